What follows belongs to an exercise in optimizing a design on an open flow for small area; a production flow would make more cautious choices. Where RTL was checked, it was by simulation tests only, not by an equivalence proof against the original. The runs stand in the order in which they began. Some may have run side by side, so a run need not build on the results above it, and the first need not be the original design. Not every run is shown, and edits may drop behaviour that the tests do not exercise. No functional check of the RTL was part of runs 15 and 19. In runs 12 to 33 the design's own scripts or RTL, not TritonCTS, make the clock network. The clock port is modelled as an ideal driver, which makes a skipped or thinned clock tree look cheaper than it is; a real chip needs a root buffer or a tree. Power and IR drop assume default switching activity.

===== flow/run.sh =====
#!/bin/bash
# synth_recipe.tcl (not shown) runs the flow's synth.tcl, then flattens the netlist and writes it again
# the make line also repeats each setting of config.mk as NAME=value (left out here)
make -C /OpenROAD-flow-scripts/flow DESIGN_CONFIG=/design/flow/config.mk WORK_HOME=/design/flow/orfs CLKGATE_MAP_FILE= SYNTH_SCRIPT=/design/flow/synth_recipe.tcl finish

===== flow/config.mk =====
export PLATFORM = sky130hd
export DESIGN_NAME = top_wrapper
export DESIGN_NICKNAME = top_wrapper
export VERILOG_FILES = /design/flow/design.v
export SDC_FILE = /design/flow/constraint.sdc
export NUM_CORES = 4
export LEC_CHECK = 0
export CAP_MARGIN = 20
export CORE_MARGIN = 2
export CORE_UTILIZATION = 40
export SLEW_MARGIN = 20

===== flow/constraint.sdc =====
create_clock -name core_clock -period 10.0 [get_ports {clk}]
set_input_delay 2.0000 -clock core_clock [delete_from_list [all_inputs] [get_ports {clk}]]
set_output_delay 2.0000 -clock core_clock [all_outputs]
set_load 0.01 [all_outputs]

===== flow/design.v =====
`timescale 1ns / 1ps
module spi_dac(
    input  wire        sys_clk,        
    input  wire        rst_n,
    output wire        mosi1,
    output reg         sclk,
    output reg         cs_n,
    input  wire        start,
    output reg         done
    );
parameter clk_freq = 100000000;
parameter baud_rate = 115200;   
localparam clkcount = (clk_freq/baud_rate);  
integer count;
wire sclk_rise = !(count < clkcount/2) && !sclk;
always@(posedge sys_clk)
    begin
     if (!rst_n) begin
        count <= 0;
        sclk <= 0;
        end else if(count < clkcount/2)
        count <= count + 1;
        else begin
        count <= 0;
        sclk <= ~sclk;
      end 
end
reg  [3:0]  shiftCounter;
reg  [15:0] temp1, temp2;
reg enShiftCounter;
always @(posedge sys_clk) begin
    if (!rst_n) begin                
        temp1        <= 16'h0;          
        end
    else if (sclk_rise && start) begin
        temp1        <= {4'b0000, 12'hfff};  
  end
end
parameter IDLE       = 2'd0,
          SAMPLE     = 2'd1,
          SHIFT_DATA = 2'd2,
          DONE       = 2'd3;
reg [1:0] state, nstate;
assign mosi1 = (state == SHIFT_DATA) ? temp1[15-shiftCounter] : 1'b0;
always @(posedge sys_clk) begin
    if (!rst_n)
        state <= IDLE;
    else if (sclk_rise)
        state <= nstate;
end   
always @(*) begin
    case (state)
        IDLE: begin
            if (start)
                nstate = SAMPLE;
            else
                nstate = IDLE;
        end
        SAMPLE: begin
            nstate = SHIFT_DATA;
        end
        SHIFT_DATA: begin
            if (shiftCounter == 4'b1111)
                nstate = DONE;
            else
                nstate = SHIFT_DATA;
        end
        DONE: begin
            nstate = IDLE;
        end
        default: nstate = IDLE;
    endcase
end
always @(*) begin
    case (state)
        IDLE: begin
            done           = 0;
            cs_n           = 1;
            enShiftCounter = 0;
        end
        SAMPLE: begin
            done           = 0;
            cs_n           = 1;
            enShiftCounter = 0;
        end
        SHIFT_DATA: begin
            done           = 0;
            cs_n           = 0;
            enShiftCounter = 1;
        end
        DONE: begin
            done           = 1;
            cs_n           = 1;
            enShiftCounter = 0;
        end
        default: begin
            done           = 0;
            cs_n           = 1;
            enShiftCounter = 0;
        end
    endcase
end
always@(posedge sys_clk)
begin
if (sclk_rise)
case(state)
IDLE, SAMPLE, DONE : shiftCounter <= 0;
SHIFT_DATA : shiftCounter <= shiftCounter + 1;
default : shiftCounter <= 0;
endcase
end
endmodule
`timescale 1ns / 1ps
module spi_adc_with_fifo_wr(
    input  wire        clk,         
    input  wire        reset_n,     
    input  wire        sample,      
    input  wire        din1,        
    output reg         cs_n,        
    output reg         sclk,
    output reg         write_to_fifo,       
    output reg         ready,
    output reg         done,
    output wire [7:0] adc1_dout   
);
reg  [3:0]  bit_count;               
reg  [15:0] adc1_data, adc2_data;    
parameter IDLE             = 3'd0,
          SAMPLE           = 3'd1,
          READ_DONE        = 3'd3,
          SEND_FIRST_BYTE  = 3'd4,
          SEND_SECOND_BYTE = 3'd5,
          DONE             = 3'd6;
reg [2:0] state, nstate;            
assign adc1_dout = (state == SEND_FIRST_BYTE ) ? adc1_data[7:0] : (state == SEND_SECOND_BYTE)? {4'h0,adc1_data[11:8]} : 12'h0;
parameter clk_freq = 100000000;
parameter baud_rate = 115200;   
localparam clkcount = (clk_freq/baud_rate);  
integer count;
wire sclk_rise = !(count < clkcount/2) && !sclk;
always@(posedge clk)
    begin
     if (!reset_n) begin
        count <= 0;
        sclk <= 0;
        end else if(count < clkcount/2)
        count <= count + 1;
        else begin
        count <= 0;
        sclk <= ~sclk;
      end 
end
always @(posedge clk) begin
    if (!reset_n) begin
        bit_count  <= 0;
        adc1_data  <= 16'h0000;
        adc2_data  <= 16'h0000;
    end else if (!sclk_rise) begin
    end else if (state == SAMPLE && bit_count != 4'd15) begin
        bit_count  <= bit_count + 1;
        adc1_data  <= {adc1_data[14:0], din1};   
    end else begin
        bit_count <= 0;
    end
end
always @(posedge clk) begin
    if (!reset_n)
        state <= IDLE;
    else if (sclk_rise)
        state <= nstate;
end
always @(*) begin
    case (state)
        IDLE: begin
            if (sample)
                nstate = SAMPLE;
            else
                nstate = IDLE;
        end
        SAMPLE: begin
            if (bit_count == 4'd15)
                nstate = READ_DONE;
            else
                nstate = SAMPLE;
        end
        READ_DONE: begin
            nstate = SEND_FIRST_BYTE;
        end
        SEND_FIRST_BYTE:begin
            nstate = SEND_SECOND_BYTE;
        end
        SEND_SECOND_BYTE:begin
            nstate = DONE;
        end
        DONE:begin
            nstate = IDLE;
        end
        default: begin
            nstate = IDLE;
        end
    endcase
end
always @(*) begin
    case (state)
        IDLE: begin
            write_to_fifo = 0;
            cs_n  = 1;    
            ready = 1;    
            done  = 0;
        end
        SAMPLE: begin
            write_to_fifo = 0;
            cs_n  = 0;    
            ready = 0;    
            done  = 0;
        end
        READ_DONE: begin
            write_to_fifo = 0;
            cs_n  = 1;    
            ready = 0;    
            done  = 0;
        end
       SEND_FIRST_BYTE:begin
            write_to_fifo = 1;
            cs_n  = 1;    
            ready = 0;    
            done  = 0; 
       end
      SEND_SECOND_BYTE:begin
            write_to_fifo = 1;
            cs_n  = 1;    
            ready = 0;    
            done  = 0; 
       end
       DONE: begin
            write_to_fifo = 0;
            cs_n  = 1;    
            ready = 1;    
            done  = 1; 
       end
        default: begin
            write_to_fifo = 0;
            cs_n  = 1;
            ready = 1;
            done  = 0;
        end
    endcase
end
endmodule
`timescale 1ns / 1ps
module fifo_top(
    input  wire        rst_n,
    input  wire        clk,
    input  wire        en,
    input  wire        push_in,
    input  wire        pop_in,
    input  wire [7:0]  din,
    output wire [7:0]  dout,
    output wire        empty,
    output wire        full
);
parameter clk_freq = 100000000;
parameter baud_rate = 115200;   
localparam clkcount = (clk_freq/baud_rate);  
integer count;
reg sclk;
wire sclk_rise = !(count < clkcount/2) && !sclk;
always@(posedge clk)
    begin
     if (!rst_n) begin
        count <= 0;
        sclk <= 0;
        end else if(count < clkcount/2)
        count <= count + 1;
        else begin
        count <= 0;
        sclk <= ~sclk;
      end 
end
reg  [7:0] mem [15:0];
reg  [3:0] waddr;
wire       push, pop;
reg empty_t;
always @(posedge clk) begin
    if (rst_n == 1'b0)
        empty_t <= 1'b0;
    else if (sclk_rise) begin
        case ({push, pop})
            2'b01:   empty_t <= (~|(waddr) | ~en);
            2'b10:   empty_t <= 1'b0;
            default: empty_t <= (~|(waddr) | ~en);
        endcase
    end
end
reg full_t;
always @(posedge clk) begin
    if (rst_n == 1'b0)
        full_t <= 1'b0;
    else if (sclk_rise) begin
        case ({push, pop})
            2'b10: full_t <= (&(waddr) | ~en);
            2'b01: full_t <= 1'b0;
            default: full_t <= (&(waddr) | ~en)  ;
        endcase
    end
end
assign push = push_in & ~full_t;
assign pop  = pop_in  & ~empty_t;
assign dout = mem[0];
always @(posedge clk) begin
    if (rst_n == 1'b0)
        waddr <= 4'h0;
    else if (sclk_rise) begin
        case ({push, pop})
            2'b10: if (waddr != 4'hf && !full_t) waddr <= waddr + 1;
            2'b01: if (waddr != 0 && !empty_t)   waddr <= waddr - 1;
            default: ;
        endcase
    end
end
integer i;
always @(posedge clk) begin
    if (rst_n == 1'b0) begin
        for (i = 0; i < 16; i = i + 1)
            mem[i] <= 8'h00;
    end
    else if (sclk_rise) begin
        case ({push, pop})
            2'b00: ;  
            2'b01: begin  
                for (i = 0; i < 15; i = i + 1)
                    mem[i] <= mem[i+1];
                mem[15] <= 8'h00;
            end
            2'b10: begin  
                mem[waddr] <= din;
            end
            2'b11: begin  
                for (i = 0; i < 15; i = i + 1)
                    mem[i] <= mem[i+1];
                mem[15] <= 8'h00;
                mem[waddr - 1] <= din;
            end
        endcase
    end
end
assign empty = empty_t;
assign full  = full_t;
endmodule
module uarttx
(
input clk,rst_n,
input newd,
input fifo_empty,
input [7:0] fifo_in,
output reg pop_data,
output reg tx,
output reg donetx
);
parameter clk_freq = 100000000;
parameter baud_rate = 115200;   
localparam clkcount = (clk_freq/baud_rate);  
integer count;
reg uclk;
  always@(posedge clk)
    begin
      if(rst_n == 1'b0) begin
        count <= 0;
        uclk <= 0;
      end
      else if(count < clkcount/2)
        count <= count + 1;
      else begin
        count <= 0;
        uclk <= ~uclk;
      end 
end
wire uclk_rise = !(count < clkcount/2) && !uclk;
integer counts;
parameter idle = 0,
          start = 1,
          transfer = 2,
          get_data_from_fifo = 3,
          done     = 4;
reg [2:0] state;
  reg [7:0] din;
  always@(posedge clk)
    begin
      if(rst_n == 1'b0) 
      begin
        state <= idle;
        counts <= 0;
        tx     <= 1'b1;
        donetx <= 1'b0;
        pop_data <= 0;
      end
     else if (uclk_rise)
     begin
     case(state)
       idle:
         begin
           counts <= 0;
           tx     <= 1'b1;
           donetx <= 1'b0;
           pop_data <= 0; 
           if(start== 1'b1 & fifo_empty == 1'b0)
             state <= get_data_from_fifo;
           else
             state <= idle;
         end
         get_data_from_fifo: begin
             din       <= fifo_in;
             pop_data <= 1;  
             state     <= transfer; 
         end
      transfer: begin
         pop_data <= 0; 
        if(counts <= 7) begin
           counts <= counts + 1;
           tx <= din[counts];
           state <= transfer;
        end
        else 
        begin
           counts <= 0;
           tx <= 1'b1;
           state <= idle;
          donetx <= 1'b1;
        end
      end
      default : state <= idle;
    endcase
  end
end
endmodule
module top_wrapper (
    input  wire       clk,
    input  wire       rst_n,
    input  wire       start_sample,    
    input  wire       din1,            
    output wire       cs_n,
    output wire       sclk,
    output wire       dac_sclk,
    output wire       dac_cs,
    output wire       dac_mosi,
    output wire       tx             
);
  wire        write_to_fifo;
  wire [7:0]  adc_data;
  wire        pop_data;       
  wire [7:0]  fifo_in;        
  wire        new_data;       
  wire fifo_empty;
  wire dac_done;
  wire ready;
  wire adc_done;
  wire fifo_full;
  wire donetx;
spi_dac u_spi_dac (
    .sys_clk   (clk),
    .rst_n     (rst_n),
    .mosi1     (dac_mosi),
    .sclk      (dac_sclk),
    .cs_n      (dac_cs),
    .start     (start_sample),
    .done      (dac_done)
);
  spi_adc_with_fifo_wr u_spi_adc (
    .clk(clk),
    .reset_n(rst_n),
    .sample(start_sample),
    .din1(din1),
    .cs_n(cs_n),
    .sclk(sclk),
    .write_to_fifo(write_to_fifo),
    .ready(ready),
    .done(adc_done),
    .adc1_dout(adc_data)
  );
  fifo_top u_fifo (
    .rst_n(rst_n),
    .clk(clk),
    .en(start_sample),                   
    .push_in(write_to_fifo),     
    .pop_in(pop_data),           
    .din(adc_data),              
    .dout(fifo_in),              
    .empty(fifo_empty),
    .full(fifo_full)
  );
  uarttx u_uarttx_inst (
    .clk       (clk),
    .rst_n     (rst_n),
    .fifo_empty(fifo_empty),
    .newd      (start_sample),     
    .fifo_in   (fifo_in),      
    .pop_data  (pop_data),     
    .tx        (tx),           
    .donetx    (donetx)        
  );
endmodule

==> results of run 1 <==
per-layer routing:
layer / GRT usage (%) / routed length [um] / share of wire, %
met1: 21.4 / 15600 / 48
met2: 25.7 / 15000 / 46
met3: 3.23 / 1490 / 4.6
met4: 4.83 / 680 / 2.1
met5: 0 / 0 / 0
layout make-up:
cell class	count	area share, %
clock buffers	55	6.41
clock inverters	14	0.691
inverters	40	0.846
multi-input cells	1183	41.6
flip-flops and latches	336	45.8
well taps	525	3.70
repair buffers	21	0.987
worst paths after layout:
kind	end	from	depth (start not counted)
worst max register to register	u_fifo.mem[9][2]$_DFFE_PP_	u_spi_adc.state[2]$_SDFFE_PN0P_	9
worst max-delay path	cs_n	u_spi_adc.state[0]$_SDFFE_PN0P_	3
worst min-delay path	u_uarttx_inst.din[6]$_DFFE_PP_	u_fifo.mem[0][6]$_DFFE_PP_	0
worst min register to register	u_uarttx_inst.din[6]$_DFFE_PP_	u_fifo.mem[0][6]$_DFFE_PP_	0
registers in the layout (all words and copies together) (netlist names), 8 cells and up:
| name | flops |
|---|---|
| u_fifo.mem | 128 |
| u_spi_adc.adc1_data | 12 |
| u_spi_adc.count | 32 |
| u_fifo.count | 32 |
| u_uarttx_inst.counts | 32 |
| u_spi_dac.count | 32 |
| u_uarttx_inst.din | 8 |
| u_uarttx_inst.count | 32 |
worst reg2reg max path, cell delays in order, from the launching register on:
cell and delay (ns):
dfxtp_1 0.46, nor2b_1 0.47, nand2b_1 0.18, inv_1 0.11
ha_1 0.34, nand2b_1 0.18, o21ai_0 0.11, a221oi_1 0.85
or3_1 0.53, nand2_1 0.35
power breakdown:
part           switching [mW]  total, mW  internal, mW
registers              0.0127       1.47          1.46
clock network           0.546       1.39         0.843
logic                  0.0363     0.0482        0.0119
per-stage QoR:
stage | std cells | instance area [um^2] | worst slack, ns | util [%] | total power, mW
3_3_place_gp | 2105 | 16500 | 5.78 | 41.4 | 1.55
4_1_cts | 2174 | 17700 | 5.97 | 44.6 | 2.96
6_report | 2174 | 17700 | 6.01 | 44.6 | 2.91
2_1_floorplan | 1663 | 16100 | 6.46 | - | 1.53
5_1_grt | 2174 | 17700 | 5.76 | 44.6 | 3.01
3_5_place_dp | 2105 | 16500 | 5.72 | 41.4 | 1.55
cell usage after synthesis, types with 3 or more instances:
| cell type | instances | share of area (%) |
|---|---|---|
| o32ai_1 | 3 | 0.16 |
| a311oi_1 | 3 | 0.16 |
| clkbuf_1 | 57 | 1.3 |
| edfxtp_1 | 140 | 26 |
| buf_1 | 4 | 0.093 |
| nand3_1 | 69 | 2.1 |
| a21oi_1 | 55 | 1.7 |
| o21a_1 | 3 | 0.14 |
| nor2b_1 | 5 | 0.19 |
| mux2_2 | 4 | 0.28 |
| and3_1 | 22 | 0.85 |
| nand4_1 | 35 | 1.4 |
| nand2_1 | 233 | 5.4 |
| o31ai_1 | 6 | 0.28 |
| o22ai_1 | 10 | 0.39 |
| and2_1 | 12 | 0.46 |
| dfxtp_1 | 196 | 24 |
| buf_2 | 26 | 0.81 |
| nand2b_1 | 16 | 0.62 |
| nor3_1 | 49 | 1.5 |
| o21ai_0 | 41 | 1.3 |
| xor2_1 | 43 | 2.3 |
| or4_1 | 8 | 0.37 |
| buf_6 | 6 | 0.42 |
| o311a_1 | 6 | 0.37 |
| nor2_1 | 170 | 4.0 |
| nor4_1 | 51 | 2.0 |
| mux2i_1 | 127 | 7.9 |
| a211oi_1 | 3 | 0.14 |
| and4_1 | 30 | 1.6 |
| a221oi_1 | 3 | 0.16 |
| or3_1 | 28 | 1.1 |
| a31oi_1 | 8 | 0.31 |
| inv_1 | 40 | 0.93 |
| xnor2_1 | 77 | 4.2 |
| ha_1 | 16 | 1.2 |
| buf_4 | 10 | 0.46 |
| nand4b_1 | 6 | 0.33 |
cells by family (layout without fill, tap and decap cells):
group / after synthesis / in the layout / synth area share, %
AOI/OAI and AO/OA: 170 / 170 / 6.92
xor gates and xnor gates: 120 / 120 / 6.51
adders and majority gates: 16 / 16 / 1.24
buffers and inverters: 144 / 130 / 4.07
DFF: 336 / 336 / 50.3
muxes: 133 / 133 / 8.43
and+or+nand+nor: 744 / 744 / 22.5
==> reports/metrics.cfg, run 1 <==
[status]
outcome=finished clean

[route]
first_pass_iters=5
drt-initial-drc-count=790
drcViolationCount=0
routed_wl_um=32700
detailroute.via_count=11600
wire_per_inst_um=15.0
detail-route-antenna-nets=0
via_per_inst=5.34

[clock_network]
insertion_delay_ns=0.53
clk_pin_slew_worst_paths_ns=0.06
cts_made_buffers=39
cts_tree=built
postCtsSetupBuffers=0
ctsRootBufferMaster=clkbuf_16
h-tree-depth=2
cts_hold_buffers=0
post_cts_resized=0
cts_buffer_depth=3
cts_sinks=336

[floorplanning]
die_h_um=205
die-area_um2=42000
core_area_um2=39800
ioPinCount=10
floorplan.initialDensity_pct=40.5
placement_rows=73
die_w_um=205

[final_layout]
filler_cell_count=3741
seqCellArea_um2=8130
multi_input_area_um2=7380
area.growth.synth_to_final_pct=9.91
most-common-layout-cells=nand2_1, dfxtp_1, nor2_1, edfxtp_1, mux2i_1
design.final.nets=1641
layout_commonest_cell=nand2_1
drive_gt1_share_pct=5.82
antennaDiodeCount=0

[timing]
fin_worst_hold_slack_ns=0.417
period_minus_slack_ns=3.99
clock.fmax_mhz=251
max_slew.worst_pin.slew_ns=1.03
setup_viol_count_final=0
period_share_pct=39.9
report.final.hold_viol_count=0
rsz0062_at_grt=false
finClkSkew_ns=0.0214
slew_violations=0
slew_headroom_pct=31.4
timing.setup.tns_ns=0

[synthesis]
synth_enable_flop_cells=140
syn_avg_cell_area_um2=9.71
synth_async_sr_flop_share_pct=0
ys_types=72
ys.warnings.count=4
yosysSeqAreaShare_pct=50.3
syn-num-nets=1683
synthesis.instances=1663
ys_seq_elements=336
netlist_area_um2=16100
ys_dominant_reg_cell=dfxtp_1

[run]
max_capacitance_violation_count=0

[grt]
antenna_violations_before_repair=0
grt_util_all_layers_pct=15.9
via_count_of_the_first_global_routing_pass=11000
grt_pass1_wl_um=55400
grt_max_degree=81
global_route.overflow_total=0

[worst_setup_path]
timing.critical_path.to_type=output pin
setup.worst_path.start_class=flop
worst-path-buf-inv=1
worstPathCellList=nor2b_1 -> nand2b_1 -> clkdlybuf4s50_1
required_time_at_the_worst_slack_endpoint_ns=8.00
crit_path_max_fanout=9
critPathKind=reg -> out
timing.critical_path.max_delay_family=flip-flops
timing.reg2reg.setup_slack_ns=6.07
critical-path-max-stage-delay_ns=0.51
arrival_ns=1.99
cell_with_the_largest_stage_delay_on_the_worst_path=dfxtp_1

[placed_design]
port_buffers=9
gp_routability_congestion=0.810
post-dp-hpwl_um=20600

[power_and_ir_drop]
power_leakage_nw=6.23
worst_ir_drop_vdd_mv=0.109
power-per-cell-area_nw_per_um2=164

[min_path]
min-delay-path-class=reg -> reg

==> inputs of run 2 (changes only) <==
==> flow/design.v (replaced) <==
module top_wrapper (
    input  wire       clk,
    input  wire       rst_n,
    input  wire       start_sample,
    input  wire       din1,
    output wire       cs_n,
    output wire       sclk,
    output wire       dac_sclk,
    output wire       dac_cs,
    output wire       dac_mosi,
    output wire       tx
);
  wire rst = !rst_n;
  reg  [8:0] lf;
  reg        sc;
  wire       term = (lf == 9'd364);
  wire       E    = term & !sc;
  always @(posedge clk) begin
    if (rst | term) lf <= 9'd0;
    else            lf <= {lf[7:0], ~(lf[8] ^ lf[4])};
    if (rst)        sc <= 1'b0;
    else if (term)  sc <= ~sc;
  end
  assign sclk     = sc;
  assign dac_sclk = sc;
  reg  [4:0]  as;
  reg  [11:0] adc;
  wire adc_w1 = (as == 5'd17);
  wire adc_w2 = (as == 5'd18);
  always @(posedge clk) begin
    if (rst) as <= 5'd31;
    else if (E) begin
      if (as == 5'd19 || (as == 5'd31 && !start_sample)) as <= 5'd31;
      else as <= as + 5'd1;
    end
    if (E && !as[4] && as[3:0] != 4'd15) adc <= {adc[10:0], din1};
  end
  assign cs_n = as[4];
  reg [4:0] ds;
  always @(posedge clk) begin
    if (rst) ds <= 5'd17;
    else if (E) begin
      if (ds == 5'd17) ds <= start_sample ? 5'd31 : 5'd17;
      else ds <= ds + 5'd1;
    end
  end
  assign dac_cs   = ds[4];
  assign dac_mosi = !ds[4] & (ds[3] | ds[2]);
  reg       ug, ux;       
  reg [8:0] sr;           
  reg       txr;
  reg  [3:0] w;
  reg        e, f;
  wire push = (adc_w1 | adc_w2) & !f;
  wire pop  = ux & sr[8] & !e;
  wire w0   = (w == 4'd0);
  wire w15  = (w == 4'd15);
  always @(posedge clk) begin
    if (rst) begin
      w <= 4'd0; e <= 1'b0; f <= 1'b0;
    end else if (E) begin
      case ({push, pop})
        2'b10: begin
          if (!w15) w <= w + 4'd1;
          e <= 1'b0;
          f <= w15 | !start_sample;
        end
        2'b01: begin
          if (!w0) w <= w - 4'd1;
          e <= w0 | !start_sample;
          f <= 1'b0;
        end
        default: begin
          e <= w0 | !start_sample;
          f <= w15 | !start_sample;
        end
      endcase
    end
  end
  reg [6:0] ph;
  reg       pend, act;
  wire      ph_last = &ph;
  always @(posedge clk) begin
    if (rst) begin
      ph <= 7'd0; pend <= 1'b1; act <= 1'b0;
    end else begin
      ph <= ph + 7'd1;
      if (ph_last) act <= pend;
      if (E) pend <= 1'b1;
      else if (ph_last) pend <= 1'b0;
    end
  end
  reg  [127:0] R;
  wire [3:0]   j    = ph[6:3];
  wire [2:0]   bi   = ph[2:0];
  wire [3:0]   tgt  = pop ? w - 4'd1 : w;
  wire         clr  = !ug & !ux & w0 & !e;    
  wire         dbit = adc_w1 ? adc[bi] : (!bi[2] & adc[{2'b10, bi[1:0]}]);
  wire         rin  = !act                ? R[127] :
                      clr                 ? 1'b0 :
                      (push && j == tgt)  ? dbit :
                      pop                 ? ((j == 4'd15) ? 1'b0 : R[119]) :
                                            R[127];
  always @(posedge clk) R <= {R[126:0], rin};
  wire cap   = act & ug & (ph[6:4] == 3'd0) & (!ph[3] | ph[2:0] == 3'd0);
  wire sr_in = cap & (ph[3] | R[127]);
  always @(posedge clk) begin
    if (cap | (E & ux)) sr <= {sr_in, sr[8:1]};
    if (rst) begin
      ug <= 1'b0; ux <= 1'b0; txr <= 1'b1;
    end else if (E) begin
      if (ug) begin
        ug <= 1'b0; ux <= 1'b1;
      end else if (ux) begin
        if (sr[8:1] == 8'd0) begin ux <= 1'b0; txr <= 1'b1; end
        else txr <= sr[0];
      end else if (!e) begin
        ug <= 1'b1;
      end
    end
  end
  assign tx = txr;
endmodule
==> run 2 against run 1 <==
Die area down 66%. Register-to-register slack better by 1.6 ns. Global-route usage down 4.7 points. Flip-flop and latch count down 149. Clock skew down 0.016 ns. Non-clock buffer count down 11. Design area down 65%. Count of clock-buffer cells in the layout down 37. Wire length down 78%.
==> reports/metrics.cfg, run 2 <==
[status]
outcome=finished clean

[worst_setup_path]
setup.worst_path.start=ds[2]$_SDFFE_PN0P_
arrival_ns=1.50  ; -0.49 ns
critical-path-max-stage-delay_ns=0.53  ; +0.02 ns
timing.reg2reg.setup_slack_ns=7.70  ; +1.63 ns
endpoint=dac_mosi
r2r.worst_path.cells=4  ; -5
crit-reg2reg-capture=sr[4]$_DFFE_PP_
required_time_at_the_worst_slack_endpoint_ns=8.00  ; about the same
worstPathCellList=nor2_1 -> nor2_1 -> clkdlybuf4s50_1
critPathKind=reg -> out
setup.worst_path.start_class=flop
regToRegStartpoint=lf[2]$_SDFF_PP0_
crit_path_max_fanout=5  ; -4
worst-path-buf-inv=1  ; unchanged
critical-path-top-cell-by-count=nor2_1
cell_with_the_largest_stage_delay_on_the_worst_path=clkdlybuf4s50_1
timing.critical_path.max_delay_family=buffers and inverters
timing.critical_path.to_type=output pin
cp.depth=3  ; unchanged

[synthesis]
syn-num-nets=406  ; -76%
synth_top_cell_area_share_pct=62.5  ; +36 points
post_synth_most_frequent_cells=dfxtp_1, nand2_1, edfxtp_1
ys_types=55  ; -24%
synthMostInstantiatedCell=dfxtp_1
ys.warnings.count=1  ; -3
synth_async_sr_flop_share_pct=0  ; unchanged
yosysSeqAreaShare_pct=74.3  ; +24 points
netlist_area_um2=5320  ; -67%
netlist.top_cell.by_area=dfxtp_1
synthesis.instances=392  ; -76%
synth_enable_flop_cells=21  ; -85%
ys_seq_elements=187  ; -44%
synth.area.top_cells=dfxtp_1, edfxtp_1, ha_1
ys_dominant_reg_cell=dfxtp_1
syn_avg_cell_area_um2=13.6  ; +40%

[clock_network]
h-tree-depth=4  ; +2
post_cts_resized=0  ; unchanged
clk_pin_slew_worst_paths_ns=0.07  ; about the same
postCtsSetupBuffers=0  ; unchanged
cts_made_buffers=17  ; -56%
ctsRootBufferMaster=clkbuf_16
cts_sinks=187  ; -44%
cts_hold_buffers=0  ; unchanged
cts_buffer_depth=2  ; -1
insertion_delay_ns=0.41  ; -0.12 ns
cts_tree=built

[placed_design]
worst_setup_slack_post_dpl_ns=6.23  ; +0.514 ns
post-dp-hpwl_um=4400  ; -79%
port_buffers=9  ; unchanged
gp_routability_congestion=0.713  ; -12%
placed_cell_area_um2=5570  ; -66%

[final_layout]
top_register=R
multi_input_area_um2=1270  ; -83%
area.growth.synth_to_final_pct=16.0
most-common-layout-cells=dfxtp_1, nand2_1, edfxtp_1, clkbuf_16
layout_commonest_cell=dfxtp_1
filler_cell_count=1198  ; -68%
final_core_area_utilization_pct=47.0  ; +2.4 points
largest_register_ff_count=128  ; unchanged
antennaDiodeCount=0  ; unchanged
stdcell_area_um2=6170  ; -65%
largest_registers=R: 128 flops, adc: 12 flops
seqCellArea_um2=3950  ; -51%
drive_gt1_share_pct=10.7  ; +4.9 points
design.final.nets=422  ; -74%

[power_and_ir_drop]
seq_power_share_pct=53.5  ; +2.9 points
power_leakage_nw=2.40  ; -61%
power.share.clock_pct=45.7  ; -2.0 points
worst_ir_drop_vdd_mv=0.137  ; +26%
finalPower_mw=1.42  ; -51%
power-per-cell-area_nw_per_um2=231  ; +41%
netSwitchingFraction_pct=20.5  ; +0.051 points
pwr-share-comb_pct=0.8  ; -0.9 points
internal_power_mw=1.13  ; -51%
switching_power_uw=292  ; -51%

[floorplanning]
ioPinCount=10  ; unchanged
core_area_um2=13100  ; -67%
die-area_um2=14200  ; -66%
placement_rows=42  ; -42%
die_w_um=119  ; -42%
floorplan.initialDensity_pct=40.5  ; -0.044 points
die_h_um=119  ; -42%

[grt]
global_route.overflow_total=0  ; unchanged
grt_pass1_wl_um=12300  ; -78%
via_count_of_the_first_global_routing_pass=2696  ; -76%
grt_util_all_layers_pct=11.2  ; -4.7 points
grt_max_degree=36  ; -56%
antenna_violations_before_repair=0  ; unchanged

[timing]
slew_violations=0  ; unchanged
finClkSkew_ns=0.00582  ; -0.0155 ns
setup_viol_count_final=0  ; unchanged
slew_headroom_pct=32.7  ; +1.3 points
max_slew.worst_pin.slew_ns=1.01  ; -0.0195 ns
report.final.hold_viol_count=0  ; unchanged
finalWorstSetupSlack_ns=6.50  ; +0.488 ns
rsz0062_at_grt=false
period_minus_slack_ns=3.50  ; -0.488 ns
period_share_pct=35.0  ; -4.9 points
clock.fmax_mhz=285  ; +14%
timing.setup.tns_ns=0  ; unchanged

[min_path]
worst_hold_startpoint=R[111]$_DFF_P_
min-delay-path-class=reg -> reg

[route]
drt-initial-drc-count=107  ; -86%
wire_per_inst_um=12.1  ; -20%
via_per_inst=4.52  ; -15%
drcViolationCount=0  ; unchanged
detail-route-antenna-nets=0  ; unchanged
first_pass_iters=4  ; -1
routed_wl_um=7220  ; -78%
detailroute.via_count=2701  ; -77%

[run]
max_capacitance_violation_count=0  ; unchanged

[run 2: metal layers]
layer	track usage (%)	routed length (um)	part of all wire [%]	vias to the layer above
met5	0	0	0	-
met4	4.93	97	1.3	0
met3	4.79	226	3.1	10
met2	16.2	3190	44	27
met1	14.6	3700	51	1296
li1	-	-	-	1368
[run 2: worst min-delay path by stage]
stage | slack [ns] | endpoint | depth (start not counted)
global route | 0.33 | R[92]$_DFF_P_ | 0
detailed placement | 0.31 | R[28]$_DFF_P_ | 0
global placement | 0.31 | R[83]$_DFF_P_ | 0
floorplan | 0.31 | R[100]$_DFF_P_ | 0
CTS | 0.33 | R[127]$_DFF_P_ | 0
finish | 0.33 | R[112]$_DFF_P_ | 0
[run 2: area by class of cell]
class | count | share of cell area [%]
clock buffer | 18 | 7.30
clock inverter | 14 | 2.41
inverter | 9 | 0.547
multi-input combinational | 183 | 20.6
sequential | 187 | 64.0
tap | 176 | 3.57
timing repair buffer | 10 | 1.58
[run 2: through the flow]
step,hold slack (ns),cells
final,0.326,597
after global routing,0.331,597
after CTS,0.329,597
after detailed placement,0.312,565
after global placement,0.312,565
after floorplan,0.310,392
[run 2: kinds of logic after synthesis]
family,Yosys count,synth area share [%]
compound gates,42,5.31
mux,10,2.59
fa+ha+maj,10,2.35
buf+inv,22,1.86
simple gates,106,11.1
flops,187,74.3
xor+xnor,15,2.47
[run 2: power by group through the flow]
| stage | registers (mW) | clock network (mW) | logic, mW |
|---|---|---|---|
| floorplan | 0.777 | 0 | 0.00894 |
| global placement | 0.779 | 0 | 0.0109 |
| detailed placement | 0.779 | 0 | 0.0114 |
| CTS | 0.762 | 0.671 | 0.0115 |
| global route | 0.762 | 0.702 | 0.0123 |
| finish | 0.762 | 0.651 | 0.0111 |
==> inputs of run 3 (changes only) <==
--- a/flow/design.v
+++ b/flow/design.v
@@ -23,17 +23,19 @@
   end
   assign sclk     = sc;
   assign dac_sclk = sc;
-  reg  [4:0]  as;
-  reg  [11:0] adc;
+  reg  [4:0] as;
+  reg        db;                  
+  reg  [3:0] hn;                  
   wire adc_w1 = (as == 5'd17);
   wire adc_w2 = (as == 5'd18);
+  wire adc_sh = (as[4:3] == 2'b00 && as[3:0] != 4'd0) || as[4:3] == 2'b01;  
   always @(posedge clk) begin
     if (rst) as <= 5'd31;
     else if (E) begin
       if (as == 5'd19 || (as == 5'd31 && !start_sample)) as <= 5'd31;
       else as <= as + 5'd1;
     end
-    if (E && !as[4] && as[3:0] != 4'd15) adc <= {adc[10:0], din1};
+    if (E) db <= din1;
   end
   assign cs_n = as[4];
   reg [4:0] ds;
@@ -84,28 +86,29 @@
     if (rst) begin
       ph <= 7'd0; pend <= 1'b1; act <= 1'b0;
     end else begin
-      ph <= ph + 7'd1;
+      ph <= ph + ((E & pop) ? 7'h79 : 7'h01);
       if (ph_last) act <= pend;
       if (E) pend <= 1'b1;
       else if (ph_last) pend <= 1'b0;
     end
   end
   reg  [127:0] R;
-  wire [3:0]   j    = ph[6:3];
+  reg          dly;
   wire [2:0]   bi   = ph[2:0];
-  wire [3:0]   tgt  = pop ? w - 4'd1 : w;
-  wire         clr  = !ug & !ux & w0 & !e;    
-  wire         dbit = adc_w1 ? adc[bi] : (!bi[2] & adc[{2'b10, bi[1:0]}]);
-  wire         rin  = !act                ? R[127] :
-                      clr                 ? 1'b0 :
-                      (push && j == tgt)  ? dbit :
-                      pop                 ? ((j == 4'd15) ? 1'b0 : R[119]) :
-                                            R[127];
-  always @(posedge clk) R <= {R[126:0], rin};
-  wire cap   = act & ug & (ph[6:4] == 3'd0) & (!ph[3] | ph[2:0] == 3'd0);
-  wire sr_in = cap & (ph[3] | R[127]);
+  wire         atw  = act & (ph[6:3] == w);
+  wire         rin  = (atw & adc_sh) ? ((bi == 3'd0) ? db : dly) :
+                      (atw & adc_w2) ? (!bi[2] & hn[bi[1:0]]) :
+                                       R[127];
   always @(posedge clk) begin
-    if (cap | (E & ux)) sr <= {sr_in, sr[8:1]};
+    R   <= {R[126:0], rin};
+    dly <= R[127];
+    if (atw & adc_sh & (bi == 3'd7)) hn <= {hn[2:0], R[127]};
+  end
+  wire cap  = act & ug & (ph[6:3] == 4'd0);
+  always @(posedge clk) begin
+    if (cap | (E & ux)) sr[7:0] <= {cap ? (!w0 & R[127]) : sr[8], sr[7:1]};
+    if (cap) sr[8] <= 1'b1;
+    else if (E & ux) sr[8] <= 1'b0;
     if (rst) begin
       ug <= 1'b0; ux <= 1'b0; txr <= 1'b1;
     end else if (E) begin
==> run 3 against run 2 <==
Total power is 1.4% lower. Design area is 4.2% lower. Wire length is 5.3% lower. Sequential share of layout area is 0.58 points lower. Global-route usage is 0.46 points higher. Core utilization is 1.6 points higher. Via count is 6.0% lower. Area after synthesis is 5.4% lower. Hold slack worse by 0.0014 ns. Sequential power is 3.9% lower. Worst setup slack worse by 0.043 ns.
==> reports/metrics.cfg, run 3 <==
[route]
drt-initial-drc-count=85  ; -21%
wire_per_inst_um=12.0  ; -1.1%
via_per_inst=4.44  ; -1.9%
drcViolationCount=0  ; unchanged
routed_wl_um=6840  ; -5.3%
detail-route-antenna-nets=0  ; unchanged
first_pass_iters=4  ; unchanged
detailroute.via_count=2538  ; -6.0%

[worst_setup_path]
critPathKind=in -> reg
timing.critical_path.max_delay_family=buffers and inverters
setup.worst_path.start_class=input port
worst-path-buf-inv=2  ; +1
arrival_ns=3.86  ; +2.36 ns
critical-path-max-stage-delay_ns=0.87  ; +0.34 ns
required_time_at_the_worst_slack_endpoint_ns=10.31  ; +2.31 ns
r2r.worst_path.cells=8  ; +4
crit_path_max_fanout=19  ; +14
timing.critical_path.to_type=flop
regToRegStartpoint=lf[2]$_SDFF_PP0_
worstPathCellList=clkdlybuf4s50_1 -> clkinv_1 -> a211oi_2
crit-reg2reg-capture=ph[5]$_SDFF_PN0_
cell_with_the_largest_stage_delay_on_the_worst_path=clkdlybuf4s50_1
timing.reg2reg.setup_slack_ns=7.19  ; -0.51 ns

[min_path]
min_delay_worst_endpoint=R[92]$_DFF_P_
worst_hold_startpoint=R[91]$_DFF_P_
whs_path_depth=0  ; unchanged
min-delay-path-class=reg -> reg

[clock_network]
cts_buffer_depth=2  ; unchanged
cts_tree=built
h-tree-depth=4  ; unchanged
cts_hold_buffers=0  ; unchanged
post_cts_resized=0  ; unchanged
insertion_delay_ns=0.42  ; about the same
ctsRootBufferMaster=clkbuf_16
postCtsSetupBuffers=0  ; unchanged
cts_sinks=181  ; -3.2%
clk_pin_slew_worst_paths_ns=0.06  ; about the same
cts_made_buffers=17  ; unchanged

[grt]
grt_max_degree=20  ; -44%
grt_pass1_wl_um=11600  ; -5.6%
grt_util_all_layers_pct=11.7  ; +0.46 points
antenna_violations_before_repair=0  ; unchanged
global_route.overflow_total=0  ; unchanged
via_count_of_the_first_global_routing_pass=2433  ; -9.8%

[final_layout]
filler_cell_count=1069  ; -11%
design.final.nets=411  ; -2.6%
area.growth.synth_to_final_pct=17.5
antennaDiodeCount=0  ; unchanged
stdcell_area_um2=5910  ; -4.2%
largest_registers=R: 128 flops, lf: 9 flops, sr: 9 flops
layout_commonest_cell=dfxtp_1
most-common-layout-cells=dfxtp_1, nand2_1, clkbuf_16, nor2_1, a21oi_1
top_register=R
drive_gt1_share_pct=9.65  ; -1.0 points
fin_cells=572  ; -4.2%
largest_register_ff_count=128  ; unchanged
multi_input_area_um2=1210  ; -4.9%
seqCellArea_um2=3750  ; -5.1%

[floorplanning]
die-area_um2=13500  ; -5.2%
die_h_um=116  ; -2.7%
placement_rows=40  ; -4.8%
core_area_um2=12200  ; -7.4%
die_w_um=116  ; -2.7%
ioPinCount=10  ; unchanged
floorplan.initialDensity_pct=41.4  ; +0.87 points

[timing]
finClkSkew_ns=0.0145  ; +0.00868 ns
period_share_pct=35.5  ; +0.43 points
report.final.hold_viol_count=0  ; unchanged
period_minus_slack_ns=3.55  ; +0.0431 ns
slew_violations=0  ; unchanged
max_slew.worst_pin.slew_ns=0.630  ; -0.377 ns
fin_worst_hold_slack_ns=0.324  ; -0.00137 ns
timing.setup.tns_ns=0  ; unchanged
rsz0062_at_grt=false
clock.fmax_mhz=282  ; -1.2%
setup_viol_count_final=0  ; unchanged
slew_headroom_pct=57.9  ; +25 points

[synthesis]
netlist.top_cell.by_area=dfxtp_1
ys_types=52  ; -5.5%
ys_seq_elements=181  ; -3.2%
synth_async_sr_flop_share_pct=0  ; unchanged
syn_avg_cell_area_um2=13.6  ; +0.46%
syn-num-nets=389  ; -4.2%
netlist_area_um2=5030  ; -5.4%
synth_enable_flop_cells=13  ; -38%
post_synth_most_frequent_cells=dfxtp_1, nand2_1, a21oi_1, nor2_1, ha_1
ys.warnings.count=1  ; unchanged
synthMostInstantiatedCell=dfxtp_1
synthesis.instances=369  ; -5.9%
synth_top_cell_area_share_pct=66.8  ; +4.4 points
ys_dominant_reg_cell=dfxtp_1
synth.area.top_cells=dfxtp_1, edfxtp_1, ha_1
yosysSeqAreaShare_pct=74.6  ; +0.29 points

[placed_design]
numPlacedInstances=540  ; -4.4%
placed_cell_area_um2=5310  ; -4.8%
post-dp-hpwl_um=4160  ; -5.4%
gp_routability_congestion=0.678  ; -4.8%
port_buffers=9  ; unchanged

[power_and_ir_drop]
finalPower_mw=1.40  ; -1.4%
power_leakage_nw=2.41  ; +0.23%
internal_power_mw=1.14  ; +0.55%
netSwitchingFraction_pct=18.9  ; -1.6 points
power.share.clock_pct=47.1  ; +1.4 points
pwr-share-comb_pct=0.7  ; about the same
seq_power_share_pct=52.2  ; -1.3 points
switching_power_uw=266  ; -9.1%
power-per-cell-area_nw_per_um2=237  ; +2.9%
worst_ir_drop_vdd_mv=0.145  ; +6.1%

[run]
max_capacitance_violation_count=0  ; unchanged

[status]
outcome=finished clean

[run 3: cell count changes after synthesis, sizes merged, moves of 4 or more]
cell,previous run,this run
a21oi,8,18
and2,13,6
nor2,11,17
ha,10,15
a21boi,5,0
nor2b,10,3
nand2,25,21
nand3,13,7
clkbuf,8,4
edfxtp,21,13
[run 3: worst max-delay path by stage]
| stage | from | endpoint | depth (start not counted) |
|---|---|---|---|
| 4_1_cts | ds[2]$_SDFFE_PN0N_ | dac_mosi | 3 |
| 6_report | rst_n | w[1]$_SDFFE_PN0P_ | 3 |
| 2_1_floorplan | rst_n | act$_SDFFE_PN0P_ | 4 |
| 3_3_place_gp | rst_n | w[1]$_SDFFE_PN0P_ | 3 |
| 5_1_grt | rst_n | w[1]$_SDFFE_PN0P_ | 3 |
| 3_5_place_dp | rst_n | w[1]$_SDFFE_PN0P_ | 3 |
[run 3: cells by family (layout without fill, tap and decap cells)]
| family | Yosys count | in the layout | share of synthesized area, % |
|---|---|---|---|
| buffers and inverters | 18 | 53 | 1.44 |
| adders and majority gates | 16 | 16 | 4.13 |
| xor gates and xnor gates | 17 | 17 | 2.96 |
| DFF | 181 | 181 | 74.6 |
| AOI/OAI and AO/OA | 41 | 41 | 5.27 |
| muxes | 6 | 6 | 1.44 |
| and+or+nand+nor | 90 | 90 | 10.2 |
[run 3: per-stage QoR]
stage                     worst slack [ns]  util (%)
final                                 6.45      48.6
after floorplan                       7.17         -
after detailed placement              6.05      43.6
after CTS                             6.46      48.6
after global placement                6.20      43.6
after global routing                  6.30      48.6
[run 3: final cells by class]
class | count | share of cell area, %
Sequential cell | 181 | 63.5
Multi-Input combinational cell | 170 | 20.4
Inverter | 12 | 0.762
Clock inverter | 10 | 1.93
Timing Repair Buffer | 9 | 1.52
Clock buffer | 22 | 8.38
Tap cell | 168 | 3.55
[run 3: per-layer routing]
layer  share of wire (%)  track usage, %  up-vias
met3                 3.4            4.46        8
met2                  43            15.9       29
li1                    -               -     1301
met1                  52            15.5     1200
met4                 1.8            7.46        0
met5                   0               0        -
[run 3: power by group through the flow]
stage | logic, mW | registers, mW | clock network (mW)
floorplan | 0.00747 | 0.748 | 0
global placement | 0.0104 | 0.749 | 0
detailed placement | 0.0104 | 0.749 | 0
CTS | 0.0105 | 0.732 | 0.678
global route | 0.0116 | 0.732 | 0.709
finish | 0.0103 | 0.732 | 0.662
==> inputs of run 4 (changes only) <==
--- a/flow/config.mk
+++ b/flow/config.mk
@@ -8,4 +8,7 @@
 export CAP_MARGIN = 20
 export CORE_MARGIN = 2
 export CORE_UTILIZATION = 40
+export CTS_BUF_LIST = sky130_fd_sc_hd__clkbuf_8
+export CTS_CLUSTER_DIAMETER = 150
+export CTS_CLUSTER_SIZE = 50
 export SLEW_MARGIN = 20
==> run 4 against run 3 <==
Still clean on timing, DRC and antenna. Critical endpoint is now dac_mosi. Core utilization shrank 1.5 points. Area after synthesis is the same. Synthesized cell count is the same. Wire length shrank 1.7%. Sequential share of layout area grew 2.1 points. Maximum frequency grew 0.14%. Clock power shrank 24%. Largest power group unchanged. Register-to-register slack is essentially flat. Sequential power is essentially flat.
==> reports/metrics.cfg, run 4 <==
[route]
detailroute.via_count=2542  ; +0.16%
detail-route-antenna-nets=0  ; unchanged
drt-initial-drc-count=104  ; +22%
drcViolationCount=0  ; unchanged
via_per_inst=4.44  ; +0.16%
routed_wl_um=6730  ; -1.7%
first_pass_iters=4  ; unchanged
wire_per_inst_um=11.8  ; -1.7%

[worst_setup_path]
crit_path_max_fanout=7  ; -12
worstPathCellList=nor2_1 -> nor2_1 -> clkdlybuf4s50_1
required_time_at_the_worst_slack_endpoint_ns=8.00  ; -2.31 ns
arrival_ns=1.54  ; -2.32 ns
critPathKind=reg -> out
timing.critical_path.max_delay_family=buffers and inverters
critical-path-top-cell-by-count=nor2_1
setup.worst_path.start_class=flop
worst-path-buf-inv=1  ; -1
timing.critical_path.to_type=output pin
cell_with_the_largest_stage_delay_on_the_worst_path=clkdlybuf4s50_1
critical-path-max-stage-delay_ns=0.53  ; -0.34 ns

[synthesis]
synth_enable_flop_cells=13  ; unchanged
yosysSeqAreaShare_pct=74.6  ; unchanged
ys_dominant_reg_cell=dfxtp_1
synthMostInstantiatedCell=dfxtp_1
syn_avg_cell_area_um2=13.6  ; unchanged
netlist_area_um2=5030  ; unchanged
synth_top_cell_area_share_pct=66.8  ; unchanged
synth_xor_area_share_pct=2.96  ; unchanged
synthesis.instances=369  ; unchanged
synth.area.mux_share_pct=1.44  ; unchanged
ys_seq_elements=181  ; unchanged
ys_types=52  ; unchanged
synth_async_sr_flop_share_pct=0  ; unchanged
main_combinational_cell_family_by_area_after_synthesis=simple AND/OR/NAND/NOR gates
ys.warnings.count=1  ; unchanged
synth.area.top_cells=dfxtp_1, edfxtp_1, ha_1
post_synth_most_frequent_cells=dfxtp_1, nand2_1, a21oi_1, nor2_1, ha_1
syn-num-nets=389  ; unchanged
netlist.top_cell.by_area=dfxtp_1
synth_simple_gate_area_share_pct=10.2  ; unchanged
compound_gate_fraction_of_synth_area_pct=5.27  ; unchanged
synth_fa_ha_area_share_pct=4.13  ; unchanged

[power_and_ir_drop]
finalPower_mw=1.24  ; -11%
power_leakage_nw=2.33  ; -3.4%
worst_ir_drop_vdd_mv=0.131  ; -9.8%
power-per-cell-area_nw_per_um2=217  ; -8.5%

[grt]
global_route.overflow_total=0  ; unchanged
grt_util_all_layers_pct=11.4  ; -0.25 points
grt_max_degree=20  ; unchanged
antenna_violations_before_repair=0  ; unchanged
via_count_of_the_first_global_routing_pass=2410  ; -0.95%
grt_pass1_wl_um=11500  ; -1.4%

[clock_network]
cts_buffer_depth=2  ; unchanged
ctsRootBufferMaster=clkbuf_8
postCtsSetupBuffers=0  ; unchanged
cts_tree=built
h-tree-depth=4  ; unchanged
clk_pin_slew_worst_paths_ns=0.09  ; +0.03 ns
cts_hold_buffers=0  ; unchanged
post_cts_resized=0  ; unchanged
insertion_delay_ns=0.43  ; about the same
cts_sinks=181  ; unchanged
cts_made_buffers=17  ; unchanged

[final_layout]
drive_gt1_share_pct=9.65  ; unchanged
filler_cell_count=1082  ; +1.2%
top_register=R
largest_registers=R: 128 flops, lf: 9 flops, sr: 9 flops
layout_commonest_cell=dfxtp_1
most-common-layout-cells=dfxtp_1, nand2_1, clkbuf_8, nor2_1, a21oi_1
final_core_area_utilization_pct=47.1  ; -1.5 points
fin_cells=572  ; unchanged
antennaDiodeCount=0  ; unchanged
design.final.nets=411  ; unchanged
largest_register_ff_count=128  ; unchanged
area.growth.synth_to_final_pct=13.8

[run]
max_capacitance_violation_count=0  ; unchanged

[timing]
period_minus_slack_ns=3.54  ; -0.00510 ns
period_share_pct=35.4  ; -0.051 points
setup_viol_count_final=0  ; unchanged
fin_worst_hold_slack_ns=0.325  ; +0.000613 ns
finClkSkew_ns=0.00669  ; -0.00782 ns
rsz0062_at_grt=false
clock.fmax_mhz=282  ; +0.14%
slew_violations=0  ; unchanged
report.final.hold_viol_count=0  ; unchanged
max_slew.worst_pin.slew_ns=0.631  ; +0.00103 ns
slew_headroom_pct=57.8  ; -0.069 points
timing.setup.tns_ns=0  ; unchanged

[min_path]
min-delay-path-class=reg -> reg

[status]
outcome=finished clean

[placed_design]
post-dp-hpwl_um=4160  ; unchanged
port_buffers=9  ; unchanged
numPlacedInstances=540  ; unchanged
gp_routability_congestion=0.678  ; unchanged

[floorplanning]
ioPinCount=10  ; unchanged
die_w_um=116  ; unchanged
die-area_um2=13500  ; unchanged
core_area_um2=12200  ; unchanged
placement_rows=40  ; unchanged
floorplan.initialDensity_pct=41.4  ; unchanged
die_h_um=116  ; unchanged

-- run 4: path summary, 6_finish.rpt --
path / startpoint / to / slack [ns] / cells after the start
worst min register to register: R[76]$_DFF_P_ / R[77]$_DFF_P_ / 0.32 / 0
worst max register to register: lf[2]$_SDFF_PP0_ / ph[5]$_SDFF_PN0_ / 7.18 / 8
worst max-delay path: ds[2]$_SDFFE_PN0N_ / dac_mosi / 6.46 / 3
worst min-delay path: R[76]$_DFF_P_ / R[77]$_DFF_P_ / 0.32 / 0
-- run 4: area by class of cell --
type / count / area, um^2 / share of cell area, %
sequential: 181 / 3750 / 65.5
multi-input combinational: 170 / 1210 / 21.1
clock buffer: 20 / 275 / 4.81
tap: 168 / 210 / 3.67
clock inverter: 12 / 148 / 2.58
timing repair buffer: 9 / 90.1 / 1.57
inverter: 12 / 45.0 / 0.786
-- run 4: stage by stage --
stage	area, um^2	setup WS (ns)
finish	5730	6.46
global route	5730	6.33
CTS	5730	6.42
detailed placement	5310	6.05
global placement	5310	6.20
floorplan	5030	7.17
-- run 4: cells by family (layout without fill, tap and decap cells) --
| group | Yosys count | count (layout) |
|---|---|---|
| xor+xnor | 17 | 17 |
| simple gates | 90 | 90 |
| compound gates | 41 | 41 |
| buf+inv | 18 | 53 |
| flops | 181 | 181 |
| fa+ha+maj | 16 | 16 |
| mux | 6 | 6 |
-- run 4: metal layers --
metal | up-vias | share of wire [%] | global-route usage, % | routed length, um
met5 | - | 0 | 0 | 0
met4 | 0 | 1.1 | 5.00 | 76
met3 | 7 | 4.1 | 5.29 | 273
met2 | 40 | 42 | 15.6 | 2850
met1 | 1199 | 52 | 15.5 | 3520
li1 | 1296 | - | - | -
-- run 4: power by group --
group	internal, mW	leakage, nW	switching, mW
registers	0.729	1.48	0.00227
logic	0.00489	0.630	0.00546
clock network	0.267	0.221	0.235
==> inputs of run 5 (changes only) <==
--- a/flow/config.mk
+++ b/flow/config.mk
@@ -9,6 +9,6 @@
 export CORE_MARGIN = 2
 export CORE_UTILIZATION = 40
 export CTS_BUF_LIST = sky130_fd_sc_hd__clkbuf_8
-export CTS_CLUSTER_DIAMETER = 150
-export CTS_CLUSTER_SIZE = 50
+export CTS_CLUSTER_DIAMETER = 100
+export CTS_CLUSTER_SIZE = 30
 export SLEW_MARGIN = 20
==> run 5 against run 4 <==
Still clean. Maximum frequency stayed put. Total power stayed put. Flip-flop and latch count did not move. Design area unchanged. Via count unchanged. Non-clock buffer count unchanged. Clock skew is the same. Worst setup slack did not move. Count of clock-buffer cells in the layout did not move. Critical path type unchanged. Critical endpoint unchanged.
==> reports/metrics.cfg, run 5 <==
[status]
outcome=finished clean

[route]
drt-initial-drc-count=104  ; unchanged
wire_per_inst_um=11.8  ; unchanged
first_pass_iters=4  ; unchanged
via_per_inst=4.44  ; unchanged
drcViolationCount=0  ; unchanged
routed_wl_um=6730  ; unchanged
detailroute.via_count=2542  ; unchanged
detail-route-antenna-nets=0  ; unchanged

[timing]
rsz0062_at_grt=false
period_share_pct=35.4  ; unchanged
setup_viol_count_final=0  ; unchanged
slew_violations=0  ; unchanged
finalWorstSetupSlack_ns=6.46  ; unchanged
max_slew.worst_pin.slew_ns=0.631  ; unchanged
slew_headroom_pct=57.8  ; unchanged
finClkSkew_ns=0.00669  ; unchanged
timing.setup.tns_ns=0  ; unchanged
report.final.hold_viol_count=0  ; unchanged
clock.fmax_mhz=282  ; unchanged
period_minus_slack_ns=3.54  ; unchanged

[synthesis]
yosysSeqAreaShare_pct=74.6  ; unchanged
netlist_area_um2=5030  ; unchanged
post_synth_most_frequent_cells=dfxtp_1, nand2_1, a21oi_1, nor2_1, ha_1
syn-num-nets=389  ; unchanged
syn_avg_cell_area_um2=13.6  ; unchanged
ys_seq_elements=181  ; unchanged
ys_types=52  ; unchanged
synth_top_cell_area_share_pct=66.8  ; unchanged
synth.area.top_cells=dfxtp_1, edfxtp_1, ha_1
synth_async_sr_flop_share_pct=0  ; unchanged
netlist.top_cell.by_area=dfxtp_1
ys.warnings.count=1  ; unchanged
synthMostInstantiatedCell=dfxtp_1
ys_dominant_reg_cell=dfxtp_1
synth_enable_flop_cells=13  ; unchanged
synthesis.instances=369  ; unchanged

[worst_setup_path]
required_time_at_the_worst_slack_endpoint_ns=8.00  ; about the same
setup.worst_path.start_class=flop
crit_path_max_fanout=7  ; unchanged
arrival_ns=1.54  ; about the same
timing.critical_path.to_type=output pin
critPathKind=reg -> out
timing.critical_path.max_delay_family=buffers and inverters
cell_with_the_largest_stage_delay_on_the_worst_path=clkdlybuf4s50_1
critical-path-top-cell-by-count=nor2_1
critical-path-max-stage-delay_ns=0.53  ; about the same
worst-path-buf-inv=1  ; unchanged
worstPathCellList=nor2_1 -> nor2_1 -> clkdlybuf4s50_1

[floorplanning]
die-area_um2=13500  ; unchanged
core_area_um2=12200  ; unchanged
die_w_um=116  ; unchanged
ioPinCount=10  ; unchanged
floorplan.initialDensity_pct=41.4  ; unchanged
die_h_um=116  ; unchanged
placement_rows=40  ; unchanged

[min_path]
min-delay-path-class=reg -> reg

[clock_network]
cts_tree=built
cts_hold_buffers=0  ; unchanged
cts_made_buffers=17  ; unchanged
clk_pin_slew_worst_paths_ns=0.09  ; about the same
insertion_delay_ns=0.43  ; about the same
postCtsSetupBuffers=0  ; unchanged
cts_sinks=181  ; unchanged
h-tree-depth=4  ; unchanged
cts_buffer_depth=2  ; unchanged
post_cts_resized=0  ; unchanged
ctsRootBufferMaster=clkbuf_8

[placed_design]
port_buffers=9  ; unchanged
gp_routability_congestion=0.678  ; unchanged
worst_setup_slack_post_dpl_ns=6.05  ; unchanged
post-dp-hpwl_um=4160  ; unchanged

[power_and_ir_drop]
power-per-cell-area_nw_per_um2=217  ; unchanged
power_leakage_nw=2.33  ; unchanged
worst_ir_drop_vdd_mv=0.131  ; unchanged

[final_layout]
design.final.nets=411  ; unchanged
filler_cell_count=1082  ; unchanged
largest_registers=R: 128 flops, lf: 9 flops, sr: 9 flops
antennaDiodeCount=0  ; unchanged
largest_register_ff_count=128  ; unchanged
layout_commonest_cell=dfxtp_1
drive_gt1_share_pct=9.65  ; unchanged
area.growth.synth_to_final_pct=13.8  ; unchanged
most-common-layout-cells=dfxtp_1, nand2_1, clkbuf_8, nor2_1, a21oi_1
top_register=R

[grt]
grt_max_degree=20  ; unchanged
grt_util_all_layers_pct=11.4  ; unchanged
grt_pass1_wl_um=11500  ; unchanged
global_route.overflow_total=0  ; unchanged
antenna_violations_before_repair=0  ; unchanged
via_count_of_the_first_global_routing_pass=2410  ; unchanged

[run]
max_capacitance_violation_count=0  ; unchanged

run 5: worst register-to-register path, delay by kind of cell, from the launching register on:
| family | cells | cell delay, ns |
|---|---|---|
| flip-flops | 1 | 0.35 |
| XOR/XNOR | 1 | 0.17 |
| AND/OR/NAND/NOR | 4 | 1.37 |
| adder cells (fa/ha/maj) | 1 | 0.38 |
| AO/OA/AOI/OAI | 2 | 0.42 |
run 5: area by class of cell:
type,count,area (um^2),area share (%)
clock buffers,20,275,4.81
repair buffers,9,90.1,1.57
flip-flops and latches,181,3750,65.5
clock inverters,12,148,2.58
well taps,168,210,3.67
multi-input cells,170,1210,21.1
inverters,12,45.0,0.786
run 5: logic make-up (layout without fill, tap and decap cells):
kind of cell / after synthesis / count (layout) / share of synthesized area (%)
AND/OR/NAND/NOR: 90 / 90 / 10.2
adder cells (fa/ha/maj): 16 / 16 / 4.13
AO/OA/AOI/OAI: 41 / 41 / 5.27
multiplexers: 6 / 6 / 1.44
flip-flops: 181 / 181 / 74.6
buffers and inverters: 18 / 53 / 1.44
XOR/XNOR: 17 / 17 / 2.96
run 5: power breakdown:
part	switching, mW	internal [mW]
registers	0.00227	0.729
logic	0.00546	0.00489
clock network	0.235	0.267
total	0.243	1.00
run 5: layer usage:
layer	track usage [%]	share of wire [%]	vias to the layer above
met2	15.6	42	40
met4	5.00	1.1	0
met5	0	0	-
li1	-	-	1296
met3	5.29	4.1	7
met1	15.5	52	1199
run 5: path summary, 6_finish.rpt:
path | startpoint | end | slack [ns] | depth (start not counted)
max | ds[2]$_SDFFE_PN0N_ | dac_mosi | 6.46 | 3
min | R[76]$_DFF_P_ | R[77]$_DFF_P_ | 0.32 | 0
max reg2reg | lf[2]$_SDFF_PP0_ | ph[5]$_SDFF_PN0_ | 7.18 | 8
min reg2reg | R[76]$_DFF_P_ | R[77]$_DFF_P_ | 0.32 | 0
run 5: metrics by stage:
stage          cell area, um^2  utilization, %  hold slack, ns  cells  power, mW
6_report                  5730            47.1           0.325    572       1.24
5_1_grt                   5730            47.1           0.330    572       1.29
4_1_cts                   5730            47.1           0.324    572       1.26
3_5_place_dp              5310            43.6           0.312    540      0.759
3_3_place_gp              5310            43.6           0.313    540      0.759
2_1_floorplan             5030               -           0.310    369      0.755
==> inputs of run 6 (changes only) <==
--- a/flow/config.mk
+++ b/flow/config.mk
@@ -8,7 +8,7 @@
 export CAP_MARGIN = 20
 export CORE_MARGIN = 2
 export CORE_UTILIZATION = 40
-export CTS_BUF_LIST = sky130_fd_sc_hd__clkbuf_8
-export CTS_CLUSTER_DIAMETER = 100
-export CTS_CLUSTER_SIZE = 30
+export CTS_BUF_LIST = sky130_fd_sc_hd__clkbuf_16
+export CTS_CLUSTER_DIAMETER = 200
+export CTS_CLUSTER_SIZE = 60
 export SLEW_MARGIN = 20
==> run 6 against run 5 <==
Synthesized cell count unchanged. Critical path type is now in -> reg. Largest power group unchanged. Highest routed layer unchanged. Clock skew increased by 0.0021 ns. Global-route usage increased by 0.13 points. Clock power increased by 26%. Count of clock-buffer cells in the layout decreased by 2. Hold slack got worse by 0.0025 ns. Non-clock buffer count unchanged. Via count decreased by 0.16%. Critical endpoint is now w[1]$_SDFFE_PN0P_. Area after synthesis unchanged.
==> reports/metrics.cfg, run 6 <==
[route]
dr_wl_met3_um=263  ; -3.7%
route.met2.wl_um=2890  ; +1.4%
drt-initial-drc-count=87  ; -16%
wire_per_inst_um=11.9  ; +1.6%
top_signal_layer_used=met4
detail-route-antenna-nets=0  ; unchanged
via_per_inst=4.44  ; -0.16%
first_pass_iters=4  ; unchanged
wl_met1_um=3550  ; +0.94%
drcViolationCount=0  ; unchanged
detailroute.via_count=2538  ; -0.16%
routed_wl_um=6830  ; +1.6%

[clock_network]
clk_pin_slew_worst_paths_ns=0.06  ; -0.03 ns
insertion_delay_ns=0.41  ; -0.02 ns
cts_made_buffers=17  ; unchanged
h-tree-depth=4  ; unchanged
cts_hold_buffers=0  ; unchanged
cts_sinks=181  ; unchanged
postCtsSetupBuffers=0  ; unchanged
ctsRootBufferMaster=clkbuf_16
post_cts_resized=0  ; unchanged
cts_tree=built
cts_buffer_depth=2  ; unchanged

[timing]
period_share_pct=35.4  ; about the same
clock.fmax_mhz=282  ; about the same
setup_viol_count_final=0  ; unchanged
rsz0062_at_grt=false
slew_headroom_pct=57.7  ; -0.13 points
max_slew.worst_pin.slew_ns=0.633  ; +0.00198 ns
slew_violations=0  ; unchanged
period_minus_slack_ns=3.54  ; -0.000640 ns
timing.setup.tns_ns=0  ; unchanged
report.final.hold_viol_count=0  ; unchanged
finClkSkew_ns=0.00878  ; +0.00209 ns

[final_layout]
largest_register_ff_count=128  ; unchanged
top_register=R
final_core_area_utilization_pct=48.4  ; +1.3 points
design.final.nets=411  ; unchanged
antennaDiodeCount=0  ; unchanged
layout_commonest_cell=dfxtp_1
largest_registers=R: 128 flops, lf: 9 flops, sr: 9 flops
drive_gt1_share_pct=8.91  ; -0.74 points
area.growth.synth_to_final_pct=16.9
most-common-layout-cells=dfxtp_1, nand2_1, clkbuf_16, nor2_1, a21oi_1

[synthesis]
ys_dominant_reg_cell=dfxtp_1
ys_seq_elements=181  ; unchanged
synth_async_sr_flop_share_pct=0  ; unchanged
post_synth_most_frequent_cells=dfxtp_1, nand2_1, a21oi_1, nor2_1, ha_1
syn_avg_cell_area_um2=13.6  ; unchanged
ys_types=52  ; unchanged
synth_top_cell_area_share_pct=66.8  ; unchanged
synthMostInstantiatedCell=dfxtp_1
yosysSeqAreaShare_pct=74.6  ; unchanged
syn-num-nets=389  ; unchanged
synth.area.top_cells=dfxtp_1, edfxtp_1, ha_1
ys.warnings.count=1  ; unchanged
netlist_area_um2=5030  ; unchanged
synth_enable_flop_cells=13  ; unchanged
synthesis.instances=369  ; unchanged
netlist.top_cell.by_area=dfxtp_1

[floorplanning]
die_w_um=116  ; unchanged
floorplan.initialDensity_pct=41.4  ; unchanged
die-area_um2=13500  ; unchanged
placement_rows=40  ; unchanged
ioPinCount=10  ; unchanged
core_area_um2=12200  ; unchanged
die_h_um=116  ; unchanged

[grt]
via_count_of_the_first_global_routing_pass=2451  ; +1.7%
grt_pass1_wl_um=11600  ; +1.3%
global_route.overflow_total=0  ; unchanged
grt_util_all_layers_pct=11.5  ; +0.13 points
grt_max_degree=20  ; unchanged
antenna_violations_before_repair=0  ; unchanged

[worst_setup_path]
timing.critical_path.max_delay_family=buffers and inverters
cell_with_the_largest_stage_delay_on_the_worst_path=clkdlybuf4s50_1
required_time_at_the_worst_slack_endpoint_ns=10.31  ; +2.31 ns
setup.worst_path.start_class=input port
regToRegStartpoint=lf[2]$_SDFF_PP0_
crit_path_max_fanout=19  ; +12
arrival_ns=3.85  ; +2.31 ns
timing.critical_path.to_type=flop
crit-reg2reg-capture=ph[5]$_SDFF_PN0_
r2r.worst_path.cells=8  ; unchanged
worstPathCellList=clkdlybuf4s50_1 -> clkinv_1 -> a211oi_2
cp.depth=3  ; unchanged
worst-path-buf-inv=2  ; +1
critical-path-max-stage-delay_ns=0.87  ; +0.34 ns
setup.worst_path.start=rst_n
timing.reg2reg.setup_slack_ns=7.20  ; +0.02 ns
critPathKind=in -> reg
endpoint=w[1]$_SDFFE_PN0P_

[power_and_ir_drop]
power-per-cell-area_nw_per_um2=234  ; +7.8%
power_leakage_nw=2.39  ; +2.9%
worst_ir_drop_vdd_mv=0.148  ; +13%

[placed_design]
post-dp-hpwl_um=4160  ; unchanged
gp_routability_congestion=0.678  ; unchanged
port_buffers=9  ; unchanged

[run]
max_capacitance_violation_count=0  ; unchanged

[min_path]
min-delay-path-class=reg -> reg

[status]
outcome=finished clean

run 6: cell counts after synthesis:
Identical to the previous run, type by type.
run 6: metrics by stage:
stage	setup slack [ns]	power, mW	std cells	cell area (um^2)	hold WS (ns)
after floorplan	7.17	0.755	369	5030	0.310
after global placement	6.20	0.759	540	5310	0.313
after detailed placement	6.05	0.759	540	5310	0.312
after CTS	6.46	1.40	572	5880	0.323
after global routing	6.30	1.43	572	5880	0.329
final	6.46	1.38	572	5880	0.322
run 6: power by group:
group / switching [mW] / internal [mW] / total (mW)
combinational: 0.00544 / 0.00488 / 0.0103
sequential: 0.00224 / 0.730 / 0.732
clock: 0.255 / 0.380 / 0.635
total: 0.263 / 1.11 / 1.38
run 6: per-layer routing:
layer / GRT usage, % / vias to the layer above
met2: 15.9 / 28
met5: 0 / -
met1: 15.5 / 1199
li1: - / 1302
met3: 5.09 / 9
met4: 5.56 / 0
run 6: logic make-up after synthesis:
| group | after synthesis | synth area share [%] |
|---|---|---|
| DFF | 181 | 74.6 |
| and+or+nand+nor | 90 | 10.2 |
| AOI/OAI and AO/OA | 41 | 5.27 |
| buffers and inverters | 18 | 1.44 |
| xor gates and xnor gates | 17 | 2.96 |
| adders and majority gates | 16 | 4.13 |
| muxes | 6 | 1.44 |
run 6: worst min path at each step:
stage,slack (ns),startpoint,cells past startpoint,endpoint
3_3_place_gp,0.31,R[45]$_DFF_P_,0,R[46]$_DFF_P_
2_1_floorplan,0.31,R[99]$_DFF_P_,0,R[100]$_DFF_P_
5_1_grt,0.33,R[76]$_DFF_P_,0,R[77]$_DFF_P_
6_report,0.32,R[107]$_DFF_P_,0,R[108]$_DFF_P_
4_1_cts,0.32,R[73]$_DFF_P_,0,R[74]$_DFF_P_
3_5_place_dp,0.31,R[28]$_DFF_P_,0,R[29]$_DFF_P_
run 6: area by class of cell:
type	instances	area (um^2)
clock inverters	14	129
inverters	12	45.0
repair buffers	9	90.1
clock buffers	18	450
fillers	1080	6280
multi-input cells	170	1210
flip-flops and latches	181	3750
well taps	168	210
==> inputs of run 7 (changes only) <==
==> flow/flow/run.sh (new file) <==
#!/bin/bash
# Standard layout, with clock tree synthesis options of our own.
set -euo pipefail
export CTS_ARGS="-sink_clustering_enable -repair_clock_nets -dont_use_dummy_load -buf_list sky130_fd_sc_hd__clkbuf_8 -sink_clustering_size 60 -sink_clustering_max_diameter 200 -sink_buffer_max_cap_derate 0.1"
bash standard.sh > standard.log 2>&1
==> flow/standard.sh (new file) <==
#!/bin/bash
# synth_recipe.tcl (not shown) runs the flow's synth.tcl, then flattens the netlist and writes it again
# the make line also repeats each setting of config.mk as NAME=value (left out here)
make -C /OpenROAD-flow-scripts/flow DESIGN_CONFIG=/design/flow/config.mk WORK_HOME=/design/flow/orfs CLKGATE_MAP_FILE= SYNTH_SCRIPT=/design/flow/synth_recipe.tcl "${@:-finish}"
--- a/flow/config.mk
+++ b/flow/config.mk
@@ -8,7 +8,4 @@
 export CAP_MARGIN = 20
 export CORE_MARGIN = 2
 export CORE_UTILIZATION = 40
-export CTS_BUF_LIST = sky130_fd_sc_hd__clkbuf_16
-export CTS_CLUSTER_DIAMETER = 200
-export CTS_CLUSTER_SIZE = 60
 export SLEW_MARGIN = 20
removed: flow/run.sh
==> run 7 against run 6 <==
Still clean on timing, DRC and antenna. Sequential power barely moved. Total power fell by 21%. Clock skew rose by 0.0092 ns. First-iteration DRC count rose by 9.2%. Area after synthesis did not move. Critical path depth did not move. Hold slack got worse by 0.0095 ns. Worst setup slack got worse by 0.0090 ns. Register-to-register slack barely moved. Clock power fell by 45%. Cell count fell by 2.6%. Non-clock buffer count did not move. Critical path type unchanged. Critical endpoint unchanged. Highest routed layer unchanged.
==> reports/metrics.cfg, run 7 <==
[floorplanning]
die_h_um=116  ; unchanged
die_w_um=116  ; unchanged
placement_rows=40  ; unchanged
ioPinCount=10  ; unchanged
floorplan.initialDensity_pct=41.4  ; unchanged
core_area_um2=12200  ; unchanged
die-area_um2=13500  ; unchanged

[synthesis]
synthMostInstantiatedCell=dfxtp_1
yosysSeqAreaShare_pct=74.6  ; unchanged
ys_seq_elements=181  ; unchanged
syn_avg_cell_area_um2=13.6  ; unchanged
synth_top_cell_area_share_pct=66.8  ; unchanged
netlist_area_um2=5030  ; unchanged
synth_async_sr_flop_share_pct=0  ; unchanged
post_synth_most_frequent_cells=dfxtp_1, nand2_1, a21oi_1, nor2_1, ha_1
ys_dominant_reg_cell=dfxtp_1
syn-num-nets=389  ; unchanged
synth_enable_flop_cells=13  ; unchanged
ys_types=52  ; unchanged
netlist.top_cell.by_area=dfxtp_1
synth.area.top_cells=dfxtp_1, edfxtp_1, ha_1
ys.warnings.count=1  ; unchanged
synthesis.instances=369  ; unchanged

[placed_design]
worst_setup_slack_post_dpl_ns=6.05  ; unchanged
port_buffers=9  ; unchanged
post-dp-hpwl_um=4160  ; unchanged
gp_routability_congestion=0.678  ; unchanged
numPlacedInstances=540  ; unchanged

[grt]
global_route.overflow_total=0  ; unchanged
via_count_of_the_first_global_routing_pass=2389  ; -2.5%
grt_util_all_layers_pct=11.4  ; -0.19 points
grt_max_degree=20  ; unchanged
antenna_violations_before_repair=0  ; unchanged
grt_pass1_wl_um=11400  ; -2.3%

[final_layout]
drive_gt1_share_pct=6.43  ; -2.5 points
antennaDiodeCount=0  ; unchanged
largest_registers=R: 128 flops, lf: 9 flops, sr: 9 flops
final_core_area_utilization_pct=45.5  ; -2.8 points
most-common-layout-cells=dfxtp_1, nand2_1, nor2_1, a21oi_1, clkbuf_8
top_register=R
largest_register_ff_count=128  ; unchanged
layout_commonest_cell=dfxtp_1
filler_cell_count=1102  ; +2.0%
fin_cells=557  ; -2.6%
area.growth.synth_to_final_pct=10.1
design.final.nets=411  ; unchanged

[clock_network]
cts_sinks=181  ; unchanged
clk_pin_slew_worst_paths_ns=0.08  ; +0.02 ns
insertion_delay_ns=0.42  ; about the same
cts_tree=built
postCtsSetupBuffers=0  ; unchanged
ctsRootBufferMaster=clkbuf_8
cts_made_buffers=17  ; unchanged
post_cts_resized=0  ; unchanged
cts_buffer_depth=2  ; unchanged
h-tree-depth=4  ; unchanged
cts_hold_buffers=0  ; unchanged

[worst_setup_path]
timing.critical_path.to_type=flop
crit_path_max_fanout=19  ; unchanged
timing.critical_path.max_delay_family=buffers and inverters
setup.worst_path.start_class=input port
worstPathCellList=clkdlybuf4s50_1 -> clkinv_1 -> a211oi_2
timing.reg2reg.setup_slack_ns=7.19  ; about the same
required_time_at_the_worst_slack_endpoint_ns=10.31  ; about the same
cell_with_the_largest_stage_delay_on_the_worst_path=clkdlybuf4s50_1
regToRegStartpoint=lf[2]$_SDFF_PP0_
worst-path-buf-inv=2  ; unchanged
arrival_ns=3.86  ; about the same
r2r.worst_path.cells=8  ; unchanged
critical-path-max-stage-delay_ns=0.88  ; about the same
critPathKind=in -> reg
crit-reg2reg-capture=ph[5]$_SDFF_PN0_

[route]
first_pass_iters=4  ; unchanged
detail-route-antenna-nets=0  ; unchanged
wire_per_inst_um=12.0  ; +0.50%
routed_wl_um=6680  ; -2.1%
via_per_inst=4.50  ; +1.4%
drcViolationCount=0  ; unchanged
detailroute.via_count=2507  ; -1.2%
drt-initial-drc-count=95  ; +9.2%

[min_path]
worst_hold_startpoint=R[65]$_DFF_P_
min_delay_worst_endpoint=R[66]$_DFF_P_
min-delay-path-class=reg -> reg
whs_path_depth=0  ; unchanged

[power_and_ir_drop]
worst_ir_drop_vdd_mv=0.113  ; -24%
finalPower_mw=1.09  ; -21%
power_leakage_nw=2.23  ; -7.0%
power-per-cell-area_nw_per_um2=197  ; -16%

[timing]
finalWorstSetupSlack_ns=6.45  ; -0.00903 ns
finClkSkew_ns=0.0180  ; +0.00923 ns
slew_violations=0  ; unchanged
timing.setup.tns_ns=0  ; unchanged
rsz0062_at_grt=false
setup_viol_count_final=0  ; unchanged
clock.fmax_mhz=282  ; -0.25%
max_slew.worst_pin.slew_ns=0.637  ; +0.00341 ns
period_minus_slack_ns=3.55  ; +0.00903 ns
period_share_pct=35.5  ; +0.090 points
slew_headroom_pct=57.4  ; -0.23 points
report.final.hold_viol_count=0  ; unchanged

[status]
outcome=finished clean

[run]
max_capacitance_violation_count=0  ; unchanged

run 7: cell counts after synthesis:
No cell type changed its count.
run 7: how the worst max path moves through the flow:
stage                             from                end  slack, ns  cells after the start
floorplan                        rst_n   act$_SDFFE_PN0P_       7.17                      4
global placement                 rst_n  w[1]$_SDFFE_PN0P_       6.20                      3
detailed placement               rst_n  w[1]$_SDFFE_PN0P_       6.05                      3
CTS                 ds[2]$_SDFFE_PN0N_           dac_mosi       6.43                      3
global route                     rst_n  w[1]$_SDFFE_PN0P_       6.33                      3
finish                           rst_n  w[1]$_SDFFE_PN0P_       6.45                      3
run 7: final cells by class:
cell class              instances  area [um^2]  share of cell area (%)
flip-flops and latches        181         3750                    67.8
multi-input cells             170         1210                    21.8
clock buffers                  17          234                    4.22
well taps                     168          210                    3.79
repair buffers                  9         90.1                    1.63
inverters                      12         45.0                   0.813
run 7: power breakdown:
part | switching (mW) | internal [mW]
Clock | 0.200 | 0.150
Sequential | 0.00226 | 0.730
Combinational | 0.00547 | 0.00488
run 7: through the flow:
step	cell area [um^2]	hold WS, ns
finish	5540	0.313
global route	5540	0.319
CTS	5540	0.313
detailed placement	5310	0.312
global placement	5310	0.313
floorplan	5030	0.310
run 7: logic make-up (layout without fill, tap and decap cells):
group	count (synthesis)	in the layout	synth area share, %
flip-flops	181	181	74.6
AND/OR/NAND/NOR	90	90	10.2
AO/OA/AOI/OAI	41	41	5.27
buffers and inverters	18	38	1.44
XOR/XNOR	17	17	2.96
adder cells (fa/ha/maj)	16	16	4.13
multiplexers	6	6	1.44
run 7: routing by layer:
| metal | vias up | wire, um | GRT usage (%) |
|---|---|---|---|
| li1 | 1279 | - | - |
| met1 | 1183 | 3560 | 15.4 |
| met3 | 9 | 274 | 6.02 |
| met2 | 36 | 2760 | 15.2 |
| met4 | 0 | 86 | 4.60 |
| met5 | - | 0 | 0 |
==> inputs of run 8 (changes only) <==
==> flow/flow/run.sh (replaced) <==
#!/bin/bash
# Standard layout, with clock tree synthesis options of our own.
set -euo pipefail
export CTS_ARGS="-sink_clustering_enable -repair_clock_nets -dont_use_dummy_load -buf_list sky130_fd_sc_hd__clkbuf_16 -sink_clustering_size 100 -sink_clustering_max_diameter 500 -sink_buffer_max_cap_derate 0.5"
bash standard.sh > standard.log 2>&1
==> run 8 against run 7 <==
Maximum frequency hardly changed. Sequential share of layout area is 2.3 points lower. Worst setup slack worse by 0.0023 ns. Count of clock-buffer cells in the layout stayed put. Area after synthesis stayed put. Largest cell class unchanged.
==> reports/metrics.cfg, run 8 <==
[synthesis]
synthesis.instances=369  ; unchanged
synth_async_sr_flop_share_pct=0  ; unchanged
ys_dominant_reg_cell=dfxtp_1
yosysSeqAreaShare_pct=74.6  ; unchanged
synth_enable_flop_cells=13  ; unchanged
ys_types=52  ; unchanged
ys_seq_elements=181  ; unchanged
ys.warnings.count=1  ; unchanged
netlist.top_cell.by_area=dfxtp_1
netlist_area_um2=5030  ; unchanged
synth.area.top_cells=dfxtp_1, edfxtp_1, ha_1
synthMostInstantiatedCell=dfxtp_1
post_synth_most_frequent_cells=dfxtp_1, nand2_1, a21oi_1, nor2_1, ha_1
synth_top_cell_area_share_pct=66.8  ; unchanged
syn-num-nets=389  ; unchanged
syn_avg_cell_area_um2=13.6  ; unchanged

[worst_setup_path]
regToRegStartpoint=lf[2]$_SDFF_PP0_
cell_with_the_largest_stage_delay_on_the_worst_path=clkdlybuf4s50_1
required_time_at_the_worst_slack_endpoint_ns=10.30  ; about the same
r2r.worst_path.cells=8  ; unchanged
critPathKind=in -> reg
worstPathCellList=clkdlybuf4s50_1 -> clkinv_1 -> a211oi_2
crit_path_max_fanout=19  ; unchanged
timing.reg2reg.setup_slack_ns=7.20  ; about the same
timing.critical_path.max_delay_family=buffers and inverters
worst-path-buf-inv=2  ; unchanged
critical-path-max-stage-delay_ns=0.88  ; about the same
cp.depth=3  ; unchanged
arrival_ns=3.85  ; about the same
setup.worst_path.start_class=input port
timing.critical_path.to_type=flop
crit-reg2reg-capture=ph[5]$_SDFF_PN0_

[final_layout]
stdcell_area_um2=5730  ; +3.5%
largest_register_ff_count=128  ; unchanged
largest_registers=R: 128 flops, lf: 9 flops, sr: 9 flops
most-common-layout-cells=dfxtp_1, nand2_1, nor2_1, a21oi_1, clkbuf_16
design.final.nets=411  ; unchanged
drive_gt1_share_pct=6.43  ; unchanged
top_register=R
antennaDiodeCount=0  ; unchanged
layout_commonest_cell=dfxtp_1
area.growth.synth_to_final_pct=13.9

[placed_design]
post-dp-hpwl_um=4160  ; unchanged
placed_cell_area_um2=5310  ; unchanged
gp_routability_congestion=0.678  ; unchanged
port_buffers=9  ; unchanged

[floorplanning]
die-area_um2=13500  ; unchanged
core_area_um2=12200  ; unchanged
die_w_um=116  ; unchanged
placement_rows=40  ; unchanged
floorplan.initialDensity_pct=41.4  ; unchanged
die_h_um=116  ; unchanged
ioPinCount=10  ; unchanged

[status]
outcome=finished clean

[route]
drcViolationCount=0  ; unchanged
first_pass_iters=4  ; unchanged
routed_wl_um=6650  ; -0.55%
detailroute.via_count=2507  ; unchanged
drt-initial-drc-count=98  ; +3.2%
detail-route-antenna-nets=0  ; unchanged
via_per_inst=4.50  ; unchanged
wire_per_inst_um=11.9  ; -0.55%

[clock_network]
cts_sinks=181  ; unchanged
cts_tree=built
cts_buffer_depth=2  ; unchanged
insertion_delay_ns=0.41  ; about the same
post_cts_resized=0  ; unchanged
cts_made_buffers=17  ; unchanged
ctsRootBufferMaster=clkbuf_16
h-tree-depth=4  ; unchanged
cts_hold_buffers=0  ; unchanged
clk_pin_slew_worst_paths_ns=0.06  ; -0.02 ns
postCtsSetupBuffers=0  ; unchanged

[grt]
grt_max_degree=20  ; unchanged
via_count_of_the_first_global_routing_pass=2413  ; +1.0%
grt_pass1_wl_um=11400  ; unchanged
grt_util_all_layers_pct=11.3  ; -0.026 points
antenna_violations_before_repair=0  ; unchanged
global_route.overflow_total=0  ; unchanged

[timing]
timing.setup.tns_ns=0  ; unchanged
slew_violations=0  ; unchanged
slew_headroom_pct=57.4  ; -0.060 points
period_share_pct=35.5  ; about the same
fin_worst_hold_slack_ns=0.318  ; +0.00528 ns
clock.fmax_mhz=282  ; about the same
rsz0062_at_grt=false
period_minus_slack_ns=3.55  ; +0.00230 ns
report.final.hold_viol_count=0  ; unchanged
max_slew.worst_pin.slew_ns=0.638  ; +0.000888 ns
setup_viol_count_final=0  ; unchanged
finClkSkew_ns=0.0142  ; -0.00378 ns

[power_and_ir_drop]
netSwitchingFraction_pct=18.0  ; -1.0 points
pwr-share-comb_pct=0.8  ; about the same
seq_power_share_pct=58.4  ; -8.6 points
finalPower_mw=1.26  ; +15%
switching_power_uw=226  ; +8.8%
internal_power_mw=1.03  ; +16%
worst_ir_drop_vdd_mv=0.112  ; -0.87%
power.share.clock_pct=40.8  ; +8.7 points
power-per-cell-area_nw_per_um2=219  ; +11%
power_leakage_nw=2.31  ; +3.9%

[min_path]
min-delay-path-class=reg -> reg
min_delay_worst_endpoint=R[74]$_DFF_P_
worst_hold_startpoint=R[73]$_DFF_P_
whs_path_depth=0  ; unchanged

[run]
max_capacitance_violation_count=0  ; unchanged

run 8: how the worst max path moves through the flow:
stage / end / startpoint / slack (ns)
after CTS: dac_mosi / ds[2]$_SDFFE_PN0N_ / 6.47
after floorplan: act$_SDFFE_PN0P_ / rst_n / 7.17
after global placement: w[1]$_SDFFE_PN0P_ / rst_n / 6.20
after global routing: w[1]$_SDFFE_PN0P_ / rst_n / 6.29
final: w[1]$_SDFFE_PN0P_ / rst_n / 6.45
after detailed placement: w[1]$_SDFFE_PN0P_ / rst_n / 6.05
run 8: worst register-to-register path: cells and delay by family, from the launching register on:
family	cells	cell delay, ns
AND/OR/NAND/NOR	4	1.37
flip-flops	1	0.34
AO/OA/AOI/OAI	2	0.42
XOR/XNOR	1	0.17
adder cells (fa/ha/maj)	1	0.38
run 8: logic make-up after synthesis:
| kind of cell | Yosys count | synth area share (%) |
|---|---|---|
| AOI/OAI and AO/OA | 41 | 5.27 |
| xor gates and xnor gates | 17 | 2.96 |
| adders and majority gates | 16 | 4.13 |
| buffers and inverters | 18 | 1.44 |
| DFF | 181 | 74.6 |
| muxes | 6 | 1.44 |
| and+or+nand+nor | 90 | 10.2 |
run 8: final cells by class:
class                   count  area [um^2]
flip-flops and latches    181         3750
inverters                  12         45.0
clock buffers              17          425
fillers                  1081         6430
multi-input cells         170         1210
well taps                 168          210
repair buffers              9         90.1
run 8: stage by stage:
stage                     util, %  instances  setup WS, ns
after floorplan                 -        369          7.17
after global placement       43.6        540          6.20
final                        47.1        557          6.45
after CTS                    47.1        557          6.47
after detailed placement     43.6        540          6.05
after global routing         47.1        557          6.29
run 8: metal layers:
| layer | share of wire, % | global-route usage (%) |
|---|---|---|
| met2 | 42 | 15.3 |
| met1 | 53 | 15.3 |
| met4 | 1.5 | 6.75 |
| met5 | 0 | 0 |
| met3 | 3.8 | 4.46 |
run 8: power by group through the flow:
stage / combinational (mW) / sequential, mW / clock [mW]
after floorplan: 0.00747 / 0.748 / 0
after global placement: 0.0104 / 0.749 / 0
after detailed placement: 0.0104 / 0.749 / 0
after CTS: 0.0105 / 0.733 / 0.530
after global routing: 0.0116 / 0.733 / 0.557
final: 0.0103 / 0.733 / 0.513
==> inputs of run 9 (changes only) <==
==> flow/flow/run.sh (replaced) <==
#!/bin/bash
# Standard layout, with clock tree synthesis told not to add dummy loads.
set -euo pipefail
export CTS_ARGS="-sink_clustering_enable -repair_clock_nets -dont_use_dummy_load -buf_list sky130_fd_sc_hd__clkbuf_8 -sink_clustering_size 30 -sink_clustering_max_diameter 100"
bash standard.sh > standard.log 2>&1
==> run 9 against run 8 <==
Hold slack worse by 0.0053 ns. Maximum frequency about the same. Critical path depth unchanged. Core utilization down 1.6 points. First-iteration DRC count down 3.1%. Clock power down 32%. Worst setup slack better by 0.0023 ns. Global-route usage about the same. Largest power group unchanged.
==> reports/metrics.cfg, run 9 <==
[status]
outcome=finished clean

[final_layout]
seqCellArea_um2=3750  ; unchanged
largest_registers=R: 128 flops, lf: 9 flops, sr: 9 flops
most-common-layout-cells=dfxtp_1, nand2_1, nor2_1, a21oi_1, clkbuf_8
area.growth.synth_to_final_pct=10.1
design.final.nets=411  ; unchanged
multi_input_area_um2=1210  ; unchanged
fin_cells=557  ; unchanged
drive_gt1_share_pct=6.43  ; unchanged
antennaDiodeCount=0  ; unchanged
layout_commonest_cell=dfxtp_1
final_core_area_utilization_pct=45.5  ; -1.6 points
filler_cell_count=1102  ; +1.9%
largest_register_ff_count=128  ; unchanged
top_register=R

[floorplanning]
die_h_um=116  ; unchanged
core_area_um2=12200  ; unchanged
die_w_um=116  ; unchanged
ioPinCount=10  ; unchanged
placement_rows=40  ; unchanged
floorplan.initialDensity_pct=41.4  ; unchanged
die-area_um2=13500  ; unchanged

[timing]
setup_viol_count_final=0  ; unchanged
fin_worst_hold_slack_ns=0.313  ; -0.00528 ns
slew_violations=0  ; unchanged
period_share_pct=35.5  ; about the same
slew_headroom_pct=57.4  ; +0.060 points
timing.setup.tns_ns=0  ; unchanged
max_slew.worst_pin.slew_ns=0.637  ; -0.000888 ns
period_minus_slack_ns=3.55  ; -0.00230 ns
rsz0062_at_grt=false
report.final.hold_viol_count=0  ; unchanged
finClkSkew_ns=0.0180  ; +0.00378 ns
clock.fmax_mhz=282  ; about the same

[power_and_ir_drop]
power.share.clock_pct=32.1  ; -8.7 points
internal_power_uw=885  ; -14%
power-per-cell-area_nw_per_um2=197  ; -10%
netSwitchingFraction_pct=19.0  ; +1.0 points
finalPower_mw=1.09  ; -13%
switching_power_uw=207  ; -8.0%
pwr-share-comb_pct=0.9  ; about the same
seq_power_share_pct=67.0  ; +8.6 points
power_leakage_nw=2.23  ; -3.8%
worst_ir_drop_vdd_mv=0.113  ; +0.87%

[clock_network]
cts_tree=built
cts_made_buffers=17  ; unchanged
cts_hold_buffers=0  ; unchanged
ctsRootBufferMaster=clkbuf_8
insertion_delay_ns=0.42  ; about the same
postCtsSetupBuffers=0  ; unchanged
h-tree-depth=4  ; unchanged
clk_pin_slew_worst_paths_ns=0.08  ; +0.02 ns
cts_sinks=181  ; unchanged
post_cts_resized=0  ; unchanged
cts_buffer_depth=2  ; unchanged

[grt]
antenna_violations_before_repair=0  ; unchanged
grt_util_all_layers_pct=11.4  ; +0.026 points
grt_pass1_wl_um=11400  ; unchanged
grt_max_degree=20  ; unchanged
via_count_of_the_first_global_routing_pass=2389  ; -0.99%
global_route.overflow_total=0  ; unchanged

[synthesis]
synth.area.mux_share_pct=1.44  ; unchanged
synth.area.top_cells=dfxtp_1, edfxtp_1, ha_1
post_synth_most_frequent_cells=dfxtp_1, nand2_1, a21oi_1, nor2_1, ha_1
synth_enable_flop_cells=13  ; unchanged
synth_fa_ha_area_share_pct=4.13  ; unchanged
synthMostInstantiatedCell=dfxtp_1
main_combinational_cell_family_by_area_after_synthesis=simple AND/OR/NAND/NOR gates
synth_simple_gate_area_share_pct=10.2  ; unchanged
netlist_area_um2=5030  ; unchanged
ys_types=52  ; unchanged
synthesis.instances=369  ; unchanged
ys_dominant_reg_cell=dfxtp_1
synth_top_cell_area_share_pct=66.8  ; unchanged
netlist.top_cell.by_area=dfxtp_1
syn-num-nets=389  ; unchanged
yosysSeqAreaShare_pct=74.6  ; unchanged
synth_async_sr_flop_share_pct=0  ; unchanged
compound_gate_fraction_of_synth_area_pct=5.27  ; unchanged
syn_avg_cell_area_um2=13.6  ; unchanged
synth_xor_area_share_pct=2.96  ; unchanged
ys.warnings.count=1  ; unchanged
ys_seq_elements=181  ; unchanged

[min_path]
whs_path_depth=0  ; unchanged
min_delay_worst_endpoint=R[66]$_DFF_P_
min-delay-path-class=reg -> reg
worst_hold_startpoint=R[65]$_DFF_P_

[route]
first_pass_iters=4  ; unchanged
drt-initial-drc-count=95  ; -3.1%
wire_per_inst_um=12.0  ; +0.56%
detailroute.via_count=2507  ; unchanged
drcViolationCount=0  ; unchanged
detail-route-antenna-nets=0  ; unchanged
routed_wl_um=6680  ; +0.56%
via_per_inst=4.50  ; unchanged

[placed_design]
gp_routability_congestion=0.678  ; unchanged
port_buffers=9  ; unchanged
numPlacedInstances=540  ; unchanged
post-dp-hpwl_um=4160  ; unchanged

[worst_setup_path]
arrival_ns=3.86  ; about the same
crit-reg2reg-capture=ph[5]$_SDFF_PN0_
timing.reg2reg.setup_slack_ns=7.19  ; about the same
regToRegStartpoint=lf[2]$_SDFF_PP0_
r2r.worst_path.cells=8  ; unchanged
critPathKind=in -> reg
crit_path_max_fanout=19  ; unchanged
timing.critical_path.to_type=flop
setup.worst_path.start_class=input port
required_time_at_the_worst_slack_endpoint_ns=10.31  ; about the same

[run]
max_capacitance_violation_count=0  ; unchanged

## run 9: cell counts after synthesis
Identical to the previous run, type by type.
## run 9: power by group through the flow
stage / Sequential, mW / Combinational (mW) / Clock (mW)
final: 0.732 / 0.0104 / 0.350
after global routing: 0.732 / 0.0117 / 0.393
after CTS: 0.732 / 0.0105 / 0.364
after detailed placement: 0.749 / 0.0104 / 0
after global placement: 0.749 / 0.0104 / 0
after floorplan: 0.748 / 0.00747 / 0
## run 9: critical path, stage by stage
cell             delay [ns]
clkdlybuf4s50_1        0.88
clkinv_1               0.65
a211oi_2               0.33
## run 9: final cells by class
cell class	count	share of cell area, %
clock buffer	17	4.22
inverter	12	0.813
multi-input combinational	170	21.8
sequential	181	67.8
tap	168	3.79
timing repair buffer	9	1.63
## run 9: worst max-delay path by stage
stage,start,end
floorplan,rst_n,act$_SDFFE_PN0P_
global placement,rst_n,w[1]$_SDFFE_PN0P_
detailed placement,rst_n,w[1]$_SDFFE_PN0P_
CTS,ds[2]$_SDFFE_PN0N_,dac_mosi
global route,rst_n,w[1]$_SDFFE_PN0P_
finish,rst_n,w[1]$_SDFFE_PN0P_
## run 9: per-stage QoR
stage	cell area, um^2	setup WS, ns
floorplan	5030	7.17
global placement	5310	6.20
detailed placement	5310	6.05
CTS	5540	6.43
global route	5540	6.33
finish	5540	6.45
## run 9: cell families (layout without fill, tap and decap cells)
| logic type | after synthesis | in the layout |
|---|---|---|
| DFF | 181 | 181 |
| and+or+nand+nor | 90 | 90 |
| AOI/OAI and AO/OA | 41 | 41 |
| buffers and inverters | 18 | 38 |
| xor gates and xnor gates | 17 | 17 |
| adders and majority gates | 16 | 16 |
| muxes | 6 | 6 |
## run 9: routing by layer
metal	GRT usage, %	part of all wire [%]	wire length [um]
met2	15.2	41	2760
met1	15.4	53	3560
met4	4.60	1.3	86
met3	6.02	4.1	274
met5	0	0	0
==> inputs of run 10 (changes only) <==
==> flow/flow/run.sh (replaced) <==
#!/bin/bash
# Standard layout, with clock tree synthesis options of our own.
set -euo pipefail
export CTS_ARGS="-sink_clustering_enable -repair_clock_nets -dont_use_dummy_load -buf_list sky130_fd_sc_hd__clkbuf_8 -sink_buffer_max_cap_derate 0.3"
bash standard.sh > standard.log 2>&1
==> run 10 against run 9 <==
Register-to-register slack barely moved. Still clean. Clock power barely moved. Via count did not move. Hold slack did not move. Count of clock-buffer cells in the layout did not move. Core utilization did not move. Synthesized cell count did not move. Non-clock buffer count did not move. Die area did not move. Critical path depth did not move. Wire length did not move. Maximum frequency did not move.
==> reports/metrics.cfg, run 10 <==
[status]
outcome=finished clean

[worst_setup_path]
timing.critical_path.to_type=flop
arrival_ns=3.86  ; about the same
setup.worst_path.start_class=input port
required_time_at_the_worst_slack_endpoint_ns=10.31  ; about the same
critPathKind=in -> reg
crit_path_max_fanout=19  ; unchanged

[route]
first_pass_iters=4  ; unchanged
detailroute.via_count=2507  ; unchanged
detail-route-antenna-nets=0  ; unchanged
drcViolationCount=0  ; unchanged
routed_wl_um=6680  ; unchanged
drt-initial-drc-count=95  ; unchanged
wire_per_inst_um=12.0  ; unchanged
via_per_inst=4.50  ; unchanged

[synthesis]
synth_xor_area_share_pct=2.96  ; unchanged
synth.area.top_cells=dfxtp_1, edfxtp_1, ha_1
syn_avg_cell_area_um2=13.6  ; unchanged
compound_gate_fraction_of_synth_area_pct=5.27  ; unchanged
netlist_area_um2=5030  ; unchanged
synth_async_sr_flop_share_pct=0  ; unchanged
ys_dominant_reg_cell=dfxtp_1
yosysSeqAreaShare_pct=74.6  ; unchanged
netlist.top_cell.by_area=dfxtp_1
synth_enable_flop_cells=13  ; unchanged
synth_fa_ha_area_share_pct=4.13  ; unchanged
post_synth_most_frequent_cells=dfxtp_1, nand2_1, a21oi_1, nor2_1, ha_1
main_combinational_cell_family_by_area_after_synthesis=simple AND/OR/NAND/NOR gates
synthesis.instances=369  ; unchanged
syn-num-nets=389  ; unchanged
ys.warnings.count=1  ; unchanged
synth.area.mux_share_pct=1.44  ; unchanged
ys_seq_elements=181  ; unchanged
synthMostInstantiatedCell=dfxtp_1
ys_types=52  ; unchanged
synth_top_cell_area_share_pct=66.8  ; unchanged
synth_simple_gate_area_share_pct=10.2  ; unchanged

[timing]
period_minus_slack_ns=3.55  ; unchanged
report.final.hold_viol_count=0  ; unchanged
setup_viol_count_final=0  ; unchanged
rsz0062_at_grt=false
period_share_pct=35.5  ; unchanged
finClkSkew_ns=0.0180  ; unchanged
slew_violations=0  ; unchanged
fin_worst_hold_slack_ns=0.313  ; unchanged
clock.fmax_mhz=282  ; unchanged
timing.setup.tns_ns=0  ; unchanged
max_slew.worst_pin.slew_ns=0.637  ; unchanged
slew_headroom_pct=57.4  ; unchanged

[clock_network]
insertion_delay_ns=0.42  ; about the same
cts_sinks=181  ; unchanged
post_cts_resized=0  ; unchanged
cts_made_buffers=17  ; unchanged
postCtsSetupBuffers=0  ; unchanged
cts_hold_buffers=0  ; unchanged
ctsRootBufferMaster=clkbuf_8
cts_tree=built
clk_pin_slew_worst_paths_ns=0.08  ; about the same
cts_buffer_depth=2  ; unchanged
h-tree-depth=4  ; unchanged

[power_and_ir_drop]
internal_power_uw=885  ; unchanged
seq_power_share_pct=67.0  ; about the same
power-per-cell-area_nw_per_um2=197  ; unchanged
power.share.clock_pct=32.1  ; about the same
netSwitchingFraction_pct=19.0  ; unchanged
pwr-share-comb_pct=0.9  ; about the same
power_leakage_nw=2.23  ; unchanged
worst_ir_drop_vdd_mv=0.113  ; unchanged
switching_power_uw=207  ; unchanged

[final_layout]
top_register=R
largest_register_ff_count=128  ; unchanged
area.growth.synth_to_final_pct=10.1  ; unchanged
most-common-layout-cells=dfxtp_1, nand2_1, nor2_1, a21oi_1, clkbuf_8
fin_cells=557  ; unchanged
filler_cell_count=1102  ; unchanged
layout_commonest_cell=dfxtp_1
largest_registers=R: 128 flops, lf: 9 flops, sr: 9 flops
design.final.nets=411  ; unchanged
antennaDiodeCount=0  ; unchanged
drive_gt1_share_pct=6.43  ; unchanged

[grt]
grt_max_degree=20  ; unchanged
grt_pass1_wl_um=11400  ; unchanged
grt_util_all_layers_pct=11.4  ; unchanged
global_route.overflow_total=0  ; unchanged
antenna_violations_before_repair=0  ; unchanged
via_count_of_the_first_global_routing_pass=2389  ; unchanged

[floorplanning]
ioPinCount=10  ; unchanged
floorplan.initialDensity_pct=41.4  ; unchanged
die_w_um=116  ; unchanged
die_h_um=116  ; unchanged
core_area_um2=12200  ; unchanged
die-area_um2=13500  ; unchanged
placement_rows=40  ; unchanged

[placed_design]
port_buffers=9  ; unchanged
numPlacedInstances=540  ; unchanged
gp_routability_congestion=0.678  ; unchanged
post-dp-hpwl_um=4160  ; unchanged

[min_path]
min-delay-path-class=reg -> reg

[run]
max_capacitance_violation_count=0  ; unchanged

## run 10: layer usage
layer / part of all wire, % / GRT usage (%) / vias up
li1: - / - / 1279
met1: 53 / 15.4 / 1183
met2: 41 / 15.2 / 36
met3: 4.1 / 6.02 / 9
met4: 1.3 / 4.60 / 0
met5: 0 / 0 / -
## run 10: path summary, 6_finish.rpt
check                   startpoint                 to  slack [ns]  cells past startpoint
hold reg to reg      R[65]$_DFF_P_      R[66]$_DFF_P_        0.31                      0
hold / removal       R[65]$_DFF_P_      R[66]$_DFF_P_        0.31                      0
setup reg to reg  lf[2]$_SDFF_PP0_   ph[5]$_SDFF_PN0_        7.19                      8
setup / recovery             rst_n  w[1]$_SDFFE_PN0P_        6.45                      3
## run 10: through the flow
step / instance area (um^2) / util [%] / setup slack (ns) / power, mW
5_1_grt: 5540 / 45.5 / 6.33 / 1.14
3_5_place_dp: 5310 / 43.6 / 6.05 / 0.759
4_1_cts: 5540 / 45.5 / 6.43 / 1.11
6_report: 5540 / 45.5 / 6.45 / 1.09
3_3_place_gp: 5310 / 43.6 / 6.20 / 0.759
2_1_floorplan: 5030 / - / 7.17 / 0.755
## run 10: cell families (layout without fill, tap and decap cells)
kind of cell    count (synthesis)  after routing
compound gates                 41             41
xor+xnor                       17             17
fa+ha+maj                      16             16
buf+inv                        18             38
flops                         181            181
mux                             6              6
simple gates                   90             90
## run 10: critical path, cell delays in order
cell and delay (ns):
clkdlybuf4s50_1 0.88, clkinv_1 0.65, a211oi_2 0.33
## run 10: power groups by stage
stage	Combinational (mW)	Clock (mW)	Sequential, mW
final	0.0104	0.350	0.732
after global routing	0.0117	0.393	0.732
after floorplan	0.00747	0	0.748
after global placement	0.0104	0	0.749
after CTS	0.0105	0.364	0.732
after detailed placement	0.0104	0	0.749
## run 10: cell type report
cell class | count | area, um^2 | area share (%)
timing repair buffer | 9 | 90.1 | 1.63
tap | 168 | 210 | 3.79
multi-input combinational | 170 | 1210 | 21.8
inverter | 12 | 45.0 | 0.813
clock buffer | 17 | 234 | 4.22
sequential | 181 | 3750 | 67.8
==> inputs of run 11 (changes only) <==
==> flow/flow/run.sh (replaced) <==
#!/bin/bash
# Standard layout, with clock tree synthesis options of our own.
set -euo pipefail
export CTS_ARGS="-sink_clustering_enable -repair_clock_nets -dont_use_dummy_load -buf_list sky130_fd_sc_hd__clkbuf_8 -sink_buffer_max_cap_derate 1.0"
bash standard.sh > standard.log 2>&1
==> run 11 against run 10 <==
Still clean. Wire length unchanged. Area after synthesis unchanged. Critical path depth unchanged. Clock skew unchanged. Largest power group unchanged.
==> reports/metrics.cfg, run 11 <==
[status]
outcome=finished clean

[run]
max_capacitance_violation_count=0  ; unchanged

[synthesis]
post_synth_most_frequent_cells=dfxtp_1, nand2_1, a21oi_1, nor2_1, ha_1
ys.warnings.count=1  ; unchanged
synth_top_cell_area_share_pct=66.8  ; unchanged
ys_seq_elements=181  ; unchanged
syn-num-nets=389  ; unchanged
netlist.top_cell.by_area=dfxtp_1
ys_types=52  ; unchanged
synthMostInstantiatedCell=dfxtp_1
synth.area.top_cells=dfxtp_1, edfxtp_1, ha_1
ys_dominant_reg_cell=dfxtp_1
synth_enable_flop_cells=13  ; unchanged
synthesis.instances=369  ; unchanged
synth_async_sr_flop_share_pct=0  ; unchanged
yosysSeqAreaShare_pct=74.6  ; unchanged
netlist_area_um2=5030  ; unchanged
syn_avg_cell_area_um2=13.6  ; unchanged

[final_layout]
seqCellArea_um2=3750  ; unchanged
area.growth.synth_to_final_pct=10.1  ; unchanged
largest_registers=R: 128 flops, lf: 9 flops, sr: 9 flops
antennaDiodeCount=0  ; unchanged
design.final.nets=411  ; unchanged
layout_commonest_cell=dfxtp_1
drive_gt1_share_pct=6.43  ; unchanged
top_register=R
filler_cell_count=1102  ; unchanged
fin_cells=557  ; unchanged
stdcell_area_um2=5540  ; unchanged
most-common-layout-cells=dfxtp_1, nand2_1, nor2_1, a21oi_1, clkbuf_8
multi_input_area_um2=1210  ; unchanged
largest_register_ff_count=128  ; unchanged
final_core_area_utilization_pct=45.5  ; unchanged

[worst_setup_path]
cell_with_the_largest_stage_delay_on_the_worst_path=clkdlybuf4s50_1
critPathKind=in -> reg
timing.critical_path.to_type=flop
arrival_ns=3.86  ; about the same
timing.reg2reg.setup_slack_ns=7.19  ; about the same
crit-reg2reg-capture=ph[5]$_SDFF_PN0_
worstPathCellList=clkdlybuf4s50_1 -> clkinv_1 -> a211oi_2
regToRegStartpoint=lf[2]$_SDFF_PP0_
r2r.worst_path.cells=8  ; unchanged
critical-path-max-stage-delay_ns=0.88  ; about the same
crit_path_max_fanout=19  ; unchanged
setup.worst_path.start_class=input port
required_time_at_the_worst_slack_endpoint_ns=10.31  ; about the same

[clock_network]
cts_tree=built
cts_made_buffers=17  ; unchanged
postCtsSetupBuffers=0  ; unchanged
clk_pin_slew_worst_paths_ns=0.08  ; about the same
ctsRootBufferMaster=clkbuf_8
cts_hold_buffers=0  ; unchanged
cts_sinks=181  ; unchanged
h-tree-depth=4  ; unchanged
insertion_delay_ns=0.42  ; about the same
post_cts_resized=0  ; unchanged
cts_buffer_depth=2  ; unchanged

[power_and_ir_drop]
worst_ir_drop_vdd_mv=0.113  ; unchanged
finalPower_mw=1.09  ; unchanged
power_leakage_nw=2.23  ; unchanged
power-per-cell-area_nw_per_um2=197  ; unchanged

[floorplanning]
floorplan.initialDensity_pct=41.4  ; unchanged
die_h_um=116  ; unchanged
die-area_um2=13500  ; unchanged
core_area_um2=12200  ; unchanged
die_w_um=116  ; unchanged
placement_rows=40  ; unchanged
ioPinCount=10  ; unchanged

[timing]
finalWorstSetupSlack_ns=6.45  ; unchanged
slew_headroom_pct=57.4  ; unchanged
setup_viol_count_final=0  ; unchanged
report.final.hold_viol_count=0  ; unchanged
rsz0062_at_grt=false
max_slew.worst_pin.slew_ns=0.637  ; unchanged
timing.setup.tns_ns=0  ; unchanged
slew_violations=0  ; unchanged
period_minus_slack_ns=3.55  ; unchanged
fin_worst_hold_slack_ns=0.313  ; unchanged
period_share_pct=35.5  ; unchanged
finClkSkew_ns=0.0180  ; unchanged
clock.fmax_mhz=282  ; unchanged

[grt]
global_route.peak_usage_layer=met1
grt_max_degree=20  ; unchanged
antenna_violations_before_repair=0  ; unchanged
grt_pass1_wl_um=11400  ; unchanged
global_route.usage.met2_pct=15.2  ; unchanged
global_route.overflow_total=0  ; unchanged
met3_usage_pct=6.02  ; unchanged
grt_util_all_layers_pct=11.4  ; unchanged
grt_util_met1_pct=15.4  ; unchanged
via_count_of_the_first_global_routing_pass=2389  ; unchanged

[placed_design]
post-dp-hpwl_um=4160  ; unchanged
port_buffers=9  ; unchanged
numPlacedInstances=540  ; unchanged
worst_setup_slack_post_dpl_ns=6.05  ; unchanged
gp_routability_congestion=0.678  ; unchanged
placed_cell_area_um2=5310  ; unchanged

[route]
detailroute.via_count=2507  ; unchanged
detail-route-antenna-nets=0  ; unchanged
first_pass_iters=4  ; unchanged
wire_per_inst_um=12.0  ; unchanged
drcViolationCount=0  ; unchanged
drt-initial-drc-count=95  ; unchanged
routed_wl_um=6680  ; unchanged
via_per_inst=4.50  ; unchanged

[min_path]
worst_hold_startpoint=R[65]$_DFF_P_
whs_path_depth=0  ; unchanged
min-delay-path-class=reg -> reg
min_delay_worst_endpoint=R[66]$_DFF_P_

-- run 11: cell counts after synthesis --
Identical to the previous run, type by type.
-- run 11: cell type report --
class / instances / share of cell area, %
Sequential cell: 181 / 67.8
Multi-Input combinational cell: 170 / 21.8
Clock buffer: 17 / 4.22
Tap cell: 168 / 3.79
Timing Repair Buffer: 9 / 1.63
Inverter: 12 / 0.813
-- run 11: worst max-delay path, delay by kind of cell --
| kind | cells | cell delay, ns |
|---|---|---|
| buffers and inverters | 2 | 1.53 |
| AOI/OAI and AO/OA | 1 | 0.33 |
-- run 11: how the worst max path moves through the flow --
stage / start / slack [ns] / endpoint
3_5_place_dp: rst_n / 6.05 / w[1]$_SDFFE_PN0P_
5_1_grt: rst_n / 6.33 / w[1]$_SDFFE_PN0P_
3_3_place_gp: rst_n / 6.20 / w[1]$_SDFFE_PN0P_
6_report: rst_n / 6.45 / w[1]$_SDFFE_PN0P_
2_1_floorplan: rst_n / 7.17 / act$_SDFFE_PN0P_
4_1_cts: ds[2]$_SDFFE_PN0N_ / 6.43 / dac_mosi
-- run 11: power by group --
group,internal [mW],switching (mW)
clock network,0.150,0.200
registers,0.730,0.00226
logic,0.00488,0.00547
total,0.885,0.207
-- run 11: kinds of logic (layout without fill, tap and decap cells) --
kind of cell | after synthesis | in the layout | synth area share [%]
DFF | 181 | 181 | 74.6
and+or+nand+nor | 90 | 90 | 10.2
AOI/OAI and AO/OA | 41 | 41 | 5.27
buffers and inverters | 18 | 38 | 1.44
xor gates and xnor gates | 17 | 17 | 2.96
adders and majority gates | 16 | 16 | 4.13
muxes | 6 | 6 | 1.44
-- run 11: layer usage --
layer | share of wire, % | routed length (um)
met5 | 0 | 0
met2 | 41 | 2760
met3 | 4.1 | 274
met1 | 53 | 3560
met4 | 1.3 | 86
==> inputs of run 12 (changes only) <==
==> flow/flow/run.sh (replaced) <==
#!/bin/bash
# Standard layout, except that the clock tree is built by flow/cts_tree.tcl:
# the clock port drives CTS_NLEAF buffers (through a root buffer if
# CTS_ROOT_CELL is set), each driving one group of flip-flops chosen by
# position; and the ports are buffered with the smallest buffer.
set -euo pipefail
export PRE_CTS_TCL="$PWD/flow/cts_tree.tcl"
export CTS_NLEAF=10
export CTS_LEAF_CELL=sky130_fd_sc_hd__clkbuf_8
export CTS_ROOT_CELL=sky130_fd_sc_hd__clkbuf_16
export BUFFER_PORTS_ARGS="-inputs -outputs -buffer_cell sky130_fd_sc_hd__buf_1"
bash standard.sh > standard.log 2>&1
==> flow/flow/cts_tree.tcl (new file) <==
# A small clock tree in place of TritonCTS: the clock flip-flops are split
# into NLEAF groups by position (k-means), each group is driven by one clock
# buffer placed at its centre, and the clock port drives the group buffers,
# directly or through one root buffer (CTS_ROOT_CELL).
proc clock_tree_synthesis {args} {
  set nleaf  $::env(CTS_NLEAF)
  set bufcell $::env(CTS_LEAF_CELL)
  set block [ord::get_db_block]
  set db [ord::get_db]
  set clknet [$block findNet clk]
  set master [$db findMaster $bufcell]
  # sinks and their positions
  set sinks {}
  foreach it [$clknet getITerms] {
    set inst [$it getInst]
    set bb [$inst getBBox]
    set x [expr {([$bb xMin] + [$bb xMax]) / 2.0}]
    set y [expr {([$bb yMin] + [$bb yMax]) / 2.0}]
    lappend sinks [list $it $x $y]
  }
  set n [llength $sinks]
  puts "custom cts: $n sinks, $nleaf groups of $bufcell"
  # k-means, seeded along the sorted x+y diagonal
  set sorted [lsort -real -index 1 [lmap s $sinks {list $s [expr {[lindex $s 1] + [lindex $s 2]}]}]]
  set cx {}; set cy {}
  for {set k 0} {$k < $nleaf} {incr k} {
    set s [lindex [lindex $sorted [expr {int(($k + 0.5) * $n / $nleaf)}]] 0]
    lappend cx [lindex $s 1]; lappend cy [lindex $s 2]
  }
  set cap [expr {int(ceil(1.0 * $n / $nleaf)) + 2}]
  for {set iter 0} {$iter < 30} {incr iter} {
    # balanced assignment: greedy by distance with a size cap
    set pairs {}
    set i 0
    foreach s $sinks {
      for {set k 0} {$k < $nleaf} {incr k} {
        set d [expr {abs([lindex $s 1] - [lindex $cx $k]) + abs([lindex $s 2] - [lindex $cy $k])}]
        lappend pairs [list $d $i $k]
      }
      incr i
    }
    set pairs [lsort -real -index 0 $pairs]
    set asg [lrepeat $n -1]
    set cnt [lrepeat $nleaf 0]
    foreach p $pairs {
      lassign $p d i k
      if {[lindex $asg $i] >= 0} continue
      if {[lindex $cnt $k] >= $cap} continue
      lset asg $i $k
      lset cnt $k [expr {[lindex $cnt $k] + 1}]
    }
    set sx [lrepeat $nleaf 0.0]; set sy [lrepeat $nleaf 0.0]
    for {set i 0} {$i < $n} {incr i} {
      set k [lindex $asg $i]
      lset sx $k [expr {[lindex $sx $k] + [lindex [lindex $sinks $i] 1]}]
      lset sy $k [expr {[lindex $sy $k] + [lindex [lindex $sinks $i] 2]}]
    }
    for {set k 0} {$k < $nleaf} {incr k} {
      if {[lindex $cnt $k] > 0} {
        lset cx $k [expr {[lindex $sx $k] / [lindex $cnt $k]}]
        lset cy $k [expr {[lindex $sy $k] / [lindex $cnt $k]}]
      }
    }
  }
  puts "custom cts: group sizes $cnt"
  # optional root buffer between the clock port and the group buffers
  set drvnet $clknet
  if {[info exists ::env(CTS_ROOT_CELL)] && $::env(CTS_ROOT_CELL) ne ""} {
    set rmaster [$db findMaster $::env(CTS_ROOT_CELL)]
    set root [odb::dbInst_create $block $rmaster "clkbuf_root"]
    set drvnet [odb::dbNet_create $block "clknet_root"]
    $drvnet setSigType CLOCK
    [$root findITerm A] connect $clknet
    [$root findITerm X] connect $drvnet
    set mx 0.0; set my 0.0
    for {set k 0} {$k < $nleaf} {incr k} {
      set mx [expr {$mx + [lindex $cx $k] / $nleaf}]
      set my [expr {$my + [lindex $cy $k] / $nleaf}]
    }
    $root setLocation [expr {int($mx)}] [expr {int($my)}]
    $root setPlacementStatus PLACED
  }
  # make the group buffers and nets
  for {set k 0} {$k < $nleaf} {incr k} {
    set buf [odb::dbInst_create $block $master "clkbuf_leaf_$k"]
    set net [odb::dbNet_create $block "clknet_leaf_$k"]
    $net setSigType CLOCK
    [$buf findITerm A] connect $drvnet
    [$buf findITerm X] connect $net
    set w [[$buf getMaster] getWidth]
    set h [[$buf getMaster] getHeight]
    $buf setLocation [expr {int([lindex $cx $k] - $w / 2)}] [expr {int([lindex $cy $k] - $h / 2)}]
    $buf setPlacementStatus PLACED
    for {set i 0} {$i < $n} {incr i} {
      if {[lindex $asg $i] == $k} {
        set it [lindex [lindex $sinks $i] 0]
        $it disconnect
        $it connect $net
      }
    }
  }
  $clknet setSigType CLOCK
  set_propagated_clock [all_clocks]
}
==> run 12 against run 11 <==
Still clean. Wire length is 1.7% lower. Core utilization down 1.0 points. Die area unchanged. Sequential power barely moved. Maximum frequency increased by 9.6%. Flip-flop and latch count unchanged. Design area is 2.3% lower. Critical path depth is the same. Total power shrank 4.9%. Register-to-register slack hardly changed. Area after synthesis did not move. Worst setup slack better by 0.31 ns. Largest cell class unchanged.
==> reports/metrics.cfg, run 12 <==
[worst_setup_path]
worst-path-buf-inv=2  ; unchanged
timing.reg2reg.setup_slack_ns=7.19  ; about the same
arrival_ns=3.53  ; -0.33 ns
setup.worst_path.start_class=input port
critPathKind=in -> reg
crit-reg2reg-capture=ph[5]$_SDFF_PN0_
regToRegStartpoint=lf[2]$_SDFF_PP0_
setup.worst_path.start=rst_n
endpoint=w[1]$_SDFFE_PN0P_
r2r.worst_path.cells=8  ; unchanged
required_time_at_the_worst_slack_endpoint_ns=10.29  ; -0.02 ns
crit_path_max_fanout=19  ; unchanged
cp.depth=3  ; unchanged
worstPathCellList=buf_1 -> clkinv_1 -> a211oi_2
critical-path-max-stage-delay_ns=0.67  ; -0.21 ns
timing.critical_path.max_delay_family=buffers and inverters
cell_with_the_largest_stage_delay_on_the_worst_path=clkinv_1
timing.critical_path.to_type=flop

[synthesis]
netlist.top_cell.by_area=dfxtp_1
synth_top_cell_area_share_pct=66.8  ; unchanged
ys_seq_elements=181  ; unchanged
synth_simple_gate_area_share_pct=10.2  ; unchanged
netlist_area_um2=5030  ; unchanged
synth_fa_ha_area_share_pct=4.13  ; unchanged
syn-num-nets=389  ; unchanged
compound_gate_fraction_of_synth_area_pct=5.27  ; unchanged
ys_dominant_reg_cell=dfxtp_1
synth_async_sr_flop_share_pct=0  ; unchanged
post_synth_most_frequent_cells=dfxtp_1, nand2_1, a21oi_1, nor2_1, ha_1
synthMostInstantiatedCell=dfxtp_1
syn_avg_cell_area_um2=13.6  ; unchanged
ys.warnings.count=1  ; unchanged
synth_xor_area_share_pct=2.96  ; unchanged
synthesis.instances=369  ; unchanged
synth.area.top_cells=dfxtp_1, edfxtp_1, ha_1
synth_enable_flop_cells=13  ; unchanged
synth.area.mux_share_pct=1.44  ; unchanged
yosysSeqAreaShare_pct=74.6  ; unchanged
main_combinational_cell_family_by_area_after_synthesis=simple AND/OR/NAND/NOR gates
ys_types=52  ; unchanged

[status]
outcome=finished clean

[final_layout]
antennaDiodeCount=0  ; unchanged
final_core_area_utilization_pct=44.5  ; -1.0 points
largest_registers=R: 128 flops, lf: 9 flops, sr: 9 flops
drive_gt1_share_pct=4.96  ; -1.5 points
top_register=R
filler_cell_count=1142  ; +3.6%
largest_register_ff_count=128  ; unchanged
design.final.nets=405  ; -1.5%
area.growth.synth_to_final_pct=7.53
stdcell_area_um2=5410  ; -2.3%
layout_commonest_cell=dfxtp_1
most-common-layout-cells=dfxtp_1, nand2_1, nor2_1, a21oi_1, ha_1

[power_and_ir_drop]
power-per-cell-area_nw_per_um2=192  ; -2.6%
power_leakage_nw=2.16  ; -2.8%
worst_ir_drop_vdd_mv=0.140  ; +24%

[min_path]
min-delay-path-class=reg -> reg

[grt]
global_route.usage.met2_pct=14.7  ; -0.51 points
grt_max_degree=22  ; +10%
via_count_of_the_first_global_routing_pass=2298  ; -3.8%
grt_util_all_layers_pct=9.96  ; -1.4 points
global_route.peak_usage_layer=met1
grt_util_met1_pct=15.8  ; +0.48 points
global_route.overflow_total=0  ; unchanged
grt_pass1_wl_um=11200  ; -1.6%
antenna_violations_before_repair=0  ; unchanged
met3_usage_pct=1.61  ; -4.4 points

[floorplanning]
core_area_um2=12200  ; unchanged
die_h_um=116  ; unchanged
placement_rows=40  ; unchanged
die_w_um=116  ; unchanged
die-area_um2=13500  ; unchanged
ioPinCount=10  ; unchanged
floorplan.initialDensity_pct=41.4  ; unchanged

[timing]
period_share_pct=32.4  ; -3.1 points
period_minus_slack_ns=3.24  ; -0.311 ns
clock.fmax_mhz=309  ; +9.6%
finalWorstSetupSlack_ns=6.76  ; +0.311 ns
rsz0062_at_grt=false
timing.setup.tns_ns=0  ; unchanged
max_slew.worst_pin.slew_ns=0.760  ; +0.123 ns
setup_viol_count_final=0  ; unchanged
slew_headroom_pct=49.4  ; -8.1 points
report.final.hold_viol_count=0  ; unchanged
slew_violations=0  ; unchanged
finClkSkew_ns=0.0471  ; +0.0291 ns

[clock_network]
postCtsSetupBuffers=0  ; unchanged
cts_hold_buffers=0  ; unchanged
clk_pin_slew_worst_paths_ns=0.12  ; +0.04 ns
insertion_delay_ns=0.37  ; -0.05 ns
post_cts_resized=0  ; unchanged

[route]
first_pass_iters=4  ; unchanged
drcViolationCount=0  ; unchanged
detailroute.via_count=2443  ; -2.6%
drt-initial-drc-count=124  ; +31%
wire_per_inst_um=11.9  ; -0.60%
via_per_inst=4.43  ; -1.5%
routed_wl_um=6570  ; -1.7%
detail-route-antenna-nets=0  ; unchanged

[run]
max_capacitance_violation_count=0  ; unchanged

[placed_design]
worst_setup_slack_post_dpl_ns=6.39  ; +0.340 ns
post-dp-hpwl_um=4220  ; +1.4%
placed_cell_area_um2=5250  ; -1.1%
gp_routability_congestion=0.721  ; +6.3%
port_buffers=9  ; unchanged

## run 12: worst min path at each step
stage	start	end	slack, ns	cells past startpoint
floorplan	R[99]$_DFF_P_	R[100]$_DFF_P_	0.31	0
global placement	R[105]$_DFF_P_	R[106]$_DFF_P_	0.31	0
detailed placement	R[3]$_DFF_P_	R[4]$_DFF_P_	0.31	0
CTS	R[124]$_DFF_P_	R[125]$_DFF_P_	0.29	0
global route	R[124]$_DFF_P_	R[125]$_DFF_P_	0.29	0
finish	R[124]$_DFF_P_	R[125]$_DFF_P_	0.29	0
## run 12: kinds of logic (layout without fill, tap and decap cells)
kind of cell             count (synthesis)  count (layout)
AO/OA/AOI/OAI                           41              41
XOR/XNOR                                17              17
adder cells (fa/ha/maj)                 16              16
buffers and inverters                   18              32
flip-flops                             181             181
multiplexers                             6               6
AND/OR/NAND/NOR                         90              90
## run 12: metrics by stage
step                      total power [mW]  hold WS [ns]  instances
after global placement               0.758         0.312        540
after global routing                  1.08         0.294        551
after floorplan                      0.755         0.310        369
final                                 1.04         0.288        551
after detailed placement             0.758         0.312        540
after CTS                             1.06         0.289        551
## run 12: area by class of cell
class	count	area (um^2)	area share (%)
Tap cell	168	210	3.88
Inverter	12	45.0	0.832
Buffer	11	163	3.01
Multi-Input combinational cell	170	1210	22.3
Timing Repair Buffer	9	33.8	0.624
Sequential cell	181	3750	69.4
## run 12: where the power goes
part           internal [mW]  leakage (nW)  switching, mW
Combinational        0.00413         0.605        0.00551
Clock                  0.109        0.0842          0.188
Sequential             0.730          1.48        0.00222
## run 12: worst reg2reg max path: stages (launching register included)
cell and delay [ns]:
dfxtp_1 0.36, nor3b_1 0.40, nand3_1 0.29, nor3b_1 0.60, ha_1 0.39, a41o_1 0.23
a21oi_1 0.18, xor2_1 0.16, nor2_1 0.05
## run 12: routing by layer
metal	routed length [um]	vias to the layer above
met2	2620	20
met1	3600	1144
met5	0	-
li1	-	1268
met4	104	0
met3	245	11
==> inputs of run 13 (changes only) <==
--- a/flow/flow/run.sh
+++ b/flow/flow/run.sh
@@ -5,7 +5,7 @@
 # position; and the ports are buffered with the smallest buffer.
 set -euo pipefail
 export PRE_CTS_TCL="$PWD/flow/cts_tree.tcl"
-export CTS_NLEAF=10
+export CTS_NLEAF=12
 export CTS_LEAF_CELL=sky130_fd_sc_hd__clkbuf_8
 export CTS_ROOT_CELL=sky130_fd_sc_hd__clkbuf_16
 export BUFFER_PORTS_ARGS="-inputs -outputs -buffer_cell sky130_fd_sc_hd__buf_1"
==> run 13 against run 12 <==
First-iteration DRC count fell by 16%. Critical path type unchanged. Global-route usage up 0.079 points. Wire length grew 0.56%. Via count is 1.0% higher. Core utilization is 0.23 points higher. Register-to-register slack about the same. Die area unchanged. Maximum frequency grew 0.36%.
==> reports/metrics.cfg, run 13 <==
[status]
outcome=finished clean

[grt]
global_route.overflow_total=0  ; unchanged
via_count_of_the_first_global_routing_pass=2328  ; +1.3%
antenna_violations_before_repair=0  ; unchanged
grt_util_all_layers_pct=10.0  ; +0.079 points
grt_pass1_wl_um=11300  ; +0.68%
grt_max_degree=20  ; -9.1%

[worst_setup_path]
critPathKind=in -> reg
crit-reg2reg-capture=ph[6]$_SDFF_PN0_
setup.worst_path.start_class=input port
crit_path_max_fanout=19  ; unchanged
timing.critical_path.to_type=flop
critical-path-max-stage-delay_ns=0.66  ; about the same
timing.reg2reg.setup_slack_ns=7.20  ; about the same
r2r.worst_path.cells=8  ; unchanged
cell_with_the_largest_stage_delay_on_the_worst_path=clkinv_1
regToRegStartpoint=lf[2]$_SDFF_PP0_
required_time_at_the_worst_slack_endpoint_ns=10.28  ; about the same
worstPathCellList=buf_1 -> clkinv_1 -> a211oi_2
arrival_ns=3.51  ; -0.02 ns

[final_layout]
most-common-layout-cells=dfxtp_1, nand2_1, nor2_1, a21oi_1, ha_1
largest_register_ff_count=128  ; unchanged
area.growth.synth_to_final_pct=8.08
filler_cell_count=1136  ; -0.53%
antennaDiodeCount=0  ; unchanged
final_core_area_utilization_pct=44.7  ; +0.23 points
top_register=R
design.final.nets=407  ; +0.49%
drive_gt1_share_pct=5.45  ; +0.49 points
largest_registers=R: 128 flops, lf: 9 flops, sr: 9 flops
layout_commonest_cell=dfxtp_1

[synthesis]
syn_avg_cell_area_um2=13.6  ; unchanged
ys_types=52  ; unchanged
netlist.top_cell.by_area=dfxtp_1
synthesis.instances=369  ; unchanged
ys_dominant_reg_cell=dfxtp_1
ys_seq_elements=181  ; unchanged
ys.warnings.count=1  ; unchanged
yosysSeqAreaShare_pct=74.6  ; unchanged
netlist_area_um2=5030  ; unchanged
synth_async_sr_flop_share_pct=0  ; unchanged
post_synth_most_frequent_cells=dfxtp_1, nand2_1, a21oi_1, nor2_1, ha_1
synth.area.top_cells=dfxtp_1, edfxtp_1, ha_1
syn-num-nets=389  ; unchanged
synthMostInstantiatedCell=dfxtp_1
synth_enable_flop_cells=13  ; unchanged
synth_top_cell_area_share_pct=66.8  ; unchanged

[timing]
timing.setup.tns_ns=0  ; unchanged
period_share_pct=32.3  ; -0.12 points
finalWorstSetupSlack_ns=6.77  ; +0.0116 ns
slew_headroom_pct=50.1  ; +0.75 points
clock.fmax_mhz=310  ; +0.36%
finClkSkew_ns=0.0139  ; -0.0331 ns
rsz0062_at_grt=false
report.final.hold_viol_count=0  ; unchanged
period_minus_slack_ns=3.23  ; -0.0116 ns
setup_viol_count_final=0  ; unchanged
max_slew.worst_pin.slew_ns=0.748  ; -0.0112 ns
slew_violations=0  ; unchanged

[power_and_ir_drop]
finalPower_mw=1.06  ; +2.1%
switching_power_uw=201  ; +2.5%
pwr-share-comb_pct=0.9  ; about the same
internal_power_uw=860  ; +2.0%
power_leakage_nw=2.18  ; +0.66%
power-per-cell-area_nw_per_um2=195  ; +1.6%
netSwitchingFraction_pct=18.9  ; +0.074 points
worst_ir_drop_vdd_mv=0.119  ; -15%
power.share.clock_pct=30.1  ; +1.5 points
seq_power_share_pct=69.0  ; -1.4 points

[clock_network]
clk_pin_slew_worst_paths_ns=0.09  ; -0.03 ns
postCtsSetupBuffers=0  ; unchanged
post_cts_resized=0  ; unchanged
cts_hold_buffers=0  ; unchanged
insertion_delay_ns=0.36  ; about the same

[floorplanning]
placement_rows=40  ; unchanged
floorplan.initialDensity_pct=41.4  ; unchanged
ioPinCount=10  ; unchanged
die-area_um2=13500  ; unchanged
die_h_um=116  ; unchanged
core_area_um2=12200  ; unchanged
die_w_um=116  ; unchanged

[route]
first_pass_iters=4  ; unchanged
via_per_inst=4.46  ; +0.66%
detailroute.via_count=2468  ; +1.0%
drt-initial-drc-count=104  ; -16%
drcViolationCount=0  ; unchanged
detail-route-antenna-nets=0  ; unchanged
wire_per_inst_um=12.0  ; +0.20%
routed_wl_um=6610  ; +0.56%

[placed_design]
gp_routability_congestion=0.721  ; unchanged
port_buffers=9  ; unchanged
worst_setup_slack_post_dpl_ns=6.39  ; unchanged
post-dp-hpwl_um=4220  ; unchanged

[min_path]
whs_path_depth=0  ; unchanged
worst_hold_startpoint=R[58]$_DFF_P_
min_delay_worst_endpoint=R[59]$_DFF_P_
min-delay-path-class=reg -> reg

[run]
max_capacitance_violation_count=0  ; unchanged

## run 13: cell counts after synthesis
No cell type changed its count.
## run 13: kinds of logic after synthesis
| kind of cell | count (synthesis) | share of synthesized area [%] |
|---|---|---|
| DFF | 181 | 74.6 |
| and+or+nand+nor | 90 | 10.2 |
| AOI/OAI and AO/OA | 41 | 5.27 |
| buffers and inverters | 18 | 1.44 |
| xor gates and xnor gates | 17 | 2.96 |
| adders and majority gates | 16 | 4.13 |
| muxes | 6 | 1.44 |
## run 13: area by class of cell
| cell class | instances | area, um^2 | share of cell area, % |
|---|---|---|---|
| multi-input combinational | 170 | 1210 | 22.2 |
| buffer | 13 | 190 | 3.50 |
| timing repair buffer | 9 | 33.8 | 0.621 |
| inverter | 12 | 45.0 | 0.828 |
| tap | 168 | 210 | 3.86 |
| sequential | 181 | 3750 | 69.0 |
## run 13: layer usage
layer | global-route usage (%) | wire (um) | up-vias
li1 | - | - | 1274
met1 | 15.6 | 3510 | 1159
met2 | 14.9 | 2730 | 22
met3 | 1.19 | 164 | 13
met4 | 2.62 | 204 | 0
met5 | 0 | 0 | -
## run 13: critical path, delay by kind of cell
kind	cells	cell delay, ns
AO/OA/AOI/OAI	1	0.29
buffers and inverters	2	1.21
## run 13: how the worst max path moves through the flow
stage | slack, ns | cells past startpoint | end | start
2_1_floorplan | 7.17 | 4 | act$_SDFFE_PN0P_ | rst_n
3_3_place_gp | 6.45 | 3 | w[1]$_SDFFE_PN0P_ | rst_n
3_5_place_dp | 6.39 | 3 | w[1]$_SDFFE_PN0P_ | rst_n
4_1_cts | 6.76 | 3 | w[1]$_SDFFE_PN0P_ | rst_n
5_1_grt | 6.60 | 3 | f$_SDFFE_PN0N_ | rst_n
6_report | 6.77 | 3 | w[1]$_SDFFE_PN0P_ | rst_n
## run 13: per-stage QoR
stage          instances  instance area, um^2  hold WS, ns
5_1_grt              553                 5440        0.321
3_3_place_gp         540                 5250        0.312
3_5_place_dp         540                 5250        0.312
4_1_cts              553                 5440        0.317
2_1_floorplan        369                 5030        0.310
6_report             553                 5440        0.312
## run 13: power groups by stage
stage | Clock [mW] | Sequential, mW | Combinational (mW)
2_1_floorplan | 0 | 0.748 | 0.00747
3_3_place_gp | 0 | 0.749 | 0.00961
3_5_place_dp | 0 | 0.748 | 0.00976
4_1_cts | 0.333 | 0.731 | 0.00981
5_1_grt | 0.359 | 0.732 | 0.0110
6_report | 0.320 | 0.731 | 0.00964
==> inputs of run 14 (changes only) <==
--- a/flow/flow/run.sh
+++ b/flow/flow/run.sh
@@ -5,7 +5,7 @@
 # position; and the ports are buffered with the smallest buffer.
 set -euo pipefail
 export PRE_CTS_TCL="$PWD/flow/cts_tree.tcl"
-export CTS_NLEAF=12
+export CTS_NLEAF=11
 export CTS_LEAF_CELL=sky130_fd_sc_hd__clkbuf_8
 export CTS_ROOT_CELL=sky130_fd_sc_hd__clkbuf_16
 export BUFFER_PORTS_ARGS="-inputs -outputs -buffer_cell sky130_fd_sc_hd__buf_1"
==> run 14 against run 13 <==
Hold slack better by 0.0016 ns. Clock skew up 0.0029 ns. Design area down 0.25%. Sequential power about the same.
==> reports/metrics.cfg, run 14 <==
[floorplanning]
die-area_um2=13500  ; unchanged
die_h_um=116  ; unchanged
floorplan.initialDensity_pct=41.4  ; unchanged
core_area_um2=12200  ; unchanged
die_w_um=116  ; unchanged
ioPinCount=10  ; unchanged
placement_rows=40  ; unchanged

[grt]
grt_util_met1_pct=15.5  ; -0.14 points
met3_usage_pct=1.87  ; +0.67 points
global_route.overflow_total=0  ; unchanged
grt_pass1_wl_um=11200  ; -0.43%
antenna_violations_before_repair=0  ; unchanged
grt_max_degree=20  ; unchanged
global_route.peak_usage_layer=met1
global_route.usage.met2_pct=15.0  ; +0.039 points
via_count_of_the_first_global_routing_pass=2314  ; -0.60%
grt_util_all_layers_pct=9.95  ; -0.090 points

[final_layout]
most-common-layout-cells=dfxtp_1, nand2_1, nor2_1, a21oi_1, ha_1
layout_commonest_cell=dfxtp_1
stdcell_area_um2=5430  ; -0.25%
largest_registers=R: 128 flops, lf: 9 flops, sr: 9 flops
top_register=R
design.final.nets=406  ; -0.25%
largest_register_ff_count=128  ; unchanged
antennaDiodeCount=0  ; unchanged
drive_gt1_share_pct=5.21  ; -0.25 points
fin_cells=552  ; -0.18%
area.growth.synth_to_final_pct=7.81

[synthesis]
synthesis.instances=369  ; unchanged
syn_avg_cell_area_um2=13.6  ; unchanged
main_combinational_cell_family_by_area_after_synthesis=simple AND/OR/NAND/NOR gates
ys_types=52  ; unchanged
ys_seq_elements=181  ; unchanged
post_synth_most_frequent_cells=dfxtp_1, nand2_1, a21oi_1, nor2_1, ha_1
ys.warnings.count=1  ; unchanged
netlist.top_cell.by_area=dfxtp_1
synth_top_cell_area_share_pct=66.8  ; unchanged
synth_async_sr_flop_share_pct=0  ; unchanged
netlist_area_um2=5030  ; unchanged
synth.area.mux_share_pct=1.44  ; unchanged
syn-num-nets=389  ; unchanged
synth_enable_flop_cells=13  ; unchanged
synth.area.top_cells=dfxtp_1, edfxtp_1, ha_1
synth_simple_gate_area_share_pct=10.2  ; unchanged
synth_fa_ha_area_share_pct=4.13  ; unchanged
ys_dominant_reg_cell=dfxtp_1
synthMostInstantiatedCell=dfxtp_1
yosysSeqAreaShare_pct=74.6  ; unchanged
compound_gate_fraction_of_synth_area_pct=5.27  ; unchanged
synth_xor_area_share_pct=2.96  ; unchanged

[worst_setup_path]
critical-path-max-stage-delay_ns=0.65  ; about the same
crit-reg2reg-capture=ph[6]$_SDFF_PN0_
timing.reg2reg.setup_slack_ns=7.23  ; +0.03 ns
cell_with_the_largest_stage_delay_on_the_worst_path=clkinv_1
arrival_ns=3.51  ; about the same
worstPathCellList=buf_1 -> clkinv_1 -> a211oi_2
timing.critical_path.max_delay_family=buffers and inverters
critPathKind=in -> reg
worst-path-buf-inv=2  ; unchanged
cp.depth=3  ; unchanged
timing.critical_path.to_type=flop
crit_path_max_fanout=19  ; unchanged
required_time_at_the_worst_slack_endpoint_ns=10.28  ; about the same
regToRegStartpoint=lf[2]$_SDFF_PP0_
r2r.worst_path.cells=8  ; unchanged
setup.worst_path.start_class=input port

[route]
wire_per_inst_um=11.9  ; -0.50%
via_per_inst=4.44  ; -0.51%
detailroute.via_count=2451  ; -0.69%
first_pass_iters=3  ; -1
drt-initial-drc-count=117  ; +13%
detail-route-antenna-nets=0  ; unchanged
routed_wl_um=6560  ; -0.68%
drcViolationCount=0  ; unchanged

[placed_design]
placed_cell_area_um2=5250  ; unchanged
worst_setup_slack_post_dpl_ns=6.39  ; unchanged
numPlacedInstances=540  ; unchanged
post-dp-hpwl_um=4220  ; unchanged
port_buffers=9  ; unchanged
gp_routability_congestion=0.721  ; unchanged

[clock_network]
clk_pin_slew_worst_paths_ns=0.09  ; about the same
insertion_delay_ns=0.36  ; about the same
post_cts_resized=0  ; unchanged
postCtsSetupBuffers=0  ; unchanged
cts_hold_buffers=0  ; unchanged

[min_path]
whs_path_depth=0  ; unchanged
min-delay-path-class=reg -> reg
min_delay_worst_endpoint=R[59]$_DFF_P_
worst_hold_startpoint=R[58]$_DFF_P_

[timing]
max_slew.worst_pin.slew_ns=0.755  ; +0.00643 ns
finClkSkew_ns=0.0169  ; +0.00293 ns
slew_violations=0  ; unchanged
timing.setup.tns_ns=0  ; unchanged
slew_headroom_pct=49.7  ; -0.43 points
rsz0062_at_grt=false
finalWorstSetupSlack_ns=6.76  ; -0.00787 ns
report.final.hold_viol_count=0  ; unchanged
setup_viol_count_final=0  ; unchanged
period_minus_slack_ns=3.24  ; +0.00787 ns
clock.fmax_mhz=309  ; -0.24%
period_share_pct=32.4  ; +0.079 points

[power_and_ir_drop]
power-per-cell-area_nw_per_um2=193  ; -0.97%
worst_ir_drop_vdd_mv=0.138  ; +15%
power_leakage_nw=2.17  ; -0.33%

[run]
max_capacitance_violation_count=0  ; unchanged

[status]
outcome=finished clean

[run 14: cell counts after synthesis]
No cell type changed its count.
[run 14: layout make-up]
cell class	instances	area, um^2
well taps	168	210
flip-flops and latches	181	3750
fillers	1137	6740
plain buffers	12	176
repair buffers	9	33.8
inverters	12	45.0
multi-input cells	170	1210
[run 14: metrics by stage]
| stage | hold slack (ns) | util [%] | power [mW] |
|---|---|---|---|
| 3_5_place_dp | 0.312 | 43.2 | 0.758 |
| 6_report | 0.314 | 44.6 | 1.05 |
| 2_1_floorplan | 0.310 | - | 0.755 |
| 5_1_grt | 0.320 | 44.6 | 1.09 |
| 4_1_cts | 0.316 | 44.6 | 1.06 |
| 3_3_place_gp | 0.312 | 43.2 | 0.758 |
[run 14: routing by layer]
metal | wire length [um] | share of wire, % | vias to the layer above
met5 | 0 | 0 | -
met4 | 67 | 1.0 | 0
met3 | 278 | 4.2 | 8
met2 | 2740 | 42 | 22
met1 | 3480 | 53 | 1151
li1 | - | - | 1270
[run 14: cells by family (layout without fill, tap and decap cells)]
logic type	Yosys count	count (layout)
XOR/XNOR	17	17
multiplexers	6	6
flip-flops	181	181
adder cells (fa/ha/maj)	16	16
buffers and inverters	18	33
AND/OR/NAND/NOR	90	90
AO/OA/AOI/OAI	41	41
[run 14: how the worst max path moves through the flow]
| stage | start | endpoint | slack (ns) |
|---|---|---|---|
| after floorplan | rst_n | act$_SDFFE_PN0P_ | 7.17 |
| final | rst_n | w[1]$_SDFFE_PN0P_ | 6.76 |
| after detailed placement | rst_n | w[1]$_SDFFE_PN0P_ | 6.39 |
| after global routing | rst_n | f$_SDFFE_PN0N_ | 6.60 |
| after CTS | rst_n | w[1]$_SDFFE_PN0P_ | 6.76 |
| after global placement | rst_n | w[1]$_SDFFE_PN0P_ | 6.45 |
[run 14: report_power, final]
part	leakage [nW]	internal, mW	switching, mW
clock network	0.0914	0.118	0.189
logic	0.605	0.00413	0.00547
registers	1.48	0.729	0.00226
==> inputs of run 15 (changes only) <==
==> flow/design.v (replaced) <==
module top_wrapper (
    input  wire       clk,
    input  wire       rst_n,
    input  wire       start_sample,
    input  wire       din1,
    output wire       cs_n,
    output wire       sclk,
    output wire       dac_sclk,
    output wire       dac_cs,
    output wire       dac_mosi,
    output wire       tx
);
  wire rst = !rst_n;
  reg  [8:0] lf;
  reg        sc;
  wire       term = (lf == 9'd364);
  wire       E    = term & !sc;
  always @(posedge clk) begin
    if (rst | term) lf <= 9'd0;
    else            lf <= {lf[7:0], ~(lf[8] ^ lf[4])};
    if (rst)        sc <= 1'b0;
    else if (term)  sc <= ~sc;
  end
  assign sclk     = sc;
  assign dac_sclk = sc;
  reg  [4:0] as;
  reg        db;                  
  wire adc_w1 = (as == 5'd17);
  wire adc_w2 = (as == 5'd18);
  wire       aset = (as == 5'd19) | (&as & !start_sample);
  wire [4:0] at   = {&as[3:0], &as[2:0], &as[1:0], as[0], 1'b1};
  always @(posedge clk) begin
    if (rst) as <= 5'd31;
    else if (E) as <= (as ^ at) | {5{aset}};
    if (E) db <= din1;
  end
  assign cs_n = as[4];
  reg [4:0] ds;
  wire       dset = (ds == 5'd16) | (ds == 5'd30 & !start_sample);
  wire [4:0] dt   = {&ds[3:0], &ds[2:0], &ds[1:0], ds[0], 1'b1};
  always @(posedge clk) begin
    if (rst) ds <= 5'd30;
    else if (E) ds <= dset ? 5'd30 : (ds ^ dt);
  end
  assign dac_cs   = ds[4];
  assign dac_mosi = !ds[4] & (ds[3] | ds[2]);
  reg       ug, ux;       
  reg [8:0] sr;           
  reg       txr;
  reg  [3:0] w;
  reg        e, f;
  wire push = (adc_w1 | adc_w2) & !f;
  wire pop  = ux & sr[8] & !e;
  wire w0   = (w == 4'd0);
  wire w15  = (w == 4'd15);
  wire push_only = push & !pop;
  wire pop_only  = pop & !push;
  wire wu = E & push_only & !w15;
  wire wd = E & pop_only;
  wire [3:0] wt = {(wu & w[0] & w[1] & w[2]) | (wd & !w[0] & !w[1] & !w[2]),
                   (wu & w[0] & w[1])        | (wd & !w[0] & !w[1]),
                   (wu & w[0])               | (wd & !w[0]),
                   wu | wd};
  always @(posedge clk) begin
    if (rst) begin
      w <= 4'd0; e <= 1'b0; f <= 1'b0;
    end else begin
      w <= w ^ wt;
      if (E) begin
        e <= !push_only & (w0 | !start_sample);
        f <= !pop_only & (w15 | !start_sample);
      end
    end
  end
  reg [6:0] ph;
  reg       pend, act;
  wire      ph_last = &ph;
  wire       cy  = &ph[2:0];
  wire       pp  = E & pop;
  wire       pu  = cy & !pp;
  wire       pdn = pp & !cy;
  wire [6:0] pt  = {(pu & ph[3] & ph[4] & ph[5]) | (pdn & !ph[3] & !ph[4] & !ph[5]),
                    (pu & ph[3] & ph[4])         | (pdn & !ph[3] & !ph[4]),
                    (pu & ph[3])                 | (pdn & !ph[3]),
                    pu | pdn,
                    ph[1] & ph[0], ph[0], 1'b1};
  always @(posedge clk) begin
    if (rst) begin
      ph <= 7'd0; pend <= 1'b1; act <= 1'b0;
    end else begin
      ph <= ph ^ pt;
      if (ph_last) act <= pend;
      if (E) pend <= 1'b1;
      else if (ph_last) pend <= 1'b0;
    end
  end
  reg  [127:0] R;
  reg  [3:0]   hr;                            
  wire [2:0]   bi   = ph[2:0];
  wire         atw  = (ph[6:3] == w);
  wire         wlo  = atw & (as[4:3] == 2'b01) & (bi == ~as[2:0]);
  wire         whi  = atw & adc_w2;
  wire         rin  = wlo ? db : whi ? (!bi[2] & hr[3]) : R[127];
  wire         hin  = (as[4:2] == 3'b001 && ph[1:0] == ~as[1:0]) ? db : hr[3];
  always @(posedge clk) begin
    R  <= {R[126:0], rin};
    hr <= {hr[2:0], hin};
  end
  wire cap  = act & ug & (ph[6:3] == 4'd0);
  wire xe   = E & ux;
  wire done = (sr[8:1] == 8'd0);
  always @(posedge clk) begin
    if (cap | xe) sr[7:0] <= {cap ? (!w0 & R[127]) : sr[8], sr[7:1]};
    sr[8] <= cap | (sr[8] & !xe);
    if (rst) begin
      ug <= 1'b0; ux <= 1'b0; txr <= 1'b1;
    end else if (E) begin
      ug  <= !ug & !ux & !e;
      ux  <= ug | (ux & !done);
      if (ux) txr <= sr[0];
    end
  end
  assign tx = txr;
endmodule
==> run 15 against run 14 <==
Cell count is 4.5% lower. Flip-flop and latch count shrank 1. Design area decreased by 2.7%. Clock power about the same. Wire length shrank 4.2%. Worst setup slack gained 0.16 ns. First-iteration DRC count down 17%. Critical path type is now reg -> out. Largest cell class unchanged. Largest power group unchanged.
==> reports/metrics.cfg, run 15 <==
[route]
wire_per_inst_um=11.9  ; +0.39%
via_per_inst=4.58  ; +3.1%
routed_wl_um=6290  ; -4.2%
detail-route-antenna-nets=0  ; unchanged
detailroute.via_count=2412  ; -1.6%
drt-initial-drc-count=97  ; -17%
first_pass_iters=5  ; +2
drcViolationCount=0  ; unchanged

[final_layout]
drive_gt1_share_pct=5.00  ; -0.21 points
area.growth.synth_to_final_pct=7.30
multi_input_area_um2=1150  ; -4.9%
filler_cell_count=1093  ; -3.9%
layout_commonest_cell=dfxtp_1
largest_registers=R: 128 flops, lf: 9 flops, sr: 9 flops
design.final.nets=399  ; -1.7%
most-common-layout-cells=dfxtp_1, nand2_1, and2_1, ha_1
largest_register_ff_count=128  ; unchanged
seqCellArea_um2=3690  ; -1.6%
antennaDiodeCount=0  ; unchanged
top_register=R
stdcell_area_um2=5280  ; -2.7%

[timing]
slew_headroom_pct=62.3  ; +13 points
report.final.hold_viol_count=0  ; unchanged
timing.setup.tns_ns=0  ; unchanged
period_minus_slack_ns=3.07  ; -0.162 ns
slew_violations=0  ; unchanged
max_slew.worst_pin.slew_ns=0.564  ; -0.191 ns
period_share_pct=30.7  ; -1.6 points
setup_viol_count_final=0  ; unchanged
finClkSkew_ns=0.0291  ; +0.0123 ns
rsz0062_at_grt=false
clock.fmax_mhz=325  ; +5.3%

[floorplanning]
core_area_um2=12000  ; -1.2%
die_h_um=115  ; -1.1%
die_w_um=115  ; -1.1%
placement_rows=40  ; unchanged
die-area_um2=13200  ; -2.2%
ioPinCount=10  ; unchanged
floorplan.initialDensity_pct=40.9  ; -0.44 points

[clock_network]
insertion_delay_ns=0.36  ; about the same
postCtsSetupBuffers=0  ; unchanged
clk_pin_slew_worst_paths_ns=0.10  ; about the same
cts_hold_buffers=0  ; unchanged
post_cts_resized=0  ; unchanged

[worst_setup_path]
regToRegStartpoint=lf[1]$_SDFF_PP0_
timing.reg2reg.setup_slack_ns=7.49  ; +0.26 ns
crit-reg2reg-capture=ph[5]$_SDFF_PN0_
r2r.worst_path.cells=10  ; +2
setup.worst_path.start=ds[2]$_SDFFE_PN1P_
critPathKind=reg -> out
crit_path_max_fanout=6  ; -13
arrival_ns=1.07  ; -2.44 ns
setup.worst_path.start_class=flop
timing.critical_path.to_type=output pin
required_time_at_the_worst_slack_endpoint_ns=8.00  ; -2.28 ns
endpoint=dac_mosi

[power_and_ir_drop]
power_leakage_nw=2.07  ; -4.7%
switching_power_uw=197  ; +0.25%
worst_ir_drop_vdd_mv=0.123  ; -11%
internal_power_uw=846  ; -0.66%
power-per-cell-area_nw_per_um2=198  ; +2.3%
netSwitchingFraction_pct=18.9  ; +0.14 points
power.share.clock_pct=29.6  ; +0.3 points
pwr-share-comb_pct=0.8  ; about the same
seq_power_share_pct=69.6  ; -0.2 points

[grt]
global_route.overflow_total=0  ; unchanged
antenna_violations_before_repair=0  ; unchanged
grt_max_degree=34  ; +70%
grt_util_all_layers_pct=9.42  ; -0.54 points
via_count_of_the_first_global_routing_pass=2205  ; -4.7%
grt_pass1_wl_um=10500  ; -6.7%

[synthesis]
synth.area.top_cells=dfxtp_1, edfxtp_1, ha_1
ys_dominant_reg_cell=dfxtp_1
synthesis.instances=367  ; -0.54%
synth_async_sr_flop_share_pct=0  ; unchanged
ys_seq_elements=180  ; -0.55%
yosysSeqAreaShare_pct=75.1  ; +0.52 points
synth_enable_flop_cells=9  ; -4
ys_types=46  ; -12%
synthMostInstantiatedCell=dfxtp_1
synth_top_cell_area_share_pct=69.6  ; +2.8 points
netlist.top_cell.by_area=dfxtp_1
netlist_area_um2=4920  ; -2.3%
post_synth_most_frequent_cells=dfxtp_1, nand2_1, and2_1
ys.warnings.count=1  ; unchanged
syn-num-nets=384  ; -1.3%
syn_avg_cell_area_um2=13.4  ; -1.8%

[placed_design]
placed_cell_area_um2=5100  ; -2.8%
port_buffers=9  ; unchanged
post-dp-hpwl_um=3850  ; -8.8%
gp_routability_congestion=0.758  ; +5.1%

[min_path]
min-delay-path-class=reg -> reg

[run]
max_capacitance_violation_count=0  ; unchanged

[status]
outcome=finished clean

[run 15: cell types whose count changed in the layout (fill, tap and decap cells not counted), sizes merged, moves of 4 or more]
cell | before | now
and3 | 9 | 4
edfxtp | 13 | 9
inv | 11 | 6
and2 | 6 | 17
a21oi | 18 | 11
nor3 | 1 | 5
nor2b | 3 | 10
xor2 | 10 | 5
nor2 | 17 | 8
[run 15: worst min path at each step]
| stage | startpoint | end | slack (ns) | cells past startpoint |
|---|---|---|---|---|
| floorplan | R[99]$_DFF_P_ | R[100]$_DFF_P_ | 0.31 | 0 |
| global placement | R[117]$_DFF_P_ | R[118]$_DFF_P_ | 0.31 | 0 |
| global route | R[52]$_DFF_P_ | R[53]$_DFF_P_ | 0.30 | 0 |
| finish | R[52]$_DFF_P_ | R[53]$_DFF_P_ | 0.29 | 0 |
| CTS | R[52]$_DFF_P_ | R[53]$_DFF_P_ | 0.30 | 0 |
| detailed placement | R[32]$_DFF_P_ | R[33]$_DFF_P_ | 0.31 | 0 |
[run 15: cells by family (layout without fill, tap and decap cells)]
| logic type | count (synthesis) | after routing | synth area share, % |
|---|---|---|---|
| buffers and inverters | 17 | 30 | 1.55 |
| AOI/OAI and AO/OA | 34 | 34 | 4.15 |
| and+or+nand+nor | 104 | 104 | 12.3 |
| xor gates and xnor gates | 13 | 13 | 2.32 |
| DFF | 180 | 180 | 75.1 |
| adders and majority gates | 13 | 13 | 3.31 |
| muxes | 6 | 6 | 1.25 |
[run 15: through the flow]
stage / hold WS [ns] / setup WS (ns) / std cells / total power, mW / utilization [%]
CTS: 0.298 / 6.91 / 527 / 1.06 / 43.9
global route: 0.298 / 6.86 / 527 / 1.08 / 43.9
finish: 0.294 / 6.93 / 527 / 1.04 / 43.9
detailed placement: 0.312 / 6.82 / 515 / 0.751 / 42.5
floorplan: 0.310 / 7.17 / 367 / 0.748 / -
global placement: 0.311 / 6.90 / 515 / 0.751 / 42.5
[run 15: final cells by class]
cell class	count	area share [%]
Timing Repair Buffer	11	0.925
Sequential cell	180	70.0
Buffer	12	3.34
Multi-Input combinational cell	170	21.7
Tap cell	147	3.49
Inverter	7	0.498
[run 15: layer usage]
layer	vias up	GRT usage, %	wire length (um)
li1	1251	-	-
met3	11	1.63	270
met2	31	14.1	2520
met5	-	0	0
met1	1119	14.4	3380
met4	0	1.93	120
[run 15: power groups by stage]
stage | Clock, mW | Sequential (mW) | Combinational (mW)
after floorplan | 0 | 0.742 | 0.00646
after global placement | 0 | 0.742 | 0.00844
after detailed placement | 0 | 0.742 | 0.00867
after CTS | 0.323 | 0.726 | 0.00874
after global routing | 0.347 | 0.726 | 0.0100
final | 0.309 | 0.725 | 0.00859
[run 15: critical path, stage by stage, from the launching register on]
cell and delay (ns):
dfxtp_1 0.42, nor2_1 0.07, nor2_1 0.08, buf_1 0.15
==> inputs of run 16 (changes only) <==
--- a/flow/design.v
+++ b/flow/design.v
@@ -107,17 +107,21 @@
     hr <= {hr[2:0], hin};
   end
   wire cap  = act & ug & (ph[6:3] == 4'd0);
-  wire xe   = E & ux;
-  wire done = (sr[8:1] == 8'd0);
   always @(posedge clk) begin
-    if (cap | xe) sr[7:0] <= {cap ? (!w0 & R[127]) : sr[8], sr[7:1]};
-    sr[8] <= cap | (sr[8] & !xe);
+    if (cap | (E & ux)) sr[7:0] <= {cap ? (!w0 & R[127]) : sr[8], sr[7:1]};
+    if (cap) sr[8] <= 1'b1;
+    else if (E & ux) sr[8] <= 1'b0;
     if (rst) begin
       ug <= 1'b0; ux <= 1'b0; txr <= 1'b1;
     end else if (E) begin
-      ug  <= !ug & !ux & !e;
-      ux  <= ug | (ux & !done);
-      if (ux) txr <= sr[0];
+      if (ug) begin
+        ug <= 1'b0; ux <= 1'b1;
+      end else if (ux) begin
+        if (sr[8:1] == 8'd0) begin ux <= 1'b0; txr <= 1'b1; end
+        else txr <= sr[0];
+      end else if (!e) begin
+        ug <= 1'b1;
+      end
     end
   end
   assign tx = txr;
==> run 16 against run 15 <==
Still clean. Maximum frequency is 10% lower. Total power shrank 0.51%. Via count down 1.8%. Sequential share of layout area increased by 0.94 points. Register-to-register slack lost 0.05 ns. Clock power shrank 2%. Cell count is 1.1% lower. Synthesized cell count shrank 1.4%. First-iteration DRC count up 3.1%. Hold slack better by 0.023 ns.
==> reports/metrics.cfg, run 16 <==
[timing]
finClkSkew_ns=0.0215  ; -0.00759 ns
rsz0062_at_grt=false
timing.setup.tns_ns=0  ; unchanged
slew_violations=0  ; unchanged
setup_viol_count_final=0  ; unchanged
clock.fmax_mhz=292  ; -10%
max_slew.worst_pin.slew_ns=0.591  ; +0.0278 ns
report.final.hold_viol_count=0  ; unchanged
period_minus_slack_ns=3.43  ; +0.356 ns
slew_headroom_pct=60.3  ; -2.0 points
finalWorstSetupSlack_ns=6.57  ; -0.356 ns
period_share_pct=34.3  ; +3.6 points

[synthesis]
ys.warnings.count=1  ; unchanged
ys_types=45  ; -2.2%
ys_seq_elements=180  ; unchanged
post_synth_most_frequent_cells=dfxtp_1, nand2_1, a21oi_1, nor2_1, ha_1
ys_dominant_reg_cell=dfxtp_1
syn_avg_cell_area_um2=13.4  ; +0.38%
synth_enable_flop_cells=9  ; unchanged
syn-num-nets=379  ; -1.3%
netlist_area_um2=4870  ; -0.99%
synthesis.instances=362  ; -1.4%
yosysSeqAreaShare_pct=75.9  ; +0.75 points
synth_top_cell_area_share_pct=70.3  ; +0.70 points
synthMostInstantiatedCell=dfxtp_1
synth_async_sr_flop_share_pct=0  ; unchanged
netlist.top_cell.by_area=dfxtp_1
synth.area.top_cells=dfxtp_1, edfxtp_1, ha_1

[final_layout]
design.final.nets=393  ; -1.5%
layout_commonest_cell=dfxtp_1
antennaDiodeCount=0  ; unchanged
area.growth.synth_to_final_pct=6.94
most-common-layout-cells=dfxtp_1, nand2_1, nor2_1, a21oi_1, ha_1
drive_gt1_share_pct=5.08  ; +0.080 points
final_core_area_utilization_pct=43.5  ; -0.40 points
stdcell_area_um2=5210  ; -1.3%
largest_registers=R: 128 flops, lf: 9 flops, sr: 9 flops
top_register=R
filler_cell_count=1101  ; +0.73%
largest_register_ff_count=128  ; unchanged

[floorplanning]
core_area_um2=12000  ; -0.42%
placement_rows=40  ; unchanged
die_h_um=114  ; -0.48%
ioPinCount=10  ; unchanged
floorplan.initialDensity_pct=40.7  ; -0.24 points
die_w_um=114  ; -0.48%
die-area_um2=13100  ; -0.96%

[worst_setup_path]
setup.worst_path.start=rst_n
required_time_at_the_worst_slack_endpoint_ns=10.23  ; +2.23 ns
critPathKind=in -> reg
setup.worst_path.start_class=input port
timing.critical_path.to_type=flop
regToRegStartpoint=lf[1]$_SDFF_PP0_
crit_path_max_fanout=19  ; +13
arrival_ns=3.65  ; +2.58 ns

[route]
detailroute.via_count=2368  ; -1.8%
first_pass_iters=4  ; -1
via_per_inst=4.55  ; -0.69%
wire_per_inst_um=12.2  ; +2.6%
drcViolationCount=0  ; unchanged
routed_wl_um=6380  ; +1.4%
drt-initial-drc-count=100  ; +3.1%
detail-route-antenna-nets=0  ; unchanged

[grt]
via_count_of_the_first_global_routing_pass=2254  ; +2.2%
antenna_violations_before_repair=0  ; unchanged
grt_max_degree=20  ; -41%
grt_util_all_layers_pct=9.87  ; +0.46 points
grt_pass1_wl_um=10800  ; +3.2%
global_route.overflow_total=0  ; unchanged

[power_and_ir_drop]
power_leakage_nw=2.05  ; -1.1%
finalPower_mw=1.04  ; -0.51%
worst_ir_drop_vdd_mv=0.151  ; +22%
power-per-cell-area_nw_per_um2=199  ; +0.83%

[clock_network]
clk_pin_slew_worst_paths_ns=0.09  ; about the same
post_cts_resized=0  ; unchanged
insertion_delay_ns=0.35  ; about the same
cts_hold_buffers=0  ; unchanged
postCtsSetupBuffers=0  ; unchanged

[placed_design]
port_buffers=9  ; unchanged
placed_cell_area_um2=5030  ; -1.4%
post-dp-hpwl_um=4030  ; +4.8%
worst_setup_slack_post_dpl_ns=6.17  ; -0.650 ns
gp_routability_congestion=0.754  ; -0.51%

[run]
max_capacitance_violation_count=0  ; unchanged

[status]
outcome=finished clean

[min_path]
worst_hold_startpoint=R[75]$_DFF_P_
min-delay-path-class=reg -> reg

## run 16: worst paths after layout
path	endpoint	slack, ns	cells past startpoint
max	ds[1]$_SDFFE_PN1N_	6.57	4
min reg2reg	R[76]$_DFF_P_	0.32	0
min	R[76]$_DFF_P_	0.32	0
max reg2reg	ph[5]$_SDFF_PN0_	7.44	10
## run 16: kinds of logic after synthesis
| family | after synthesis | synth area share, % |
|---|---|---|
| muxes | 4 | 0.848 |
| DFF | 180 | 75.9 |
| buffers and inverters | 18 | 1.95 |
| and+or+nand+nor | 94 | 10.4 |
| xor gates and xnor gates | 17 | 3.06 |
| AOI/OAI and AO/OA | 36 | 4.50 |
| adders and majority gates | 13 | 3.34 |
## run 16: power breakdown
part | internal, mW | switching, mW | total, mW
logic | 0.00319 | 0.00475 | 0.00794
registers | 0.723 | 0.00175 | 0.725
clock network | 0.118 | 0.187 | 0.304
## run 16: critical path, stage by stage
cell,delay (ns)
buf_1,0.35
clkinv_1,0.62
a31oi_1,0.54
o211ai_1,0.14
## run 16: layout make-up
type	instances	area, um^2	area share, %
repair buffers	9	33.8	0.649
plain buffers	12	176	3.39
flip-flops and latches	180	3690	70.9
well taps	147	184	3.53
inverters	9	38.8	0.745
multi-input cells	164	1080	20.7
## run 16: through the flow
stage | cells | hold slack, ns
2_1_floorplan | 362 | 0.310
3_3_place_gp | 509 | 0.313
3_5_place_dp | 509 | 0.312
4_1_cts | 521 | 0.320
5_1_grt | 521 | 0.321
6_report | 521 | 0.317
## run 16: layer usage
layer	part of all wire (%)	wire length (um)	up-vias	track usage, %
met5	0	0	-	0
met4	1.7	111	0	2.11
met3	3.3	210	8	1.38
met2	43	2770	24	15.2
met1	52	3290	1114	14.9
li1	-	-	1222	-
==> inputs of run 17 (changes only) <==
--- a/flow/flow/run.sh
+++ b/flow/flow/run.sh
@@ -5,7 +5,7 @@
 # position; and the ports are buffered with the smallest buffer.
 set -euo pipefail
 export PRE_CTS_TCL="$PWD/flow/cts_tree.tcl"
-export CTS_NLEAF=11
+export CTS_NLEAF=10
 export CTS_LEAF_CELL=sky130_fd_sc_hd__clkbuf_8
 export CTS_ROOT_CELL=sky130_fd_sc_hd__clkbuf_16
 export BUFFER_PORTS_ARGS="-inputs -outputs -buffer_cell sky130_fd_sc_hd__buf_1"
--- a/flow/config.mk
+++ b/flow/config.mk
@@ -7,5 +7,5 @@
 export LEC_CHECK = 0
 export CAP_MARGIN = 20
 export CORE_MARGIN = 2
-export CORE_UTILIZATION = 40
+export CORE_UTILIZATION = 70
 export SLEW_MARGIN = 20
==> run 17 against run 16 <==
Design area is 1.9% lower. Sequential share of layout area increased by 1.4 points. Clock power decreased by 4%. Die area down 42%. Synthesized cell count is the same. Register-to-register slack got worse by 0.02 ns. Core utilization rose by 32 points. Wire length grew 6.8%. Critical endpoint unchanged. Largest cell class unchanged.
==> reports/metrics.cfg, run 17 <==
[worst_setup_path]
worst-path-buf-inv=2  ; unchanged
worstPathCellList=buf_1 -> clkinv_1 -> a31oi_1 -> o211ai_1
required_time_at_the_worst_slack_endpoint_ns=10.19  ; -0.04 ns
arrival_ns=3.61  ; -0.04 ns
setup.worst_path.start_class=input port
critical-path-max-stage-delay_ns=0.59  ; -0.03 ns
critPathKind=in -> reg
timing.critical_path.max_delay_family=buffers and inverters
timing.critical_path.to_type=flop
crit_path_max_fanout=19  ; unchanged
cell_with_the_largest_stage_delay_on_the_worst_path=clkinv_1

[synthesis]
synth.area.top_cells=dfxtp_1, edfxtp_1, ha_1
synth_top_cell_area_share_pct=70.3  ; unchanged
netlist.top_cell.by_area=dfxtp_1
ys_seq_elements=180  ; unchanged
synthMostInstantiatedCell=dfxtp_1
ys_types=45  ; unchanged
ys_dominant_reg_cell=dfxtp_1
post_synth_most_frequent_cells=dfxtp_1, nand2_1, a21oi_1, nor2_1, ha_1
syn_avg_cell_area_um2=13.4  ; unchanged
yosysSeqAreaShare_pct=75.9  ; unchanged
synth_async_sr_flop_share_pct=0  ; unchanged
netlist_area_um2=4870  ; unchanged
synthesis.instances=362  ; unchanged
ys.warnings.count=1  ; unchanged
syn-num-nets=379  ; unchanged
synth_enable_flop_cells=9  ; unchanged

[run]
max_capacitance_violation_count=0  ; unchanged

[power_and_ir_drop]
power.share.clock_pct=28.6  ; -0.7 points
power-per-cell-area_nw_per_um2=201  ; +0.84%
seq_power_share_pct=70.7  ; +0.8 points
worst_ir_drop_vdd_mv=0.162  ; +7.3%
internal_power_uw=836  ; -0.99%
netSwitchingFraction_pct=18.6  ; -0.048 points
pwr-share-comb_pct=0.8  ; about the same
switching_power_uw=191  ; -1.3%
power_leakage_nw=2.04  ; -0.35%

[timing]
slew_headroom_pct=62.3  ; +2.0 points
max_slew.worst_pin.slew_ns=0.561  ; -0.0300 ns
timing.setup.tns_ns=0  ; unchanged
finClkSkew_ns=0.0290  ; +0.00744 ns
period_minus_slack_ns=3.42  ; -0.00896 ns
setup_viol_count_final=0  ; unchanged
period_share_pct=34.2  ; -0.090 points
clock.fmax_mhz=292  ; +0.26%
rsz0062_at_grt=false
report.final.hold_viol_count=0  ; unchanged
slew_violations=0  ; unchanged

[placed_design]
port_buffers=9  ; unchanged
numPlacedInstances=442  ; -13%
post-dp-hpwl_um=4280  ; +6.2%
gp_routability_congestion=0.787  ; +4.4%

[route]
wire_per_inst_um=15.0  ; +23%
routed_wl_um=6810  ; +6.8%
drcViolationCount=0  ; unchanged
detail-route-antenna-nets=0  ; unchanged
detailroute.via_count=2394  ; +1.1%
drt-initial-drc-count=90  ; -10%
first_pass_iters=4  ; unchanged
via_per_inst=5.28  ; +16%

[floorplanning]
die_h_um=87.4  ; -24%
die-area_um2=7640  ; -42%
ioPinCount=10  ; unchanged
placement_rows=30  ; -25%
die_w_um=87.4  ; -24%
floorplan.initialDensity_pct=72.1  ; +31 points
core_area_um2=6760  ; -44%

[grt]
antenna_violations_before_repair=0  ; unchanged
global_route.usage.met2_pct=28.7  ; +14 points
grt_util_met1_pct=27.4  ; +12 points
global_route.peak_usage_layer=met2
grt_max_degree=21  ; +5.0%
grt_pass1_wl_um=11100  ; +2.6%
global_route.overflow_total=0  ; unchanged
grt_util_all_layers_pct=18.1  ; +8.2 points
via_count_of_the_first_global_routing_pass=2304  ; +2.2%
met3_usage_pct=1.80  ; +0.42 points

[clock_network]
insertion_delay_ns=0.35  ; about the same
postCtsSetupBuffers=0  ; unchanged
cts_hold_buffers=0  ; unchanged
clk_pin_slew_worst_paths_ns=0.11  ; +0.02 ns
post_cts_resized=0  ; unchanged

[final_layout]
most-common-layout-cells=dfxtp_1, nand2_1, nor2_1, a21oi_1, ha_1
layout_commonest_cell=dfxtp_1
filler_cell_count=423  ; -62%
seqCellArea_um2=3690  ; unchanged
antennaDiodeCount=0  ; unchanged
top_register=R
area.growth.synth_to_final_pct=4.93
largest_registers=R: 128 flops, lf: 9 flops, sr: 9 flops
design.final.nets=392  ; -0.25%
drive_gt1_share_pct=4.83  ; -0.25 points
multi_input_area_um2=1080  ; unchanged
largest_register_ff_count=128  ; unchanged
fin_cells=453  ; -13%

[status]
outcome=finished clean

[min_path]
min-delay-path-class=reg -> reg

## run 17: layout make-up
type | count | area share [%]
Buffer | 11 | 3.18
Inverter | 9 | 0.759
Sequential cell | 180 | 72.3
Timing Repair Buffer | 9 | 0.661
Tap cell | 80 | 1.96
Multi-Input combinational cell | 164 | 21.1
## run 17: path summary, 6_finish.rpt
check	start	endpoint	slack, ns	cells past startpoint
worst min register to register	R[58]$_DFF_P_	R[59]$_DFF_P_	0.32	0
worst max register to register	lf[1]$_SDFF_PP0_	ph[5]$_SDFF_PN0_	7.42	10
worst max-delay path	rst_n	ds[1]$_SDFFE_PN1N_	6.58	4
worst min-delay path	R[58]$_DFF_P_	R[59]$_DFF_P_	0.32	0
## run 17: power by group through the flow
stage | sequential, mW | combinational, mW | clock, mW
floorplan | 0.741 | 0.00585 | 0
global placement | 0.742 | 0.00762 | 0
detailed placement | 0.742 | 0.00792 | 0
CTS | 0.725 | 0.00798 | 0.302
global route | 0.726 | 0.00904 | 0.324
finish | 0.725 | 0.00798 | 0.293
## run 17: worst reg2reg max path: stages, from the launching register on
cell      delay, ns
dfxtp_1        0.33
or3_4          0.39
or4_1          0.65
clkinv_4       0.25
nand2b_1       0.11
inv_1          0.07
ha_1           0.19
nor3b_1        0.20
a31oi_1        0.08
xor2_1         0.16
nor2_1         0.09
## run 17: routing by layer
layer | vias up | routed length, um
li1 | 1230 | -
met1 | 1122 | 3440
met2 | 32 | 3080
met3 | 10 | 184
met4 | 0 | 103
met5 | - | 0
## run 17: per-stage QoR
step / cell area (um^2) / power (mW) / hold WS, ns / worst slack, ns / util, %
floorplan: 4870 / 0.747 / 0.310 / 7.29 / -
global placement: 4950 / 0.749 / 0.312 / 6.32 / 73.2
detailed placement: 4950 / 0.750 / 0.312 / 6.24 / 73.2
CTS: 5110 / 1.04 / 0.313 / 6.58 / 75.6
global route: 5110 / 1.06 / 0.322 / 6.36 / 75.6
finish: 5110 / 1.03 / 0.317 / 6.58 / 75.6
## run 17: cells by family (layout without fill, tap and decap cells)
| group | count (synthesis) | after routing | share of synthesized area, % |
|---|---|---|---|
| XOR/XNOR | 17 | 17 | 3.06 |
| AND/OR/NAND/NOR | 94 | 94 | 10.4 |
| flip-flops | 180 | 180 | 75.9 |
| multiplexers | 4 | 4 | 0.848 |
| adder cells (fa/ha/maj) | 13 | 13 | 3.34 |
| buffers and inverters | 18 | 29 | 1.95 |
| AO/OA/AOI/OAI | 36 | 36 | 4.50 |
==> inputs of run 18 (changes only) <==
--- a/flow/flow/run.sh
+++ b/flow/flow/run.sh
@@ -5,7 +5,7 @@
 # position; and the ports are buffered with the smallest buffer.
 set -euo pipefail
 export PRE_CTS_TCL="$PWD/flow/cts_tree.tcl"
-export CTS_NLEAF=10
+export CTS_NLEAF=9
 export CTS_LEAF_CELL=sky130_fd_sc_hd__clkbuf_8
 export CTS_ROOT_CELL=sky130_fd_sc_hd__clkbuf_16
 export BUFFER_PORTS_ARGS="-inputs -outputs -buffer_cell sky130_fd_sc_hd__buf_1"
==> run 18 against run 17 <==
Cell count down 0.22%. Die area unchanged. Sequential power about the same. Wire length down 1.6%. Highest routed layer unchanged. Via count down 1.4%. Clock power down 3%. Largest power group unchanged. First-iteration DRC count down 23%. Global-route usage down 0.32 points. Area after synthesis unchanged. Hold slack better by 0.0060 ns. Worst setup slack better by 0.023 ns.
==> reports/metrics.cfg, run 18 <==
[synthesis]
ys.warnings.count=1  ; unchanged
yosysSeqAreaShare_pct=75.9  ; unchanged
syn_avg_cell_area_um2=13.4  ; unchanged
synth_async_sr_flop_share_pct=0  ; unchanged
ys_dominant_reg_cell=dfxtp_1
synth_top_cell_area_share_pct=70.3  ; unchanged
synth.area.top_cells=dfxtp_1, edfxtp_1, ha_1
synthesis.instances=362  ; unchanged
ys_seq_elements=180  ; unchanged
ys_types=45  ; unchanged
netlist.top_cell.by_area=dfxtp_1
syn-num-nets=379  ; unchanged
synth_enable_flop_cells=9  ; unchanged
post_synth_most_frequent_cells=dfxtp_1, nand2_1, a21oi_1, nor2_1, ha_1
synthMostInstantiatedCell=dfxtp_1
netlist_area_um2=4870  ; unchanged

[power_and_ir_drop]
switching_power_uw=190  ; about the same
worst_ir_drop_vdd_mv=0.169  ; +4.2%
power-per-cell-area_nw_per_um2=200  ; -0.57%
seq_power_share_pct=71.3  ; +0.6 points
finalPower_mw=1.02  ; -0.84%
netSwitchingFraction_pct=18.7  ; +0.14 points
power.share.clock_pct=27.9  ; -0.7 points
pwr-share-comb_pct=0.8  ; about the same
internal_power_uw=827  ; -1.0%
power_leakage_nw=2.03  ; -0.35%

[timing]
max_slew.worst_pin.slew_ns=0.564  ; +0.00228 ns
finClkSkew_ns=0.0203  ; -0.00870 ns
period_minus_slack_ns=3.40  ; -0.0227 ns
clock.fmax_mhz=294  ; +0.67%
rsz0062_at_grt=false
timing.setup.tns_ns=0  ; unchanged
report.final.hold_viol_count=0  ; unchanged
period_share_pct=34.0  ; -0.23 points
slew_violations=0  ; unchanged
setup_viol_count_final=0  ; unchanged
slew_headroom_pct=62.2  ; -0.15 points

[final_layout]
top_register=R
most-common-layout-cells=dfxtp_1, nand2_1, nor2_1, a21oi_1, ha_1
final_core_area_utilization_pct=75.4  ; -0.20 points
area.growth.synth_to_final_pct=4.65
design.final.nets=391  ; -0.26%
drive_gt1_share_pct=4.57  ; -0.26 points
layout_commonest_cell=dfxtp_1
largest_registers=R: 128 flops, lf: 9 flops, sr: 9 flops
antennaDiodeCount=0  ; unchanged
largest_register_ff_count=128  ; unchanged

[worst_setup_path]
crit_path_max_fanout=19  ; unchanged
critPathKind=in -> reg
required_time_at_the_worst_slack_endpoint_ns=10.21  ; +0.02 ns
critical-path-max-stage-delay_ns=0.59  ; about the same
timing.critical_path.max_delay_family=buffers and inverters
cell_with_the_largest_stage_delay_on_the_worst_path=clkinv_1
setup.worst_path.start_class=input port
arrival_ns=3.61  ; about the same
worstPathCellList=buf_1 -> clkinv_1 -> a31oi_1 -> o211ai_1
timing.critical_path.to_type=flop
worst-path-buf-inv=2  ; unchanged

[grt]
grt_pass1_wl_um=11000  ; -0.99%
global_route.overflow_total=0  ; unchanged
antenna_violations_before_repair=0  ; unchanged
grt_max_degree=23  ; +9.5%
via_count_of_the_first_global_routing_pass=2282  ; -0.95%
grt_util_all_layers_pct=17.8  ; -0.32 points

[clock_network]
insertion_delay_ns=0.35  ; about the same
clk_pin_slew_worst_paths_ns=0.11  ; about the same
postCtsSetupBuffers=0  ; unchanged
cts_hold_buffers=0  ; unchanged
post_cts_resized=0  ; unchanged

[route]
drcViolationCount=0  ; unchanged
routed_wl_um=6700  ; -1.6%
detail-route-antenna-nets=0  ; unchanged
detailroute.via_count=2360  ; -1.4%
first_pass_iters=4  ; unchanged
drt-initial-drc-count=69  ; -23%
via_per_inst=5.22  ; -1.2%
wire_per_inst_um=14.8  ; -1.4%

[run]
max_capacitance_violation_count=0  ; unchanged

[floorplanning]
floorplan.initialDensity_pct=72.1  ; unchanged
placement_rows=30  ; unchanged
die_w_um=87.4  ; unchanged
core_area_um2=6760  ; unchanged
ioPinCount=10  ; unchanged
die_h_um=87.4  ; unchanged
die-area_um2=7640  ; unchanged

[status]
outcome=finished clean

[min_path]
min-delay-path-class=reg -> reg

[placed_design]
post-dp-hpwl_um=4280  ; unchanged
port_buffers=9  ; unchanged
gp_routability_congestion=0.787  ; unchanged

[run 18: cell counts after synthesis]
No cell type changed its count.
[run 18: final timing paths]
path	from	end	slack, ns	cells after the start
setup / recovery	rst_n	ds[1]$_SDFFE_PN1N_	6.60	4
hold / removal	R[0]$_DFF_P_	R[1]$_DFF_P_	0.32	0
setup reg to reg	lf[1]$_SDFF_PP0_	ph[5]$_SDFF_PN0_	7.34	10
hold reg to reg	R[0]$_DFF_P_	R[1]$_DFF_P_	0.32	0
[run 18: worst reg2reg max path: stages (launching register included)]
cell	delay [ns]
dfxtp_1	0.33
or3_4	0.39
or4_1	0.65
clkinv_4	0.25
nand2b_1	0.12
inv_1	0.08
ha_1	0.19
nor3b_1	0.23
a31oi_1	0.08
xor2_1	0.16
nor2_1	0.09
[run 18: kinds of logic after synthesis]
kind of cell | Yosys count | synth area share (%)
simple gates | 94 | 10.4
flops | 180 | 75.9
buf+inv | 18 | 1.95
xor+xnor | 17 | 3.06
mux | 4 | 0.848
compound gates | 36 | 4.50
fa+ha+maj | 13 | 3.34
[run 18: cell type report]
| class | count | area [um^2] |
|---|---|---|
| sequential | 180 | 3690 |
| fill | 429 | 1660 |
| multi-input combinational | 164 | 1080 |
| buffer | 10 | 149 |
| tap | 80 | 100 |
| inverter | 9 | 38.8 |
| timing repair buffer | 9 | 33.8 |
[run 18: power groups by stage]
| stage | clock network [mW] | registers [mW] | logic [mW] |
|---|---|---|---|
| after CTS | 0.288 | 0.725 | 0.00797 |
| after global placement | 0 | 0.742 | 0.00762 |
| after floorplan | 0 | 0.741 | 0.00585 |
| after detailed placement | 0 | 0.742 | 0.00792 |
| after global routing | 0.312 | 0.726 | 0.00905 |
| final | 0.284 | 0.726 | 0.00797 |
[run 18: layer usage]
layer	vias up	share of wire (%)	track usage [%]
li1	1224	-	-
met1	1085	51	27.3
met2	40	44	27.9
met3	11	4.0	1.61
met4	0	1.5	3.36
met5	-	0	0
[run 18: stage by stage]
step / hold WS (ns) / area [um^2] / cells / setup WS, ns
final: 0.323 / 5090 / 452 / 6.60
after global routing: 0.326 / 5090 / 452 / 6.37
after CTS: 0.324 / 5090 / 452 / 6.60
after global placement: 0.312 / 4950 / 442 / 6.32
after detailed placement: 0.312 / 4950 / 442 / 6.24
after floorplan: 0.310 / 4870 / 362 / 7.29
==> inputs of run 19 (changes only) <==
--- a/flow/design.v
+++ b/flow/design.v
@@ -44,13 +44,14 @@
   end
   assign dac_cs   = ds[4];
   assign dac_mosi = !ds[4] & (ds[3] | ds[2]);
-  reg       ug, ux;       
-  reg [8:0] sr;           
+  reg [3:0] u;
+  reg       pb;           
+  reg       nb;           
   reg       txr;
   reg  [3:0] w;
   reg        e, f;
   wire push = (adc_w1 | adc_w2) & !f;
-  wire pop  = ux & sr[8] & !e;
+  wire pop  = (u == 4'd0) & !e;
   wire w0   = (w == 4'd0);
   wire w15  = (w == 4'd15);
   wire push_only = push & !pop;
@@ -72,9 +73,7 @@
       end
     end
   end
-  reg [6:0] ph;
-  reg       pend, act;
-  wire      ph_last = &ph;
+  reg  [6:0] ph;
   wire       cy  = &ph[2:0];
   wire       pp  = E & pop;
   wire       pu  = cy & !pp;
@@ -85,43 +84,34 @@
                     pu | pdn,
                     ph[1] & ph[0], ph[0], 1'b1};
   always @(posedge clk) begin
-    if (rst) begin
-      ph <= 7'd0; pend <= 1'b1; act <= 1'b0;
-    end else begin
-      ph <= ph ^ pt;
-      if (ph_last) act <= pend;
-      if (E) pend <= 1'b1;
-      else if (ph_last) pend <= 1'b0;
-    end
+    if (rst) ph <= 7'd0;
+    else     ph <= ph ^ pt;
   end
   reg  [127:0] R;
   reg  [3:0]   hr;                            
   wire [2:0]   bi   = ph[2:0];
   wire         atw  = (ph[6:3] == w);
   wire         wlo  = atw & (as[4:3] == 2'b01) & (bi == ~as[2:0]);
-  wire         whi  = atw & adc_w2;
+  wire         whi  = atw & adc_w2 & !(w15 & pb);
   wire         rin  = wlo ? db : whi ? (!bi[2] & hr[3]) : R[127];
   wire         hin  = (as[4:2] == 3'b001 && ph[1:0] == ~as[1:0]) ? db : hr[3];
   always @(posedge clk) begin
     R  <= {R[126:0], rin};
     hr <= {hr[2:0], hin};
   end
-  wire cap  = act & ug & (ph[6:3] == 4'd0);
+  wire rd = !u[3] & (ph[6:3] == {4{pb}}) & (ph[2:0] == u[2:0]);
   always @(posedge clk) begin
-    if (cap | (E & ux)) sr[7:0] <= {cap ? (!w0 & R[127]) : sr[8], sr[7:1]};
-    if (cap) sr[8] <= 1'b1;
-    else if (E & ux) sr[8] <= 1'b0;
+    if (rd) nb <= R[127] & (pb | !w0);
     if (rst) begin
-      ug <= 1'b0; ux <= 1'b0; txr <= 1'b1;
+      u <= 4'd9; txr <= 1'b1;
     end else if (E) begin
-      if (ug) begin
-        ug <= 1'b0; ux <= 1'b1;
-      end else if (ux) begin
-        if (sr[8:1] == 8'd0) begin ux <= 1'b0; txr <= 1'b1; end
-        else txr <= sr[0];
-      end else if (!e) begin
-        ug <= 1'b1;
-      end
+      if (u == 4'd9) begin
+        if (!e) u <= 4'd15;
+      end else u <= u + 4'd1;
+      if (!u[3]) txr <= nb;
+      else if (u == 4'd8) txr <= 1'b1;
+      if (u == 4'd15) pb <= 1'b0;
+      else if (u == 4'd0) pb <= !e;
     end
   end
   assign tx = txr;
==> run 19 against run 18 <==
First-iteration DRC count up 36%. Critical path type unchanged. Core utilization increased by 0.32 points. Sequential share of layout area shrank 4.6 points. Still clean. Area after synthesis increased by 0.85%. Clock skew increased by 0.00063 ns.
==> reports/metrics.cfg, run 19 <==
[grt]
global_route.overflow_total=0  ; unchanged
antenna_violations_before_repair=0  ; unchanged
grt_max_degree=25  ; +8.7%
grt_util_all_layers_pct=18.7  ; +0.93 points
grt_pass1_wl_um=11500  ; +5.1%
via_count_of_the_first_global_routing_pass=2438  ; +6.8%

[synthesis]
synth_async_sr_flop_share_pct=0  ; unchanged
post_synth_most_frequent_cells=dfxtp_1, nand2_1, ha_1
ys_dominant_reg_cell=dfxtp_1
ys_seq_elements=173  ; -3.9%
netlist.top_cell.by_area=dfxtp_1
synth.area.top_cells=dfxtp_1, ha_1, nand2_1
ys_types=58  ; +29%
synthesis.instances=381  ; +5.2%
synth_enable_flop_cells=3  ; -6
synth_top_cell_area_share_pct=69.3  ; -1.0 points
ys.warnings.count=1  ; unchanged
syn-num-nets=401  ; +5.8%
synthMostInstantiatedCell=dfxtp_1
netlist_area_um2=4910  ; +0.85%
syn_avg_cell_area_um2=12.9  ; -4.2%
yosysSeqAreaShare_pct=71.2  ; -4.7 points

[route]
via_per_inst=5.16  ; -1.2%
first_pass_iters=4  ; unchanged
detail-route-antenna-nets=0  ; unchanged
wire_per_inst_um=14.0  ; -5.3%
detailroute.via_count=2508  ; +6.3%
drcViolationCount=0  ; unchanged
routed_wl_um=6830  ; +1.8%
drt-initial-drc-count=94  ; +36%

[worst_setup_path]
critical-path-max-stage-delay_ns=0.65  ; +0.06 ns
setup.worst_path.start_class=input port
timing.critical_path.to_type=flop
critPathKind=in -> reg
required_time_at_the_worst_slack_endpoint_ns=10.21  ; about the same
worstPathCellList=buf_1 -> inv_1 -> a21oi_1 -> o211ai_1
arrival_ns=3.75  ; +0.14 ns
cell_with_the_largest_stage_delay_on_the_worst_path=buf_1
crit_path_max_fanout=24  ; +5
timing.critical_path.max_delay_family=buffers and inverters
worst-path-buf-inv=2  ; unchanged

[timing]
timing.setup.tns_ns=0  ; unchanged
max_slew.worst_pin.slew_ns=0.888  ; +0.324 ns
slew_headroom_pct=40.8  ; -21 points
fin_worst_hold_slack_ns=0.310  ; -0.0130 ns
report.final.hold_viol_count=0  ; unchanged
finClkSkew_ns=0.0209  ; +0.000630 ns
rsz0062_at_grt=false
clock.fmax_mhz=282  ; -4.1%
setup_viol_count_final=0  ; unchanged
slew_violations=0  ; unchanged
period_share_pct=35.4  ; +1.4 points
period_minus_slack_ns=3.54  ; +0.145 ns

[min_path]
min-delay-path-class=reg -> reg

[clock_network]
cts_hold_buffers=0  ; unchanged
clk_pin_slew_worst_paths_ns=0.11  ; about the same
post_cts_resized=0  ; unchanged
insertion_delay_ns=0.35  ; about the same
postCtsSetupBuffers=0  ; unchanged

[floorplanning]
placement_rows=30  ; unchanged
floorplan.initialDensity_pct=72.3  ; +0.21 points
core_area_um2=6790  ; +0.56%
ioPinCount=10  ; unchanged
die_h_um=87.8  ; +0.41%
die-area_um2=7700  ; +0.81%
die_w_um=87.8  ; +0.41%

[placed_design]
gp_routability_congestion=0.825  ; +4.9%
numPlacedInstances=476  ; +7.7%
port_buffers=9  ; unchanged
placed_cell_area_um2=5000  ; +1.0%
post-dp-hpwl_um=4440  ; +3.7%

[power_and_ir_drop]
power-per-cell-area_nw_per_um2=191  ; -4.6%
worst_ir_drop_vdd_mv=0.170  ; +0.63%
power_leakage_nw=2.04  ; +0.17%
finalPower_uw=981  ; -3.6%

[final_layout]
antennaDiodeCount=0  ; unchanged
area.growth.synth_to_final_pct=4.79
largest_register_ff_count=128  ; unchanged
largest_registers=R: 128 flops, lf: 9 flops, ph: 7 flops
stdcell_area_um2=5140  ; +0.98%
fin_cells=486  ; +7.5%
design.final.nets=412  ; +5.4%
drive_gt1_share_pct=6.67  ; +2.1 points
most-common-layout-cells=dfxtp_1, nand2_1, ha_1, nor2_1, inv_1
top_register=R
layout_commonest_cell=dfxtp_1

[run]
max_capacitance_violation_count=0  ; unchanged

[status]
outcome=finished clean

==> run 19: cell count changes in the layout (fill, tap and decap cells not counted), moves of 4 or more <==
cell / delta
edfxtp_1: -6
inv_1: +6
xor2_1: -4
and2_1: -6
and3_1: +7
nand3_1: +5
==> run 19: where the power goes <==
part	switching (mW)	internal, mW	leakage, nW
clock network	0.178	0.100	0.0770
logic	0.00511	0.00339	0.564
registers	0.00224	0.692	1.40
total	0.185	0.796	2.04
==> run 19: path summary, 6_finish.rpt <==
path                         from            endpoint  slack, ns  depth (start not counted)
hold / removal      R[62]$_DFF_P_       R[63]$_DFF_P_       0.31                          0
setup reg to reg  sc$_SDFFE_PN0N_    ph[6]$_SDFF_PN0_       7.82                         10
hold reg to reg     R[62]$_DFF_P_       R[63]$_DFF_P_       0.31                          0
setup / recovery            rst_n  as[1]$_SDFFE_PN1P_       6.46                          4
==> run 19: worst reg2reg max path: cells and delay by family (launching register included) <==
family | cells | cell delay [ns]
buffers and inverters | 2 | 0.32
AO/OA/AOI/OAI | 1 | 0.20
adder cells (fa/ha/maj) | 1 | 0.15
XOR/XNOR | 1 | 0.15
AND/OR/NAND/NOR | 5 | 0.90
flip-flops | 1 | 0.38
==> run 19: cells by family after synthesis <==
kind of cell               count (synthesis)  synth area share, %
buffers and inverters                     25                 2.60
and+or+nand+nor                          104                 12.8
DFF                                      173                 71.2
muxes                                      6                 1.27
adders and majority gates                 16                 4.08
AOI/OAI and AO/OA                         42                 5.38
xor gates and xnor gates                  15                 2.68
==> run 19: routing by layer <==
metal  share of wire [%]  vias to the layer above  track usage [%]
li1                    -                     1290                -
met5                   0                        -                0
met3                 3.4                       14             2.17
met1                  50                     1172             26.7
met2                  44                       32             30.9
met4                 2.4                        0             4.62
==> run 19: layout make-up <==
cell class                      count  area [um^2]
Sequential cell                   173         3490
Fill cell                         421         1650
Multi-Input combinational cell    183         1290
Buffer                             10          149
Tap cell                           96          120
Inverter                           14         52.6
Timing Repair Buffer               10         41.3
==> run 19: stage by stage <==
| stage | setup slack, ns | util [%] |
|---|---|---|
| 6_report | 6.46 | 75.7 |
| 5_1_grt | 6.19 | 75.7 |
| 4_1_cts | 6.51 | 75.7 |
| 3_5_place_dp | 6.14 | 73.5 |
| 3_3_place_gp | 6.20 | 73.5 |
| 2_1_floorplan | 7.10 | - |
==> inputs of run 20 (changes only) <==
--- a/flow/design.v
+++ b/flow/design.v
@@ -103,15 +103,12 @@
   always @(posedge clk) begin
     if (rd) nb <= R[127] & (pb | !w0);
     if (rst) begin
-      u <= 4'd9; txr <= 1'b1;
+      u <= 4'd14; txr <= 1'b1;
     end else if (E) begin
-      if (u == 4'd9) begin
-        if (!e) u <= 4'd15;
-      end else u <= u + 4'd1;
-      if (!u[3]) txr <= nb;
-      else if (u == 4'd8) txr <= 1'b1;
-      if (u == 4'd15) pb <= 1'b0;
-      else if (u == 4'd0) pb <= !e;
+      if (u == 4'd8) u <= 4'd14;
+      else if (u != 4'd14 || !e) u <= u + 4'd1;
+      txr <= u[3] | nb;
+      pb  <= (u == 4'd0) ? !e : (pb & !u[3]);
     end
   end
   assign tx = txr;
==> run 20 against run 19 <==
Wire length decreased by 0.35%. Via count decreased by 2.2%. Critical path type unchanged. First-iteration DRC count grew 3.2%. Largest power group unchanged. Synthesized cell count decreased by 1.3%. Still clean on timing, DRC and antenna. Core utilization decreased by 0.81 points.
==> reports/metrics.cfg, run 20 <==
[status]
outcome=finished clean

[worst_setup_path]
timing.critical_path.max_delay_family=buffers and inverters
worst-path-buf-inv=2  ; unchanged
crit_path_max_fanout=23  ; -4.2%
required_time_at_the_worst_slack_endpoint_ns=10.23  ; +0.02 ns
regToRegStartpoint=lf[2]$_SDFF_PP0_
cell_with_the_largest_stage_delay_on_the_worst_path=buf_1
arrival_ns=3.71  ; -0.04 ns
setup.worst_path.start_class=input port
critPathKind=in -> reg
r2r.worst_path.cells=8  ; -2
worstPathCellList=buf_1 -> inv_1 -> a21oi_1 -> o211ai_1
critical-path-max-stage-delay_ns=0.61  ; -0.04 ns
cp.depth=4  ; unchanged
crit-reg2reg-capture=ph[5]$_SDFF_PN0_
timing.reg2reg.setup_slack_ns=7.34  ; -0.48 ns
timing.critical_path.to_type=flop

[timing]
rsz0062_at_grt=false
slew_headroom_pct=44.7  ; +3.9 points
finClkSkew_ns=0.0271  ; +0.00622 ns
period_minus_slack_ns=3.48  ; -0.0596 ns
report.final.hold_viol_count=0  ; unchanged
clock.fmax_mhz=287  ; +1.7%
timing.setup.tns_ns=0  ; unchanged
setup_viol_count_final=0  ; unchanged
max_slew.worst_pin.slew_ns=0.829  ; -0.0587 ns
slew_violations=0  ; unchanged
period_share_pct=34.8  ; -0.60 points

[final_layout]
antennaDiodeCount=0  ; unchanged
stdcell_area_um2=5030  ; -2.2%
fin_cells=463  ; -4.7%
top_register=R
design.final.nets=405  ; -1.7%
layout_commonest_cell=dfxtp_1
largest_register_ff_count=128  ; unchanged
area.growth.synth_to_final_pct=4.68
largest_registers=R: 128 flops, lf: 9 flops, ph: 7 flops
drive_gt1_share_pct=5.22  ; -1.4 points
most-common-layout-cells=dfxtp_1, nand2_1, nor2_1, ha_1, inv_1

[synthesis]
ys_dominant_reg_cell=dfxtp_1
synth.area.top_cells=dfxtp_1, ha_1, xor2_1
main_combinational_cell_family_by_area_after_synthesis=simple AND/OR/NAND/NOR gates
netlist.top_cell.by_area=dfxtp_1
synthMostInstantiatedCell=dfxtp_1
ys_types=48  ; -17%
synth_enable_flop_cells=3  ; unchanged
synth_async_sr_flop_share_pct=0  ; unchanged
synthesis.instances=376  ; -1.3%
synth_simple_gate_area_share_pct=11.1  ; -1.7 points
netlist_area_um2=4810  ; -2.1%
ys_seq_elements=173  ; unchanged
ys.warnings.count=1  ; unchanged
synth_xor_area_share_pct=3.46  ; +0.78 points
syn-num-nets=396  ; -1.2%
compound_gate_fraction_of_synth_area_pct=4.61  ; -0.77 points
syn_avg_cell_area_um2=12.8  ; -0.76%
synth.area.mux_share_pct=1.54  ; +0.26 points
yosysSeqAreaShare_pct=72.7  ; +1.5 points
synth_top_cell_area_share_pct=70.8  ; +1.5 points
post_synth_most_frequent_cells=dfxtp_1, nand2_1, nor2_1
synth_fa_ha_area_share_pct=4.16  ; +0.086 points

[clock_network]
post_cts_resized=0  ; unchanged
clk_pin_slew_worst_paths_ns=0.11  ; about the same
insertion_delay_ns=0.36  ; about the same
postCtsSetupBuffers=0  ; unchanged
cts_hold_buffers=0  ; unchanged

[floorplanning]
ioPinCount=10  ; unchanged
die-area_um2=7550  ; -2.0%
die_h_um=86.9  ; -0.99%
core_area_um2=6720  ; -1.1%
placement_rows=30  ; unchanged
die_w_um=86.9  ; -0.99%
floorplan.initialDensity_pct=71.6  ; -0.70 points

[min_path]
min-delay-path-class=reg -> reg
worst_hold_startpoint=R[124]$_DFF_P_
whs_path_depth=0  ; unchanged
min_delay_worst_endpoint=R[125]$_DFF_P_

[placed_design]
post-dp-hpwl_um=4330  ; -2.5%
placed_cell_area_um2=4880  ; -2.2%
port_buffers=9  ; unchanged
numPlacedInstances=453  ; -4.8%
gp_routability_congestion=0.788  ; -4.6%

[grt]
global_route.overflow_total=0  ; unchanged
antenna_violations_before_repair=0  ; unchanged
grt_util_all_layers_pct=18.5  ; -0.17 points
via_count_of_the_first_global_routing_pass=2280  ; -6.5%
grt_max_degree=24  ; -4.0%
grt_pass1_wl_um=11300  ; -2.3%

[power_and_ir_drop]
worst_ir_drop_vdd_mv=0.219  ; +29%
power-per-cell-area_nw_per_um2=194  ; +1.9%
power_leakage_nw=2.05  ; +0.64%

[route]
detailroute.via_count=2452  ; -2.2%
routed_wl_um=6800  ; -0.35%
drcViolationCount=0  ; unchanged
detail-route-antenna-nets=0  ; unchanged
first_pass_iters=4  ; unchanged
drt-initial-drc-count=97  ; +3.2%
via_per_inst=5.30  ; +2.6%
wire_per_inst_um=14.7  ; +4.6%

[run]
max_capacitance_violation_count=0  ; unchanged

==> run 20: power breakdown <==
group | switching (mW) | internal (mW)
combinational | 0.00483 | 0.00355
sequential | 0.00218 | 0.692
clock | 0.175 | 0.100
total | 0.182 | 0.796
==> run 20: worst max-delay path by stage <==
stage                     slack [ns]    startpoint            endpoint
after floorplan                 7.10  start_sample  ds[3]$_SDFFE_PN1P_
after global placement          6.26         rst_n  as[1]$_SDFFE_PN1P_
after detailed placement        6.19         rst_n  as[1]$_SDFFE_PN1P_
after CTS                       6.54         rst_n  as[1]$_SDFFE_PN1P_
after global routing            6.37         rst_n  as[1]$_SDFFE_PN1P_
final                           6.52         rst_n  as[1]$_SDFFE_PN1P_
==> run 20: through the flow <==
stage | utilization, % | hold slack, ns | setup slack [ns] | power (mW)
global placement | 72.7 | 0.311 | 6.26 | 0.718
finish | 74.9 | 0.324 | 6.52 | 0.978
floorplan | - | 0.310 | 7.10 | 0.716
CTS | 74.9 | 0.326 | 6.54 | 0.986
detailed placement | 72.7 | 0.312 | 6.19 | 0.719
global route | 74.9 | 0.328 | 6.37 | 1.01
==> run 20: logic make-up after synthesis <==
group	count (synthesis)
simple gates	99
fa+ha+maj	16
flops	173
compound gates	35
xor+xnor	19
mux	7
buf+inv	27
==> run 20: layout make-up <==
type / instances / area (um^2)
Inverter: 15 / 61.3
Buffer: 10 / 149
Fill cell: 417 / 1690
Timing Repair Buffer: 9 / 33.8
Sequential cell: 173 / 3490
Tap cell: 80 / 100
Multi-Input combinational cell: 176 / 1200
==> run 20: worst reg2reg max path: cells and delay by family (launching register included) <==
family                   cells  cell delay, ns
adder cells (fa/ha/maj)      1            0.22
XOR/XNOR                     1            0.15
flip-flops                   1            0.35
AND/OR/NAND/NOR              5            1.66
AO/OA/AOI/OAI                1            0.14
==> run 20: routing by layer <==
metal	part of all wire, %	track usage, %	wire length (um)
met4	2.2	4.40	152
met2	45	29.4	3060
met3	2.9	2.18	195
met5	0	0	0
met1	50	27.5	3390
==> inputs of run 21 (changes only) <==
--- a/flow/config.mk
+++ b/flow/config.mk
@@ -7,5 +7,5 @@
 export LEC_CHECK = 0
 export CAP_MARGIN = 20
 export CORE_MARGIN = 2
-export CORE_UTILIZATION = 70
+export CORE_UTILIZATION = 60
 export SLEW_MARGIN = 20
==> run 21 against run 20 <==
Design area increased by 0.55%. Sequential power is essentially flat. Largest power group unchanged. Still clean on timing, DRC and antenna. Via count shrank 2.5%.
==> reports/metrics.cfg, run 21 <==
[status]
outcome=finished clean

[worst_setup_path]
cp.depth=4  ; unchanged
arrival_ns=3.65  ; -0.06 ns
setup.worst_path.start_class=input port
cell_with_the_largest_stage_delay_on_the_worst_path=buf_1
timing.reg2reg.setup_slack_ns=7.38  ; +0.04 ns
crit_path_max_fanout=23  ; unchanged
worstPathCellList=buf_1 -> inv_1 -> a21oi_1 -> o211ai_1
worst-path-buf-inv=2  ; unchanged
crit-reg2reg-capture=ph[5]$_SDFF_PN0_
endpoint=as[1]$_SDFFE_PN1P_
required_time_at_the_worst_slack_endpoint_ns=10.23  ; about the same
timing.critical_path.max_delay_family=buffers and inverters
regToRegStartpoint=lf[2]$_SDFF_PP0_
critPathKind=in -> reg
setup.worst_path.start=rst_n
timing.critical_path.to_type=flop
critical-path-max-stage-delay_ns=0.58  ; -0.03 ns
r2r.worst_path.cells=8  ; unchanged

[grt]
grt_util_all_layers_pct=15.1  ; -3.4 points
global_route.overflow_total=0  ; unchanged
grt_pass1_wl_um=10800  ; -4.5%
via_count_of_the_first_global_routing_pass=2120  ; -7.0%
grt_max_degree=24  ; unchanged
antenna_violations_before_repair=0  ; unchanged

[placed_design]
port_buffers=9  ; unchanged
post-dp-hpwl_um=3990  ; -7.9%
gp_routability_congestion=0.775  ; -1.7%

[timing]
period_share_pct=34.2  ; -0.67 points
clock.fmax_mhz=293  ; +2.0%
fin_worst_hold_slack_ns=0.316  ; -0.00789 ns
timing.setup.tns_ns=0  ; unchanged
max_slew.worst_pin.slew_ns=0.794  ; -0.0348 ns
setup_viol_count_final=0  ; unchanged
report.final.hold_viol_count=0  ; unchanged
slew_headroom_pct=47.0  ; +2.3 points
rsz0062_at_grt=false
finClkSkew_ns=0.0367  ; +0.00956 ns
period_minus_slack_ns=3.42  ; -0.0667 ns
slew_violations=0  ; unchanged

[final_layout]
most-common-layout-cells=dfxtp_1, nand2_1, nor2_1, ha_1, inv_1
area.growth.synth_to_final_pct=5.26
filler_cell_count=596  ; +43%
largest_register_ff_count=128  ; unchanged
design.final.nets=405  ; unchanged
top_register=R
drive_gt1_share_pct=5.22  ; unchanged
layout_commonest_cell=dfxtp_1
antennaDiodeCount=0  ; unchanged
largest_registers=R: 128 flops, lf: 9 flops, ph: 7 flops

[synthesis]
syn-num-nets=396  ; unchanged
synth_async_sr_flop_share_pct=0  ; unchanged
syn_avg_cell_area_um2=12.8  ; unchanged
netlist_area_um2=4810  ; unchanged
yosysSeqAreaShare_pct=72.7  ; unchanged
post_synth_most_frequent_cells=dfxtp_1, nand2_1, nor2_1
ys_dominant_reg_cell=dfxtp_1
synth_top_cell_area_share_pct=70.8  ; unchanged
ys_seq_elements=173  ; unchanged
synthMostInstantiatedCell=dfxtp_1
netlist.top_cell.by_area=dfxtp_1
synth_enable_flop_cells=3  ; unchanged
ys.warnings.count=1  ; unchanged
ys_types=48  ; unchanged
synthesis.instances=376  ; unchanged
synth.area.top_cells=dfxtp_1, ha_1, xor2_1

[route]
drcViolationCount=0  ; unchanged
detail-route-antenna-nets=0  ; unchanged
routed_wl_um=6270  ; -7.8%
first_pass_iters=4  ; unchanged
detailroute.via_count=2391  ; -2.5%
via_per_inst=4.93  ; -6.9%
drt-initial-drc-count=67  ; -31%
wire_per_inst_um=12.9  ; -12%

[floorplanning]
die_w_um=93.5  ; +7.6%
die-area_um2=8750  ; +16%
die_h_um=93.5  ; +7.6%
core_area_um2=7730  ; +15%
floorplan.initialDensity_pct=62.2  ; -9.3 points
ioPinCount=10  ; unchanged
placement_rows=32  ; +6.7%

[min_path]
min-delay-path-class=reg -> reg

[power_and_ir_drop]
power-per-cell-area_nw_per_um2=194  ; -0.24%
worst_ir_drop_vdd_mv=0.163  ; -25%
power_leakage_nw=2.05  ; unchanged

[clock_network]
cts_hold_buffers=0  ; unchanged
clk_pin_slew_worst_paths_ns=0.12  ; about the same
postCtsSetupBuffers=0  ; unchanged
insertion_delay_ns=0.36  ; about the same
post_cts_resized=0  ; unchanged

[run]
max_capacitance_violation_count=0  ; unchanged

==> run 21: logic make-up (layout without fill, tap and decap cells) <==
family	count (synthesis)	in the layout	share of synthesized area, %
DFF	173	173	72.7
and+or+nand+nor	99	99	11.1
AOI/OAI and AO/OA	35	35	4.61
buffers and inverters	27	34	2.47
xor gates and xnor gates	19	19	3.46
adders and majority gates	16	16	4.16
muxes	7	7	1.54
==> run 21: stage by stage <==
step                      setup slack [ns]  cell area [um^2]  cells  power (mW)  util [%]
after floorplan                       7.10              4810    376       0.716         -
after global placement                6.24              4910    475       0.718      63.6
after detailed placement              6.13              4910    475       0.718      63.6
after CTS                             6.51              5060    485       0.993      65.5
after global routing                  6.24              5060    485        1.02      65.5
final                                 6.58              5060    485       0.981      65.5
==> run 21: cell type report <==
class	count	area (um^2)	area share, %
Sequential cell	173	3490	69.0
Multi-Input combinational cell	176	1200	23.6
Buffer	10	149	2.94
Tap cell	102	128	2.52
Inverter	15	61.3	1.21
Timing Repair Buffer	9	33.8	0.667
==> run 21: report_power, final <==
group	internal, mW	switching [mW]
Clock	0.100	0.179
Sequential	0.692	0.00205
Combinational	0.00346	0.00441
Total	0.796	0.185
==> run 21: how the worst min path moves through the flow <==
stage | depth (start not counted) | from | endpoint
floorplan | 0 | R[99]$_DFF_P_ | R[100]$_DFF_P_
global placement | 0 | R[121]$_DFF_P_ | R[122]$_DFF_P_
CTS | 0 | R[84]$_DFF_P_ | R[85]$_DFF_P_
global route | 0 | R[84]$_DFF_P_ | R[85]$_DFF_P_
finish | 0 | R[84]$_DFF_P_ | R[85]$_DFF_P_
detailed placement | 0 | R[124]$_DFF_P_ | R[125]$_DFF_P_
==> run 21: routing by layer <==
layer	vias up	GRT usage, %	share of wire, %
met4	0	3.31	2.0
met5	-	0	0
met1	1109	25.4	55
met2	18	20.8	39
met3	9	1.69	3.0
li1	1255	-	-
==> inputs of run 22 (changes only) <==
--- a/flow/flow/run.sh
+++ b/flow/flow/run.sh
@@ -5,7 +5,7 @@
 # position; and the ports are buffered with the smallest buffer.
 set -euo pipefail
 export PRE_CTS_TCL="$PWD/flow/cts_tree.tcl"
-export CTS_NLEAF=9
+export CTS_NLEAF=10
 export CTS_LEAF_CELL=sky130_fd_sc_hd__clkbuf_8
 export CTS_ROOT_CELL=sky130_fd_sc_hd__clkbuf_16
 export BUFFER_PORTS_ARGS="-inputs -outputs -buffer_cell sky130_fd_sc_hd__buf_1"
--- a/flow/config.mk
+++ b/flow/config.mk
@@ -7,5 +7,5 @@
 export LEC_CHECK = 0
 export CAP_MARGIN = 20
 export CORE_MARGIN = 2
-export CORE_UTILIZATION = 60
+export CORE_UTILIZATION = 70
 export SLEW_MARGIN = 20
==> run 22 against run 21 <==
Area after synthesis unchanged. Cell count shrank 4.3%. Synthesized cell count stayed put. Critical endpoint unchanged.
==> reports/metrics.cfg, run 22 <==
[status]
outcome=finished clean

[timing]
period_minus_slack_ns=3.53  ; +0.113 ns
timing.setup.tns_ns=0  ; unchanged
finalWorstSetupSlack_ns=6.47  ; -0.113 ns
period_share_pct=35.3  ; +1.1 points
rsz0062_at_grt=false
max_slew.worst_pin.slew_ns=0.838  ; +0.0437 ns
finClkSkew_ns=0.0407  ; +0.00399 ns
slew_headroom_pct=44.1  ; -2.9 points
slew_violations=0  ; unchanged
report.final.hold_viol_count=0  ; unchanged
setup_viol_count_final=0  ; unchanged
clock.fmax_mhz=283  ; -3.2%

[worst_setup_path]
required_time_at_the_worst_slack_endpoint_ns=10.18  ; -0.05 ns
arrival_ns=3.71  ; +0.06 ns
critPathKind=in -> reg
timing.reg2reg.setup_slack_ns=7.38  ; about the same
timing.critical_path.to_type=flop
crit_path_max_fanout=23  ; unchanged
setup.worst_path.start_class=input port

[grt]
global_route.overflow_total=0  ; unchanged
via_count_of_the_first_global_routing_pass=2301  ; +8.5%
grt_pass1_wl_um=11200  ; +4.5%
antenna_violations_before_repair=0  ; unchanged
grt_max_degree=24  ; unchanged
grt_util_all_layers_pct=18.6  ; +3.4 points

[clock_network]
cts_hold_buffers=0  ; unchanged
post_cts_resized=0  ; unchanged
postCtsSetupBuffers=0  ; unchanged
insertion_delay_ns=0.35  ; about the same
clk_pin_slew_worst_paths_ns=0.10  ; -0.02 ns

[synthesis]
netlist.top_cell.by_area=dfxtp_1
syn_avg_cell_area_um2=12.8  ; unchanged
ys_types=48  ; unchanged
netlist_area_um2=4810  ; unchanged
synth_fa_ha_area_share_pct=4.16  ; unchanged
post_synth_most_frequent_cells=dfxtp_1, nand2_1, nor2_1
synth_enable_flop_cells=3  ; unchanged
ys_dominant_reg_cell=dfxtp_1
synth.area.top_cells=dfxtp_1, ha_1, xor2_1
synth_async_sr_flop_share_pct=0  ; unchanged
syn-num-nets=396  ; unchanged
synth_xor_area_share_pct=3.46  ; unchanged
synthesis.instances=376  ; unchanged
main_combinational_cell_family_by_area_after_synthesis=simple AND/OR/NAND/NOR gates
ys_seq_elements=173  ; unchanged
compound_gate_fraction_of_synth_area_pct=4.61  ; unchanged
synth_top_cell_area_share_pct=70.8  ; unchanged
yosysSeqAreaShare_pct=72.7  ; unchanged
synthMostInstantiatedCell=dfxtp_1
synth.area.mux_share_pct=1.54  ; unchanged
synth_simple_gate_area_share_pct=11.1  ; unchanged
ys.warnings.count=1  ; unchanged

[route]
detail-route-antenna-nets=0  ; unchanged
via_per_inst=5.31  ; +7.7%
wire_per_inst_um=14.8  ; +14%
drt-initial-drc-count=111  ; +66%
detailroute.via_count=2464  ; +3.1%
routed_wl_um=6860  ; +9.4%
drcViolationCount=0  ; unchanged
first_pass_iters=5  ; +1

[placed_design]
post-dp-hpwl_um=4330  ; +8.6%
numPlacedInstances=453  ; -4.6%
placed_cell_area_um2=4880  ; -0.56%
port_buffers=9  ; unchanged
worst_setup_slack_post_dpl_ns=6.19  ; +0.0615 ns
gp_routability_congestion=0.788  ; +1.7%

[floorplanning]
die_w_um=86.9  ; -7.1%
core_area_um2=6720  ; -13%
floorplan.initialDensity_pct=71.6  ; +9.3 points
die_h_um=86.9  ; -7.1%
ioPinCount=10  ; unchanged
placement_rows=30  ; -6.3%
die-area_um2=7550  ; -14%

[power_and_ir_drop]
power-per-cell-area_nw_per_um2=197  ; +1.6%
worst_ir_drop_vdd_mv=0.181  ; +11%
finalPower_uw=994  ; +1.3%
power_leakage_nw=2.06  ; +0.35%

[final_layout]
stdcell_area_um2=5050  ; -0.27%
layout_commonest_cell=dfxtp_1
area.growth.synth_to_final_pct=4.97
most-common-layout-cells=dfxtp_1, nand2_1, nor2_1, ha_1, inv_1
largest_registers=R: 128 flops, lf: 9 flops, ph: 7 flops
drive_gt1_share_pct=5.47  ; +0.25 points
fin_cells=464  ; -4.3%
design.final.nets=406  ; +0.25%
largest_register_ff_count=128  ; unchanged
top_register=R
antennaDiodeCount=0  ; unchanged

[run]
max_capacitance_violation_count=0  ; unchanged

[min_path]
min-delay-path-class=reg -> reg

run 22: changes by cell type in the layout (fill, tap and decap cells not counted):
cell	change
clkbuf_8	+1
run 22: metrics by stage:
stage	util, %	hold WS [ns]
CTS	75.1	0.332
floorplan	-	0.310
global route	75.1	0.332
finish	75.1	0.324
global placement	72.7	0.311
detailed placement	72.7	0.312
run 22: path summary, 6_finish.rpt:
path	start	end	cells after the start
max reg2reg	lf[2]$_SDFF_PP0_	ph[5]$_SDFF_PN0_	8
max	rst_n	as[1]$_SDFFE_PN1P_	4
min reg2reg	R[28]$_DFF_P_	R[29]$_DFF_P_	0
min	R[28]$_DFF_P_	R[29]$_DFF_P_	0
run 22: critical path, stage by stage:
cell and delay, ns:
buf_1 0.61, inv_1 0.51, a21oi_1 0.44, o211ai_1 0.14
run 22: area by class of cell:
| cell class | instances | area (um^2) |
|---|---|---|
| buffer | 11 | 163 |
| fill | 420 | 1670 |
| inverter | 15 | 61.3 |
| multi-input combinational | 176 | 1200 |
| sequential | 173 | 3490 |
| tap | 80 | 100 |
| timing repair buffer | 9 | 33.8 |
run 22: logic make-up (layout without fill, tap and decap cells):
group	count (synthesis)	count (layout)
buffers and inverters	27	35
XOR/XNOR	19	19
adder cells (fa/ha/maj)	16	16
AND/OR/NAND/NOR	99	99
AO/OA/AOI/OAI	35	35
flip-flops	173	173
multiplexers	7	7
run 22: per-layer routing:
metal	up-vias	global-route usage [%]	routed length, um
met3	20	2.94	306
met2	56	28.5	2980
li1	1260	-	-
met4	0	4.83	180
met1	1128	27.7	3390
met5	-	0	0
run 22: power breakdown:
| part | total (mW) | internal [mW] | switching [mW] |
|---|---|---|---|
| sequential | 0.694 | 0.692 | 0.00225 |
| clock | 0.291 | 0.109 | 0.182 |
| combinational | 0.00833 | 0.00355 | 0.00477 |
==> inputs of run 23 (changes only) <==
==> flow/flow/run.sh (replaced) <==
#!/bin/bash
# Standard layout, except that the clock tree is built by flow/cts_tree.tcl
# (a root buffer and CTS_NLEAF or more group buffers, each driving the
# flip-flops of one area), and the ports are buffered with the smallest
# buffer. Each tool's output goes to standard.log and the ORFS logs.
set -euo pipefail
export PRE_CTS_TCL="$PWD/flow/cts_tree.tcl"
export CTS_NLEAF=8
export CTS_SLEW_TARGET_PS=115
export CTS_LEAF_CELL=sky130_fd_sc_hd__clkbuf_8
export CTS_ROOT_CELL=sky130_fd_sc_hd__clkbuf_16
export BUFFER_PORTS_ARGS="-inputs -outputs -buffer_cell sky130_fd_sc_hd__buf_1"
bash standard.sh > standard.log 2>&1
==> flow/flow/cts_tree.tcl (replaced) <==
# A small clock tree in place of TritonCTS. The clock flip-flops are split
# into groups by position (balanced k-means), each group is driven by one
# clock buffer at its centre, and one root buffer between the clock port and
# the group buffers. The number of groups starts at CTS_NLEAF and grows until
# the largest slew at a flip-flop clock pin, estimated from the placement,
# is at most CTS_SLEW_TARGET_PS.

proc cts_groups {sinks nleaf} {
  set n [llength $sinks]
  set sorted [lsort -real -index 1 [lmap s $sinks {list $s [expr {[lindex $s 1] + [lindex $s 2]}]}]]
  set cx {}; set cy {}
  for {set k 0} {$k < $nleaf} {incr k} {
    set s [lindex [lindex $sorted [expr {int(($k + 0.5) * $n / $nleaf)}]] 0]
    lappend cx [lindex $s 1]; lappend cy [lindex $s 2]
  }
  set cap [expr {int(ceil(1.0 * $n / $nleaf)) + 2}]
  for {set iter 0} {$iter < 30} {incr iter} {
    set pairs {}
    set i 0
    foreach s $sinks {
      for {set k 0} {$k < $nleaf} {incr k} {
        set d [expr {abs([lindex $s 1] - [lindex $cx $k]) + abs([lindex $s 2] - [lindex $cy $k])}]
        lappend pairs [list $d $i $k]
      }
      incr i
    }
    set pairs [lsort -real -index 0 $pairs]
    set asg [lrepeat $n -1]
    set cnt [lrepeat $nleaf 0]
    foreach p $pairs {
      lassign $p d i k
      if {[lindex $asg $i] >= 0} continue
      if {[lindex $cnt $k] >= $cap} continue
      lset asg $i $k
      lset cnt $k [expr {[lindex $cnt $k] + 1}]
    }
    set sx [lrepeat $nleaf 0.0]; set sy [lrepeat $nleaf 0.0]
    for {set i 0} {$i < $n} {incr i} {
      set k [lindex $asg $i]
      lset sx $k [expr {[lindex $sx $k] + [lindex [lindex $sinks $i] 1]}]
      lset sy $k [expr {[lindex $sy $k] + [lindex [lindex $sinks $i] 2]}]
    }
    for {set k 0} {$k < $nleaf} {incr k} {
      if {[lindex $cnt $k] > 0} {
        lset cx $k [expr {[lindex $sx $k] / [lindex $cnt $k]}]
        lset cy $k [expr {[lindex $sy $k] / [lindex $cnt $k]}]
      }
    }
  }
  return [list $asg $cx $cy $cnt]
}

proc cts_place {inst x y} {
  set m [$inst getMaster]
  $inst setLocation [expr {int($x - [$m getWidth] / 2)}] [expr {int($y - [$m getHeight] / 2)}]
  $inst setPlacementStatus PLACED
}

proc cts_build {sinks nleaf} {
  set block [ord::get_db_block]
  set db [ord::get_db]
  set clknet [$block findNet clk]
  lassign [cts_groups $sinks $nleaf] asg cx cy cnt
  puts "custom cts: $nleaf groups, sizes $cnt"
  set root [odb::dbInst_create $block [$db findMaster $::env(CTS_ROOT_CELL)] "clkbuf_root"]
  set rnet [odb::dbNet_create $block "clknet_root"]
  $rnet setSigType CLOCK
  [$root findITerm A] connect $clknet
  [$root findITerm X] connect $rnet
  set mx 0.0; set my 0.0
  for {set k 0} {$k < $nleaf} {incr k} {
    set mx [expr {$mx + [lindex $cx $k] / $nleaf}]
    set my [expr {$my + [lindex $cy $k] / $nleaf}]
  }
  cts_place $root $mx $my
  set lmaster [$db findMaster $::env(CTS_LEAF_CELL)]
  set n [llength $sinks]
  for {set k 0} {$k < $nleaf} {incr k} {
    set buf [odb::dbInst_create $block $lmaster "clkbuf_leaf_$k"]
    set net [odb::dbNet_create $block "clknet_leaf_$k"]
    $net setSigType CLOCK
    [$buf findITerm A] connect $rnet
    [$buf findITerm X] connect $net
    cts_place $buf [lindex $cx $k] [lindex $cy $k]
    for {set i 0} {$i < $n} {incr i} {
      if {[lindex $asg $i] == $k} {
        set it [lindex [lindex $sinks $i] 0]
        $it disconnect
        $it connect $net
      }
    }
  }
}

proc cts_teardown {sinks nleaf} {
  set block [ord::get_db_block]
  set clknet [$block findNet clk]
  foreach s $sinks {
    set it [lindex $s 0]
    $it disconnect
    $it connect $clknet
  }
  for {set k 0} {$k < $nleaf} {incr k} {
    odb::dbInst_destroy [$block findInst "clkbuf_leaf_$k"]
    odb::dbNet_destroy [$block findNet "clknet_leaf_$k"]
  }
  odb::dbInst_destroy [$block findInst "clkbuf_root"]
  odb::dbNet_destroy [$block findNet "clknet_root"]
}

proc cts_max_slew_ps {} {
  estimate_parasitics -placement
  set worst 0.0
  foreach pin [all_registers -clock_pins -edge_triggered] {
    foreach edge {rise fall} {
      set s [get_property $pin slew_max_$edge]
      set ps [expr {[sta::time_ui_sta $s] * 1e12}]
      if {$ps > $worst} { set worst $ps }
    }
  }
  return $worst
}

proc clock_tree_synthesis {args} {
  set block [ord::get_db_block]
  set clknet [$block findNet clk]
  set sinks {}
  foreach it [$clknet getITerms] {
    set bb [[$it getInst] getBBox]
    lappend sinks [list $it [expr {([$bb xMin] + [$bb xMax]) / 2.0}] [expr {([$bb yMin] + [$bb yMax]) / 2.0}]]
  }
  puts "custom cts: [llength $sinks] sinks"
  set_propagated_clock [all_clocks]
  set nleaf $::env(CTS_NLEAF)
  while {1} {
    cts_build $sinks $nleaf
    set slew [cts_max_slew_ps]
    puts "custom cts: $nleaf groups, estimated worst clock pin slew $slew ps"
    if {$slew <= $::env(CTS_SLEW_TARGET_PS) || $nleaf >= 40} break
    cts_teardown $sinks $nleaf
    incr nleaf
  }
  $clknet setSigType CLOCK
}
--- a/flow/config.mk
+++ b/flow/config.mk
@@ -7,5 +7,5 @@
 export LEC_CHECK = 0
 export CAP_MARGIN = 20
 export CORE_MARGIN = 2
-export CORE_UTILIZATION = 70
+export CORE_UTILIZATION = 60
 export SLEW_MARGIN = 20
==> run 23 against run 22 <==
Core utilization shrank 9.4 points. Design area up 0.55%. Clock power about the same. Die area rose by 16%.
==> reports/metrics.cfg, run 23 <==
[status]
outcome=finished clean

[route]
first_pass_iters=4  ; -1
via_per_inst=4.93  ; -7.2%
drcViolationCount=0  ; unchanged
detailroute.via_count=2394  ; -2.8%
routed_wl_um=6260  ; -8.8%
wire_per_inst_um=12.9  ; -13%
detail-route-antenna-nets=0  ; unchanged
drt-initial-drc-count=60  ; -46%

[worst_setup_path]
timing.reg2reg.setup_slack_ns=7.37  ; about the same
setup.worst_path.start_class=input port
cell_with_the_largest_stage_delay_on_the_worst_path=buf_1
regToRegStartpoint=lf[2]$_SDFF_PP0_
timing.critical_path.to_type=flop
critPathKind=in -> reg
worstPathCellList=buf_1 -> inv_1 -> a21oi_1 -> o211ai_1
arrival_ns=3.65  ; -0.06 ns
r2r.worst_path.cells=8  ; unchanged
crit_path_max_fanout=23  ; unchanged
setup.worst_path.start=rst_n
critical-path-max-stage-delay_ns=0.58  ; -0.03 ns
crit-reg2reg-capture=ph[5]$_SDFF_PN0_
required_time_at_the_worst_slack_endpoint_ns=10.22  ; +0.04 ns

[final_layout]
largest_registers=R: 128 flops, lf: 9 flops, ph: 7 flops
stdcell_area_um2=5070  ; +0.55%
filler_cell_count=601  ; +43%
most-common-layout-cells=dfxtp_1, nand2_1, nor2_1, ha_1, inv_1
final_core_area_utilization_pct=65.7  ; -9.4 points
largest_register_ff_count=128  ; unchanged
design.final.nets=406  ; unchanged
area.growth.synth_to_final_pct=5.54
layout_commonest_cell=dfxtp_1
drive_gt1_share_pct=5.47  ; unchanged
top_register=R
antennaDiodeCount=0  ; unchanged

[timing]
rsz0062_at_grt=false
fin_worst_hold_slack_ns=0.324  ; +0.0000180 ns
finClkSkew_ns=0.0208  ; -0.0199 ns
clock.fmax_mhz=292  ; +3.0%
period_minus_slack_ns=3.43  ; -0.102 ns
setup_viol_count_final=0  ; unchanged
max_slew.worst_pin.slew_ns=0.797  ; -0.0417 ns
report.final.hold_viol_count=0  ; unchanged
slew_headroom_pct=46.9  ; +2.8 points
timing.setup.tns_ns=0  ; unchanged
period_share_pct=34.3  ; -1.0 points
slew_violations=0  ; unchanged

[floorplanning]
core_area_um2=7730  ; +15%
die_w_um=93.5  ; +7.6%
die-area_um2=8750  ; +16%
ioPinCount=10  ; unchanged
die_h_um=93.5  ; +7.6%
floorplan.initialDensity_pct=62.2  ; -9.3 points
placement_rows=32  ; +6.7%

[clock_network]
insertion_delay_ns=0.35  ; about the same
clk_pin_slew_worst_paths_ns=0.10  ; about the same
cts_hold_buffers=0  ; unchanged
post_cts_resized=0  ; unchanged
postCtsSetupBuffers=0  ; unchanged

[grt]
grt_pass1_wl_um=10700  ; -5.1%
global_route.overflow_total=0  ; unchanged
antenna_violations_before_repair=0  ; unchanged
via_count_of_the_first_global_routing_pass=2121  ; -7.8%
grt_util_all_layers_pct=15.0  ; -3.6 points
grt_max_degree=24  ; unchanged

[power_and_ir_drop]
finalPower_uw=991  ; -0.28%
worst_ir_drop_vdd_mv=0.175  ; -3.1%
power-per-cell-area_nw_per_um2=195  ; -0.82%
power_leakage_nw=2.06  ; unchanged

[synthesis]
synthesis.instances=376  ; unchanged
ys_types=48  ; unchanged
synth_enable_flop_cells=3  ; unchanged
synth_top_cell_area_share_pct=70.8  ; unchanged
yosysSeqAreaShare_pct=72.7  ; unchanged
netlist.top_cell.by_area=dfxtp_1
synth_async_sr_flop_share_pct=0  ; unchanged
post_synth_most_frequent_cells=dfxtp_1, nand2_1, nor2_1
ys_seq_elements=173  ; unchanged
synthMostInstantiatedCell=dfxtp_1
netlist_area_um2=4810  ; unchanged
synth.area.top_cells=dfxtp_1, ha_1, xor2_1
ys_dominant_reg_cell=dfxtp_1
syn_avg_cell_area_um2=12.8  ; unchanged
syn-num-nets=396  ; unchanged
ys.warnings.count=1  ; unchanged

[placed_design]
gp_routability_congestion=0.775  ; -1.7%
post-dp-hpwl_um=3990  ; -7.9%
port_buffers=9  ; unchanged
placed_cell_area_um2=4910  ; +0.56%

[min_path]
whs_path_depth=0  ; unchanged
min_delay_worst_endpoint=R[112]$_DFF_P_
worst_hold_startpoint=R[111]$_DFF_P_
min-delay-path-class=reg -> reg

[run]
max_capacitance_violation_count=0  ; unchanged

-- run 23: cell counts after synthesis --
Identical to the previous run, type by type.
-- run 23: final cells by class --
class                      count  area (um^2)  share of cell area (%)
buffer                        11          163                    3.21
timing repair buffer           9         33.8                   0.666
tap                          102          128                    2.51
inverter                      15         61.3                    1.21
multi-input combinational    176         1200                    23.6
sequential                   173         3490                    68.8
-- run 23: worst max path at each step --
stage                                    end  slack, ns
after global placement    as[1]$_SDFFE_PN1P_       6.24
after global routing      as[1]$_SDFFE_PN1P_       6.24
after floorplan           ds[3]$_SDFFE_PN1P_       7.10
after CTS                 as[1]$_SDFFE_PN1P_       6.50
after detailed placement  as[1]$_SDFFE_PN1P_       6.13
final                     as[1]$_SDFFE_PN1P_       6.57
-- run 23: cells by family (layout without fill, tap and decap cells) --
group / after synthesis / after routing / synth area share (%)
buffers and inverters: 27 / 35 / 2.47
adders and majority gates: 16 / 16 / 4.16
AOI/OAI and AO/OA: 35 / 35 / 4.61
and+or+nand+nor: 99 / 99 / 11.1
xor gates and xnor gates: 19 / 19 / 3.46
DFF: 173 / 173 / 72.7
muxes: 7 / 7 / 1.54
-- run 23: critical path, delay by kind of cell --
family | cells | cell delay [ns]
AOI/OAI and AO/OA | 2 | 0.58
buffers and inverters | 2 | 1.06
-- run 23: power breakdown --
group          internal, mW  total, mW  switching, mW
registers             0.692      0.694        0.00205
logic               0.00346    0.00787        0.00441
clock network         0.109      0.289          0.180
-- run 23: per-stage QoR --
| stage | std cells | worst slack, ns |
|---|---|---|
| after floorplan | 376 | 7.10 |
| after global placement | 475 | 6.24 |
| after detailed placement | 475 | 6.13 |
| after CTS | 486 | 6.50 |
| after global routing | 486 | 6.24 |
| final | 486 | 6.57 |
-- run 23: routing by layer --
metal | routed length [um] | up-vias | part of all wire (%) | track usage [%]
met2 | 2500 | 22 | 40 | 20.9
met3 | 227 | 14 | 3.6 | 1.93
met5 | 0 | - | 0 | 0
li1 | - | 1256 | - | -
met1 | 3400 | 1102 | 54 | 24.9
met4 | 132 | 0 | 2.1 | 2.57
==> inputs of run 24 (changes only) <==
--- a/flow/config.mk
+++ b/flow/config.mk
@@ -7,5 +7,5 @@
 export LEC_CHECK = 0
 export CAP_MARGIN = 20
 export CORE_MARGIN = 2
-export CORE_UTILIZATION = 60
+export CORE_UTILIZATION = 70
 export SLEW_MARGIN = 20
==> run 24 against run 23 <==
Global-route usage is 4.1 points higher. First-iteration DRC count grew 95%. Core utilization increased by 9.4 points. Maximum frequency decreased by 3.8%. Design area shrank 0.54%. Cell count down 4.5%. Wire length up 12%. Area after synthesis unchanged. Synthesized cell count stayed put. Via count rose by 3.4%. Flip-flop and latch count unchanged. Largest cell class unchanged.
==> reports/metrics.cfg, run 24 <==
[status]
outcome=finished clean

[grt]
grt_util_all_layers_pct=19.1  ; +4.1 points
global_route.overflow_total=0  ; unchanged
grt_util_met1_pct=28.5  ; +3.6 points
global_route.usage.met2_pct=28.7  ; +7.9 points
via_count_of_the_first_global_routing_pass=2328  ; +9.8%
met3_usage_pct=3.32  ; +1.4 points
global_route.peak_usage_layer=met2
grt_pass1_wl_um=11500  ; +7.9%
antenna_violations_before_repair=0  ; unchanged
grt_max_degree=24  ; unchanged

[clock_network]
postCtsSetupBuffers=0  ; unchanged
clk_pin_slew_worst_paths_ns=0.11  ; about the same
cts_hold_buffers=0  ; unchanged
insertion_delay_ns=0.35  ; about the same
post_cts_resized=0  ; unchanged

[synthesis]
synth_top_cell_area_share_pct=70.8  ; unchanged
netlist.top_cell.by_area=dfxtp_1
synth_async_sr_flop_share_pct=0  ; unchanged
syn-num-nets=396  ; unchanged
synth_enable_flop_cells=3  ; unchanged
ys_seq_elements=173  ; unchanged
netlist_area_um2=4810  ; unchanged
ys_types=48  ; unchanged
synth.area.top_cells=dfxtp_1, ha_1, xor2_1
post_synth_most_frequent_cells=dfxtp_1, nand2_1, nor2_1
synthMostInstantiatedCell=dfxtp_1
ys_dominant_reg_cell=dfxtp_1
yosysSeqAreaShare_pct=72.7  ; unchanged
syn_avg_cell_area_um2=12.8  ; unchanged
synthesis.instances=376  ; unchanged
ys.warnings.count=1  ; unchanged

[final_layout]
largest_register_ff_count=128  ; unchanged
top_register=R
largest_registers=R: 128 flops, lf: 9 flops, ph: 7 flops
antennaDiodeCount=0  ; unchanged
design.final.nets=406  ; unchanged
area.growth.synth_to_final_pct=4.97
drive_gt1_share_pct=5.47  ; unchanged
fin_cells=464  ; -4.5%
most-common-layout-cells=dfxtp_1, nand2_1, nor2_1, ha_1, inv_1
layout_commonest_cell=dfxtp_1

[route]
drt-initial-drc-count=117  ; +95%
via_per_inst=5.34  ; +8.3%
routed_wl_um=7020  ; +12%
detailroute.via_count=2476  ; +3.4%
detail-route-antenna-nets=0  ; unchanged
drcViolationCount=0  ; unchanged
wire_per_inst_um=15.1  ; +18%
first_pass_iters=5  ; +1

[power_and_ir_drop]
power-per-cell-area_nw_per_um2=197  ; +0.81%
internal_power_uw=805  ; about the same
power.share.clock_pct=29.3  ; about the same
netSwitchingFraction_pct=19.0  ; +0.19 points
pwr-share-comb_pct=0.9  ; about the same
worst_ir_drop_vdd_mv=0.182  ; +3.8%
power_leakage_nw=2.06  ; unchanged
seq_power_share_pct=69.9  ; about the same
switching_power_uw=189  ; +1.3%

[floorplanning]
die-area_um2=7550  ; -14%
die_h_um=86.9  ; -7.1%
ioPinCount=10  ; unchanged
core_area_um2=6720  ; -13%
placement_rows=30  ; -6.3%
floorplan.initialDensity_pct=71.6  ; +9.3 points
die_w_um=86.9  ; -7.1%

[worst_setup_path]
critPathKind=in -> reg
arrival_ns=3.74  ; +0.09 ns
r2r.worst_path.cells=8  ; unchanged
setup.worst_path.start_class=input port
regToRegStartpoint=lf[2]$_SDFF_PP0_
required_time_at_the_worst_slack_endpoint_ns=10.18  ; -0.04 ns
timing.reg2reg.setup_slack_ns=7.37  ; about the same
timing.critical_path.to_type=flop
crit-reg2reg-capture=ph[5]$_SDFF_PN0_
worstPathCellList=buf_1 -> inv_1 -> a21oi_1 -> o211ai_1
crit_path_max_fanout=23  ; unchanged
critical-path-max-stage-delay_ns=0.64  ; +0.06 ns
cell_with_the_largest_stage_delay_on_the_worst_path=buf_1

[placed_design]
post-dp-hpwl_um=4330  ; +8.6%
numPlacedInstances=453  ; -4.6%
port_buffers=9  ; unchanged
gp_routability_congestion=0.788  ; +1.7%

[timing]
finClkSkew_ns=0.0402  ; +0.0194 ns
period_share_pct=35.6  ; +1.3 points
clock.fmax_mhz=281  ; -3.8%
timing.setup.tns_ns=0  ; unchanged
rsz0062_at_grt=false
period_minus_slack_ns=3.56  ; +0.134 ns
report.final.hold_viol_count=0  ; unchanged
slew_violations=0  ; unchanged
max_slew.worst_pin.slew_ns=0.872  ; +0.0751 ns
fin_worst_hold_slack_ns=0.328  ; +0.00358 ns
slew_headroom_pct=41.9  ; -5.0 points
setup_viol_count_final=0  ; unchanged

[min_path]
whs_path_depth=0  ; unchanged
min-delay-path-class=reg -> reg
min_delay_worst_endpoint=R[29]$_DFF_P_
worst_hold_startpoint=R[28]$_DFF_P_

[run]
max_capacitance_violation_count=0  ; unchanged

## run 24: final cells by class
cell class,instances,area (um^2)
multi-input cells,176,1200
fillers,397,1670
flip-flops and latches,173,3490
repair buffers,9,33.8
well taps,80,100
plain buffers,11,163
inverters,15,61.3
## run 24: kinds of logic after synthesis
family                     Yosys count  share of synthesized area, %
DFF                                173                          72.7
and+or+nand+nor                     99                          11.1
AOI/OAI and AO/OA                   35                          4.61
buffers and inverters               27                          2.47
xor gates and xnor gates            19                          3.46
adders and majority gates           16                          4.16
muxes                                7                          1.54
## run 24: routing by layer
layer,vias up,part of all wire (%)
met4,0,2.6
met2,46,44
li1,1254,-
met1,1159,50
met3,17,4.0
met5,-,0
## run 24: worst max path at each step
stage	endpoint	cells past startpoint	start	slack [ns]
finish	as[1]$_SDFFE_PN1P_	4	rst_n	6.44
global route	as[1]$_SDFFE_PN1P_	4	rst_n	6.29
CTS	as[1]$_SDFFE_PN1P_	4	rst_n	6.51
detailed placement	as[1]$_SDFFE_PN1P_	4	rst_n	6.19
global placement	as[1]$_SDFFE_PN1P_	4	rst_n	6.26
floorplan	ds[3]$_SDFFE_PN1P_	4	start_sample	7.10
## run 24: through the flow
step	setup slack (ns)	utilization, %	power (mW)	area (um^2)
final	6.44	75.1	0.994	5050
after CTS	6.51	75.1	1.00	5050
after global routing	6.29	75.1	1.03	5050
after detailed placement	6.19	72.7	0.719	4880
after global placement	6.26	72.7	0.718	4880
after floorplan	7.10	-	0.716	4810
## run 24: power groups by stage
stage	Combinational [mW]	Clock, mW	Sequential (mW)
after global routing	0.00948	0.322	0.695
after detailed placement	0.00830	0	0.710
final	0.00850	0.291	0.694
after floorplan	0.00625	0	0.709
after global placement	0.00789	0	0.710
after CTS	0.00853	0.298	0.694
## run 24: worst max-delay path, delay by kind of cell
kind / cells / cell delay (ns)
buffers and inverters: 2 / 1.16
AO/OA/AOI/OAI: 2 / 0.58
==> inputs of run 25 (changes only) <==
--- a/flow/flow/cts_tree.tcl
+++ b/flow/flow/cts_tree.tcl
@@ -13,13 +13,13 @@
     set s [lindex [lindex $sorted [expr {int(($k + 0.5) * $n / $nleaf)}]] 0]
     lappend cx [lindex $s 1]; lappend cy [lindex $s 2]
   }
-  set cap [expr {int(ceil(1.0 * $n / $nleaf)) + 2}]
+  set cap [expr {int(ceil(1.0 * $n / $nleaf))}]
   for {set iter 0} {$iter < 30} {incr iter} {
     set pairs {}
     set i 0
     foreach s $sinks {
       for {set k 0} {$k < $nleaf} {incr k} {
-        set d [expr {abs([lindex $s 1] - [lindex $cx $k]) + abs([lindex $s 2] - [lindex $cy $k])}]
+        set d [expr {pow([lindex $s 1] - [lindex $cx $k], 2) + pow([lindex $s 2] - [lindex $cy $k], 2)}]
         lappend pairs [list $d $i $k]
       }
       incr i
==> run 25 against run 24 <==
Cell count grew 0.22%. Synthesized cell count is the same. Critical path depth unchanged. Flip-flop and latch count stayed put. Core utilization up 0.20 points. Maximum frequency increased by 2.2%. Clock skew is 0.027 ns lower. Design area increased by 0.27%. Total power rose by 1.1%. Via count is essentially flat. Die area stayed put. Area after synthesis unchanged. Largest power group unchanged.
==> reports/metrics.cfg, run 25 <==
[synthesis]
syn-num-nets=396  ; unchanged
synth.area.top_cells=dfxtp_1, ha_1, xor2_1
synth_top_cell_area_share_pct=70.8  ; unchanged
ys_types=48  ; unchanged
post_synth_most_frequent_cells=dfxtp_1, nand2_1, nor2_1
synthesis.instances=376  ; unchanged
netlist_area_um2=4810  ; unchanged
netlist.top_cell.by_area=dfxtp_1
synth_enable_flop_cells=3  ; unchanged
ys.warnings.count=1  ; unchanged
ys_seq_elements=173  ; unchanged
synthMostInstantiatedCell=dfxtp_1
synth_async_sr_flop_share_pct=0  ; unchanged
syn_avg_cell_area_um2=12.8  ; unchanged
ys_dominant_reg_cell=dfxtp_1
yosysSeqAreaShare_pct=72.7  ; unchanged

[worst_setup_path]
critical-path-max-stage-delay_ns=0.62  ; -0.02 ns
critPathKind=in -> reg
cell_with_the_largest_stage_delay_on_the_worst_path=buf_1
crit-reg2reg-capture=ph[5]$_SDFF_PN0_
setup.worst_path.start_class=input port
crit_path_max_fanout=23  ; unchanged
regToRegStartpoint=lf[2]$_SDFF_PP0_
timing.critical_path.to_type=flop
required_time_at_the_worst_slack_endpoint_ns=10.23  ; +0.05 ns
worstPathCellList=buf_1 -> inv_1 -> a21oi_1 -> o211ai_1
timing.reg2reg.setup_slack_ns=7.37  ; about the same
endpoint=as[1]$_SDFFE_PN1P_
setup.worst_path.start=rst_n
r2r.worst_path.cells=8  ; unchanged
arrival_ns=3.71  ; -0.03 ns

[grt]
grt_pass1_wl_um=11500  ; -0.24%
grt_max_degree=24  ; unchanged
antenna_violations_before_repair=0  ; unchanged
global_route.overflow_total=0  ; unchanged
grt_util_all_layers_pct=18.9  ; -0.13 points
via_count_of_the_first_global_routing_pass=2321  ; -0.30%

[final_layout]
layout_commonest_cell=dfxtp_1
antennaDiodeCount=0  ; unchanged
multi_input_area_um2=1200  ; unchanged
drive_gt1_share_pct=5.71  ; +0.25 points
filler_cell_count=418  ; +5.3%
area.growth.synth_to_final_pct=5.26
largest_registers=R: 128 flops, lf: 9 flops, ph: 7 flops
seqCellArea_um2=3490  ; unchanged
largest_register_ff_count=128  ; unchanged
fin_cells=465  ; +0.22%
design.final.nets=407  ; +0.25%
top_register=R
final_core_area_utilization_pct=75.3  ; +0.20 points
most-common-layout-cells=dfxtp_1, nand2_1, nor2_1, ha_1, inv_1

[clock_network]
postCtsSetupBuffers=0  ; unchanged
clk_pin_slew_worst_paths_ns=0.10  ; about the same
insertion_delay_ns=0.35  ; about the same
post_cts_resized=0  ; unchanged
cts_hold_buffers=0  ; unchanged

[floorplanning]
die-area_um2=7550  ; unchanged
placement_rows=30  ; unchanged
floorplan.initialDensity_pct=71.6  ; unchanged
die_w_um=86.9  ; unchanged
ioPinCount=10  ; unchanged
core_area_um2=6720  ; unchanged
die_h_um=86.9  ; unchanged

[status]
outcome=finished clean

[route]
drt-initial-drc-count=105  ; -10%
detailroute.via_count=2478  ; +0.081%
via_per_inst=5.33  ; -0.13%
first_pass_iters=4  ; -1
routed_wl_um=6950  ; -1.0%
drcViolationCount=0  ; unchanged
wire_per_inst_um=14.9  ; -1.3%
detail-route-antenna-nets=0  ; unchanged

[min_path]
whs_path_depth=0  ; unchanged
min-delay-path-class=reg -> reg

[power_and_ir_drop]
worst_ir_drop_vdd_mv=0.212  ; +17%
finalPower_mw=1.00  ; +1.1%
power_leakage_nw=2.06  ; +0.35%
switching_power_uw=191  ; +1.3%
seq_power_share_pct=69.1  ; -0.8 points
netSwitchingFraction_pct=19.0  ; +0.033 points
power-per-cell-area_nw_per_um2=198  ; +0.80%
power.share.clock_pct=30.1  ; +0.8 points
pwr-share-comb_pct=0.8  ; about the same
internal_power_uw=813  ; +1.0%

[run]
max_capacitance_violation_count=0  ; unchanged

[placed_design]
port_buffers=9  ; unchanged
numPlacedInstances=453  ; unchanged
post-dp-hpwl_um=4330  ; unchanged
gp_routability_congestion=0.788  ; unchanged

[timing]
setup_viol_count_final=0  ; unchanged
period_share_pct=34.8  ; -0.76 points
timing.setup.tns_ns=0  ; unchanged
period_minus_slack_ns=3.48  ; -0.0755 ns
finClkSkew_ns=0.0137  ; -0.0265 ns
clock.fmax_mhz=287  ; +2.2%
report.final.hold_viol_count=0  ; unchanged
rsz0062_at_grt=false
slew_headroom_pct=43.5  ; +1.6 points
slew_violations=0  ; unchanged
max_slew.worst_pin.slew_ns=0.847  ; -0.0242 ns

-- run 25: area by class of cell --
class | count | share of cell area [%]
buffer | 12 | 3.49
sequential | 173 | 69.0
inverter | 15 | 1.21
tap | 80 | 1.98
timing repair buffer | 9 | 0.667
multi-input combinational | 176 | 23.6
-- run 25: critical path, delay by kind of cell --
| kind | cells | cell delay (ns) |
|---|---|---|
| AO/OA/AOI/OAI | 2 | 0.58 |
| buffers and inverters | 2 | 1.13 |
-- run 25: through the flow --
step / cell area (um^2) / hold slack [ns] / worst slack, ns
global route: 5060 / 0.333 / 6.38
floorplan: 4810 / 0.310 / 7.10
global placement: 4880 / 0.311 / 6.26
detailed placement: 4880 / 0.312 / 6.19
finish: 5060 / 0.322 / 6.52
CTS: 5060 / 0.322 / 6.55
-- run 25: layer usage --
layer  part of all wire, %  track usage, %  routed length [um]
met1                    49            27.9                3410
met2                    45            30.2                3110
met3                   3.6            2.09                 249
met4                   2.7            4.83                 189
met5                     0               0                   0
-- run 25: cells by family (layout without fill, tap and decap cells) --
| group | after synthesis | after routing | synth area share (%) |
|---|---|---|---|
| fa+ha+maj | 16 | 16 | 4.16 |
| compound gates | 35 | 35 | 4.61 |
| simple gates | 99 | 99 | 11.1 |
| xor+xnor | 19 | 19 | 3.46 |
| buf+inv | 27 | 36 | 2.47 |
| mux | 7 | 7 | 1.54 |
| flops | 173 | 173 | 72.7 |
-- run 25: how the worst min path moves through the flow --
stage | startpoint | to | slack [ns]
5_1_grt | R[124]$_DFF_P_ | R[125]$_DFF_P_ | 0.33
3_5_place_dp | R[49]$_DFF_P_ | R[50]$_DFF_P_ | 0.31
2_1_floorplan | R[99]$_DFF_P_ | R[100]$_DFF_P_ | 0.31
4_1_cts | R[6]$_DFF_P_ | R[7]$_DFF_P_ | 0.32
6_report | R[6]$_DFF_P_ | R[7]$_DFF_P_ | 0.32
3_3_place_gp | R[92]$_DFF_P_ | R[93]$_DFF_P_ | 0.31
-- run 25: power by group through the flow --
| stage | logic, mW | registers [mW] | clock network [mW] |
|---|---|---|---|
| after global routing | 0.00940 | 0.695 | 0.332 |
| after detailed placement | 0.00830 | 0.710 | 0 |
| after global placement | 0.00789 | 0.710 | 0 |
| after floorplan | 0.00625 | 0.709 | 0 |
| after CTS | 0.00840 | 0.694 | 0.307 |
| final | 0.00835 | 0.694 | 0.302 |
==> inputs of run 26 (changes only) <==
--- a/flow/config.mk
+++ b/flow/config.mk
@@ -7,5 +7,5 @@
 export LEC_CHECK = 0
 export CAP_MARGIN = 20
 export CORE_MARGIN = 2
-export CORE_UTILIZATION = 70
+export CORE_UTILIZATION = 60
 export SLEW_MARGIN = 20
==> run 26 against run 25 <==
Sequential share of layout area down 0.19 points. Via count decreased by 2.5%. Clock skew rose by 0.0023 ns. Clock power shrank 3%. Synthesized cell count unchanged. Area after synthesis unchanged. Largest cell class unchanged. Highest routed layer unchanged.
==> reports/metrics.cfg, run 26 <==
[power_and_ir_drop]
power_leakage_nw=2.06  ; -0.35%
switching_power_uw=190  ; -0.83%
seq_power_share_pct=69.8  ; +0.7 points
power.share.clock_pct=29.4  ; -0.7 points
worst_ir_drop_vdd_mv=0.163  ; -23%
power-per-cell-area_nw_per_um2=196  ; -1.3%
pwr-share-comb_pct=0.8  ; about the same
internal_power_uw=805  ; -1.1%
finalPower_uw=994  ; -1.0%
netSwitchingFraction_pct=19.1  ; +0.035 points

[synthesis]
synth_top_cell_area_share_pct=70.8  ; unchanged
ys.warnings.count=1  ; unchanged
ys_dominant_reg_cell=dfxtp_1
syn-num-nets=396  ; unchanged
synthMostInstantiatedCell=dfxtp_1
synth_async_sr_flop_share_pct=0  ; unchanged
synthesis.instances=376  ; unchanged
netlist_area_um2=4810  ; unchanged
ys_seq_elements=173  ; unchanged
netlist.top_cell.by_area=dfxtp_1
post_synth_most_frequent_cells=dfxtp_1, nand2_1, nor2_1
synth_enable_flop_cells=3  ; unchanged
syn_avg_cell_area_um2=12.8  ; unchanged
ys_types=48  ; unchanged
yosysSeqAreaShare_pct=72.7  ; unchanged
synth.area.top_cells=dfxtp_1, ha_1, xor2_1

[timing]
max_slew.worst_pin.slew_ns=0.799  ; -0.0486 ns
slew_violations=0  ; unchanged
period_minus_slack_ns=3.44  ; -0.0473 ns
finClkSkew_ns=0.0159  ; +0.00225 ns
clock.fmax_mhz=291  ; +1.4%
slew_headroom_pct=46.7  ; +3.2 points
timing.setup.tns_ns=0  ; unchanged
fin_worst_hold_slack_ns=0.328  ; +0.00571 ns
report.final.hold_viol_count=0  ; unchanged
setup_viol_count_final=0  ; unchanged
period_share_pct=34.4  ; -0.47 points
rsz0062_at_grt=false

[grt]
grt_pass1_wl_um=10800  ; -5.6%
grt_max_degree=24  ; unchanged
via_count_of_the_first_global_routing_pass=2137  ; -7.9%
antenna_violations_before_repair=0  ; unchanged
grt_util_all_layers_pct=15.3  ; -3.7 points
global_route.overflow_total=0  ; unchanged

[worst_setup_path]
required_time_at_the_worst_slack_endpoint_ns=10.22  ; about the same
r2r.worst_path.cells=8  ; unchanged
crit_path_max_fanout=23  ; unchanged
critPathKind=in -> reg
arrival_ns=3.65  ; -0.06 ns
setup.worst_path.start_class=input port
timing.critical_path.to_type=flop

[placed_design]
gp_routability_congestion=0.775  ; -1.7%
numPlacedInstances=475  ; +4.9%
port_buffers=9  ; unchanged
post-dp-hpwl_um=3990  ; -7.9%

[route]
first_pass_iters=5  ; +1
via_per_inst=4.97  ; -6.7%
drt-initial-drc-count=73  ; -30%
wire_per_inst_um=13.1  ; -12%
drcViolationCount=0  ; unchanged
detail-route-antenna-nets=0  ; unchanged
routed_wl_um=6360  ; -8.5%
detailroute.via_count=2416  ; -2.5%

[floorplanning]
core_area_um2=7730  ; +15%
die_w_um=93.5  ; +7.6%
placement_rows=32  ; +6.7%
ioPinCount=10  ; unchanged
floorplan.initialDensity_pct=62.2  ; -9.3 points
die-area_um2=8750  ; +16%
die_h_um=93.5  ; +7.6%

[final_layout]
area.growth.synth_to_final_pct=5.54
fin_cells=486  ; +4.5%
layout_commonest_cell=dfxtp_1
top_register=R
most-common-layout-cells=dfxtp_1, nand2_1, nor2_1, ha_1, inv_1
design.final.nets=406  ; -0.25%
drive_gt1_share_pct=5.47  ; -0.25 points
final_core_area_utilization_pct=65.7  ; -9.7 points
largest_registers=R: 128 flops, lf: 9 flops, ph: 7 flops
largest_register_ff_count=128  ; unchanged
antennaDiodeCount=0  ; unchanged

[clock_network]
postCtsSetupBuffers=0  ; unchanged
clk_pin_slew_worst_paths_ns=0.09  ; about the same
post_cts_resized=0  ; unchanged
cts_hold_buffers=0  ; unchanged
insertion_delay_ns=0.36  ; about the same

[min_path]
min-delay-path-class=reg -> reg
whs_path_depth=0  ; unchanged

[run]
max_capacitance_violation_count=0  ; unchanged

[status]
outcome=finished clean

[run 26: cell counts after synthesis]
No cell type changed its count.
[run 26: metal layers]
| layer | share of wire, % | global-route usage [%] |
|---|---|---|
| met5 | 0 | 0 |
| met4 | 2.1 | 2.94 |
| met3 | 3.0 | 2.10 |
| met2 | 41 | 21.5 |
| met1 | 53 | 25.1 |
[run 26: final cells by class]
cell class | count | area [um^2]
Buffer | 11 | 163
Fill cell | 592 | 2650
Inverter | 15 | 61.3
Multi-Input combinational cell | 176 | 1200
Sequential cell | 173 | 3490
Tap cell | 102 | 128
Timing Repair Buffer | 9 | 33.8
[run 26: power by group through the flow]
stage          clock (mW)  sequential (mW)  combinational [mW]
2_1_floorplan           0            0.709             0.00625
3_3_place_gp            0            0.710             0.00790
3_5_place_dp            0            0.710             0.00808
4_1_cts             0.304            0.694             0.00814
5_1_grt             0.326            0.695             0.00952
6_report            0.292            0.694             0.00788
[run 26: worst paths after layout]
path | from | end | slack [ns]
worst max-delay path | rst_n | as[1]$_SDFFE_PN1P_ | 6.56
worst min-delay path | R[92]$_DFF_P_ | R[93]$_DFF_P_ | 0.33
worst max register to register | lf[2]$_SDFF_PP0_ | ph[5]$_SDFF_PN0_ | 7.34
worst min register to register | R[92]$_DFF_P_ | R[93]$_DFF_P_ | 0.33
[run 26: cell families (layout without fill, tap and decap cells)]
family          after synthesis  after routing  share of synthesized area (%)
flops                       173            173                           72.7
simple gates                 99             99                           11.1
compound gates               35             35                           4.61
buf+inv                      27             35                           2.47
xor+xnor                     19             19                           3.46
fa+ha+maj                    16             16                           4.16
mux                           7              7                           1.54
[run 26: stage by stage]
step                instance area (um^2)  setup WS, ns
floorplan                           4810          7.10
global placement                    4910          6.24
detailed placement                  4910          6.13
CTS                                 5070          6.50
global route                        5070          6.23
finish                              5070          6.56
[run 26: critical path, cell delays in order]
cell and delay (ns):
buf_1 0.59, inv_1 0.47, a21oi_1 0.43, o211ai_1 0.16
==> inputs of run 27 (changes only) <==
--- a/flow/flow/run.sh
+++ b/flow/flow/run.sh
@@ -8,6 +8,6 @@
 export CTS_NLEAF=8
 export CTS_SLEW_TARGET_PS=115
 export CTS_LEAF_CELL=sky130_fd_sc_hd__clkbuf_8
-export CTS_ROOT_CELL=sky130_fd_sc_hd__clkbuf_16
+export CTS_ROOT_CELL=sky130_fd_sc_hd__clkbuf_4
 export BUFFER_PORTS_ARGS="-inputs -outputs -buffer_cell sky130_fd_sc_hd__buf_1"
 bash standard.sh > standard.log 2>&1
--- a/flow/flow/cts_tree.tcl
+++ b/flow/flow/cts_tree.tcl
@@ -13,13 +13,13 @@
     set s [lindex [lindex $sorted [expr {int(($k + 0.5) * $n / $nleaf)}]] 0]
     lappend cx [lindex $s 1]; lappend cy [lindex $s 2]
   }
-  set cap [expr {int(ceil(1.0 * $n / $nleaf))}]
+  set cap [expr {int(ceil(1.0 * $n / $nleaf)) + 2}]
   for {set iter 0} {$iter < 30} {incr iter} {
     set pairs {}
     set i 0
     foreach s $sinks {
       for {set k 0} {$k < $nleaf} {incr k} {
-        set d [expr {pow([lindex $s 1] - [lindex $cx $k], 2) + pow([lindex $s 2] - [lindex $cy $k], 2)}]
+        set d [expr {abs([lindex $s 1] - [lindex $cx $k]) + abs([lindex $s 2] - [lindex $cy $k])}]
         lappend pairs [list $d $i $k]
       }
       incr i
--- a/flow/config.mk
+++ b/flow/config.mk
@@ -7,5 +7,5 @@
 export LEC_CHECK = 0
 export CAP_MARGIN = 20
 export CORE_MARGIN = 2
-export CORE_UTILIZATION = 60
+export CORE_UTILIZATION = 70
 export SLEW_MARGIN = 20
==> run 27 against run 26 <==
Cell count down 4.5%. Hold slack got worse by 0.0036 ns. Design area is 0.89% lower. Critical endpoint unchanged. Via count rose by 1.8%. Synthesized cell count did not move. Die area down 14%. Register-to-register slack improved by 0.04 ns. Area after synthesis stayed put. Flip-flop and latch count unchanged. Sequential share of layout area rose by 0.62 points. Clock skew rose by 0.024 ns.
==> reports/metrics.cfg, run 27 <==
[final_layout]
design.final.nets=406  ; unchanged
drive_gt1_share_pct=5.47  ; unchanged
area.growth.synth_to_final_pct=4.61
most-common-layout-cells=dfxtp_1, nand2_1, nor2_1, ha_1, inv_1
largest_register_ff_count=128  ; unchanged
antennaDiodeCount=0  ; unchanged
layout_commonest_cell=dfxtp_1
largest_registers=R: 128 flops, lf: 9 flops, ph: 7 flops
fin_cells=464  ; -4.5%
top_register=R
filler_cell_count=418  ; -29%
final_core_area_utilization_pct=74.9  ; +9.2 points

[route]
via_per_inst=5.30  ; +6.6%
drt-initial-drc-count=90  ; +23%
wire_per_inst_um=14.6  ; +12%
detail-route-antenna-nets=0  ; unchanged
drcViolationCount=0  ; unchanged
first_pass_iters=4  ; -1
routed_wl_um=6800  ; +6.9%
detailroute.via_count=2459  ; +1.8%

[floorplanning]
die_w_um=86.9  ; -7.1%
die-area_um2=7550  ; -14%
placement_rows=30  ; -6.3%
ioPinCount=10  ; unchanged
core_area_um2=6720  ; -13%
die_h_um=86.9  ; -7.1%
floorplan.initialDensity_pct=71.6  ; +9.3 points

[placed_design]
gp_routability_congestion=0.788  ; +1.7%
numPlacedInstances=453  ; -4.6%
port_buffers=9  ; unchanged
post-dp-hpwl_um=4330  ; +8.6%

[synthesis]
synth_simple_gate_area_share_pct=11.1  ; unchanged
netlist_area_um2=4810  ; unchanged
ys_dominant_reg_cell=dfxtp_1
compound_gate_fraction_of_synth_area_pct=4.61  ; unchanged
synth_fa_ha_area_share_pct=4.16  ; unchanged
post_synth_most_frequent_cells=dfxtp_1, nand2_1, nor2_1
synth_async_sr_flop_share_pct=0  ; unchanged
syn_avg_cell_area_um2=12.8  ; unchanged
ys.warnings.count=1  ; unchanged
synth_enable_flop_cells=3  ; unchanged
syn-num-nets=396  ; unchanged
synth.area.mux_share_pct=1.54  ; unchanged
ys_types=48  ; unchanged
netlist.top_cell.by_area=dfxtp_1
ys_seq_elements=173  ; unchanged
synthesis.instances=376  ; unchanged
synthMostInstantiatedCell=dfxtp_1
yosysSeqAreaShare_pct=72.7  ; unchanged
main_combinational_cell_family_by_area_after_synthesis=simple AND/OR/NAND/NOR gates
synth_xor_area_share_pct=3.46  ; unchanged
synth.area.top_cells=dfxtp_1, ha_1, xor2_1
synth_top_cell_area_share_pct=70.8  ; unchanged

[timing]
slew_violations=0  ; unchanged
setup_viol_count_final=0  ; unchanged
period_share_pct=33.7  ; -0.65 points
clock.fmax_mhz=297  ; +1.9%
finClkSkew_ns=0.0396  ; +0.0237 ns
report.final.hold_viol_count=0  ; unchanged
timing.setup.tns_ns=0  ; unchanged
rsz0062_at_grt=false
period_minus_slack_ns=3.37  ; -0.0649 ns
max_slew.worst_pin.slew_ns=0.846  ; +0.0476 ns
slew_headroom_pct=43.6  ; -3.2 points

[worst_setup_path]
critPathKind=in -> reg
crit_path_max_fanout=23  ; unchanged
timing.reg2reg.setup_slack_ns=7.38  ; +0.04 ns
arrival_ns=3.70  ; +0.05 ns
required_time_at_the_worst_slack_endpoint_ns=10.33  ; +0.11 ns
setup.worst_path.start_class=input port
timing.critical_path.to_type=flop

[power_and_ir_drop]
power_leakage_nw=2.05  ; -0.38%
finalPower_uw=977  ; -1.7%
power-per-cell-area_nw_per_um2=194  ; -0.81%
worst_ir_drop_vdd_mv=0.162  ; -0.37%

[grt]
grt_util_all_layers_pct=18.3  ; +3.0 points
grt_pass1_wl_um=11100  ; +2.5%
antenna_violations_before_repair=0  ; unchanged
via_count_of_the_first_global_routing_pass=2282  ; +6.8%
global_route.overflow_total=0  ; unchanged
grt_max_degree=24  ; unchanged

[run]
max_capacitance_violation_count=0  ; unchanged

[min_path]
min-delay-path-class=reg -> reg

[clock_network]
postCtsSetupBuffers=0  ; unchanged
cts_hold_buffers=0  ; unchanged
insertion_delay_ns=0.50  ; +0.14 ns
clk_pin_slew_worst_paths_ns=0.11  ; +0.02 ns
post_cts_resized=0  ; unchanged

[status]
outcome=finished clean

run 27: area by class of cell:
cell class	count	area, um^2	share of cell area (%)
multi-input cells	176	1200	23.8
flip-flops and latches	173	3490	69.5
plain buffers	11	145	2.89
inverters	15	61.3	1.22
repair buffers	9	33.8	0.672
well taps	80	100	1.99
run 27: worst max-delay path, cell delays in order:
cell      delay (ns)
buf_1           0.62
inv_1           0.51
a21oi_1         0.43
o211ai_1        0.14
run 27: worst paths after layout:
path	startpoint	endpoint	depth (start not counted)
worst max-delay path	rst_n	as[1]$_SDFFE_PN1P_	4
worst min-delay path	R[28]$_DFF_P_	R[29]$_DFF_P_	0
worst max register to register	lf[2]$_SDFF_PP0_	ph[5]$_SDFF_PN0_	8
worst min register to register	R[28]$_DFF_P_	R[29]$_DFF_P_	0
run 27: cells by family after synthesis:
family,Yosys count
compound gates,35
xor+xnor,19
fa+ha+maj,16
buf+inv,27
flops,173
mux,7
simple gates,99
run 27: report_power, final:
group | switching (mW) | internal [mW] | total (mW)
logic | 0.00478 | 0.00356 | 0.00834
registers | 0.00222 | 0.692 | 0.694
clock network | 0.181 | 0.0935 | 0.275
total | 0.188 | 0.789 | 0.977
run 27: routing by layer:
layer  vias up  wire [um]  GRT usage (%)  part of all wire [%]
li1       1254          -              -                     -
met1      1137       3390           27.0                    50
met2        46       2910           28.2                    43
met4         0        211           5.11                   3.1
met5         -          0              0                     0
met3        22        281           3.13                   4.1
run 27: stage by stage:
step | cell area (um^2) | hold slack, ns | setup slack (ns)
after floorplan | 4810 | 0.310 | 7.10
after global placement | 4880 | 0.311 | 6.26
after detailed placement | 4880 | 0.312 | 6.19
after CTS | 5030 | 0.333 | 6.68
after global routing | 5030 | 0.332 | 6.49
final | 5030 | 0.324 | 6.63
==> inputs of run 28 (changes only) <==
--- a/flow/flow/run.sh
+++ b/flow/flow/run.sh
@@ -8,6 +8,6 @@
 export CTS_NLEAF=8
 export CTS_SLEW_TARGET_PS=115
 export CTS_LEAF_CELL=sky130_fd_sc_hd__clkbuf_8
-export CTS_ROOT_CELL=sky130_fd_sc_hd__clkbuf_4
+export CTS_ROOT_CELL=sky130_fd_sc_hd__clkbuf_8
 export BUFFER_PORTS_ARGS="-inputs -outputs -buffer_cell sky130_fd_sc_hd__buf_1"
 bash standard.sh > standard.log 2>&1
==> run 28 against run 27 <==
Critical path type unchanged. Area after synthesis did not move. Largest power group unchanged. Clock skew barely moved. Largest cell class unchanged. Cell count did not move. Register-to-register slack barely moved.
==> reports/metrics.cfg, run 28 <==
[synthesis]
yosysSeqAreaShare_pct=72.7  ; unchanged
ys_types=48  ; unchanged
ys_seq_elements=173  ; unchanged
ys_dominant_reg_cell=dfxtp_1
synth_async_sr_flop_share_pct=0  ; unchanged
netlist.top_cell.by_area=dfxtp_1
synthMostInstantiatedCell=dfxtp_1
syn-num-nets=396  ; unchanged
synth_enable_flop_cells=3  ; unchanged
syn_avg_cell_area_um2=12.8  ; unchanged
ys.warnings.count=1  ; unchanged
synth_top_cell_area_share_pct=70.8  ; unchanged
post_synth_most_frequent_cells=dfxtp_1, nand2_1, nor2_1
synth.area.top_cells=dfxtp_1, ha_1, xor2_1
synthesis.instances=376  ; unchanged
netlist_area_um2=4810  ; unchanged

[route]
detailroute.via_count=2465  ; +0.24%
first_pass_iters=4  ; unchanged
drcViolationCount=0  ; unchanged
drt-initial-drc-count=97  ; +7.8%
wire_per_inst_um=14.7  ; +0.34%
routed_wl_um=6820  ; +0.34%
via_per_inst=5.31  ; +0.24%
detail-route-antenna-nets=0  ; unchanged

[timing]
period_minus_slack_ns=3.47  ; +0.0993 ns
clock.fmax_mhz=288  ; -2.9%
timing.setup.tns_ns=0  ; unchanged
slew_violations=0  ; unchanged
report.final.hold_viol_count=0  ; unchanged
slew_headroom_pct=44.1  ; +0.50 points
setup_viol_count_final=0  ; unchanged
rsz0062_at_grt=false
finClkSkew_ns=0.0401  ; +0.000468 ns
period_share_pct=34.7  ; +0.99 points
max_slew.worst_pin.slew_ns=0.839  ; -0.00756 ns

[floorplanning]
placement_rows=30  ; unchanged
ioPinCount=10  ; unchanged
die_w_um=86.9  ; unchanged
die-area_um2=7550  ; unchanged
die_h_um=86.9  ; unchanged
floorplan.initialDensity_pct=71.6  ; unchanged
core_area_um2=6720  ; unchanged

[final_layout]
antennaDiodeCount=0  ; unchanged
filler_cell_count=417  ; -0.24%
most-common-layout-cells=dfxtp_1, nand2_1, nor2_1, ha_1, inv_1
largest_registers=R: 128 flops, lf: 9 flops, ph: 7 flops
largest_register_ff_count=128  ; unchanged
design.final.nets=406  ; unchanged
top_register=R
layout_commonest_cell=dfxtp_1
area.growth.synth_to_final_pct=4.74
drive_gt1_share_pct=5.47  ; unchanged

[placed_design]
port_buffers=9  ; unchanged
post-dp-hpwl_um=4330  ; unchanged
gp_routability_congestion=0.788  ; unchanged

[worst_setup_path]
arrival_ns=3.70  ; about the same
timing.critical_path.to_type=flop
critPathKind=in -> reg
regToRegStartpoint=lf[2]$_SDFF_PP0_
setup.worst_path.start=rst_n
setup.worst_path.start_class=input port
timing.reg2reg.setup_slack_ns=7.38  ; about the same
crit_path_max_fanout=23  ; unchanged
required_time_at_the_worst_slack_endpoint_ns=10.23  ; -0.10 ns

[power_and_ir_drop]
worst_ir_drop_vdd_mv=0.171  ; +5.6%
power_leakage_nw=2.05  ; +0.13%
power-per-cell-area_nw_per_um2=195  ; +0.59%
finalPower_uw=984  ; +0.71%

[clock_network]
clk_pin_slew_worst_paths_ns=0.10  ; about the same
cts_hold_buffers=0  ; unchanged
post_cts_resized=0  ; unchanged
insertion_delay_ns=0.40  ; -0.10 ns
postCtsSetupBuffers=0  ; unchanged

[grt]
grt_util_all_layers_pct=18.4  ; +0.13 points
antenna_violations_before_repair=0  ; unchanged
grt_pass1_wl_um=11200  ; +0.87%
grt_max_degree=24  ; unchanged
via_count_of_the_first_global_routing_pass=2296  ; +0.61%
global_route.overflow_total=0  ; unchanged

[status]
outcome=finished clean

[run]
max_capacitance_violation_count=0  ; unchanged

[min_path]
min-delay-path-class=reg -> reg
worst_hold_startpoint=R[28]$_DFF_P_

-- run 28: stage by stage --
stage / utilization [%] / instance area [um^2] / setup slack (ns) / hold WS, ns / instances
2_1_floorplan: - / 4810 / 7.10 / 0.310 / 376
3_5_place_dp: 72.7 / 4880 / 6.19 / 0.312 / 453
5_1_grt: 75.0 / 5040 / 6.38 / 0.332 / 464
4_1_cts: 75.0 / 5040 / 6.57 / 0.333 / 464
6_report: 75.0 / 5040 / 6.53 / 0.326 / 464
3_3_place_gp: 72.7 / 4880 / 6.26 / 0.311 / 453
-- run 28: where the power goes --
group | leakage (nW) | switching, mW | total, mW | internal, mW
registers | 1.40 | 0.00221 | 0.694 | 0.692
logic | 0.572 | 0.00477 | 0.00833 | 0.00356
clock network | 0.0791 | 0.182 | 0.282 | 0.0995
total | 2.05 | 0.189 | 0.984 | 0.795
-- run 28: routing by layer --
layer | vias up | track usage [%] | part of all wire (%)
met5 | - | 0 | 0
met4 | 0 | 4.83 | 2.4
met3 | 15 | 2.65 | 3.9
met2 | 49 | 28.5 | 44
met1 | 1143 | 27.5 | 49
li1 | 1258 | - | -
-- run 28: layout make-up --
cell class	count	area [um^2]	area share, %
buffer	11	151	3.01
multi-input combinational	176	1200	23.8
sequential	173	3490	69.4
tap	80	100	1.99
inverter	15	61.3	1.22
timing repair buffer	9	33.8	0.671
-- run 28: path summary, 6_finish.rpt --
check | endpoint | cells past startpoint
worst min register to register | R[29]$_DFF_P_ | 0
worst max-delay path | as[1]$_SDFFE_PN1P_ | 4
worst max register to register | ph[5]$_SDFF_PN0_ | 8
worst min-delay path | R[29]$_DFF_P_ | 0
-- run 28: logic make-up after synthesis --
kind of cell    share of synthesized area [%]
buf+inv                                  2.47
compound gates                           4.61
fa+ha+maj                                4.16
flops                                    72.7
simple gates                             11.1
xor+xnor                                 3.46
mux                                      1.54
-- run 28: critical path: stages --
cell,delay (ns)
buf_1,0.61
inv_1,0.51
a21oi_1,0.43
o211ai_1,0.14
==> inputs of run 29 (changes only) <==
--- a/flow/flow/run.sh
+++ b/flow/flow/run.sh
@@ -7,7 +7,7 @@
 export PRE_CTS_TCL="$PWD/flow/cts_tree.tcl"
 export CTS_NLEAF=8
 export CTS_SLEW_TARGET_PS=115
-export CTS_LEAF_CELL=sky130_fd_sc_hd__clkbuf_8
-export CTS_ROOT_CELL=sky130_fd_sc_hd__clkbuf_8
+export CTS_LEAF_CELL=sky130_fd_sc_hd__buf_6
+export CTS_ROOT_CELL=sky130_fd_sc_hd__clkbuf_4
 export BUFFER_PORTS_ARGS="-inputs -outputs -buffer_cell sky130_fd_sc_hd__buf_1"
 bash standard.sh > standard.log 2>&1
==> run 29 against run 28 <==
Largest power group unchanged. Clock skew is 0.00068 ns higher. Die area stayed put. Hold slack worse by 0.016 ns. Largest cell class unchanged. Critical path type unchanged. Cell count is 0.22% higher. Sequential power hardly changed. First-iteration DRC count is 2.1% lower. Design area is 0.40% lower. Core utilization is 0.30 points lower. Critical path depth stayed put. Wire length is 0.72% lower.
==> reports/metrics.cfg, run 29 <==
[final_layout]
filler_cell_count=420  ; +0.72%
drive_gt1_share_pct=5.71  ; +0.25 points
top_register=R
multi_input_area_um2=1200  ; unchanged
layout_commonest_cell=dfxtp_1
largest_register_ff_count=128  ; unchanged
area.growth.synth_to_final_pct=4.32
seqCellArea_um2=3490  ; unchanged
most-common-layout-cells=dfxtp_1, nand2_1, nor2_1, ha_1, inv_1
largest_registers=R: 128 flops, lf: 9 flops, ph: 7 flops
antennaDiodeCount=0  ; unchanged
design.final.nets=407  ; +0.25%

[synthesis]
synth_enable_flop_cells=3  ; unchanged
ys_types=48  ; unchanged
syn_avg_cell_area_um2=12.8  ; unchanged
netlist_area_um2=4810  ; unchanged
yosysSeqAreaShare_pct=72.7  ; unchanged
synth.area.top_cells=dfxtp_1, ha_1, xor2_1
ys_dominant_reg_cell=dfxtp_1
synthMostInstantiatedCell=dfxtp_1
synth_top_cell_area_share_pct=70.8  ; unchanged
ys_seq_elements=173  ; unchanged
syn-num-nets=396  ; unchanged
netlist.top_cell.by_area=dfxtp_1
ys.warnings.count=1  ; unchanged
synth_async_sr_flop_share_pct=0  ; unchanged
synthesis.instances=376  ; unchanged
post_synth_most_frequent_cells=dfxtp_1, nand2_1, nor2_1

[grt]
via_count_of_the_first_global_routing_pass=2318  ; +0.96%
grt_max_degree=24  ; unchanged
global_route.overflow_total=0  ; unchanged
grt_util_all_layers_pct=18.4  ; about the same
antenna_violations_before_repair=0  ; unchanged
grt_pass1_wl_um=11200  ; about the same

[timing]
setup_viol_count_final=0  ; unchanged
max_slew.worst_pin.slew_ns=0.851  ; +0.0125 ns
period_minus_slack_ns=3.35  ; -0.119 ns
timing.setup.tns_ns=0  ; unchanged
period_share_pct=33.5  ; -1.2 points
finalWorstSetupSlack_ns=6.65  ; +0.119 ns
rsz0062_at_grt=false
slew_violations=0  ; unchanged
clock.fmax_mhz=298  ; +3.6%
slew_headroom_pct=43.2  ; -0.84 points
report.final.hold_viol_count=0  ; unchanged
finClkSkew_ns=0.0408  ; +0.000681 ns

[floorplanning]
floorplan.initialDensity_pct=71.6  ; unchanged
core_area_um2=6720  ; unchanged
die-area_um2=7550  ; unchanged
ioPinCount=10  ; unchanged
die_h_um=86.9  ; unchanged
die_w_um=86.9  ; unchanged
placement_rows=30  ; unchanged

[min_path]
worst_hold_startpoint=R[4]$_DFF_P_
whs_path_depth=0  ; unchanged
min-delay-path-class=reg -> reg

[worst_setup_path]
regToRegStartpoint=lf[2]$_SDFF_PP0_
crit_path_max_fanout=23  ; unchanged
required_time_at_the_worst_slack_endpoint_ns=10.35  ; +0.12 ns
r2r.worst_path.cells=8  ; unchanged
setup.worst_path.start_class=input port
critPathKind=in -> reg
setup.worst_path.start=rst_n
arrival_ns=3.70  ; about the same
timing.critical_path.to_type=flop

[route]
drcViolationCount=0  ; unchanged
detailroute.via_count=2486  ; +0.85%
first_pass_iters=4  ; unchanged
wire_per_inst_um=14.6  ; -0.93%
drt-initial-drc-count=95  ; -2.1%
via_per_inst=5.35  ; +0.64%
routed_wl_um=6770  ; -0.72%
detail-route-antenna-nets=0  ; unchanged

[placed_design]
port_buffers=9  ; unchanged
gp_routability_congestion=0.788  ; unchanged
post-dp-hpwl_um=4330  ; unchanged
worst_setup_slack_post_dpl_ns=6.19  ; unchanged

[clock_network]
insertion_delay_ns=0.49  ; +0.09 ns
cts_hold_buffers=0  ; unchanged
postCtsSetupBuffers=0  ; unchanged
clk_pin_slew_worst_paths_ns=0.10  ; about the same
post_cts_resized=0  ; unchanged

[power_and_ir_drop]
worst_ir_drop_vdd_mv=0.163  ; -4.5%
power-per-cell-area_nw_per_um2=195  ; -0.43%
power_leakage_nw=2.04  ; -0.39%

[run]
max_capacitance_violation_count=0  ; unchanged

[status]
outcome=finished clean

[run 29: worst max-delay path, stage by stage]
cell and delay [ns]:
buf_1 0.62, inv_1 0.50, a21oi_1 0.43, o211ai_1 0.14
[run 29: per-layer routing]
metal	share of wire [%]	vias to the layer above	global-route usage, %	wire [um]
li1	-	1265	-	-
met1	49	1148	26.9	3340
met2	44	53	28.9	2970
met3	4.5	20	2.56	306
met4	2.3	0	5.26	155
met5	0	-	0	0
[run 29: layout make-up]
cell class | instances | area share, %
multi-input combinational | 176 | 23.8
timing repair buffer | 9 | 0.673
buffer | 12 | 2.62
inverter | 15 | 1.22
sequential | 173 | 69.6
tap | 80 | 2.00
[run 29: cells by family (layout without fill, tap and decap cells)]
| group | after synthesis | after routing | share of synthesized area (%) |
|---|---|---|---|
| mux | 7 | 7 | 1.54 |
| buf+inv | 27 | 36 | 2.47 |
| xor+xnor | 19 | 19 | 3.46 |
| simple gates | 99 | 99 | 11.1 |
| compound gates | 35 | 35 | 4.61 |
| fa+ha+maj | 16 | 16 | 4.16 |
| flops | 173 | 173 | 72.7 |
[run 29: stage by stage]
step / hold WS, ns / area [um^2] / instances / utilization [%] / power [mW]
6_report: 0.309 / 5020 / 465 / 74.7 / 0.976
5_1_grt: 0.311 / 5020 / 465 / 74.7 / 1.01
4_1_cts: 0.310 / 5020 / 465 / 74.7 / 0.984
3_5_place_dp: 0.312 / 4880 / 453 / 72.7 / 0.719
3_3_place_gp: 0.311 / 4880 / 453 / 72.7 / 0.718
2_1_floorplan: 0.310 / 4810 / 376 / - / 0.716
[run 29: final timing paths]
| path | endpoint | slack, ns |
|---|---|---|
| worst max-delay path | as[1]$_SDFFE_PN1P_ | 6.65 |
| worst min-delay path | R[5]$_DFF_P_ | 0.31 |
| worst max register to register | ph[5]$_SDFF_PN0_ | 7.32 |
| worst min register to register | R[5]$_DFF_P_ | 0.31 |
[run 29: power breakdown]
group          switching [mW]  internal (mW)  leakage, nW  total, mW
clock network           0.185         0.0885       0.0712      0.273
registers             0.00226          0.692         1.40      0.694
logic                 0.00477        0.00355        0.572    0.00833
==> inputs of run 30 (changes only) <==
--- a/flow/flow/run.sh
+++ b/flow/flow/run.sh
@@ -7,7 +7,7 @@
 export PRE_CTS_TCL="$PWD/flow/cts_tree.tcl"
 export CTS_NLEAF=8
 export CTS_SLEW_TARGET_PS=115
-export CTS_LEAF_CELL=sky130_fd_sc_hd__buf_6
-export CTS_ROOT_CELL=sky130_fd_sc_hd__clkbuf_4
+export CTS_LEAF_CELL=sky130_fd_sc_hd__clkbuf_8
+export CTS_ROOT_CELL=sky130_fd_sc_hd__clkbuf_1
 export BUFFER_PORTS_ARGS="-inputs -outputs -buffer_cell sky130_fd_sc_hd__buf_1"
 bash standard.sh > standard.log 2>&1
==> run 30 against run 29 <==
Sequential power about the same. Core utilization increased by 0.76 points. Highest routed layer unchanged. Global-route usage decreased by 0.24 points.
==> reports/metrics.cfg, run 30 <==
[clock_network]
insertion_delay_ns=1.14  ; +0.65 ns
clk_pin_slew_worst_paths_ns=0.10  ; about the same
post_cts_resized=0  ; unchanged
postCtsSetupBuffers=0  ; unchanged
cts_hold_buffers=0  ; unchanged

[floorplanning]
core_area_um2=6720  ; unchanged
die-area_um2=7550  ; unchanged
placement_rows=30  ; unchanged
floorplan.initialDensity_pct=71.6  ; unchanged
die_w_um=86.9  ; unchanged
die_h_um=86.9  ; unchanged
ioPinCount=10  ; unchanged

[worst_setup_path]
critPathKind=reg -> out
required_time_at_the_worst_slack_endpoint_ns=8.00  ; -2.35 ns
cell_with_the_largest_stage_delay_on_the_worst_path=dfxtp_1
arrival_ns=1.87  ; -1.83 ns
setup.worst_path.start_class=flop
critical-path-max-stage-delay_ns=0.43  ; -0.19 ns
critical-path-top-cell-by-count=nor2_1
worstPathCellList=nor2_1 -> nor2_1 -> buf_1
timing.critical_path.to_type=output pin
crit_path_max_fanout=6  ; -74%

[final_layout]
top_register=R
drive_gt1_share_pct=5.94  ; +0.23 points
area.growth.synth_to_final_pct=5.39
antennaDiodeCount=0  ; unchanged
seqCellArea_um2=3490  ; unchanged
layout_commonest_cell=dfxtp_1
filler_cell_count=416  ; -0.95%
design.final.nets=409  ; +0.49%
largest_register_ff_count=128  ; unchanged
most-common-layout-cells=dfxtp_1, nand2_1, nor2_1, ha_1, inv_1
final_core_area_utilization_pct=75.4  ; +0.76 points
largest_registers=R: 128 flops, lf: 9 flops, ph: 7 flops
fin_cells=467  ; +0.43%
multi_input_area_um2=1200  ; unchanged

[timing]
rsz0062_at_grt=false
clock.fmax_mhz=259  ; -13%
fin_worst_hold_slack_ns=0.326  ; +0.0163 ns
slew_headroom_pct=27.2  ; -16 points
report.final.hold_viol_count=0  ; unchanged
period_minus_slack_ns=3.87  ; +0.516 ns
slew_violations=0  ; unchanged
period_share_pct=38.7  ; +5.2 points
setup_viol_count_final=0  ; unchanged
timing.setup.tns_ns=0  ; unchanged
finClkSkew_ns=0.0132  ; -0.0276 ns
max_slew.worst_pin.slew_ns=1.09  ; +0.241 ns

[power_and_ir_drop]
power-per-cell-area_nw_per_um2=198  ; +1.8%
worst_ir_drop_vdd_mv=0.167  ; +2.4%
power_leakage_nw=2.07  ; +1.1%

[run]
max_capacitance_violation_count=0  ; unchanged

[placed_design]
gp_routability_congestion=0.788  ; unchanged
port_buffers=9  ; unchanged
post-dp-hpwl_um=4330  ; unchanged
numPlacedInstances=453  ; unchanged

[grt]
grt_max_degree=24  ; unchanged
via_count_of_the_first_global_routing_pass=2329  ; +0.47%
antenna_violations_before_repair=0  ; unchanged
global_route.overflow_total=0  ; unchanged
grt_util_all_layers_pct=18.2  ; -0.24 points
grt_pass1_wl_um=11100  ; -0.98%

[synthesis]
synth_enable_flop_cells=3  ; unchanged
synthMostInstantiatedCell=dfxtp_1
ys.warnings.count=1  ; unchanged
synthesis.instances=376  ; unchanged
ys_types=48  ; unchanged
post_synth_most_frequent_cells=dfxtp_1, nand2_1, nor2_1
syn-num-nets=396  ; unchanged
ys_seq_elements=173  ; unchanged
ys_dominant_reg_cell=dfxtp_1
syn_avg_cell_area_um2=12.8  ; unchanged
synth.area.top_cells=dfxtp_1, ha_1, xor2_1
synth_async_sr_flop_share_pct=0  ; unchanged
netlist.top_cell.by_area=dfxtp_1
synth_top_cell_area_share_pct=70.8  ; unchanged
netlist_area_um2=4810  ; unchanged
yosysSeqAreaShare_pct=72.7  ; unchanged

[route]
drt-initial-drc-count=94  ; -1.1%
first_pass_iters=4  ; unchanged
detailroute.via_count=2486  ; unchanged
via_per_inst=5.32  ; -0.43%
drcViolationCount=0  ; unchanged
detail-route-antenna-nets=0  ; unchanged
wire_per_inst_um=14.4  ; -0.83%
routed_wl_um=6740  ; -0.40%

[min_path]
min-delay-path-class=reg -> reg

[status]
outcome=finished clean

## run 30: per-layer routing
metal  track usage (%)  routed length [um]  part of all wire [%]
met3              2.65                 291                   4.3
met4              5.54                 233                   3.5
met1              26.2                3320                    49
met2              28.7                2900                    43
met5                 0                   0                     0
## run 30: final timing paths
check,startpoint,end,slack [ns],cells after the start
setup / recovery,ds[2]$_SDFFE_PN1P_,dac_mosi,6.13,3
hold / removal,R[124]$_DFF_P_,R[125]$_DFF_P_,0.33,0
setup reg to reg,lf[2]$_SDFF_PP0_,ph[5]$_SDFF_PN0_,7.37,8
hold reg to reg,R[124]$_DFF_P_,R[125]$_DFF_P_,0.33,0
## run 30: area by class of cell
| cell class | count | share of cell area (%) |
|---|---|---|
| well taps | 80 | 1.98 |
| inverters | 15 | 1.21 |
| flip-flops and latches | 173 | 68.9 |
| multi-input cells | 176 | 23.6 |
| repair buffers | 9 | 0.667 |
| plain buffers | 14 | 3.60 |
## run 30: cell families after synthesis
family,share of synthesized area (%)
flip-flops,72.7
AND/OR/NAND/NOR,11.1
AO/OA/AOI/OAI,4.61
buffers and inverters,2.47
XOR/XNOR,3.46
adder cells (fa/ha/maj),4.16
multiplexers,1.54
## run 30: critical path: cells and delay by family, from the launching register on
kind	cells	cell delay, ns
flops	1	0.43
buf+inv	1	0.15
simple gates	2	0.15
## run 30: stage by stage
step           instance area [um^2]  setup WS, ns  total power, mW
6_report                       5070          6.13             1.00
3_3_place_gp                   4880          6.26            0.718
5_1_grt                        5070          5.97             1.03
3_5_place_dp                   4880          6.19            0.719
2_1_floorplan                  4810          7.10            0.716
4_1_cts                        5070          6.02             1.01
## run 30: power breakdown
part / internal, mW / total, mW / switching (mW)
sequential: 0.692 / 0.694 / 0.00224
clock: 0.117 / 0.301 / 0.184
combinational: 0.00355 / 0.00830 / 0.00475
total: 0.813 / 1.00 / 0.191
==> inputs of run 31 (changes only) <==
--- a/flow/flow/run.sh
+++ b/flow/flow/run.sh
@@ -7,7 +7,7 @@
 export PRE_CTS_TCL="$PWD/flow/cts_tree.tcl"
 export CTS_NLEAF=8
 export CTS_SLEW_TARGET_PS=115
-export CTS_LEAF_CELL=sky130_fd_sc_hd__clkbuf_8
-export CTS_ROOT_CELL=sky130_fd_sc_hd__clkbuf_1
+export CTS_LEAF_CELL=sky130_fd_sc_hd__buf_6
+export CTS_ROOT_CELL=sky130_fd_sc_hd__clkbuf_4
 export BUFFER_PORTS_ARGS="-inputs -outputs -buffer_cell sky130_fd_sc_hd__buf_1"
 bash standard.sh > standard.log 2>&1
--- a/flow/config.mk
+++ b/flow/config.mk
@@ -7,5 +7,5 @@
 export LEC_CHECK = 0
 export CAP_MARGIN = 20
 export CORE_MARGIN = 2
-export CORE_UTILIZATION = 70
+export CORE_UTILIZATION = 60
 export SLEW_MARGIN = 20
==> run 31 against run 30 <==
Still clean. Clock power down about 10%. First-iteration DRC count down 30%. Total power down 3.1%. Design area down 0.47%. Worst setup slack better by 0.56 ns. Critical endpoint is now as[1]$_SDFFE_PN1P_.
==> reports/metrics.cfg, run 31 <==
[status]
outcome=finished clean

[route]
drt-initial-drc-count=66  ; -30%
wire_per_inst_um=12.8  ; -11%
via_per_inst=4.94  ; -7.2%
detail-route-antenna-nets=0  ; unchanged
routed_wl_um=6250  ; -7.3%
first_pass_iters=4  ; unchanged
detailroute.via_count=2407  ; -3.2%
drcViolationCount=0  ; unchanged

[power_and_ir_drop]
power-per-cell-area_nw_per_um2=193  ; -2.6%
worst_ir_drop_vdd_mv=0.173  ; +3.2%
finalPower_uw=973  ; -3.1%
power_leakage_nw=2.04  ; -1.1%

[final_layout]
largest_register_ff_count=128  ; unchanged
most-common-layout-cells=dfxtp_1, nand2_1, nor2_1, ha_1, inv_1
largest_registers=R: 128 flops, lf: 9 flops, ph: 7 flops
final_core_area_utilization_pct=65.3  ; -10 points
drive_gt1_share_pct=5.71  ; -0.23 points
top_register=R
fin_cells=487  ; +4.3%
antennaDiodeCount=0  ; unchanged
seqCellArea_um2=3490  ; unchanged
multi_input_area_um2=1200  ; unchanged
area.growth.synth_to_final_pct=4.89
stdcell_area_um2=5040  ; -0.47%
layout_commonest_cell=dfxtp_1
design.final.nets=407  ; -0.49%
filler_cell_count=596  ; +43%

[floorplanning]
floorplan.initialDensity_pct=62.2  ; -9.3 points
core_area_um2=7730  ; +15%
die_w_um=93.5  ; +7.6%
placement_rows=32  ; +6.7%
die_h_um=93.5  ; +7.6%
ioPinCount=10  ; unchanged
die-area_um2=8750  ; +16%

[grt]
global_route.usage.met2_pct=21.1  ; -7.6 points
grt_max_degree=24  ; unchanged
global_route.overflow_total=0  ; unchanged
antenna_violations_before_repair=0  ; unchanged
global_route.peak_usage_layer=met1
met3_usage_pct=1.29  ; -1.4 points
grt_pass1_wl_um=10800  ; -2.3%
grt_util_met1_pct=25.4  ; -0.85 points
grt_util_all_layers_pct=15.2  ; -3.0 points
via_count_of_the_first_global_routing_pass=2150  ; -7.7%

[timing]
slew_violations=0  ; unchanged
timing.setup.tns_ns=0  ; unchanged
setup_viol_count_final=0  ; unchanged
report.final.hold_viol_count=0  ; unchanged
finClkSkew_ns=0.0228  ; +0.00962 ns
clock.fmax_mhz=302  ; +17%
slew_headroom_pct=47.4  ; +20 points
period_share_pct=33.1  ; -5.6 points
rsz0062_at_grt=false
period_minus_slack_ns=3.31  ; -0.561 ns
max_slew.worst_pin.slew_ns=0.788  ; -0.304 ns

[synthesis]
syn_avg_cell_area_um2=12.8  ; unchanged
synth.area.top_cells=dfxtp_1, ha_1, xor2_1
post_synth_most_frequent_cells=dfxtp_1, nand2_1, nor2_1
ys.warnings.count=1  ; unchanged
synthMostInstantiatedCell=dfxtp_1
yosysSeqAreaShare_pct=72.7  ; unchanged
synth_top_cell_area_share_pct=70.8  ; unchanged
ys_dominant_reg_cell=dfxtp_1
syn-num-nets=396  ; unchanged
synth_async_sr_flop_share_pct=0  ; unchanged
ys_seq_elements=173  ; unchanged
synth_enable_flop_cells=3  ; unchanged
netlist_area_um2=4810  ; unchanged
ys_types=48  ; unchanged
netlist.top_cell.by_area=dfxtp_1
synthesis.instances=376  ; unchanged

[worst_setup_path]
required_time_at_the_worst_slack_endpoint_ns=10.33  ; +2.33 ns
critPathKind=in -> reg
arrival_ns=3.64  ; +1.77 ns
setup.worst_path.start_class=input port
timing.reg2reg.setup_slack_ns=7.35  ; -0.02 ns
timing.critical_path.to_type=flop
crit_path_max_fanout=23  ; +17

[clock_network]
cts_hold_buffers=0  ; unchanged
insertion_delay_ns=0.48  ; -0.66 ns
postCtsSetupBuffers=0  ; unchanged
post_cts_resized=0  ; unchanged
clk_pin_slew_worst_paths_ns=0.10  ; about the same

[placed_design]
gp_routability_congestion=0.775  ; -1.7%
port_buffers=9  ; unchanged
placed_cell_area_um2=4910  ; +0.56%
numPlacedInstances=475  ; +4.9%
post-dp-hpwl_um=3990  ; -7.9%

[run]
max_capacitance_violation_count=0  ; unchanged

[min_path]
min-delay-path-class=reg -> reg

[run 31: cell count changes in the layout (fill, tap and decap cells not counted), sizes merged]
cell and delta:
buf +11, clkbuf -13
[run 31: through the flow]
stage	hold slack [ns]	worst slack, ns
final	0.316	6.69
after global routing	0.327	6.37
after CTS	0.323	6.64
after detailed placement	0.312	6.13
after global placement	0.311	6.24
after floorplan	0.310	7.10
[run 31: final timing paths]
path,startpoint,end,cells after the start
max,rst_n,as[1]$_SDFFE_PN1P_,4
min,R[119]$_DFF_P_,R[120]$_DFF_P_,0
max reg2reg,lf[2]$_SDFF_PP0_,ph[5]$_SDFF_PN0_,8
min reg2reg,R[119]$_DFF_P_,R[120]$_DFF_P_,0
[run 31: layer usage]
metal,vias to the layer above,wire length [um]
li1,1259,-
met1,1121,3400
met2,13,2540
met3,14,117
met4,0,195
met5,-,0
[run 31: power breakdown]
part | leakage (nW) | internal (mW) | switching, mW
combinational | 0.572 | 0.00346 | 0.00440
sequential | 1.40 | 0.692 | 0.00205
clock | 0.0712 | 0.0885 | 0.183
total | 2.04 | 0.784 | 0.189
[run 31: cells by family after synthesis]
kind of cell	share of synthesized area, %
DFF	72.7
and+or+nand+nor	11.1
AOI/OAI and AO/OA	4.61
buffers and inverters	2.47
xor gates and xnor gates	3.46
adders and majority gates	4.16
muxes	1.54
[run 31: final cells by class]
class / count / area share [%]
timing repair buffer: 9 / 0.670
multi-input combinational: 176 / 23.7
buffer: 12 / 2.60
sequential: 173 / 69.3
tap: 102 / 2.53
inverter: 15 / 1.22
[run 31: worst max-delay path: stages]
cell      delay [ns]
buf_1           0.58
inv_1           0.48
a21oi_1         0.43
o211ai_1        0.15
==> inputs of run 32 (changes only) <==
--- a/flow/config.mk
+++ b/flow/config.mk
@@ -7,5 +7,5 @@
 export LEC_CHECK = 0
 export CAP_MARGIN = 20
 export CORE_MARGIN = 2
-export CORE_UTILIZATION = 60
+export CORE_UTILIZATION = 80
 export SLEW_MARGIN = 20
==> run 32 against run 31 <==
Still clean. Via count rose by 15%. Flip-flop and latch count stayed put. Worst setup slack lost 0.16 ns. Sequential power is essentially flat. Sequential share of layout area is 0.62 points higher. Register-to-register slack got worse by 0.27 ns. Global-route usage rose by 15 points. Clock skew is 0.0016 ns higher. Clock power is essentially flat. Total power is 0.51% higher. Design area shrank 0.89%. Critical path depth unchanged. Critical path type unchanged.
==> reports/metrics.cfg, run 32 <==
[final_layout]
drive_gt1_share_pct=5.47  ; -0.25 points
top_register=R
antennaDiodeCount=0  ; unchanged
design.final.nets=406  ; -0.25%
largest_register_ff_count=128  ; unchanged
largest_registers=R: 128 flops, lf: 9 flops, ph: 7 flops
filler_cell_count=242  ; -59%
stdcell_area_um2=5000  ; -0.89%
multi_input_area_um2=1200  ; unchanged
area.growth.synth_to_final_pct=3.96
layout_commonest_cell=dfxtp_1
seqCellArea_um2=3490  ; unchanged
most-common-layout-cells=dfxtp_1, nand2_1, nor2_1, ha_1, inv_1

[timing]
timing.setup.tns_ns=0  ; unchanged
report.final.hold_viol_count=0  ; unchanged
slew_headroom_pct=38.6  ; -8.9 points
period_share_pct=34.7  ; +1.6 points
setup_viol_count_final=0  ; unchanged
max_slew.worst_pin.slew_ns=0.921  ; +0.133 ns
finClkSkew_ns=0.0244  ; +0.00160 ns
period_minus_slack_ns=3.47  ; +0.164 ns
slew_violations=0  ; unchanged
rsz0062_at_grt=false
clock.fmax_mhz=288  ; -4.7%

[route]
via_per_inst=6.04  ; +22%
wire_per_inst_um=20.8  ; +62%
detailroute.via_count=2774  ; +15%
drcViolationCount=0  ; unchanged
routed_wl_um=9550  ; +53%
detail-route-antenna-nets=0  ; unchanged
drt-initial-drc-count=277  ; +320%
first_pass_iters=6  ; +2

[synthesis]
syn-num-nets=396  ; unchanged
ys_types=48  ; unchanged
ys_dominant_reg_cell=dfxtp_1
synthMostInstantiatedCell=dfxtp_1
netlist_area_um2=4810  ; unchanged
synth_async_sr_flop_share_pct=0  ; unchanged
post_synth_most_frequent_cells=dfxtp_1, nand2_1, nor2_1
synthesis.instances=376  ; unchanged
netlist.top_cell.by_area=dfxtp_1
synth.area.top_cells=dfxtp_1, ha_1, xor2_1
synth_enable_flop_cells=3  ; unchanged
synth_top_cell_area_share_pct=70.8  ; unchanged
ys.warnings.count=1  ; unchanged
yosysSeqAreaShare_pct=72.7  ; unchanged
syn_avg_cell_area_um2=12.8  ; unchanged
ys_seq_elements=173  ; unchanged

[clock_network]
clk_pin_slew_worst_paths_ns=0.12  ; +0.02 ns
postCtsSetupBuffers=0  ; unchanged
insertion_delay_ns=0.51  ; +0.03 ns
cts_hold_buffers=0  ; unchanged
post_cts_resized=0  ; unchanged

[worst_setup_path]
crit_path_max_fanout=23  ; unchanged
setup.worst_path.start_class=input port
timing.critical_path.to_type=flop
worstPathCellList=buf_1 -> inv_1 -> a21oi_1 -> nand3_1
arrival_ns=3.84  ; +0.20 ns
required_time_at_the_worst_slack_endpoint_ns=10.37  ; +0.04 ns
critical-path-max-stage-delay_ns=0.67  ; +0.09 ns
critPathKind=in -> reg
timing.critical_path.max_delay_family=buffers and inverters
worst-path-buf-inv=2  ; unchanged
cell_with_the_largest_stage_delay_on_the_worst_path=buf_1

[power_and_ir_drop]
power_leakage_nw=2.04  ; -0.30%
power-per-cell-area_nw_per_um2=196  ; +1.4%
worst_ir_drop_vdd_mv=0.178  ; +3.2%

[run]
max_capacitance_violation_count=0  ; unchanged

[grt]
grt_util_all_layers_pct=30.1  ; +15 points
grt_pass1_wl_um=14800  ; +37%
global_route.peak_usage_layer=met2
via_count_of_the_first_global_routing_pass=2749  ; +28%
global_route.usage.met2_pct=50.6  ; +29 points
grt_max_degree=24  ; unchanged
global_route.overflow_total=0  ; unchanged
grt_util_met1_pct=38.2  ; +13 points
met3_usage_pct=4.40  ; +3.1 points
antenna_violations_before_repair=0  ; unchanged

[min_path]
min-delay-path-class=reg -> reg

[floorplanning]
core_area_um2=5850  ; -24%
die_h_um=81.5  ; -13%
floorplan.initialDensity_pct=82.2  ; +20 points
die-area_um2=6650  ; -24%
ioPinCount=10  ; unchanged
die_w_um=81.5  ; -13%
placement_rows=28  ; -13%

[status]
outcome=finished clean

[placed_design]
post-dp-hpwl_um=5430  ; +36%
gp_routability_congestion=0.876  ; +13%
port_buffers=9  ; unchanged
placed_cell_area_um2=4880  ; -0.69%

## run 32: cell counts after synthesis
No cell type changed its count.
## run 32: worst reg2reg max path, stage by stage (launching register included)
cell	delay [ns]
dfxtp_1	0.36
nor3b_1	0.34
or4b_1	0.78
or2_2	0.45
ha_1	0.24
and3_1	0.21
a21oi_1	0.17
xor2_1	0.17
nor2_1	0.07
## run 32: area by class of cell
cell class	count	share of cell area (%)
repair buffers	9	0.676
multi-input cells	176	23.9
plain buffers	11	2.40
well taps	75	1.88
inverters	15	1.23
flip-flops and latches	173	69.9
## run 32: through the flow
step | util, % | setup WS (ns) | hold slack, ns | cells | power, mW
after floorplan | - | 7.10 | 0.310 | 376 | 0.716
after global placement | 83.4 | 6.31 | 0.311 | 448 | 0.718
after detailed placement | 83.4 | 6.16 | 0.312 | 448 | 0.719
after CTS | 85.4 | 6.64 | 0.307 | 459 | 0.978
after global routing | 85.4 | 6.39 | 0.319 | 459 | 1.00
final | 85.4 | 6.53 | 0.312 | 459 | 0.978
## run 32: where the power goes
group / leakage, nW / switching [mW] / internal [mW]
Combinational: 0.572 / 0.00641 / 0.00379
Clock: 0.0651 / 0.192 / 0.0812
Sequential: 1.40 / 0.00272 / 0.692
## run 32: routing by layer
layer  up-vias  wire [um]  share of wire [%]
met5         -          0                  0
met4         0        584                6.1
met3        51        639                6.7
met2       182       4600                 48
met1      1285       3730                 39
li1       1256          -                  -
## run 32: path summary, 6_finish.rpt
| kind | from | endpoint | slack, ns | cells past startpoint |
|---|---|---|---|---|
| worst max-delay path | rst_n | as[2]$_SDFFE_PN1P_ | 6.53 | 4 |
| worst min-delay path | R[35]$_DFF_P_ | R[36]$_DFF_P_ | 0.31 | 0 |
| worst max register to register | lf[2]$_SDFF_PP0_ | ph[5]$_SDFF_PN0_ | 7.08 | 8 |
| worst min register to register | R[35]$_DFF_P_ | R[36]$_DFF_P_ | 0.31 | 0 |
## run 32: cells by family (layout without fill, tap and decap cells)
kind of cell    Yosys count  in the layout  share of synthesized area (%)
simple gates             99             99                           11.1
xor+xnor                 19             19                           3.46
flops                   173            173                           72.7
buf+inv                  27             35                           2.47
mux                       7              7                           1.54
fa+ha+maj                16             16                           4.16
compound gates           35             35                           4.61
==> inputs of run 33 (changes only) <==
==> flow/flow/run.sh (replaced) <==
#!/bin/bash
# Standard layout (standard.sh, standard synthesis unchanged), except
# that the clock tree is built by flow/cts_tree.tcl in place of TritonCTS (a
# root buffer, and CTS_NLEAF or more group buffers each driving the
# flip-flops of one area, as many as it takes to keep the estimated clock pin
# slew within CTS_SLEW_TARGET_PS), and the ports are buffered with the
# smallest buffer. The output of every tool goes to standard.log here and to
# the ORFS logs under orfs/logs.
set -euo pipefail
export PRE_CTS_TCL="$PWD/flow/cts_tree.tcl"
export CTS_NLEAF=8
export CTS_SLEW_TARGET_PS=115
export CTS_LEAF_CELL=sky130_fd_sc_hd__buf_6
export CTS_ROOT_CELL=sky130_fd_sc_hd__clkbuf_4
export BUFFER_PORTS_ARGS="-inputs -outputs -buffer_cell sky130_fd_sc_hd__buf_1"
bash standard.sh > standard.log 2>&1
--- a/flow/config.mk
+++ b/flow/config.mk
@@ -7,5 +7,5 @@
 export LEC_CHECK = 0
 export CAP_MARGIN = 20
 export CORE_MARGIN = 2
-export CORE_UTILIZATION = 80
+export CORE_UTILIZATION = 70
 export SLEW_MARGIN = 20
==> run 33 against run 32 <==
Area after synthesis did not move. Maximum frequency rose by 3.5%. Sequential share of layout area fell by 0.24 points. Design area rose by 0.35%. Critical path depth did not move. First-iteration DRC count fell by 66%. Worst setup slack improved by 0.12 ns. Hold slack got worse by 0.0029 ns. Largest cell class unchanged. Synthesized cell count did not move. Core utilization fell by 11 points. Global-route usage fell by 12 points. Wire length fell by 29%.
==> reports/metrics.cfg, run 33 <==
[status]
outcome=finished clean

[final_layout]
design.final.nets=407  ; +0.25%
filler_cell_count=420  ; +74%
largest_register_ff_count=128  ; unchanged
top_register=R
area.growth.synth_to_final_pct=4.32
most-common-layout-cells=dfxtp_1, nand2_1, nor2_1, ha_1, inv_1
drive_gt1_share_pct=5.71  ; +0.25 points
antennaDiodeCount=0  ; unchanged
final_core_area_utilization_pct=74.7  ; -11 points
layout_commonest_cell=dfxtp_1
largest_registers=R: 128 flops, lf: 9 flops, ph: 7 flops

[timing]
setup_viol_count_final=0  ; unchanged
slew_violations=0  ; unchanged
period_share_pct=33.5  ; -1.2 points
clock.fmax_mhz=298  ; +3.5%
finalWorstSetupSlack_ns=6.65  ; +0.118 ns
max_slew.worst_pin.slew_ns=0.851  ; -0.0699 ns
period_minus_slack_ns=3.35  ; -0.118 ns
timing.setup.tns_ns=0  ; unchanged
slew_headroom_pct=43.2  ; +4.7 points
finClkSkew_ns=0.0408  ; +0.0164 ns
report.final.hold_viol_count=0  ; unchanged
rsz0062_at_grt=false

[min_path]
whs_path_depth=0  ; unchanged
min_delay_worst_endpoint=R[5]$_DFF_P_
worst_hold_startpoint=R[4]$_DFF_P_
min-delay-path-class=reg -> reg

[clock_network]
post_cts_resized=0  ; unchanged
postCtsSetupBuffers=0  ; unchanged
clk_pin_slew_worst_paths_ns=0.10  ; -0.02 ns
insertion_delay_ns=0.49  ; -0.02 ns
cts_hold_buffers=0  ; unchanged

[power_and_ir_drop]
netSwitchingFraction_pct=19.7  ; -0.89 points
power-per-cell-area_nw_per_um2=195  ; -0.55%
finalPower_uw=976  ; -0.20%
internal_power_uw=784  ; +0.92%
seq_power_share_pct=71.1  ; about the same
power.share.clock_pct=28.0  ; about the same
switching_power_uw=192  ; -4.5%
power_leakage_nw=2.04  ; +0.30%
worst_ir_drop_vdd_mv=0.163  ; -8.3%
pwr-share-comb_pct=0.9  ; about the same

[placed_design]
post-dp-hpwl_um=4330  ; -20%
worst_setup_slack_post_dpl_ns=6.19  ; +0.0290 ns
port_buffers=9  ; unchanged
gp_routability_congestion=0.788  ; -10%

[synthesis]
synth_top_cell_area_share_pct=70.8  ; unchanged
netlist_area_um2=4810  ; unchanged
synth_enable_flop_cells=3  ; unchanged
ys_seq_elements=173  ; unchanged
synth.area.top_cells=dfxtp_1, ha_1, xor2_1
synth_async_sr_flop_share_pct=0  ; unchanged
ys.warnings.count=1  ; unchanged
synthMostInstantiatedCell=dfxtp_1
ys_types=48  ; unchanged
post_synth_most_frequent_cells=dfxtp_1, nand2_1, nor2_1
synthesis.instances=376  ; unchanged
netlist.top_cell.by_area=dfxtp_1
ys_dominant_reg_cell=dfxtp_1
syn_avg_cell_area_um2=12.8  ; unchanged
syn-num-nets=396  ; unchanged
yosysSeqAreaShare_pct=72.7  ; unchanged

[floorplanning]
ioPinCount=10  ; unchanged
die_w_um=86.9  ; +6.6%
die-area_um2=7550  ; +14%
die_h_um=86.9  ; +6.6%
placement_rows=30  ; +7.1%
floorplan.initialDensity_pct=71.6  ; -11 points
core_area_um2=6720  ; +15%

[grt]
grt_max_degree=24  ; unchanged
global_route.overflow_total=0  ; unchanged
grt_util_all_layers_pct=18.4  ; -12 points
antenna_violations_before_repair=0  ; unchanged
via_count_of_the_first_global_routing_pass=2318  ; -16%
grt_pass1_wl_um=11200  ; -24%

[run]
max_capacitance_violation_count=0  ; unchanged

[worst_setup_path]
timing.critical_path.to_type=flop
setup.worst_path.start_class=input port
crit_path_max_fanout=23  ; unchanged
r2r.worst_path.cells=8  ; unchanged
regToRegStartpoint=lf[2]$_SDFF_PP0_
timing.reg2reg.setup_slack_ns=7.32  ; +0.24 ns
arrival_ns=3.70  ; -0.14 ns
crit-reg2reg-capture=ph[5]$_SDFF_PN0_
required_time_at_the_worst_slack_endpoint_ns=10.35  ; -0.02 ns
critPathKind=in -> reg

[route]
detail-route-antenna-nets=0  ; unchanged
routed_wl_um=6770  ; -29%
drt-initial-drc-count=95  ; -66%
first_pass_iters=4  ; -2
via_per_inst=5.35  ; -12%
wire_per_inst_um=14.6  ; -30%
detailroute.via_count=2486  ; -10%
drcViolationCount=0  ; unchanged

==> run 33: changes by cell type in the layout (fill, tap and decap cells not counted), sizes merged <==
cell / delta
buf: +1
==> run 33: critical path, stage by stage <==
cell      delay, ns
buf_1          0.62
inv_1          0.50
a21oi_1        0.43
o211ai_1       0.14
==> run 33: cell families (layout without fill, tap and decap cells) <==
group	after synthesis	after routing	share of synthesized area (%)
flip-flops	173	173	72.7
AND/OR/NAND/NOR	99	99	11.1
AO/OA/AOI/OAI	35	35	4.61
buffers and inverters	27	36	2.47
XOR/XNOR	19	19	3.46
adder cells (fa/ha/maj)	16	16	4.16
multiplexers	7	7	1.54
==> run 33: cell type report <==
| class | count | area [um^2] | area share (%) |
|---|---|---|---|
| Buffer | 12 | 131 | 2.62 |
| Inverter | 15 | 61.3 | 1.22 |
| Multi-Input combinational cell | 176 | 1200 | 23.8 |
| Sequential cell | 173 | 3490 | 69.6 |
| Tap cell | 80 | 100 | 2.00 |
| Timing Repair Buffer | 9 | 33.8 | 0.673 |
==> run 33: per-stage QoR <==
stage / hold slack [ns] / cells / cell area [um^2]
after floorplan: 0.310 / 376 / 4810
after global placement: 0.311 / 453 / 4880
after detailed placement: 0.312 / 453 / 4880
after CTS: 0.310 / 465 / 5020
after global routing: 0.311 / 465 / 5020
final: 0.309 / 465 / 5020
==> run 33: power groups by stage <==
stage | clock network, mW | logic [mW] | registers (mW)
after CTS | 0.281 | 0.00839 | 0.694
after global placement | 0 | 0.00789 | 0.710
after detailed placement | 0 | 0.00830 | 0.710
after floorplan | 0 | 0.00625 | 0.709
after global routing | 0.303 | 0.00941 | 0.695
final | 0.273 | 0.00833 | 0.694
==> run 33: how the worst max path moves through the flow <==
stage	startpoint	to	slack [ns]
final	rst_n	as[1]$_SDFFE_PN1P_	6.65
after global routing	rst_n	as[1]$_SDFFE_PN1P_	6.52
after CTS	rst_n	as[1]$_SDFFE_PN1P_	6.69
after detailed placement	rst_n	as[1]$_SDFFE_PN1P_	6.19
after global placement	rst_n	as[1]$_SDFFE_PN1P_	6.26
after floorplan	start_sample	ds[3]$_SDFFE_PN1P_	7.10
==> run 33: metal layers <==
layer  up-vias  part of all wire [%]  track usage (%)
met5         -                     0                0
met4         0                   2.3             5.26
met3        20                   4.5             2.56
met2        53                    44             28.9
met1      1148                    49             26.9
li1       1265                     -                -

[what the ideal ports hide]
The results above use ideal ports. As a check the final layouts listed here were re-extracted and re-timed, cells and wires unchanged.
Step 1: set_driving_cell puts a clkbuf_16 on clk and a buf_2 on each other input, an assumption about the parent block.
Step 2 times the ports against the registers' clock, not the clock port: input delays grow and output delays shrink by t, the midpoint of the rising clock arrivals with the driver on.
Three values: ideal ports, drivers, drivers and shift; two values: the first two.
run	t (ns)	slack for setup (ns)	hold WS [ns]	worst setup path after step 2	worst register clock-pin slew, ns
run 1	0.575	6.008 / 5.956 / 5.717	0.417 / 0.417 / 0.417	input to register	0.06 / 0.06
run 2	0.447	6.496 / 6.460 / 6.288	0.326 / 0.326 / 0.326	input to register	0.07 / 0.07
run 3	0.449	6.453 / 6.453 / 6.022	0.324 / 0.324 / 0.324	input to register	0.06 / 0.06
run 4	0.456	6.459 / 6.428 / 6.026	0.325 / 0.325 / 0.325	input to register	0.09 / 0.09
run 5	0.456	6.459 / 6.428 / 6.026	0.325 / 0.325 / 0.325	input to register	0.09 / 0.09
run 6	0.447	6.459 / 6.451 / 6.029	0.322 / 0.322 / 0.322	input to register	0.06 / 0.06
run 7	0.448	6.450 / 6.447 / 6.012	0.313 / 0.313 / 0.313	input to register	0.08 / 0.08
run 8	0.439	6.448 / 6.465 / 6.026	0.318 / 0.318 / 0.318	input to register	0.06 / 0.06
run 9	0.448	6.450 / 6.447 / 6.012	0.313 / 0.313 / 0.313	input to register	0.08 / 0.08
run 10	0.448	6.450 / 6.447 / 6.012	0.313 / 0.313 / 0.313	input to register	0.08 / 0.08
run 11	0.448	6.450 / 6.447 / 6.012	0.313 / 0.313 / 0.313	input to register	0.08 / 0.08
run 12	0.376	6.761 / 6.766 / 6.391	0.288 / 0.288 / 0.288	input to register	0.12 / 0.12
run 13	0.384	6.773 / 6.777 / 6.394	0.312 / 0.312 / 0.312	input to register	0.09 / 0.09
run 14	0.387	6.765 / 6.773 / 6.387	0.314 / 0.314 / 0.314	input to register	0.10 / 0.10
run 15	0.377	6.927 / 6.894 / 6.808	0.294 / 0.294 / 0.294	input to register	0.11 / 0.11
run 16	0.375	6.571 / 6.577 / 6.202	0.317 / 0.317 / 0.317	input to register	0.10 / 0.10
run 17	0.369	6.580 / 6.582 / 6.213	0.317 / 0.317 / 0.317	input to register	0.11 / 0.11
run 18	0.374	6.602 / 6.605 / 6.231	0.323 / 0.323 / 0.323	input to register	0.12 / 0.12
run 19	0.373	6.458 / 6.461 / 6.088	0.310 / 0.310 / 0.310	input to register	0.11 / 0.11
run 20	0.377	6.517 / 6.523 / 6.146	0.324 / 0.324 / 0.324	input to register	0.13 / 0.13
run 21	0.373	6.584 / 6.590 / 6.217	0.316 / 0.316 / 0.316	input to register	0.12 / 0.12
run 22	0.365	6.471 / 6.477 / 6.112	0.324 / 0.324 / 0.324	input to register	0.11 / 0.11
run 23	0.371	6.573 / 6.579 / 6.208	0.324 / 0.324 / 0.324	input to register	0.11 / 0.11
run 24	0.368	6.440 / 6.447 / 6.079	0.328 / 0.328 / 0.328	input to register	0.11 / 0.11
run 25	0.377	6.515 / 6.519 / 6.143	0.322 / 0.322 / 0.322	input to register	0.10 / 0.10
run 26	0.380	6.563 / 6.568 / 6.188	0.328 / 0.328 / 0.328	input to register	0.11 / 0.11
run 27	0.513	6.628 / 6.630 / 6.117	0.324 / 0.324 / 0.324	input to register	0.11 / 0.11
run 28	0.409	6.528 / 6.529 / 6.119	0.326 / 0.326 / 0.326	input to register	0.11 / 0.11
run 29	0.498	6.647 / 6.648 / 6.149	0.309 / 0.309 / 0.309	input to register	0.11 / 0.11
run 30	1.166	6.132 / 6.102 / 6.171	0.326 / 0.326 / 0.326	input to register	0.10 / 0.10
run 31	0.499	6.693 / 6.692 / 6.193	0.316 / 0.316 / 0.316	input to register	0.11 / 0.11
run 32	0.522	6.529 / 6.525 / 6.004	0.312 / 0.312 / 0.312	input to register	0.12 / 0.12
run 33	0.498	6.647 / 6.648 / 6.149	0.309 / 0.309 / 0.309	input to register	0.11 / 0.11
After both steps every run listed still meets setup and hold. For run 32, which loses most, drivers alone change the setup slack by -0.004 ns; drivers and shift together by -0.525 ns.
